From an optimization exercise on the open Yosys and OpenROAD flow, aimed at small area, a short achievable clock period and few clock cycles; shortcuts taken in it are not production practice. Where RTL was checked, it was by simulation tests only, not by an equivalence proof against the original. Order is by start time. A run may have started before the one above it ended, and the first run may already hold edits. Some runs may be left out. An edit can pass the tests and still lose a function that they never use. No functional check of the RTL was part of runs 5 to 8 and 10.

$ cat design/flow/config.mk
export PLATFORM = sky130hd
export DESIGN_NAME = cpu
export DESIGN_NICKNAME = cpu
export VERILOG_FILES = /design/flow/design.v
export SDC_FILE = /design/flow/constraint.sdc
export NUM_CORES = 4
export LEC_CHECK = 0
export CAP_MARGIN = 20
export CORE_MARGIN = 2
export CORE_UTILIZATION = 40
export SLEW_MARGIN = 20
$ cat design/flow/constraint.sdc
create_clock -name core_clock -period 8.0 [get_ports {clk}]
set_input_delay 1.6000 -clock core_clock [delete_from_list [all_inputs] [get_ports {clk}]]
set_output_delay 1.6000 -clock core_clock [all_outputs]
set_load 0.01 [all_outputs]
$ cat design/flow/design.v
module ALUb
	(output reg [7:0] Result,
	output reg [3:0] NZVC,  
	input wire [7:0] A, B,
	input wire [2:0] ALU_Sel);
	always @ (*)
		begin
			case (ALU_Sel)
				3'b000: begin		 
							{NZVC[0], Result} = A + B; 		 
							NZVC[3] = Result[7];			 
							if (Result==0)
								NZVC[2] = 1;				 
							else
								NZVC[2] = 0;
							if (A[7]==0 && B[7]==0 && Result[7]==1) 		 
								NZVC[1] = 1;
							else if (A[7]==1 && B[7]==1 && Result[7]==0)
								NZVC[1] = 1;
							else
								NZVC[1] = 0;
						end
				3'b001: begin		 
							{NZVC[0], Result} = A + 1;
							NZVC[3] = Result[7];
							if (Result==0)
								NZVC[2] = 1;
							else
								NZVC[2] = 0;
							if (A[7]==0 && Result[7]==1) 
								NZVC[1] = 1;
							else
								NZVC[1] = 0;
						end	
				3'b010: begin		 
							{NZVC[0], Result} = A - B;
							NZVC[3] = Result[7];
							if (Result==0)
								NZVC[2] = 1;
							else
								NZVC[2] = 0;
							if (A[7]==0 && B[7]==1 && Result[7]==1) 
								NZVC[1] = 1;
							else if (A[7]==1 && B[7]==0 && Result[7]==0)
								NZVC[1] = 1;
							else 
								NZVC[1] = 0;
						end
				3'b011: begin		 
							{NZVC[0], Result} = A - 1;
							NZVC[3] = Result[7];
							if (Result==0)
								NZVC[2] = 1;
							else
								NZVC[2] = 0;
							if (A[7]==1 && Result[7]==0) 
								NZVC[1] = 1;
							else 
								NZVC[1] = 0;          
						end	
				3'b100: begin			 
							Result = A & B;
							NZVC[3] = Result[7];
							if (Result==0)
								NZVC[2] = 1;
							else
								NZVC[2] = 0;
							NZVC[1] = 0;
							NZVC[0] = 0;
						end
				3'b101: begin		 
							Result = A | B;
							NZVC[3] = Result[7];
							if (Result==0)
								NZVC[2] = 1;
							else
								NZVC[2] = 0;
							NZVC[1] = 0;
							NZVC[0] = 0;
						end
				3'b110: begin		 
							Result = A ^ B;
							NZVC[3] = Result[7];
							if (Result==0)
								NZVC[2] = 1;
							else
								NZVC[2] = 0;
							NZVC[1] = 0;
							NZVC[0] = 0;
						end
				3'b111: begin		 
							Result = ~A;
							NZVC[3] = Result[7];
							if (Result==0)
								NZVC[2] = 1;
							else
								NZVC[2] = 0;
							NZVC[1] = 0;
							NZVC[0] = 0;
						end	
				default: begin
							Result = 8'hXX;
							NZVC = 4'hX; 
						end
				endcase	
		end	
endmodule
module data_path 
	(output reg [7:0] address,
	output reg [7:0] to_memory,
	output reg [7:0] IR_out,
	output reg [3:0] CCR_Result, 
	input wire [7:0] from_memory,
	input wire [2:0] ALU_Sel,
	input wire [1:0] Bus1_Sel, Bus2_Sel,
	input wire IR_Load, MAR_Load, PC_Load, A_Load, B_Load, CCR_Load, PC_Inc,
	input wire Clk, Reset);
	wire [3:0] NZVC;
	reg [7:0] IR;
	reg [7:0] Bus1, Bus2;
	reg [7:0] PC, MAR, A, B;
	wire [7:0] ALU_Result;
	always @ (Bus1_Sel, PC, A, B) 
	begin: MUX_BUS1
		case (Bus1_Sel)
			2'b00 : Bus1 = PC;
			2'b01 : Bus1 = A;
			2'b10 : Bus1 = B; 
			default : Bus1 = 8'h00;
		endcase 
	end
	always @ (Bus2_Sel, ALU_Result, Bus1, from_memory) 
	begin: MUX_BUS2
		case (Bus2_Sel)
			2'b00 : Bus2 = ALU_Result;
			2'b01 : Bus2 = Bus1;
			2'b10 : Bus2 = from_memory; 
			default : Bus2 = 8'h00;
		endcase 
	end	
	always @ (Bus1, MAR) 
	begin
		to_memory = Bus1;
		address = MAR; 
	end
	always @ (posedge Clk or negedge Reset)
	begin: INSTRUCTION_REGISTER
		if (!Reset) begin
			IR <= 8'h00;
			IR_out <= 8'h00;  
		end else begin
			if (IR_Load) begin
				IR <= Bus2;
				IR_out <= Bus2;
			end
		end
	end
	always @ (posedge Clk or negedge Reset)
	begin: MEMORY_ADDRESS_REGISTER
		if (!Reset)
			MAR <= 8'h00;
		else
			if (MAR_Load)
				MAR <= Bus2;
	end
	always @ (posedge Clk or negedge Reset)
	begin: PROGRAM_COUNTER
		if (!Reset)
			PC <= 8'h00;
		else
			if (PC_Load)
				PC <= Bus2;
			else if (PC_Inc)
				PC <= MAR + 1;
	end
	always @ (posedge Clk or negedge Reset)  
	begin: A_REGISTER
		if (!Reset)
			A <= 8'h00;
		else
			if (A_Load)
				A <= Bus2;
	end
	always @ (posedge Clk or negedge Reset)  
	begin: B_REGISTER
		if (!Reset)
			B <= 8'h00;
		else
			if (B_Load)
				B <= Bus2;
	end
	ALUb alu(.A(A), .B(B), .ALU_Sel(ALU_Sel), .NZVC(NZVC), .Result(ALU_Result));  
	always @ (posedge Clk or negedge Reset)  
	begin: CONDITION_CODE_REGISTER
		if (!Reset)
			CCR_Result <= 4'h0;
		else
			if (CCR_Load)
				CCR_Result <= NZVC;
	end
endmodule
module control_unit 
	(output reg IR_Load, 
	 output reg MAR_Load, 
	 output reg PC_Load, PC_Inc, 
	 output reg A_Load, B_Load,
	 output reg CCR_Load,
	 output reg [2:0] ALU_Sel,
	 output reg [1:0] Bus1_Sel, Bus2_Sel,
	 output reg write, 
	 input wire [7:0] IR, 
	 input wire [3:0] CCR_Result,
     input wire Clk, Reset);
  	reg [7:0] current_state, next_state;
  	parameter S0_FETCH = 0,   
              S1_FETCH = 1,
              S2_FETCH = 2,
              S3_DECODE = 3,  
              S4_LDA_IMM = 4,  
              S5_LDA_IMM = 5,
              S6_LDA_IMM = 6,
              S4_LDA_DIR = 7,  
              S5_LDA_DIR = 8,
              S6_LDA_DIR = 9,
              S7_LDA_DIR = 10,
              S8_LDA_DIR = 11,
			  S4_STA_DIR = 12,  
			  S5_STA_DIR = 13, 
			  S6_STA_DIR = 14, 
			  S7_STA_DIR = 15, 
			  S4_LDB_IMM = 16,  
			  S5_LDB_IMM = 17,
			  S6_LDB_IMM = 18,
			  S4_LDB_DIR = 19,  
			  S5_LDB_DIR = 20,
			  S6_LDB_DIR = 21,
			  S7_LDB_DIR = 22,
			  S8_LDB_DIR = 23,
			  S4_STB_DIR = 24,  
			  S5_STB_DIR = 25,
			  S6_STB_DIR = 26,
			  S7_STB_DIR = 27,
			  S4_BRA = 28,  
			  S5_BRA = 29,
			  S6_BRA = 30,
			  S4_BEQ = 31,  
			  S5_BEQ = 32,
			  S6_BEQ = 33,
			  S7_BEQ = 34,  
			  S4_BNE = 35,  
			  S5_BNE = 36,
			  S6_BNE = 37,
			  S7_BNE = 38,  
			  S4_BMI = 39,  
			  S5_BMI = 40,
			  S6_BMI = 41, 
			  S7_BMI = 42,  
			  S4_BPL = 43,  
			  S5_BPL = 44,
			  S6_BPL = 45,
			  S7_BPL = 46,  
			  S4_BVS = 47,  
			  S5_BVS = 48,
			  S6_BVS = 49,
			  S7_BVS = 50,  
			  S4_BVC = 51,  
			  S5_BVC = 52, 
			  S6_BVC = 53,
			  S7_BVC = 54,  
			  S4_BCS = 55,  
			  S5_BCS = 56,
			  S6_BCS = 57,
			  S7_BCS = 58,  
			  S4_BCC = 59,  
			  S5_BCC = 60,
			  S6_BCC = 61,
			  S7_BCC = 62,  
			  S4_ADD_AB = 63,  
			  S4_SUB_AB = 64,  
			  S4_AND_AB = 65,  
			  S4_OR_AB = 66,  
 			  S4_INCA = 67,  
			  S4_INCB = 68,  
			  S4_DECA = 69,  
			  S4_DECB = 70,  
			  S4_XORAB = 71,  
			  S4_NOTA = 72,  
			  S4_NOTB = 73,  
			  S4_ADDAB_LDB = 74,  
			  S8_BSKIP = 75;  
			  parameter LDA_IMM = 8'h86;  
			  parameter LDA_DIR = 8'h87;  
			  parameter LDB_IMM = 8'h88;  
			  parameter LDB_DIR = 8'h89;  
			  parameter STA_DIR = 8'h96;  
			  parameter STB_DIR = 8'h97;  
			  parameter ADD_AB = 8'h42;  
			  parameter SUB_AB = 8'h43;  
			  parameter AND_AB = 8'h44;  
			  parameter OR_AB = 8'h45;  
			  parameter INCA = 8'h46;  
			  parameter INCB = 8'h47;  
			  parameter DECA = 8'h48;  
			  parameter DECB = 8'h49;  
			  parameter XOR_AB = 8'h4A;  
			  parameter NOTA = 8'h4B;  
			  parameter NOTB = 8'h4C;  
			  parameter ADDAB_LDB = 8'h4D;  
			  parameter BRA = 8'h20;  
			  parameter BMI = 8'h21;  
			  parameter BPL = 8'h22;  
			  parameter BEQ = 8'h23;  
			  parameter BNE = 8'h24;  
			  parameter BVS = 8'h25;  
			  parameter BVC = 8'h26;  
			  parameter BCS = 8'h27;  
			  parameter BCC = 8'h28;  
  	always @ (posedge Clk or negedge Reset)
  		begin: STATE_MEMORY
  			if (!Reset)
  				current_state <= S0_FETCH;
  			else
  				current_state <= next_state;
  		end
  	always @ (*)
  		begin: NEXT_STATE_LOGIC
  			case (current_state)
  				S0_FETCH : next_state = S1_FETCH;
  				S1_FETCH : next_state = S2_FETCH;
  				S2_FETCH : next_state = S3_DECODE;
  				S3_DECODE : if (IR == LDA_IMM) next_state = S4_LDA_IMM;
  							 else if (IR == LDA_DIR) next_state = S4_LDA_DIR;
  							 else if (IR == STA_DIR) next_state = S4_STA_DIR;
							 else if (IR == LDB_IMM) next_state = S4_LDB_IMM;
							 else if (IR == LDB_DIR) next_state = S4_LDB_DIR;
							 else if (IR == STA_DIR) next_state = S4_STA_DIR;
							 else if (IR == STB_DIR) next_state = S4_STB_DIR;
							 else if (IR == ADD_AB) next_state = S4_ADD_AB;
							 else if (IR == ADDAB_LDB) next_state = S4_ADDAB_LDB;
							 else if (IR == SUB_AB) next_state = S4_SUB_AB;
							 else if (IR == AND_AB) next_state = S4_AND_AB;
							 else if (IR == OR_AB) next_state = S4_OR_AB;
							 else if (IR == INCA) next_state = S4_INCA;
							 else if (IR == INCB) next_state = S4_INCB;
							 else if (IR == DECA) next_state = S4_DECA;
							 else if (IR == DECB) next_state = S4_DECB;
							 else if (IR == XOR_AB) next_state = S4_XORAB;
							 else if (IR == NOTA) next_state = S4_NOTA;
							 else if (IR == NOTB) next_state = S4_NOTB;
							 else if (IR == BRA) next_state = S4_BRA;
							 else if (IR == BMI) 
								begin
									if (CCR_Result[3] == 1)
										next_state = S4_BMI;
									else
										next_state = S7_BMI;
								end
							 else if (IR == BPL) 
								begin
									if (CCR_Result[3] == 0)
										next_state = S4_BPL;
									else
										next_state = S7_BPL;
								end
							 else if (IR == BEQ) 
							 	begin
									if (CCR_Result[2] == 1)
										next_state = S4_BEQ;
									else
										next_state = S7_BEQ;
								end
							 else if (IR == BNE) 
							 	begin
									if (CCR_Result[2] == 0)
										next_state = S4_BNE;
									else
										next_state = S7_BNE;
								end
							 else if (IR == BVS) 
							 	begin
									if (CCR_Result[1] == 1)
										next_state = S4_BVS;
									else
										next_state = S7_BVS;
								end
							 else if (IR == BVC) 
							 	begin
									if (CCR_Result[1] == 0)
										next_state = S4_BVC;
									else
										next_state = S7_BVC;
								end
							 else if (IR == BCS) 
							 	begin
									if (CCR_Result[0] == 1)
										next_state = S4_BCS;
									else
										next_state = S7_BCS;
								end
							 else if (IR == BCC) 
							 	begin
									if (CCR_Result[0] == 0)
										next_state = S4_BCC;
									else
										next_state = S7_BCC;
								end
							 else next_state = S3_DECODE;  
  				S4_LDA_IMM : next_state = S5_LDA_IMM;  
  				S5_LDA_IMM : next_state = S6_LDA_IMM;
				S6_LDA_IMM : next_state = S0_FETCH;
				S4_LDA_DIR : next_state = S5_LDA_DIR;
				S5_LDA_DIR : next_state = S6_LDA_DIR;
				S6_LDA_DIR : next_state = S7_LDA_DIR;
				S7_LDA_DIR : next_state = S8_LDA_DIR;
				S8_LDA_DIR : next_state = S0_FETCH;
				S4_STA_DIR : next_state = S5_STA_DIR;
				S5_STA_DIR : next_state = S6_STA_DIR;
				S6_STA_DIR : next_state = S7_STA_DIR;
				S7_STA_DIR : next_state = S0_FETCH;
				S4_LDB_IMM : next_state = S5_LDB_IMM;
				S5_LDB_IMM : next_state = S6_LDB_IMM;
				S6_LDB_IMM : next_state = S0_FETCH;
				S4_LDB_DIR : next_state = S5_LDB_DIR;
				S5_LDB_DIR : next_state = S6_LDB_DIR;
				S6_LDB_DIR : next_state = S7_LDB_DIR;
				S7_LDB_DIR : next_state = S8_LDB_DIR;
				S8_LDB_DIR : next_state = S0_FETCH;
				S4_STB_DIR : next_state = S5_STB_DIR;
				S5_STB_DIR : next_state = S6_STB_DIR;
				S6_STB_DIR : next_state = S7_STB_DIR;
				S7_STB_DIR : next_state = S0_FETCH;
				S4_BRA : next_state = S5_BRA;
				S5_BRA : next_state = S6_BRA;
				S6_BRA : next_state = S0_FETCH;
			  	S4_BEQ : next_state = S5_BEQ;
				S5_BEQ : next_state = S6_BEQ;
				S6_BEQ : next_state = S0_FETCH;
				S7_BEQ : next_state = S8_BSKIP;
				S4_BNE : next_state = S5_BNE;
				S5_BNE : next_state = S6_BNE;
				S6_BNE : next_state = S0_FETCH;
				S7_BNE : next_state = S8_BSKIP;
				S4_BMI : next_state = S5_BMI;
				S5_BMI : next_state = S6_BMI;
				S6_BMI : next_state = S0_FETCH;
				S7_BMI : next_state = S8_BSKIP;
				S4_BPL : next_state = S5_BPL;
				S5_BPL : next_state = S6_BPL;
				S6_BPL : next_state = S0_FETCH;
				S7_BPL : next_state = S8_BSKIP;
				S4_BVS : next_state = S5_BVS;
				S5_BVS : next_state = S6_BVS;
				S6_BVS : next_state = S0_FETCH;
				S7_BVS : next_state = S8_BSKIP;
				S4_BVC : next_state = S5_BVC;
				S5_BVC : next_state = S6_BVC;
				S6_BVC : next_state = S0_FETCH;
				S7_BVC : next_state = S8_BSKIP;
				S4_BCS : next_state = S5_BCS;
				S5_BCS : next_state = S6_BCS;
				S6_BCS : next_state = S0_FETCH;
				S7_BCS : next_state = S8_BSKIP;
				S4_BCC : next_state = S5_BCC;
				S5_BCC : next_state = S6_BCC;
				S6_BCC : next_state = S0_FETCH;
				S7_BCC : next_state = S8_BSKIP;
				S8_BSKIP : next_state = S0_FETCH;
				S4_ADD_AB : next_state = S0_FETCH;
				S4_SUB_AB : next_state = S0_FETCH;
				S4_AND_AB : next_state = S0_FETCH;
				S4_OR_AB : next_state = S0_FETCH;
				S4_INCA : next_state = S0_FETCH;
  				default  : next_state = S0_FETCH;
  			endcase
  		end
  		always @ (*)
  			begin: OUTPUT_LOGIC
  				case (current_state)
  					S0_FETCH : 
  						begin  
  							IR_Load = 0;
							MAR_Load = 1;
							PC_Load = 0;
							PC_Inc = 0;
 							A_Load = 0;
							B_Load = 0;
 							ALU_Sel = 3'b000;
 							CCR_Load = 0;
 							Bus1_Sel = 2'b00;  
  							Bus2_Sel = 2'b01;  
 							write = 0;
						end
					S1_FETCH : 
  						begin  
  							IR_Load = 0;
							MAR_Load = 0;
							PC_Load = 0;
							PC_Inc = 1;
 							A_Load = 0;
							B_Load = 0;
 							ALU_Sel = 3'b000;
 							CCR_Load = 0;
 							Bus1_Sel = 2'b00;  
  							Bus2_Sel = 2'b01;  
 							write = 0;
						end
					S2_FETCH :
						begin  
							IR_Load = 1;
							MAR_Load = 0;
							PC_Load = 0;
							PC_Inc = 0;
 							A_Load = 0;
							B_Load = 0;
 							ALU_Sel = 3'b000;
 							CCR_Load = 0;
 							Bus1_Sel = 2'b00;  
  							Bus2_Sel = 2'b10;  
 							write = 0;
						end
					S3_DECODE : 
  						begin  
  							IR_Load = 0;
							MAR_Load = 0;
							PC_Load = 0;
							PC_Inc = 0;
 							A_Load = 0;
							B_Load = 0;
 							ALU_Sel = 3'b000;
 							CCR_Load = 0;
 							Bus1_Sel = 2'b00;  
  							Bus2_Sel = 2'b01;  
 							write = 0;
						end
					S4_LDA_IMM : 
  						begin  
  							IR_Load = 0;
							MAR_Load = 1;
							PC_Load = 0;
							PC_Inc = 0;
 							A_Load = 0;
							B_Load = 0;
 							ALU_Sel = 3'b000;
 							CCR_Load = 0;
 							Bus1_Sel = 2'b00;  
  							Bus2_Sel = 2'b01;  
 							write = 0;
						end
					S5_LDA_IMM : 
  						begin  
  							IR_Load = 0;
							MAR_Load = 0;
							PC_Load = 0;
							PC_Inc = 1;
 							A_Load = 0;
							B_Load = 0;
 							ALU_Sel = 3'b000;
 							CCR_Load = 0;
 							Bus1_Sel = 2'b00;  
  							Bus2_Sel = 2'b10;  
 							write = 0;
						end
					S6_LDA_IMM : 
  						begin  
  							IR_Load = 0;
							MAR_Load = 0;
							PC_Load = 0;
							PC_Inc = 0;
 							A_Load = 1;
							B_Load = 0;
 							ALU_Sel = 3'b000;
 							CCR_Load = 0;
 							Bus1_Sel = 2'b00;  
  							Bus2_Sel = 2'b10;  
 							write = 0;
						end
					S4_LDA_DIR : 
  						begin  
  							IR_Load = 0;
							MAR_Load = 1;
							PC_Load = 0;
							PC_Inc = 0;
 							A_Load = 0;
							B_Load = 0;
 							ALU_Sel = 3'b000;
 							CCR_Load = 0;
 							Bus1_Sel = 2'b00;  
  							Bus2_Sel = 2'b01;  
 							write = 0;
						end
					S5_LDA_DIR : 
  						begin  
  							IR_Load = 0;
							MAR_Load = 0;
							PC_Load = 0;
							PC_Inc = 1;
 							A_Load = 0;
							B_Load = 0;
 							ALU_Sel = 3'b000;
 							CCR_Load = 0;
 							Bus1_Sel = 2'b00;  
  							Bus2_Sel = 2'b10;  
 							write = 0;
						end
					S6_LDA_DIR : 
  						begin  
  							IR_Load = 0;
							MAR_Load = 1;
							PC_Load = 0;
							PC_Inc = 0;
 							A_Load = 0;
							B_Load = 0;
 							ALU_Sel = 3'b000;
 							CCR_Load = 0;
 							Bus1_Sel = 2'b00;  
  							Bus2_Sel = 2'b10;  
 							write = 0;
						end
					S7_LDA_DIR :
						begin  
  							IR_Load = 0;
							MAR_Load = 0;
							PC_Load = 0;
							PC_Inc = 0;
 							A_Load = 0;
							B_Load = 0;
 							ALU_Sel = 3'b000;
 							CCR_Load = 0;
 							Bus1_Sel = 2'b00;  
  							Bus2_Sel = 2'b10;  
 							write = 0;
						end
					S8_LDA_DIR :
						begin  
  							IR_Load = 0;
							MAR_Load = 0;
							PC_Load = 0;
							PC_Inc = 0;
 							A_Load = 1;
							B_Load = 0;
 							ALU_Sel = 3'b000;
 							CCR_Load = 0;
 							Bus1_Sel = 2'b00;  
  							Bus2_Sel = 2'b10;  
 							write = 0;
						end
					S4_LDB_IMM : 
  						begin  
  							IR_Load = 0;
							MAR_Load = 1;
							PC_Load = 0;
							PC_Inc = 0;
 							A_Load = 0;
							B_Load = 0;
 							ALU_Sel = 3'b000;
 							CCR_Load = 0;
 							Bus1_Sel = 2'b00;  
  							Bus2_Sel = 2'b01;  
 							write = 0;
						end
					S5_LDB_IMM : 
  						begin  
  							IR_Load = 0;
							MAR_Load = 0;
							PC_Load = 0;
							PC_Inc = 1;
 							A_Load = 0;
							B_Load = 0;
 							ALU_Sel = 3'b000;
 							CCR_Load = 0;
 							Bus1_Sel = 2'b00;  
  							Bus2_Sel = 2'b10;  
 							write = 0;
						end
					S6_LDB_IMM : 
  						begin  
  							IR_Load = 0;
							MAR_Load = 0;
							PC_Load = 0;
							PC_Inc = 0;
 							A_Load = 0;
							B_Load = 1;
 							ALU_Sel = 3'b000;
 							CCR_Load = 0;
 							Bus1_Sel = 2'b00;  
  							Bus2_Sel = 2'b10;  
 							write = 0;
						end
					S4_LDB_DIR : 
  						begin  
  							IR_Load = 0;
							MAR_Load = 1;
							PC_Load = 0;
							PC_Inc = 0;
 							A_Load = 0;
							B_Load = 0;
 							ALU_Sel = 3'b000;
 							CCR_Load = 0;
 							Bus1_Sel = 2'b00;  
  							Bus2_Sel = 2'b01;  
 							write = 0;
						end
					S5_LDB_DIR : 
  						begin  
  							IR_Load = 0;
							MAR_Load = 0;
							PC_Load = 0;
							PC_Inc = 1;
 							A_Load = 0;
							B_Load = 0;
 							ALU_Sel = 3'b000;
 							CCR_Load = 0;
 							Bus1_Sel = 2'b00;  
  							Bus2_Sel = 2'b10;  
 							write = 0;
						end
					S6_LDB_DIR : 
  						begin  
  							IR_Load = 0;
							MAR_Load = 1;
							PC_Load = 0;
							PC_Inc = 0;
 							A_Load = 0;
							B_Load = 0;
 							ALU_Sel = 3'b000;
 							CCR_Load = 0;
 							Bus1_Sel = 2'b00;  
  							Bus2_Sel = 2'b10;  
 							write = 0;
						end
					S7_LDB_DIR : 
  						begin  
  							IR_Load = 0;
							MAR_Load = 0;
							PC_Load = 0;
							PC_Inc = 0;
 							A_Load = 0;
							B_Load = 0;
 							ALU_Sel = 3'b000;
 							CCR_Load = 0;
 							Bus1_Sel = 2'b00;  
  							Bus2_Sel = 2'b10;  
 							write = 0;
						end
					S8_LDB_DIR :
						begin  
  							IR_Load = 0;
							MAR_Load = 0;
							PC_Load = 0;
							PC_Inc = 0;
 							A_Load = 0;
							B_Load = 1;
 							ALU_Sel = 3'b000;
 							CCR_Load = 0;
 							Bus1_Sel = 2'b00;  
  							Bus2_Sel = 2'b10;  
 							write = 0;
						end
					S4_STA_DIR : 
  						begin  
  							IR_Load = 0;
							MAR_Load = 1;
							PC_Load = 0;
							PC_Inc = 0;
 							A_Load = 0;
							B_Load = 0;
 							ALU_Sel = 3'b000;
 							CCR_Load = 0;
 							Bus1_Sel = 2'b00;  
  							Bus2_Sel = 2'b01;  
 							write = 0;
						end
					S5_STA_DIR : 
  						begin  
  							IR_Load = 0;
							MAR_Load = 0;
							PC_Load = 0;
							PC_Inc = 1;
 							A_Load = 0;
							B_Load = 0;
 							ALU_Sel = 3'b000;
 							CCR_Load = 0;
 							Bus1_Sel = 2'b00;  
  							Bus2_Sel = 2'b10;  
 							write = 0;
						end
					S6_STA_DIR : 
  						begin  
  							IR_Load = 0;
							MAR_Load = 1;
							PC_Load = 0;
							PC_Inc = 0;
 							A_Load = 0;
							B_Load = 0;
 							ALU_Sel = 3'b000;
 							CCR_Load = 0;
 							Bus1_Sel = 2'b00;  
  							Bus2_Sel = 2'b10;  
 							write = 0;
						end
					S7_STA_DIR : 
  						begin  
  							IR_Load = 0;
							MAR_Load = 0;
							PC_Load = 0;
							PC_Inc = 0;
 							A_Load = 0;
							B_Load = 0;
 							ALU_Sel = 3'b000;
 							CCR_Load = 0;
 							Bus1_Sel = 2'b01;  
  							Bus2_Sel = 2'b00;  
 							write = 1;
						end
					S4_STB_DIR : 
  						begin  
  							IR_Load = 0;
							MAR_Load = 1;
							PC_Load = 0;
							PC_Inc = 0;
 							A_Load = 0;
							B_Load = 0;
 							ALU_Sel = 3'b000;
 							CCR_Load = 0;
 							Bus1_Sel = 2'b00;  
  							Bus2_Sel = 2'b01;  
 							write = 0;
						end
					S5_STB_DIR : 
  						begin  
  							IR_Load = 0;
							MAR_Load = 0;
							PC_Load = 0;
							PC_Inc = 1;
 							A_Load = 0;
							B_Load = 0;
 							ALU_Sel = 3'b000;
 							CCR_Load = 0;
 							Bus1_Sel = 2'b00;  
  							Bus2_Sel = 2'b10;  
 							write = 0;
						end
					S6_STB_DIR : 
  						begin  
  							IR_Load = 0;
							MAR_Load = 1;
							PC_Load = 0;
							PC_Inc = 0;
 							A_Load = 0;
							B_Load = 0;
 							ALU_Sel = 3'b000;
 							CCR_Load = 0;
 							Bus1_Sel = 2'b00;  
  							Bus2_Sel = 2'b10;  
 							write = 0;
						end
					S7_STB_DIR : 
  						begin  
  							IR_Load = 0;
							MAR_Load = 0;
							PC_Load = 0;
							PC_Inc = 0;
 							A_Load = 0;
							B_Load = 0;
 							ALU_Sel = 3'b000;
 							CCR_Load = 0;
 							Bus1_Sel = 2'b10;  
  							Bus2_Sel = 2'b00;  
 							write = 1;
						end
					S4_ADD_AB : 
  						begin  
  							IR_Load = 0;
							MAR_Load = 0;
							PC_Load = 0;
							PC_Inc = 0;
 							A_Load = 1;
							B_Load = 0;
 							ALU_Sel = 3'b000;
 							CCR_Load = 1;
 							Bus1_Sel = 2'b01;  
  							Bus2_Sel = 2'b00;  
 							write = 0;
						end
					S4_SUB_AB :
						begin  
							IR_Load = 0;
							MAR_Load = 0;
							PC_Load = 0;
							PC_Inc = 0;
 							A_Load = 1;
							B_Load = 0;
 							ALU_Sel = 3'b010;
 							CCR_Load = 1;
 							Bus1_Sel = 2'b01;  
  							Bus2_Sel = 2'b00;  
 							write = 0;
						end
					S4_AND_AB :
						begin  
							IR_Load = 0;
							MAR_Load = 0;
							PC_Load = 0;
							PC_Inc = 0;
 							A_Load = 1;
							B_Load = 0;
 							ALU_Sel = 3'b100;
 							CCR_Load = 1;
 							Bus1_Sel = 2'b01;  
  							Bus2_Sel = 2'b00;  
 							write = 0;
						end
					S4_OR_AB :
						begin  
							IR_Load = 0;
							MAR_Load = 0;
							PC_Load = 0;
							PC_Inc = 0;
 							A_Load = 1;
							B_Load = 0;
 							ALU_Sel = 3'b101;
 							CCR_Load = 1;
 							Bus1_Sel = 2'b01;  
  							Bus2_Sel = 2'b00;  
 							write = 0;
						end
					S4_INCA :
						begin  
							IR_Load = 0;
							MAR_Load = 0;
							PC_Load = 0;
							PC_Inc = 0;
 							A_Load = 1;
							B_Load = 0;
 							ALU_Sel = 3'b001;
 							CCR_Load = 1;
 							Bus1_Sel = 2'b01;  
  							Bus2_Sel = 2'b00;  
 							write = 0;
						end
					S4_DECA :
						begin  
							IR_Load = 0;
							MAR_Load = 0;
							PC_Load = 0;
							PC_Inc = 0;
 							A_Load = 1;
							B_Load = 0;
 							ALU_Sel = 3'b011;
 							CCR_Load = 1;
 							Bus1_Sel = 2'b01;  
  							Bus2_Sel = 2'b00;  
 							write = 0;
						end
					S4_XORAB :
						begin  
							IR_Load = 0;
							MAR_Load = 0;
							PC_Load = 0;
							PC_Inc = 0;
 							A_Load = 1;
							B_Load = 0;
 							ALU_Sel = 3'b110;
 							CCR_Load = 1;
 							Bus1_Sel = 2'b01;  
  							Bus2_Sel = 2'b00;  
 							write = 0;
						end
					S4_NOTA :
						begin  
							IR_Load = 0;
							MAR_Load = 0;
							PC_Load = 0;
							PC_Inc = 0;
 							A_Load = 1;
							B_Load = 0;
 							ALU_Sel = 3'b111;
 							CCR_Load = 1;
 							Bus1_Sel = 2'b01;  
  							Bus2_Sel = 2'b00;  
 							write = 0;
						end
					S4_ADDAB_LDB :
						begin  
							IR_Load = 0;
							MAR_Load = 0;
							PC_Load = 0;
							PC_Inc = 0;
 							A_Load = 0;
							B_Load = 1;
 							ALU_Sel = 3'b000;
 							CCR_Load = 1;
 							Bus1_Sel = 2'b01;  
  							Bus2_Sel = 2'b00;  
 							write = 0;
						end
					S4_INCB :
						begin  
							IR_Load = 0;
							MAR_Load = 0;
							PC_Load = 0;
							PC_Inc = 0;
							A_Load = 0;
							B_Load = 1;
							ALU_Sel = 3'b001;
							CCR_Load = 1;
							Bus1_Sel = 2'b10;  
							Bus2_Sel = 2'b00;  
							write = 0;
						end
					S4_DECB :
						begin  
							IR_Load = 0;
							MAR_Load = 0;
							PC_Load = 0;
							PC_Inc = 0;
							A_Load = 0;
							B_Load = 1;
							ALU_Sel = 3'b011;
							CCR_Load = 1;
							Bus1_Sel = 2'b10;  
							Bus2_Sel = 2'b00;  
							write = 0;
						end
					S4_NOTB :
						begin  
							IR_Load = 0;
							MAR_Load = 0;
							PC_Load = 0;
							PC_Inc = 0;
							A_Load = 0;
							B_Load = 1;
							ALU_Sel = 3'b111;
							CCR_Load = 1;
							Bus1_Sel = 2'b10;  
							Bus2_Sel = 2'b00;  
							write = 0;
						end
					S4_BRA :
						begin  
							IR_Load = 0;
							MAR_Load = 1;
							PC_Load = 0;
							PC_Inc = 0;
							A_Load = 0;
							B_Load = 0;
							ALU_Sel = 3'b000;
							CCR_Load = 0;
							Bus1_Sel = 2'b00;  
							Bus2_Sel = 2'b01;  
							write = 0;
						end
					S5_BRA :
						begin  
							IR_Load = 0;
							MAR_Load = 0;
							PC_Load = 0;
							PC_Inc = 0;
							A_Load = 0;
							B_Load = 0;
							ALU_Sel = 3'b000;
							CCR_Load = 0;
							Bus1_Sel = 2'b00;  
							Bus2_Sel = 2'b10;  
							write = 0;
						end
					S6_BRA :
						begin  
							IR_Load = 0;
							MAR_Load = 0;
							PC_Load = 1;
							PC_Inc = 0;
							A_Load = 0;
							B_Load = 0;
							ALU_Sel = 3'b000;
							CCR_Load = 0;
							Bus1_Sel = 2'b00;  
							Bus2_Sel = 2'b10;  
							write = 0;
						end
					S4_BMI :
						begin  
							IR_Load = 0;
							MAR_Load = 1;
							PC_Load = 0;
							PC_Inc = 0;
							A_Load = 0;
							B_Load = 0;
							ALU_Sel = 3'b000;
							CCR_Load = 0;
							Bus1_Sel = 2'b00;  
							Bus2_Sel = 2'b01;  
							write = 0;
						end
					S5_BMI :
						begin  
							IR_Load = 0;
							MAR_Load = 0;
							PC_Load = 0;
							PC_Inc = 0;
							A_Load = 0;
							B_Load = 0;
							ALU_Sel = 3'b000;
							CCR_Load = 0;
							Bus1_Sel = 2'b00;  
							Bus2_Sel = 2'b10;  
							write = 0;
						end
					S6_BMI :
						begin  
							IR_Load = 0;
							MAR_Load = 0;
							PC_Load = 1;
							PC_Inc = 0;
							A_Load = 0;
							B_Load = 0;
							ALU_Sel = 3'b000;
							CCR_Load = 0;
							Bus1_Sel = 2'b00;  
							Bus2_Sel = 2'b10;  
							write = 0;
						end
					S7_BMI :
						begin  
							IR_Load = 0;
							MAR_Load = 1;
							PC_Load = 0;
							PC_Inc = 0;
							A_Load = 0;
							B_Load = 0;
							ALU_Sel = 3'b000;
							CCR_Load = 0;
							Bus1_Sel = 2'b00;  
							Bus2_Sel = 2'b01;  
							write = 0;
						end
					S4_BPL :
						begin  
							IR_Load = 0;
							MAR_Load = 1;
							PC_Load = 0;
							PC_Inc = 0;
							A_Load = 0;
							B_Load = 0;
							ALU_Sel = 3'b000;
							CCR_Load = 0;
							Bus1_Sel = 2'b00;  
							Bus2_Sel = 2'b01;  
							write = 0;
						end
					S5_BPL :
						begin  
							IR_Load = 0;
							MAR_Load = 0;
							PC_Load = 0;
							PC_Inc = 0;
							A_Load = 0;
							B_Load = 0;
							ALU_Sel = 3'b000;
							CCR_Load = 0;
							Bus1_Sel = 2'b00;  
							Bus2_Sel = 2'b10;  
							write = 0;
						end
					S6_BPL :
						begin  
							IR_Load = 0;
							MAR_Load = 0;
							PC_Load = 1;
							PC_Inc = 0;
							A_Load = 0;
							B_Load = 0;
							ALU_Sel = 3'b000;
							CCR_Load = 0;
							Bus1_Sel = 2'b00;  
							Bus2_Sel = 2'b10;  
							write = 0;
						end
					S7_BPL :
						begin  
							IR_Load = 0;
							MAR_Load = 1;
							PC_Load = 0;
							PC_Inc = 0;
							A_Load = 0;
							B_Load = 0;
							ALU_Sel = 3'b000;
							CCR_Load = 0;
							Bus1_Sel = 2'b00;  
							Bus2_Sel = 2'b01;  
							write = 0;
						end
					S4_BEQ :
						begin  
							IR_Load = 0;
							MAR_Load = 1;
							PC_Load = 0;
							PC_Inc = 0;
							A_Load = 0;
							B_Load = 0;
							ALU_Sel = 3'b000;
							CCR_Load = 0;
							Bus1_Sel = 2'b00;  
							Bus2_Sel = 2'b01;  
							write = 0;
						end
					S5_BEQ :
						begin  
							IR_Load = 0;
							MAR_Load = 0;
							PC_Load = 0;
							PC_Inc = 0;
							A_Load = 0;
							B_Load = 0;
							ALU_Sel = 3'b000;
							CCR_Load = 0;
							Bus1_Sel = 2'b00;  
							Bus2_Sel = 2'b10;  
							write = 0;
						end
					S6_BEQ :
						begin  
							IR_Load = 0;
							MAR_Load = 0;
							PC_Load = 1;
							PC_Inc = 0;
							A_Load = 0;
							B_Load = 0;
							ALU_Sel = 3'b000;
							CCR_Load = 0;
							Bus1_Sel = 2'b00;  
							Bus2_Sel = 2'b10;  
							write = 0;
						end
					S7_BEQ :
						begin  
							IR_Load = 0;
							MAR_Load = 1;
							PC_Load = 0;
							PC_Inc = 0;
							A_Load = 0;
							B_Load = 0;
							ALU_Sel = 3'b000;
							CCR_Load = 0;
							Bus1_Sel = 2'b00;  
							Bus2_Sel = 2'b01;  
							write = 0;
						end
					S4_BNE :
						begin  
							IR_Load = 0;
							MAR_Load = 1;
							PC_Load = 0;
							PC_Inc = 0;
							A_Load = 0;
							B_Load = 0;
							ALU_Sel = 3'b000;
							CCR_Load = 0;
							Bus1_Sel = 2'b00;  
							Bus2_Sel = 2'b01;  
							write = 0;
						end
					S5_BNE :
						begin  
							IR_Load = 0;
							MAR_Load = 0;
							PC_Load = 0;
							PC_Inc = 0;
							A_Load = 0;
							B_Load = 0;
							ALU_Sel = 3'b000;
							CCR_Load = 0;
							Bus1_Sel = 2'b00;  
							Bus2_Sel = 2'b10;  
							write = 0;
						end
					S6_BNE :
						begin  
							IR_Load = 0;
							MAR_Load = 0;
							PC_Load = 1;
							PC_Inc = 0;
							A_Load = 0;
							B_Load = 0;
							ALU_Sel = 3'b000;
							CCR_Load = 0;
							Bus1_Sel = 2'b00;  
							Bus2_Sel = 2'b10;  
							write = 0;
						end
					S7_BNE :
						begin  
							IR_Load = 0;
							MAR_Load = 1;
							PC_Load = 0;
							PC_Inc = 0;
							A_Load = 0;
							B_Load = 0;
							ALU_Sel = 3'b000;
							CCR_Load = 0;
							Bus1_Sel = 2'b00;  
							Bus2_Sel = 2'b01;  
							write = 0;
						end
					S4_BVS :
						begin  
							IR_Load = 0;
							MAR_Load = 1;
							PC_Load = 0;
							PC_Inc = 0;
							A_Load = 0;
							B_Load = 0;
							ALU_Sel = 3'b000;
							CCR_Load = 0;
							Bus1_Sel = 2'b00;  
							Bus2_Sel = 2'b01;  
							write = 0;
						end
					S5_BVS :
						begin  
							IR_Load = 0;
							MAR_Load = 0;
							PC_Load = 0;
							PC_Inc = 0;
							A_Load = 0;
							B_Load = 0;
							ALU_Sel = 3'b000;
							CCR_Load = 0;
							Bus1_Sel = 2'b00;  
							Bus2_Sel = 2'b10;  
							write = 0;
						end
					S6_BVS :
						begin  
							IR_Load = 0;
							MAR_Load = 0;
							PC_Load = 1;
							PC_Inc = 0;
							A_Load = 0;
							B_Load = 0;
							ALU_Sel = 3'b000;
							CCR_Load = 0;
							Bus1_Sel = 2'b00;  
							Bus2_Sel = 2'b10;  
							write = 0;
						end
					S7_BVS :
						begin  
							IR_Load = 0;
							MAR_Load = 1;
							PC_Load = 0;
							PC_Inc = 0;
							A_Load = 0;
							B_Load = 0;
							ALU_Sel = 3'b000;
							CCR_Load = 0;
							Bus1_Sel = 2'b00;  
							Bus2_Sel = 2'b01;  
							write = 0;
						end
					S4_BVC :
						begin  
							IR_Load = 0;
							MAR_Load = 1;
							PC_Load = 0;
							PC_Inc = 0;
							A_Load = 0;
							B_Load = 0;
							ALU_Sel = 3'b000;
							CCR_Load = 0;
							Bus1_Sel = 2'b00;  
							Bus2_Sel = 2'b01;  
							write = 0;
						end
					S5_BVC :
						begin  
							IR_Load = 0;
							MAR_Load = 0;
							PC_Load = 0;
							PC_Inc = 0;
							A_Load = 0;
							B_Load = 0;
							ALU_Sel = 3'b000;
							CCR_Load = 0;
							Bus1_Sel = 2'b00;  
							Bus2_Sel = 2'b10;  
							write = 0;
						end
					S6_BVC :
						begin  
							IR_Load = 0;
							MAR_Load = 0;
							PC_Load = 1;
							PC_Inc = 0;
							A_Load = 0;
							B_Load = 0;
							ALU_Sel = 3'b000;
							CCR_Load = 0;
							Bus1_Sel = 2'b00;  
							Bus2_Sel = 2'b10;  
							write = 0;
						end
					S7_BVC :
						begin  
							IR_Load = 0;
							MAR_Load = 1;
							PC_Load = 0;
							PC_Inc = 0;
							A_Load = 0;
							B_Load = 0;
							ALU_Sel = 3'b000;
							CCR_Load = 0;
							Bus1_Sel = 2'b00;  
							Bus2_Sel = 2'b01;  
							write = 0;
						end
					S4_BCS :
						begin  
							IR_Load = 0;
							MAR_Load = 1;
							PC_Load = 0;
							PC_Inc = 0;
							A_Load = 0;
							B_Load = 0;
							ALU_Sel = 3'b000;
							CCR_Load = 0;
							Bus1_Sel = 2'b00;  
							Bus2_Sel = 2'b01;  
							write = 0;
						end
					S5_BCS :
						begin  
							IR_Load = 0;
							MAR_Load = 0;
							PC_Load = 0;
							PC_Inc = 0;
							A_Load = 0;
							B_Load = 0;
							ALU_Sel = 3'b000;
							CCR_Load = 0;
							Bus1_Sel = 2'b00;  
							Bus2_Sel = 2'b10;  
							write = 0;
						end
					S6_BCS :
						begin  
							IR_Load = 0;
							MAR_Load = 0;
							PC_Load = 1;
							PC_Inc = 0;
							A_Load = 0;
							B_Load = 0;
							ALU_Sel = 3'b000;
							CCR_Load = 0;
							Bus1_Sel = 2'b00;  
							Bus2_Sel = 2'b10;  
							write = 0;
						end
					S7_BCS :
						begin  
							IR_Load = 0;
							MAR_Load = 1;
							PC_Load = 0;
							PC_Inc = 0;
							A_Load = 0;
							B_Load = 0;
							ALU_Sel = 3'b000;
							CCR_Load = 0;
							Bus1_Sel = 2'b00;  
							Bus2_Sel = 2'b01;  
							write = 0;
						end
					S4_BCC :
						begin  
							IR_Load = 0;
							MAR_Load = 1;
							PC_Load = 0;
							PC_Inc = 0;
							A_Load = 0;
							B_Load = 0;
							ALU_Sel = 3'b000;
							CCR_Load = 0;
							Bus1_Sel = 2'b00;  
							Bus2_Sel = 2'b01;  
							write = 0;
						end
					S5_BCC :
						begin  
							IR_Load = 0;
							MAR_Load = 0;
							PC_Load = 0;
							PC_Inc = 0;
							A_Load = 0;
							B_Load = 0;
							ALU_Sel = 3'b000;
							CCR_Load = 0;
							Bus1_Sel = 2'b00;  
							Bus2_Sel = 2'b10;  
							write = 0;
						end
					S6_BCC :
						begin  
							IR_Load = 0;
							MAR_Load = 0;
							PC_Load = 1;
							PC_Inc = 0;
							A_Load = 0;
							B_Load = 0;
							ALU_Sel = 3'b000;
							CCR_Load = 0;
							Bus1_Sel = 2'b00;  
							Bus2_Sel = 2'b10;  
							write = 0;
						end
					S7_BCC :
						begin  
							IR_Load = 0;
							MAR_Load = 1;
							PC_Load = 0;
							PC_Inc = 0;
							A_Load = 0;
							B_Load = 0;
							ALU_Sel = 3'b000;
							CCR_Load = 0;
							Bus1_Sel = 2'b00;  
							Bus2_Sel = 2'b01;  
							write = 0;
						end
					S8_BSKIP :
						begin  
							IR_Load = 0;
							MAR_Load = 0;
							PC_Load = 0;
							PC_Inc = 1;
							A_Load = 0;
							B_Load = 0;
							ALU_Sel = 3'b000;
							CCR_Load = 0;
							Bus1_Sel = 2'b00;  
							Bus2_Sel = 2'b10;  
							write = 0;
						end
					default : 
						begin
							IR_Load = 0;
							MAR_Load = 0;
							PC_Load = 0;
							PC_Inc = 0;
							A_Load = 0;
							B_Load = 0;
							ALU_Sel = 3'b000;
							CCR_Load = 0;
							Bus1_Sel = 2'b00;  
							Bus2_Sel = 2'b00;  
							write = 0;
						end
  				endcase
  			end
endmodule
module cpu 
	(output wire [7:0] address,
	 output wire [7:0] to_memory,
	 output wire write,
	 input wire [7:0] from_memory, 
     input wire clk, reset);
        wire IR_Load;
    wire MAR_Load;
    wire PC_Load;
    wire PC_Inc;
    wire A_Load;
    wire B_Load;
    wire CCR_Load;
    wire[2:0] ALU_Sel;
    wire[1:0] Bus1_Sel, Bus2_Sel;
    wire[7:0] IR;
    wire[3:0] CCR_Result;
	control_unit ctrl_un0 (
        .IR_Load(IR_Load),
        .MAR_Load(MAR_Load),
        .PC_Load(PC_Load),
        .PC_Inc(PC_Inc),
        .A_Load(A_Load),
        .B_Load(B_Load),
        .CCR_Load(CCR_Load),
        .ALU_Sel(ALU_Sel),
        .Bus1_Sel(Bus1_Sel),
        .Bus2_Sel(Bus2_Sel),
        .write(write),
        .IR(IR),
        .CCR_Result(CCR_Result),
        .Clk(clk),
        .Reset(reset)
	);
	data_path dt_pht0 (
		.address(address),
        .to_memory(to_memory),
        .IR_out(IR),
        .CCR_Result(CCR_Result),
        .from_memory(from_memory),
        .ALU_Sel(ALU_Sel),
        .Bus1_Sel(Bus1_Sel),
        .Bus2_Sel(Bus2_Sel),
        .IR_Load(IR_Load),
        .MAR_Load(MAR_Load),
        .PC_Load(PC_Load),
        .PC_Inc(PC_Inc),
        .A_Load(A_Load),
        .B_Load(B_Load),
        .CCR_Load(CCR_Load),
        .Clk(clk),
        .Reset(reset)
	);
endmodule
$ cat design/flow/run.sh
#!/bin/bash
# synth_recipe.tcl (not shown) runs the flow's synth.tcl, then flattens the netlist and writes it again
# the make line also repeats each setting of config.mk as NAME=value (left out here)
make -C /OpenROAD-flow-scripts/flow DESIGN_CONFIG=/design/flow/config.mk WORK_HOME=/design/flow/orfs CLKGATE_MAP_FILE= SYNTH_SCRIPT=/design/flow/synth_recipe.tcl finish
==> results of run 1 <==
-- worst max-delay path: stages (launching register included) --
cell and delay, ns:
dfrtp_1 0.56, ha_1 0.66, nand2b_1 0.25, or4_1 0.69, and2_1 0.33, a21oi_1 0.18
a2bb2oi_1 0.28, inv_1 0.07, clkdlybuf4s50_1 0.48
-- final cells by class --
cell class                      count  area share, %
Tap cell                          188           3.57
Sequential cell                    51           19.4
Timing Repair Buffer               30           4.33
Clock buffer                        5           1.90
Multi-Input combinational cell    672           68.4
Clock inverter                      3          0.361
Inverter                           36           2.05
-- synth_stat cells (all sizes together), types with 18 or more instances --
library cell and number:
nand2 71, a21oi 68, nor2 63, o21ai 59
dfrtp 51, ha 38, clkbuf 37, inv 34
nor3 33, nand3 27, mux2 22, buf 20
a31oi 18, nor2b 18
-- stage by stage --
step / hold slack [ns] / utilization (%)
floorplan: 0.482 / -
global placement: 0.513 / 42.5
detailed placement: 0.536 / 42.5
CTS: 0.553 / 43.5
global route: 0.597 / 43.5
finish: 0.552 / 43.5
-- layout by cell type, fill, tap and decap left out, types with 4 or more instances in the layout --
| master | instances |
|---|---|
| mux2_4 | 5 |
| a32oi_1 | 4 |
| o211ai_1 | 12 |
| and3_1 | 16 |
| clkbuf_16 | 5 |
| nand2_1 | 71 |
| o21a_1 | 5 |
| mux2i_1 | 6 |
| clkdlybuf4s50_1 | 25 |
| a211oi_1 | 9 |
| nand4_1 | 8 |
| nor3b_1 | 8 |
| a22oi_1 | 5 |
| or3_1 | 6 |
| nor2_1 | 63 |
| a221o_1 | 9 |
| xnor2_1 | 17 |
| a21o_1 | 7 |
| nand3_1 | 26 |
| a31oi_1 | 18 |
| dfrtp_1 | 51 |
| and2_1 | 4 |
| o21ai_0 | 48 |
| a21oi_1 | 67 |
| o221ai_1 | 5 |
| mux2_2 | 17 |
| nor3_1 | 33 |
| inv_1 | 32 |
| o31ai_1 | 10 |
| ha_1 | 38 |
| xor2_1 | 8 |
| a221oi_1 | 7 |
| o22ai_1 | 14 |
| nand2b_1 | 12 |
| o21ai_1 | 11 |
| buf_4 | 4 |
| nor4_1 | 9 |
| nor2b_1 | 18 |
-- final timing paths --
check                            endpoint  cells past startpoint  slack [ns]
setup / recovery             to_memory[2]                      8        2.58
hold / removal               dt_pht0.B[5]                      2        0.55
setup reg to reg            dt_pht0.PC[5]                      9        3.69
hold reg to reg              dt_pht0.B[5]                      2        0.55
max in group asynchronous    dt_pht0.A[5]                      2        6.14
min in group asynchronous  dt_pht0.MAR[2]                      2        1.41
-- metal layers --
metal	track usage (%)	share of wire (%)	up-vias
met5	0	0	-
met4	8.92	3.1	0
met3	6.03	10	66
met2	43.2	44	408
met1	38.3	42	3118
li1	-	-	3016
-- sequential cells by signal, summed over array words and instances (netlist names) --
name and count:
ctrl_un0.current_state 7, dt_pht0.A 8, dt_pht0.B 8, dt_pht0.CCR_Result 4, dt_pht0.IR_out 8, dt_pht0.MAR 8
dt_pht0.PC 8
-- cells by family (layout without fill, tap and decap cells) --
kind of cell	after synthesis	count (layout)
AO/OA/AOI/OAI	274	274
multiplexers	30	30
buffers and inverters	93	74
flip-flops	51	51
AND/OR/NAND/NOR	303	303
adder cells (fa/ha/maj)	40	40
XOR/XNOR	25	25
==> key figures, run 1 <==
Worst hold path
  – Class of the most critical hold timing path: reg2reg
  – Min-delay src: dt_pht0.B[5]

Timing
  – Final Skew: 0.00616 ns
  – Fin. Hold Viols: 0
  – Normalized max-slew margin: between 20 and 30%
  – Finish-stage setup viols: 0
  – RSZ-0062 raised after global routing: no
  – Slew Viols, Final: 0
  – Fin crit period: 5.42 ns
  – Setup ws final: between 2 and 3 ns
  – Setup_tns: 0 ns
  – Final worst path period share: between 60% and 70%
  – Measured slew at the worst slew-check pin: between 1 and 1.5 ns
  – FMAX: between 150 and 200 MHz

Setup path
  – CP Launch Point: ctrl_un0.current_state[1]
  – Worst Path Required: 6.40 ns
  – CP Class: reg2out
  – WP data arrival: around 3.8 ns
  – Worst setup EP type: output pin
  – CP max FO: 17
  – CP startpoint kind: flop
  – R2r startpoint: ctrl_un0.current_state[1]

GRT
  – Vias in the first global route: around 6300
  – GRT overflow: 0
  – Tot GR Track Use: 27.7%
  – First-pass GRT wire length: approximately 36000 µm
  – Initial antenna violation count: 0
  – Largest net degree at the start of global routing: 54

Finish
  – Filler Cell Count: between 1500 and 2000
  – Final Non-Filler Cells: 985
  – ANT cells: 0
  – Total area of sequential cells: about 0.0013 mm²
  – Area of the multi-input gates: around 0.0045 mm²
  – Nets: about 850
  – P&R area growth vs syn: 6.51%
  – Fin area: about 0.0066 mm²
  – Share of layout cells above drive strength 1: slightly above 7%

Floorplanning
  – Die X: ~130 µm
  – Die Y: ~130 µm
  – Initial Utilization: about two fifths
  – Num rows: 45
  – Die ar.: about 0.016 mm²
  – IO Pins: 27
  – Core ar.: between 0.015 and 0.02 mm²

Yosys
  – Synth top area share: 20.6%
  – Xor and xnor area share after synthesis: 3.54%
  – Sequential share of the synthesized area: between 20% and 30%
  – Post-synthesis cell type count: slightly below 90
  – Synthesized instance count: 816
  – Main combinational cell family by area after synthesis: compound AO/OA/AOI/OAI gates
  – Post-synthesis mux area share: under 10%
  – Post-synthesis register bit count: 51
  – Post-synth EDFFs: 0
  – Primary FF master, synth: dfrtp_1
  – Synth Area in Compound Gates: approximately 30%
  – Avg Inst Size Synth: around 7.6 µm²
  – Synth Cell Area: a little over 0.006 mm²
  – Synthesis Warnings: 3
  – Top cells by area, synth: dfrtp_1 (21%), ha_1 (7.7%), a21oi_1 (5.4%)
  – Adder-Cell Fraction of Synth Area: between 8 and 9%
  – Area leader, netlist: dfrtp_1
  – Ys async rst share: between 90% and 100%
  – Synthesized net count: just under 900
  – Synth Area in Simple Gates: between 20% and 30%

Clock network
  – Reg clk slew, reported paths: ~0.07 ns
  – CTS Buf Count: 5
  – Clock latency (worst-skew pair): 0.30 ns
  – CTS tree: yes
  – H-tree depth: 2
  – Hold_buf cts: 0
  – Post CTS Setup Buffer Count: 0
  – PostCTS Resize Cnt: 0
  – CTS root buffer: clkbuf_16
  – CTS max path bufs: 2
  – CTS sink count: 51

Detailed routing
  – Vias: between 6000 and 7000
  – Total Wirelength: roughly 23000 µm
  – Drt pass-1 iters: 6
  – Vias per inst: roughly 6.7
  – Number of remaining DRC errors: 0
  – Final ANT Viol Nets: 0
  – Drt wl/cell: approximately 23 µm
  – DRT iter0 DRCs: ~1000

Place
  – GPL Wtd Cong: 1.03
  – Placed Area: between 0.006 and 0.007 mm²
  – DP Wirelength: around 17000 µm
  – Dpl ws: between 2 and 3 ns
  – Placed cell count: 977
  – # port buffers: 26

Run status
  – Status: finished clean

Job
  – Max cap viols: 0
Testbench counts, summed over its fixed seeds: cycles 200,438.
Power of run 1 is not shown: the default activity estimate is doubtful for this run.
==> run 2: changes to the inputs <==
==> design/flow/design.v (replaced) <==
module ALUb
	(output wire [7:0] Result,
	 output wire [3:0] NZVC,
	 input  wire [7:0] A, B,
	 input  wire [3:0] op);
	wire is_sub = (op == 4'h3);
	wire is_inc = (op == 4'h6) | (op == 4'h7);
	wire is_dec = (op == 4'h8) | (op == 4'h9);
	wire is_add = (op == 4'h2) | (op == 4'hD);
	wire [7:0] opb = is_add ? B : is_sub ? ~B : {8{is_dec}};
	wire cin = is_sub | is_inc;
	wire [8:0] sum = {1'b0, A} + {1'b0, opb} + {8'd0, cin};
	wire arith = is_add | is_sub | is_inc | is_dec;
	reg [7:0] lr;
	always @(*) begin
		case (op[1:0])
			2'b00: lr = A & B;       
			2'b01: lr = A | B;       
			2'b10: lr = A ^ B;       
			default: lr = ~A;        
		endcase
		if (op == 4'hC) lr = ~A;  
	end
	assign Result = arith ? sum[7:0] : lr;
	wire c = arith & (sum[8] ^ (is_sub | is_dec));
	wire v = arith & (A[7] == opb[7]) & (sum[7] != A[7]);
	assign NZVC = {Result[7], Result == 8'd0, v, c};
endmodule
module cpu
	(output wire [7:0] address,
	 output wire [7:0] to_memory,
	 output wire write,
	 input  wire [7:0] from_memory,
	 input  wire clk, reset);
	localparam [3:0] S_OP = 4'd0, S_IMM = 4'd1, S_DLD = 4'd2, S_DST = 4'd3, S_BR = 4'd4,
	                 S_LD1 = 4'd5, S_LD2 = 4'd6, S_WR = 4'd7, S_HALT = 4'd8;
	reg [7:0] A, B, AR, RP;
	reg [3:0] F;           
	reg [3:0] irl;         
	reg [3:0] st;
	reg aluv, fast, cap, pv;
	wire [7:0] d = from_memory;
	assign address = AR;
	assign write = (st == S_WR);
	assign to_memory = irl[0] ? B : A;
	wire ar_io = &AR[7:5];
	wire rp_io = &RP[7:5];
	wire ar_fastok = ~ar_io & (AR[6:0] != 7'h7F) & (AR != 8'hDF);
	wire rp_fastok = ~rp_io & (RP[6:0] != 7'h7F) & (RP != 8'hDF);
	wire same_rg = (AR[7] == RP[7]) & (ar_io == rp_io);
	wire [7:0] ARinc = AR + 8'd1;
	wire [7:0] RPinc = RP + 8'd1;
	wire wants = (st == S_OP) | (st == S_IMM) | (st == S_DLD) | (st == S_DST) | (st == S_BR);
	wire avail = fast | cap | ar_io;
	wire consume = wants & avail;
	wire op_alu = (d[7:4] == 4'h4) & (d[3:0] >= 4'h2) & (d[3:0] <= 4'hD);
	wire op_imm = (d == 8'h86) | (d == 8'h88);
	wire op_dld = (d == 8'h87) | (d == 8'h89);
	wire op_dst = (d == 8'h96) | (d == 8'h97);
	wire op_br  = (d[7:4] == 4'h2) & (d[3:0] <= 4'h8);
	reg taken;
	always @(*) begin
		case (irl)
			4'h0: taken = 1'b1;
			4'h1: taken = F[3];
			4'h2: taken = ~F[3];
			4'h3: taken = F[2];
			4'h4: taken = ~F[2];
			4'h5: taken = F[1];
			4'h6: taken = ~F[1];
			4'h7: taken = F[0];
			default: taken = ~F[0];
		endcase
	end
	wire [7:0] alu_r;
	wire [3:0] alu_f;
	ALUb alu (.Result(alu_r), .NZVC(alu_f), .A(A), .B(B), .op(irl));
	wire alu_to_b = (irl == 4'h7) | (irl == 4'h9) | (irl == 4'hC) | (irl == 4'hD);
	wire ld_now = (st == S_IMM & consume) | (st == S_LD1 & ar_io) | (st == S_LD2);
	wire ld_b = (st == S_IMM) ? ~irl[1] : ~irl[1];
	wire ret = (st == S_WR) | (st == S_LD1 & ar_io) | (st == S_LD2);
	wire pv_eff = (st == S_WR) ? (pv & ~same_rg) : pv;
	always @(posedge clk or negedge reset) begin
		if (!reset) begin
			A <= 8'd0; B <= 8'd0; F <= 4'd0; AR <= 8'd0;
			st <= S_OP; aluv <= 1'b0; fast <= 1'b0; cap <= 1'b0;
		end else begin
			aluv <= 1'b0;
			if (aluv) begin
				F <= alu_f;
				if (alu_to_b) B <= alu_r; else A <= alu_r;
			end
			if (ld_now) begin
				if (ld_b) B <= d; else A <= d;
			end
			if (wants) begin
				if (fast | ~avail) begin
					AR <= ar_fastok ? ARinc : AR;
					fast <= ar_fastok;
					cap <= ~ar_fastok;
				end else begin
					AR <= ARinc;
					fast <= 1'b0;
					cap <= 1'b0;
				end
			end
			if (consume) begin
				case (st)
					S_OP: begin
						if (op_alu) aluv <= 1'b1;
						st <= op_alu ? S_OP : op_imm ? S_IMM : op_dld ? S_DLD :
						      op_dst ? S_DST : op_br ? S_BR : S_HALT;
					end
					S_IMM: st <= S_OP;
					S_DLD, S_DST: begin
						AR <= d;
						st <= (st == S_DLD) ? S_LD1 : S_WR;
					end
					S_BR: begin
						st <= S_OP;
						if (taken) begin
							AR <= d; fast <= 1'b0; cap <= 1'b0;
						end
					end
					default: ;
				endcase
			end
			if (st == S_LD1 && !ar_io) begin
				st <= S_LD2;
				if (same_rg) AR <= RP;
			end
			if (ret) begin
				st <= S_OP;
				AR <= (pv_eff & rp_fastok) ? RPinc : RP;
				fast <= pv_eff & rp_fastok;
				cap <= pv_eff & ~rp_fastok;
			end
		end
	end
	always @(posedge clk) begin
		if (consume && st == S_OP) irl <= d[3:0];
		if (consume && (st == S_DLD || st == S_DST)) begin
			RP <= fast ? AR : ARinc;
			pv <= fast;
		end
		if (st == S_LD1 && !ar_io && same_rg) pv <= 1'b1;
	end
endmodule
==> key figures, run 2 <==
Yosys
  – Adder-Cell Fraction of Synth Area: under 10%
  – Post-synth EDFFs: 12
  – Synth top cells by count: nand2_1 (88), nor2_1 (49), o21ai_0 (42)
  – Main combinational cell family by area after synthesis: compound AO/OA/AOI/OAI gates
  – Top cells by area, synth: dfrtp_1 (21%), edfxtp_1 (8.4%), nand2_1 (7.7%)
  – Synthesis Warnings: 2
  – Count leader, synth: nand2_1
  – Sequential share of the synthesized area: roughly 30%
  – Area leader, netlist: dfrtp_1
  – Post-synthesis mux area share: 5.77%
  – Synth Area in Compound Gates: around 25%
  – Synth top area share: between 20% and 30%
  – Synthesized instance count: roughly 540
  – Ys async rst share: between 70 and 80%
  – Post-synthesis register bit count: 48
  – Synth Cell Area: 0.00427 mm²
  – Synthesized net count: 574
  – Post-synthesis cell type count: ~70
  – Avg Inst Size Synth: 7.95 µm²
  – Xor and xnor area share after synthesis: between 4 and 5%
  – Primary FF master, synth: dfrtp_1
  – Synth Area in Simple Gates: about 22%

Finish
  – Share of layout cells above drive strength 1: around 4.8%
  – P&R area growth vs syn: 9.14%
  – Most frequent cells in the layout: nand2_1 (88), nor2_1 (49), o21ai_0 (42)
  – ANT cells: 0
  – Nets: approximately 580
  – Fin area: roughly 0.0047 mm²
  – Final Non-Filler Cells: approximately 680
  – Most common cell after layout, fill and taps aside: nand2_1

Detailed routing
  – DRT iter0 DRCs: around 150
  – Vias: approximately 3900
  – Drt pass-1 iters: 4
  – Drt wl/cell: 16.4 µm
  – Vias per inst: roughly 5.7
  – Final ANT Viol Nets: 0
  – Total Wirelength: 11200 µm
  – Number of remaining DRC errors: 0

Setup path
  – R2R depth: 14
  – Slowest Stage Delay on Critical Path: between 0.9 and 1 ns
  – Worst Path Required: 8.20 ns
  – CP max FO: 21
  – Most frequent cell on the critical path: a21oi_1
  – CP Cell Sequence: and2b_4 > nor2b_1 > a21oi_1 > nor2_1 > a21oi_1 > fa_1 > fa_1 > nor2b_1 > o31ai_1 > a21oi_1 > xor2_1 > mux2i_1 > o21ai_1 > mux2_2
  – Worst setup EP type: flop
  – WP data arrival: about 4.4 ns
  – Critical-path top delay cell: edfxtp_1
  – CP startpoint kind: flop
  – CP Class: reg2reg

Clock network
  – H-tree depth: 2
  – CTS Buf Count: 5
  – Clock latency (worst-skew pair): around 0.30 ns
  – CTS max path bufs: 2
  – Hold_buf cts: 0
  – CTS tree: yes
  – PostCTS Resize Cnt: 0
  – Reg clk slew, reported paths: about 0.090 ns
  – CTS sink count: 48
  – Post CTS Setup Buffer Count: 0
  – CTS root buffer: clkbuf_8

Place
  – DP Wirelength: ~8400 µm
  – Placed cell count: between 600 and 700
  – # port buffers: 26
  – GPL Wtd Cong: about 0.87
  – Placed Area: 0.00457 mm²

GRT
  – Met1 GRT Util: between 20% and 30%
  – Initial antenna violation count: 0
  – Most used routing layer: met2
  – GRT overflow: 0
  – GR Util met2: 34.8%
  – Vias in the first global route: 3812
  – Largest net degree at the start of global routing: 44
  – First-pass GRT wire length: about 19000 µm
  – Global Route met3 Usage: under 10%
  – Tot GR Track Use: between 20% and 30%

Timing
  – Slew Viols, Final: 0
  – Final worst path period share: 52.9%
  – FMAX: about 240 MHz
  – Measured slew at the worst slew-check pin: 0.927 ns
  – Final Skew: between 0.006 and 0.007 ns
  – Finish-stage setup viols: 0
  – Normalized max-slew margin: 38.2%
  – RSZ-0062 raised after global routing: no
  – Fin crit period: between 4 and 5 ns
  – Setup_tns: 0 ns
  – Fin. Hold Viols: 0

Run status
  – Status: finished clean

Floorplanning
  – Initial Utilization: around two fifths
  – Core ar.: 0.0103 mm²
  – Die X: 107 µm
  – Die ar.: around 0.012 mm²
  – Die Y: 107 µm
  – Num rows: 37
  – IO Pins: 27

Worst hold path
  – Hold Path Depth: 2
  – Class of the most critical hold timing path: reg2reg

Job
  – Max cap viols: 0
run 2: cell types whose count changed in the layout (fill, tap and decap cells not counted), sizes merged, moves of 13 or more:
cell / change
a21oi: -31
nor3: -26
nand3: -22
mux2: -17
nand2: +17
dfrtp: -16
ha: -13
nor2: -13
run 2: logic make-up after synthesis:
family	after synthesis
DFF	48
buffers and inverters	52
muxes	24
adders and majority gates	27
xor gates and xnor gates	21
and+or+nand+nor	201
AOI/OAI and AO/OA	164
run 2: worst max-delay path, delay by kind of cell (launching register included):
family	cells	cell delay, ns
muxes	2	0.48
AOI/OAI and AO/OA	5	0.65
adders and majority gates	2	0.83
DFF	1	0.97
and+or+nand+nor	4	1.08
xor gates and xnor gates	1	0.10
run 2: area by class of cell:
type / count / area [µm²]
fillers: 1050 / 5660
inverters: 24 / 90.1
flip-flops and latches: 48 / 1260
clock buffers: 5 / 68.8
well taps: 136 / 170
multi-input cells: 437 / 2780
repair buffers: 29 / 283
clock inverters: 3 / 17.5
run 2: per-stage QoR:
stage	worst slack, ns	hold slack (ns)	util (%)
after floorplan	4.52	0.468	-
after global placement	3.86	0.515	44.3
after detailed placement	3.77	0.524	44.3
after CTS	3.76	0.547	45.1
after global routing	3.34	0.589	45.1
final	3.76	0.547	45.1
run 2: worst paths after layout:
path / from / end / slack (ns)
worst max-delay path: irl[1] / B[6] / 3.76
worst min-delay path: RP[1] / AR[1] / 0.55
worst max register to register: irl[1] / B[6] / 3.76
worst min register to register: RP[1] / AR[1] / 0.55
max in group asynchronous: reset / AR[0] / 5.92
min in group asynchronous: reset / cap / 1.71
run 2: routing by layer:
metal / up-vias / wire (µm)
met1: 1856 / 5140
met2: 84 / 5460
met5: - / 0
li1: 1922 / -
met4: 0 / 259
met3: 21 / 339
Testbench counts for the RTL of run 2, summed over its fixed seeds: cycles 69,132.
Power of run 2 is not shown: the default activity estimate is doubtful for this run.
==> run 3: changes to the inputs <==
--- a/design/flow/config.mk
+++ b/design/flow/config.mk
@@ -7,2 +7,3 @@
 export LEC_CHECK = 0
+export ABC_CLOCK_PERIOD_IN_PS = 2500
 export CAP_MARGIN = 20
==> key figures, run 3 <==
Yosys
  – Synth Cell Area: 0.00427 mm²
  – Synth top cells by count: nand2_1 (88), nor2_1 (49), o21ai_0 (42)
  – Ys async rst share: 72.9%
  – Synthesis Warnings: 2
  – Count leader, synth: nand2_1
  – Synthesized net count: 574
  – Sequential share of the synthesized area: ~29%
  – Synth top area share: about a fifth
  – Post-synthesis register bit count: 48
  – Post-synth EDFFs: 12
  – Avg Inst Size Synth: ~8 µm²
  – Top cells by area, synth: dfrtp_1 (21%), edfxtp_1 (8.4%), nand2_1 (7.7%)
  – Post-synthesis cell type count: 69
  – Synthesized instance count: between 500 and 600
  – Area leader, netlist: dfrtp_1
  – Primary FF master, synth: dfrtp_1

Clock network
  – CTS tree: yes
  – Reg clk slew, reported paths: 0.09 ns
  – Hold_buf cts: 0
  – H-tree depth: 2
  – CTS Buf Count: 5
  – PostCTS Resize Cnt: 0
  – CTS root buffer: clkbuf_8
  – CTS max path bufs: 2
  – Clock latency (worst-skew pair): ~0.3 ns
  – Post CTS Setup Buffer Count: 0
  – CTS sink count: 48

Timing
  – Fin crit period: 4.24 ns
  – Measured slew at the worst slew-check pin: 0.927 ns
  – Slew Viols, Final: 0
  – RSZ-0062 raised after global routing: no
  – Final Skew: roughly 0.006 ns
  – Normalized max-slew margin: 38.2%
  – Final worst path period share: between 50% and 60%
  – Setup_tns: 0 ns
  – Fin. Hold Viols: 0
  – Finish-stage setup viols: 0
  – FMAX: approximately 240 MHz

Finish
  – Share of layout cells above drive strength 1: approximately 4.8%
  – Most common cell after layout, fill and taps aside: nand2_1
  – Nets: slightly below 600
  – Fin area: approximately 0.0047 mm²
  – P&R area growth vs syn: 9.14%
  – ANT cells: 0
  – Most frequent cells in the layout: nand2_1 (88), nor2_1 (49), o21ai_0 (42)

Detailed routing
  – Wl on met1: between 5000 and 6000 µm
  – Final ANT Viol Nets: 0
  – DRT iter0 DRCs: between 150 and 200
  – Metal3 WL: 339 µm
  – Number of remaining DRC errors: 0
  – Vias: 3883
  – Top layer reached by signal wires: met4
  – Drt pass-1 iters: 4
  – Met2 wire length: 5460 µm
  – Total Wirelength: around 11000 µm
  – Vias per inst: 5.69
  – Drt wl/cell: approximately 16 µm

Setup path
  – CP Class: reg2reg
  – Worst setup EP type: flop
  – CP max FO: 21
  – WP data arrival: between 4 and 5 ns
  – Worst Path Required: 8.20 ns
  – CP startpoint kind: flop
  – R2R setup slack: 3.76 ns

GRT
  – First-pass GRT wire length: between 15000 and 20000 µm
  – Vias in the first global route: between 3000 and 4000
  – Largest net degree at the start of global routing: 44
  – GRT overflow: 0
  – Initial antenna violation count: 0
  – Tot GR Track Use: about 21%

Floorplanning
  – Die X: roughly 110 µm
  – Die ar.: 0.0115 mm²
  – Num rows: 37
  – Die Y: 107 µm
  – IO Pins: 27
  – Core ar.: 0.0103 mm²
  – Initial Utilization: 41.4%

Worst hold path
  – Class of the most critical hold timing path: reg2reg

Run status
  – Status: finished clean

Place
  – GPL Wtd Cong: about 0.87
  – DP Wirelength: approximately 8400 µm
  – Placed Area: about 0.0046 mm²
  – # port buffers: 26

Job
  – Max cap viols: 0
-- run 3: through the flow --
stage	setup WS [ns]	instances	hold WS, ns	util [%]
after floorplan	4.52	537	0.468	-
after global placement	3.86	674	0.515	44.3
after detailed placement	3.77	674	0.524	44.3
after CTS	3.76	682	0.547	45.1
after global routing	3.34	682	0.589	45.1
final	3.76	682	0.547	45.1
-- run 3: kinds of logic after synthesis --
group           synth area share (%)
simple gates                    21.9
compound gates                  24.7
buf+inv                         5.60
flops                           29.4
fa+ha+maj                       8.26
mux                             5.77
xor+xnor                        4.31
-- run 3: worst paths after layout --
path	start	end	cells after the start
min in group asynchronous	reset	cap	2
worst min register to register	RP[1]	AR[1]	2
worst min-delay path	RP[1]	AR[1]	2
worst max-delay path	irl[1]	B[6]	14
max in group asynchronous	reset	AR[0]	2
worst max register to register	irl[1]	B[6]	14
-- run 3: layout make-up --
type | count | area [µm²]
multi-input combinational | 437 | 2780
sequential | 48 | 1260
inverter | 24 | 90.1
fill | 1050 | 5660
timing repair buffer | 29 | 283
clock buffer | 5 | 68.8
tap | 136 | 170
clock inverter | 3 | 17.5
-- run 3: per-layer routing --
metal,vias to the layer above,GRT usage (%)
met5,-,0
met4,0,6.22
met3,21,2.48
met2,84,34.8
met1,1856,27.6
li1,1922,-
-- run 3: critical path, stage by stage, from the launching register on --
cell and delay, ns:
edfxtp_1 0.97, and2b_4 0.32, nor2b_1 0.46, a21oi_1 0.14
nor2_1 0.10, a21oi_1 0.07, fa_1 0.44, fa_1 0.39
nor2b_1 0.20, o31ai_1 0.11, a21oi_1 0.23, xor2_1 0.10
mux2i_1 0.21, o21ai_1 0.10, mux2_2 0.27
Power of run 3 is not shown: the default activity estimate is doubtful for this run.
==> run 4: changes to the inputs <==
--- a/design/flow/config.mk
+++ b/design/flow/config.mk
@@ -7,3 +7,2 @@
 export LEC_CHECK = 0
-export ABC_CLOCK_PERIOD_IN_PS = 2500
 export CAP_MARGIN = 20
@@ -11,2 +10,3 @@
 export CORE_UTILIZATION = 40
+export SETUP_SLACK_MARGIN = 5.0
 export SLEW_MARGIN = 20
==> key figures, run 4 <==
Yosys
  – Synthesized instance count: 537
  – Count leader, synth: nand2_1
  – Post-synthesis cell type count: 69
  – Synth top area share: 20.5%
  – Sequential share of the synthesized area: 29.4%
  – Avg Inst Size Synth: roughly 8.0 µm²
  – Synth Cell Area: around 0.0043 mm²
  – Top cells by area, synth: dfrtp_1 (21%), edfxtp_1 (8.4%), nand2_1 (7.7%)
  – Post-synth EDFFs: 12
  – Post-synthesis register bit count: 48
  – Area leader, netlist: dfrtp_1
  – Synthesis Warnings: 2
  – Synthesized net count: around 570
  – Synth top cells by count: nand2_1 (88), nor2_1 (49), o21ai_0 (42)
  – Primary FF master, synth: dfrtp_1
  – Ys async rst share: 72.9%

Detailed routing
  – Vias: around 4100
  – Total Wirelength: about 12000 µm
  – Final ANT Viol Nets: 0
  – Number of remaining DRC errors: 0
  – DRT iter0 DRCs: 270
  – Drt wl/cell: about 17 µm
  – Drt pass-1 iters: 4
  – Vias per inst: about 5.7

GRT
  – GRT overflow: 0
  – Largest net degree at the start of global routing: 44
  – Tot GR Track Use: approximately 22%
  – Initial antenna violation count: 0
  – Vias in the first global route: 3862
  – First-pass GRT wire length: 19900 µm

Job
  – Max cap viols: 0

Setup path
  – CP max FO: 3
  – R2R depth: 14
  – CP startpoint kind: flop
  – R2R setup slack: roughly 4.7 ns
  – WP data arrival: ~3.5 ns
  – CP Class: reg2reg
  – R2r startpoint: irl[3]
  – Worst Path Required: a little over 8 ns
  – Worst setup EP type: flop
  – Critical R2R Capture: B[6]

Clock network
  – CTS Buf Count: 5
  – CTS max path bufs: 2
  – CTS tree: yes
  – Clock latency (worst-skew pair): around 0.32 ns
  – CTS root buffer: clkbuf_8
  – CTS sink count: 48
  – H-tree depth: 2
  – Reg clk slew, reported paths: 0.10 ns

Floorplanning
  – Die Y: 107 µm
  – Initial Utilization: 41.4%
  – Die ar.: between 0.01 and 0.015 mm²
  – Num rows: 37
  – Core ar.: 0.0103 mm²
  – Die X: ~110 µm
  – IO Pins: 27

Timing
  – RSZ-0062 raised after global routing: yes
  – Measured slew at the worst slew-check pin: slightly below 0.9 ns
  – Final worst path period share: between 40% and 50%
  – Final Skew: 0.00535 ns
  – Normalized max-slew margin: about two fifths
  – Setup_tns: 0 ns
  – Finish-stage setup viols: 0
  – Fin. Hold Viols: 0
  – FMAX: between 300 and 400 MHz
  – Slew Viols, Final: 0
  – Fin crit period: approximately 3.3 ns

Place
  – GPL Wtd Cong: 0.835
  – # port buffers: 26
  – DP Wirelength: around 8300 µm

Finish
  – Most frequent cells in the layout: nand2_1 (87), nor2_1 (49), o21ai_0 (35)
  – Filler Cell Count: between 900 and 1000
  – P&R area growth vs syn: 18.9%
  – Most common cell after layout, fill and taps aside: nand2_1
  – Share of layout cells above drive strength 1: around 16%
  – Nets: ~600
  – ANT cells: 0

Run status
  – Status: finished clean

Worst hold path
  – Class of the most critical hold timing path: reg2reg
  – Hold Path Depth: 2
  – Min-delay src: F[3]
  – Hold Path End: F[3]
run 4: cell type report:
class / count / area (µm²) / area share, %
clock buffers: 5 / 68.8 / 1.36
well taps: 136 / 170 / 3.35
repair buffers: 56 / 520 / 10.3
inverters: 24 / 90.1 / 1.77
flip-flops and latches: 48 / 1270 / 25.0
multi-input cells: 438 / 2940 / 57.9
clock inverters: 3 / 18.8 / 0.370
run 4: critical path: stages (launching register included):
cell and delay [ns]:
edfxtp_1 0.44, and2b_4 0.27, nor2b_4 0.19, a21oi_2 0.07, nor2_1 0.14, a21oi_2 0.06, fa_2 0.41, fa_2 0.40
nor2b_4 0.18, o31ai_4 0.08, a21oi_2 0.19, xor2_1 0.09, mux2i_1 0.25, o21ai_1 0.10, mux2_4 0.27
run 4: how the worst max path moves through the flow:
stage / cells after the start / end / start
2_1_floorplan: 15 / B[6] / irl[3]
3_3_place_gp: 14 / B[6] / irl[1]
3_5_place_dp: 14 / B[6] / irl[1]
4_1_cts: 14 / A[7] / irl[1]
5_1_grt: 14 / B[6] / irl[3]
6_report: 14 / B[6] / irl[3]
run 4: logic make-up (layout without fill, tap and decap cells):
kind of cell	Yosys count	in the layout	share of synthesized area, %
adder cells (fa/ha/maj)	27	27	8.26
buffers and inverters	52	88	5.60
XOR/XNOR	21	21	4.31
AND/OR/NAND/NOR	201	202	21.9
multiplexers	24	24	5.77
flip-flops	48	48	29.4
AO/OA/AOI/OAI	164	164	24.7
run 4: through the flow:
stage / utilization (%) / hold slack (ns) / instance area (µm²) / worst slack, ns / cells
detailed placement: 44.3 / 0.522 / 4570 / 3.79 / 672
global route: 49.2 / 0.580 / 5080 / 4.58 / 710
global placement: 44.3 / 0.517 / 4570 / 3.88 / 672
floorplan: - / 0.468 / 4310 / 4.87 / 537
CTS: 47.6 / 0.551 / 4920 / 4.71 / 702
finish: 49.2 / 0.563 / 5080 / 4.74 / 710
run 4: repair_timing:
item	CTS	global route
resized for setup	42	34
buffers inserted	21	7
hold buffers	0	0
setup endpoints to repair	36	29
gates cloned	1	1
endpoints found under the hold margin	0	0
pin swaps	11	14
run 4: metal layers:
layer / global-route usage (%) / share of wire (%)
met1: 28.8 / 43
met2: 36.8 / 48
met3: 2.78 / 5.4
met4: 9.18 / 3.2
met5: 0 / 0
Power of run 4 is not shown: the default activity estimate is doubtful for this run.
==> run 5: changes to the inputs <==
==> design/flow/design.v (replaced) <==
module ALUb
	(output wire [7:0] Result,
	 output wire [3:0] NZVC,
	 input  wire [7:0] A, B,
	 input  wire y_b, y_nb, y_one, cin, pen, gen, arith, cinv);
	wire [7:0] Y = (B & {8{y_b}}) | (~B & {8{y_nb}}) | {8{y_one}};
	wire [7:0] p = A ^ Y;
	wire [7:0] g = A & Y;
	wire [8:0] c;
	assign c[0] = cin;
	genvar i;
	generate for (i = 0; i < 8; i = i + 1) begin : chain
		assign c[i+1] = (g[i] & arith) | (p[i] & c[i]);
	end endgenerate
	wire [7:0] lr = (p & {8{pen}}) ^ (g & {8{gen}});
	assign Result = lr ^ c[7:0];
	wire zsum = (p == {A[6:0] | Y[6:0], cin});
	wire z = arith ? zsum : (lr == 8'd0);
	assign NZVC = {Result[7], z, c[8] ^ c[7], c[8] ^ cinv};
endmodule
module cpu
	(output wire [7:0] address,
	 output wire [7:0] to_memory,
	 output wire write,
	 input  wire [7:0] from_memory,
	 input  wire clk, reset);
	reg s_op, s_imm, s_dld, s_dst, s_br, s_ld1, s_ld2, s_wr;
	reg [7:0] A, B, AR, RP;
	reg [3:0] F;           
	reg [3:0] irl;         
	reg aluv, fast, cap, pv, bad;
	wire [7:0] d = from_memory;
	assign address = AR;
	assign write = s_wr;
	assign to_memory = irl[0] ? B : A;
	wire ar_io = &AR[7:5];
	wire rp_io = &RP[7:5];
	wire ar_fastok = ~ar_io & (AR[6:0] != 7'h7F) & (AR != 8'hDF);
	wire rp_fastok = ~rp_io & (RP[6:0] != 7'h7F) & (RP != 8'hDF);
	wire same_rg = (AR[7] == RP[7]) & (ar_io == rp_io);
	wire wants = s_op | s_imm | s_dld | s_dst | s_br;
	wire avail = fast | cap | ar_io;
	wire consume = wants & avail;
	wire op_alu = d[6];
	wire op_imm = d[7] & ~d[4] & ~d[0];
	wire op_dld = d[7] & ~d[4] & d[0];
	wire op_dst = d[7] & d[4];
	wire op_br  = d[5];
	wire op_valid = ((d[7:4] == 4'h4) & (d[3:0] >= 4'h2) & (d[3:0] <= 4'hD)) |
	                (d == 8'h86) | (d == 8'h88) | (d == 8'h87) | (d == 8'h89) |
	                (d == 8'h96) | (d == 8'h97) |
	                ((d[7:4] == 4'h2) & (d[3:0] <= 4'h8));
	reg taken;
	always @(*) begin
		case (irl)
			4'h0: taken = 1'b1;
			4'h1: taken = F[3];
			4'h2: taken = ~F[3];
			4'h3: taken = F[2];
			4'h4: taken = ~F[2];
			4'h5: taken = F[1];
			4'h6: taken = ~F[1];
			4'h7: taken = F[0];
			default: taken = ~F[0];
		endcase
	end
	wire [3:0] o = d[3:0];
	wire dsub = (o == 4'h3);
	wire dinc = (o == 4'h6) | (o == 4'h7);
	wire ddec = (o == 4'h8) | (o == 4'h9);
	wire dadd = (o == 4'h2) | (o == 4'hD);
	wire dand = (o == 4'h4);
	wire dor  = (o == 4'h5);
	wire dnot = (o == 4'hB) | (o == 4'hC);
	reg c_yb, c_ynb, c_yone, c_cin, c_pen, c_gen, c_arith, c_cinv, alu_to_b;
	always @(posedge clk) begin
		c_yb    <= dadd | dand | dor | (o == 4'hA);
		c_ynb   <= dsub;
		c_yone  <= ddec | dnot;
		c_cin   <= dsub | dinc;
		c_pen   <= ~dand;
		c_gen   <= dand | dor;
		c_arith <= dadd | dsub | dinc | ddec;
		c_cinv  <= dsub | ddec;
		alu_to_b <= (o == 4'h7) | (o == 4'h9) | (o == 4'hC) | (o == 4'hD);
	end
	wire [7:0] alu_r;
	wire [3:0] alu_f;
	ALUb alu (.Result(alu_r), .NZVC(alu_f), .A(A), .B(B),
	          .y_b(c_yb), .y_nb(c_ynb), .y_one(c_yone), .cin(c_cin), .pen(c_pen),
	          .gen(c_gen), .arith(c_arith), .cinv(c_cinv));
	wire ld_now = (s_imm & consume) | (s_ld1 & ar_io) | s_ld2;
	wire ld_b = ~irl[1];
	wire ret = s_wr | (s_ld1 & ar_io) | s_ld2;
	wire clob = s_wr & same_rg;
	wire pv_eff = pv & ~clob;
	wire hold = s_ld1 & ~ar_io & ~(same_rg & pv);
	wire sel_d = consume & (s_dld | s_dst | (s_br & taken));
	wire use_rp = s_ld1 | s_ld2 | s_wr;
	wire step_a = fast | ~avail;
	wire inc = use_rp ? (ret & (pv ? (pv_eff & rp_fastok) : 1'b1)) :
	           (wants & (~step_a | ar_fastok));
	wire [7:0] base = use_rp ? RP : AR;
	wire [7:0] base1 = base + 8'd1;
	wire [7:0] nxt = sel_d ? d : hold ? AR : inc ? base1 : base;
	always @(posedge clk or negedge reset) begin
		if (!reset) begin
			A <= 8'd0; B <= 8'd0; F <= 4'd0; AR <= 8'd0;
			aluv <= 1'b0; fast <= 1'b0; cap <= 1'b0; bad <= 1'b0;
			s_op <= 1'b1; s_imm <= 1'b0; s_dld <= 1'b0; s_dst <= 1'b0;
			s_br <= 1'b0; s_ld1 <= 1'b0; s_ld2 <= 1'b0; s_wr <= 1'b0;
		end else begin
			if (aluv) begin
				F <= alu_f;
				if (alu_to_b) B <= alu_r; else A <= alu_r;
			end
			if (ld_now) begin
				if (ld_b) B <= d; else A <= d;
			end
			aluv <= consume & s_op & op_alu;
			AR <= nxt;
			if (ret) begin
				fast <= pv_eff & rp_fastok;
				cap <= pv_eff & ~rp_fastok;
			end else if (wants) begin
				fast <= ~sel_d & step_a & ar_fastok;
				cap <= ~sel_d & step_a & ~ar_fastok;
			end
			bad <= consume & s_op & ~op_valid;
			s_op  <= ~bad & ((s_op & ~(consume & ~op_alu)) | (consume & (s_imm | s_br)) |
			                 ret);
			s_imm <= ~bad & ((s_imm & ~consume) | (s_op & consume & op_imm));
			s_dld <= ~bad & ((s_dld & ~consume) | (s_op & consume & op_dld));
			s_dst <= ~bad & ((s_dst & ~consume) | (s_op & consume & op_dst));
			s_br  <= ~bad & ((s_br & ~consume) | (s_op & consume & op_br));
			s_ld1 <= ~bad & s_dld & consume;
			s_ld2 <= ~bad & s_ld1 & ~ar_io;
			s_wr  <= ~bad & s_dst & consume;
		end
	end
	always @(posedge clk) begin
		if (consume && s_op) irl <= d[3:0];
		if (consume && (s_dld || s_dst)) begin
			RP <= AR;
			pv <= fast;
		end
	end
endmodule
==> key figures, run 5 <==
Setup path
  – Worst setup EP type: output pin
  – CP startpoint kind: flop
  – R2R depth: 11
  – Worst Path Buf+Inv: 2
  – CP Class: reg2out
  – CP Cell Sequence: buf_4 > o21ai_0 > clkdlybuf4s15_1
  – Cell family with most CP delay: buffers and inverters
  – Worst Setup EP: to_memory[5]
  – CP Launch Point: irl[0]
  – R2R setup slack: 5.22 ns
  – Critical-path top delay cell: edfxtp_1
  – Worst Path Required: between 6 and 7 ns
  – R2r startpoint: c_ynb
  – Slowest Stage Delay on Critical Path: about 0.46 ns
  – WP data arrival: ~1.4 ns
  – Critical R2R Capture: B[7]
  – Cell count along the critical path: 3
  – CP max FO: 10

Detailed routing
  – Vias: roughly 3800
  – Wl on met1: between 5000 and 6000 µm
  – Top layer reached by signal wires: met4
  – Drt pass-1 iters: 5
  – Vias per inst: 5.71
  – Total Wirelength: 11700 µm
  – Met2 wire length: between 5000 and 6000 µm
  – Metal3 WL: 700 µm
  – Final ANT Viol Nets: 0
  – Drt wl/cell: around 18 µm
  – DRT iter0 DRCs: just under 300
  – Number of remaining DRC errors: 0

Run status
  – Status: finished clean

Clock network
  – H-tree depth: 3
  – CTS Buf Count: 9
  – Reg clk slew, reported paths: ~0.08 ns
  – CTS tree: yes
  – Hold_buf cts: 0
  – Clock latency (worst-skew pair): ~0.35 ns
  – CTS sink count: between 60 and 70
  – CTS root buffer: clkbuf_8
  – CTS max path bufs: 2

GRT
  – GRT overflow: 0
  – First-pass GRT wire length: between 15000 and 20000 µm
  – Initial antenna violation count: 0
  – Largest net degree at the start of global routing: 41
  – Vias in the first global route: 3624
  – Tot GR Track Use: a little over a fifth

Floorplanning
  – Num rows: 37
  – Die Y: roughly 110 µm
  – Core ar.: 0.0104 mm²
  – Initial Utilization: just over 40%
  – Die X: around 110 µm
  – Die ar.: around 0.012 mm²
  – IO Pins: 27

Timing
  – Normalized max-slew margin: between 20 and 30%
  – Slew Viols, Final: 0
  – RSZ-0062 raised after global routing: yes
  – Fin. Hold Viols: 0
  – Setup_tns: 0 ns
  – Final Skew: between 0.009 and 0.01 ns
  – Final worst path period share: approximately two fifths
  – Fin crit period: 3.04 ns
  – Measured slew at the worst slew-check pin: about 1.1 ns
  – Finish-stage setup viols: 0
  – FMAX: roughly 330 MHz
  – Final hold slack: between 0.5 and 0.6 ns

Yosys
  – Top cells by area, synth: dfrtp_1 (23%), edfxtp_1 (9.1%), nand2_1 (7.0%)
  – Synth Cell Area: roughly 0.0043 mm²
  – Synthesized instance count: slightly above 500
  – Avg Inst Size Synth: ~8.5 µm²
  – Sequential share of the synthesized area: a little under two fifths
  – Post-synthesis cell type count: 68
  – Primary FF master, synth: dfrtp_1
  – Area leader, netlist: dfrtp_1
  – Synthesized net count: roughly 530
  – Count leader, synth: nand2_1
  – Synth top cells by count: nand2_1 (80), dfrtp_1 (39), o21ai_0 (34)
  – Ys async rst share: roughly 65%
  – Synth top area share: a little under a quarter
  – Post-synth EDFFs: 13
  – Post-synthesis register bit count: between 60 and 70
  – Synthesis Warnings: 1

Finish
  – ANT cells: 0
  – Final Non-Filler Cells: 666
  – Nets: between 500 and 600
  – Most frequent cells in the layout: nand2_1 (78), nor2_1 (33), dfrtp_1 (30)
  – Core Util, Final: ~47%
  – P&R area growth vs syn: 14.4%
  – Share of layout cells above drive strength 1: a little over an eighth
  – Most common cell after layout, fill and taps aside: nand2_1

Place
  – # port buffers: 26
  – DP Wirelength: roughly 8000 µm
  – GPL Wtd Cong: 0.828
  – Placed cell count: ~640

Job
  – Max cap viols: 0

Worst hold path
  – Class of the most critical hold timing path: reg2reg
-- run 5: changes by cell type after synthesis, sizes merged, moves of 7 or more --
cell | before | now
nor3 | 7 | 15
o21ai | 60 | 35
dfxtp | 1 | 9
nor4 | 0 | 7
buf | 18 | 10
a21oi | 37 | 19
nor2 | 50 | 34
nand2 | 88 | 80
o2bb2ai | 7 | 0
clkbuf | 10 | 18
ha | 25 | 17
nand2b | 4 | 14
a211o | 0 | 11
mux2i | 19 | 10
-- run 5: how the worst min path moves through the flow --
stage,startpoint,endpoint,slack [ns],cells past startpoint
global route,AR[4],RP[4],0.55,0
CTS,F[0],F[0],0.55,2
finish,AR[4],RP[4],0.53,0
detailed placement,F[0],F[0],0.53,2
floorplan,F[0],F[0],0.48,2
global placement,F[0],F[0],0.53,2
-- run 5: final cells by class --
class,instances,area (µm²)
clock buffers,10,138
fillers,1021,5470
clock inverters,6,45.0
well taps,136,170
flip-flops and latches,62,1580
repair buffers,38,362
multi-input cells,393,2530
inverters,21,78.8
-- run 5: metrics by stage --
| step | cell area [µm²] | setup slack, ns |
|---|---|---|
| floorplan | 4290 | 5.39 |
| global placement | 4580 | 4.70 |
| detailed placement | 4580 | 4.66 |
| CTS | 4810 | 4.89 |
| global route | 4900 | 4.87 |
| finish | 4900 | 4.96 |
-- run 5: per-layer routing --
layer  up-vias  GRT usage (%)
li1       1847              -
met1      1843           30.5
met2       102           30.5
met3        13           5.02
met4         0           5.68
met5         -              0
-- run 5: timing repair --
item | 4_1_cts | 5_1_grt
cloned | 0 | 1
buffers inserted | 4 | 6
endpoints found under the setup margin | 15 | 19
gates resized for setup | 21 | 38
-- run 5: worst register-to-register path: cells and delay by family (launching register included) --
kind            cells  cell delay [ns]
flops               1             0.54
buf+inv             1             0.05
xor+xnor            1             0.26
fa+ha+maj           2             0.52
compound gates      6             1.09
simple gates        1             0.18
-- run 5: logic make-up after synthesis --
family / after synthesis / share of synthesized area (%)
XOR/XNOR: 25 / 5.11
flip-flops: 62 / 36.7
AND/OR/NAND/NOR: 217 / 25.5
buffers and inverters: 49 / 4.99
adder cells (fa/ha/maj): 17 / 4.96
AO/OA/AOI/OAI: 120 / 19.4
multiplexers: 14 / 3.39
Power of run 5 is not shown: the default activity estimate is doubtful for this run.
==> run 6: changes to the inputs <==
--- a/design/flow/design.v
+++ b/design/flow/design.v
@@ -26,3 +26,4 @@
 	 input  wire clk, reset);
-	reg s_op, s_imm, s_dld, s_dst, s_br, s_ld1, s_ld2, s_wr;
+	localparam [3:0] S_OP = 4'd0, S_IMM = 4'd1, S_DLD = 4'd2, S_DST = 4'd3, S_BR = 4'd4,
+	                 S_LD1 = 4'd5, S_LD2 = 4'd6, S_WR = 4'd7, S_HALT = 4'd8;
 	reg [7:0] A, B, AR, RP;
@@ -30,6 +31,7 @@
 	reg [3:0] irl;         
-	reg aluv, fast, cap, pv, bad;
+	reg [3:0] st;
+	reg aluv, fast, cap, pv;
 	wire [7:0] d = from_memory;
 	assign address = AR;
-	assign write = s_wr;
+	assign write = (st == S_WR);
 	assign to_memory = irl[0] ? B : A;
@@ -40,3 +42,3 @@
 	wire same_rg = (AR[7] == RP[7]) & (ar_io == rp_io);
-	wire wants = s_op | s_imm | s_dld | s_dst | s_br;
+	wire wants = (st == S_OP) | (st == S_IMM) | (st == S_DLD) | (st == S_DST) | (st == S_BR);
 	wire avail = fast | cap | ar_io;
@@ -52,2 +54,3 @@
 	                ((d[7:4] == 4'h2) & (d[3:0] <= 4'h8));
+	reg bad;
 	reg taken;
@@ -91,16 +94,14 @@
 	          .gen(c_gen), .arith(c_arith), .cinv(c_cinv));
-	wire ld_now = (s_imm & consume) | (s_ld1 & ar_io) | s_ld2;
+	wire ld_now = (st == S_IMM & consume) | (st == S_LD1 & ar_io) | (st == S_LD2);
 	wire ld_b = ~irl[1];
-	wire ret = s_wr | (s_ld1 & ar_io) | s_ld2;
-	wire clob = s_wr & same_rg;
-	wire pv_eff = pv & ~clob;
-	wire hold = s_ld1 & ~ar_io & ~(same_rg & pv);
-	wire sel_d = consume & (s_dld | s_dst | (s_br & taken));
-	wire use_rp = s_ld1 | s_ld2 | s_wr;
+	wire ret = (st == S_WR) | (st == S_LD1 & ar_io) | (st == S_LD2);
+	wire pv_eff = pv & ~((st == S_WR) & same_rg);
+	wire ld1_pf = (st == S_LD1) & ~ar_io & same_rg & pv;    
+	wire sel_d = consume & ((st == S_DLD) | (st == S_DST) | ((st == S_BR) & taken));
+	wire sel_rp = ret | ld1_pf;
 	wire step_a = fast | ~avail;
-	wire inc = use_rp ? (ret & (pv ? (pv_eff & rp_fastok) : 1'b1)) :
-	           (wants & (~step_a | ar_fastok));
-	wire [7:0] base = use_rp ? RP : AR;
-	wire [7:0] base1 = base + 8'd1;
-	wire [7:0] nxt = sel_d ? d : hold ? AR : inc ? base1 : base;
+	wire inc = ret ? (pv ? (pv_eff & rp_fastok) : 1'b1) :
+	           (wants & (step_a ? ar_fastok : 1'b1));
+	wire [7:0] base = sel_rp ? RP : AR;
+	wire [7:0] nxt = base + {7'd0, inc};
 	always @(posedge clk or negedge reset) begin
@@ -108,5 +109,3 @@
 			A <= 8'd0; B <= 8'd0; F <= 4'd0; AR <= 8'd0;
-			aluv <= 1'b0; fast <= 1'b0; cap <= 1'b0; bad <= 1'b0;
-			s_op <= 1'b1; s_imm <= 1'b0; s_dld <= 1'b0; s_dst <= 1'b0;
-			s_br <= 1'b0; s_ld1 <= 1'b0; s_ld2 <= 1'b0; s_wr <= 1'b0;
+			st <= S_OP; aluv <= 1'b0; fast <= 1'b0; cap <= 1'b0; bad <= 1'b0;
 		end else begin
@@ -119,4 +118,4 @@
 			end
-			aluv <= consume & s_op & op_alu;
-			AR <= nxt;
+			aluv <= consume & (st == S_OP) & op_alu;
+			AR <= sel_d ? d : nxt;
 			if (ret) begin
@@ -128,12 +127,15 @@
 			end
-			bad <= consume & s_op & ~op_valid;
-			s_op  <= ~bad & ((s_op & ~(consume & ~op_alu)) | (consume & (s_imm | s_br)) |
-			                 ret);
-			s_imm <= ~bad & ((s_imm & ~consume) | (s_op & consume & op_imm));
-			s_dld <= ~bad & ((s_dld & ~consume) | (s_op & consume & op_dld));
-			s_dst <= ~bad & ((s_dst & ~consume) | (s_op & consume & op_dst));
-			s_br  <= ~bad & ((s_br & ~consume) | (s_op & consume & op_br));
-			s_ld1 <= ~bad & s_dld & consume;
-			s_ld2 <= ~bad & s_ld1 & ~ar_io;
-			s_wr  <= ~bad & s_dst & consume;
+			bad <= consume & (st == S_OP) & ~op_valid;
+			if (bad) st <= S_HALT;
+			else case (st)
+				S_OP:  if (consume)
+					st <= op_alu ? S_OP : op_imm ? S_IMM : op_dld ? S_DLD :
+					      op_dst ? S_DST : op_br ? S_BR : S_HALT;
+				S_IMM, S_BR: if (consume) st <= S_OP;
+				S_DLD: if (consume) st <= S_LD1;
+				S_DST: if (consume) st <= S_WR;
+				S_LD1: st <= ar_io ? S_OP : S_LD2;
+				S_LD2, S_WR: st <= S_OP;
+				default: ;
+			endcase
 		end
@@ -141,4 +143,4 @@
 	always @(posedge clk) begin
-		if (consume && s_op) irl <= d[3:0];
-		if (consume && (s_dld || s_dst)) begin
+		if (consume && st == S_OP) irl <= d[3:0];
+		if (consume && (st == S_DLD || st == S_DST)) begin
 			RP <= AR;
==> key figures, run 6 <==
Yosys
  – Top cells by area, synth: dfrtp_1 (22%), edfxtp_1 (9.7%), nand2_1 (6.5%)
  – Post-synthesis cell type count: between 60 and 70
  – Sequential share of the synthesized area: between 30% and 40%
  – Post-synthesis register bit count: 58
  – Synthesized net count: between 400 and 500
  – Synth top cells by count: nand2_1 (70), dfrtp_1 (36), nor2_1 (31)
  – Area leader, netlist: dfrtp_1
  – Primary FF master, synth: dfrtp_1
  – Post-synth EDFFs: 13
  – Ys async rst share: between 60% and 70%
  – Avg Inst Size Synth: 8.70 µm²
  – Count leader, synth: nand2_1
  – Synthesis Warnings: 1
  – Synth Cell Area: 0.00404 mm²
  – Synthesized instance count: between 400 and 500
  – Synth top area share: between 20 and 25%

Finish
  – Total area of sequential cells: ~0.0015 mm²
  – ANT cells: 0
  – Most frequent cells in the layout: nand2_1 (70), nor2_1 (31), dfrtp_1 (28)
  – Filler Cell Count: between 900 and 1000
  – Nets: 513
  – P&R area growth vs syn: 15.5%
  – Most common cell after layout, fill and taps aside: nand2_1
  – Area of the multi-input gates: 0.00240 mm²
  – Share of layout cells above drive strength 1: 14.1%

Timing
  – Fin. Hold Viols: 0
  – FMAX: around 340 MHz
  – Measured slew at the worst slew-check pin: approximately 0.9 ns
  – RSZ-0062 raised after global routing: no
  – Final Skew: 0.00677 ns
  – Slew Viols, Final: 0
  – Finish-stage setup viols: 0
  – Final worst path period share: 36.5%
  – Normalized max-slew margin: between 40% and 50%
  – Fin crit period: between 2 and 3 ns
  – Setup_tns: 0 ns

Detailed routing
  – Vias per inst: roughly 5.5
  – Total Wirelength: about 10000 µm
  – Vias: roughly 3500
  – DRT iter0 DRCs: about 240
  – Final ANT Viol Nets: 0
  – Drt wl/cell: 16.8 µm
  – Number of remaining DRC errors: 0
  – Drt pass-1 iters: 5

Clock network
  – Hold_buf cts: 0
  – Reg clk slew, reported paths: 0.07 ns
  – CTS tree: yes
  – CTS Buf Count: 9
  – Clock latency (worst-skew pair): ~0.34 ns
  – H-tree depth: 3
  – CTS sink count: 58
  – CTS max path bufs: 2
  – CTS root buffer: clkbuf_8

GRT
  – Vias in the first global route: 3342
  – First-pass GRT wire length: ~17000 µm
  – Initial antenna violation count: 0
  – GRT overflow: 0
  – Largest net degree at the start of global routing: 37
  – Tot GR Track Use: roughly 20%

Worst hold path
  – Hold Path Depth: 0
  – Class of the most critical hold timing path: reg2reg

Floorplanning
  – Core ar.: ~0.0098 mm²
  – Initial Utilization: roughly two fifths
  – Die Y: ~100 µm
  – IO Pins: 27
  – Die X: between 100 and 150 µm
  – Num rows: 36
  – Die ar.: between 0.01 and 0.015 mm²

Setup path
  – Worst Path Required: about 6.4 ns
  – WP data arrival: about 1.3 ns
  – CP startpoint kind: flop
  – R2R depth: 13
  – Worst setup EP type: output pin
  – CP max FO: 4
  – CP Class: reg2out

Place
  – DP Wirelength: 7620 µm
  – GPL Wtd Cong: between 0.8 and 0.9
  – # port buffers: 26

Run status
  – Status: finished clean

Job
  – Max cap viols: 0
run 6: routing by layer:
layer | global-route usage [%] | wire length, µm
met5 | 0 | 0
met4 | 5.69 | 118
met3 | 3.57 | 327
met2 | 31.9 | 5130
met1 | 27.4 | 4900
run 6: final cells by class:
class | instances | area share [%]
Tap cell | 133 | 3.57
Clock buffer | 16 | 4.56
Inverter | 23 | 1.85
Multi-Input combinational cell | 356 | 51.5
Sequential cell | 58 | 31.8
Timing Repair Buffer | 37 | 6.77
run 6: timing repair:
action / in CTS / in global routing
resized for setup: 23 / 24
pin swaps: 1 / 2
setup buffers: 9 / 1
endpoints found under the setup margin: 18 / 18
run 6: kinds of logic (layout without fill, tap and decap cells):
kind of cell	after synthesis	count (layout)	synth area share (%)
buffers and inverters	50	76	5.40
multiplexers	21	21	5.67
AO/OA/AOI/OAI	107	107	18.7
XOR/XNOR	32	32	6.95
flip-flops	58	58	36.5
AND/OR/NAND/NOR	177	177	21.0
adder cells (fa/ha/maj)	19	19	5.83
run 6: path summary, 6_finish.rpt:
check                            from    end  slack, ns
worst max-delay path            st[3]  write       5.08
worst min-delay path            AR[0]  RP[0]       0.51
worst max register to register  AR[2]  AR[7]       5.14
worst min register to register  AR[0]  RP[0]       0.51
max in group asynchronous       reset  st[1]       5.99
min in group asynchronous       reset    cap       1.39
run 6: critical path: stages (launching register included):
cell	delay (ns)
dfrtp_2	0.43
nor2b_4	0.15
nand3_1	0.08
inv_1	0.09
clkdlybuf4s15_1	0.24
run 6: metrics by stage:
stage	cell area [µm²]	hold slack (ns)	setup slack [ns]	utilization, %	cells
6_report	4660	0.509	5.08	47.7	623
5_1_grt	4660	0.525	5.00	47.7	623
3_5_place_dp	4330	0.495	4.59	44.3	597
2_1_floorplan	4040	0.444	5.11	-	464
3_3_place_gp	4330	0.476	4.61	44.3	597
4_1_cts	4620	0.502	4.75	47.3	622
Power of run 6 is not shown: the default activity estimate is doubtful for this run.
==> run 7: changes to the inputs <==
--- a/design/flow/config.mk
+++ b/design/flow/config.mk
@@ -7,3 +7,3 @@
 export LEC_CHECK = 0
-export CAP_MARGIN = 20
+export CAP_MARGIN = 0
 export CORE_MARGIN = 2
@@ -11,2 +11,2 @@
 export SETUP_SLACK_MARGIN = 5.0
-export SLEW_MARGIN = 20
+export SLEW_MARGIN = 0
==> key figures, run 7 <==
Setup path
  – Slowest Stage Delay on Critical Path: between 0.4 and 0.5 ns
  – Worst Path Required: between 6 and 7 ns
  – CP max FO: 4
  – Cell family with most CP delay: flip-flops
  – CP startpoint kind: flop
  – CP Class: reg2out
  – Critical-path top delay cell: dfrtp_2
  – CP Cell Sequence: nor2b_4 > nand3_1 > inv_1 > clkdlybuf4s15_1
  – Worst Path Buf+Inv: 2
  – Worst setup EP type: output pin
  – WP data arrival: 1.32 ns

Detailed routing
  – Drt pass-1 iters: 5
  – Met2 wire length: between 5000 and 6000 µm
  – Metal3 WL: about 390 µm
  – Final ANT Viol Nets: 0
  – Vias: about 3500
  – Drt wl/cell: 16.7 µm
  – Wl on met1: just under 5000 µm
  – DRT iter0 DRCs: roughly 240
  – Vias per inst: ~5.5
  – Top layer reached by signal wires: met4
  – Number of remaining DRC errors: 0
  – Total Wirelength: about 10000 µm

Finish
  – Most common cell after layout, fill and taps aside: nand2_1
  – Total area of sequential cells: between 0.001 and 0.0015 mm²
  – ANT cells: 0
  – Share of layout cells above drive strength 1: 13.9%
  – P&R area growth vs syn: 15.3%
  – Most frequent cells in the layout: nand2_1 (70), nor2_1 (31), dfrtp_1 (28)
  – Filler Cell Count: 962
  – Area of the multi-input gates: ~0.0024 mm²
  – Nets: between 500 and 600

Yosys
  – Post-synthesis cell type count: 64
  – Post-synthesis register bit count: 58
  – Area leader, netlist: dfrtp_1
  – Synthesized instance count: approximately 460
  – Primary FF master, synth: dfrtp_1
  – Synth top cells by count: nand2_1 (70), dfrtp_1 (36), nor2_1 (31)
  – Synthesized net count: 492
  – Xor and xnor area share after synthesis: between 6 and 7%
  – Adder-Cell Fraction of Synth Area: under 10%
  – Post-synth EDFFs: 13
  – Avg Inst Size Synth: 8.70 µm²
  – Post-synthesis mux area share: approximately 5.7%
  – Synthesis Warnings: 1
  – Count leader, synth: nand2_1
  – Ys async rst share: slightly above 60%
  – Synth Cell Area: roughly 0.004 mm²
  – Sequential share of the synthesized area: 36.5%
  – Synth Area in Compound Gates: 18.7%
  – Synth top area share: between 20 and 25%
  – Main combinational cell family by area after synthesis: simple AND/OR/NAND/NOR gates
  – Top cells by area, synth: dfrtp_1 (22%), edfxtp_1 (9.7%), nand2_1 (6.5%)
  – Synth Area in Simple Gates: a little over a fifth

Clock network
  – Clock latency (worst-skew pair): 0.34 ns
  – CTS root buffer: clkbuf_8
  – H-tree depth: 3
  – CTS sink count: 58
  – CTS tree: yes
  – CTS max path bufs: 2
  – CTS Buf Count: 9
  – Reg clk slew, reported paths: 0.07 ns

Timing
  – Fin crit period: about 2.9 ns
  – Final Skew: around 0.0074 ns
  – Setup_tns: 0 ns
  – RSZ-0062 raised after global routing: no
  – Fin. Hold Viols: 0
  – Slew Viols, Final: 0
  – Measured slew at the worst slew-check pin: ~1.1 ns
  – Normalized max-slew margin: between 20% and 30%
  – FMAX: between 300 and 400 MHz
  – Finish-stage setup viols: 0
  – Final worst path period share: between 30 and 40%

Worst hold path
  – Class of the most critical hold timing path: reg2reg

GRT
  – Largest net degree at the start of global routing: 37
  – Tot GR Track Use: 19.9%
  – First-pass GRT wire length: around 17000 µm
  – Vias in the first global route: approximately 3300
  – Initial antenna violation count: 0
  – GRT overflow: 0

Job
  – Max cap viols: 0

Floorplanning
  – Num rows: 36
  – Die X: roughly 100 µm
  – Initial Utilization: 41.3%
  – Die ar.: around 0.011 mm²
  – IO Pins: 27
  – Die Y: between 100 and 150 µm
  – Core ar.: about 0.0098 mm²

Run status
  – Status: finished clean

Place
  – # port buffers: 26
  – DP Wirelength: ~7600 µm
  – GPL Wtd Cong: approximately 0.8
==> run 7: layout make-up <==
cell class / count / area share, %
multi-input combinational: 356 / 51.4
inverter: 23 / 1.86
tap: 133 / 3.58
sequential: 58 / 31.8
timing repair buffer: 37 / 6.78
clock buffer: 16 / 4.57
==> run 7: logic make-up after synthesis <==
logic type                 count (synthesis)
muxes                                     21
and+or+nand+nor                          177
buffers and inverters                     50
xor gates and xnor gates                  32
AOI/OAI and AO/OA                        107
adders and majority gates                 19
DFF                                       58
==> run 7: final timing paths <==
check,startpoint,endpoint,slack (ns),cells after the start
max,st[3],write,5.08,4
min,AR[0],RP[0],0.51,0
max reg2reg,AR[2],AR[7],5.13,13
min reg2reg,AR[0],RP[0],0.51,0
max in group asynchronous,reset,st[1],6.00,1
min in group asynchronous,reset,cap,1.39,1
==> run 7: layer usage <==
| metal | track usage (%) | vias up |
|---|---|---|
| li1 | - | 1687 |
| met1 | 27.4 | 1687 |
| met2 | 31.9 | 72 |
| met3 | 3.57 | 9 |
| met4 | 5.69 | 0 |
| met5 | 0 | - |
==> run 7: through the flow <==
| stage | area, µm² | worst slack (ns) | hold WS [ns] | utilization [%] | std cells |
|---|---|---|---|---|---|
| CTS | 4620 | 4.75 | 0.502 | 47.3 | 622 |
| global placement | 4330 | 4.61 | 0.476 | 44.3 | 597 |
| floorplan | 4040 | 5.11 | 0.444 | - | 464 |
| global route | 4650 | 5.00 | 0.525 | 47.6 | 623 |
| finish | 4650 | 5.08 | 0.508 | 47.6 | 623 |
| detailed placement | 4330 | 4.59 | 0.495 | 44.3 | 597 |
==> run 7: what timing repair did <==
item	in CTS	in global routing
pin swaps	1	2
gates resized for setup	23	24
setup endpoints to repair	18	18
hold buffers	0	0
cloned	0	0
buffers inserted	9	1
Power of run 7 is not shown: the default activity estimate is doubtful for this run.
==> run 8: changes to the inputs <==
--- a/design/flow/config.mk
+++ b/design/flow/config.mk
@@ -7,6 +7,7 @@
 export LEC_CHECK = 0
-export CAP_MARGIN = 0
+export CAP_MARGIN = 20
 export CORE_MARGIN = 2
 export CORE_UTILIZATION = 40
+export CTS_BUF_LIST = sky130_fd_sc_hd__clkbuf_4 sky130_fd_sc_hd__clkbuf_2
 export SETUP_SLACK_MARGIN = 5.0
-export SLEW_MARGIN = 0
+export SLEW_MARGIN = 20
==> key figures, run 8 <==
Yosys
  – Area leader, netlist: dfrtp_1
  – Synth Cell Area: slightly above 0.004 mm²
  – Synth top area share: between 20 and 25%
  – Ys async rst share: between 60% and 70%
  – Sequential share of the synthesized area: a little over a third
  – Post-synthesis register bit count: 58
  – Top cells by area, synth: dfrtp_1 (22%), edfxtp_1 (9.7%), nand2_1 (6.5%)
  – Count leader, synth: nand2_1
  – Post-synthesis cell type count: 64
  – Post-synth EDFFs: 13
  – Primary FF master, synth: dfrtp_1
  – Synth top cells by count: nand2_1 (70), dfrtp_1 (36), nor2_1 (31)
  – Synthesized net count: approximately 500
  – Avg Inst Size Synth: roughly 8.7 µm²
  – Synthesized instance count: about 460
  – Synthesis Warnings: 1

Detailed routing
  – Metal3 WL: between 200 and 300 µm
  – Vias per inst: between 5 and 6
  – Drt wl/cell: between 15 and 20 µm
  – Top layer reached by signal wires: met4
  – Wl on met1: between 4000 and 5000 µm
  – Vias: about 3500
  – DRT iter0 DRCs: between 200 and 250
  – Final ANT Viol Nets: 0
  – Met2 wire length: 5140 µm
  – Number of remaining DRC errors: 0
  – Total Wirelength: between 10000 and 15000 µm
  – Drt pass-1 iters: 5

Timing
  – Final Skew: approximately 0.015 ns
  – RSZ-0062 raised after global routing: yes
  – Normalized max-slew margin: between 40 and 50%
  – Fin crit period: between 3 and 4 ns
  – Slew Viols, Final: 0
  – Final worst path period share: 38.4%
  – Measured slew at the worst slew-check pin: roughly 0.89 ns
  – Setup_tns: 0 ns
  – FMAX: ~330 MHz
  – Finish-stage setup viols: 0
  – Fin. Hold Viols: 0

Finish
  – ANT cells: 0
  – Most frequent cells in the layout: nand2_1 (70), nor2_1 (31), dfrtp_1 (29)
  – Share of layout cells above drive strength 1: approximately 16%
  – Nets: roughly 520
  – P&R area growth vs syn: 16.3%
  – Fin area: between 0.004 and 0.005 mm²
  – Most common cell after layout, fill and taps aside: nand2_1

Clock network
  – Hold_buf cts: 0
  – CTS Buf Count: 9
  – CTS sink count: between 50 and 60
  – Reg clk slew, reported paths: roughly 0.1 ns
  – Clock latency (worst-skew pair): roughly 0.4 ns
  – CTS root buffer: clkbuf_4
  – CTS max path bufs: 2
  – H-tree depth: 3
  – CTS tree: yes

Setup path
  – CP Cell Sequence: buf_4 > buf_6 > mux2_2 > buf_6
  – Worst Path Buf+Inv: 3
  – CP max FO: 5
  – Cell family with most CP delay: flip-flops
  – Worst Path Required: approximately 6.4 ns
  – CP Class: reg2out
  – Worst setup EP type: output pin
  – Critical-path top delay cell: edfxtp_1
  – Most frequent cell on the critical path: buf_6
  – CP startpoint kind: flop
  – Slowest Stage Delay on Critical Path: approximately 0.42 ns
  – WP data arrival: approximately 1.5 ns

Run status
  – Status: finished clean

Place
  – GPL Wtd Cong: 0.805
  – DP Wirelength: roughly 7600 µm
  – Placed Area: about 0.0043 mm²
  – # port buffers: 26

Job
  – Max cap viols: 0

GRT
  – First-pass GRT wire length: roughly 17000 µm
  – Tot GR Track Use: around a fifth
  – Largest net degree at the start of global routing: 37
  – Initial antenna violation count: 0
  – Vias in the first global route: 3378
  – GRT overflow: 0

Floorplanning
  – Die X: 104 µm
  – Die ar.: 0.0109 mm²
  – Initial Utilization: slightly above 40%
  – IO Pins: 27
  – Num rows: 36
  – Die Y: 104 µm
  – Core ar.: ~0.0098 mm²

Worst hold path
  – Class of the most critical hold timing path: reg2reg
[run 8: changes by cell type in the layout (fill, tap and decap cells not counted), sizes merged]
cell	previous run	this run
dlygate4sd2	4	2
buf	12	26
bufinv	0	2
clkinv	0	2
clkbuf	21	14
dlymetal6s2s	3	4
[run 8: path summary, 6_finish.rpt]
check	startpoint	to	slack, ns	depth (start not counted)
setup / recovery	irl[0]	to_memory[7]	4.93	4
hold / removal	bad	st[0]	0.52	1
setup reg to reg	c_ynb	B[6]	5.13	11
hold reg to reg	bad	st[0]	0.52	1
max in group asynchronous	reset	st[1]	6.07	1
min in group asynchronous	reset	cap	1.31	1
[run 8: cells by family (layout without fill, tap and decap cells)]
family / Yosys count / count (layout) / synth area share [%]
flip-flops: 58 / 58 / 36.5
buffers and inverters: 50 / 86 / 5.40
AND/OR/NAND/NOR: 177 / 177 / 21.0
multiplexers: 21 / 21 / 5.67
XOR/XNOR: 32 / 32 / 6.95
adder cells (fa/ha/maj): 19 / 19 / 5.83
AO/OA/AOI/OAI: 107 / 107 / 18.7
[run 8: per-layer routing]
metal	global-route usage (%)	vias up
li1	-	1704
met1	28.0	1712
met2	32.6	64
met3	3.70	12
met4	4.83	0
met5	0	-
[run 8: what timing repair did]
| item | in CTS | in global routing |
|---|---|---|
| setup endpoints to repair | 20 | 20 |
| gates resized for setup | 40 | 19 |
| endpoints found under the hold margin | 0 | 0 |
| pin swaps | 1 | 1 |
| setup buffers | 17 | 3 |
[run 8: area by class of cell]
class                           instances  area [µm²]
Fill cell                             963        5080
Timing Repair Buffer                   47         408
Sequential cell                        58        1480
Multi-Input combinational cell        356        2390
Clock inverter                          4        67.6
Tap cell                              133         166
Clock buffer                           12        90.1
Inverter                               23        86.3
[run 8: stage by stage]
| stage | util (%) | instances | hold slack (ns) | worst slack, ns |
|---|---|---|---|---|
| floorplan | - | 464 | 0.444 | 5.11 |
| global placement | 44.3 | 597 | 0.476 | 4.61 |
| detailed placement | 44.3 | 597 | 0.495 | 4.59 |
| CTS | 47.4 | 630 | 0.501 | 4.91 |
| global route | 48.0 | 633 | 0.523 | 4.85 |
| finish | 48.0 | 633 | 0.520 | 4.93 |
Power of run 8 is not shown: the default activity estimate is doubtful for this run.
==> run 9: changes to the inputs <==
--- a/design/flow/design.v
+++ b/design/flow/design.v
@@ -16,5 +16,3 @@
 	assign Result = lr ^ c[7:0];
-	wire zsum = (p == {A[6:0] | Y[6:0], cin});
-	wire z = arith ? zsum : (lr == 8'd0);
-	assign NZVC = {Result[7], z, c[8] ^ c[7], c[8] ^ cinv};
+	assign NZVC = {Result[7], 1'b0, c[8] ^ c[7], c[8] ^ cinv};
 endmodule
@@ -30,2 +28,4 @@
 	reg [3:0] F;           
+	reg zpend, zsrc;
+	wire z_now = zpend ? ~|(zsrc ? B : A) : F[2];
 	reg [3:0] irl;         
@@ -61,4 +61,4 @@
 			4'h2: taken = ~F[3];
-			4'h3: taken = F[2];
-			4'h4: taken = ~F[2];
+			4'h3: taken = z_now;
+			4'h4: taken = ~z_now;
 			4'h5: taken = F[1];
@@ -97,11 +97,13 @@
 	wire ret = (st == S_WR) | (st == S_LD1 & ar_io) | (st == S_LD2);
-	wire pv_eff = pv & ~((st == S_WR) & same_rg);
-	wire ld1_pf = (st == S_LD1) & ~ar_io & same_rg & pv;    
+	wire clob = (st == S_WR) & same_rg;
+	wire pv_eff = pv & ~clob;
+	wire hold = (st == S_LD1) & ~ar_io & ~(same_rg & pv);
 	wire sel_d = consume & ((st == S_DLD) | (st == S_DST) | ((st == S_BR) & taken));
-	wire sel_rp = ret | ld1_pf;
+	wire use_rp = (st == S_LD1) | (st == S_LD2) | (st == S_WR);
 	wire step_a = fast | ~avail;
-	wire inc = ret ? (pv ? (pv_eff & rp_fastok) : 1'b1) :
-	           (wants & (step_a ? ar_fastok : 1'b1));
-	wire [7:0] base = sel_rp ? RP : AR;
-	wire [7:0] nxt = base + {7'd0, inc};
+	wire inc = use_rp ? (ret & (pv ? (pv_eff & rp_fastok) : 1'b1)) :
+	           (wants & (~step_a | ar_fastok));
+	wire [7:0] base = use_rp ? RP : AR;
+	wire [7:0] base1 = base + 8'd1;
+	wire [7:0] nxt = sel_d ? d : hold ? AR : inc ? base1 : base;
 	always @(posedge clk or negedge reset) begin
@@ -109,6 +111,8 @@
 			A <= 8'd0; B <= 8'd0; F <= 4'd0; AR <= 8'd0;
-			st <= S_OP; aluv <= 1'b0; fast <= 1'b0; cap <= 1'b0; bad <= 1'b0;
+			st <= S_OP; aluv <= 1'b0; fast <= 1'b0; cap <= 1'b0; bad <= 1'b0; zpend <= 1'b0;
 		end else begin
+			zpend <= aluv;
+			if (zpend) F[2] <= z_now;
 			if (aluv) begin
-				F <= alu_f;
+				{F[3], F[1:0]} <= {alu_f[3], alu_f[1:0]};
 				if (alu_to_b) B <= alu_r; else A <= alu_r;
@@ -119,3 +123,3 @@
 			aluv <= consume & (st == S_OP) & op_alu;
-			AR <= sel_d ? d : nxt;
+			AR <= nxt;
 			if (ret) begin
@@ -143,2 +147,3 @@
 	always @(posedge clk) begin
+		zsrc <= alu_to_b;
 		if (consume && st == S_OP) irl <= d[3:0];
--- a/design/flow/config.mk
+++ b/design/flow/config.mk
@@ -10,3 +10,2 @@
 export CORE_UTILIZATION = 40
-export CTS_BUF_LIST = sky130_fd_sc_hd__clkbuf_4 sky130_fd_sc_hd__clkbuf_2
 export SETUP_SLACK_MARGIN = 5.0
==> key figures, run 9 <==
Setup path
  – Worst setup EP type: output pin
  – CP startpoint kind: flop
  – CP max FO: 9
  – CP Class: reg2out
  – Worst Path Required: ~6.4 ns
  – WP data arrival: roughly 1.5 ns

Yosys
  – Synth top area share: between 20% and 30%
  – Main combinational cell family by area after synthesis: simple AND/OR/NAND/NOR gates
  – Primary FF master, synth: dfrtp_1
  – Xor and xnor area share after synthesis: roughly 5.1%
  – Synth Cell Area: ~0.0039 mm²
  – Synth Area in Simple Gates: between 20% and 30%
  – Avg Inst Size Synth: between 8 and 9 µm²
  – Post-synth EDFFs: 13
  – Synth top cells by count: nand2_1 (66), nor2_1 (42), dfrtp_1 (37)
  – Area leader, netlist: dfrtp_1
  – Sequential share of the synthesized area: between 30% and 40%
  – Synthesis Warnings: 1
  – Count leader, synth: nand2_1
  – Post-synthesis cell type count: between 60 and 70
  – Adder-Cell Fraction of Synth Area: 2.85%
  – Top cells by area, synth: dfrtp_1 (23%), edfxtp_1 (9.9%), nand2_1 (6.3%)
  – Synthesized instance count: 460
  – Post-synthesis mux area share: 5.65%
  – Synthesized net count: roughly 480
  – Synth Area in Compound Gates: about a fifth
  – Ys async rst share: between 60% and 70%
  – Post-synthesis register bit count: 60

GRT
  – GRT overflow: 0
  – Initial antenna violation count: 0
  – First-pass GRT wire length: about 18000 µm
  – Largest net degree at the start of global routing: 38
  – Vias in the first global route: 3327
  – Tot GR Track Use: between 20 and 25%

Finish
  – Share of layout cells above drive strength 1: 12.9%
  – P&R area growth vs syn: 15.3%
  – Most common cell after layout, fill and taps aside: nand2_1
  – Filler Cell Count: 933
  – Most frequent cells in the layout: nand2_1 (66), nor2_1 (41), o21ai_0 (30)
  – ANT cells: 0
  – Nets: about 500

Detailed routing
  – Vias: ~3500
  – Drt pass-1 iters: 4
  – Drt wl/cell: about 17 µm
  – Number of remaining DRC errors: 0
  – Final ANT Viol Nets: 0
  – Total Wirelength: 10800 µm
  – DRT iter0 DRCs: about 160
  – Vias per inst: approximately 5.7

Timing
  – Setup_tns: 0 ns
  – Finish-stage setup viols: 0
  – Final Skew: ~0.0082 ns
  – Final worst path period share: between 30% and 40%
  – Normalized max-slew margin: a little over two fifths
  – Fin crit period: about 3 ns
  – Slew Viols, Final: 0
  – FMAX: 325 MHz
  – RSZ-0062 raised after global routing: yes
  – Fin. Hold Viols: 0
  – Measured slew at the worst slew-check pin: between 0.8 and 0.9 ns

Place
  – DP Wirelength: about 7500 µm
  – # port buffers: 26
  – GPL Wtd Cong: about 0.9

Clock network
  – Reg clk slew, reported paths: around 0.070 ns
  – CTS root buffer: clkbuf_8
  – CTS sink count: 60
  – H-tree depth: 3
  – Clock latency (worst-skew pair): 0.34 ns
  – CTS Buf Count: 9
  – Hold_buf cts: 0
  – CTS tree: yes
  – CTS max path bufs: 2

Floorplanning
  – Die ar.: ~0.011 mm²
  – IO Pins: 27
  – Core ar.: a little under 0.01 mm²
  – Initial Utilization: approximately 40%
  – Die X: slightly above 100 µm
  – Die Y: 103 µm
  – Num rows: 36

Worst hold path
  – Class of the most critical hold timing path: reg2reg

Job
  – Max cap viols: 0

Run status
  – Status: finished clean
==> run 9: changes by cell type after synthesis, sizes merged, moves of 4 or more <==
| cell | change |
|---|---|
| ha | -9 |
| nand2 | -4 |
| nand4b | +4 |
| nor2 | +11 |
| a21oi | +8 |
| xor2 | -9 |
| nand2b | +5 |
| inv | -14 |
| o221ai | +5 |
==> run 9: path summary, 6_finish.rpt <==
path | to | cells after the start | start | slack [ns]
worst max-delay path | to_memory[2] | 3 | irl[0] | 4.93
worst min-delay path | zsrc | 0 | alu_to_b | 0.37
worst max register to register | A[7] | 10 | c_ynb | 5.26
worst min register to register | zsrc | 0 | alu_to_b | 0.37
max in group asynchronous | st[0] | 1 | reset | 6.03
min in group asynchronous | B[6] | 1 | reset | 1.37
==> run 9: routing by layer <==
metal / track usage (%) / share of wire [%] / vias to the layer above / wire length [µm]
met4: 6.78 / 1.2 / 0 / 126
li1: - / - / 1713 / -
met5: 0 / 0 / - / 0
met3: 4.37 / 5.0 / 12 / 534
met2: 32.8 / 44 / 88 / 4780
met1: 30.7 / 49 / 1702 / 5330
==> run 9: per-stage QoR <==
step                      cell area, µm²  util, %  hold slack (ns)  setup WS, ns  instances
after floorplan                     3950        -            0.343          5.29        460
after global placement              4230     43.7            0.357          4.57        592
after detailed placement            4230     43.7            0.352          4.51        592
after CTS                           4510     46.6            0.369          4.92        617
after global routing                4550     47.0            0.390          4.86        620
final                               4550     47.0            0.372          4.93        620
==> run 9: logic make-up (layout without fill, tap and decap cells) <==
kind of cell	count (synthesis)	after routing
AO/OA/AOI/OAI	124	124
XOR/XNOR	23	23
buffers and inverters	37	64
flip-flops	60	60
AND/OR/NAND/NOR	186	186
multiplexers	21	21
adder cells (fa/ha/maj)	9	9
==> run 9: area by class of cell <==
type / count / area (µm²) / area share (%)
Clock buffer: 11 / 163 / 3.58
Clock inverter: 5 / 32.5 / 0.715
Inverter: 9 / 33.8 / 0.743
Multi-Input combinational cell: 363 / 2270 / 49.9
Sequential cell: 60 / 1530 / 33.7
Tap cell: 133 / 166 / 3.66
Timing Repair Buffer: 39 / 352 / 7.73
==> run 9: critical path: stages (launching register included) <==
cell and delay [ns]:
edfxtp_1 0.35, buf_6 0.15, mux2_2 0.35, dlygate4sd2_1 0.29
==> run 9: repair_timing <==
action | 4_1_cts | 5_1_grt
setup endpoints to repair | 16 | 16
buffers inserted | 9 | 3
pin swaps | 0 | 2
resized for setup | 23 | 6
Testbench counts for the RTL of run 9, summed over its fixed seeds: cycles 69,132.
Power of run 9 is not shown: the default activity estimate is doubtful for this run.
==> run 10: changes to the inputs <==
--- a/design/flow/design.v
+++ b/design/flow/design.v
@@ -69,3 +69,3 @@
 	end
-	wire [3:0] o = d[3:0];
+	wire [3:0] o = irl;
 	wire dsub = (o == 4'h3);
@@ -77,14 +77,11 @@
 	wire dnot = (o == 4'hB) | (o == 4'hC);
-	reg c_yb, c_ynb, c_yone, c_cin, c_pen, c_gen, c_arith, c_cinv, alu_to_b;
-	always @(posedge clk) begin
-		c_yb    <= dadd | dand | dor | (o == 4'hA);
-		c_ynb   <= dsub;
-		c_yone  <= ddec | dnot;
-		c_cin   <= dsub | dinc;
-		c_pen   <= ~dand;
-		c_gen   <= dand | dor;
-		c_arith <= dadd | dsub | dinc | ddec;
-		c_cinv  <= dsub | ddec;
-		alu_to_b <= (o == 4'h7) | (o == 4'h9) | (o == 4'hC) | (o == 4'hD);
-	end
+	wire c_yb    = dadd | dand | dor | (o == 4'hA);
+	wire c_ynb   = dsub;
+	wire c_yone  = ddec | dnot;
+	wire c_cin   = dsub | dinc;
+	wire c_pen   = ~dand;
+	wire c_gen   = dand | dor;
+	wire c_arith = dadd | dsub | dinc | ddec;
+	wire c_cinv  = dsub | ddec;
+	wire alu_to_b = (o == 4'h7) | (o == 4'h9) | (o == 4'hC) | (o == 4'hD);
 	wire [7:0] alu_r;
--- a/design/flow/config.mk
+++ b/design/flow/config.mk
@@ -7,2 +7,3 @@
 export LEC_CHECK = 0
+export ABC_AREA = 1
 export CAP_MARGIN = 20
==> key figures, run 10 <==
Run status
  – Status: finished clean

Finish
  – P&R area growth vs syn: 20.1%
  – Final Non-Filler Cells: 662
  – Most common cell after layout, fill and taps aside: nand2_1
  – Share of layout cells above drive strength 1: 19.6%
  – Nets: around 570
  – Most frequent cells in the layout: nand2_1 (116), nor2_1 (52), inv_1 (49)
  – Filler Cell Count: ~920
  – ANT cells: 0

Place
  – DP Wirelength: around 7700 µm
  – # port buffers: 26
  – GPL Wtd Cong: just over 0.9
  – Placed cell count: approximately 620

Floorplanning
  – Num rows: 35
  – Die ar.: approximately 0.01 mm²
  – Die X: roughly 100 µm
  – Core ar.: 0.00911 mm²
  – Initial Utilization: 40.5%
  – Die Y: roughly 100 µm
  – IO Pins: 27

Setup path
  – WP data arrival: ~1.6 ns
  – R2r startpoint: irl[0]
  – R2R setup slack: 4.90 ns
  – CP Cell Sequence: buf_4 > buf_4 > buf_6 > nand2_1 > nand2_1 > dlygate4sd2_1
  – CP startpoint kind: flop
  – Critical-path top delay cell: edfxtp_1
  – Worst Path Required: around 6.4 ns
  – Worst setup EP type: output pin
  – Slowest Stage Delay on Critical Path: between 0.4 and 0.5 ns
  – CP max FO: 4
  – CP Class: reg2out
  – Critical R2R Capture: A[7]
  – R2R depth: 26

Timing
  – Setup_tns: 0 ns
  – Final hold slack: around 0.5 ns
  – Final Skew: about 0.014 ns
  – FMAX: 312 MHz
  – RSZ-0062 raised after global routing: yes
  – Fin crit period: roughly 3.2 ns
  – Fin. Hold Viols: 0
  – Slew Viols, Final: 0
  – Finish-stage setup viols: 0
  – Normalized max-slew margin: 40.9%
  – Final worst path period share: 40.1%
  – Measured slew at the worst slew-check pin: 0.883 ns

Detailed routing
  – Vias per inst: between 5 and 6
  – Drt wl/cell: between 15 and 20 µm
  – Vias: approximately 3600
  – Final ANT Viol Nets: 0
  – DRT iter0 DRCs: approximately 300
  – Total Wirelength: 10800 µm
  – Drt pass-1 iters: 5
  – Number of remaining DRC errors: 0

Clock network
  – CTS Buf Count: 5
  – Clock latency (worst-skew pair): approximately 0.30 ns
  – CTS sink count: between 50 and 60
  – H-tree depth: 2
  – CTS tree: yes
  – CTS root buffer: clkbuf_8
  – Reg clk slew, reported paths: ~0.10 ns
  – CTS max path bufs: 2

Worst hold path
  – Hold Path End: st[2]
  – Class of the most critical hold timing path: reg2reg
  – Min-delay src: bad
  – Hold Path Depth: 1

GRT
  – Initial antenna violation count: 0
  – GRT overflow: 0
  – Most used routing layer: met2
  – Largest net degree at the start of global routing: 38
  – Tot GR Track Use: approximately 22%
  – GR Util met2: 35.6%
  – Global Route met3 Usage: ~2.4%
  – First-pass GRT wire length: 17200 µm
  – Met1 GRT Util: between 30% and 40%
  – Vias in the first global route: 3441

Yosys
  – Top cells by area, synth: dfrtp_1 (25%), nand2_1 (12%), edfxtp_1 (11%)
  – Ys async rst share: 72.5%
  – Synthesized instance count: ~500
  – Synth top area share: 25.1%
  – Synthesis Warnings: 1
  – Synth top cells by count: nand2_1 (117), nor2_1 (57), inv_1 (50)
  – Synth Cell Area: ~0.0037 mm²
  – Sequential share of the synthesized area: 36.2%
  – Primary FF master, synth: dfrtp_1
  – Post-synth EDFFs: 13
  – Post-synthesis cell type count: 46
  – Post-synthesis register bit count: roughly 50
  – Avg Inst Size Synth: between 7 and 8 µm²
  – Synthesized net count: around 500
  – Area leader, netlist: dfrtp_1
  – Count leader, synth: nand2_1

Job
  – Max cap viols: 0
## run 10: worst max-delay path by stage
stage                 from      endpoint  slack [ns]  cells after the start
detailed placement  irl[0]          A[7]        4.40                     25
CTS                 irl[0]  to_memory[5]        4.93                      5
floorplan           irl[0]          A[7]        5.04                     26
global route        irl[0]          A[7]        4.67                     26
global placement    irl[0]          A[7]        4.54                     25
finish              irl[0]  to_memory[5]        4.80                      6
## run 10: repair_timing
| item | CTS | global route |
|---|---|---|
| setup endpoints to repair | 27 | 23 |
| gates resized for setup | 33 | 23 |
| gates cloned | 0 | 0 |
| buffers inserted | 19 | 11 |
| hold buffers | 0 | 0 |
| pin swaps | 1 | 16 |
## run 10: metrics by stage
stage	area, µm²	util [%]	setup WS [ns]
5_1_grt	4430	48.6	4.67
4_1_cts	4280	47.0	4.93
3_3_place_gp	4020	44.2	4.54
6_report	4430	48.6	4.80
2_1_floorplan	3690	-	5.04
3_5_place_dp	4020	44.2	4.40
## run 10: kinds of logic after synthesis
group,count (synthesis),share of synthesized area (%)
simple gates,249,31.0
compound gates,96,16.4
buf+inv,67,7.63
flops,51,36.2
xor+xnor,21,5.19
fa+ha+maj,9,3.05
mux,2,0.543
## run 10: worst max-delay path, delay by kind of cell (launching register included)
| kind | cells | cell delay, ns |
|---|---|---|
| flops | 1 | 0.49 |
| buf+inv | 4 | 0.69 |
| simple gates | 2 | 0.12 |
## run 10: area by class of cell
class	instances	area, µm²	area share (%)
inverter	59	226	5.11
tap	111	139	3.13
timing repair buffer	56	454	10.3
multi-input combinational	377	2160	48.8
clock buffer	6	72.6	1.64
sequential	51	1340	30.2
clock inverter	2	37.5	0.847
## run 10: layer usage
metal / up-vias / part of all wire, %
li1: 1767 / -
met1: 1694 / 47
met2: 119 / 47
met3: 13 / 4.8
met4: 0 / 1.3
met5: - / 0
Power of run 10 is not shown: the default activity estimate is doubtful for this run.
==> run 11: changes to the inputs <==
--- a/design/flow/design.v
+++ b/design/flow/design.v
@@ -69,3 +69,3 @@
 	end
-	wire [3:0] o = irl;
+	wire [3:0] o = d[3:0];
 	wire dsub = (o == 4'h3);
@@ -77,11 +77,14 @@
 	wire dnot = (o == 4'hB) | (o == 4'hC);
-	wire c_yb    = dadd | dand | dor | (o == 4'hA);
-	wire c_ynb   = dsub;
-	wire c_yone  = ddec | dnot;
-	wire c_cin   = dsub | dinc;
-	wire c_pen   = ~dand;
-	wire c_gen   = dand | dor;
-	wire c_arith = dadd | dsub | dinc | ddec;
-	wire c_cinv  = dsub | ddec;
-	wire alu_to_b = (o == 4'h7) | (o == 4'h9) | (o == 4'hC) | (o == 4'hD);
+	reg c_yb, c_ynb, c_yone, c_cin, c_pen, c_gen, c_arith, c_cinv, alu_to_b;
+	always @(posedge clk) begin
+		c_yb    <= dadd | dand | dor | (o == 4'hA);
+		c_ynb   <= dsub;
+		c_yone  <= ddec | dnot;
+		c_cin   <= dsub | dinc;
+		c_pen   <= ~dand;
+		c_gen   <= dand | dor;
+		c_arith <= dadd | dsub | dinc | ddec;
+		c_cinv  <= dsub | ddec;
+		alu_to_b <= (o == 4'h7) | (o == 4'h9) | (o == 4'hC) | (o == 4'hD);
+	end
 	wire [7:0] alu_r;
==> key figures, run 11 <==
Setup path
  – CP Cell Sequence: clkdlybuf4s50_1
  – CP Class: reg2out
  – Worst Path Required: approximately 6.4 ns
  – Worst setup EP type: output pin
  – CP max FO: 5
  – Cell family with most CP delay: buffers and inverters
  – Critical-path top delay cell: clkdlybuf4s50_1
  – CP startpoint kind: flop
  – Slowest Stage Delay on Critical Path: about 0.57 ns
  – Worst Path Buf+Inv: 1
  – WP data arrival: between 1 and 1.5 ns

Timing
  – Measured slew at the worst slew-check pin: 0.923 ns
  – Finish-stage setup viols: 0
  – Slew Viols, Final: 0
  – Setup_tns: 0 ns
  – Final worst path period share: 36.6%
  – Normalized max-slew margin: between 30% and 40%
  – RSZ-0062 raised after global routing: no
  – Fin crit period: 2.93 ns
  – Final Skew: 0.0155 ns
  – FMAX: roughly 340 MHz
  – Fin. Hold Viols: 0

Finish
  – Most common cell after layout, fill and taps aside: nand2_1
  – Share of layout cells above drive strength 1: around a tenth
  – Filler Cell Count: between 900 and 1000
  – Most frequent cells in the layout: nand2_1 (158), inv_1 (65), nand3_1 (44), nor2_1 (44), o21ai_0 (42)
  – ANT cells: 0
  – Core Util, Final: between 40% and 50%
  – Nets: roughly 600
  – P&R area growth vs syn: 15.2%
  – Fin area: around 0.0045 mm²

Yosys
  – Primary FF master, synth: dfrtp_1
  – Post-synthesis register bit count: 60
  – Synth top area share: 23.8%
  – Synth top cells by count: nand2_1 (158), inv_1 (65), o21ai_0 (49)
  – Post-synthesis cell type count: 38
  – Synth Cell Area: 0.00389 mm²
  – Top cells by area, synth: dfrtp_1 (24%), nand2_1 (15%), edfxtp_1 (10%)
  – Count leader, synth: nand2_1
  – Avg Inst Size Synth: 7.07 µm²
  – Post-synth EDFFs: 13
  – Area leader, netlist: dfrtp_1
  – Synthesized instance count: 550
  – Synthesis Warnings: 1
  – Sequential share of the synthesized area: 39.0%
  – Ys async rst share: 61.7%
  – Synthesized net count: approximately 570

Detailed routing
  – Final ANT Viol Nets: 0
  – DRT iter0 DRCs: between 200 and 250
  – Drt pass-1 iters: 4
  – Vias per inst: around 5.3
  – Top layer reached by signal wires: met4
  – Drt wl/cell: between 10 and 15 µm
  – Vias: 3768
  – Total Wirelength: about 11000 µm
  – Number of remaining DRC errors: 0
  – Wl on met1: approximately 5300 µm
  – Met2 wire length: around 4700 µm
  – Metal3 WL: 567 µm

Floorplanning
  – IO Pins: 27
  – Die X: between 100 and 150 µm
  – Num rows: 35
  – Core ar.: roughly 0.0093 mm²
  – Die Y: between 100 and 150 µm
  – Initial Utilization: 41.7%
  – Die ar.: around 0.011 mm²

Clock network
  – H-tree depth: 3
  – CTS max path bufs: 2
  – CTS sink count: 60
  – Hold_buf cts: 0
  – Clock latency (worst-skew pair): about 0.34 ns
  – CTS Buf Count: 9
  – CTS tree: yes
  – Reg clk slew, reported paths: 0.07 ns
  – CTS root buffer: clkbuf_8

GRT
  – GRT overflow: 0
  – Initial antenna violation count: 0
  – First-pass GRT wire length: approximately 18000 µm
  – Largest net degree at the start of global routing: 38
  – Tot GR Track Use: 22.3%
  – Vias in the first global route: between 3000 and 4000

Place
  – Placed Area: approximately 0.0043 mm²
  – DP Wirelength: between 7000 and 8000 µm
  – GPL Wtd Cong: just over 0.9
  – # port buffers: 26

Run status
  – Status: finished clean

Worst hold path
  – Class of the most critical hold timing path: reg2reg

Job
  – Max cap viols: 0
[run 11: through the flow]
step / instances / setup WS [ns] / hold slack, ns
finish: 717 / 5.07 / 0.401
global route: 717 / 5.01 / 0.416
CTS: 717 / 4.99 / 0.397
detailed placement: 694 / 4.72 / 0.390
global placement: 694 / 4.78 / 0.396
floorplan: 550 / 5.41 / 0.351
[run 11: layout make-up]
cell class,instances,area [µm²],share of cell area [%]
inverters,72,273,6.08
clock inverters,1,30.0,0.670
clock buffers,15,176,3.94
multi-input cells,407,2050,45.7
flip-flops and latches,60,1520,34.0
well taps,129,161,3.60
repair buffers,33,269,6.00
[run 11: kinds of logic (layout without fill, tap and decap cells)]
kind of cell | Yosys count | after routing | share of synthesized area [%]
and+or+nand+nor | 274 | 274 | 30.3
AOI/OAI and AO/OA | 103 | 103 | 14.7
buffers and inverters | 83 | 121 | 8.42
DFF | 60 | 60 | 39.0
xor gates and xnor gates | 21 | 21 | 4.73
adders and majority gates | 9 | 9 | 2.89
[run 11: per-layer routing]
metal | global-route usage (%) | up-vias
met1 | 33.8 | 1774
met2 | 32.3 | 112
met5 | 0 | -
met3 | 4.07 | 20
li1 | - | 1862
met4 | 6.77 | 0
[run 11: what timing repair did]
action	4_1_cts	5_1_grt
endpoints found under the setup margin	10	10
resized for setup	36	13
pin swaps	1	0
buffers inserted	7	0
[run 11: worst paths after layout]
| check | slack (ns) | to | startpoint | cells after the start |
|---|---|---|---|---|
| max | 5.07 | address[2] | AR[2] | 1 |
| min | 0.40 | zsrc | alu_to_b | 0 |
| max reg2reg | 5.54 | F[0] | c_yb | 21 |
| min reg2reg | 0.40 | zsrc | alu_to_b | 0 |
| max in group asynchronous | 5.97 | AR[0] | reset | 1 |
| min in group asynchronous | 1.39 | B[5] | reset | 1 |
Testbench counts for the RTL of run 11, summed over its fixed seeds: cycles 69,132.
Power of run 11 is not shown: the default activity estimate is doubtful for this run.
==> run 12: changes to the inputs <==
==> design/flow/flow/run.sh (new file) <==
#!/bin/bash
# The standard layout, with timing repair aiming at a larger setup margin.
set -euo pipefail
sed 's/SETUP_SLACK_MARGIN=[0-9.]*/SETUP_SLACK_MARGIN=5.5/' standard.sh > standard_margin.sh
bash standard_margin.sh > standard.log 2>&1
==> design/flow/standard.sh (new file) <==
#!/bin/bash
# synth_recipe.tcl (not shown) runs the flow's synth.tcl, then flattens the netlist and writes it again
# the make line also repeats each setting of config.mk as NAME=value (left out here)
make -C /OpenROAD-flow-scripts/flow DESIGN_CONFIG=/design/flow/config.mk WORK_HOME=/design/flow/orfs CLKGATE_MAP_FILE= SYNTH_SCRIPT=/design/flow/synth_recipe.tcl "${@:-finish}"
removed: design/flow/run.sh
==> key figures, run 12 <==
Detailed routing
  – DRT iter0 DRCs: 174
  – Number of remaining DRC errors: 0
  – Drt pass-1 iters: 4
  – Total Wirelength: ~11000 µm
  – Final ANT Viol Nets: 0
  – Drt wl/cell: about 15 µm
  – Vias: about 3900
  – Vias per inst: about 5.2

Setup path
  – R2r startpoint: B[0]
  – CP Class: reg2out
  – CP max FO: 3
  – CP Launch Point: irl[0]
  – CP startpoint kind: flop
  – R2R depth: 22
  – WP data arrival: about 1.3 ns
  – Worst Path Required: about 6.4 ns
  – Worst setup EP type: output pin

Floorplanning
  – Die ar.: around 0.011 mm²
  – Num rows: 35
  – IO Pins: 27
  – Core ar.: slightly above 0.009 mm²
  – Die X: just over 100 µm
  – Die Y: between 100 and 150 µm
  – Initial Utilization: about two fifths

Finish
  – Filler Cell Count: 954
  – P&R area growth vs syn: 19.6%
  – Nets: 620
  – Final Non-Filler Cells: around 740
  – Fin area: 0.00465 mm²
  – ANT cells: 0
  – Most frequent cells in the layout: nand2_1 (144), inv_1 (59), nor2_1 (43)
  – Most common cell after layout, fill and taps aside: nand2_1
  – Share of layout cells above drive strength 1: around a fifth
  – Core Util, Final: 49.9%

GRT
  – Tot GR Track Use: 22.5%
  – First-pass GRT wire length: between 15000 and 20000 µm
  – GRT overflow: 0
  – Vias in the first global route: 3614
  – Initial antenna violation count: 0
  – Largest net degree at the start of global routing: 38

Clock network
  – CTS max path bufs: 2
  – CTS root buffer: clkbuf_8
  – Reg clk slew, reported paths: ~0.09 ns
  – CTS tree: yes
  – CTS sink count: 60
  – Clock latency (worst-skew pair): approximately 0.35 ns
  – CTS Buf Count: 9
  – H-tree depth: 3
  – Hold_buf cts: 0

Place
  – Placed cell count: between 600 and 700
  – # port buffers: 26
  – DP Wirelength: 7860 µm
  – Placed Area: between 0.004 and 0.005 mm²
  – GPL Wtd Cong: roughly 0.9

Yosys
  – Synthesized net count: 569
  – Synthesis Warnings: 1
  – Top cells by area, synth: dfrtp_1 (24%), nand2_1 (15%), edfxtp_1 (10%)
  – Ys async rst share: 61.7%
  – Synth top cells by count: nand2_1 (158), inv_1 (65), o21ai_0 (49)
  – Post-synthesis register bit count: 60
  – Synth Cell Area: between 0.003 and 0.004 mm²
  – Sequential share of the synthesized area: between 30% and 40%
  – Post-synthesis cell type count: 38
  – Count leader, synth: nand2_1
  – Area leader, netlist: dfrtp_1
  – Post-synth EDFFs: 13
  – Avg Inst Size Synth: roughly 7.1 µm²
  – Synth top area share: about a quarter
  – Synthesized instance count: 550
  – Primary FF master, synth: dfrtp_1

Timing
  – Fin crit period: around 3 ns
  – Fin. Hold Viols: 0
  – Normalized max-slew margin: between 30 and 40%
  – Final worst path period share: 36.5%
  – Final Skew: around 0.020 ns
  – Slew Viols, Final: 0
  – Measured slew at the worst slew-check pin: ~0.94 ns
  – Setup_tns: 0 ns
  – Finish-stage setup viols: 0
  – RSZ-0062 raised after global routing: yes
  – FMAX: roughly 340 MHz

Worst hold path
  – Hold Path Depth: 0
  – Class of the most critical hold timing path: reg2reg
  – Min-delay src: alu_to_b

Run status
  – Status: finished clean

Job
  – Max cap viols: 0
-- run 12: routing by layer --
layer	global-route usage (%)	vias up	wire (µm)	share of wire, %
li1	-	1903	-	-
met1	33.9	1825	5530	50
met2	32.5	107	4660	42
met3	3.80	20	577	5.3
met4	7.79	0	212	1.9
met5	0	-	0	0
-- run 12: cells by family after synthesis --
logic type | Yosys count | synth area share (%)
buffers and inverters | 83 | 8.42
AND/OR/NAND/NOR | 274 | 30.3
AO/OA/AOI/OAI | 103 | 14.7
adder cells (fa/ha/maj) | 9 | 2.89
XOR/XNOR | 21 | 4.73
flip-flops | 60 | 39.0
-- run 12: what timing repair did --
action / in CTS / in global routing
pin swaps: 2 / 9
gates cloned: 0 / 1
resized for setup: 89 / 48
endpoints found under the setup margin: 25 / 32
hold endpoints to repair: 0 / 0
buffers inserted: 17 / 7
-- run 12: critical path, cell delays in order (launching register included) --
cell and delay [ns]:
edfxtp_1 0.47, buf_6 0.17, buf_6 0.11, o21ai_1 0.09, buf_2 0.14
-- run 12: stage by stage --
step | hold WS, ns | setup WS [ns]
2_1_floorplan | 0.351 | 5.52
3_3_place_gp | 0.390 | 4.78
3_5_place_dp | 0.390 | 4.74
4_1_cts | 0.389 | 5.10
5_1_grt | 0.392 | 5.04
6_report | 0.386 | 5.08
-- run 12: cell type report --
cell class / count / area [µm²] / area share (%)
Clock buffer: 11 / 153 / 3.28
Clock inverter: 5 / 35.0 / 0.753
Inverter: 72 / 275 / 5.92
Multi-Input combinational cell: 407 / 2130 / 45.7
Sequential cell: 60 / 1520 / 32.7
Tap cell: 129 / 161 / 3.47
Timing Repair Buffer: 51 / 378 / 8.12
-- run 12: path summary, 6_finish.rpt --
path                           endpoint  slack, ns
max                        to_memory[6]       5.08
min                                zsrc       0.39
max reg2reg                        F[0]       5.56
min reg2reg                        zsrc       0.39
max in group asynchronous         st[3]       5.95
min in group asynchronous          B[6]       1.39
Power of run 12 is not shown: the default activity estimate is doubtful for this run.
==> run 13: changes to the inputs <==
==> design/flow/flow/run.sh (replaced) <==
#!/bin/bash
# The standard layout, with timing repair aiming at a larger setup margin.
set -euo pipefail
sed 's/SETUP_SLACK_MARGIN=[0-9.]*/SETUP_SLACK_MARGIN=6.0/' standard.sh > standard_margin.sh
bash standard_margin.sh > standard.log 2>&1
==> key figures, run 13 <==
Yosys
  – Synthesis Warnings: 1
  – Adder-Cell Fraction of Synth Area: under 10%
  – Post-synthesis register bit count: 60
  – Post-synthesis mux area share: 0%
  – Synth Area in Compound Gates: between 10% and 20%
  – Synthesized net count: 569
  – Post-synthesis cell type count: 38
  – Top cells by area, synth: dfrtp_1 (24%), nand2_1 (15%), edfxtp_1 (10%)
  – Synth top area share: between 20% and 30%
  – Sequential share of the synthesized area: 39.0%
  – Primary FF master, synth: dfrtp_1
  – Synth Cell Area: around 0.004 mm²
  – Count leader, synth: nand2_1
  – Post-synth EDFFs: 13
  – Synth Area in Simple Gates: 30.3%
  – Synth top cells by count: nand2_1 (158), inv_1 (65), o21ai_0 (49)
  – Area leader, netlist: dfrtp_1
  – Main combinational cell family by area after synthesis: simple AND/OR/NAND/NOR gates
  – Avg Inst Size Synth: 7.07 µm²
  – Ys async rst share: around 62%
  – Xor and xnor area share after synthesis: 4.73%
  – Synthesized instance count: 550

Setup path
  – Worst setup EP type: output pin
  – R2r startpoint: B[0]
  – Worst Path Required: ~6.4 ns
  – Cell family with most CP delay: buffers and inverters
  – Critical-path top delay cell: edfxtp_1
  – R2R setup slack: about 5.6 ns
  – CP Launch Point: irl[0]
  – Slowest Stage Delay on Critical Path: between 0.4 and 0.5 ns
  – Critical R2R Capture: B[7]
  – CP Cell Sequence: buf_6 > buf_12 > o21ai_2 > buf_2
  – CP Class: reg2out
  – Cell count along the critical path: 4
  – R2R depth: 21
  – WP data arrival: ~1.3 ns
  – Worst Path Buf+Inv: 3
  – Worst Setup EP: to_memory[2]
  – CP startpoint kind: flop
  – CP max FO: 8

GRT
  – First-pass GRT wire length: 18400 µm
  – Tot GR Track Use: a little under a quarter
  – Initial antenna violation count: 0
  – GRT overflow: 0
  – Vias in the first global route: between 3000 and 4000
  – Largest net degree at the start of global routing: 38

Clock network
  – H-tree depth: 3
  – CTS sink count: 60
  – Reg clk slew, reported paths: roughly 0.07 ns
  – Hold_buf cts: 0
  – CTS max path bufs: 2
  – CTS root buffer: clkbuf_8
  – Clock latency (worst-skew pair): between 0.3 and 0.4 ns
  – CTS tree: yes
  – CTS Buf Count: 9

Timing
  – Final Skew: about 0.011 ns
  – FMAX: approximately 340 MHz
  – Fin crit period: between 2 and 3 ns
  – Fin. Hold Viols: 0
  – Finish-stage setup viols: 0
  – Slew Viols, Final: 0
  – Setup_tns: 0 ns
  – Final worst path period share: ~37%
  – Normalized max-slew margin: roughly three fifths
  – RSZ-0062 raised after global routing: yes
  – Measured slew at the worst slew-check pin: just over 0.6 ns

Detailed routing
  – Drt pass-1 iters: 5
  – Final ANT Viol Nets: 0
  – Vias per inst: between 5 and 6
  – DRT iter0 DRCs: between 200 and 250
  – Number of remaining DRC errors: 0
  – Drt wl/cell: about 16 µm
  – Vias: roughly 4000
  – Total Wirelength: 12100 µm

Job
  – Max cap viols: 0

Finish
  – ANT cells: 0
  – P&R area growth vs syn: 40.3%
  – Share of layout cells above drive strength 1: about 35%
  – Most common cell after layout, fill and taps aside: nand2_1
  – Nets: 639
  – Most frequent cells in the layout: nand2_1 (118), inv_1 (54), nor2_1 (35)

Floorplanning
  – Die ar.: about 0.011 mm²
  – Die X: about 100 µm
  – Num rows: 35
  – Die Y: 103 µm
  – Initial Utilization: around two fifths
  – Core ar.: around 0.0093 mm²
  – IO Pins: 27

Place
  – DP Wirelength: just under 8000 µm
  – GPL Wtd Cong: 0.962
  – # port buffers: 26

Worst hold path
  – Class of the most critical hold timing path: reg2reg
  – Hold Path Depth: 0

Run status
  – Status: finished clean
-- run 13: cell counts after synthesis --
No cell type changed its count.
-- run 13: final cells by class --
cell class | instances | area, µm²
timing repair buffer | 70 | 674
fill | 848 | 3870
tap | 129 | 161
sequential | 60 | 1530
multi-input combinational | 407 | 2560
inverter | 72 | 329
clock buffer | 14 | 195
clock inverter | 2 | 12.5
-- run 13: cell families (layout without fill, tap and decap cells) --
family / count (synthesis) / count (layout)
simple gates: 274 / 274
buf+inv: 83 / 158
compound gates: 103 / 103
xor+xnor: 21 / 21
flops: 60 / 60
fa+ha+maj: 9 / 9
-- run 13: layer usage --
layer	GRT usage (%)	part of all wire, %	vias up
met3	2.98	4.3	23
met5	0	0	-
met1	32.6	46	1946
met4	7.69	2.0	0
met2	36.6	47	125
li1	-	-	1946
-- run 13: worst min path at each step --
stage            to      from  slack, ns
4_1_cts        zsrc  alu_to_b       0.40
6_report       zsrc  alu_to_b       0.41
3_5_place_dp   zsrc  alu_to_b       0.40
2_1_floorplan  zsrc  alu_to_b       0.35
3_3_place_gp   zsrc  alu_to_b       0.40
5_1_grt        zsrc  alu_to_b       0.41
-- run 13: timing repair --
| action | CTS | global route |
|---|---|---|
| endpoints found under the hold margin | 0 | 0 |
| buffers inserted | 31 | 12 |
| gates cloned | 1 | 0 |
| gates resized for setup | 177 | 99 |
| setup endpoints to repair | 111 | 47 |
| pin swaps | 19 | 29 |
-- run 13: stage by stage --
step	util, %	area [µm²]	instances	setup slack, ns	hold slack (ns)
floorplan	-	4090	550	5.60	0.351
global placement	47.1	4400	694	4.59	0.403
detailed placement	47.1	4400	694	4.53	0.399
CTS	53.7	5010	742	5.09	0.401
global route	58.5	5460	754	5.05	0.410
finish	58.5	5460	754	5.08	0.405
Power of run 13 is not shown: the default activity estimate is doubtful for this run.
==> run 14: changes to the inputs <==
--- a/design/flow/design.v
+++ b/design/flow/design.v
@@ -35,4 +35,6 @@
 	assign address = AR;
-	assign write = (st == S_WR);
-	assign to_memory = irl[0] ? B : A;
+	reg [7:0] W;
+	reg wr;
+	assign write = wr;
+	assign to_memory = W;
 	wire ar_io = &AR[7:5];
@@ -111,3 +113,3 @@
 			A <= 8'd0; B <= 8'd0; F <= 4'd0; AR <= 8'd0;
-			st <= S_OP; aluv <= 1'b0; fast <= 1'b0; cap <= 1'b0; bad <= 1'b0; zpend <= 1'b0;
+			st <= S_OP; aluv <= 1'b0; fast <= 1'b0; cap <= 1'b0; bad <= 1'b0; zpend <= 1'b0; wr <= 1'b0;
 		end else begin
@@ -132,2 +134,3 @@
 			bad <= consume & (st == S_OP) & ~op_valid;
+			wr <= ~bad & consume & (st == S_DST);
 			if (bad) st <= S_HALT;
@@ -148,2 +151,3 @@
 		zsrc <= alu_to_b;
+		W <= irl[0] ? B : A;
 		if (consume && st == S_OP) irl <= d[3:0];
==> design/flow/flow/run.sh (replaced) <==
#!/bin/bash
# The standard layout, with timing repair aiming at a larger setup margin.
set -euo pipefail
sed 's/SETUP_SLACK_MARGIN=[0-9.]*/SETUP_SLACK_MARGIN=5.5/' standard.sh > standard_margin.sh
bash standard_margin.sh > standard.log 2>&1
==> key figures, run 14 <==
Timing
  – Normalized max-slew margin: between 30 and 40%
  – Fin. Hold Viols: 0
  – Finish-stage setup viols: 0
  – RSZ-0062 raised after global routing: yes
  – Measured slew at the worst slew-check pin: 0.952 ns
  – Setup ws final: between 5 and 6 ns
  – Setup_tns: 0 ns
  – Slew Viols, Final: 0
  – Fin crit period: 2.52 ns
  – Final worst path period share: between 30% and 40%
  – FMAX: 396 MHz
  – Final Skew: between 0.01 and 0.015 ns

Place
  – # port buffers: 26
  – DP Wirelength: 7990 µm
  – Dpl ws: around 4.8 ns
  – GPL Wtd Cong: roughly 0.87

Worst hold path
  – Class of the most critical hold timing path: reg2reg
  – Hold Path Depth: 0
  – Min-delay src: alu_to_b

Detailed routing
  – Drt wl/cell: 14.6 µm
  – Number of remaining DRC errors: 0
  – DRT iter0 DRCs: between 300 and 400
  – Drt pass-1 iters: 5
  – Total Wirelength: 10900 µm
  – Vias per inst: 5.14
  – Final ANT Viol Nets: 0
  – Vias: 3841

Yosys
  – Sequential share of the synthesized area: about 40%
  – Count leader, synth: nand2_1
  – Synthesis Warnings: 1
  – Post-synthesis register bit count: 69
  – Ys async rst share: a little under three fifths
  – Synth Cell Area: ~0.0042 mm²
  – Synthesized instance count: ~570
  – Synth top area share: between 20 and 25%
  – Post-synthesis cell type count: 44
  – Top cells by area, synth: dfrtp_1 (22%), nand2_1 (13%), edfxtp_1 (9.2%)
  – Synthesized net count: 587
  – Primary FF master, synth: dfrtp_1
  – Post-synth EDFFs: 13
  – Synth top cells by count: nand2_1 (152), inv_1 (64), nor2_1 (42)
  – Avg Inst Size Synth: ~7.5 µm²
  – Area leader, netlist: dfrtp_1

Setup path
  – Worst Path Buf+Inv: 1
  – Cell family with most CP delay: flip-flops
  – R2R depth: 20
  – Critical R2R Capture: B[7]
  – WP data arrival: between 0.9 and 1 ns
  – Cell count along the critical path: 1
  – Worst Setup EP: address[6]
  – R2R setup slack: 5.76 ns
  – Worst setup EP type: output pin
  – Worst Path Required: between 6 and 7 ns
  – CP Launch Point: AR[6]
  – R2r startpoint: c_yone
  – Slowest Stage Delay on Critical Path: between 0.4 and 0.5 ns
  – Critical-path top delay cell: dfrtp_2
  – CP max FO: 3
  – CP Cell Sequence: buf_6
  – CP startpoint kind: flop
  – CP Class: reg2out

Floorplanning
  – Core ar.: between 0.01 and 0.015 mm²
  – Die Y: 107 µm
  – Die ar.: 0.0115 mm²
  – Die X: about 110 µm
  – IO Pins: 27
  – Num rows: 37
  – Initial Utilization: between 40% and 50%

Clock network
  – CTS root buffer: clkbuf_8
  – Reg clk slew, reported paths: 0.08 ns
  – H-tree depth: 3
  – Clock latency (worst-skew pair): approximately 0.36 ns
  – CTS Buf Count: 9
  – Hold_buf cts: 0
  – CTS tree: yes
  – CTS sink count: 69
  – CTS max path bufs: 2

Finish
  – Most common cell after layout, fill and taps aside: nand2_1
  – Area of the multi-input gates: ~0.0022 mm²
  – Share of layout cells above drive strength 1: between 10% and 20%
  – Most frequent cells in the layout: nand2_1 (151), inv_1 (62), nor2_1 (40)
  – Total area of sequential cells: ~0.0017 mm²
  – P&R area growth vs syn: 13.9%
  – Core Util, Final: between 40% and 50%
  – Filler Cell Count: around 1000
  – ANT cells: 0
  – Nets: ~630

GRT
  – GRT overflow: 0
  – Largest net degree at the start of global routing: 39
  – Tot GR Track Use: a little over a fifth
  – Vias in the first global route: about 3700
  – First-pass GRT wire length: 18600 µm
  – Initial antenna violation count: 0

Run status
  – Status: finished clean

Job
  – Max cap viols: 0
-- run 14: cell count changes after synthesis, sizes merged, moves of 3 or more --
cell	previous run	this run
a21oi	32	24
o2111ai	3	0
nor2	50	47
nand2	166	183
dfxtp	10	18
o21ai	55	52
inv	71	74
nand4	8	11
-- run 14: routing by layer --
metal | global-route usage, % | vias to the layer above | share of wire, %
met4 | 8.81 | 0 | 1.9
met1 | 30.2 | 1810 | 48
met2 | 31.7 | 101 | 45
li1 | - | 1914 | -
met3 | 2.19 | 16 | 5.3
met5 | 0 | - | 0
-- run 14: area by class of cell --
| cell class | count | area share [%] |
|---|---|---|
| sequential | 69 | 35.4 |
| timing repair buffer | 38 | 6.13 |
| clock buffer | 11 | 2.71 |
| multi-input combinational | 414 | 45.7 |
| tap | 136 | 3.52 |
| clock inverter | 5 | 0.569 |
| inverter | 75 | 5.97 |
-- run 14: logic make-up (layout without fill, tap and decap cells) --
kind of cell    Yosys count  in the layout  share of synthesized area [%]
simple gates            294            294                           32.2
compound gates           90             90                           12.5
buf+inv                  85            129                           8.25
flops                    69             69                           40.0
xor+xnor                 21             21                           4.33
fa+ha+maj                 9              9                           2.65
-- run 14: per-stage QoR --
| stage | instance area [µm²] | hold WS (ns) | std cells |
|---|---|---|---|
| floorplan | 4250 | 0.351 | 568 |
| global placement | 4610 | 0.385 | 720 |
| detailed placement | 4610 | 0.388 | 720 |
| CTS | 4830 | 0.392 | 744 |
| global route | 4840 | 0.411 | 748 |
| finish | 4840 | 0.386 | 748 |
-- run 14: worst min path at each step --
stage	end	slack, ns
4_1_cts	zsrc	0.39
3_5_place_dp	zsrc	0.39
5_1_grt	zsrc	0.41
2_1_floorplan	zsrc	0.35
6_report	zsrc	0.39
3_3_place_gp	zsrc	0.39
-- run 14: what timing repair did --
item                                    4_1_cts  5_1_grt
gates resized for setup                      75       23
endpoints found under the setup margin       24       29
buffers inserted                              8        4
hold endpoints to repair                      0        0
Testbench counts for the RTL of run 14, summed over its fixed seeds: cycles 69,132.
Power of run 14 is not shown: the default activity estimate is doubtful for this run.
==> run 15: changes to the inputs <==
==> design/flow/flow/run.sh (replaced) <==
#!/bin/bash
# The standard layout, with timing repair aiming at a larger setup margin.
set -euo pipefail
sed 's/SETUP_SLACK_MARGIN=[0-9.]*/SETUP_SLACK_MARGIN=5.6/' standard.sh > standard_margin.sh
bash standard_margin.sh > standard.log 2>&1
==> key figures, run 15 <==
Finish
  – Most common cell after layout, fill and taps aside: nand2_1
  – Filler Cell Count: approximately 1000
  – Share of layout cells above drive strength 1: about a fifth
  – Total area of sequential cells: 0.00171 mm²
  – ANT cells: 0
  – Most frequent cells in the layout: nand2_1 (151), inv_1 (59), nor2_1 (39)
  – Nets: 630
  – P&R area growth vs syn: 15.6%
  – Area of the multi-input gates: between 0.002 and 0.0025 mm²

Detailed routing
  – Drt pass-1 iters: 5
  – Total Wirelength: roughly 11000 µm
  – Vias: 3827
  – Final ANT Viol Nets: 0
  – DRT iter0 DRCs: 225
  – Drt wl/cell: 14.9 µm
  – Vias per inst: ~5.1
  – Number of remaining DRC errors: 0

Floorplanning
  – Die X: about 110 µm
  – Num rows: 37
  – Initial Utilization: 41.2%
  – IO Pins: 27
  – Core ar.: about 0.010 mm²
  – Die ar.: 0.0115 mm²
  – Die Y: 107 µm

GRT
  – GRT overflow: 0
  – Initial antenna violation count: 0
  – GR Util met2: 31.6%
  – Tot GR Track Use: 20.5%
  – Largest net degree at the start of global routing: 39
  – Most used routing layer: met2
  – Global Route met3 Usage: ~2.8%
  – Met1 GRT Util: around 30%
  – First-pass GRT wire length: about 18000 µm
  – Vias in the first global route: between 3000 and 4000

Clock network
  – CTS sink count: between 60 and 70
  – CTS Buf Count: 9
  – CTS root buffer: clkbuf_8
  – Clock latency (worst-skew pair): 0.35 ns
  – Hold_buf cts: 0
  – CTS max path bufs: 2
  – H-tree depth: 3
  – CTS tree: yes
  – Reg clk slew, reported paths: 0.08 ns

Timing
  – RSZ-0062 raised after global routing: yes
  – FMAX: between 400 and 500 MHz
  – Final worst path period share: 31.2%
  – Slew Viols, Final: 0
  – Finish-stage setup viols: 0
  – Fin. Hold Viols: 0
  – Setup_tns: 0 ns
  – Final Skew: between 0.007 and 0.008 ns
  – Normalized max-slew margin: 36.2%
  – Measured slew at the worst slew-check pin: 0.957 ns
  – Fin crit period: around 2.5 ns

Setup path
  – Worst Path Required: approximately 6.4 ns
  – CP Launch Point: AR[0]
  – Worst setup EP type: output pin
  – WP data arrival: about 0.90 ns
  – Slowest Stage Delay on Critical Path: between 0.4 and 0.5 ns
  – Critical-path top delay cell: dfrtp_2
  – CP max FO: 2
  – CP startpoint kind: flop
  – Worst Path Buf+Inv: 1
  – R2r startpoint: B[0]
  – Cell family with most CP delay: flip-flops
  – CP Class: reg2out
  – CP Cell Sequence: buf_6

Place
  – GPL Wtd Cong: between 0.8 and 0.9
  – DP Wirelength: 8010 µm
  – # port buffers: 26

Yosys
  – Post-synthesis cell type count: 44
  – Count leader, synth: nand2_1
  – Synth top cells by count: nand2_1 (152), inv_1 (64), nor2_1 (42)
  – Top cells by area, synth: dfrtp_1 (22%), nand2_1 (13%), edfxtp_1 (9.2%)
  – Area leader, netlist: dfrtp_1
  – Synth top area share: ~22%
  – Synthesis Warnings: 1
  – Sequential share of the synthesized area: between 40% and 50%
  – Ys async rst share: roughly 55%
  – Synth Cell Area: roughly 0.0042 mm²
  – Avg Inst Size Synth: approximately 7.5 µm²
  – Synthesized net count: ~600
  – Primary FF master, synth: dfrtp_1
  – Post-synth EDFFs: 13
  – Post-synthesis register bit count: 69
  – Synthesized instance count: 568

Job
  – Max cap viols: 0

Worst hold path
  – Min-delay src: alu_to_b
  – Class of the most critical hold timing path: reg2reg

Run status
  – Status: finished clean
-- run 15: changes by cell type in the layout (fill, tap and decap cells not counted), sizes merged --
cell           change
clkdlybuf4s15      -2
clkdlybuf4s50      -1
clkinvlp           -1
dlygate4sd2        +1
dlymetal6s2s       -1
buf                +9
clkinv             -4
clkbuf             +3
-- run 15: metrics by stage --
step                      hold slack (ns)  utilization (%)  area, µm²  std cells  setup slack (ns)
after floorplan                     0.351                -       4250        568              5.64
after global placement              0.380             44.7       4620        720              4.82
after detailed placement            0.373             44.7       4620        720              4.79
after CTS                           0.384             46.6       4810        744              5.49
after global routing                0.389             47.6       4910        752              5.48
final                               0.384             47.6       4910        752              5.50
-- run 15: layer usage --
layer	wire length (µm)	vias up
met1	5390	1784
met4	171	0
met3	563	13
met2	5060	98
li1	-	1932
met5	0	-
-- run 15: timing repair --
| item | 4_1_cts | 5_1_grt |
|---|---|---|
| pin swaps | 0 | 3 |
| setup endpoints to repair | 26 | 29 |
| endpoints found under the hold margin | 0 | 0 |
| gates resized for setup | 91 | 27 |
| setup buffers | 8 | 8 |
-- run 15: cell families after synthesis --
logic type	Yosys count	share of synthesized area, %
buffers and inverters	85	8.25
and+or+nand+nor	294	32.2
AOI/OAI and AO/OA	90	12.5
DFF	69	40.0
adders and majority gates	9	2.65
xor gates and xnor gates	21	4.33
-- run 15: worst register-to-register path, stage by stage, from the launching register on --
cell and delay [ns]:
dfrtp_1 0.37, inv_1 0.08, nand2_1 0.06, nand3_1 0.07, ha_1 0.29, nand2_1 0.08
nand2_2 0.08, nand2_2 0.06, nand2_2 0.06, nand2_1 0.07, nand2_2 0.06, nand2_2 0.06
nand2_2 0.07, nand2_1 0.08, nand2_2 0.08, nand2_2 0.08, nand2_2 0.07, nand2_4 0.09
nand2_2 0.08, nand2_4 0.09, nand3_1 0.08, a21oi_2 0.12
-- run 15: worst paths after layout --
| path | to | slack [ns] | cells after the start |
|---|---|---|---|
| setup reg to reg | B[7] | 5.78 | 21 |
| setup / recovery | address[0] | 5.50 | 1 |
| max in group asynchronous | AR[1] | 5.94 | 1 |
| hold reg to reg | zsrc | 0.38 | 0 |
| min in group asynchronous | A[5] | 1.40 | 1 |
| hold / removal | zsrc | 0.38 | 0 |
-- run 15: layout make-up --
cell class / count / area share (%)
multi-input combinational: 414 / 45.5
clock buffer: 16 / 4.10
sequential: 69 / 34.8
tap: 136 / 3.46
inverter: 75 / 5.93
timing repair buffer: 42 / 6.16
Power of run 15 is not shown: the default activity estimate is doubtful for this run.
==> run 16: changes to the inputs <==
==> design/flow/flow/run.sh (replaced) <==
#!/bin/bash
# The standard layout, with timing repair aiming at a larger setup margin
# and the port buffers made with sky130_fd_sc_hd__buf_1.
set -euo pipefail
sed 's/SETUP_SLACK_MARGIN=[0-9.]*/SETUP_SLACK_MARGIN=5.5/' standard.sh > standard_margin.sh
export BUFFER_PORTS_ARGS="-buffer_cell sky130_fd_sc_hd__buf_1"
bash standard_margin.sh > standard.log 2>&1
==> key figures, run 16 <==
Timing
  – Normalized max-slew margin: 37.3%
  – Fin. Hold Viols: 0
  – Fin crit period: 2.51 ns
  – Setup_tns: 0 ns
  – FMAX: between 300 and 400 MHz
  – Slew Viols, Final: 0
  – Setup ws final: 5.49 ns
  – Measured slew at the worst slew-check pin: approximately 0.94 ns
  – RSZ-0062 raised after global routing: yes
  – Finish-stage setup viols: 0
  – Final worst path period share: between 30% and 40%
  – Final Skew: 0.00978 ns

Yosys
  – Synth top cells by count: nand2_1 (152), inv_1 (64), nor2_1 (42)
  – Synthesized instance count: roughly 570
  – Post-synthesis register bit count: slightly below 70
  – Synthesized net count: 587
  – Synth top area share: between 20% and 30%
  – Post-synthesis cell type count: between 40 and 50
  – Synth Cell Area: between 0.004 and 0.005 mm²
  – Primary FF master, synth: dfrtp_1
  – Count leader, synth: nand2_1
  – Synthesis Warnings: 1
  – Post-synth EDFFs: 13
  – Top cells by area, synth: dfrtp_1 (22%), nand2_1 (13%), edfxtp_1 (9.2%)
  – Area leader, netlist: dfrtp_1
  – Avg Inst Size Synth: about 7.5 µm²
  – Ys async rst share: a little under three fifths
  – Sequential share of the synthesized area: between 40% and 50%

Setup path
  – Worst Setup EP: address[6]
  – CP Class: reg2out
  – Cell count along the critical path: 1
  – WP data arrival: approximately 0.9 ns
  – R2R setup slack: between 5 and 6 ns
  – R2R depth: 16
  – CP Launch Point: AR[6]
  – Worst setup EP type: output pin
  – CP startpoint kind: flop
  – CP max FO: 3
  – Worst Path Buf+Inv: 1
  – Cell family with most CP delay: flip-flops
  – Slowest Stage Delay on Critical Path: roughly 0.43 ns
  – Critical-path top delay cell: dfrtp_2
  – Worst Path Required: around 6.4 ns
  – Critical R2R Capture: AR[6]
  – R2r startpoint: st[1]
  – CP Cell Sequence: buf_6

Detailed routing
  – Vias per inst: between 5 and 6
  – Total Wirelength: about 11000 µm
  – Drt pass-1 iters: 4
  – DRT iter0 DRCs: ~250
  – Vias: around 3800
  – Drt wl/cell: approximately 14 µm
  – Number of remaining DRC errors: 0
  – Final ANT Viol Nets: 0

GRT
  – Largest net degree at the start of global routing: 39
  – GRT overflow: 0
  – Tot GR Track Use: between 10% and 20%
  – Initial antenna violation count: 0
  – Vias in the first global route: approximately 3500
  – First-pass GRT wire length: roughly 18000 µm

Worst hold path
  – Class of the most critical hold timing path: reg2reg

Clock network
  – CTS Buf Count: 9
  – CTS sink count: 69
  – Reg clk slew, reported paths: around 0.080 ns
  – Clock latency (worst-skew pair): between 0.3 and 0.4 ns
  – CTS max path bufs: 2
  – CTS root buffer: clkbuf_8
  – H-tree depth: 3
  – CTS tree: yes

Floorplanning
  – Core ar.: ~0.010 mm²
  – Num rows: 37
  – Die Y: 107 µm
  – IO Pins: 27
  – Initial Utilization: between 40% and 50%
  – Die X: roughly 110 µm
  – Die ar.: between 0.01 and 0.015 mm²

Finish
  – Most frequent cells in the layout: nand2_1 (152), inv_1 (63), nor2_1 (41)
  – Most common cell after layout, fill and taps aside: nand2_1
  – P&R area growth vs syn: 13.2%
  – Nets: 629
  – Share of layout cells above drive strength 1: a little under a fifth
  – ANT cells: 0

Place
  – Dpl ws: just over 5 ns
  – # port buffers: 26
  – DP Wirelength: ~7900 µm
  – GPL Wtd Cong: 0.855

Job
  – Max cap viols: 0

Run status
  – Status: finished clean
==> run 16: worst min path at each step <==
stage,from,endpoint,slack (ns),cells after the start
3_3_place_gp,alu_to_b,zsrc,0.38,0
5_1_grt,alu_to_b,zsrc,0.40,0
2_1_floorplan,alu_to_b,zsrc,0.35,0
6_report,alu_to_b,zsrc,0.38,0
3_5_place_dp,alu_to_b,zsrc,0.38,0
4_1_cts,alu_to_b,zsrc,0.39,0
==> run 16: what timing repair did <==
action,in CTS,in global routing
hold buffers,0,0
setup buffers,9,6
hold endpoints to repair,0,0
gates resized for setup,8,16
endpoints found under the setup margin,9,14
pin swaps,0,0
==> run 16: cells by family (layout without fill, tap and decap cells) <==
group,after synthesis,in the layout,share of synthesized area [%]
buffers and inverters,85,132,8.25
XOR/XNOR,21,21,4.33
AND/OR/NAND/NOR,294,294,32.2
flip-flops,69,69,40.0
AO/OA/AOI/OAI,90,90,12.5
adder cells (fa/ha/maj),9,9,2.65
==> run 16: layer usage <==
layer,share of wire [%],vias up,wire length (µm),GRT usage (%)
met5,0,-,0,0
met3,3.7,18,402,2.86
met4,2.2,0,242,8.35
met2,44,74,4810,30.1
li1,-,1928,-,-
met1,50,1815,5370,28.7
==> run 16: layout make-up <==
| class | instances | area [µm²] |
|---|---|---|
| Clock buffer | 12 | 145 |
| Clock inverter | 4 | 48.8 |
| Fill cell | 1027 | 5510 |
| Inverter | 75 | 293 |
| Multi-Input combinational cell | 414 | 2200 |
| Sequential cell | 69 | 1710 |
| Tap cell | 136 | 170 |
| Timing Repair Buffer | 41 | 243 |
==> run 16: through the flow <==
step / hold slack, ns / area (µm²) / cells / util [%]
after global routing: 0.396 / 4810 / 751 / 46.6
after detailed placement: 0.381 / 4460 / 720 / 43.2
final: 0.381 / 4810 / 751 / 46.6
after floorplan: 0.351 / 4250 / 568 / -
after global placement: 0.384 / 4460 / 720 / 43.2
after CTS: 0.391 / 4730 / 745 / 45.8
Power of run 16 is not shown: the default activity estimate is doubtful for this run.
==> run 17: changes to the inputs <==
==> design/flow/flow/run.sh (replaced) <==
#!/bin/bash
# The standard layout (standard.sh) with three changes in how it is made:
#  - logic mapping with the ABC area script flow/abc_area.script (a copy of
#    the ORFS scripts folder is used, with only that file replaced);
#  - port buffers made with sky130_fd_sc_hd__buf_2;
#  - timing repair aiming at a setup margin of 5.5 ns.
# The design, constraints, clock period and all other settings are the standard flow's.
set -euo pipefail
here=$(pwd)
rm -rf "$here/orfs_scripts"
cp -r "$FLOW_HOME/scripts" "$here/orfs_scripts"
cp "$here/flow/abc_area.script" "$here/orfs_scripts/abc_area.script"
sed -e 's/SETUP_SLACK_MARGIN=[0-9.]*/SETUP_SLACK_MARGIN=5.5/' \
    -e "s|^make -C |make SCRIPTS_DIR=$here/orfs_scripts -C |" standard.sh > standard_custom.sh
export BUFFER_PORTS_ARGS="-buffer_cell sky130_fd_sc_hd__buf_2"
bash standard_custom.sh > standard.log 2>&1
==> design/flow/flow/abc_area.script (new file) <==
strash
&get -n
&st
&syn2
&dch -f
&nf -a
&put
strash
dch -f
map -a
amap
topo
stime -c
buffer -c
upsize -c
dnsize -c
==> key figures, run 17 <==
Run status
  – Status: finished clean

GRT
  – Initial antenna violation count: 0
  – Largest net degree at the start of global routing: 39
  – First-pass GRT wire length: 16900 µm
  – GRT overflow: 0
  – Most used routing layer: met1
  – GR Util met2: about 31%
  – Global Route met3 Usage: under 10%
  – Vias in the first global route: between 3000 and 4000
  – Tot GR Track Use: a little over a fifth
  – Met1 GRT Util: between 30% and 40%

Finish
  – Most frequent cells in the layout: inv_1 (53), nor2_1 (49), buf_4 (44)
  – Core Util, Final: 52.0%
  – ANT cells: 0
  – Most common cell after layout, fill and taps aside: inv_1
  – Share of layout cells above drive strength 1: between 20% and 30%
  – Nets: approximately 530
  – P&R area growth vs syn: 26.9%
  – Fin area: 0.00476 mm²

Setup path
  – R2R depth: 12
  – CP Cell Sequence: or4_1 > or3_1 > nor4_2 > o22ai_2 > o311ai_1 > a31oi_1 > nor3_2 > nor2_4 > clkinv_4 > nor2_4 > a32oi_1 > o32ai_1
  – Worst Path Buf+Inv: 1
  – CP Launch Point: A[3]
  – Most frequent cell on the critical path: nor2_4
  – Cell family with most CP delay: simple AND/OR/NAND/NOR gates
  – Critical R2R Capture: fast
  – R2r startpoint: A[3]
  – Worst Setup EP: fast
  – Cell count along the critical path: 12
  – CP Class: reg2reg
  – WP data arrival: approximately 3.1 ns
  – R2R setup slack: about 5.1 ns
  – Slowest Stage Delay on Critical Path: 0.49 ns
  – Critical-path top delay cell: or4_1
  – Worst setup EP type: flop
  – CP max FO: 8
  – Worst Path Required: approximately 8 ns
  – CP startpoint kind: flop

Yosys
  – Area leader, netlist: dfrtp_1
  – Avg Inst Size Synth: approximately 8.6 µm²
  – Synthesized instance count: 437
  – Primary FF master, synth: dfrtp_1
  – Synthesized net count: between 400 and 500
  – Synthesis Warnings: 1
  – Post-synthesis register bit count: a little under 70
  – Synth Cell Area: between 0.003 and 0.004 mm²
  – Synth top area share: roughly 25%
  – Synth top cells by count: inv_1 (64), nor2_1 (55), dfrtp_1 (38)
  – Post-synthesis cell type count: between 50 and 60
  – Top cells by area, synth: dfrtp_1 (25%), edfxtp_1 (10%), dfxtp_1 (9.6%)
  – Post-synth EDFFs: 13
  – Sequential share of the synthesized area: roughly 45%
  – Ys async rst share: a little under three fifths
  – Count leader, synth: inv_1

Floorplanning
  – Core ar.: ~0.0092 mm²
  – Initial Utilization: about 41%
  – Die ar.: a little over 0.01 mm²
  – Num rows: 35
  – Die Y: 101 µm
  – IO Pins: 27
  – Die X: ~100 µm

Detailed routing
  – Number of remaining DRC errors: 0
  – Drt pass-1 iters: 5
  – Drt wl/cell: approximately 17 µm
  – Vias per inst: slightly below 6
  – Final ANT Viol Nets: 0
  – Total Wirelength: ~11000 µm
  – Vias: between 3000 and 4000
  – DRT iter0 DRCs: between 200 and 300

Clock network
  – H-tree depth: 3
  – Clock latency (worst-skew pair): 0.35 ns
  – CTS Buf Count: 9
  – CTS tree: yes
  – CTS max path bufs: 2
  – CTS root buffer: clkbuf_8
  – CTS sink count: slightly below 70
  – Reg clk slew, reported paths: approximately 0.08 ns

Timing
  – RSZ-0062 raised after global routing: yes
  – Fin. Hold Viols: 0
  – Setup_tns: 0 ns
  – Normalized max-slew margin: 40.7%
  – Final worst path period share: between 30% and 40%
  – Final Skew: between 0.007 and 0.008 ns
  – FMAX: about 350 MHz
  – Slew Viols, Final: 0
  – Fin crit period: roughly 2.9 ns
  – Finish-stage setup viols: 0
  – Measured slew at the worst slew-check pin: 0.889 ns

Worst hold path
  – Class of the most critical hold timing path: reg2reg

Job
  – Max cap viols: 0

Place
  – GPL Wtd Cong: approximately 0.9
  – DP Wirelength: ~7400 µm
  – # port buffers: 26
  – Placed Area: 0.00408 mm²
-- run 17: cell count changes in the layout (fill, tap and decap cells not counted), moves of 15 or more --
cell | before | now
nand2_1 | 152 | 30
nand3_1 | 38 | 4
buf_4 | 15 | 44
nand2_2 | 27 | 1
buf_2 | 2 | 22
o221ai_1 | 0 | 18
buf_1 | 15 | 0
o21ai_0 | 37 | 22
o22ai_1 | 2 | 17
-- run 17: worst min path at each step --
stage | startpoint | end | slack (ns) | cells after the start
finish | alu_to_b | zsrc | 0.38 | 0
detailed placement | alu_to_b | zsrc | 0.37 | 0
floorplan | alu_to_b | zsrc | 0.35 | 0
global route | alu_to_b | zsrc | 0.39 | 0
CTS | alu_to_b | zsrc | 0.38 | 0
global placement | alu_to_b | zsrc | 0.38 | 0
-- run 17: final cells by class --
| class | count | area [µm²] |
|---|---|---|
| clock buffers | 16 | 201 |
| repair buffers | 72 | 517 |
| well taps | 111 | 139 |
| multi-input cells | 292 | 1930 |
| flip-flops and latches | 69 | 1710 |
| fillers | 828 | 4390 |
| inverters | 68 | 269 |
-- run 17: logic make-up (layout without fill, tap and decap cells) --
group | after synthesis | after routing | share of synthesized area (%)
AND/OR/NAND/NOR | 130 | 130 | 16.0
AO/OA/AOI/OAI | 147 | 147 | 26.4
adder cells (fa/ha/maj) | 9 | 9 | 3.00
flip-flops | 69 | 69 | 45.4
buffers and inverters | 76 | 156 | 7.84
XOR/XNOR | 6 | 6 | 1.40
-- run 17: metal layers --
metal | up-vias | wire length [µm]
li1 | 1731 | -
met1 | 1737 | 4980
met2 | 152 | 4870
met3 | 21 | 748
met4 | 0 | 201
met5 | - | 0
-- run 17: worst register-to-register path: cells and delay by family (launching register included) --
| family | cells | cell delay, ns |
|---|---|---|
| buffers and inverters | 1 | 0.10 |
| flip-flops | 1 | 0.40 |
| AO/OA/AOI/OAI | 5 | 0.79 |
| AND/OR/NAND/NOR | 6 | 1.44 |
-- run 17: repair_timing --
action,in CTS,in global routing
setup endpoints to repair,38,36
hold buffers,0,0
pin swaps,15,15
gates resized for setup,25,17
setup buffers,34,10
-- run 17: metrics by stage --
stage	worst slack [ns]	cells	hold slack (ns)
detailed placement	5.02	568	0.373
CTS	5.16	618	0.379
global placement	5.11	568	0.379
floorplan	5.39	437	0.351
finish	5.14	628	0.384
global route	5.04	628	0.387
Power of run 17 is not shown: the default activity estimate is doubtful for this run.
==> run 18: changes to the inputs <==
==> design/flow/flow/run.sh (replaced) <==
#!/bin/bash
# The standard layout, with timing repair aiming at a larger setup margin
# and the port buffers made with sky130_fd_sc_hd__buf_2.
set -euo pipefail
sed 's/SETUP_SLACK_MARGIN=[0-9.]*/SETUP_SLACK_MARGIN=5.5/' standard.sh > standard_margin.sh
export BUFFER_PORTS_ARGS="-buffer_cell sky130_fd_sc_hd__buf_2"
bash standard_margin.sh > standard.log 2>&1
removed: design/flow/flow/abc_area.script
==> key figures, run 18 <==
GRT
  – Vias in the first global route: around 3600
  – First-pass GRT wire length: approximately 18000 µm
  – GRT overflow: 0
  – Largest net degree at the start of global routing: 39
  – Tot GR Track Use: 20.3%
  – Initial antenna violation count: 0

Clock network
  – CTS tree: yes
  – Clock latency (worst-skew pair): between 0.3 and 0.4 ns
  – CTS sink count: 69
  – CTS root buffer: clkbuf_8
  – CTS max path bufs: 2
  – CTS Buf Count: 9
  – Reg clk slew, reported paths: around 0.070 ns
  – Hold_buf cts: 0
  – H-tree depth: 3

Finish
  – Most common cell after layout, fill and taps aside: nand2_1
  – Share of layout cells above drive strength 1: between 10% and 20%
  – ANT cells: 0
  – P&R area growth vs syn: 13.1%
  – Nets: between 600 and 700
  – Most frequent cells in the layout: nand2_1 (152), inv_1 (63), nor2_1 (41)

Yosys
  – Synthesis Warnings: 1
  – Synth Cell Area: roughly 0.0042 mm²
  – Avg Inst Size Synth: around 7.5 µm²
  – Synthesized instance count: 568
  – Post-synth EDFFs: 13
  – Synth top cells by count: nand2_1 (152), inv_1 (64), nor2_1 (42)
  – Synth top area share: 22.4%
  – Ys async rst share: a little under three fifths
  – Post-synthesis cell type count: 44
  – Top cells by area, synth: dfrtp_1 (22%), nand2_1 (13%), edfxtp_1 (9.2%)
  – Area leader, netlist: dfrtp_1
  – Count leader, synth: nand2_1
  – Synthesized net count: 587
  – Post-synthesis register bit count: between 60 and 70
  – Primary FF master, synth: dfrtp_1
  – Sequential share of the synthesized area: between 40 and 50%

Timing
  – Fin crit period: about 2.5 ns
  – Finish-stage setup viols: 0
  – Measured slew at the worst slew-check pin: around 0.96 ns
  – Normalized max-slew margin: between 30% and 40%
  – Setup_tns: 0 ns
  – RSZ-0062 raised after global routing: yes
  – Slew Viols, Final: 0
  – Fin. Hold Viols: 0
  – Final worst path period share: a little under a third
  – FMAX: around 400 MHz
  – Final Skew: ~0.0078 ns

Floorplanning
  – Num rows: 37
  – IO Pins: 27
  – Initial Utilization: around 41%
  – Die Y: 107 µm
  – Die X: ~110 µm
  – Core ar.: between 0.01 and 0.015 mm²
  – Die ar.: 0.0115 mm²

Setup path
  – R2R depth: 16
  – Worst Path Required: approximately 6.4 ns
  – WP data arrival: ~0.9 ns
  – Critical-path top delay cell: dfrtp_2
  – Worst Path Buf+Inv: 1
  – CP max FO: 2
  – Worst setup EP type: output pin
  – R2r startpoint: st[1]
  – CP Cell Sequence: buf_6
  – Slowest Stage Delay on Critical Path: 0.42 ns
  – CP startpoint kind: flop
  – CP Class: reg2out
  – Cell family with most CP delay: flip-flops
  – Critical R2R Capture: AR[6]
  – R2R setup slack: around 5.8 ns

Worst hold path
  – Min-delay src: alu_to_b
  – Class of the most critical hold timing path: reg2reg
  – Hold Path End: zsrc
  – Hold Path Depth: 0

Detailed routing
  – Drt pass-1 iters: 5
  – Total Wirelength: 11000 µm
  – Vias: 3868
  – Final ANT Viol Nets: 0
  – Drt wl/cell: around 15 µm
  – DRT iter0 DRCs: a little under 300
  – Number of remaining DRC errors: 0
  – Vias per inst: just over 5

Run status
  – Status: finished clean

Job
  – Max cap viols: 0

Place
  – GPL Wtd Cong: ~0.87
  – # port buffers: 26
  – DP Wirelength: just over 8000 µm
run 18: area by class of cell:
type | instances | area [µm²]
fillers | 1056 | 5520
multi-input cells | 414 | 2210
flip-flops and latches | 69 | 1710
inverters | 75 | 289
repair buffers | 38 | 251
well taps | 136 | 170
clock buffers | 15 | 166
clock inverters | 1 | 5.00
run 18: worst max-delay path by stage:
| stage | from | end | cells after the start |
|---|---|---|---|
| after floorplan | from_memory[2] | bad | 7 |
| after global placement | from_memory[2] | bad | 8 |
| after CTS | AR[7] | address[7] | 1 |
| after global routing | AR[2] | address[2] | 1 |
| after detailed placement | from_memory[2] | bad | 8 |
| final | AR[6] | address[6] | 1 |
run 18: timing repair:
item                                   4_1_cts  5_1_grt
gates cloned                                 0        0
endpoints found under the hold margin        0        0
setup endpoints to repair                    8       18
buffers inserted                             8        4
resized for setup                            9        7
run 18: logic make-up (layout without fill, tap and decap cells):
logic type | Yosys count | after routing | synth area share, %
XOR/XNOR | 21 | 21 | 4.33
flip-flops | 69 | 69 | 40.0
buffers and inverters | 85 | 129 | 8.25
AND/OR/NAND/NOR | 294 | 294 | 32.2
AO/OA/AOI/OAI | 90 | 90 | 12.5
adder cells (fa/ha/maj) | 9 | 9 | 2.65
run 18: layer usage:
metal	vias to the layer above	share of wire (%)	global-route usage, %
li1	1917	-	-
met1	1830	49	29.2
met2	103	44	30.6
met3	18	4.6	2.98
met4	0	2.3	8.44
met5	-	0	0
run 18: stage by stage:
step | hold WS (ns) | area [µm²] | instances | utilization [%] | setup WS [ns]
3_3_place_gp | 0.384 | 4490 | 720 | 43.5 | 5.32
3_5_place_dp | 0.374 | 4490 | 720 | 43.5 | 5.25
5_1_grt | 0.396 | 4810 | 748 | 46.6 | 5.48
2_1_floorplan | 0.351 | 4250 | 568 | - | 5.60
4_1_cts | 0.379 | 4750 | 744 | 46.0 | 5.48
6_report | 0.376 | 4810 | 748 | 46.6 | 5.50
Power of run 18 is not shown: the default activity estimate is doubtful for this run.
==> run 19: changes to the inputs <==
==> design/flow/flow/run.sh (replaced) <==
#!/bin/bash
# The standard layout (standard.sh) with three changes in how it is made:
#  - logic mapping with the ABC area script flow/abc_area.script (a copy of
#    the ORFS scripts folder is used, with only that file replaced);
#  - port buffers made with sky130_fd_sc_hd__buf_2;
#  - timing repair aiming at a setup margin of 5.5 ns.
# The design, constraints, clock period and all other settings are the standard flow's.
set -euo pipefail
here=$(pwd)
rm -rf "$here/orfs_scripts"
cp -r "$FLOW_HOME/scripts" "$here/orfs_scripts"
cp "$here/flow/abc_area.script" "$here/orfs_scripts/abc_area.script"
sed -e 's/SETUP_SLACK_MARGIN=[0-9.]*/SETUP_SLACK_MARGIN=5.5/' \
    -e "s|^make -C |make SCRIPTS_DIR=$here/orfs_scripts -C |" standard.sh > standard_custom.sh
export BUFFER_PORTS_ARGS="-buffer_cell sky130_fd_sc_hd__buf_2"
bash standard_custom.sh > standard.log 2>&1
==> design/flow/flow/abc_area.script (new file) <==
strash
dc2
dch -f
map -D 1800
strash
dch -f
map -D 1800
topo
stime -c
buffer -c
upsize -c
dnsize -c
==> key figures, run 19 <==
Setup path
  – Cell count along the critical path: 2
  – Worst Path Buf+Inv: 2
  – Critical-path top delay cell: dfrtp_1
  – Worst Setup EP: address[6]
  – CP Class: reg2out
  – Slowest Stage Delay on Critical Path: ~0.4 ns
  – CP Cell Sequence: buf_4 > buf_2
  – R2R depth: 14
  – R2R setup slack: ~5.5 ns
  – Cell family with most CP delay: flip-flops
  – R2r startpoint: AR[5]
  – CP max FO: 3
  – Critical R2R Capture: AR[7]
  – Worst setup EP type: output pin
  – Worst Path Required: approximately 6.4 ns
  – CP startpoint kind: flop
  – WP data arrival: around 1.0 ns
  – CP Launch Point: AR[6]

Floorplanning
  – Core ar.: roughly 0.009 mm²
  – Die X: 102 µm
  – Die Y: ~100 µm
  – Die ar.: about 0.010 mm²
  – IO Pins: 27
  – Initial Utilization: approximately two fifths
  – Num rows: 35

Yosys
  – Xor and xnor area share after synthesis: between 5 and 6%
  – Post-synthesis cell type count: 43
  – Synthesized instance count: around 480
  – Top cells by area, synth: dfrtp_1 (25%), edfxtp_1 (10%), nand2_1 (9.9%)
  – Ys async rst share: 55.1%
  – Synthesis Warnings: 1
  – Post-synthesis register bit count: slightly below 70
  – Synth Area in Compound Gates: roughly a fifth
  – Synth top cells by count: nand2_1 (101), inv_1 (47), nor2_1 (43)
  – Synth Area in Simple Gates: approximately a fifth
  – Synth top area share: 24.9%
  – Synthesized net count: between 400 and 500
  – Sequential share of the synthesized area: 44.5%
  – Adder-Cell Fraction of Synth Area: slightly below 3%
  – Area leader, netlist: dfrtp_1
  – Main combinational cell family by area after synthesis: simple AND/OR/NAND/NOR gates
  – Post-synthesis mux area share: 0%
  – Synth Cell Area: approximately 0.0038 mm²
  – Post-synth EDFFs: 13
  – Avg Inst Size Synth: approximately 8 µm²
  – Count leader, synth: nand2_1
  – Primary FF master, synth: dfrtp_1

GRT
  – Vias in the first global route: roughly 3300
  – GRT overflow: 0
  – First-pass GRT wire length: 16700 µm
  – Largest net degree at the start of global routing: 39
  – Tot GR Track Use: a little over a fifth
  – Initial antenna violation count: 0

Finish
  – P&R area growth vs syn: 20.5%
  – Filler Cell Count: 864
  – Most common cell after layout, fill and taps aside: nand2_1
  – Nets: 553
  – Share of layout cells above drive strength 1: 22.1%
  – Core Util, Final: 49.8%
  – Most frequent cells in the layout: nand2_1 (97), inv_1 (45), nor2_1 (41)
  – ANT cells: 0
  – Fin area: roughly 0.0046 mm²

Worst hold path
  – Class of the most critical hold timing path: reg2reg

Place
  – Placed Area: 0.00408 mm²
  – # port buffers: 26
  – DP Wirelength: about 7100 µm
  – GPL Wtd Cong: 0.892

Timing
  – Fin. Hold Viols: 0
  – RSZ-0062 raised after global routing: yes
  – Normalized max-slew margin: 38.3%
  – Fin crit period: 2.64 ns
  – Final worst path period share: 33.0%
  – Finish-stage setup viols: 0
  – Slew Viols, Final: 0
  – Setup_tns: 0 ns
  – Final Skew: 0.0105 ns
  – Measured slew at the worst slew-check pin: approximately 0.93 ns
  – FMAX: about 380 MHz

Clock network
  – CTS root buffer: clkbuf_8
  – CTS Buf Count: 9
  – CTS tree: yes
  – H-tree depth: 3
  – CTS max path bufs: 2
  – Clock latency (worst-skew pair): 0.36 ns
  – Reg clk slew, reported paths: about 0.08 ns
  – CTS sink count: between 60 and 70

Job
  – Max cap viols: 0

Detailed routing
  – Final ANT Viol Nets: 0
  – Number of remaining DRC errors: 0
  – Drt pass-1 iters: 5
  – Vias per inst: 5.34
  – Total Wirelength: 10400 µm
  – Drt wl/cell: about 16 µm
  – DRT iter0 DRCs: between 200 and 250
  – Vias: 3569

Run status
  – Status: finished clean
-- run 19: logic make-up (layout without fill, tap and decap cells) --
family | count (synthesis) | after routing
AO/OA/AOI/OAI | 123 | 123
XOR/XNOR | 22 | 22
flip-flops | 69 | 69
adder cells (fa/ha/maj) | 9 | 9
buffers and inverters | 71 | 133
AND/OR/NAND/NOR | 183 | 183
-- run 19: through the flow --
step / instances / hold WS (ns) / setup WS, ns
2_1_floorplan: 477 / 0.351 / 5.49
3_3_place_gp: 620 / 0.386 / 5.16
3_5_place_dp: 620 / 0.380 / 5.14
4_1_cts: 652 / 0.390 / 5.41
5_1_grt: 668 / 0.402 / 5.27
6_report: 668 / 0.391 / 5.36
-- run 19: layer usage --
metal  vias up  global-route usage (%)  part of all wire, %
li1       1736                       -                    -
met4         0                    9.25                  2.1
met2       112                    31.3                   44
met3        16                    3.45                  5.2
met5         -                       0                    0
met1      1705                    30.8                   48
-- run 19: how the worst min path moves through the flow --
stage                   from   end  slack (ns)  cells past startpoint
finish              alu_to_b  zsrc        0.39                      0
global route        alu_to_b  zsrc        0.40                      0
CTS                 alu_to_b  zsrc        0.39                      0
detailed placement  alu_to_b  zsrc        0.38                      0
global placement    alu_to_b  zsrc        0.39                      0
floorplan           alu_to_b  zsrc        0.35                      0
-- run 19: final cells by class --
type / instances / area (µm²) / area share [%]
repair buffers: 58 / 387 / 8.40
multi-input cells: 337 / 1970 / 42.8
flip-flops and latches: 69 / 1700 / 37.0
clock buffers: 14 / 153 / 3.32
inverters: 59 / 221 / 4.81
well taps: 129 / 161 / 3.51
clock inverters: 2 / 10.0 / 0.217
-- run 19: timing repair --
action,4_1_cts,5_1_grt
pin swaps,14,16
cloned,0,0
endpoints found under the setup margin,25,34
gates resized for setup,12,19
endpoints found under the hold margin,0,0
buffers inserted,16,16
hold buffers,0,0
Power of run 19 is not shown: the default activity estimate is doubtful for this run.
==> run 20: changes to the inputs <==
==> design/flow/flow/abc_area.script (replaced) <==
strash
dc2
dch -f
map -a
strash
dch -f
map -a
topo
stime -c
buffer -c
upsize -c
dnsize -c
==> key figures, run 20 <==
Clock network
  – Hold_buf cts: 0
  – Reg clk slew, reported paths: ~0.08 ns
  – CTS sink count: a little under 70
  – CTS Buf Count: 9
  – Clock latency (worst-skew pair): 0.35 ns
  – CTS max path bufs: 2
  – CTS tree: yes
  – H-tree depth: 3
  – CTS root buffer: clkbuf_8

Yosys
  – Count leader, synth: nand2_1
  – Post-synthesis cell type count: 51
  – Ys async rst share: between 50% and 60%
  – Synth top area share: 24.5%
  – Avg Inst Size Synth: a little over 8 µm²
  – Area leader, netlist: dfrtp_1
  – Synth Cell Area: 0.00388 mm²
  – Synth top cells by count: nand2_1 (99), inv_1 (52), nor2_1 (39), o21ai_0 (39), dfrtp_1 (38)
  – Synthesized instance count: between 400 and 500
  – Post-synth EDFFs: 13
  – Synthesized net count: ~500
  – Sequential share of the synthesized area: 43.8%
  – Primary FF master, synth: dfrtp_1
  – Synthesis Warnings: 1
  – Post-synthesis register bit count: slightly below 70
  – Top cells by area, synth: dfrtp_1 (24%), edfxtp_1 (10%), nand2_1 (9.6%)

Finish
  – Filler Cell Count: between 800 and 900
  – Most common cell after layout, fill and taps aside: nand2_1
  – Nets: approximately 550
  – P&R area growth vs syn: 22.9%
  – Fin area: approximately 0.0048 mm²
  – ANT cells: 0
  – Most frequent cells in the layout: nand2_1 (96), inv_1 (47), dfrtp_1 (37), nor2_1 (37), o21ai_0 (32)
  – Share of layout cells above drive strength 1: about 25%

Setup path
  – CP Class: reg2out
  – Critical-path top delay cell: dfrtp_2
  – Slowest Stage Delay on Critical Path: around 0.45 ns
  – Worst Path Required: between 6 and 7 ns
  – CP startpoint kind: flop
  – Worst setup EP type: output pin
  – R2R setup slack: 5.42 ns
  – CP Cell Sequence: buf_6 > buf_6
  – Most frequent cell on the critical path: buf_6
  – CP max FO: 3
  – WP data arrival: slightly above 1 ns

Detailed routing
  – Drt pass-1 iters: 5
  – Final ANT Viol Nets: 0
  – Total Wirelength: between 10000 and 15000 µm
  – Number of remaining DRC errors: 0
  – Drt wl/cell: 16.1 µm
  – Vias: 3524
  – Vias per inst: between 5 and 6
  – DRT iter0 DRCs: 161

Timing
  – Measured slew at the worst slew-check pin: between 0.9 and 1 ns
  – Setup ws final: around 5.4 ns
  – Final hold slack: 0.360 ns
  – Slew Viols, Final: 0
  – FMAX: 381 MHz
  – Fin crit period: 2.63 ns
  – RSZ-0062 raised after global routing: yes
  – Finish-stage setup viols: 0
  – Fin. Hold Viols: 0
  – Final worst path period share: around 33%
  – Final Skew: roughly 0.013 ns
  – Normalized max-slew margin: between 30% and 40%
  – Setup_tns: 0 ns

Place
  – # port buffers: 26
  – Dpl ws: 5.07 ns
  – DP Wirelength: roughly 7600 µm
  – Placed Area: about 0.0041 mm²
  – GPL Wtd Cong: 0.865

GRT
  – Vias in the first global route: approximately 3500
  – First-pass GRT wire length: between 15000 and 20000 µm
  – Largest net degree at the start of global routing: 39
  – Tot GR Track Use: between 20% and 30%
  – GRT overflow: 0
  – Initial antenna violation count: 0

Floorplanning
  – Core ar.: 0.00933 mm²
  – Num rows: 35
  – Die Y: between 100 and 150 µm
  – IO Pins: 27
  – Die ar.: 0.0105 mm²
  – Die X: around 100 µm
  – Initial Utilization: approximately two fifths

Run status
  – Status: finished clean

Worst hold path
  – Class of the most critical hold timing path: reg2reg

Job
  – Max cap viols: 0
-- run 20: cell types whose count changed in the layout (fill, tap and decap cells not counted), sizes merged, moves of 3 or more --
cell and delta:
nor3 +6, o21ai +5, buf -10, a21oi +4, nand2 -3, a31oi -3
-- run 20: cell type report --
class	count	area (µm²)	area share (%)
Multi-Input combinational cell	339	2100	44.1
Sequential cell	69	1700	35.7
Timing Repair Buffer	49	360	7.55
Inverter	62	239	5.01
Clock buffer	13	191	4.01
Tap cell	129	161	3.38
Clock inverter	3	15.0	0.314
-- run 20: logic make-up after synthesis --
logic type      share of synthesized area [%]
fa+ha+maj                                2.90
flops                                    43.8
buf+inv                                  7.70
compound gates                           20.6
simple gates                             20.5
xor+xnor                                 4.51
-- run 20: worst paths after layout --
path                          start          to  cells after the start
setup / recovery              AR[7]  address[7]                      2
hold / removal             alu_to_b        zsrc                      0
setup reg to reg               B[0]        F[0]                     14
hold reg to reg            alu_to_b        zsrc                      0
max in group asynchronous     reset       AR[7]                      1
min in group asynchronous     reset       AR[0]                      1
-- run 20: layer usage --
metal | global-route usage (%) | wire length [µm]
met1 | 25.1 | 4420
met2 | 37.6 | 5440
met3 | 5.22 | 567
met4 | 8.92 | 240
met5 | 0 | 0
-- run 20: critical path, delay by kind of cell, from the launching register on --
family	cells	cell delay, ns
flops	1	0.45
buf+inv	2	0.24
-- run 20: repair_timing --
item / CTS / global route
setup endpoints to repair: 27 / 30
buffers inserted: 14 / 8
pin swaps: 10 / 25
cloned: 0 / 1
resized for setup: 11 / 51
-- run 20: metrics by stage --
stage,std cells,util [%]
finish,664,51.2
global route,664,51.2
CTS,655,48.0
detailed placement,625,44.2
global placement,625,44.2
floorplan,482,-
Power of run 20 is not shown: the default activity estimate is doubtful for this run.
==> run 21: changes to the inputs <==
==> design/flow/flow/run.sh (replaced) <==
#!/bin/bash
# The standard layout, with timing repair aiming at a larger setup margin
# and the port buffers made with sky130_fd_sc_hd__buf_2.
set -euo pipefail
sed 's/SETUP_SLACK_MARGIN=[0-9.]*/SETUP_SLACK_MARGIN=5.5/' standard.sh > standard_margin.sh
export BUFFER_PORTS_ARGS="-buffer_cell sky130_fd_sc_hd__buf_2"
bash standard_margin.sh > standard.log 2>&1
--- a/design/flow/config.mk
+++ b/design/flow/config.mk
@@ -10,3 +10,3 @@
 export CORE_MARGIN = 2
-export CORE_UTILIZATION = 40
+export CORE_UTILIZATION = 65
 export SETUP_SLACK_MARGIN = 5.0
removed: design/flow/flow/abc_area.script
==> key figures, run 21 <==
Clock network
  – CTS sink count: 69
  – CTS Buf Count: 9
  – CTS max path bufs: 2
  – CTS root buffer: clkbuf_8
  – Clock latency (worst-skew pair): between 0.3 and 0.4 ns
  – Reg clk slew, reported paths: 0.07 ns
  – H-tree depth: 3
  – CTS tree: yes
  – Hold_buf cts: 0

Yosys
  – Primary FF master, synth: dfrtp_1
  – Ys async rst share: between 50% and 60%
  – Top cells by area, synth: dfrtp_1 (22%), nand2_1 (13%), edfxtp_1 (9.2%)
  – Sequential share of the synthesized area: approximately 40%
  – Area leader, netlist: dfrtp_1
  – Synth top cells by count: nand2_1 (152), inv_1 (64), nor2_1 (42)
  – Post-synthesis cell type count: 44
  – Post-synth EDFFs: 13
  – Synthesized instance count: 568
  – Count leader, synth: nand2_1
  – Avg Inst Size Synth: between 7 and 8 µm²
  – Synth top area share: between 20 and 25%
  – Post-synthesis register bit count: a little under 70
  – Synthesis Warnings: 1
  – Synth Cell Area: between 0.004 and 0.005 mm²
  – Synthesized net count: just under 600

Finish
  – Most frequent cells in the layout: nand2_1 (152), inv_1 (63), nor2_1 (42)
  – Area of the multi-input gates: about 0.0022 mm²
  – ANT cells: 0
  – P&R area growth vs syn: 11.7%
  – Fin area: 0.00475 mm²
  – Nets: ~630
  – Total area of sequential cells: between 0.0015 and 0.002 mm²
  – Share of layout cells above drive strength 1: roughly 20%
  – Filler Cell Count: roughly 500
  – Most common cell after layout, fill and taps aside: nand2_1

Timing
  – Fin. Hold Viols: 0
  – RSZ-0062 raised after global routing: yes
  – Final worst path period share: around a third
  – Finish-stage setup viols: 0
  – FMAX: around 400 MHz
  – Final Skew: approximately 0.0082 ns
  – Slew Viols, Final: 0
  – Fin crit period: about 2.5 ns
  – Setup_tns: 0 ns
  – Normalized max-slew margin: between 40% and 50%
  – Measured slew at the worst slew-check pin: approximately 0.9 ns

Worst hold path
  – Class of the most critical hold timing path: reg2reg

Place
  – GPL Wtd Cong: slightly below 0.9
  – # port buffers: 26
  – Placed Area: ~0.0044 mm²
  – DP Wirelength: 7820 µm

Setup path
  – Critical R2R Capture: F[0]
  – CP Launch Point: AR[0]
  – CP Cell Sequence: buf_6
  – R2r startpoint: c_ynb
  – Critical-path top delay cell: dfrtp_2
  – WP data arrival: 0.91 ns
  – Cell family with most CP delay: flip-flops
  – Worst setup EP type: output pin
  – Worst Setup EP: address[0]
  – R2R depth: 21
  – R2R setup slack: 5.69 ns
  – CP max FO: 2
  – Cell count along the critical path: 1
  – CP startpoint kind: flop
  – CP Class: reg2out
  – Worst Path Buf+Inv: 1
  – Slowest Stage Delay on Critical Path: 0.43 ns
  – Worst Path Required: roughly 6.4 ns

Detailed routing
  – Drt wl/cell: around 16 µm
  – DRT iter0 DRCs: 385
  – Number of remaining DRC errors: 0
  – Final ANT Viol Nets: 0
  – Vias: 3994
  – Total Wirelength: approximately 11000 µm
  – Vias per inst: just under 6
  – Drt pass-1 iters: 5

Floorplanning
  – Core ar.: roughly 0.0063 mm²
  – Die X: ~85 µm
  – IO Pins: 27
  – Initial Utilization: 66.9%
  – Num rows: 29
  – Die ar.: roughly 0.007 mm²
  – Die Y: 84.9 µm

Job
  – Max cap viols: 0

Run status
  – Status: finished clean

GRT
  – GRT overflow: 0
  – Vias in the first global route: roughly 3700
  – First-pass GRT wire length: between 15000 and 20000 µm
  – Largest net degree at the start of global routing: 39
  – Initial antenna violation count: 0
  – Tot GR Track Use: a little under a third
## run 21: cell count changes in the layout (fill, tap and decap cells not counted), sizes merged, moves of 3 or more
| cell | previous run | this run |
|---|---|---|
| xnor2 | 8 | 11 |
| inv | 60 | 73 |
| nand4 | 3 | 11 |
| nand2 | 101 | 183 |
| clkbuf | 14 | 11 |
| a31oi | 6 | 0 |
| nand3 | 10 | 44 |
| a22oi | 13 | 2 |
| o311ai | 3 | 0 |
| o211ai | 11 | 5 |
| nor2 | 43 | 47 |
| nor3 | 18 | 4 |
| a21oi | 29 | 24 |
| buf | 48 | 40 |
## run 21: cells by family after synthesis
family	count (synthesis)	synth area share, %
compound gates	90	12.5
xor+xnor	21	4.33
fa+ha+maj	9	2.65
buf+inv	85	8.25
flops	69	40.0
simple gates	294	32.2
## run 21: stage by stage
step / setup slack, ns / cells / utilization, % / hold slack, ns
floorplan: 5.60 / 568 / - / 0.351
global placement: 5.34 / 661 / 69.5 / 0.391
detailed placement: 5.29 / 661 / 69.5 / 0.383
CTS: 5.49 / 685 / 73.6 / 0.392
global route: 5.46 / 691 / 74.8 / 0.422
finish: 5.49 / 691 / 74.8 / 0.392
## run 21: worst min path at each step
stage               startpoint  endpoint  slack, ns  cells after the start
floorplan             alu_to_b      zsrc       0.35                      0
global placement      alu_to_b      zsrc       0.39                      0
detailed placement    alu_to_b      zsrc       0.38                      0
CTS                   alu_to_b      zsrc       0.39                      0
global route          alu_to_b      zsrc       0.42                      0
finish                alu_to_b      zsrc       0.39                      0
## run 21: layout make-up
| type | count | area share [%] |
|---|---|---|
| multi-input combinational | 414 | 46.5 |
| inverter | 75 | 6.17 |
| clock buffer | 11 | 2.98 |
| sequential | 69 | 36.0 |
| tap | 77 | 2.03 |
| timing repair buffer | 40 | 5.35 |
| clock inverter | 5 | 1.05 |
## run 21: metal layers
metal / up-vias / wire, µm / track usage (%) / share of wire (%)
met4: 0 / 165 / 8.37 / 1.5
met2: 167 / 4870 / 49.0 / 45
met5: - / 0 / 0 / 0
li1: 1926 / - / - / -
met3: 19 / 833 / 4.28 / 7.7
met1: 1882 / 4910 / 45.6 / 46
## run 21: repair_timing
| action | in CTS | in global routing |
|---|---|---|
| gates resized for setup | 4 | 6 |
| endpoints found under the setup margin | 8 | 14 |
| buffers inserted | 8 | 6 |
Power of run 21 is not shown: the default activity estimate is doubtful for this run.
==> run 22: changes to the inputs <==
--- a/design/flow/config.mk
+++ b/design/flow/config.mk
@@ -7,6 +7,5 @@
 export LEC_CHECK = 0
-export ABC_AREA = 1
 export CAP_MARGIN = 20
 export CORE_MARGIN = 2
-export CORE_UTILIZATION = 65
+export CORE_UTILIZATION = 40
 export SETUP_SLACK_MARGIN = 5.0
==> key figures, run 22 <==
Run status
  – Status: finished clean

Detailed routing
  – Vias: 3630
  – Final ANT Viol Nets: 0
  – DRT iter0 DRCs: between 200 and 250
  – Drt pass-1 iters: 4
  – Total Wirelength: approximately 11000 µm
  – Vias per inst: between 5 and 6
  – Number of remaining DRC errors: 0
  – Drt wl/cell: between 15 and 20 µm

GRT
  – Most used routing layer: met1
  – Vias in the first global route: approximately 3300
  – First-pass GRT wire length: roughly 18000 µm
  – Global Route met3 Usage: ~3.2%
  – Largest net degree at the start of global routing: 39
  – GR Util met2: between 30% and 40%
  – GRT overflow: 0
  – Initial antenna violation count: 0
  – Tot GR Track Use: approximately 21%
  – Met1 GRT Util: 30.9%

Place
  – # port buffers: 26
  – Placed Area: 0.00428 mm²
  – GPL Wtd Cong: about 0.84
  – DP Wirelength: roughly 7400 µm

Timing
  – Finish-stage setup viols: 0
  – FMAX: 397 MHz
  – RSZ-0062 raised after global routing: yes
  – Fin crit period: roughly 2.5 ns
  – Measured slew at the worst slew-check pin: between 0.9 and 1 ns
  – Final hold slack: 0.379 ns
  – Setup_tns: 0 ns
  – Fin. Hold Viols: 0
  – Final worst path period share: a little under a third
  – Slew Viols, Final: 0
  – Normalized max-slew margin: 37.2%
  – Final Skew: approximately 0.0053 ns

Setup path
  – Slowest Stage Delay on Critical Path: roughly 0.44 ns
  – Worst Path Buf+Inv: 1
  – WP data arrival: between 0.9 and 1 ns
  – Worst Path Required: roughly 6.4 ns
  – CP startpoint kind: flop
  – CP Class: reg2out
  – Worst setup EP type: output pin
  – Critical-path top delay cell: dfrtp_2
  – CP max FO: 3
  – CP Cell Sequence: buf_6
  – CP Launch Point: AR[5]
  – Cell family with most CP delay: flip-flops
  – R2r startpoint: c_ynb

Yosys
  – Count leader, synth: nand2_1
  – Sequential share of the synthesized area: a little over two fifths
  – Primary FF master, synth: dfrtp_1
  – Synth top cells by count: nand2_1 (68), nor2_1 (44), dfrtp_1 (38)
  – Ys async rst share: between 50% and 60%
  – Top cells by area, synth: dfrtp_1 (23%), edfxtp_1 (9.6%), dfxtp_1 (8.8%)
  – Synthesized net count: between 400 and 500
  – Synth top area share: 23.3%
  – Post-synth EDFFs: 13
  – Synthesis Warnings: 1
  – Avg Inst Size Synth: roughly 8.9 µm²
  – Area leader, netlist: dfrtp_1
  – Synth Cell Area: ~0.004 mm²
  – Post-synthesis cell type count: 62
  – Post-synthesis register bit count: 69
  – Synthesized instance count: 460

Finish
  – Total area of sequential cells: around 0.0017 mm²
  – Nets: 522
  – Most common cell after layout, fill and taps aside: nand2_1
  – Area of the multi-input gates: approximately 0.0024 mm²
  – P&R area growth vs syn: 21.1%
  – Most frequent cells in the layout: nand2_1 (67), nor2_1 (42), o21ai_0 (31), buf_4 (31), dfrtp_1 (30)
  – Fin area: between 0.004 and 0.005 mm²
  – ANT cells: 0
  – Filler Cell Count: 936
  – Share of layout cells above drive strength 1: roughly a quarter
  – Core Util, Final: about half

Clock network
  – CTS sink count: slightly below 70
  – CTS max path bufs: 2
  – CTS Buf Count: 9
  – Reg clk slew, reported paths: around 0.08 ns
  – CTS root buffer: clkbuf_8
  – H-tree depth: 3
  – Clock latency (worst-skew pair): 0.35 ns
  – CTS tree: yes
  – Hold_buf cts: 0

Floorplanning
  – Die ar.: 0.0110 mm²
  – Core ar.: between 0.009 and 0.01 mm²
  – Die Y: roughly 100 µm
  – Initial Utilization: 41.5%
  – Die X: 105 µm
  – Num rows: 36
  – IO Pins: 27

Job
  – Max cap viols: 0

Worst hold path
  – Min-delay src: alu_to_b
  – Class of the most critical hold timing path: reg2reg
==> run 22: cell type report <==
cell class	count	area share, %
sequential	69	34.8
tap	133	3.37
multi-input combinational	356	48.7
clock buffer	11	2.86
timing repair buffer	58	8.39
clock inverter	5	1.19
inverter	9	0.684
==> run 22: cells by family after synthesis <==
kind of cell    Yosys count  synth area share (%)
compound gates          122                  19.7
xor+xnor                 24                  5.16
fa+ha+maj                10                  3.04
buf+inv                  35                  3.77
flops                    69                  41.7
mux                      20                  5.25
simple gates            180                  21.4
==> run 22: path summary, 6_finish.rpt <==
path | to | slack (ns) | cells past startpoint
worst max-delay path | address[5] | 5.48 | 1
worst max register to register | B[7] | 5.53 | 10
worst min register to register | zsrc | 0.38 | 0
min in group asynchronous | AR[3] | 1.39 | 1
worst min-delay path | zsrc | 0.38 | 0
max in group asynchronous | B[4] | 5.96 | 1
==> run 22: what timing repair did <==
action                     in CTS  in global routing
setup buffers                  21                 10
resized for setup              21                 21
pin swaps                       5                  7
setup endpoints to repair      27                 23
==> run 22: per-stage QoR <==
step / instances / worst slack, ns
finish: 641 / 5.48
global route: 641 / 5.46
CTS: 631 / 5.46
detailed placement: 594 / 5.07
global placement: 594 / 5.12
floorplan: 460 / 5.53
==> run 22: worst reg2reg max path, stage by stage, from the launching register on <==
cell	delay, ns
dfxtp_4	0.37
nor2b_4	0.12
a211o_1	0.27
ha_4	0.25
a21oi_4	0.16
o221ai_4	0.13
a31o_4	0.27
a32oi_4	0.24
xnor2_2	0.18
o21ai_1	0.09
mux2_4	0.28
==> run 22: layer usage <==
metal | wire length (µm) | vias to the layer above | part of all wire, %
li1 | - | 1730 | -
met1 | 5510 | 1762 | 49
met2 | 5070 | 117 | 45
met3 | 551 | 21 | 4.9
met4 | 218 | 0 | 1.9
met5 | 0 | - | 0
Power of run 22 is not shown: the default activity estimate is doubtful for this run.
==> run 23: changes to the inputs <==
--- a/design/flow/design.v
+++ b/design/flow/design.v
@@ -79,3 +79,3 @@
 	wire dnot = (o == 4'hB) | (o == 4'hC);
-	reg c_yb, c_ynb, c_yone, c_cin, c_pen, c_gen, c_arith, c_cinv, alu_to_b;
+	reg c_yb, c_ynb, c_yone, c_cin, c_arith;
 	always @(posedge clk) begin
@@ -85,8 +85,8 @@
 		c_cin   <= dsub | dinc;
-		c_pen   <= ~dand;
-		c_gen   <= dand | dor;
 		c_arith <= dadd | dsub | dinc | ddec;
-		c_cinv  <= dsub | ddec;
-		alu_to_b <= (o == 4'h7) | (o == 4'h9) | (o == 4'hC) | (o == 4'hD);
 	end
+	wire c_pen   = ~(irl == 4'h4);
+	wire c_gen   = (irl == 4'h4) | (irl == 4'h5);
+	wire c_cinv  = (irl == 4'h3) | (irl == 4'h8) | (irl == 4'h9);
+	wire alu_to_b = (irl == 4'h7) | (irl == 4'h9) | (irl == 4'hC) | (irl == 4'hD);
 	wire [7:0] alu_r;
--- a/design/flow/config.mk
+++ b/design/flow/config.mk
@@ -7,2 +7,3 @@
 export LEC_CHECK = 0
+export ABC_AREA = 1
 export CAP_MARGIN = 20
==> key figures, run 23 <==
Run status
  – Status: finished clean

Place
  – # port buffers: 26
  – DP Wirelength: roughly 7800 µm
  – GPL Wtd Cong: 0.890

Job
  – Max cap viols: 0

Timing
  – Final Skew: ~0.0087 ns
  – Finish-stage setup viols: 0
  – Slew Viols, Final: 0
  – Fin. Hold Viols: 0
  – Setup_tns: 0 ns
  – Normalized max-slew margin: about two fifths
  – Fin crit period: about 2.5 ns
  – RSZ-0062 raised after global routing: yes
  – Measured slew at the worst slew-check pin: 0.927 ns
  – Final worst path period share: between 30% and 40%
  – FMAX: ~400 MHz

Floorplanning
  – Initial Utilization: about 42%
  – Die Y: approximately 110 µm
  – Die X: 105 µm
  – Die ar.: around 0.011 mm²
  – Core ar.: ~0.0099 mm²
  – IO Pins: 27
  – Num rows: 36

Setup path
  – CP Cell Sequence: buf_6
  – CP max FO: 2
  – CP Launch Point: AR[0]
  – CP Class: reg2out
  – Critical-path top delay cell: dfrtp_2
  – Worst setup EP type: output pin
  – CP startpoint kind: flop
  – Cell family with most CP delay: flip-flops
  – Worst Path Required: around 6.4 ns
  – Slowest Stage Delay on Critical Path: 0.43 ns
  – R2r startpoint: B[0]
  – Worst Path Buf+Inv: 1
  – WP data arrival: a little over 0.9 ns

Detailed routing
  – Final ANT Viol Nets: 0
  – Vias: ~3800
  – DRT iter0 DRCs: between 200 and 300
  – Drt wl/cell: roughly 15 µm
  – Number of remaining DRC errors: 0
  – Drt pass-1 iters: 5
  – Total Wirelength: ~11000 µm
  – Vias per inst: 5.24

Worst hold path
  – Min-delay src: F[0]
  – Class of the most critical hold timing path: reg2reg

Yosys
  – Synth top area share: roughly 23%
  – Post-synthesis register bit count: 65
  – Synthesized net count: 562
  – Ys async rst share: 58.5%
  – Sequential share of the synthesized area: roughly two fifths
  – Post-synth EDFFs: 13
  – Synthesized instance count: about 540
  – Synth top cells by count: nand2_1 (124), inv_1 (62), o21ai_0 (45)
  – Primary FF master, synth: dfrtp_1
  – Top cells by area, synth: dfrtp_1 (23%), nand2_1 (11%), edfxtp_1 (9.5%)
  – Area leader, netlist: dfrtp_1
  – Synth Cell Area: 0.00410 mm²
  – Synthesis Warnings: 1
  – Avg Inst Size Synth: ~7.6 µm²
  – Count leader, synth: nand2_1
  – Post-synthesis cell type count: between 40 and 50

Finish
  – P&R area growth vs syn: 16.1%
  – ANT cells: 0
  – Total area of sequential cells: roughly 0.0016 mm²
  – Share of layout cells above drive strength 1: between 20% and 30%
  – Filler Cell Count: 960
  – Area of the multi-input gates: around 0.0022 mm²
  – Most frequent cells in the layout: nand2_1 (117), inv_1 (62), o21ai_0 (44)
  – Most common cell after layout, fill and taps aside: nand2_1
  – Nets: a little over 600

GRT
  – Largest net degree at the start of global routing: 39
  – GRT overflow: 0
  – Initial antenna violation count: 0
  – Vias in the first global route: roughly 3500
  – First-pass GRT wire length: 18100 µm
  – Tot GR Track Use: between 20 and 25%

Clock network
  – Reg clk slew, reported paths: around 0.07 ns
  – CTS Buf Count: 9
  – CTS max path bufs: 2
  – CTS tree: yes
  – Clock latency (worst-skew pair): 0.36 ns
  – H-tree depth: 3
  – CTS sink count: 65
  – CTS root buffer: clkbuf_8
  – Hold_buf cts: 0
run 23: final timing paths:
| kind | to | slack, ns | depth (start not counted) |
|---|---|---|---|
| min in group asynchronous | A[5] | 1.38 | 1 |
| worst max-delay path | address[0] | 5.49 | 1 |
| worst min register to register | F[0] | 0.49 | 2 |
| worst max register to register | A[7] | 5.65 | 21 |
| worst min-delay path | F[0] | 0.49 | 2 |
| max in group asynchronous | AR[7] | 5.98 | 1 |
run 23: per-layer routing:
| metal | vias up | GRT usage [%] | share of wire, % |
|---|---|---|---|
| met5 | - | 0 | 0 |
| met4 | 0 | 8.57 | 2.3 |
| met3 | 21 | 3.09 | 3.9 |
| met2 | 86 | 31.5 | 45 |
| met1 | 1793 | 29.3 | 48 |
| li1 | 1892 | - | - |
run 23: cells by family (layout without fill, tap and decap cells):
group / count (synthesis) / in the layout / share of synthesized area, %
DFF: 65 / 65 / 39.5
xor gates and xnor gates: 20 / 20 / 4.27
buffers and inverters: 85 / 133 / 8.57
and+or+nand+nor: 248 / 248 / 28.2
AOI/OAI and AO/OA: 116 / 116 / 16.7
adders and majority gates: 9 / 9 / 2.75
run 23: through the flow:
step	util (%)	hold WS, ns	instances	area (µm²)	worst slack [ns]
2_1_floorplan	-	0.447	543	4100	5.61
3_3_place_gp	43.9	0.475	693	4330	5.38
3_5_place_dp	43.9	0.473	693	4330	5.27
4_1_cts	47.1	0.503	717	4640	5.49
5_1_grt	48.3	0.524	724	4760	5.46
6_report	48.3	0.492	724	4760	5.49
run 23: cell type report:
cell class	count	share of cell area, %
Timing Repair Buffer	41	5.75
Tap cell	133	3.49
Sequential cell	65	34.2
Multi-Input combinational cell	393	45.7
Clock inverter	5	1.60
Inverter	76	6.10
Clock buffer	11	3.18
run 23: timing repair:
| item | in CTS | in global routing |
|---|---|---|
| cloned | 0 | 0 |
| endpoints found under the hold margin | 0 | 0 |
| setup endpoints to repair | 8 | 20 |
| pin swaps | 0 | 7 |
| resized for setup | 7 | 19 |
| setup buffers | 8 | 7 |
Testbench counts for the RTL of run 23, summed over its fixed seeds: cycles 69,132.
Power of run 23 is not shown: the default activity estimate is doubtful for this run.
==> run 24: changes to the inputs <==
--- a/design/flow/config.mk
+++ b/design/flow/config.mk
@@ -11,2 +11,4 @@
 export CORE_UTILIZATION = 40
+export CTS_BUF_LIST = sky130_fd_sc_hd__clkbuf_8
+export CTS_CLUSTER_SIZE = 25
 export SETUP_SLACK_MARGIN = 5.0
==> key figures, run 24 <==
Yosys
  – Ys async rst share: 58.5%
  – Primary FF master, synth: dfrtp_1
  – Post-synth EDFFs: 13
  – Sequential share of the synthesized area: slightly below 40%
  – Post-synthesis register bit count: 65
  – Avg Inst Size Synth: about 7.6 µm²
  – Post-synthesis cell type count: between 40 and 50
  – Top cells by area, synth: dfrtp_1 (23%), nand2_1 (11%), edfxtp_1 (9.5%)
  – Synth top area share: between 20% and 30%
  – Synth Cell Area: 0.00410 mm²
  – Count leader, synth: nand2_1
  – Synthesized net count: between 500 and 600
  – Synth top cells by count: nand2_1 (124), inv_1 (62), o21ai_0 (45)
  – Synthesis Warnings: 1
  – Area leader, netlist: dfrtp_1
  – Synthesized instance count: 543

Timing
  – Normalized max-slew margin: 38.2%
  – FMAX: ~400 MHz
  – Fin. Hold Viols: 0
  – Final Skew: approximately 0.0087 ns
  – RSZ-0062 raised after global routing: yes
  – Final worst path period share: 31.3%
  – Slew Viols, Final: 0
  – Finish-stage setup viols: 0
  – Setup_tns: 0 ns
  – Fin crit period: roughly 2.5 ns
  – Measured slew at the worst slew-check pin: roughly 0.93 ns

Floorplanning
  – Die ar.: 0.0111 mm²
  – Num rows: 36
  – Die Y: around 110 µm
  – Core ar.: between 0.009 and 0.01 mm²
  – IO Pins: 27
  – Initial Utilization: about two fifths
  – Die X: between 100 and 150 µm

Finish
  – Share of layout cells above drive strength 1: a little over a fifth
  – Most frequent cells in the layout: nand2_1 (117), inv_1 (62), o21ai_0 (44)
  – Filler Cell Count: 960
  – Nets: slightly above 600
  – ANT cells: 0
  – P&R area growth vs syn: 16.1%
  – Most common cell after layout, fill and taps aside: nand2_1

Worst hold path
  – Hold Path Depth: 2
  – Hold Path End: F[0]
  – Min-delay src: F[0]
  – Class of the most critical hold timing path: reg2reg

Setup path
  – Critical-path top delay cell: dfrtp_2
  – R2R setup slack: around 5.7 ns
  – CP startpoint kind: flop
  – Worst Path Buf+Inv: 1
  – Critical R2R Capture: A[7]
  – WP data arrival: 0.91 ns
  – CP Class: reg2out
  – R2r startpoint: B[0]
  – R2R depth: 21
  – Worst setup EP type: output pin
  – CP max FO: 2
  – CP Cell Sequence: buf_6
  – Worst Path Required: 6.40 ns
  – Slowest Stage Delay on Critical Path: around 0.43 ns
  – Cell family with most CP delay: flip-flops

GRT
  – GRT overflow: 0
  – Largest net degree at the start of global routing: 39
  – Vias in the first global route: between 3000 and 4000
  – Initial antenna violation count: 0
  – Tot GR Track Use: between 20% and 30%
  – First-pass GRT wire length: between 15000 and 20000 µm

Detailed routing
  – Total Wirelength: roughly 11000 µm
  – DRT iter0 DRCs: between 200 and 300
  – Drt wl/cell: ~15 µm
  – Vias per inst: approximately 5.2
  – Vias: approximately 3800
  – Number of remaining DRC errors: 0
  – Final ANT Viol Nets: 0
  – Drt pass-1 iters: 5

Run status
  – Status: finished clean

Clock network
  – CTS max path bufs: 2
  – CTS root buffer: clkbuf_8
  – CTS Buf Count: 9
  – CTS sink count: 65
  – Clock latency (worst-skew pair): about 0.36 ns
  – Reg clk slew, reported paths: roughly 0.07 ns
  – CTS tree: yes
  – H-tree depth: 3

Job
  – Max cap viols: 0

Place
  – # port buffers: 26
  – DP Wirelength: just under 8000 µm
  – GPL Wtd Cong: roughly 0.9
## run 24: layout make-up
| class | instances | area, µm² | area share [%] |
|---|---|---|---|
| sequential | 65 | 1630 | 34.2 |
| clock buffer | 11 | 151 | 3.18 |
| inverter | 76 | 290 | 6.10 |
| tap | 133 | 166 | 3.49 |
| clock inverter | 5 | 76.3 | 1.60 |
| multi-input combinational | 393 | 2170 | 45.7 |
| timing repair buffer | 41 | 274 | 5.75 |
## run 24: logic make-up after synthesis
family          after synthesis  synth area share, %
buf+inv                      85                 8.57
fa+ha+maj                     9                 2.75
flops                        65                 39.5
simple gates                248                 28.2
compound gates              116                 16.7
xor+xnor                     20                 4.27
## run 24: timing repair
action	in CTS	in global routing
pin swaps	0	7
endpoints found under the setup margin	8	20
gates resized for setup	7	19
hold buffers	0	0
buffers inserted	8	7
## run 24: worst max path at each step
| stage | start | to | slack (ns) | depth (start not counted) |
|---|---|---|---|---|
| final | AR[0] | address[0] | 5.49 | 1 |
| after global routing | B[0] | F[0] | 5.46 | 21 |
| after floorplan | from_memory[2] | bad | 5.61 | 7 |
| after global placement | from_memory[2] | bad | 5.38 | 8 |
| after detailed placement | from_memory[2] | bad | 5.27 | 8 |
| after CTS | AR[1] | address[1] | 5.49 | 1 |
## run 24: routing by layer
| metal | GRT usage (%) | wire length, µm | vias up |
|---|---|---|---|
| met2 | 31.5 | 5030 | 86 |
| met1 | 29.3 | 5360 | 1793 |
| met5 | 0 | 0 | - |
| met3 | 3.09 | 437 | 21 |
| li1 | - | - | 1892 |
| met4 | 8.57 | 255 | 0 |
## run 24: metrics by stage
step           worst slack, ns  util, %  hold slack (ns)  instance area (µm²)  cells
5_1_grt                   5.46     48.3            0.524                 4760    724
4_1_cts                   5.49     47.1            0.503                 4640    717
3_5_place_dp              5.27     43.9            0.473                 4330    693
3_3_place_gp              5.38     43.9            0.475                 4330    693
2_1_floorplan             5.61        -            0.447                 4100    543
6_report                  5.49     48.3            0.492                 4760    724
Power of run 24 is not shown: the default activity estimate is doubtful for this run.
==> run 25: changes to the inputs <==
--- a/design/flow/config.mk
+++ b/design/flow/config.mk
@@ -11,4 +11,4 @@
 export CORE_UTILIZATION = 40
-export CTS_BUF_LIST = sky130_fd_sc_hd__clkbuf_8
-export CTS_CLUSTER_SIZE = 25
+export CTS_CLUSTER_DIAMETER = 100
+export CTS_CLUSTER_SIZE = 30
 export SETUP_SLACK_MARGIN = 5.0
==> key figures, run 25 <==
Setup path
  – CP Cell Sequence: buf_6
  – Slowest Stage Delay on Critical Path: 0.43 ns
  – CP startpoint kind: flop
  – Critical-path top delay cell: dfrtp_2
  – CP Launch Point: AR[0]
  – Worst Path Buf+Inv: 1
  – Cell family with most CP delay: flip-flops
  – Worst Path Required: ~6.4 ns
  – R2r startpoint: B[0]
  – CP max FO: 2
  – CP Class: reg2out
  – Worst setup EP type: output pin
  – WP data arrival: a little over 0.9 ns

Timing
  – Measured slew at the worst slew-check pin: ~0.9 ns
  – Normalized max-slew margin: between 30% and 40%
  – Finish-stage setup viols: 0
  – Final worst path period share: 31.3%
  – FMAX: approximately 400 MHz
  – Final Skew: between 0.008 and 0.009 ns
  – Slew Viols, Final: 0
  – RSZ-0062 raised after global routing: yes
  – Fin crit period: approximately 2.5 ns
  – Setup_tns: 0 ns
  – Fin. Hold Viols: 0

Job
  – Max cap viols: 0

Floorplanning
  – Initial Utilization: approximately two fifths
  – Die ar.: roughly 0.011 mm²
  – Num rows: 36
  – Core ar.: between 0.009 and 0.01 mm²
  – IO Pins: 27
  – Die Y: between 100 and 150 µm
  – Die X: 105 µm

Place
  – GPL Wtd Cong: 0.890
  – DP Wirelength: about 7800 µm
  – Placed Area: about 0.0043 mm²
  – # port buffers: 26

Yosys
  – Top cells by area, synth: dfrtp_1 (23%), nand2_1 (11%), edfxtp_1 (9.5%)
  – Synth Cell Area: about 0.0041 mm²
  – Primary FF master, synth: dfrtp_1
  – Sequential share of the synthesized area: approximately two fifths
  – Post-synthesis register bit count: between 60 and 70
  – Synthesis Warnings: 1
  – Post-synth EDFFs: 13
  – Ys async rst share: slightly below 60%
  – Synth top area share: between 20% and 30%
  – Avg Inst Size Synth: between 7 and 8 µm²
  – Synthesized net count: 562
  – Count leader, synth: nand2_1
  – Synthesized instance count: roughly 540
  – Synth top cells by count: nand2_1 (124), inv_1 (62), o21ai_0 (45)
  – Area leader, netlist: dfrtp_1
  – Post-synthesis cell type count: 46

Finish
  – Nets: a little over 600
  – P&R area growth vs syn: 16.1%
  – Share of layout cells above drive strength 1: a little over a fifth
  – ANT cells: 0
  – Most common cell after layout, fill and taps aside: nand2_1
  – Most frequent cells in the layout: nand2_1 (117), inv_1 (62), o21ai_0 (44)
  – Filler Cell Count: 960
  – Area of the multi-input gates: between 0.002 and 0.0025 mm²
  – Fin area: 0.00476 mm²
  – Total area of sequential cells: 0.00163 mm²

Clock network
  – CTS max path bufs: 2
  – CTS tree: yes
  – Reg clk slew, reported paths: approximately 0.070 ns
  – CTS sink count: 65
  – CTS Buf Count: 9
  – H-tree depth: 3
  – Hold_buf cts: 0
  – Clock latency (worst-skew pair): roughly 0.36 ns
  – CTS root buffer: clkbuf_8

Worst hold path
  – Class of the most critical hold timing path: reg2reg
  – Min-delay src: F[0]

GRT
  – First-pass GRT wire length: between 15000 and 20000 µm
  – Vias in the first global route: approximately 3500
  – Largest net degree at the start of global routing: 39
  – Tot GR Track Use: 20.7%
  – GRT overflow: 0
  – Initial antenna violation count: 0

Run status
  – Status: finished clean

Detailed routing
  – Total Wirelength: between 10000 and 15000 µm
  – Number of remaining DRC errors: 0
  – Drt pass-1 iters: 5
  – Final ANT Viol Nets: 0
  – Vias: about 3800
  – Drt wl/cell: roughly 15 µm
  – Vias per inst: around 5.2
  – DRT iter0 DRCs: approximately 270
==> run 25: what timing repair did <==
action	4_1_cts	5_1_grt
setup buffers	8	7
resized for setup	7	19
setup endpoints to repair	8	20
gates cloned	0	0
pin swaps	0	7
==> run 25: kinds of logic after synthesis <==
family                   share of synthesized area, %
AND/OR/NAND/NOR                                  28.2
XOR/XNOR                                         4.27
adder cells (fa/ha/maj)                          2.75
AO/OA/AOI/OAI                                    16.7
flip-flops                                       39.5
buffers and inverters                            8.57
==> run 25: final timing paths <==
path / endpoint / slack [ns] / cells after the start
worst max-delay path: address[0] / 5.49 / 1
worst min-delay path: F[0] / 0.49 / 2
worst max register to register: A[7] / 5.65 / 21
worst min register to register: F[0] / 0.49 / 2
max in group asynchronous: AR[7] / 5.98 / 1
min in group asynchronous: A[5] / 1.38 / 1
==> run 25: through the flow <==
step / hold WS (ns) / utilization, % / setup WS, ns / cells
floorplan: 0.447 / - / 5.61 / 543
global placement: 0.475 / 43.9 / 5.38 / 693
detailed placement: 0.473 / 43.9 / 5.27 / 693
CTS: 0.503 / 47.1 / 5.49 / 717
global route: 0.524 / 48.3 / 5.46 / 724
finish: 0.492 / 48.3 / 5.49 / 724
==> run 25: worst min-delay path, cell delays in order, from the launching register on <==
cell and delay, ns:
dfrtp_1 0.35, nand2_1 0.05, nand2_1 0.06
==> run 25: cell type report <==
class                   count  share of cell area [%]
flip-flops and latches     65                    34.2
clock inverters             5                    1.60
well taps                 133                    3.49
multi-input cells         393                    45.7
repair buffers             41                    5.75
inverters                  76                    6.10
clock buffers              11                    3.18
==> run 25: layer usage <==
layer  track usage (%)  routed length, µm  up-vias  part of all wire, %
met5                 0                  0        -                    0
met2              31.5               5030       86                   45
met1              29.3               5360     1793                   48
met4              8.57                255        0                  2.3
met3              3.09                437       21                  3.9
li1                  -                  -     1892                    -
Power of run 25 is not shown: the default activity estimate is doubtful for this run.
==> run 26: changes to the inputs <==
--- a/design/flow/flow/run.sh
+++ b/design/flow/flow/run.sh
@@ -4,3 +4,3 @@
 set -euo pipefail
-sed 's/SETUP_SLACK_MARGIN=[0-9.]*/SETUP_SLACK_MARGIN=5.5/' standard.sh > standard_margin.sh
+sed 's/SETUP_SLACK_MARGIN=[0-9.]*/SETUP_SLACK_MARGIN=5.6/' standard.sh > standard_margin.sh
 export BUFFER_PORTS_ARGS="-buffer_cell sky130_fd_sc_hd__buf_2"
--- a/design/flow/config.mk
+++ b/design/flow/config.mk
@@ -11,4 +11,2 @@
 export CORE_UTILIZATION = 40
-export CTS_CLUSTER_DIAMETER = 100
-export CTS_CLUSTER_SIZE = 30
 export SETUP_SLACK_MARGIN = 5.0
==> key figures, run 26 <==
GRT
  – GRT overflow: 0
  – First-pass GRT wire length: around 18000 µm
  – Tot GR Track Use: between 20% and 30%
  – Largest net degree at the start of global routing: 39
  – Initial antenna violation count: 0
  – Vias in the first global route: approximately 3500

Clock network
  – Clock latency (worst-skew pair): 0.36 ns
  – CTS Buf Count: 9
  – CTS sink count: 65
  – CTS tree: yes
  – Reg clk slew, reported paths: roughly 0.080 ns
  – CTS max path bufs: 2
  – Hold_buf cts: 0
  – H-tree depth: 3
  – CTS root buffer: clkbuf_8

Timing
  – Slew Viols, Final: 0
  – Setup_tns: 0 ns
  – Setup ws final: between 5 and 6 ns
  – FMAX: between 300 and 400 MHz
  – Normalized max-slew margin: about two fifths
  – Final worst path period share: between 30% and 40%
  – Fin crit period: 2.51 ns
  – Measured slew at the worst slew-check pin: between 0.9 and 1 ns
  – Fin. Hold Viols: 0
  – Finish-stage setup viols: 0
  – Final Skew: roughly 0.011 ns
  – RSZ-0062 raised after global routing: yes

Floorplanning
  – Die Y: roughly 110 µm
  – Die X: about 110 µm
  – Initial Utilization: 41.6%
  – IO Pins: 27
  – Core ar.: roughly 0.0099 mm²
  – Die ar.: 0.0111 mm²
  – Num rows: 36

Yosys
  – Sequential share of the synthesized area: around 40%
  – Synth Cell Area: 0.00410 mm²
  – Area leader, netlist: dfrtp_1
  – Avg Inst Size Synth: approximately 7.6 µm²
  – Count leader, synth: nand2_1
  – Primary FF master, synth: dfrtp_1
  – Post-synthesis cell type count: between 40 and 50
  – Top cells by area, synth: dfrtp_1 (23%), nand2_1 (11%), edfxtp_1 (9.5%)
  – Synthesis Warnings: 1
  – Ys async rst share: between 50% and 60%
  – Synth top area share: a little under a quarter
  – Synthesized instance count: 543
  – Post-synthesis register bit count: between 60 and 70
  – Post-synth EDFFs: 13
  – Synthesized net count: about 560
  – Synth top cells by count: nand2_1 (124), inv_1 (62), o21ai_0 (45)

Detailed routing
  – Total Wirelength: 11300 µm
  – DRT iter0 DRCs: about 250
  – Metal3 WL: 510 µm
  – Met2 wire length: around 5100 µm
  – Drt pass-1 iters: 5
  – Wl on met1: around 5400 µm
  – Drt wl/cell: between 15 and 20 µm
  – Number of remaining DRC errors: 0
  – Vias per inst: between 5 and 6
  – Final ANT Viol Nets: 0
  – Top layer reached by signal wires: met4
  – Vias: 3828

Finish
  – Filler Cell Count: ~950
  – Final Non-Filler Cells: 732
  – Fin area: 0.00489 mm²
  – Share of layout cells above drive strength 1: 23.9%
  – ANT cells: 0
  – Total area of sequential cells: 0.00163 mm²
  – Area of the multi-input gates: 0.00221 mm²
  – Nets: just over 600
  – Most frequent cells in the layout: nand2_1 (114), inv_1 (62), o21ai_0 (42), nor2_1 (42), dfrtp_1 (34)
  – Most common cell after layout, fill and taps aside: nand2_1
  – P&R area growth vs syn: 19.3%

Job
  – Max cap viols: 0

Setup path
  – CP max FO: 2
  – Cell family with most CP delay: flip-flops
  – Slowest Stage Delay on Critical Path: 0.43 ns
  – Worst setup EP type: output pin
  – R2r startpoint: B[0]
  – Critical-path top delay cell: dfrtp_2
  – R2R setup slack: between 5 and 6 ns
  – CP Class: reg2out
  – Worst Path Required: approximately 6.4 ns
  – CP Launch Point: AR[0]
  – CP Cell Sequence: buf_6
  – WP data arrival: a little over 0.9 ns
  – CP startpoint kind: flop
  – Worst Path Buf+Inv: 1

Run status
  – Status: finished clean

Place
  – Placed cell count: ~700
  – DP Wirelength: ~7800 µm
  – # port buffers: 26
  – GPL Wtd Cong: around 0.9
  – Placed Area: about 0.0043 mm²
  – Dpl ws: roughly 5.3 ns

Worst hold path
  – Class of the most critical hold timing path: reg2reg
  – Min-delay src: F[0]
## run 26: cell counts after synthesis
Identical to the previous run, type by type.
## run 26: through the flow
stage                     hold WS, ns  utilization, %
after global placement          0.475            43.9
after floorplan                 0.447               -
after global routing            0.524            49.6
final                           0.493            49.6
after detailed placement        0.473            43.9
after CTS                       0.503            47.1
## run 26: kinds of logic after synthesis
family,synth area share [%]
buffers and inverters,8.57
xor gates and xnor gates,4.27
AOI/OAI and AO/OA,16.7
and+or+nand+nor,28.2
adders and majority gates,2.75
DFF,39.5
## run 26: path summary, 6_finish.rpt
| kind | endpoint | cells after the start |
|---|---|---|
| max | address[0] | 1 |
| min | F[0] | 2 |
| max reg2reg | A[7] | 21 |
| min reg2reg | F[0] | 2 |
| max in group asynchronous | AR[0] | 1 |
| min in group asynchronous | zpend | 1 |
## run 26: repair_timing
item,4_1_cts,5_1_grt
gates resized for setup,9,34
pin swaps,0,12
endpoints found under the setup margin,10,37
setup buffers,8,15
## run 26: tightest hold or removal path, cell delays in order, from the launching register on
cell	delay (ns)
dfrtp_1	0.35
nand2_1	0.05
nand2_1	0.06
## run 26: per-layer routing
layer  vias to the layer above  global-route usage [%]
met3                        18                    3.09
met2                        98                    31.7
met5                         -                       0
met4                         0                    8.57
met1                      1814                    29.3
li1                       1898                       -
## run 26: layout make-up
type	count	area share, %
timing repair buffer	49	7.47
clock inverter	5	1.56
clock buffer	11	3.09
multi-input combinational	393	45.2
inverter	76	5.93
sequential	65	33.4
tap	133	3.40
Power of run 26 is not shown: the default activity estimate is doubtful for this run.
==> run 27: changes to the inputs <==
--- a/design/flow/flow/run.sh
+++ b/design/flow/flow/run.sh
@@ -4,3 +4,3 @@
 set -euo pipefail
-sed 's/SETUP_SLACK_MARGIN=[0-9.]*/SETUP_SLACK_MARGIN=5.6/' standard.sh > standard_margin.sh
+sed 's/SETUP_SLACK_MARGIN=[0-9.]*/SETUP_SLACK_MARGIN=5.45/' standard.sh > standard_margin.sh
 export BUFFER_PORTS_ARGS="-buffer_cell sky130_fd_sc_hd__buf_2"
==> key figures, run 27 <==
Yosys
  – Post-synthesis register bit count: 65
  – Synth Area in Simple Gates: between 20 and 30%
  – Synth top area share: 23.2%
  – Synth Area in Compound Gates: between 10% and 20%
  – Count leader, synth: nand2_1
  – Adder-Cell Fraction of Synth Area: about 2.7%
  – Synth top cells by count: nand2_1 (124), inv_1 (62), o21ai_0 (45)
  – Post-synthesis mux area share: 0%
  – Synthesis Warnings: 1
  – Synthesized instance count: 543
  – Main combinational cell family by area after synthesis: simple AND/OR/NAND/NOR gates
  – Synth Cell Area: ~0.0041 mm²
  – Primary FF master, synth: dfrtp_1
  – Area leader, netlist: dfrtp_1
  – Ys async rst share: between 50% and 60%
  – Xor and xnor area share after synthesis: under 10%
  – Synthesized net count: 562
  – Post-synth EDFFs: 13
  – Avg Inst Size Synth: 7.55 µm²
  – Post-synthesis cell type count: 46
  – Sequential share of the synthesized area: 39.5%
  – Top cells by area, synth: dfrtp_1 (23%), nand2_1 (11%), edfxtp_1 (9.5%)

Finish
  – Fin area: about 0.0046 mm²
  – Core Util, Final: a little under half
  – P&R area growth vs syn: 13.4%
  – Most frequent cells in the layout: nand2_1 (122), inv_1 (62), o21ai_0 (44)
  – ANT cells: 0
  – Nets: roughly 600
  – Share of layout cells above drive strength 1: roughly a fifth
  – Most common cell after layout, fill and taps aside: nand2_1
  – Final Non-Filler Cells: around 700

GRT
  – Initial antenna violation count: 0
  – Largest net degree at the start of global routing: 39
  – Most used routing layer: met2
  – Tot GR Track Use: ~21%
  – Global Route met3 Usage: 3.09%
  – GRT overflow: 0
  – GR Util met2: 31.5%
  – Met1 GRT Util: between 20 and 30%
  – First-pass GRT wire length: approximately 18000 µm
  – Vias in the first global route: between 3000 and 4000

Place
  – # port buffers: 26
  – Placed cell count: roughly 690
  – Placed Area: 0.00433 mm²
  – GPL Wtd Cong: ~0.9
  – DP Wirelength: 7750 µm

Clock network
  – Clock latency (worst-skew pair): approximately 0.36 ns
  – CTS sink count: 65
  – Reg clk slew, reported paths: about 0.080 ns
  – CTS max path bufs: 2
  – CTS Buf Count: 9
  – CTS root buffer: clkbuf_8
  – H-tree depth: 3
  – CTS tree: yes

Setup path
  – Worst Path Buf+Inv: 1
  – Critical-path top delay cell: dfrtp_1
  – CP startpoint kind: flop
  – WP data arrival: a little over 0.9 ns
  – Slowest Stage Delay on Critical Path: around 0.42 ns
  – Worst setup EP type: output pin
  – Worst Path Required: between 6 and 7 ns
  – CP Class: reg2out
  – Cell family with most CP delay: flip-flops
  – CP max FO: 5
  – CP Cell Sequence: buf_2

Floorplanning
  – Core ar.: 0.00986 mm²
  – Die Y: between 100 and 150 µm
  – Initial Utilization: 41.6%
  – Die X: ~110 µm
  – IO Pins: 27
  – Die ar.: 0.0111 mm²
  – Num rows: 36

Detailed routing
  – Total Wirelength: ~11000 µm
  – Drt pass-1 iters: 5
  – Final ANT Viol Nets: 0
  – Drt wl/cell: around 15 µm
  – Vias: roughly 3700
  – DRT iter0 DRCs: between 200 and 250
  – Vias per inst: around 5.2
  – Number of remaining DRC errors: 0

Timing
  – Fin crit period: 2.53 ns
  – Fin. Hold Viols: 0
  – Final Skew: around 0.0096 ns
  – Normalized max-slew margin: ~38%
  – Measured slew at the worst slew-check pin: about 0.92 ns
  – Final worst path period share: between 30% and 40%
  – RSZ-0062 raised after global routing: yes
  – Slew Viols, Final: 0
  – Setup_tns: 0 ns
  – FMAX: 396 MHz
  – Finish-stage setup viols: 0

Run status
  – Status: finished clean

Worst hold path
  – Class of the most critical hold timing path: reg2reg

Job
  – Max cap viols: 0
==> run 27: final cells by class <==
class / count / area [µm²]
fillers: 970 / 5220
multi-input cells: 393 / 2140
flip-flops and latches: 65 / 1630
inverters: 76 / 287
repair buffers: 35 / 198
well taps: 133 / 166
clock buffers: 11 / 151
clock inverters: 5 / 76.3
==> run 27: layer usage <==
metal | vias to the layer above | routed length (µm) | part of all wire (%)
met3 | 19 | 554 | 5.1
li1 | 1880 | - | -
met2 | 102 | 4880 | 45
met4 | 0 | 225 | 2.1
met1 | 1739 | 5190 | 48
met5 | - | 0 | 0
==> run 27: logic make-up (layout without fill, tap and decap cells) <==
logic type,Yosys count,after routing
simple gates,248,248
compound gates,116,116
buf+inv,85,127
flops,65,65
xor+xnor,20,20
fa+ha+maj,9,9
==> run 27: final timing paths <==
path,start,to,slack [ns],cells after the start
max,AR[3],address[3],5.47,1
min,F[0],F[0],0.49,2
max reg2reg,B[0],A[7],5.63,21
min reg2reg,F[0],F[0],0.49,2
max in group asynchronous,reset,AR[7],5.98,1
min in group asynchronous,reset,A[5],1.38,1
==> run 27: through the flow <==
stage          setup slack, ns  hold WS [ns]
2_1_floorplan             5.61         0.447
3_3_place_gp              5.38         0.475
3_5_place_dp              5.27         0.473
4_1_cts                   5.46         0.503
5_1_grt                   5.38         0.524
6_report                  5.47         0.492
==> run 27: worst min-delay path, cell delays in order (launching register included) <==
cell and delay, ns:
dfrtp_1 0.35, nand2_1 0.05, nand2_1 0.06
==> run 27: repair_timing <==
action                                  4_1_cts  5_1_grt
pin swaps                                     0        1
buffers inserted                              7        2
resized for setup                             4        7
endpoints found under the setup margin        7       10
hold buffers                                  0        0
Power of run 27 is not shown: the default activity estimate is doubtful for this run.
==> run 28: changes to the inputs <==
--- a/design/flow/flow/run.sh
+++ b/design/flow/flow/run.sh
@@ -4,3 +4,3 @@
 set -euo pipefail
-sed 's/SETUP_SLACK_MARGIN=[0-9.]*/SETUP_SLACK_MARGIN=5.45/' standard.sh > standard_margin.sh
+sed 's/SETUP_SLACK_MARGIN=[0-9.]*/SETUP_SLACK_MARGIN=5.35/' standard.sh > standard_margin.sh
 export BUFFER_PORTS_ARGS="-buffer_cell sky130_fd_sc_hd__buf_2"
==> key figures, run 28 <==
Run status
  – Status: finished clean

Clock network
  – CTS root buffer: clkbuf_8
  – Clock latency (worst-skew pair): 0.36 ns
  – H-tree depth: 3
  – Hold_buf cts: 0
  – CTS max path bufs: 2
  – Post CTS Setup Buffer Count: 0
  – Reg clk slew, reported paths: around 0.08 ns
  – CTS tree: yes
  – CTS Buf Count: 9
  – CTS sink count: 65

GRT
  – Largest net degree at the start of global routing: 39
  – First-pass GRT wire length: roughly 18000 µm
  – GRT overflow: 0
  – Tot GR Track Use: 20.3%
  – Vias in the first global route: between 3000 and 4000
  – Initial antenna violation count: 0

Timing
  – Normalized max-slew margin: between 30% and 40%
  – FMAX: around 390 MHz
  – Measured slew at the worst slew-check pin: roughly 0.9 ns
  – Final worst path period share: 32.4%
  – Setup_tns: 0 ns
  – Slew Viols, Final: 0
  – Final Skew: ~0.009 ns
  – Fin. Hold Viols: 0
  – Finish-stage setup viols: 0
  – Fin crit period: about 2.6 ns
  – RSZ-0062 raised after global routing: yes

Yosys
  – Synth Cell Area: ~0.004 mm²
  – Synth top area share: a little under a quarter
  – Post-synthesis register bit count: 65
  – Post-synthesis cell type count: 46
  – Top cells by area, synth: dfrtp_1 (23%), nand2_1 (11%), edfxtp_1 (9.5%)
  – Post-synth EDFFs: 13
  – Count leader, synth: nand2_1
  – Sequential share of the synthesized area: between 30 and 40%
  – Synthesis Warnings: 1
  – Area leader, netlist: dfrtp_1
  – Synthesized net count: about 560
  – Ys async rst share: 58.5%
  – Synth top cells by count: nand2_1 (124), inv_1 (62), o21ai_0 (45)
  – Avg Inst Size Synth: 7.55 µm²
  – Synthesized instance count: around 540
  – Primary FF master, synth: dfrtp_1

Setup path
  – Critical-path top delay cell: dfrtp_1
  – Slowest Stage Delay on Critical Path: approximately 0.46 ns
  – CP Cell Sequence: buf_2
  – CP Class: reg2out
  – Cell family with most CP delay: flip-flops
  – WP data arrival: 0.99 ns
  – Worst setup EP type: output pin
  – CP max FO: 6
  – Worst Path Buf+Inv: 1
  – Worst Path Required: roughly 6.4 ns
  – CP startpoint kind: flop

Finish
  – Most common cell after layout, fill and taps aside: nand2_1
  – Final Non-Filler Cells: between 700 and 800
  – Filler Cell Count: slightly below 1000
  – Most frequent cells in the layout: nand2_1 (122), inv_1 (62), o21ai_0 (45)
  – ANT cells: 0
  – P&R area growth vs syn: 11.4%
  – Nets: 590
  – Share of layout cells above drive strength 1: roughly 17%

Place
  – Placed cell count: about 700
  – GPL Wtd Cong: 0.890
  – DP Wirelength: 7750 µm
  – # port buffers: 26

Detailed routing
  – Total Wirelength: approximately 11000 µm
  – Drt wl/cell: about 15 µm
  – Final ANT Viol Nets: 0
  – Vias: between 3000 and 4000
  – DRT iter0 DRCs: roughly 220
  – Number of remaining DRC errors: 0
  – Vias per inst: around 5.2
  – Drt pass-1 iters: 5

Floorplanning
  – Die ar.: between 0.01 and 0.015 mm²
  – Core ar.: between 0.009 and 0.01 mm²
  – Num rows: 36
  – Initial Utilization: between 40% and 50%
  – IO Pins: 27
  – Die X: 105 µm
  – Die Y: 105 µm

Worst hold path
  – Class of the most critical hold timing path: reg2reg

Job
  – Max cap viols: 0
-- run 28: cell counts after synthesis --
No cell type changed its count.
-- run 28: worst paths after layout --
path,startpoint,to,slack (ns),cells past startpoint
min reg2reg,F[0],F[0],0.49,2
min in group asynchronous,reset,A[5],1.38,1
max reg2reg,B[0],A[7],5.61,21
min,F[0],F[0],0.49,2
max in group asynchronous,reset,AR[7],5.99,1
max,AR[5],address[5],5.41,1
-- run 28: cell families (layout without fill, tap and decap cells) --
family                     Yosys count  after routing  share of synthesized area (%)
and+or+nand+nor                    248            248                           28.2
AOI/OAI and AO/OA                  116            116                           16.7
buffers and inverters               85            118                           8.57
DFF                                 65             65                           39.5
xor gates and xnor gates            20             20                           4.27
adders and majority gates            9              9                           2.75
-- run 28: per-layer routing --
layer	wire length, µm	GRT usage (%)
met5	0	0
met3	422	4.02
met2	4750	31.0
met1	5300	28.7
met4	165	6.57
-- run 28: through the flow --
step           setup slack, ns  utilization [%]  instance area [µm²]  hold slack, ns
5_1_grt                   5.34             46.3                 4570           0.524
6_report                  5.41             46.3                 4570           0.491
4_1_cts                   5.35             46.2                 4560           0.503
3_3_place_gp              5.38             43.9                 4330           0.475
3_5_place_dp              5.27             43.9                 4330           0.473
2_1_floorplan             5.61                -                 4100           0.447
-- run 28: final cells by class --
class,instances,area [µm²],area share (%)
tap,133,166,3.64
clock inverter,5,76.3,1.67
clock buffer,11,151,3.31
inverter,76,287,6.27
timing repair buffer,26,130,2.85
multi-input combinational,393,2130,46.7
sequential,65,1630,35.6
-- run 28: repair_timing --
item                                    CTS  global route
endpoints found under the setup margin    0             4
endpoints found under the hold margin     0             0
gates resized for setup                   0             5
Power of run 28 is not shown: the default activity estimate is doubtful for this run.
==> run 29: changes to the inputs <==
--- a/design/flow/flow/run.sh
+++ b/design/flow/flow/run.sh
@@ -4,3 +4,3 @@
 set -euo pipefail
-sed 's/SETUP_SLACK_MARGIN=[0-9.]*/SETUP_SLACK_MARGIN=5.35/' standard.sh > standard_margin.sh
+sed 's/SETUP_SLACK_MARGIN=[0-9.]*/SETUP_SLACK_MARGIN=5.2/' standard.sh > standard_margin.sh
 export BUFFER_PORTS_ARGS="-buffer_cell sky130_fd_sc_hd__buf_2"
==> key figures, run 29 <==
Setup path
  – Slowest Stage Delay on Critical Path: ~0.49 ns
  – Critical-path top delay cell: dfrtp_1
  – CP Cell Sequence: buf_2
  – Cell family with most CP delay: flip-flops
  – R2R setup slack: 5.50 ns
  – CP Class: reg2out
  – Worst Path Buf+Inv: 1
  – CP startpoint kind: flop
  – WP data arrival: roughly 1 ns
  – Worst Path Required: ~6.4 ns
  – CP max FO: 7
  – Worst setup EP type: output pin

Detailed routing
  – Vias per inst: between 5 and 6
  – Vias: 3677
  – Total Wirelength: 10600 µm
  – Number of remaining DRC errors: 0
  – Drt wl/cell: roughly 15 µm
  – Drt pass-1 iters: 5
  – Final ANT Viol Nets: 0
  – DRT iter0 DRCs: 215

Clock network
  – PostCTS Resize Cnt: 0
  – CTS sink count: 65
  – CTS max path bufs: 2
  – CTS root buffer: clkbuf_8
  – Reg clk slew, reported paths: roughly 0.07 ns
  – CTS tree: yes
  – H-tree depth: 3
  – CTS Buf Count: 9
  – Clock latency (worst-skew pair): roughly 0.36 ns
  – Post CTS Setup Buffer Count: 0
  – Hold_buf cts: 0

Floorplanning
  – Num rows: 36
  – Die Y: about 110 µm
  – Initial Utilization: about two fifths
  – IO Pins: 27
  – Die X: between 100 and 150 µm
  – Core ar.: between 0.009 and 0.01 mm²
  – Die ar.: about 0.011 mm²

Place
  – # port buffers: 26
  – GPL Wtd Cong: 0.890
  – DP Wirelength: approximately 7800 µm

Yosys
  – Synth top area share: 23.2%
  – Post-synthesis cell type count: 46
  – Count leader, synth: nand2_1
  – Synthesis Warnings: 1
  – Post-synth EDFFs: 13
  – Synthesized instance count: approximately 540
  – Synth top cells by count: nand2_1 (124), inv_1 (62), o21ai_0 (45)
  – Avg Inst Size Synth: approximately 7.6 µm²
  – Synth Cell Area: around 0.0041 mm²
  – Sequential share of the synthesized area: approximately 40%
  – Post-synthesis register bit count: between 60 and 70
  – Synthesized net count: approximately 560
  – Top cells by area, synth: dfrtp_1 (23%), nand2_1 (11%), edfxtp_1 (9.5%)
  – Primary FF master, synth: dfrtp_1
  – Area leader, netlist: dfrtp_1
  – Ys async rst share: 58.5%

Timing
  – Normalized max-slew margin: a little under two fifths
  – Setup_tns: 0 ns
  – Final worst path period share: roughly 33%
  – Measured slew at the worst slew-check pin: between 0.9 and 1 ns
  – Fin. Hold Viols: 0
  – Slew Viols, Final: 0
  – Finish-stage setup viols: 0
  – Fin crit period: ~2.6 ns
  – Final Skew: between 0.008 and 0.009 ns
  – RSZ-0062 raised after global routing: no
  – FMAX: roughly 380 MHz

Finish
  – P&R area growth vs syn: 11.2%
  – Most common cell after layout, fill and taps aside: nand2_1
  – Most frequent cells in the layout: nand2_1 (124), inv_1 (62), o21ai_0 (45)
  – Filler Cell Count: 970
  – ANT cells: 0
  – Total area of sequential cells: 0.00162 mm²
  – Nets: 590
  – Area of the multi-input gates: approximately 0.0021 mm²
  – Share of layout cells above drive strength 1: between 15 and 20%

Run status
  – Status: finished clean

Job
  – Max cap viols: 0

GRT
  – Vias in the first global route: 3483
  – Tot GR Track Use: between 20% and 30%
  – First-pass GRT wire length: roughly 18000 µm
  – Initial antenna violation count: 0
  – GRT overflow: 0
  – Largest net degree at the start of global routing: 39

Worst hold path
  – Class of the most critical hold timing path: reg2reg
==> run 29: logic make-up (layout without fill, tap and decap cells) <==
family	after synthesis	in the layout	synth area share [%]
adder cells (fa/ha/maj)	9	9	2.75
AND/OR/NAND/NOR	248	248	28.2
XOR/XNOR	20	20	4.27
flip-flops	65	65	39.5
AO/OA/AOI/OAI	116	116	16.7
buffers and inverters	85	118	8.57
==> run 29: per-stage QoR <==
stage                     hold WS, ns  std cells  worst slack [ns]  cell area (µm²)  utilization (%)
after floorplan                 0.447        543              5.61             4100                -
after global routing            0.524        709              5.23             4560             46.2
final                           0.491        709              5.37             4560             46.2
after global placement          0.475        693              5.38             4330             43.9
after detailed placement        0.473        693              5.27             4330             43.9
after CTS                       0.503        709              5.35             4560             46.2
==> run 29: path summary, 6_finish.rpt <==
path,from,to,cells past startpoint
setup / recovery,AR[7],address[7],1
hold / removal,F[0],F[0],2
setup reg to reg,c_yb,A[7],21
hold reg to reg,F[0],F[0],2
max in group asynchronous,reset,cap,1
min in group asynchronous,reset,A[5],1
==> run 29: area by class of cell <==
class                      instances  share of cell area, %
clock buffer                      11                   3.32
tap                              133                   3.65
multi-input combinational        393                   46.7
sequential                        65                   35.6
clock inverter                     5                   1.67
inverter                          76                   6.28
timing repair buffer              26                   2.85
==> run 29: routing by layer <==
metal  vias up  global-route usage (%)  routed length (µm)
li1       1858                       -                   -
met1      1734                    28.7                5320
met2        71                    31.0                4750
met3        14                    4.02                 359
met4         0                    6.57                 157
met5         -                       0                   0
Power of run 29 is not shown: the default activity estimate is doubtful for this run.
==> run 30: changes to the inputs <==
==> design/flow/flow/run.sh (replaced) <==
#!/bin/bash
# The standard layout (standard.sh), with two changes in how it is made:
#  - timing repair aims at a setup margin of 5.45 ns instead of 5.0 ns;
#  - the port buffers are made with sky130_fd_sc_hd__buf_2.
# The design, constraints, clock period and all other settings are the standard flow's.
# The whole output of the tools goes to standard.log (and ORFS's own logs).
set -euo pipefail
sed 's/SETUP_SLACK_MARGIN=[0-9.]*/SETUP_SLACK_MARGIN=5.45/' standard.sh > standard_margin.sh
export BUFFER_PORTS_ARGS="-buffer_cell sky130_fd_sc_hd__buf_2"
bash standard_margin.sh > standard.log 2>&1
==> key figures, run 30 <==
Run status
  – Status: finished clean

Finish
  – Final Non-Filler Cells: roughly 700
  – Most common cell after layout, fill and taps aside: nand2_1
  – Share of layout cells above drive strength 1: a little under a fifth
  – P&R area growth vs syn: 13.4%
  – ANT cells: 0
  – Nets: 599
  – Most frequent cells in the layout: nand2_1 (122), inv_1 (62), o21ai_0 (44)
  – Core Util, Final: approximately 47%

Detailed routing
  – Vias: 3740
  – Number of remaining DRC errors: 0
  – Final ANT Viol Nets: 0
  – Total Wirelength: 10900 µm
  – DRT iter0 DRCs: 232
  – Drt pass-1 iters: 5
  – Vias per inst: between 5 and 6
  – Drt wl/cell: ~15 µm

Clock network
  – Hold_buf cts: 0
  – CTS Buf Count: 9
  – CTS max path bufs: 2
  – H-tree depth: 3
  – CTS sink count: 65
  – CTS root buffer: clkbuf_8
  – Clock latency (worst-skew pair): around 0.36 ns
  – CTS tree: yes
  – Reg clk slew, reported paths: around 0.080 ns

Floorplanning
  – Num rows: 36
  – Initial Utilization: about two fifths
  – Die X: between 100 and 150 µm
  – Die Y: approximately 110 µm
  – Core ar.: between 0.009 and 0.01 mm²
  – IO Pins: 27
  – Die ar.: between 0.01 and 0.015 mm²

GRT
  – GRT overflow: 0
  – Tot GR Track Use: approximately 21%
  – Vias in the first global route: 3533
  – First-pass GRT wire length: 18000 µm
  – Initial antenna violation count: 0
  – Largest net degree at the start of global routing: 39

Setup path
  – Critical-path top delay cell: dfrtp_1
  – CP startpoint kind: flop
  – CP Class: reg2out
  – Slowest Stage Delay on Critical Path: roughly 0.42 ns
  – CP Cell Sequence: buf_2
  – Cell family with most CP delay: flip-flops
  – CP max FO: 5
  – Worst setup EP type: output pin
  – Worst Path Buf+Inv: 1
  – WP data arrival: about 0.93 ns
  – Worst Path Required: 6.40 ns

Timing
  – Setup_tns: 0 ns
  – Finish-stage setup viols: 0
  – Fin crit period: 2.53 ns
  – Fin. Hold Viols: 0
  – Slew Viols, Final: 0
  – Final worst path period share: between 30% and 40%
  – RSZ-0062 raised after global routing: yes
  – Final hold slack: 0.492 ns
  – Final Skew: between 0.009 and 0.01 ns
  – Normalized max-slew margin: a little under 40%
  – Measured slew at the worst slew-check pin: between 0.9 and 1 ns
  – FMAX: about 400 MHz

Yosys
  – Top cells by area, synth: dfrtp_1 (23%), nand2_1 (11%), edfxtp_1 (9.5%)
  – Primary FF master, synth: dfrtp_1
  – Count leader, synth: nand2_1
  – Ys async rst share: 58.5%
  – Post-synthesis register bit count: 65
  – Synth top cells by count: nand2_1 (124), inv_1 (62), o21ai_0 (45)
  – Area leader, netlist: dfrtp_1
  – Synth top area share: 23.2%
  – Sequential share of the synthesized area: 39.5%
  – Synth Cell Area: just over 0.004 mm²
  – Post-synth EDFFs: 13
  – Synthesis Warnings: 1
  – Synthesized instance count: approximately 540
  – Post-synthesis cell type count: 46
  – Avg Inst Size Synth: between 7 and 8 µm²
  – Synthesized net count: 562

Job
  – Max cap viols: 0

Place
  – Placed cell count: about 700
  – # port buffers: 26
  – DP Wirelength: 7750 µm
  – GPL Wtd Cong: approximately 0.89

Worst hold path
  – Class of the most critical hold timing path: reg2reg
## run 30: changes by cell type in the layout (fill, tap and decap cells not counted), moves of 2 or more
| cell | previous run | this run |
|---|---|---|
| buf_4 | 0 | 9 |
| dfxtp_1 | 14 | 12 |
| dfrtp_2 | 0 | 4 |
| dfrtp_1 | 38 | 34 |
| dfxtp_2 | 0 | 2 |
| nand2_1 | 124 | 122 |
## run 30: tightest hold or removal path, cell delays in order (launching register included)
cell and delay (ns):
dfrtp_1 0.35, nand2_1 0.05, nand2_1 0.06
## run 30: cells by family after synthesis
family	Yosys count	share of synthesized area, %
adders and majority gates	9	2.75
and+or+nand+nor	248	28.2
DFF	65	39.5
xor gates and xnor gates	20	4.27
AOI/OAI and AO/OA	116	16.7
buffers and inverters	85	8.57
## run 30: area by class of cell
class / instances / area [µm²]
sequential: 65 / 1630
fill: 970 / 5220
multi-input combinational: 393 / 2140
clock buffer: 11 / 151
clock inverter: 5 / 76.3
tap: 133 / 166
timing repair buffer: 35 / 198
inverter: 76 / 287
## run 30: routing by layer
| metal | vias up | part of all wire (%) | track usage, % |
|---|---|---|---|
| li1 | 1880 | - | - |
| met1 | 1739 | 48 | 29.3 |
| met2 | 102 | 45 | 31.5 |
| met3 | 19 | 5.1 | 3.09 |
| met4 | 0 | 2.1 | 8.57 |
| met5 | - | 0 | 0 |
## run 30: timing repair
| item | CTS | global route |
|---|---|---|
| hold endpoints to repair | 0 | 0 |
| setup endpoints to repair | 7 | 10 |
| pin swaps | 0 | 1 |
| setup buffers | 7 | 2 |
| resized for setup | 4 | 7 |
## run 30: per-stage QoR
step                setup slack [ns]  cell area [µm²]
finish                          5.47             4650
global route                    5.38             4650
CTS                             5.46             4620
detailed placement              5.27             4330
global placement                5.38             4330
floorplan                       5.61             4100
## run 30: worst paths after layout
kind,cells past startpoint,endpoint,start,slack [ns]
hold / removal,2,F[0],F[0],0.49
hold reg to reg,2,F[0],F[0],0.49
setup reg to reg,21,A[7],B[0],5.63
setup / recovery,1,address[3],AR[3],5.47
min in group asynchronous,1,A[5],reset,1.38
max in group asynchronous,1,AR[7],reset,5.98
Power of run 30 is not shown: the default activity estimate is doubtful for this run.
==> run 31: changes to the inputs <==
==> design/flow/flow/run.sh (replaced) <==
#!/bin/bash
# The standard layout (standard.sh), with three changes in how it is made:
#  - logic mapping with the ABC area script flow/abc_area.script (a copy of
#    the ORFS scripts folder is used, with only that file replaced; it adds
#    rounds of choice-based remapping and don't-care optimisation);
#  - timing repair aims at a setup margin of 5.45 ns instead of 5.0 ns;
#  - the port buffers are made with sky130_fd_sc_hd__buf_2.
# The design, constraints, clock period and all other settings are the standard flow's.
# The whole output of the tools goes to standard.log (and ORFS's own logs).
set -euo pipefail
here=$(pwd)
rm -rf "$here/orfs_scripts"
cp -r "$FLOW_HOME/scripts" "$here/orfs_scripts"
cp "$here/flow/abc_area.script" "$here/orfs_scripts/abc_area.script"
sed -e 's/SETUP_SLACK_MARGIN=[0-9.]*/SETUP_SLACK_MARGIN=5.45/' \
    -e "s|^make -C |make SCRIPTS_DIR=$here/orfs_scripts -C |" standard.sh > standard_custom.sh
export BUFFER_PORTS_ARGS="-buffer_cell sky130_fd_sc_hd__buf_2"
bash standard_custom.sh > standard.log 2>&1
==> design/flow/flow/abc_area.script (new file) <==
strash
dc2
dch -f
map -B 0.9
mfs
strash
dch -f
map -B 0.9
mfs
strash
dch -f
map -B 0.9
topo
stime -c
buffer -c
upsize -c
dnsize -c
==> key figures, run 31 <==
Clock network
  – Hold_buf cts: 0
  – Clock latency (worst-skew pair): approximately 0.34 ns
  – CTS Buf Count: 9
  – Reg clk slew, reported paths: ~0.070 ns
  – CTS root buffer: clkbuf_8
  – CTS tree: yes
  – H-tree depth: 3
  – CTS sink count: between 60 and 70
  – CTS max path bufs: 2

Finish
  – Filler Cell Count: between 900 and 1000
  – Nets: around 580
  – Final Non-Filler Cells: 695
  – ANT cells: 0
  – Share of layout cells above drive strength 1: about 18%
  – Most frequent cells in the layout: nand2_1 (117), inv_1 (59), nor2_1 (41)
  – Fin area: about 0.0045 mm²
  – P&R area growth vs syn: 13.7%
  – Most common cell after layout, fill and taps aside: nand2_1

Yosys
  – Post-synthesis register bit count: 65
  – Synthesized instance count: roughly 520
  – Synthesis Warnings: 1
  – Adder-Cell Fraction of Synth Area: under 10%
  – Area leader, netlist: dfrtp_1
  – Avg Inst Size Synth: 7.66 µm²
  – Post-synthesis mux area share: 0%
  – Synth Area in Simple Gates: 28.4%
  – Synth top area share: 24.0%
  – Synth top cells by count: nand2_1 (124), inv_1 (61), nor2_1 (41)
  – Post-synth EDFFs: 13
  – Primary FF master, synth: dfrtp_1
  – Synth Cell Area: around 0.0040 mm²
  – Synthesized net count: ~540
  – Count leader, synth: nand2_1
  – Sequential share of the synthesized area: 40.9%
  – Synth Area in Compound Gates: around 16%
  – Xor and xnor area share after synthesis: roughly 3.8%
  – Top cells by area, synth: dfrtp_1 (24%), nand2_1 (12%), edfxtp_1 (9.9%)
  – Main combinational cell family by area after synthesis: simple AND/OR/NAND/NOR gates
  – Post-synthesis cell type count: 43
  – Ys async rst share: 58.5%

Place
  – # port buffers: 26
  – Placed Area: 0.00421 mm²
  – DP Wirelength: 7890 µm
  – Placed cell count: about 670
  – GPL Wtd Cong: 0.912

GRT
  – GRT overflow: 0
  – Vias in the first global route: 3464
  – Initial antenna violation count: 0
  – First-pass GRT wire length: approximately 18000 µm
  – Tot GR Track Use: a little over a fifth
  – Largest net degree at the start of global routing: 39

Setup path
  – CP Cell Sequence: buf_2
  – CP Class: reg2out
  – Critical-path top delay cell: dfrtp_2
  – Critical R2R Capture: A[7]
  – R2R setup slack: 5.65 ns
  – R2r startpoint: B[0]
  – Worst setup EP type: output pin
  – Worst Path Required: between 6 and 7 ns
  – CP startpoint kind: flop
  – CP max FO: 2
  – R2R depth: 21
  – WP data arrival: approximately 0.91 ns
  – Worst Path Buf+Inv: 1
  – Cell family with most CP delay: flip-flops
  – Slowest Stage Delay on Critical Path: 0.42 ns

Detailed routing
  – Final ANT Viol Nets: 0
  – Total Wirelength: ~11000 µm
  – Number of remaining DRC errors: 0
  – Drt wl/cell: 15.3 µm
  – DRT iter0 DRCs: ~210
  – Vias: around 3700
  – Drt pass-1 iters: 4
  – Vias per inst: roughly 5.3

Timing
  – Final Skew: 0.00559 ns
  – RSZ-0062 raised after global routing: yes
  – Measured slew at the worst slew-check pin: 0.956 ns
  – Finish-stage setup viols: 0
  – Final worst path period share: a little under a third
  – FMAX: 399 MHz
  – Setup_tns: 0 ns
  – Fin crit period: roughly 2.5 ns
  – Normalized max-slew margin: approximately 36%
  – Final hold slack: 0.493 ns
  – Fin. Hold Viols: 0
  – Slew Viols, Final: 0

Floorplanning
  – Num rows: 36
  – IO Pins: 27
  – Die ar.: between 0.01 and 0.015 mm²
  – Die Y: between 100 and 150 µm
  – Die X: 104 µm
  – Core ar.: approximately 0.0097 mm²
  – Initial Utilization: 40.9%

Worst hold path
  – Class of the most critical hold timing path: reg2reg
  – Hold Path End: pv
  – Min-delay src: fast
  – Hold Path Depth: 0

Run status
  – Status: finished clean

Job
  – Max cap viols: 0
-- run 31: cell types whose count changed in the layout (fill, tap and decap cells not counted), sizes merged, moves of 4 or more --
cell | before | now
nand4 | 10 | 6
nand3 | 33 | 37
nand2 | 147 | 135
xnor2 | 9 | 5
o211ai | 7 | 13
a21oi | 32 | 22
-- run 31: routing by layer --
layer	global-route usage (%)	wire length, µm	up-vias
li1	-	-	1800
met1	30.5	5370	1737
met2	30.9	4600	100
met3	4.03	505	17
met4	7.24	178	0
met5	0	0	-
-- run 31: per-stage QoR --
step	utilization, %	setup WS, ns
2_1_floorplan	-	5.55
3_3_place_gp	43.5	5.44
3_5_place_dp	43.5	5.40
4_1_cts	45.8	5.45
5_1_grt	46.5	5.44
6_report	46.5	5.49
-- run 31: kinds of logic (layout without fill, tap and decap cells) --
family                     after synthesis  in the layout
buffers and inverters                   78            123
xor gates and xnor gates                17             17
AOI/OAI and AO/OA                      108            108
and+or+nand+nor                        240            240
adders and majority gates                9              9
DFF                                     65             65
-- run 31: cell type report --
class                      instances  area [µm²]  area share [%]
timing repair buffer              37         213            4.72
multi-input combinational        374        2050            45.6
sequential                        65        1630            36.1
clock buffer                      12         135            3.00
tap                              133         166            3.70
inverter                          70         265            5.89
clock inverter                     4        43.8           0.972
-- run 31: worst max path at each step --
stage / startpoint / slack (ns) / cells past startpoint / end
2_1_floorplan: from_memory[0] / 5.55 / 7 / bad
3_3_place_gp: from_memory[7] / 5.44 / 6 / st[0]
3_5_place_dp: from_memory[7] / 5.40 / 6 / st[0]
4_1_cts: AR[2] / 5.45 / 1 / address[2]
5_1_grt: B[0] / 5.44 / 21 / B[7]
6_report: AR[6] / 5.49 / 1 / address[6]
-- run 31: repair_timing --
action,4_1_cts,5_1_grt
pin swaps,0,5
resized for setup,4,12
hold endpoints to repair,0,0
endpoints found under the setup margin,5,11
buffers inserted,5,6
Power of run 31 is not shown: the default activity estimate is doubtful for this run.
==> run 32: changes to the inputs <==
--- a/design/flow/flow/run.sh
+++ b/design/flow/flow/run.sh
@@ -17,2 +17,3 @@
 export BUFFER_PORTS_ARGS="-buffer_cell sky130_fd_sc_hd__buf_2"
+export CTS_ARGS="-sink_clustering_enable -repair_clock_nets -dont_use_dummy_load"
 bash standard_custom.sh > standard.log 2>&1
==> key figures, run 32 <==
Job
  – Max cap viols: 0

Clock network
  – CTS max path bufs: 2
  – CTS sink count: 65
  – H-tree depth: 3
  – Reg clk slew, reported paths: about 0.070 ns
  – CTS root buffer: clkbuf_8
  – Clock latency (worst-skew pair): between 0.3 and 0.4 ns
  – CTS tree: yes
  – Hold_buf cts: 0
  – CTS Buf Count: 9

Timing
  – Finish-stage setup viols: 0
  – Measured slew at the worst slew-check pin: ~0.96 ns
  – Normalized max-slew margin: a little over a third
  – RSZ-0062 raised after global routing: yes
  – Final Skew: about 0.015 ns
  – Setup_tns: 0 ns
  – Final worst path period share: 31.4%
  – FMAX: 398 MHz
  – Slew Viols, Final: 0
  – Fin. Hold Viols: 0
  – Fin crit period: between 2 and 3 ns

Detailed routing
  – DRT iter0 DRCs: about 250
  – Final ANT Viol Nets: 0
  – Total Wirelength: between 10000 and 15000 µm
  – Vias per inst: 5.30
  – Vias: roughly 3600
  – Number of remaining DRC errors: 0
  – Drt pass-1 iters: 5
  – Drt wl/cell: between 15 and 20 µm

Setup path
  – WP data arrival: ~0.9 ns
  – CP max FO: 4
  – Slowest Stage Delay on Critical Path: roughly 0.42 ns
  – CP startpoint kind: flop
  – CP Cell Sequence: buf_2
  – Critical-path top delay cell: dfrtp_1
  – Cell family with most CP delay: flip-flops
  – Worst Path Buf+Inv: 1
  – Worst setup EP type: output pin
  – CP Class: reg2out
  – Worst Path Required: about 6.4 ns

Yosys
  – Primary FF master, synth: dfrtp_1
  – Avg Inst Size Synth: 7.66 µm²
  – Synthesized net count: around 540
  – Count leader, synth: nand2_1
  – Area leader, netlist: dfrtp_1
  – Sequential share of the synthesized area: between 40% and 50%
  – Synth top area share: between 20% and 30%
  – Post-synth EDFFs: 13
  – Post-synthesis cell type count: 43
  – Ys async rst share: between 50% and 60%
  – Top cells by area, synth: dfrtp_1 (24%), nand2_1 (12%), edfxtp_1 (9.9%)
  – Synthesis Warnings: 1
  – Post-synthesis register bit count: 65
  – Synthesized instance count: just over 500
  – Synth Cell Area: between 0.003 and 0.004 mm²
  – Synth top cells by count: nand2_1 (124), inv_1 (61), nor2_1 (41)

Place
  – # port buffers: 26
  – Placed cell count: around 670
  – GPL Wtd Cong: slightly above 0.9
  – Placed Area: around 0.0042 mm²
  – DP Wirelength: roughly 7900 µm

Floorplanning
  – Die X: slightly above 100 µm
  – Num rows: 36
  – Die ar.: about 0.011 mm²
  – Initial Utilization: between 40 and 50%
  – Core ar.: around 0.0097 mm²
  – IO Pins: 27
  – Die Y: about 100 µm

GRT
  – Vias in the first global route: 3443
  – Largest net degree at the start of global routing: 39
  – First-pass GRT wire length: ~18000 µm
  – GRT overflow: 0
  – Tot GR Track Use: 20.7%
  – Initial antenna violation count: 0

Finish
  – Final Non-Filler Cells: a little under 700
  – Most frequent cells in the layout: nand2_1 (117), inv_1 (59), nor2_1 (41)
  – Fin area: between 0.004 and 0.005 mm²
  – Share of layout cells above drive strength 1: approximately 18%
  – Nets: about 570
  – Most common cell after layout, fill and taps aside: nand2_1
  – P&R area growth vs syn: 11.8%
  – ANT cells: 0
  – Filler Cell Count: 998

Run status
  – Status: finished clean

Worst hold path
  – Class of the most critical hold timing path: reg2reg
==> run 32: routing by layer <==
layer	track usage, %	part of all wire, %	vias up
li1	-	-	1787
met1	30.3	50	1725
met2	30.3	42	98
met3	3.84	5.2	23
met4	7.72	2.3	0
met5	0	0	-
==> run 32: path summary, 6_finish.rpt <==
check / cells past startpoint / startpoint / slack [ns] / to
setup reg to reg: 21 / B[0] / 5.65 / A[7]
setup / recovery: 1 / AR[4] / 5.49 / address[4]
hold / removal: 0 / fast / 0.49 / pv
min in group asynchronous: 1 / reset / 1.40 / A[6]
hold reg to reg: 0 / fast / 0.49 / pv
max in group asynchronous: 1 / reset / 5.93 / AR[7]
==> run 32: repair_timing <==
item                                    4_1_cts  5_1_grt
endpoints found under the setup margin        5       10
setup buffers                                 4        4
resized for setup                             5       13
hold endpoints to repair                      0        0
pin swaps                                     0        5
==> run 32: kinds of logic (layout without fill, tap and decap cells) <==
group,Yosys count,count (layout),share of synthesized area (%)
compound gates,108,108,16.2
xor+xnor,17,17,3.76
fa+ha+maj,9,9,2.84
buf+inv,78,113,7.80
flops,65,65,40.9
simple gates,240,240,28.4
==> run 32: area by class of cell <==
cell class,count,area [µm²],share of cell area (%)
inverter,70,268,6.05
tap,133,166,3.76
sequential,65,1630,36.8
clock buffer,9,124,2.80
multi-input combinational,374,2050,46.3
timing repair buffer,34,190,4.29
==> run 32: stage by stage <==
step / hold slack, ns / setup WS [ns] / utilization [%]
6_report: 0.490 / 5.49 / 45.7
5_1_grt: 0.497 / 5.45 / 45.7
4_1_cts: 0.495 / 5.45 / 45.1
3_5_place_dp: 0.469 / 5.40 / 43.5
3_3_place_gp: 0.485 / 5.44 / 43.5
2_1_floorplan: 0.447 / 5.55 / -
Power of run 32 is not shown: the default activity estimate is doubtful for this run.
==> run 33: changes to the inputs <==
--- a/design/flow/flow/run.sh
+++ b/design/flow/flow/run.sh
@@ -17,3 +17,3 @@
 export BUFFER_PORTS_ARGS="-buffer_cell sky130_fd_sc_hd__buf_2"
-export CTS_ARGS="-sink_clustering_enable -repair_clock_nets -dont_use_dummy_load"
+export CTS_ARGS="-sink_clustering_enable -repair_clock_nets -dont_use_dummy_load -sink_clustering_size 20 -sink_clustering_max_diameter 100"
 bash standard_custom.sh > standard.log 2>&1
==> key figures, run 33 <==
Timing
  – Normalized max-slew margin: 36.1%
  – Setup ws final: approximately 5.5 ns
  – RSZ-0062 raised after global routing: yes
  – Finish-stage setup viols: 0
  – Slew Viols, Final: 0
  – Measured slew at the worst slew-check pin: between 0.9 and 1 ns
  – Final Skew: 0.0148 ns
  – Final worst path period share: approximately a third
  – Setup_tns: 0 ns
  – Fin crit period: approximately 2.5 ns
  – FMAX: about 400 MHz
  – Fin. Hold Viols: 0

Yosys
  – Sequential share of the synthesized area: between 40% and 50%
  – Synth Cell Area: 0.00396 mm²
  – Synth top cells by count: nand2_1 (124), inv_1 (61), nor2_1 (41)
  – Synthesis Warnings: 1
  – Synthesized net count: ~540
  – Post-synthesis register bit count: 65
  – Post-synthesis cell type count: 43
  – Count leader, synth: nand2_1
  – Avg Inst Size Synth: 7.66 µm²
  – Top cells by area, synth: dfrtp_1 (24%), nand2_1 (12%), edfxtp_1 (9.9%)
  – Ys async rst share: between 50% and 60%
  – Post-synth EDFFs: 13
  – Area leader, netlist: dfrtp_1
  – Synth top area share: around 24%
  – Primary FF master, synth: dfrtp_1
  – Synthesized instance count: ~520

Place
  – # port buffers: 26
  – GPL Wtd Cong: 0.912
  – DP Wirelength: between 7000 and 8000 µm
  – Placed Area: roughly 0.0042 mm²
  – Dpl ws: around 5.4 ns

Setup path
  – Critical-path top delay cell: dfrtp_1
  – Worst setup EP type: output pin
  – Slowest Stage Delay on Critical Path: 0.42 ns
  – CP startpoint kind: flop
  – CP Cell Sequence: buf_2
  – R2R depth: 21
  – R2R setup slack: 5.65 ns
  – Worst Path Required: roughly 6.4 ns
  – CP Class: reg2out
  – CP max FO: 4
  – R2r startpoint: B[0]
  – Cell family with most CP delay: flip-flops
  – Critical R2R Capture: A[7]
  – WP data arrival: between 0.9 and 1 ns
  – Worst Path Buf+Inv: 1

Finish
  – Most common cell after layout, fill and taps aside: nand2_1
  – Total area of sequential cells: 0.00163 mm²
  – Nets: around 570
  – Area of the multi-input gates: approximately 0.0021 mm²
  – Filler Cell Count: 998
  – ANT cells: 0
  – P&R area growth vs syn: 11.8%
  – Most frequent cells in the layout: nand2_1 (117), inv_1 (59), nor2_1 (41)
  – Fin area: around 0.0044 mm²
  – Share of layout cells above drive strength 1: roughly 18%

Floorplanning
  – Initial Utilization: 40.9%
  – Core ar.: approximately 0.0097 mm²
  – Die X: 104 µm
  – IO Pins: 27
  – Die Y: slightly above 100 µm
  – Die ar.: 0.0107 mm²
  – Num rows: 36

Clock network
  – CTS Buf Count: 9
  – CTS max path bufs: 2
  – Clock latency (worst-skew pair): roughly 0.34 ns
  – CTS tree: yes
  – Hold_buf cts: 0
  – Reg clk slew, reported paths: 0.07 ns
  – CTS sink count: 65
  – H-tree depth: 3
  – CTS root buffer: clkbuf_8

Detailed routing
  – Number of remaining DRC errors: 0
  – Vias: ~3600
  – Final ANT Viol Nets: 0
  – Total Wirelength: around 11000 µm
  – Vias per inst: between 5 and 6
  – DRT iter0 DRCs: between 200 and 250
  – Drt pass-1 iters: 5
  – Drt wl/cell: ~16 µm

Run status
  – Status: finished clean

GRT
  – GRT overflow: 0
  – Tot GR Track Use: between 20% and 30%
  – Largest net degree at the start of global routing: 39
  – First-pass GRT wire length: 17600 µm
  – Initial antenna violation count: 0
  – Vias in the first global route: around 3400

Worst hold path
  – Min-delay src: fast
  – Class of the most critical hold timing path: reg2reg
  – Hold Path End: pv
  – Hold Path Depth: 0

Job
  – Max cap viols: 0
[run 33: cell counts after synthesis]
Identical to the previous run, type by type.
[run 33: final cells by class]
class                   instances  share of cell area (%)
multi-input cells             374                    46.3
flip-flops and latches         65                    36.8
inverters                      70                    6.05
repair buffers                 34                    4.29
well taps                     133                    3.76
clock buffers                   9                    2.80
[run 33: metrics by stage]
stage	utilization, %	hold slack [ns]	cells
floorplan	-	0.447	517
finish	45.7	0.490	685
global route	45.7	0.497	685
detailed placement	43.5	0.469	668
CTS	45.1	0.495	681
global placement	43.5	0.485	668
[run 33: metal layers]
metal | share of wire [%] | GRT usage, %
met1 | 50 | 30.3
met2 | 42 | 30.3
met3 | 5.2 | 3.84
met4 | 2.3 | 7.72
met5 | 0 | 0
[run 33: repair_timing]
item / CTS / global route
pin swaps: 0 / 5
hold endpoints to repair: 0 / 0
endpoints found under the setup margin: 5 / 10
resized for setup: 5 / 13
setup buffers: 4 / 4
[run 33: kinds of logic (layout without fill, tap and decap cells)]
family / count (synthesis) / after routing / synth area share [%]
and+or+nand+nor: 240 / 240 / 28.4
AOI/OAI and AO/OA: 108 / 108 / 16.2
buffers and inverters: 78 / 113 / 7.80
DFF: 65 / 65 / 40.9
xor gates and xnor gates: 17 / 17 / 3.76
adders and majority gates: 9 / 9 / 2.84
[run 33: how the worst max path moves through the flow]
stage | depth (start not counted) | end | from
after global routing | 21 | A[7] | B[0]
after CTS | 1 | address[2] | AR[2]
after floorplan | 7 | bad | from_memory[0]
final | 1 | address[4] | AR[4]
after global placement | 6 | st[0] | from_memory[7]
after detailed placement | 6 | st[0] | from_memory[7]
Power of run 33 is not shown: the default activity estimate is doubtful for this run.
==> run 34: changes to the inputs <==
--- a/design/flow/flow/run.sh
+++ b/design/flow/flow/run.sh
@@ -17,3 +17,3 @@
 export BUFFER_PORTS_ARGS="-buffer_cell sky130_fd_sc_hd__buf_2"
-export CTS_ARGS="-sink_clustering_enable -repair_clock_nets -dont_use_dummy_load -sink_clustering_size 20 -sink_clustering_max_diameter 100"
+export CTS_ARGS="-sink_clustering_enable -repair_clock_nets -dont_use_dummy_load -root_buf sky130_fd_sc_hd__clkbuf_16 -buf_list sky130_fd_sc_hd__clkbuf_16"
 bash standard_custom.sh > standard.log 2>&1
==> key figures, run 34 <==
Finish
  – ANT cells: 0
  – Total area of sequential cells: around 0.0016 mm²
  – Final Non-Filler Cells: 679
  – Most common cell after layout, fill and taps aside: nand2_1
  – P&R area growth vs syn: 13.2%
  – Share of layout cells above drive strength 1: between 10% and 20%
  – Filler Cell Count: slightly below 1000
  – Area of the multi-input gates: between 0.002 and 0.0025 mm²
  – Nets: approximately 570
  – Most frequent cells in the layout: nand2_1 (117), inv_1 (59), nor2_1 (41)

Setup path
  – WP data arrival: roughly 0.93 ns
  – R2R setup slack: between 5 and 6 ns
  – Cell family with most CP delay: flip-flops
  – Worst setup EP type: output pin
  – CP Class: reg2out
  – CP max FO: 5
  – CP Cell Sequence: buf_2
  – Worst Path Buf+Inv: 1
  – Critical-path top delay cell: dfrtp_2
  – CP startpoint kind: flop
  – Worst Path Required: roughly 6.4 ns
  – Slowest Stage Delay on Critical Path: roughly 0.45 ns

Yosys
  – Avg Inst Size Synth: 7.66 µm²
  – Synthesis Warnings: 1
  – Post-synth EDFFs: 13
  – Top cells by area, synth: dfrtp_1 (24%), nand2_1 (12%), edfxtp_1 (9.9%)
  – Synthesized instance count: a little over 500
  – Synthesized net count: 536
  – Primary FF master, synth: dfrtp_1
  – Synth top area share: 24.0%
  – Area leader, netlist: dfrtp_1
  – Ys async rst share: about three fifths
  – Synth Cell Area: between 0.003 and 0.004 mm²
  – Sequential share of the synthesized area: between 40% and 50%
  – Count leader, synth: nand2_1
  – Post-synthesis cell type count: 43
  – Synth top cells by count: nand2_1 (124), inv_1 (61), nor2_1 (41)
  – Post-synthesis register bit count: 65

Timing
  – Measured slew at the worst slew-check pin: 0.961 ns
  – Fin. Hold Viols: 0
  – Finish-stage setup viols: 0
  – Slew Viols, Final: 0
  – Final worst path period share: between 30% and 40%
  – Fin crit period: between 2 and 3 ns
  – FMAX: 395 MHz
  – Normalized max-slew margin: 35.9%
  – Final Skew: between 0.01 and 0.015 ns
  – Setup_tns: 0 ns
  – RSZ-0062 raised after global routing: yes

Floorplanning
  – Die X: about 100 µm
  – Core ar.: between 0.009 and 0.01 mm²
  – Initial Utilization: 40.9%
  – IO Pins: 27
  – Die Y: 104 µm
  – Num rows: 36
  – Die ar.: between 0.01 and 0.015 mm²

GRT
  – First-pass GRT wire length: roughly 18000 µm
  – Tot GR Track Use: 20.5%
  – Largest net degree at the start of global routing: 39
  – Initial antenna violation count: 0
  – Vias in the first global route: between 3000 and 4000
  – GRT overflow: 0

Clock network
  – CTS root buffer: clkbuf_16
  – Hold_buf cts: 0
  – H-tree depth: 3
  – Clock latency (worst-skew pair): roughly 0.33 ns
  – CTS sink count: 65
  – CTS Buf Count: 9
  – CTS tree: yes
  – CTS max path bufs: 2
  – Reg clk slew, reported paths: 0.05 ns

Detailed routing
  – Vias: 3590
  – Number of remaining DRC errors: 0
  – Drt pass-1 iters: 5
  – Drt wl/cell: ~16 µm
  – Vias per inst: approximately 5.3
  – DRT iter0 DRCs: about 260
  – Final ANT Viol Nets: 0
  – Total Wirelength: around 11000 µm

Place
  – Placed cell count: between 600 and 700
  – # port buffers: 26
  – DP Wirelength: about 7900 µm
  – GPL Wtd Cong: roughly 0.91

Worst hold path
  – Class of the most critical hold timing path: reg2reg

Run status
  – Status: finished clean

Job
  – Max cap viols: 0
## run 34: cell counts after synthesis
No cell type changed its count.
## run 34: repair_timing
item / CTS / global route
buffers inserted: 0 / 2
pin swaps: 0 / 5
setup endpoints to repair: 4 / 9
gates resized for setup: 4 / 13
## run 34: path summary, 6_finish.rpt
check	from	cells past startpoint	to
min in group asynchronous	reset	1	A[5]
max in group asynchronous	reset	1	AR[3]
worst max register to register	B[0]	21	A[7]
worst min-delay path	fast	0	pv
worst max-delay path	AR[5]	1	address[5]
worst min register to register	fast	0	pv
## run 34: per-layer routing
metal  GRT usage (%)  part of all wire, %
met1            30.1                   49
met2            30.4                   43
met3            3.96                  6.0
met4            7.05                  1.5
met5               0                    0
## run 34: cells by family (layout without fill, tap and decap cells)
group	count (synthesis)	after routing	share of synthesized area [%]
and+or+nand+nor	240	240	28.4
AOI/OAI and AO/OA	108	108	16.2
buffers and inverters	78	107	7.80
DFF	65	65	40.9
xor gates and xnor gates	17	17	3.76
adders and majority gates	9	9	2.84
## run 34: layout make-up
type	count	area share (%)
flip-flops and latches	65	36.3
multi-input cells	374	45.8
repair buffers	28	3.24
inverters	70	5.97
clock buffers	9	5.02
well taps	133	3.71
## run 34: stage by stage
step	cell area (µm²)	hold slack [ns]	util, %	worst slack, ns
floorplan	3960	0.447	-	5.55
global placement	4210	0.485	43.5	5.44
detailed placement	4210	0.469	43.5	5.40
CTS	4440	0.491	45.9	5.45
global route	4480	0.508	46.3	5.44
finish	4480	0.489	46.3	5.47
Power of run 34 is not shown: the default activity estimate is doubtful for this run.
==> run 35: changes to the inputs <==
--- a/design/flow/flow/run.sh
+++ b/design/flow/flow/run.sh
@@ -17,3 +17,3 @@
 export BUFFER_PORTS_ARGS="-buffer_cell sky130_fd_sc_hd__buf_2"
-export CTS_ARGS="-sink_clustering_enable -repair_clock_nets -dont_use_dummy_load -root_buf sky130_fd_sc_hd__clkbuf_16 -buf_list sky130_fd_sc_hd__clkbuf_16"
+export CTS_ARGS="-sink_clustering_enable -repair_clock_nets -dont_use_dummy_load -buf_list sky130_fd_sc_hd__clkbuf_4"
 bash standard_custom.sh > standard.log 2>&1
==> key figures, run 35 <==
GRT
  – Largest net degree at the start of global routing: 39
  – Tot GR Track Use: 20.7%
  – GRT overflow: 0
  – First-pass GRT wire length: 17700 µm
  – Initial antenna violation count: 0
  – Vias in the first global route: about 3500

Setup path
  – CP Class: reg2out
  – R2r startpoint: irl[0]
  – Worst setup EP type: output pin
  – CP Cell Sequence: buf_6
  – R2R setup slack: 5.63 ns
  – CP startpoint kind: flop
  – Worst Path Buf+Inv: 1
  – Critical R2R Capture: AR[3]
  – Cell family with most CP delay: flip-flops
  – Critical-path top delay cell: dfrtp_2
  – R2R depth: 11
  – Worst Path Required: between 6 and 7 ns
  – CP max FO: 2
  – WP data arrival: 0.99 ns
  – Slowest Stage Delay on Critical Path: 0.45 ns

Detailed routing
  – Wl on met1: approximately 5400 µm
  – DRT iter0 DRCs: about 210
  – Total Wirelength: about 11000 µm
  – Vias per inst: around 5.2
  – Top layer reached by signal wires: met4
  – Final ANT Viol Nets: 0
  – Vias: 3600
  – Drt pass-1 iters: 5
  – Met2 wire length: 4610 µm
  – Metal3 WL: 463 µm
  – Drt wl/cell: between 15 and 20 µm
  – Number of remaining DRC errors: 0

Finish
  – Most common cell after layout, fill and taps aside: nand2_1
  – Final Non-Filler Cells: 686
  – P&R area growth vs syn: 11.2%
  – Nets: roughly 570
  – Most frequent cells in the layout: nand2_1 (118), inv_1 (59), nor2_1 (41)
  – Share of layout cells above drive strength 1: between 15 and 20%
  – Core Util, Final: 45.5%
  – ANT cells: 0

Yosys
  – Primary FF master, synth: dfrtp_1
  – Post-synthesis cell type count: 43
  – Synth Cell Area: approximately 0.004 mm²
  – Synthesis Warnings: 1
  – Sequential share of the synthesized area: a little over 40%
  – Synth top area share: 24.0%
  – Count leader, synth: nand2_1
  – Ys async rst share: 58.5%
  – Area leader, netlist: dfrtp_1
  – Avg Inst Size Synth: ~7.7 µm²
  – Post-synthesis register bit count: 65
  – Synth top cells by count: nand2_1 (124), inv_1 (61), nor2_1 (41)
  – Top cells by area, synth: dfrtp_1 (24%), nand2_1 (12%), edfxtp_1 (9.9%)
  – Synthesized instance count: approximately 520
  – Synthesized net count: around 540
  – Post-synth EDFFs: 13

Clock network
  – CTS max path bufs: 2
  – Reg clk slew, reported paths: between 0.1 and 0.15 ns
  – H-tree depth: 3
  – CTS Buf Count: 9
  – Clock latency (worst-skew pair): 0.42 ns
  – CTS sink count: 65
  – CTS root buffer: clkbuf_4
  – CTS tree: yes
  – Hold_buf cts: 0

Run status
  – Status: finished clean

Timing
  – Final worst path period share: around 32%
  – Fin crit period: 2.59 ns
  – Normalized max-slew margin: around 36%
  – Measured slew at the worst slew-check pin: 0.957 ns
  – Finish-stage setup viols: 0
  – RSZ-0062 raised after global routing: yes
  – Slew Viols, Final: 0
  – Fin. Hold Viols: 0
  – Setup_tns: 0 ns
  – FMAX: roughly 390 MHz
  – Final Skew: roughly 0.023 ns
  – Setup ws final: between 5 and 6 ns

Worst hold path
  – Hold Path Depth: 0
  – Min-delay src: fast
  – Class of the most critical hold timing path: reg2reg
  – Hold Path End: pv

Floorplanning
  – Die Y: 104 µm
  – Num rows: 36
  – IO Pins: 27
  – Die ar.: roughly 0.011 mm²
  – Initial Utilization: between 40% and 50%
  – Die X: around 100 µm
  – Core ar.: roughly 0.0097 mm²

Place
  – Dpl ws: 5.40 ns
  – # port buffers: 26
  – DP Wirelength: 7890 µm
  – Placed cell count: about 670
  – GPL Wtd Cong: roughly 0.91

Job
  – Max cap viols: 0
[run 35: cell counts after synthesis]
No cell type changed its count.
[run 35: kinds of logic after synthesis]
kind of cell	count (synthesis)	share of synthesized area [%]
fa+ha+maj	9	2.84
xor+xnor	17	3.76
simple gates	240	28.4
flops	65	40.9
buf+inv	78	7.80
compound gates	108	16.2
[run 35: timing repair]
item | CTS | global route
pin swaps | 0 | 5
gates resized for setup | 10 | 12
setup endpoints to repair | 9 | 16
setup buffers | 8 | 1
[run 35: routing by layer]
metal	GRT usage, %	vias to the layer above
li1	-	1785
met1	30.4	1703
met2	31.1	92
met3	3.15	20
met4	7.53	0
met5	0	-
[run 35: layout make-up]
class | instances | area, µm²
Sequential cell | 65 | 1630
Tap cell | 133 | 166
Multi-Input combinational cell | 374 | 2050
Timing Repair Buffer | 35 | 223
Inverter | 70 | 268
Fill cell | 1001 | 5280
Clock buffer | 9 | 67.6
[run 35: stage by stage]
| step | hold slack, ns | instance area, µm² |
|---|---|---|
| 6_report | 0.503 | 4410 |
| 5_1_grt | 0.524 | 4410 |
| 4_1_cts | 0.504 | 4370 |
| 3_5_place_dp | 0.469 | 4210 |
| 3_3_place_gp | 0.485 | 4210 |
| 2_1_floorplan | 0.447 | 3960 |
[run 35: worst max-delay path by stage]
stage | startpoint | to | slack [ns] | depth (start not counted)
floorplan | from_memory[0] | bad | 5.55 | 7
global placement | from_memory[7] | st[0] | 5.44 | 6
detailed placement | from_memory[7] | st[0] | 5.40 | 6
CTS | AR[6] | address[6] | 5.41 | 1
global route | AR[7] | address[7] | 5.40 | 1
finish | AR[6] | address[6] | 5.41 | 1
Power of run 35 is not shown: the default activity estimate is doubtful for this run.
==> run 36: changes to the inputs <==
--- a/design/flow/flow/run.sh
+++ b/design/flow/flow/run.sh
@@ -17,3 +17,3 @@
 export BUFFER_PORTS_ARGS="-buffer_cell sky130_fd_sc_hd__buf_2"
-export CTS_ARGS="-sink_clustering_enable -repair_clock_nets -dont_use_dummy_load -buf_list sky130_fd_sc_hd__clkbuf_4"
+export CTS_ARGS="-sink_clustering_enable -repair_clock_nets -dont_use_dummy_load"
 bash standard_custom.sh > standard.log 2>&1
--- a/design/flow/config.mk
+++ b/design/flow/config.mk
@@ -13 +13,2 @@
 export SLEW_MARGIN = 20
+export TNS_END_PERCENT = 0
==> key figures, run 36 <==
Setup path
  – Cell family with most CP delay: flip-flops
  – CP Cell Sequence: buf_2
  – WP data arrival: 0.96 ns
  – Worst setup EP type: output pin
  – Slowest Stage Delay on Critical Path: 0.46 ns
  – CP startpoint kind: flop
  – Worst Path Required: around 6.4 ns
  – CP Class: reg2out
  – Critical-path top delay cell: dfrtp_2
  – Worst Path Buf+Inv: 1
  – R2R setup slack: ~5.6 ns
  – CP max FO: 5

Detailed routing
  – Total Wirelength: between 10000 and 15000 µm
  – Vias: between 3000 and 4000
  – Number of remaining DRC errors: 0
  – Final ANT Viol Nets: 0
  – Drt wl/cell: around 16 µm
  – Drt pass-1 iters: 4
  – DRT iter0 DRCs: around 220
  – Vias per inst: 5.28

Yosys
  – Synth top cells by count: nand2_1 (124), inv_1 (61), nor2_1 (41)
  – Area leader, netlist: dfrtp_1
  – Synth Cell Area: 0.00396 mm²
  – Synthesized net count: ~540
  – Post-synthesis cell type count: 43
  – Synthesized instance count: just over 500
  – Post-synth EDFFs: 13
  – Avg Inst Size Synth: around 7.7 µm²
  – Synth top area share: between 20% and 30%
  – Top cells by area, synth: dfrtp_1 (24%), nand2_1 (12%), edfxtp_1 (9.9%)
  – Sequential share of the synthesized area: between 40% and 50%
  – Post-synthesis register bit count: 65
  – Primary FF master, synth: dfrtp_1
  – Count leader, synth: nand2_1
  – Synthesis Warnings: 1
  – Ys async rst share: 58.5%

Finish
  – Most common cell after layout, fill and taps aside: nand2_1
  – Most frequent cells in the layout: nand2_1 (117), inv_1 (59), nor2_1 (41)
  – ANT cells: 0
  – Filler Cell Count: ~990
  – P&R area growth vs syn: 10.7%
  – Nets: around 570
  – Final Non-Filler Cells: approximately 680
  – Fin area: between 0.004 and 0.005 mm²
  – Share of layout cells above drive strength 1: between 15 and 20%

Timing
  – Measured slew at the worst slew-check pin: about 0.96 ns
  – Fin. Hold Viols: 0
  – Slew Viols, Final: 0
  – FMAX: between 300 and 400 MHz
  – Setup ws final: about 5.4 ns
  – RSZ-0062 raised after global routing: yes
  – Fin crit period: around 2.6 ns
  – Final worst path period share: 31.9%
  – Setup_tns: 0 ns
  – Final Skew: between 0.01 and 0.015 ns
  – Finish-stage setup viols: 0
  – Normalized max-slew margin: a little over a third

GRT
  – First-pass GRT wire length: 17500 µm
  – Initial antenna violation count: 0
  – Vias in the first global route: roughly 3400
  – Tot GR Track Use: slightly above 20%
  – Largest net degree at the start of global routing: 39
  – GRT overflow: 0

Clock network
  – CTS max path bufs: 2
  – Reg clk slew, reported paths: around 0.070 ns
  – CTS Buf Count: 9
  – CTS tree: yes
  – Clock latency (worst-skew pair): around 0.34 ns
  – CTS root buffer: clkbuf_8
  – CTS sink count: 65
  – Hold_buf cts: 0
  – H-tree depth: 3

Floorplanning
  – Die ar.: around 0.011 mm²
  – Initial Utilization: between 40% and 50%
  – Die X: 104 µm
  – Num rows: 36
  – IO Pins: 27
  – Die Y: slightly above 100 µm
  – Core ar.: 0.00968 mm²

Place
  – GPL Wtd Cong: between 0.9 and 1
  – Placed cell count: approximately 670
  – Dpl ws: 5.40 ns
  – # port buffers: 26
  – DP Wirelength: between 7000 and 8000 µm
  – Placed Area: 0.00421 mm²

Worst hold path
  – Class of the most critical hold timing path: reg2reg

Job
  – Max cap viols: 0

Run status
  – Status: finished clean
==> run 36: cell families after synthesis <==
kind of cell             synth area share [%]
adder cells (fa/ha/maj)                  2.84
AND/OR/NAND/NOR                          28.4
XOR/XNOR                                 3.76
flip-flops                               40.9
AO/OA/AOI/OAI                            16.2
buffers and inverters                    7.80
==> run 36: stage by stage <==
step                utilization (%)  hold slack (ns)
finish                         45.3            0.490
global route                   45.3            0.513
CTS                            44.9            0.495
detailed placement             43.5            0.469
global placement               43.5            0.485
floorplan                         -            0.447
==> run 36: area by class of cell <==
class	instances	area [µm²]	area share, %
repair buffers	28	145	3.31
well taps	133	166	3.80
inverters	70	268	6.11
multi-input cells	374	2050	46.8
clock buffers	9	124	2.83
flip-flops and latches	65	1630	37.2
==> run 36: what timing repair did <==
| item | 4_1_cts | 5_1_grt |
|---|---|---|
| buffers inserted | 1 | 1 |
| endpoints found under the hold margin | 0 | 0 |
| setup endpoints to repair | 5 | 13 |
| resized for setup | 4 | 14 |
| pin swaps | 0 | 5 |
==> run 36: worst paths after layout <==
check / startpoint / end / cells past startpoint
max in group asynchronous: reset / AR[7] / 1
min reg2reg: fast / pv / 0
max reg2reg: irl[0] / AR[3] / 11
min in group asynchronous: reset / A[6] / 1
max: AR[5] / address[5] / 1
min: fast / pv / 0
==> run 36: routing by layer <==
layer  part of all wire (%)  up-vias  global-route usage [%]  routed length, µm
met5                      0        -                       0                  0
met4                    2.0        0                    7.72                217
met3                    6.3       19                    3.84                673
met2                     42      107                    29.9               4470
met1                     49     1693                    30.3               5250
li1                       -     1769                       -                  -
Power of run 36 is not shown: the default activity estimate is doubtful for this run.
==> run 37: changes to the inputs <==
--- a/design/flow/config.mk
+++ b/design/flow/config.mk
@@ -13,2 +13,2 @@
 export SLEW_MARGIN = 20
-export TNS_END_PERCENT = 0
+export TNS_END_PERCENT = 20
==> key figures, run 37 <==
Place
  – Dpl ws: ~5.4 ns
  – GPL Wtd Cong: 0.912
  – DP Wirelength: about 7900 µm
  – # port buffers: 26

Yosys
  – Top cells by area, synth: dfrtp_1 (24%), nand2_1 (12%), edfxtp_1 (9.9%)
  – Post-synthesis cell type count: 43
  – Area leader, netlist: dfrtp_1
  – Post-synthesis register bit count: 65
  – Avg Inst Size Synth: about 7.7 µm²
  – Sequential share of the synthesized area: 40.9%
  – Synth top area share: 24.0%
  – Post-synth EDFFs: 13
  – Count leader, synth: nand2_1
  – Synthesis Warnings: 1
  – Synthesized instance count: roughly 520
  – Synth Cell Area: ~0.0040 mm²
  – Synthesized net count: 536
  – Primary FF master, synth: dfrtp_1
  – Synth top cells by count: nand2_1 (124), inv_1 (61), nor2_1 (41)
  – Ys async rst share: about three fifths

Clock network
  – CTS root buffer: clkbuf_8
  – Clock latency (worst-skew pair): around 0.34 ns
  – Reg clk slew, reported paths: ~0.070 ns
  – CTS sink count: 65
  – CTS Buf Count: 9
  – CTS max path bufs: 2
  – CTS tree: yes
  – H-tree depth: 3

Detailed routing
  – Number of remaining DRC errors: 0
  – Drt wl/cell: approximately 16 µm
  – Final ANT Viol Nets: 0
  – Drt pass-1 iters: 4
  – DRT iter0 DRCs: roughly 220
  – Vias per inst: around 5.3
  – Total Wirelength: ~11000 µm
  – Vias: approximately 3600

Worst hold path
  – Class of the most critical hold timing path: reg2reg

Setup path
  – CP startpoint kind: flop
  – CP max FO: 5
  – Slowest Stage Delay on Critical Path: ~0.46 ns
  – Worst setup EP type: output pin
  – WP data arrival: 0.96 ns
  – Worst Path Required: between 6 and 7 ns
  – Worst Path Buf+Inv: 1
  – Cell family with most CP delay: flip-flops
  – Critical-path top delay cell: dfrtp_2
  – CP Class: reg2out
  – CP Cell Sequence: buf_2

Timing
  – Measured slew at the worst slew-check pin: between 0.9 and 1 ns
  – RSZ-0062 raised after global routing: yes
  – Fin crit period: roughly 2.6 ns
  – Fin. Hold Viols: 0
  – Setup_tns: 0 ns
  – Final worst path period share: a little under a third
  – Setup ws final: approximately 5.4 ns
  – FMAX: 391 MHz
  – Normalized max-slew margin: between 30% and 40%
  – Final Skew: roughly 0.014 ns
  – Finish-stage setup viols: 0
  – Final hold slack: between 0.4 and 0.5 ns
  – Slew Viols, Final: 0

Floorplanning
  – Die ar.: around 0.011 mm²
  – Die X: just over 100 µm
  – Num rows: 36
  – IO Pins: 27
  – Initial Utilization: roughly 40%
  – Core ar.: 0.00968 mm²
  – Die Y: 104 µm

Finish
  – Most frequent cells in the layout: nand2_1 (117), inv_1 (59), nor2_1 (41)
  – Nets: approximately 570
  – Share of layout cells above drive strength 1: ~17%
  – P&R area growth vs syn: 10.7%
  – Most common cell after layout, fill and taps aside: nand2_1
  – ANT cells: 0

Run status
  – Status: finished clean

GRT
  – Tot GR Track Use: 20.5%
  – Vias in the first global route: roughly 3400
  – Largest net degree at the start of global routing: 39
  – First-pass GRT wire length: about 18000 µm
  – Initial antenna violation count: 0
  – GRT overflow: 0

Job
  – Max cap viols: 0
## run 37: cell counts after synthesis
No cell type changed its count.
## run 37: logic make-up after synthesis
| group | synth area share [%] |
|---|---|
| and+or+nand+nor | 28.4 |
| AOI/OAI and AO/OA | 16.2 |
| buffers and inverters | 7.80 |
| DFF | 40.9 |
| xor gates and xnor gates | 3.76 |
| adders and majority gates | 2.84 |
## run 37: metrics by stage
step | instances | area (µm²) | utilization (%)
after floorplan | 517 | 3960 | -
after global placement | 668 | 4210 | 43.5
final | 679 | 4380 | 45.3
after global routing | 679 | 4380 | 45.3
after CTS | 678 | 4350 | 44.9
after detailed placement | 668 | 4210 | 43.5
## run 37: area by class of cell
type                    instances  area (µm²)
clock buffers                   9         124
flip-flops and latches         65        1630
multi-input cells             374        2050
well taps                     133         166
inverters                      70         268
repair buffers                 28         145
fillers                       994        5300
## run 37: repair_timing
item | CTS | global route
resized for setup | 4 | 14
setup endpoints to repair | 5 | 13
pin swaps | 0 | 5
hold buffers | 0 | 0
setup buffers | 1 | 1
gates cloned | 0 | 0
## run 37: routing by layer
layer	wire, µm	part of all wire, %	vias up	GRT usage [%]
met4	217	2.0	0	7.72
met2	4470	42	107	29.9
met5	0	0	-	0
met3	673	6.3	19	3.84
li1	-	-	1769	-
met1	5250	49	1693	30.3
## run 37: path summary, 6_finish.rpt
path                            depth (start not counted)    endpoint  slack, ns  startpoint
max in group asynchronous                               1       AR[7]       5.93       reset
min in group asynchronous                               1        A[6]       1.41       reset
worst max-delay path                                    1  address[5]       5.44       AR[5]
worst min-delay path                                    0          pv       0.49        fast
worst max register to register                         11       AR[3]       5.62      irl[0]
worst min register to register                          0          pv       0.49        fast
Power of run 37 is not shown: the default activity estimate is doubtful for this run.
==> run 38: changes to the inputs <==
--- a/design/flow/flow/run.sh
+++ b/design/flow/flow/run.sh
@@ -1,3 +1,3 @@
 #!/bin/bash
-# The standard layout (standard.sh), with three changes in how it is made:
+# The standard layout (standard.sh), with four changes in how it is made:
 #  - logic mapping with the ABC area script flow/abc_area.script (a copy of
@@ -6,3 +6,4 @@
 #  - timing repair aims at a setup margin of 5.45 ns instead of 5.0 ns;
-#  - the port buffers are made with sky130_fd_sc_hd__buf_2.
+#  - the port buffers are made with sky130_fd_sc_hd__buf_2;
+#  - clock tree synthesis without dummy loads (otherwise ORFS's arguments).
 # The design, constraints, clock period and all other settings are the standard flow's.
--- a/design/flow/config.mk
+++ b/design/flow/config.mk
@@ -13,2 +13 @@
 export SLEW_MARGIN = 20
-export TNS_END_PERCENT = 20
==> key figures, run 38 <==
GRT
  – GRT overflow: 0
  – Initial antenna violation count: 0
  – Tot GR Track Use: between 20% and 30%
  – First-pass GRT wire length: about 18000 µm
  – Vias in the first global route: between 3000 and 4000
  – Largest net degree at the start of global routing: 39

Yosys
  – Synth top area share: 24.0%
  – Synth top cells by count: nand2_1 (124), inv_1 (61), nor2_1 (41)
  – Post-synth EDFFs: 13
  – Synthesized net count: around 540
  – Synthesis Warnings: 1
  – Ys async rst share: roughly 60%
  – Post-synthesis mux area share: 0%
  – Synth Area in Compound Gates: 16.2%
  – Main combinational cell family by area after synthesis: simple AND/OR/NAND/NOR gates
  – Xor and xnor area share after synthesis: 3.76%
  – Area leader, netlist: dfrtp_1
  – Synthesized instance count: ~520
  – Top cells by area, synth: dfrtp_1 (24%), nand2_1 (12%), edfxtp_1 (9.9%)
  – Post-synthesis register bit count: 65
  – Synth Cell Area: 0.00396 mm²
  – Count leader, synth: nand2_1
  – Primary FF master, synth: dfrtp_1
  – Avg Inst Size Synth: roughly 7.7 µm²
  – Sequential share of the synthesized area: 40.9%
  – Post-synthesis cell type count: 43
  – Adder-Cell Fraction of Synth Area: 2.84%
  – Synth Area in Simple Gates: between 20% and 30%

Timing
  – Final worst path period share: around a third
  – FMAX: roughly 400 MHz
  – Setup_tns: 0 ns
  – Finish-stage setup viols: 0
  – Final Skew: approximately 0.015 ns
  – Measured slew at the worst slew-check pin: 0.959 ns
  – Fin crit period: 2.51 ns
  – Normalized max-slew margin: between 30% and 40%
  – Slew Viols, Final: 0
  – RSZ-0062 raised after global routing: yes
  – Fin. Hold Viols: 0

Floorplanning
  – Initial Utilization: 40.9%
  – IO Pins: 27
  – Die Y: between 100 and 150 µm
  – Core ar.: ~0.0097 mm²
  – Num rows: 36
  – Die X: between 100 and 150 µm
  – Die ar.: 0.0107 mm²

Job
  – Max cap viols: 0

Setup path
  – Worst setup EP type: output pin
  – Cell family with most CP delay: flip-flops
  – Slowest Stage Delay on Critical Path: approximately 0.42 ns
  – CP max FO: 4
  – WP data arrival: slightly above 0.9 ns
  – Critical-path top delay cell: dfrtp_1
  – CP Class: reg2out
  – Worst Path Buf+Inv: 1
  – CP Cell Sequence: buf_2
  – R2r startpoint: B[0]
  – CP startpoint kind: flop
  – CP Launch Point: AR[4]
  – Worst Path Required: 6.40 ns

Clock network
  – H-tree depth: 3
  – CTS sink count: 65
  – CTS max path bufs: 2
  – CTS tree: yes
  – Clock latency (worst-skew pair): about 0.34 ns
  – CTS root buffer: clkbuf_8
  – CTS Buf Count: 9
  – Reg clk slew, reported paths: approximately 0.07 ns
  – Hold_buf cts: 0

Detailed routing
  – Drt wl/cell: 15.6 µm
  – Vias per inst: around 5.3
  – Final ANT Viol Nets: 0
  – Drt pass-1 iters: 5
  – Number of remaining DRC errors: 0
  – Vias: around 3600
  – Total Wirelength: 10700 µm
  – DRT iter0 DRCs: approximately 250

Run status
  – Status: finished clean

Place
  – GPL Wtd Cong: between 0.9 and 1
  – # port buffers: 26
  – DP Wirelength: about 7900 µm

Finish
  – P&R area growth vs syn: 11.8%
  – Share of layout cells above drive strength 1: between 15 and 20%
  – Most common cell after layout, fill and taps aside: nand2_1
  – ANT cells: 0
  – Nets: ~570
  – Most frequent cells in the layout: nand2_1 (117), inv_1 (59), nor2_1 (41)

Worst hold path
  – Class of the most critical hold timing path: reg2reg
  – Min-delay src: fast
-- run 38: changes by cell type in the layout (fill, tap and decap cells not counted) --
cell,change
buf_4,+6
-- run 38: worst paths after layout --
path,endpoint,cells after the start,slack [ns]
min in group asynchronous,A[6],1,1.40
worst min-delay path,pv,0,0.49
worst max-delay path,address[4],1,5.49
worst max register to register,A[7],21,5.65
worst min register to register,pv,0,0.49
max in group asynchronous,AR[7],1,5.93
-- run 38: layout make-up --
type,instances,area (µm²)
repair buffers,34,190
clock buffers,9,124
multi-input cells,374,2050
flip-flops and latches,65,1630
inverters,70,268
well taps,133,166
fillers,998,5260
-- run 38: logic make-up after synthesis --
kind of cell	Yosys count
adder cells (fa/ha/maj)	9
AO/OA/AOI/OAI	108
flip-flops	65
buffers and inverters	78
AND/OR/NAND/NOR	240
XOR/XNOR	17
-- run 38: timing repair --
item,4_1_cts,5_1_grt
buffers inserted,4,4
setup endpoints to repair,5,10
resized for setup,5,13
cloned,0,0
pin swaps,0,5
-- run 38: per-stage QoR --
stage          area (µm²)  hold slack [ns]  setup slack (ns)  std cells  util, %
2_1_floorplan        3960            0.447              5.55        517        -
3_5_place_dp         4210            0.469              5.40        668     43.5
3_3_place_gp         4210            0.485              5.44        668     43.5
6_report             4430            0.490              5.49        685     45.7
5_1_grt              4430            0.497              5.45        685     45.7
4_1_cts              4370            0.495              5.45        681     45.1
-- run 38: metal layers --
layer  global-route usage, %  up-vias  share of wire (%)
met2                    30.3       98                 42
met1                    30.3     1725                 50
li1                        -     1787                  -
met5                       0        -                  0
met3                    3.84       23                5.2
met4                    7.72        0                2.3
Power of run 38 is not shown: the default activity estimate is doubtful for this run.
==> run 39: changes to the inputs <==
--- a/design/flow/flow/run.sh
+++ b/design/flow/flow/run.sh
@@ -5,3 +5,3 @@
 #    rounds of choice-based remapping and don't-care optimisation);
-#  - timing repair aims at a setup margin of 5.45 ns instead of 5.0 ns;
+#  - timing repair aims at a setup margin of 5.5 ns instead of 5.0 ns;
 #  - the port buffers are made with sky130_fd_sc_hd__buf_2;
@@ -15,3 +15,3 @@
 cp "$here/flow/abc_area.script" "$here/orfs_scripts/abc_area.script"
-sed -e 's/SETUP_SLACK_MARGIN=[0-9.]*/SETUP_SLACK_MARGIN=5.45/' \
+sed -e 's/SETUP_SLACK_MARGIN=[0-9.]*/SETUP_SLACK_MARGIN=5.5/' \
     -e "s|^make -C |make SCRIPTS_DIR=$here/orfs_scripts -C |" standard.sh > standard_custom.sh
==> key figures, run 39 <==
Timing
  – Normalized max-slew margin: about 37%
  – RSZ-0062 raised after global routing: yes
  – Final Skew: 0.0153 ns
  – Final hold slack: slightly below 0.5 ns
  – Setup_tns: 0 ns
  – Fin. Hold Viols: 0
  – Slew Viols, Final: 0
  – Finish-stage setup viols: 0
  – Final worst path period share: roughly 31%
  – Measured slew at the worst slew-check pin: ~0.95 ns
  – FMAX: approximately 400 MHz
  – Fin crit period: 2.50 ns
  – Setup ws final: between 5 and 6 ns

Clock network
  – Reg clk slew, reported paths: approximately 0.07 ns
  – CTS max path bufs: 2
  – CTS sink count: 65
  – CTS tree: yes
  – CTS root buffer: clkbuf_8
  – Hold_buf cts: 0
  – CTS Buf Count: 9
  – H-tree depth: 3
  – Clock latency (worst-skew pair): 0.34 ns

Detailed routing
  – DRT iter0 DRCs: approximately 200
  – Final ANT Viol Nets: 0
  – Total Wirelength: ~11000 µm
  – Drt pass-1 iters: 5
  – Drt wl/cell: about 16 µm
  – Vias per inst: about 5.3
  – Number of remaining DRC errors: 0
  – Vias: approximately 3600

Place
  – DP Wirelength: ~7900 µm
  – # port buffers: 26
  – GPL Wtd Cong: just over 0.9
  – Dpl ws: between 5 and 6 ns

Setup path
  – CP Class: reg2out
  – Cell family with most CP delay: flip-flops
  – Cell count along the critical path: 1
  – CP max FO: 2
  – Slowest Stage Delay on Critical Path: around 0.43 ns
  – R2R depth: 21
  – WP data arrival: approximately 0.9 ns
  – CP startpoint kind: flop
  – Worst Path Required: 6.40 ns
  – Critical-path top delay cell: dfrtp_2
  – Worst Path Buf+Inv: 1
  – CP Cell Sequence: buf_6
  – Worst setup EP type: output pin

GRT
  – First-pass GRT wire length: 17700 µm
  – Initial antenna violation count: 0
  – Vias in the first global route: around 3500
  – GRT overflow: 0
  – Largest net degree at the start of global routing: 39
  – Tot GR Track Use: about a fifth

Yosys
  – Top cells by area, synth: dfrtp_1 (24%), nand2_1 (12%), edfxtp_1 (9.9%)
  – Synthesized net count: approximately 540
  – Post-synth EDFFs: 13
  – Synthesis Warnings: 1
  – Primary FF master, synth: dfrtp_1
  – Synth top area share: 24.0%
  – Synthesized instance count: 517
  – Synth top cells by count: nand2_1 (124), inv_1 (61), nor2_1 (41)
  – Synth Cell Area: around 0.0040 mm²
  – Count leader, synth: nand2_1
  – Post-synthesis cell type count: 43
  – Ys async rst share: 58.5%
  – Post-synthesis register bit count: 65
  – Area leader, netlist: dfrtp_1
  – Sequential share of the synthesized area: 40.9%
  – Avg Inst Size Synth: ~7.7 µm²

Floorplanning
  – IO Pins: 27
  – Num rows: 36
  – Die ar.: roughly 0.011 mm²
  – Die X: about 100 µm
  – Core ar.: 0.00968 mm²
  – Die Y: between 100 and 150 µm
  – Initial Utilization: 40.9%

Finish
  – P&R area growth vs syn: 13.5%
  – Filler Cell Count: roughly 1000
  – Share of layout cells above drive strength 1: ~19%
  – Most frequent cells in the layout: nand2_1 (115), inv_1 (59), nor2_1 (41)
  – Nets: between 500 and 600
  – ANT cells: 0
  – Most common cell after layout, fill and taps aside: nand2_1

Job
  – Max cap viols: 0

Worst hold path
  – Hold Path Depth: 0
  – Class of the most critical hold timing path: reg2reg

Run status
  – Status: finished clean
## run 39: cell type report
cell class                 instances  area (µm²)  area share, %
clock buffer                       9         124           2.76
inverter                          70         268           5.96
multi-input combinational        374        2070           46.1
sequential                        65        1630           36.2
tap                              133         166           3.70
timing repair buffer              37         238           5.29
## run 39: cell families (layout without fill, tap and decap cells)
logic type,Yosys count,in the layout,synth area share [%]
AND/OR/NAND/NOR,240,240,28.4
AO/OA/AOI/OAI,108,108,16.2
buffers and inverters,78,116,7.80
flip-flops,65,65,40.9
XOR/XNOR,17,17,3.76
adder cells (fa/ha/maj),9,9,2.84
## run 39: what timing repair did
| item | CTS | global route |
|---|---|---|
| pin swaps | 0 | 9 |
| gates cloned | 0 | 0 |
| buffers inserted | 8 | 3 |
| endpoints found under the setup margin | 10 | 13 |
| gates resized for setup | 9 | 17 |
## run 39: stage by stage
stage          util (%)  instance area [µm²]  cells
4_1_cts            45.6                 4410    685
5_1_grt            46.4                 4500    688
2_1_floorplan         -                 3960    517
6_report           46.4                 4500    688
3_5_place_dp       43.5                 4210    668
3_3_place_gp       43.5                 4210    668
## run 39: path summary, 6_finish.rpt
| kind | slack, ns | from | endpoint |
|---|---|---|---|
| max reg2reg | 5.67 | B[0] | B[7] |
| min in group asynchronous | 1.40 | reset | A[6] |
| min | 0.49 | fast | pv |
| max | 5.50 | AR[6] | address[6] |
| max in group asynchronous | 5.93 | reset | AR[7] |
| min reg2reg | 0.49 | fast | pv |
## run 39: layer usage
layer	wire, µm	track usage [%]	vias to the layer above	share of wire [%]
met4	231	7.72	0	2.2
met5	0	0	-	0
met3	459	3.84	21	4.3
met1	5420	30.4	1739	51
met2	4580	30.5	90	43
li1	-	-	1793	-
Power of run 39 is not shown: the default activity estimate is doubtful for this run.
==> run 40: changes to the inputs <==
--- a/design/flow/flow/run.sh
+++ b/design/flow/flow/run.sh
@@ -5,3 +5,3 @@
 #    rounds of choice-based remapping and don't-care optimisation);
-#  - timing repair aims at a setup margin of 5.5 ns instead of 5.0 ns;
+#  - timing repair aims at a setup margin of 5.4 ns instead of 5.0 ns;
 #  - the port buffers are made with sky130_fd_sc_hd__buf_2;
@@ -15,3 +15,3 @@
 cp "$here/flow/abc_area.script" "$here/orfs_scripts/abc_area.script"
-sed -e 's/SETUP_SLACK_MARGIN=[0-9.]*/SETUP_SLACK_MARGIN=5.5/' \
+sed -e 's/SETUP_SLACK_MARGIN=[0-9.]*/SETUP_SLACK_MARGIN=5.4/' \
     -e "s|^make -C |make SCRIPTS_DIR=$here/orfs_scripts -C |" standard.sh > standard_custom.sh
==> key figures, run 40 <==
Run status
  – Status: finished clean

Yosys
  – Synthesized instance count: between 500 and 600
  – Top cells by area, synth: dfrtp_1 (24%), nand2_1 (12%), edfxtp_1 (9.9%)
  – Count leader, synth: nand2_1
  – Area leader, netlist: dfrtp_1
  – Synth Cell Area: 0.00396 mm²
  – Sequential share of the synthesized area: 40.9%
  – Post-synthesis register bit count: 65
  – Synth top area share: between 20% and 30%
  – Synthesized net count: 536
  – Primary FF master, synth: dfrtp_1
  – Synthesis Warnings: 1
  – Synth top cells by count: nand2_1 (124), inv_1 (61), nor2_1 (41)
  – Post-synth EDFFs: 13
  – Ys async rst share: 58.5%
  – Post-synthesis cell type count: 43
  – Avg Inst Size Synth: about 7.7 µm²

Finish
  – ANT cells: 0
  – Filler Cell Count: 1001
  – Most common cell after layout, fill and taps aside: nand2_1
  – Final Non-Filler Cells: 677
  – P&R area growth vs syn: 9.95%
  – Most frequent cells in the layout: nand2_1 (119), inv_1 (59), nor2_1 (41)
  – Nets: about 570
  – Share of layout cells above drive strength 1: 15.3%

Timing
  – Setup_tns: 0 ns
  – Slew Viols, Final: 0
  – RSZ-0062 raised after global routing: no
  – Normalized max-slew margin: approximately 37%
  – FMAX: between 300 and 400 MHz
  – Measured slew at the worst slew-check pin: 0.952 ns
  – Final Skew: roughly 0.013 ns
  – Fin. Hold Viols: 0
  – Finish-stage setup viols: 0
  – Final worst path period share: between 30% and 40%
  – Fin crit period: about 2.6 ns

Clock network
  – Clock latency (worst-skew pair): ~0.34 ns
  – CTS Buf Count: 9
  – CTS root buffer: clkbuf_8
  – Reg clk slew, reported paths: 0.07 ns
  – CTS sink count: 65
  – CTS max path bufs: 2
  – Hold_buf cts: 0
  – CTS tree: yes
  – H-tree depth: 3

Detailed routing
  – DRT iter0 DRCs: around 220
  – Total Wirelength: around 11000 µm
  – Vias: around 3600
  – Number of remaining DRC errors: 0
  – Drt pass-1 iters: 4
  – Vias per inst: around 5.3
  – Drt wl/cell: about 16 µm
  – Final ANT Viol Nets: 0

Floorplanning
  – IO Pins: 27
  – Num rows: 36
  – Initial Utilization: between 40% and 50%
  – Die X: just over 100 µm
  – Core ar.: approximately 0.0097 mm²
  – Die ar.: between 0.01 and 0.015 mm²
  – Die Y: 104 µm

Setup path
  – Critical-path top delay cell: dfrtp_1
  – Cell family with most CP delay: flip-flops
  – Worst setup EP type: output pin
  – WP data arrival: roughly 1 ns
  – Slowest Stage Delay on Critical Path: between 0.4 and 0.5 ns
  – Worst Path Buf+Inv: 1
  – CP Class: reg2out
  – CP Cell Sequence: buf_2
  – CP max FO: 5
  – Worst Path Required: roughly 6.4 ns
  – CP startpoint kind: flop

GRT
  – Vias in the first global route: 3427
  – First-pass GRT wire length: 17500 µm
  – GRT overflow: 0
  – Largest net degree at the start of global routing: 39
  – Tot GR Track Use: about a fifth
  – Initial antenna violation count: 0

Place
  – Placed cell count: between 600 and 700
  – DP Wirelength: 7890 µm
  – # port buffers: 26
  – GPL Wtd Cong: 0.912

Worst hold path
  – Class of the most critical hold timing path: reg2reg

Job
  – Max cap viols: 0
-- run 40: cell counts after synthesis --
Identical to the previous run, type by type.
-- run 40: final timing paths --
check	depth (start not counted)	slack (ns)	endpoint	start
min in group asynchronous	1	1.42	A[5]	reset
min	0	0.49	pv	fast
max in group asynchronous	1	5.93	AR[7]	reset
min reg2reg	0	0.49	pv	fast
max reg2reg	20	5.62	A[7]	B[0]
max	1	5.41	address[6]	AR[6]
-- run 40: timing repair --
| action | 4_1_cts | 5_1_grt |
|---|---|---|
| setup endpoints to repair | 0 | 8 |
| buffers inserted | 0 | 0 |
| gates resized for setup | 0 | 11 |
-- run 40: layer usage --
metal | part of all wire [%] | track usage (%)
met2 | 43 | 30.1
met4 | 1.9 | 7.72
met3 | 5.5 | 3.84
met5 | 0 | 0
met1 | 50 | 30.0
-- run 40: logic make-up after synthesis --
kind of cell               share of synthesized area [%]
AOI/OAI and AO/OA                                   16.2
DFF                                                 40.9
adders and majority gates                           2.84
buffers and inverters                               7.80
xor gates and xnor gates                            3.76
and+or+nand+nor                                     28.4
-- run 40: cell type report --
class | count | area (µm²) | area share, %
well taps | 133 | 166 | 3.82
inverters | 70 | 268 | 6.15
repair buffers | 26 | 130 | 2.99
flip-flops and latches | 65 | 1620 | 37.3
multi-input cells | 374 | 2040 | 46.9
clock buffers | 9 | 124 | 2.84
-- run 40: through the flow --
stage | cell area, µm² | util (%) | setup slack, ns | hold slack, ns
after global routing | 4350 | 45.0 | 5.40 | 0.513
after floorplan | 3960 | - | 5.55 | 0.447
after global placement | 4210 | 43.5 | 5.44 | 0.485
final | 4350 | 45.0 | 5.41 | 0.490
after detailed placement | 4210 | 43.5 | 5.40 | 0.469
after CTS | 4330 | 44.8 | 5.40 | 0.495
Power of run 40 is not shown: the default activity estimate is doubtful for this run.

==> re-timing with driven ports <==
In the flow no input, the clock included, has a driving cell. The finished layouts below were timed again as built, in two steps. Step 1 (the two cells are an assumption about what drives the block):
set clk [get_ports {clk}]
set_driving_cell -lib_cell sky130_fd_sc_hd__clkbuf_16 $clk
set_driving_cell -lib_cell sky130_fd_sc_hd__buf_2 [delete_from_list [all_inputs] $clk]
Step 2 times the ports against the registers' clock, not the clock port: input delays grow and output delays shrink by t, the midpoint of the rising clock arrivals with the driver on. Three values: ideal ports, drivers, drivers and shift; two values: the first two.
run	t (ns)	setup WS [ns]	hold slack, ns	cell pins on the clock port's net
run 1	0.328	2.582 / 2.547 / 2.875	0.552 / 0.552 / 0.552	1
run 2	0.334	3.764 / 3.764 / 3.764	0.547 / 0.547 / 0.547	1
run 3	0.334	3.764 / 3.764 / 3.764	0.547 / 0.547 / 0.547	1
run 4	0.343	4.735 / 4.735 / 4.735	0.563 / 0.563 / 0.563	1
run 5	0.371	4.956 / 4.925 / 4.824	0.530 / 0.530 / 0.530	1
run 6	0.362	5.076 / 5.047 / 4.759	0.509 / 0.509 / 0.509	1
run 7	0.362	5.081 / 5.051 / 4.746	0.508 / 0.508 / 0.508	1
run 8	0.423	4.930 / 4.901 / 4.605	0.520 / 0.520 / 0.520	1
run 9	0.373	4.926 / 4.893 / 4.746	0.372 / 0.372 / 0.372	1
run 10	0.330	4.796 / 4.763 / 4.898	0.499 / 0.499 / 0.499	1
run 11	0.368	5.069 / 5.038 / 4.838	0.401 / 0.401 / 0.401	1
run 12	0.374	5.078 / 5.044 / 5.239	0.386 / 0.386 / 0.386	1
run 13	0.370	5.078 / 5.047 / 5.418	0.405 / 0.405 / 0.405	1
run 14	0.382	5.477 / 5.444 / 5.221	0.386 / 0.386 / 0.386	1
run 15	0.376	5.502 / 5.471 / 5.362	0.384 / 0.384 / 0.384	1
run 16	0.384	5.491 / 5.461 / 5.287	0.381 / 0.381 / 0.381	1
run 17	0.378	5.144 / 5.144 / 5.091	0.384 / 0.384 / 0.384	1
run 18	0.384	5.501 / 5.470 / 5.300	0.376 / 0.376 / 0.376	1
run 19	0.387	5.361 / 5.328 / 5.061	0.391 / 0.391 / 0.391	1
run 20	0.379	5.373 / 5.341 / 5.273	0.360 / 0.360 / 0.360	1
run 21	0.378	5.490 / 5.463 / 5.318	0.392 / 0.392 / 0.392	1
run 22	0.384	5.481 / 5.447 / 5.297	0.379 / 0.379 / 0.379	1
run 23	0.389	5.494 / 5.460 / 5.308	0.492 / 0.492 / 0.492	1
run 24	0.389	5.494 / 5.460 / 5.308	0.492 / 0.492 / 0.492	1
run 25	0.389	5.494 / 5.460 / 5.308	0.492 / 0.492 / 0.492	1
run 26	0.391	5.493 / 5.459 / 5.302	0.493 / 0.493 / 0.493	1
run 27	0.384	5.474 / 5.440 / 5.261	0.492 / 0.492 / 0.492	1
run 28	0.387	5.407 / 5.376 / 5.268	0.491 / 0.491 / 0.491	1
run 29	0.388	5.366 / 5.335 / 5.265	0.491 / 0.491 / 0.491	1
run 30	0.384	5.474 / 5.440 / 5.261	0.492 / 0.492 / 0.492	1
run 31	0.374	5.491 / 5.455 / 5.373	0.493 / 0.493 / 0.493	1
run 32	0.369	5.489 / 5.453 / 5.381	0.490 / 0.490 / 0.490	1
run 33	0.369	5.489 / 5.453 / 5.381	0.490 / 0.490 / 0.490	1
run 34	0.361	5.470 / 5.430 / 5.366	0.489 / 0.489 / 0.489	1
run 35	0.438	5.408 / 5.375 / 5.373	0.503 / 0.503 / 0.503	1
run 36	0.367	5.445 / 5.409 / 5.363	0.490 / 0.490 / 0.490	1
run 37	0.367	5.445 / 5.409 / 5.363	0.490 / 0.490 / 0.490	1
run 38	0.369	5.489 / 5.453 / 5.381	0.490 / 0.490 / 0.490	1
run 39	0.370	5.502 / 5.465 / 5.374	0.490 / 0.490 / 0.490	1
run 40	0.368	5.412 / 5.375 / 5.363	0.490 / 0.490 / 0.490	1
After both steps setup and hold are still met in every run listed. For run 7, which loses most, drivers alone change the setup slack by -0.030 ns; drivers and shift together by -0.335 ns.
